Context: an optimization exercise on an open-source flow, tuned for small area. The choices shown serve that exercise and are no tape-out recipe.
Only simulation tests tie the RTL to the original design; equivalence was not proved.
The runs stand in the order in which they began. Some may have run side by side, so a run need not build on the results above it, and the first need not be the original design.
Some runs may be left out. An edit can pass the tests and still lose a function that they never use.

--- flow/run.sh ---
#!/bin/bash
# synth_recipe.tcl (not shown) runs the flow's synth.tcl, then flattens the netlist and writes it again
# the make line also repeats each setting of config.mk as NAME=value (left out here)
make -C /OpenROAD-flow-scripts/flow DESIGN_CONFIG=/design/flow/config.mk WORK_HOME=/design/flow/orfs CLKGATE_MAP_FILE= SYNTH_SCRIPT=/design/flow/synth_recipe.tcl finish
--- flow/config.mk ---
export PLATFORM = sky130hd
export DESIGN_NAME = tx_dds
export DESIGN_NICKNAME = tx_dds
export VERILOG_FILES = /design/flow/design.v
export SDC_FILE = /design/flow/constraint.sdc
export NUM_CORES = 4
export LEC_CHECK = 0
export CAP_MARGIN = 20
export CORE_MARGIN = 2
export CORE_UTILIZATION = 40
export SLEW_MARGIN = 20
--- flow/constraint.sdc ---
create_clock -name core_clock -period 7.0 [get_ports {clk}]
set_input_delay 1.4000 -clock core_clock [delete_from_list [all_inputs] [get_ports {clk}]]
set_output_delay 1.4000 -clock core_clock [all_outputs]
set_load 0.01 [all_outputs]
--- flow/design.v ---
`timescale 1ps/1ps
module ad_mul #(
  parameter   A_DATA_WIDTH = 17,
  parameter   B_DATA_WIDTH = 17,
  parameter   DELAY_DATA_WIDTH = 16
) (
  input                                     clk,
  input   [               A_DATA_WIDTH-1:0] data_a,
  input   [               B_DATA_WIDTH-1:0] data_b,
  output  [A_DATA_WIDTH + B_DATA_WIDTH-1:0] data_p,
  input       [(DELAY_DATA_WIDTH-1):0]  ddata_in,
  output  reg [(DELAY_DATA_WIDTH-1):0]  ddata_out
);
  reg     [(DELAY_DATA_WIDTH-1):0]    p1_ddata;
  reg     [(DELAY_DATA_WIDTH-1):0]    p2_ddata;
  always @(posedge clk) begin
    p1_ddata <= ddata_in;
    p2_ddata <= p1_ddata;
    ddata_out <= p2_ddata;
  end
  reg     [               A_DATA_WIDTH-1:0] a_reg;
  reg     [               B_DATA_WIDTH-1:0] b_reg;
  reg     [A_DATA_WIDTH + B_DATA_WIDTH-1:0] m_reg;
  reg     [A_DATA_WIDTH + B_DATA_WIDTH-1:0] p_reg;
  always @(posedge clk) begin
    a_reg <= data_a;
    b_reg <= data_b;
    m_reg <= $signed(a_reg) * $signed(b_reg);
    p_reg <= m_reg;
  end
  assign data_p = p_reg;
endmodule
`timescale 1ns/100ps
module ad_dds_cordic_pipe#(
  parameter P_DW = 16,
  parameter D_DW = 16,
  parameter DELAY_DW = 1,
  parameter SHIFT = 0
) (
                      input                          clk,
                      input                          dir,
                      input             [  D_DW-1:0] dataa_x,
                      input             [  D_DW-1:0] dataa_y,
                      input             [  P_DW-1:0] dataa_z,
                      input             [  P_DW-1:0] datab_z,
                      output reg        [  D_DW-1:0] result_x,
                      output reg        [  D_DW-1:0] result_y,
                      output reg        [  P_DW-1:0] result_z,
                      input             [DELAY_DW:1] data_delay_in,
                      output            [DELAY_DW:1] data_delay_out
);
  reg   [DELAY_DW:1] data_delay;
  wire  [  D_DW-1:0]  sgn_shift_x;
  wire  [  D_DW-1:0]  sgn_shift_y;
  wire                dir_inv = ~dir;
  assign sgn_shift_x = {{SHIFT{dataa_x[D_DW-1]}}, dataa_x[D_DW-1:SHIFT]};
  assign sgn_shift_y = {{SHIFT{dataa_y[D_DW-1]}}, dataa_y[D_DW-1:SHIFT]};
  always @(posedge clk) begin
    result_x <= dataa_x + ({D_DW{dir_inv}} ^ sgn_shift_y) + dir_inv;
    result_y <= dataa_y + ({D_DW{dir}}     ^ sgn_shift_x) + dir;
    result_z <= dataa_z + ({P_DW{dir_inv}} ^     datab_z) + dir_inv;
  end
  generate
    if (DELAY_DW > 1) begin
      always @(posedge clk) begin
        data_delay <= data_delay_in;
      end
    end else begin
      always @(*) begin
        data_delay = {DELAY_DW{1'b0}};
      end
    end
  endgenerate
  assign data_delay_out = data_delay;
endmodule
`timescale 1ns/100ps
module ad_dds_sine_cordic #(
  parameter   PHASE_DW = 16,
  parameter   CORDIC_DW = 16,
  parameter   DELAY_DW  = 1
) (
  input                        clk,
  input      [ PHASE_DW-1:0]   angle,
  output reg [CORDIC_DW-1:0]   sine,
  output reg [CORDIC_DW-1:0]   cosine,
  input      [ DELAY_DW-1:0]   ddata_in,
  output reg [ DELAY_DW-1:0]   ddata_out
);
  localparam LUT_FSCALE = 1 << (PHASE_DW);
  localparam X_FSCALE = 1 << (CORDIC_DW);
  localparam APROX_DW_GAIN_ERR = (CORDIC_DW < 21) ? 4 :
                                 (CORDIC_DW <= 24) ? 7 : 0;
  localparam [CORDIC_DW-1:0] X_VALUE = ((64'd100000*(X_FSCALE/2)) + 64'd82338)/64'd164676 - APROX_DW_GAIN_ERR;
  reg  [CORDIC_DW-1:0] x0;
  reg  [CORDIC_DW-1:0] y0;
  reg  [ PHASE_DW-1:0] z0;
  wire [CORDIC_DW-1:0] x_s       [0:CORDIC_DW-1];
  wire [CORDIC_DW-1:0] y_s       [0:CORDIC_DW-1];
  wire [ PHASE_DW-1:0] z_s       [0:CORDIC_DW-1];
  wire [ DELAY_DW-1:0] data_in_d [0:CORDIC_DW-1];
  wire [ PHASE_DW-1:0] atan_table[0:CORDIC_DW-2];
  wire [          1:0] quadrant;
  generate
    if (PHASE_DW == 24) begin
      assign atan_table[ 0] = 24'd2097152;  
      assign atan_table[ 1] = 24'd1238021;  
      assign atan_table[ 2] = 24'd654136;   
      assign atan_table[ 3] = 24'd332050;   
      assign atan_table[ 4] = 24'd166669;   
      assign atan_table[ 5] = 24'd83416;    
      assign atan_table[ 6] = 24'd41718;    
      assign atan_table[ 7] = 24'd20860;    
      assign atan_table[ 8] = 24'd10430;    
      assign atan_table[ 9] = 24'd5215;     
      assign atan_table[10] = 24'd2608;     
      assign atan_table[11] = 24'd1304;     
      assign atan_table[12] = 24'd652;      
      assign atan_table[13] = 24'd326;      
      assign atan_table[14] = 24'd163;      
      assign atan_table[15] = 24'd81;       
      assign atan_table[16] = 24'd41;       
      assign atan_table[17] = 24'd20;       
      assign atan_table[18] = 24'd10;       
      assign atan_table[19] = 24'd5;        
      assign atan_table[20] = 24'd3;        
      assign atan_table[21] = 24'd1;        
      assign atan_table[22] = 24'd1;        
    end else if (PHASE_DW == 23) begin
      assign atan_table[ 0] = 23'd1048576;  
      assign atan_table[ 1] = 23'd619011;   
      assign atan_table[ 2] = 23'd327068;   
      assign atan_table[ 3] = 23'd166025;   
      assign atan_table[ 4] = 23'd83335;    
      assign atan_table[ 5] = 23'd41708;    
      assign atan_table[ 6] = 23'd20859;    
      assign atan_table[ 7] = 23'd10430;    
      assign atan_table[ 8] = 23'd5215;     
      assign atan_table[ 9] = 23'd2608;     
      assign atan_table[10] = 23'd1304;     
      assign atan_table[11] = 23'd652;      
      assign atan_table[12] = 23'd326;      
      assign atan_table[13] = 23'd163;      
      assign atan_table[14] = 23'd81;       
      assign atan_table[15] = 23'd41;       
      assign atan_table[16] = 23'd20;       
      assign atan_table[17] = 23'd10;       
      assign atan_table[18] = 23'd5;        
      assign atan_table[19] = 23'd3;        
      assign atan_table[20] = 23'd1;        
      assign atan_table[21] = 23'd1;        
    end else if (PHASE_DW == 22) begin
      assign atan_table[ 0] = 22'd524288;  
      assign atan_table[ 1] = 22'd309505;
      assign atan_table[ 2] = 22'd163534;
      assign atan_table[ 3] = 22'd83012;
      assign atan_table[ 4] = 22'd41667;
      assign atan_table[ 5] = 22'd20854;
      assign atan_table[ 6] = 22'd10430;
      assign atan_table[ 7] = 22'd5215;
      assign atan_table[ 8] = 22'd2608;
      assign atan_table[ 9] = 22'd1304;
      assign atan_table[10] = 22'd652;
      assign atan_table[11] = 22'd326;
      assign atan_table[12] = 22'd163;
      assign atan_table[13] = 22'd81;
      assign atan_table[14] = 22'd41;
      assign atan_table[15] = 22'd20;
      assign atan_table[16] = 22'd10;
      assign atan_table[17] = 22'd5;
      assign atan_table[18] = 22'd3;
      assign atan_table[19] = 22'd1;
      assign atan_table[20] = 22'd1;
    end else if (PHASE_DW == 21) begin
      assign atan_table[ 0] = 21'd262144;
      assign atan_table[ 1] = 21'd154753;
      assign atan_table[ 2] = 21'd81767;
      assign atan_table[ 3] = 21'd41506;
      assign atan_table[ 4] = 21'd20834;
      assign atan_table[ 5] = 21'd10427;
      assign atan_table[ 6] = 21'd5215;
      assign atan_table[ 7] = 21'd2608;
      assign atan_table[ 8] = 21'd1304;
      assign atan_table[ 9] = 21'd652;
      assign atan_table[10] = 21'd326;
      assign atan_table[11] = 21'd163;
      assign atan_table[12] = 21'd81;
      assign atan_table[13] = 21'd41;
      assign atan_table[14] = 21'd20;
      assign atan_table[15] = 21'd10;
      assign atan_table[16] = 21'd5;
      assign atan_table[17] = 21'd3;
      assign atan_table[18] = 21'd1;
      assign atan_table[19] = 21'd1;
    end else if (PHASE_DW == 20) begin
      assign atan_table[ 0] = 20'd131072;
      assign atan_table[ 1] = 20'd77376;
      assign atan_table[ 2] = 20'd40884;
      assign atan_table[ 3] = 20'd20753;
      assign atan_table[ 4] = 20'd10417;
      assign atan_table[ 5] = 20'd5213;
      assign atan_table[ 6] = 20'd2607;
      assign atan_table[ 7] = 20'd1304;
      assign atan_table[ 8] = 20'd652;
      assign atan_table[ 9] = 20'd326;
      assign atan_table[10] = 20'd163;
      assign atan_table[11] = 20'd81;
      assign atan_table[12] = 20'd41;
      assign atan_table[13] = 20'd20;
      assign atan_table[14] = 20'd10;
      assign atan_table[15] = 20'd5;
      assign atan_table[16] = 20'd3;
      assign atan_table[17] = 20'd1;
      assign atan_table[18] = 20'd1;
    end else if (PHASE_DW == 19) begin
      assign atan_table[ 0] = 19'd65536;
      assign atan_table[ 1] = 19'd38688;
      assign atan_table[ 2] = 19'd20442;
      assign atan_table[ 3] = 19'd10377;
      assign atan_table[ 4] = 19'd5208;
      assign atan_table[ 5] = 19'd2607;
      assign atan_table[ 6] = 19'd1304;
      assign atan_table[ 7] = 19'd652;
      assign atan_table[ 8] = 19'd326;
      assign atan_table[ 9] = 19'd163;
      assign atan_table[10] = 19'd81;
      assign atan_table[11] = 19'd41;
      assign atan_table[12] = 19'd20;
      assign atan_table[13] = 19'd10;
      assign atan_table[14] = 19'd5;
      assign atan_table[15] = 19'd3;
      assign atan_table[16] = 19'd1;
      assign atan_table[17] = 19'd1;
    end else if (PHASE_DW == 18) begin
      assign atan_table[ 0] = 18'd32768;
      assign atan_table[ 1] = 18'd19344;
      assign atan_table[ 2] = 18'd10221;
      assign atan_table[ 3] = 18'd5188;
      assign atan_table[ 4] = 18'd2604;
      assign atan_table[ 5] = 18'd1303;
      assign atan_table[ 6] = 18'd652;
      assign atan_table[ 7] = 18'd326;
      assign atan_table[ 8] = 18'd163;
      assign atan_table[ 9] = 18'd81;
      assign atan_table[10] = 18'd41;
      assign atan_table[11] = 18'd20;
      assign atan_table[12] = 18'd10;
      assign atan_table[13] = 18'd5;
      assign atan_table[14] = 18'd3;
      assign atan_table[15] = 18'd1;
      assign atan_table[16] = 18'd1;
    end else if (PHASE_DW == 17) begin
      assign atan_table[ 0] = 17'd16384;
      assign atan_table[ 1] = 17'd9672;
      assign atan_table[ 2] = 17'd5110;
      assign atan_table[ 3] = 17'd2594;
      assign atan_table[ 4] = 17'd1302;
      assign atan_table[ 5] = 17'd652;
      assign atan_table[ 6] = 17'd326;
      assign atan_table[ 7] = 17'd163;
      assign atan_table[ 8] = 17'd81;
      assign atan_table[ 9] = 17'd41;
      assign atan_table[10] = 17'd20;
      assign atan_table[11] = 17'd10;
      assign atan_table[12] = 17'd5;
      assign atan_table[13] = 17'd3;
      assign atan_table[14] = 17'd1;
      assign atan_table[15] = 17'd1;
    end else if (PHASE_DW == 16) begin
      assign atan_table[ 0] = 16'd8192;
      assign atan_table[ 1] = 16'd4836;
      assign atan_table[ 2] = 16'd2555;
      assign atan_table[ 3] = 16'd1297;
      assign atan_table[ 4] = 16'd651;
      assign atan_table[ 5] = 16'd326;
      assign atan_table[ 6] = 16'd163;
      assign atan_table[ 7] = 16'd81;
      assign atan_table[ 8] = 16'd41;
      assign atan_table[ 9] = 16'd20;
      assign atan_table[10] = 16'd10;
      assign atan_table[11] = 16'd5;
      assign atan_table[12] = 16'd3;
      assign atan_table[13] = 16'd1;
      assign atan_table[14] = 16'd1;
    end else if (PHASE_DW == 15) begin
      assign atan_table[ 0] = 15'd4096;
      assign atan_table[ 1] = 15'd2418;
      assign atan_table[ 2] = 15'd1278;
      assign atan_table[ 3] = 15'd649;
      assign atan_table[ 4] = 15'd326;
      assign atan_table[ 5] = 15'd163;
      assign atan_table[ 6] = 15'd81;
      assign atan_table[ 7] = 15'd41;
      assign atan_table[ 8] = 15'd20;
      assign atan_table[ 9] = 15'd10;
      assign atan_table[10] = 15'd5;
      assign atan_table[11] = 15'd3;
      assign atan_table[12] = 15'd1;
      assign atan_table[13] = 15'd1;
    end else if (PHASE_DW == 14) begin
      assign atan_table[ 0] = 14'd2048;
      assign atan_table[ 1] = 14'd1209;
      assign atan_table[ 2] = 14'd639;
      assign atan_table[ 3] = 14'd324;
      assign atan_table[ 4] = 14'd163;
      assign atan_table[ 5] = 14'd81;
      assign atan_table[ 6] = 14'd41;
      assign atan_table[ 7] = 14'd20;
      assign atan_table[ 8] = 14'd10;
      assign atan_table[ 9] = 14'd5;
      assign atan_table[10] = 14'd3;
      assign atan_table[11] = 14'd1;
      assign atan_table[12] = 14'd1;
    end else if (PHASE_DW == 13) begin
      assign atan_table[ 0] = 13'd1024;
      assign atan_table[ 1] = 13'd605;
      assign atan_table[ 2] = 13'd319;
      assign atan_table[ 3] = 13'd162;
      assign atan_table[ 4] = 13'd81;
      assign atan_table[ 5] = 13'd41;
      assign atan_table[ 6] = 13'd20;
      assign atan_table[ 7] = 13'd10;
      assign atan_table[ 8] = 13'd5;
      assign atan_table[ 9] = 13'd3;
      assign atan_table[10] = 13'd1;
      assign atan_table[11] = 13'd1;
    end else if (PHASE_DW == 12) begin
      assign atan_table[ 0] = 12'd512;
      assign atan_table[ 1] = 12'd302;
      assign atan_table[ 2] = 12'd160;
      assign atan_table[ 3] = 12'd81;
      assign atan_table[ 4] = 12'd41;
      assign atan_table[ 5] = 12'd20;
      assign atan_table[ 6] = 12'd10;
      assign atan_table[ 7] = 12'd5;
      assign atan_table[ 8] = 12'd3;
      assign atan_table[ 9] = 12'd1;
      assign atan_table[10] = 12'd1;
    end else if (PHASE_DW == 11) begin
      assign atan_table[ 0] = 11'd256;
      assign atan_table[ 1] = 11'd151;
      assign atan_table[ 2] = 11'd80;
      assign atan_table[ 3] = 11'd41;
      assign atan_table[ 4] = 11'd20;
      assign atan_table[ 5] = 11'd10;
      assign atan_table[ 6] = 11'd5;
      assign atan_table[ 7] = 11'd3;
      assign atan_table[ 8] = 11'd1;
      assign atan_table[ 9] = 11'd1;
    end else if (PHASE_DW == 10) begin
      assign atan_table[ 0] = 10'd128;
      assign atan_table[ 1] = 10'd76;
      assign atan_table[ 2] = 10'd40;
      assign atan_table[ 3] = 10'd20;
      assign atan_table[ 4] = 10'd10;
      assign atan_table[ 5] = 10'd5;
      assign atan_table[ 6] = 10'd3;
      assign atan_table[ 7] = 10'd1;
      assign atan_table[ 8] = 10'd1;
    end else if (PHASE_DW == 9) begin
      assign atan_table[ 0] = 9'd64;
      assign atan_table[ 1] = 9'd38;
      assign atan_table[ 2] = 9'd20;
      assign atan_table[ 3] = 9'd10;
      assign atan_table[ 4] = 9'd5;
      assign atan_table[ 5] = 9'd3;
      assign atan_table[ 6] = 9'd1;
      assign atan_table[ 7] = 9'd1;
    end else if (PHASE_DW == 8) begin
      assign atan_table[ 0] = 8'd32;
      assign atan_table[ 1] = 8'd19;
      assign atan_table[ 2] = 8'd10;
      assign atan_table[ 3] = 8'd5;
      assign atan_table[ 4] = 8'd3;
      assign atan_table[ 5] = 8'd1;
      assign atan_table[ 6] = 8'd1;
    end
  endgenerate
  assign   quadrant = angle[PHASE_DW-1:PHASE_DW-2];
  always @(posedge clk) begin
    case (quadrant)
      2'b00,
      2'b11: begin
         x0 <= X_VALUE;
         y0 <= 0;
         z0 <= angle;
      end
      2'b01: begin
         x0 <= 0;
         y0 <= X_VALUE;
         z0 <= {2'b00, angle[PHASE_DW-3:0]};
      end
      2'b10: begin
         x0 <= 0;
         y0 <= -X_VALUE;
         z0 <= {2'b11, angle[PHASE_DW-3:0]};
      end
    endcase
  end
  assign x_s[0] = x0;
  assign y_s[0] = y0;
  assign z_s[0] = z0;
  assign data_in_d[0] = ddata_in;
  genvar i;
  generate
  for (i=0; i < PHASE_DW-1; i=i+1) begin: rotation
      ad_dds_cordic_pipe #(
        .P_DW (PHASE_DW),
        .D_DW (CORDIC_DW),
        .DELAY_DW (DELAY_DW),
        .SHIFT(i)
      ) pipe (
        .clk (clk),
        .dataa_x (x_s[i]),
        .dataa_y (y_s[i]),
        .dataa_z (z_s[i]),
        .datab_z (atan_table[i]),
        .dir (z_s[i][PHASE_DW-1]),
        .result_x (x_s[i+1]),
        .result_y (y_s[i+1]),
        .result_z (z_s[i+1]),
        .data_delay_in (data_in_d[i]),
        .data_delay_out (data_in_d[i+1]));
    end
  endgenerate
  always @(posedge clk) begin
    ddata_out <= data_in_d[PHASE_DW-1];
    sine <= y_s[PHASE_DW-1];
    cosine <= x_s[PHASE_DW-1];
  end
endmodule
`timescale 1ns/100ps
module ad_dds_1 #(
  parameter   DDS_TYPE = 1,
  parameter   DDS_D_DW = 16,
  parameter   DDS_P_DW = 16
) (
  input                       clk,
  input       [DDS_P_DW-1:0]  angle,
  input       [        15:0]  scale,
  output  reg [DDS_D_DW-1:0]  dds_data
);
  localparam DDS_CORDIC_TYPE = 1;
  localparam DDS_POLINOMIAL_TYPE = 2;
  wire    [ DDS_D_DW-1:0] sine_s;
  wire    [DDS_D_DW+17:0] s1_data_s;
  generate
    if (DDS_TYPE == DDS_CORDIC_TYPE) begin
      ad_dds_sine_cordic #(
        .CORDIC_DW(DDS_D_DW),
        .PHASE_DW(DDS_P_DW),
        .DELAY_DW(1)
      ) i_dds_sine (
        .clk (clk),
        .angle (angle),
        .sine (sine_s),
        .cosine (),
        .ddata_in (1'b0),
        .ddata_out ());
    end
  endgenerate
  ad_mul #(
    .A_DATA_WIDTH(DDS_D_DW + 1),
    .B_DATA_WIDTH(17),
    .DELAY_DATA_WIDTH(1)
  ) i_dds_scale (
    .clk (clk),
    .data_a ({sine_s[DDS_D_DW-1], sine_s}),
    .data_b ({scale[15], scale}),
    .data_p (s1_data_s),
    .ddata_in (1'b0),
    .ddata_out ());
  always @(posedge clk) begin
    dds_data <= s1_data_s[DDS_D_DW+13:14];
  end
endmodule
`timescale 1ns/100ps
module ad_dds_2 #(
  parameter   DDS_DW = 16,
  parameter   PHASE_DW = 16,
  parameter   DDS_TYPE = 1,
  parameter   CORDIC_DW = 16,
  parameter   CORDIC_PHASE_DW = 16
) (
  input                   clk,
  input                   dds_format,
  input   [PHASE_DW-1:0]  dds_phase_0,
  input   [        15:0]  dds_scale_0,
  input   [PHASE_DW-1:0]  dds_phase_1,
  input   [        15:0]  dds_scale_1,
  output  [  DDS_DW-1:0]  dds_data
);
  localparam CORDIC = 1;
  localparam POLYNOMIAL = 2;
  localparam DDS_D_DW = (DDS_TYPE == CORDIC) ? CORDIC_DW : 16;
  localparam DDS_P_DW = (DDS_TYPE == CORDIC) ? CORDIC_PHASE_DW : 16;
  localparam C_T_WIDTH = (DDS_D_DW > DDS_DW) ? (DDS_D_DW - DDS_DW) : (DDS_DW - DDS_D_DW);
  reg     [  DDS_DW-1:0]  dds_data_width;
  reg     [DDS_D_DW-1:0]  dds_data_rownd;
  reg     [DDS_D_DW-1:0]  dds_data_int;
  reg     [        15:0]  dds_scale_0_d;
  reg     [        15:0]  dds_scale_1_d;
  reg     [  DDS_DW-1:0]  dds_data_out;
  wire    [DDS_D_DW-1:0]  dds_data_0_s;
  wire    [DDS_D_DW-1:0]  dds_data_1_s;
  wire    [DDS_P_DW-1:0]  dds_phase_0_s;
  wire    [DDS_P_DW-1:0]  dds_phase_1_s;
  generate
    assign dds_data = dds_data_out;
    always @(posedge clk) begin
      dds_data_out[DDS_DW-1] <= dds_data_width[DDS_DW-1] ^ dds_format;
      dds_data_out[DDS_DW-2: 0] <= dds_data_width[DDS_DW-2: 0];
    end
    always @(posedge clk) begin
      if (DDS_DW < DDS_D_DW) begin  
        dds_data_rownd <= dds_data_int + {(C_T_WIDTH){dds_data_int[DDS_D_DW-1]}};
        dds_data_width <= dds_data_rownd[DDS_D_DW-1:DDS_D_DW-DDS_DW];
      end else begin  
        dds_data_width <= dds_data_int << C_T_WIDTH;
      end
    end
    always @(posedge clk) begin
      dds_data_int <= dds_data_0_s + dds_data_1_s;
    end
    always @(posedge clk) begin
      dds_scale_0_d <= dds_scale_0;
      dds_scale_1_d <= dds_scale_1;
    end
    if (DDS_P_DW > PHASE_DW) begin
      assign dds_phase_0_s = {dds_phase_0,{DDS_P_DW-PHASE_DW{1'b0}}};
      assign dds_phase_1_s = {dds_phase_1,{DDS_P_DW-PHASE_DW{1'b0}}};
    end else begin
      assign dds_phase_0_s = dds_phase_0[(PHASE_DW-1):PHASE_DW-DDS_P_DW];
      assign dds_phase_1_s = dds_phase_1[(PHASE_DW-1):PHASE_DW-DDS_P_DW];
    end
    ad_dds_1 #(
      .DDS_TYPE(DDS_TYPE),
      .DDS_D_DW(DDS_D_DW),
      .DDS_P_DW(DDS_P_DW)
    ) i_dds_1_0 (
      .clk (clk),
      .angle (dds_phase_0_s),
      .scale (dds_scale_0_d),
      .dds_data (dds_data_0_s));
    ad_dds_1 #(
      .DDS_TYPE(DDS_TYPE),
      .DDS_D_DW(DDS_D_DW),
      .DDS_P_DW(DDS_P_DW)
    ) i_dds_1_1 (
      .clk (clk),
      .angle (dds_phase_1_s),
      .scale (dds_scale_1_d),
      .dds_data (dds_data_1_s));
  endgenerate
endmodule
`timescale 1ns/100ps
module ad_dds #(
  parameter DISABLE = 0,
  parameter DDS_DW = 16,
  parameter PHASE_DW = 16,
  parameter DDS_TYPE = 1,
  parameter CORDIC_DW = 16,
  parameter CORDIC_PHASE_DW = 16,
  parameter CLK_RATIO = 1
) (
  input                               clk,
  input                               dac_dds_format,
  input                               dac_data_sync,
  input                               dac_valid,
  input       [                15:0]  tone_1_scale,
  input       [                15:0]  tone_2_scale,
  input       [        PHASE_DW-1:0]  tone_1_init_offset,
  input       [        PHASE_DW-1:0]  tone_2_init_offset,
  input       [        PHASE_DW-1:0]  tone_1_freq_word,
  input       [        PHASE_DW-1:0]  tone_2_freq_word,
  output  reg [DDS_DW*CLK_RATIO-1:0]  dac_dds_data
);
  wire [DDS_DW*CLK_RATIO-1:0] dac_dds_data_s;
  reg                         dac_data_sync_m;
  always @(posedge clk) begin
    dac_dds_data <= dac_dds_data_s;
  end
  genvar i;
  generate
    if (DISABLE == 1) begin
      assign dac_dds_data_s = {(DDS_DW*CLK_RATIO-1){1'b0}};
    end else begin
      reg  [PHASE_DW-1:0]  dac_dds_phase_0[1:CLK_RATIO];
      reg  [PHASE_DW-1:0]  dac_dds_phase_1[1:CLK_RATIO];
      reg  [PHASE_DW-1:0]  dac_dds_phase_0_m[1:CLK_RATIO];
      reg  [PHASE_DW-1:0]  dac_dds_phase_1_m[1:CLK_RATIO];
      reg  [PHASE_DW-1:0]  dac_dds_incr_0;
      reg  [PHASE_DW-1:0]  dac_dds_incr_1;
      reg  [CLK_RATIO :1]  sync_min_pulse_m;
      always @(posedge clk) begin
        dac_data_sync_m <= dac_data_sync;
        sync_min_pulse_m[1] <= dac_data_sync_m & !dac_data_sync |
                               sync_min_pulse_m[1] & !sync_min_pulse_m[CLK_RATIO];
      end
      for (i=1; i < CLK_RATIO; i=i+1) begin: sync_delay
        always @(posedge clk) begin
          sync_min_pulse_m[i+1] <= sync_min_pulse_m[i];
        end
      end
      always @(posedge clk) begin
        dac_dds_incr_0 <= tone_1_freq_word * CLK_RATIO;
        dac_dds_incr_1 <= tone_2_freq_word * CLK_RATIO;
      end
      for (i=1; i <= CLK_RATIO; i=i+1) begin: dds_phase
        always @(posedge clk) begin
          if (dac_data_sync == 1'b1) begin
            dac_dds_phase_0[i] <= 'd0;
            dac_dds_phase_1[i] <= 'd0;
          end else if (sync_min_pulse_m[1] == 1'b1) begin
            if (i == 1) begin
              dac_dds_phase_0[1] <= tone_1_init_offset;
              dac_dds_phase_1[1] <= tone_2_init_offset;
            end else if (CLK_RATIO > 1)begin
              dac_dds_phase_0[i] <= dac_dds_phase_0[i-1] + tone_1_freq_word;
              dac_dds_phase_1[i] <= dac_dds_phase_1[i-1] + tone_2_freq_word;
            end
          end else if (dac_valid == 1'b1) begin
            dac_dds_phase_0[i] <= dac_dds_phase_0[i] + dac_dds_incr_0;
            dac_dds_phase_1[i] <= dac_dds_phase_1[i] + dac_dds_incr_1;
          end
          if (dac_data_sync == 1'b1 || sync_min_pulse_m[1]) begin
            dac_dds_phase_0_m[i] <= 'd0;
            dac_dds_phase_1_m[i] <= 'd0;
          end else begin
            dac_dds_phase_0_m[i] <= dac_dds_phase_0[i];
            dac_dds_phase_1_m[i] <= dac_dds_phase_1[i];
          end
        end
        ad_dds_2 #(
          .DDS_DW (DDS_DW),
          .PHASE_DW (PHASE_DW),
          .DDS_TYPE (DDS_TYPE),
          .CORDIC_DW (CORDIC_DW),
          .CORDIC_PHASE_DW (CORDIC_PHASE_DW)
        ) i_dds_2 (
          .clk (clk),
          .dds_format (dac_dds_format),
          .dds_phase_0 (dac_dds_phase_0_m[i]),
          .dds_scale_0 (tone_1_scale),
          .dds_phase_1 (dac_dds_phase_1_m[i]),
          .dds_scale_1 (tone_2_scale),
          .dds_data (dac_dds_data_s[(DDS_DW*i)-1:DDS_DW*(i-1)]));
      end
    end
  endgenerate
endmodule
`timescale 1ns/100ps
module tx_dds (
  input           clk,
  input           dac_dds_format,
  input           dac_data_sync,
  input           dac_valid,
  input   [15:0]  tone_1_scale,
  input   [15:0]  tone_2_scale,
  input   [15:0]  tone_1_init_offset,
  input   [15:0]  tone_2_init_offset,
  input   [15:0]  tone_1_freq_word,
  input   [15:0]  tone_2_freq_word,
  output  [11:0]  dac_dds_data
);
  ad_dds #(
    .DISABLE (0),
    .DDS_DW (12),
    .PHASE_DW (16),
    .DDS_TYPE (1),
    .CORDIC_DW (14),
    .CORDIC_PHASE_DW (13),
    .CLK_RATIO (1)
  ) i_dds (
    .clk (clk),
    .dac_dds_format (dac_dds_format),
    .dac_data_sync (dac_data_sync),
    .dac_valid (dac_valid),
    .tone_1_scale (tone_1_scale),
    .tone_2_scale (tone_2_scale),
    .tone_1_init_offset (tone_1_init_offset),
    .tone_2_init_offset (tone_2_init_offset),
    .tone_1_freq_word (tone_1_freq_word),
    .tone_2_freq_word (tone_2_freq_word),
    .dac_dds_data (dac_dds_data));
endmodule
==> run_results.csv, run 1 <==
group,metric,value,unit
critical_path,worstPathMaxFanout,16,
clock_network,postCtsHoldBufs,0,
cells_and_area,nNetsFinal,9886,
sta,hold_viol_final,0,
global_routing,grt_pass1_vias,54600,
critical_path,endpoint_kind,"register",
synth,async_flop_share,0,%
clock_network,clockRootBuffer,"clkbuf_16",
cells_and_area,layout-drive-gt1-share,3.92,%
sta,skew,0.0313,ns
routing,first_iter_violations,1733,
sta,maxSlewViolCount,0,
global_routing,grt_pass1_wl,250000,um
routing,drc,0,
global_routing,track_usage,14.4,%
worst_hold_path,hold_path_class,"reg2reg",
synth,ys_warn_count,25,
synth,netlist_area,79600,um^2
synth,seq_area_frac_synth,32.0,%
clock_network,htreeDepth,4,
floorplan,die_w,450,um
critical_path,required,7.71,ns
clock_network,clockBufferDepth,3,
sta,finalCriticalPeriod,6.38,ns
clock_network,clk_pin_slew,0.06,ns
clock_network,clkSinkCount,1272,
sta,rsz0062_at_grt,"false",
floorplan,io-pin-count,112,
clock_network,post_cts_resized,0,
critical_path,timing_worst_setup_path_type,"reg2reg",
placement,gp_congestion,0.850,
floorplan,die_height,450,um
routing,vias,53100,
clock_network,numCtsBuffers,145,
routing,routed_wl,145000,um
global_routing,overflow,0,
sta,worst_pin_slew,0.939,ns
cells_and_area,area_delta_synth_final,11.8,%
sta,max_slew_margin,37.2,%
synth,netlist_instances,8177,
synth,synth_edf_count,0,
floorplan,dieArea,203000,um^2
sta,finalSetupTns,0,ns
global_routing,grt_max_degree,70,
cells_and_area,finish.utilization,45.1,%
clock_network,cts_tree,"built",
placement,hpwl,115000,um
routing,vias_per_cell,4.78,
placement,io_buffers,111,
clock_network,post-cts-setup-buffers,0,
synth,ys_types,71,
critical_path,setup.worst_path.start_class,"register",
job,drv_cap,0,
floorplan,fp-row-count,163,
routing,ant_nets,0,
floorplan,start_util,40.3,%
sta,finalCritPeriodShare,91.1,%
synth,ys_ff_latch,1272,
synth,synth_area_per_cell,9.73,um^2
global_routing,antenna_found_initial,1,
routing,wl_per_cell,13.0,um
floorplan,design.core.area,197000,um^2
routing,drt_first_pass_iters,6,
sta,finalSetupViolations,0,
run_status,status,"no timing/DRC/antenna violations",
sta,fmax,157,MHz
synth,synth-main-ff-cell,"dfxtp_1",
clock_network,clk_latency,0.78,ns
synth,synthesis.nets,9727,
critical_path,arrival,7.09,ns
cells_and_area,insertedDiodeCount,0,
## worst max-delay path, stage by stage, from the launching register on
cell,delay (ns)
dfxtp_1,0.76
and2_1,0.26
fa_1,0.39
inv_1,0.08
fa_1,0.41
inv_1,0.09
fa_1,0.45
fa_1,0.51
fa_1,0.49
inv_1,0.05
fa_1,0.48
inv_1,0.05
ha_1,0.28
a211o_1,0.28
nor3_1,0.15
o221a_1,0.26
o211ai_1,0.13
and3_1,0.28
o221ai_1,0.37
o2111a_1,0.30
o21ba_1,0.14
xnor2_1,0.11
## cell usage in the layout (no fill, tap or decap), types with 177 or more instances in the layout
cell / synthesis / layout
xnor2_1: 659 / 659
nor2_1: 459 / 459
inv_1: 870 / 870
a21oi_1: 418 / 418
xor2_1: 411 / 411
dfxtp_1: 1272 / 1270
fa_1: 472 / 472
and2_1: 292 / 292
nand2_1: 416 / 416
o21ai_1: 177 / 177
ha_1: 978 / 978
## area by class of cell
| class | instances | area, um^2 |
|---|---|---|
| clock buffer | 201 | 4210 |
| clock inverter | 63 | 1060 |
| fill | 18600 | 108000 |
| inverter | 874 | 3280 |
| multi-input combinational | 5901 | 50300 |
| sequential | 1272 | 25500 |
| tap | 2640 | 3300 |
| timing repair buffer | 142 | 1340 |
## through the flow
step	setup slack [ns]	instance area [um^2]	std cells	hold WS (ns)
final	0.621	89000	11100	0.303
after global routing	0.174	89000	11100	0.307
after CTS	0.567	89000	11100	0.299
after detailed placement	0.564	83700	10800	0.312
after global placement	0.656	83700	10800	0.310
after floorplan	1.19	79600	8177	0.310
## cells in the mapped netlist (34+ instances only)
master	n	share of area (%)
nor2b_1	83	0.65
xor2_1	411	4.5
o21ai_0	173	1.1
nand2b_1	70	0.55
nor3_1	175	1.1
a31oi_1	37	0.29
ha_1	978	15
o21bai_1	41	0.39
or3_1	99	0.78
nor2_1	459	2.2
o21a_1	130	1.2
xnor2_1	659	7.3
a211oi_1	72	0.68
and2_1	292	2.3
and3_1	65	0.51
nand2_1	416	2.0
dfxtp_1	1272	32
fa_1	472	12
a21o_1	156	1.5
inv_1	870	4.1
clkbuf_1	97	0.46
nand3_1	81	0.51
mux2i_1	34	0.43
o41ai_1	52	0.57
a21boi_1	42	0.40
a21oi_1	418	2.6
o21ai_1	177	1.1
o31a_1	38	0.42
## worst paths after layout
check,slack [ns],start,endpoint,cells past startpoint
worst min register to register,0.30,register,register,0
worst max register to register,0.62,register,register,21
worst min-delay path,0.30,register,register,0
worst max-delay path,0.62,register,register,21
## logic make-up after synthesis
| group | Yosys count | share of synthesized area (%) |
|---|---|---|
| xor gates and xnor gates | 1070 | 11.8 |
| muxes | 58 | 0.767 |
| and+or+nand+nor | 1797 | 11.0 |
| DFF | 1272 | 32.0 |
| AOI/OAI and AO/OA | 1526 | 12.4 |
| adders and majority gates | 1450 | 27.3 |
| buffers and inverters | 1004 | 4.75 |
## metal layers
metal,global-route usage (%),wire length (um),share of wire [%]
met5,0,11,0.0076
met4,4.22,3600,2.5
met3,2.39,4330,3.0
met2,27.0,73500,51
met1,16.5,63300,44
Power of run 1 is left out: the tool's default activity adds up to more than one toggle a clock period on the data nets, which glitch-free logic cannot reach.
==> run 2: changes to the inputs <==
==> flow/design.v (replaced) <==
`timescale 1ns/100ps
module dds_scale_mul (
  input  [13:0] a,
  input  [15:0] b,
  output [13:0] p
);
  wire signed [29:0] full = $signed(a) * $signed(b);
  assign p = full[27:14];
endmodule
`timescale 1ns/100ps
module dds_angle_0 (
  input  [12:0] si,
  output [13:0] so
);
  wire sx = si[12] ^ si[11];
  wire sy = si[12];
  wire signed [10:0] z1 = {~si[10], si[9:0]};
  wire d1 = z1[10];
  wire signed [10:0] z1_n = d1 ? z1 + 11'sd605 : z1 - 11'sd605;
  wire signed [10:0] z2 = z1_n[10:0];
  wire d2 = z2[10];
  wire signed [10:0] z2_n = d2 ? z2 + 11'sd319 : z2 - 11'sd319;
  wire signed [9:0] z3 = z2_n[9:0];
  wire d3 = z3[9];
  wire signed [9:0] z3_n = d3 ? z3 + 10'sd162 : z3 - 10'sd162;
  wire signed [8:0] z4 = z3_n[8:0];
  wire d4 = z4[8];
  wire signed [8:0] z4_n = d4 ? z4 + 9'sd81 : z4 - 9'sd81;
  wire signed [7:0] z5 = z4_n[7:0];
  assign so = {sx, sy, d1, d2, d3, d4, z5};
endmodule
module dds_angle_1 (
  input  [13:0] si,
  output [13:0] so
);
  wire sx = si[13];
  wire sy = si[12];
  wire [3:0] dp = si[11:8];
  wire signed [7:0] z5 = si[7:0];
  wire d5 = z5[7];
  wire signed [7:0] z5_n = d5 ? z5 + 8'sd41 : z5 - 8'sd41;
  wire signed [6:0] z6 = z5_n[6:0];
  wire d6 = z6[6];
  wire signed [6:0] z6_n = d6 ? z6 + 7'sd20 : z6 - 7'sd20;
  wire signed [5:0] z7 = z6_n[5:0];
  wire d7 = z7[5];
  wire signed [5:0] z7_n = d7 ? z7 + 6'sd10 : z7 - 6'sd10;
  wire signed [4:0] z8 = z7_n[4:0];
  wire d8 = z8[4];
  wire signed [4:0] z8_n = d8 ? z8 + 5'sd5 : z8 - 5'sd5;
  wire signed [3:0] z9 = z8_n[3:0];
  assign so = {sx, sy, dp, d5, d6, d7, d8, z9};
endmodule
module dds_angle_2 (
  input  [13:0] si,
  output [12:0] so
);
  wire sx = si[13];
  wire sy = si[12];
  wire [7:0] dp = si[11:4];
  wire signed [3:0] z9 = si[3:0];
  wire d9 = z9[3];
  wire signed [3:0] z9_n = d9 ? z9 + 4'sd3 : z9 - 4'sd3;
  wire signed [2:0] z10 = z9_n[2:0];
  wire d10 = z10[2];
  wire signed [2:0] z10_n = d10 ? z10 + 3'sd1 : z10 - 3'sd1;
  wire signed [1:0] z11 = z10_n[1:0];
  wire d11 = z11[1];
  assign so = {sx, sy, dp, d9, d10, d11};
endmodule
`timescale 1ns/100ps
module dds_xy_table (
  input  [5:0] sel,
  output reg [27:0] xy
);
  always @(*) begin
    case (sel)
      6'd0: xy = {14'd15488, 14'd8129};
      6'd1: xy = {14'd122, 14'd8179};
      6'd2: xy = {14'd1131, 14'd8101};
      6'd3: xy = {14'd2131, 14'd7899};
      6'd4: xy = {14'd3035, 14'd7596};
      6'd5: xy = {14'd3957, 14'd7160};
      6'd6: xy = {14'd4811, 14'd6617};
      6'd7: xy = {14'd5597, 14'd5967};
      6'd8: xy = {14'd5967, 14'd5597};
      6'd9: xy = {14'd6617, 14'd4811};
      6'd10: xy = {14'd7160, 14'd3957};
      6'd11: xy = {14'd7596, 14'd3035};
      6'd12: xy = {14'd7899, 14'd2131};
      6'd13: xy = {14'd8101, 14'd1131};
      6'd14: xy = {14'd8179, 14'd122};
      6'd15: xy = {14'd8129, 14'd15488};
      6'd16: xy = {14'd8133, 14'd896};
      6'd17: xy = {14'd8181, 14'd16262};
      6'd18: xy = {14'd8103, 14'd15253};
      6'd19: xy = {14'd7899, 14'd14253};
      6'd20: xy = {14'd7598, 14'd13349};
      6'd21: xy = {14'd7160, 14'd12427};
      6'd22: xy = {14'd6617, 14'd11573};
      6'd23: xy = {14'd5965, 14'd10787};
      6'd24: xy = {14'd5598, 14'd10417};
      6'd25: xy = {14'd4810, 14'd9767};
      6'd26: xy = {14'd3956, 14'd9224};
      6'd27: xy = {14'd3032, 14'd8788};
      6'd28: xy = {14'd2131, 14'd8485};
      6'd29: xy = {14'd1131, 14'd8283};
      6'd30: xy = {14'd121, 14'd8205};
      6'd31: xy = {14'd15485, 14'd8255};
      6'd32: xy = {14'd8255, 14'd15485};
      6'd33: xy = {14'd8205, 14'd121};
      6'd34: xy = {14'd8283, 14'd1131};
      6'd35: xy = {14'd8485, 14'd2131};
      6'd36: xy = {14'd8788, 14'd3032};
      6'd37: xy = {14'd9224, 14'd3956};
      6'd38: xy = {14'd9767, 14'd4810};
      6'd39: xy = {14'd10417, 14'd5598};
      6'd40: xy = {14'd10787, 14'd5965};
      6'd41: xy = {14'd11573, 14'd6617};
      6'd42: xy = {14'd12427, 14'd7160};
      6'd43: xy = {14'd13349, 14'd7598};
      6'd44: xy = {14'd14253, 14'd7899};
      6'd45: xy = {14'd15253, 14'd8103};
      6'd46: xy = {14'd16262, 14'd8181};
      6'd47: xy = {14'd896, 14'd8133};
      6'd48: xy = {14'd900, 14'd8251};
      6'd49: xy = {14'd16264, 14'd8203};
      6'd50: xy = {14'd15255, 14'd8281};
      6'd51: xy = {14'd14253, 14'd8485};
      6'd52: xy = {14'd13351, 14'd8786};
      6'd53: xy = {14'd12427, 14'd9224};
      6'd54: xy = {14'd11573, 14'd9767};
      6'd55: xy = {14'd10785, 14'd10419};
      6'd56: xy = {14'd10419, 14'd10785};
      6'd57: xy = {14'd9767, 14'd11573};
      6'd58: xy = {14'd9224, 14'd12427};
      6'd59: xy = {14'd8786, 14'd13351};
      6'd60: xy = {14'd8485, 14'd14253};
      6'd61: xy = {14'd8281, 14'd15255};
      6'd62: xy = {14'd8203, 14'd16264};
      6'd63: xy = {14'd8251, 14'd900};
      default: xy = 28'd0;
    endcase
  end
endmodule
module dds_addsub (
  input  [13:0] a,
  input  [13:0] b,
  input         sub,
  output [13:0] s
);
  wire [13:0] bb = b ^ {14{sub}};
  wire [14:0] c;
  assign c[0] = sub;
  genvar k;
  generate
    for (k = 0; k < 14; k = k + 1) begin : g_bit
      assign s[k] = a[k] ^ bb[k] ^ c[k];
      assign c[k+1] = (a[k] & bb[k]) | (c[k] & (a[k] ^ bb[k]));
    end
  endgenerate
endmodule
module dds_sine (
  input              clk,
  input       [12:0] dv,
  output reg  [13:0] sine
);
  wire [27:0] t;
  dds_xy_table i_table (.sel (dv[12:7]), .xy (t));
  wire [13:0] x5 = t[27:14];
  wire [13:0] y5 = t[13:0];
  wire [13:0] x6;
  dds_addsub i_x5 (.a (x5), .b ({{5{y5[13]}}, y5[13:5]}), .sub (~dv[6]), .s (x6));
  wire [13:0] y6;
  dds_addsub i_y5 (.a (y5), .b ({{5{x5[13]}}, x5[13:5]}), .sub (dv[6]), .s (y6));
  reg [13:0] m0_x, m0_y;
  reg [5:0] m0_d;
  always @(posedge clk) begin
    m0_x <= x6;
    m0_y <= y6;
    m0_d <= dv[5:0];
  end
  wire [13:0] x7;
  dds_addsub i_x6 (.a (m0_x), .b ({{6{m0_y[13]}}, m0_y[13:6]}), .sub (~m0_d[5]), .s (x7));
  wire [13:0] y7;
  dds_addsub i_y6 (.a (m0_y), .b ({{6{m0_x[13]}}, m0_x[13:6]}), .sub (m0_d[5]), .s (y7));
  reg [13:0] m1_x, m1_y;
  reg [4:0] m1_d;
  always @(posedge clk) begin
    m1_x <= x7;
    m1_y <= y7;
    m1_d <= m0_d[4:0];
  end
  wire [13:0] x8;
  dds_addsub i_x7 (.a (m1_x), .b ({{7{m1_y[13]}}, m1_y[13:7]}), .sub (~m1_d[4]), .s (x8));
  wire [13:0] y8;
  dds_addsub i_y7 (.a (m1_y), .b ({{7{m1_x[13]}}, m1_x[13:7]}), .sub (m1_d[4]), .s (y8));
  reg [13:0] m2_x, m2_y;
  reg [3:0] m2_d;
  always @(posedge clk) begin
    m2_x <= x8;
    m2_y <= y8;
    m2_d <= m1_d[3:0];
  end
  wire [13:0] x9;
  dds_addsub i_x8 (.a (m2_x), .b ({{8{m2_y[13]}}, m2_y[13:8]}), .sub (~m2_d[3]), .s (x9));
  wire [13:0] y9;
  dds_addsub i_y8 (.a (m2_y), .b ({{8{m2_x[13]}}, m2_x[13:8]}), .sub (m2_d[3]), .s (y9));
  reg [13:0] m3_x, m3_y;
  reg [2:0] m3_d;
  always @(posedge clk) begin
    m3_x <= x9;
    m3_y <= y9;
    m3_d <= m2_d[2:0];
  end
  wire [13:0] x10;
  dds_addsub i_x9 (.a (m3_x), .b ({{9{m3_y[13]}}, m3_y[13:9]}), .sub (~m3_d[2]), .s (x10));
  wire [13:0] y10;
  dds_addsub i_y9 (.a (m3_y), .b ({{9{m3_x[13]}}, m3_x[13:9]}), .sub (m3_d[2]), .s (y10));
  reg [13:0] m4_x, m4_y;
  reg [1:0] m4_d;
  always @(posedge clk) begin
    m4_x <= x10;
    m4_y <= y10;
    m4_d <= m3_d[1:0];
  end
  wire [13:0] x11;
  dds_addsub i_x10 (.a (m4_x), .b ({{10{m4_y[13]}}, m4_y[13:10]}), .sub (~m4_d[1]), .s (x11));
  wire [13:0] y11;
  dds_addsub i_y10 (.a (m4_y), .b ({{10{m4_x[13]}}, m4_x[13:10]}), .sub (m4_d[1]), .s (y11));
  reg [13:0] m5_x, m5_y;
  reg [0:0] m5_d;
  always @(posedge clk) begin
    m5_x <= x11;
    m5_y <= y11;
    m5_d <= m4_d[0:0];
  end
  wire [13:0] y12;
  dds_addsub i_y11 (.a (m5_y), .b ({{11{m5_x[13]}}, m5_x[13:11]}), .sub (m5_d[0]), .s (y12));
  always @(posedge clk) sine <= y12;
endmodule
`timescale 1ns/100ps
module dds_tone (
  input         clk,
  input         zero,
  input  [12:0] phase,
  input  [15:0] scale,
  output [13:0] data
);
  reg [12:0] phase_m;
  always @(posedge clk) phase_m <= zero ? 13'd0 : phase;
  wire [13:0] a0_s;
  dds_angle_0 i_angle_0 (.si (phase_m), .so (a0_s));
  reg [13:0] a0;
  always @(posedge clk) a0 <= a0_s;
  wire [13:0] a1_s;
  dds_angle_1 i_angle_1 (.si (a0), .so (a1_s));
  reg [13:0] a1;
  always @(posedge clk) a1 <= a1_s;
  wire [12:0] a2_s;
  dds_angle_2 i_angle_2 (.si (a1), .so (a2_s));
  reg [13*5-1:0] dl;
  always @(posedge clk) dl <= {dl[13*4-1:0], a2_s};
  wire [13:0] sine;
  dds_sine i_sine (.clk (clk), .dv (dl[13*5-1:13*4]), .sine (sine));
  reg [15:0] scale_d;
  always @(posedge clk) scale_d <= scale;
  dds_scale_mul i_mul (.a (sine), .b (scale_d), .p (data));
endmodule
`timescale 1ns/100ps
`timescale 1ns/100ps
`timescale 1ns/100ps
module tx_dds (
  input           clk,
  input           dac_dds_format,
  input           dac_data_sync,
  input           dac_valid,
  input   [15:0]  tone_1_scale,
  input   [15:0]  tone_2_scale,
  input   [15:0]  tone_1_init_offset,
  input   [15:0]  tone_2_init_offset,
  input   [15:0]  tone_1_freq_word,
  input   [15:0]  tone_2_freq_word,
  output  [11:0]  dac_dds_data
);
  reg         sync_m;
  reg         sync_pulse;
  reg  [15:0] incr_0;
  reg  [15:0] incr_1;
  reg  [15:0] phase_0;
  reg  [15:0] phase_1;
  always @(posedge clk) begin
    sync_m <= dac_data_sync;
    sync_pulse <= sync_m & ~dac_data_sync;
    incr_0 <= tone_1_freq_word;
    incr_1 <= tone_2_freq_word;
    if (dac_data_sync) begin
      phase_0 <= 16'd0;
      phase_1 <= 16'd0;
    end else if (sync_pulse) begin
      phase_0 <= tone_1_init_offset;
      phase_1 <= tone_2_init_offset;
    end else if (dac_valid) begin
      phase_0 <= phase_0 + incr_0;
      phase_1 <= phase_1 + incr_1;
    end
  end
  wire zero = dac_data_sync | sync_pulse;
  wire [13:0] data_0;
  wire [13:0] data_1;
  dds_tone i_tone_0 (.clk (clk), .zero (zero), .phase (phase_0[15:3]),
                     .scale (tone_1_scale), .data (data_0));
  dds_tone i_tone_1 (.clk (clk), .zero (zero), .phase (phase_1[15:3]),
                     .scale (tone_2_scale), .data (data_1));
  reg  [13:0] data_0_d;
  reg  [13:0] data_1_d;
  always @(posedge clk) begin
    data_0_d <= data_0;
    data_1_d <= data_1;
  end
  wire [13:0] sum = data_0_d + data_1_d;
  wire [13:0] rnd = sum + {12'd0, sum[13], sum[13]};
  reg  [12*6-1:0] dly;
  reg  [11:0] fmt;
  reg  [11:0] out;
  always @(posedge clk) begin
    dly <= {dly[12*5-1:0], rnd[13:2]};
    fmt <= {dly[12*6-1] ^ dac_dds_format, dly[12*6-2:12*5]};
    out <= fmt;
  end
  assign dac_dds_data = out;
endmodule
==> run 2 against run 1 <==
Design area down 33%. Hold slack better by 0.018 ns. Non-clock buffer count up 30. Clock skew up 0.0072 ns. Synthesized cell count down 35%. Via count down 37%. Flip-flop and latch count down 410.
==> run_results.csv, run 2 <==
group,metric,value,unit
synth,synth_xor_xnor_area_share,6.58,%
clock_network,clk_pin_slew,0.06,ns
synth,synth_area_per_cell,10.0,um^2
synth,synth_edf_count,0,
clock_network,clockRootBuffer,"clkbuf_16",
routing,routed_wl,96200,um
synth,synthMuxAreaShare,1.09,%
routing,ant_nets,0,
placement,hpwl,75600,um
critical_path,crit_buf_inv,1,
routing,drt_first_pass_iters,6,
cells_and_area,final_common_cell,"inv_1",
global_routing,grt_pass1_vias,34600,
synth,synth_top_family_by_area,"adder cells",
critical_path,slowest_stage,"or3b_2",
cells_and_area,area_delta_synth_final,11.8,%
cells_and_area,nNetsFinal,6515,
global_routing,track_usage,14.6,%
critical_path,max_stage_delay,0.48,ns
job,drv_cap,0,
floorplan,io-pin-count,112,
routing,drc,0,
sta,rsz0062_at_grt,"false",
clock_network,clkSinkCount,862,
cells_and_area,insertedDiodeCount,0,
critical_path,r2r-start,"i_tone_0.phase_m[10]$_SDFF_PP0_",
clock_network,clk_latency,0.68,ns
critical_path,endpoint_kind,"register",
cells_and_area,largest_register_ffs,72,
synth,ys_types,84,
critical_path,setup.worst_path.start_class,"register",
synth,synthesis.nets,6433,
clock_network,numCtsBuffers,91,
sta,finalCritPeriodShare,93.0,%
critical_path,cp_common_cell,"ha_1",
floorplan,dieArea,136000,um^2
clock_network,cts_tree,"built",
synth,netlist_area,53400,um^2
clock_network,clockBufferDepth,3,
global_routing,antenna_found_initial,0,
worst_hold_path,hold_path_class,"reg2reg",
synth,netlist_instances,5328,
synth,synth_commonest_cells,"inv_1 (1142), dfxtp_1 (862), fa_1 (717)",
synth,yosysTopAreaCell,"dfxtp_1",
synth,synthSimpleGateAreaFrac,8.81,%
routing,wl_per_cell,13.3,um
sta,fin_hold_ws,0.320,ns
floorplan,die_height,369,um
global_routing,overflow,0,
critical_path,worstPathMaxFanout,8,
synth,yosys.area_share.adder,33.6,%
synth,ys_ff_latch,862,
floorplan,fp-row-count,134,
sta,finalSetupTns,0,ns
clock_network,postCtsHoldBufs,0,
cells_and_area,finish.utilization,44.9,%
clock_network,post-cts-setup-buffers,0,
synth,synth-main-ff-cell,"dfxtp_1",
placement,io_buffers,111,
synth,seq_area_frac_synth,32.3,%
critical_path,required,7.58,ns
run_status,status,"no timing/DRC/antenna violations",
sta,fmax,154,MHz
synth,ys_warn_count,4,
cells_and_area,fillers,12500,
synth,async_flop_share,0,%
routing,first_iter_violations,1723,
synth,synth_compound_area_share,8.21,%
synth,synthTopCellsByArea,"dfxtp_1 (32%), fa_1 (27%), inv_1 (8.0%), ha_1 (6.7%), xnor2_1 (4.1%)",
placement,gp_congestion,0.863,
placement,place_ws,0.167,ns
critical_path,path_delay_family,"compound AO/OA/AOI/OAI gates",
critical_path,arrival,7.10,ns
clock_network,post_cts_resized,0,
synth,synth.most_common_cell,"inv_1",
floorplan,design.core.area,133000,um^2
critical_path,timing_worst_setup_path_type,"reg2reg",
sta,finalCriticalPeriod,6.51,ns
sta,hold_viol_final,0,
sta,maxSlewViolCount,0,
floorplan,start_util,40.2,%
global_routing,grt_pass1_wl,165000,um
sta,worst_pin_slew,1.08,ns
global_routing,grt_max_degree,77,
critical_path,crit_path_start,"i_tone_0.phase_m[10]$_SDFF_PP0_",
routing,vias,33200,
sta,finalWorstSetupSlack,0.488,ns
cells_and_area,layout_common_cells,"inv_1 (1141), dfxtp_1 (847), fa_1 (717), nand2_1 (406), ha_1 (287)",
cells_and_area,layout-drive-gt1-share,4.78,%
clock_network,htreeDepth,3,
worst_hold_path,min-delay-start,"i_tone_0.dl[20]$_DFF_P_",
sta,max_slew_margin,27.8,%
sta,finalSetupViolations,0,
routing,vias_per_cell,4.58,
cells_and_area,regMostFlops,"dly",
sta,skew,0.0386,ns
synth,synth_top_area_share,32.3,%
floorplan,die_w,369,um
==> run 2: changes by cell type after synthesis, moves of 116 or more <==
cell / delta
nor2_1: -276
o21ai_1: -170
ha_1: -690
o21a_1: -116
nor3_1: -128
a21oi_1: -203
inv_1: +272
fa_1: +245
dfxtp_1: -410
xnor2_1: -410
xor2_1: -259
==> run 2: path summary, 6_finish.rpt <==
check	endpoint	slack (ns)	cells after the start
worst max register to register	i_tone_0.a0[6]$_DFF_P_	0.49	25
worst min register to register	i_tone_0.dl[33]$_DFF_P_	0.32	0
worst max-delay path	i_tone_0.a0[6]$_DFF_P_	0.49	25
worst min-delay path	i_tone_0.dl[33]$_DFF_P_	0.32	0
==> run 2: kinds of logic after synthesis <==
group	Yosys count
buf+inv	1329
fa+ha+maj	1006
simple gates	996
flops	862
compound gates	684
xor+xnor	401
mux	50
==> run 2: metal layers <==
layer / wire length [um] / GRT usage [%] / vias to the layer above
met4: 2220 / 4.07 / 0
met2: 49600 / 26.8 / 635
met1: 40300 / 17.3 / 15900
met5: 0 / 0 / -
li1: - / - / 16500
met3: 4110 / 2.45 / 168
==> run 2: area by class of cell <==
type	instances	area, um^2	area share, %
multi-input cells	3137	31200	52.2
flip-flops and latches	862	17300	28.9
inverters	1146	4300	7.20
clock buffers	132	2630	4.41
well taps	1768	2210	3.71
repair buffers	172	1570	2.63
clock inverters	31	524	0.878
==> run 2: worst reg2reg max path: stages (launching register included) <==
cell,delay [ns]
dfxtp_1,0.45
inv_1,0.17
ha_1,0.36
o21ai_0,0.15
or3_1,0.39
nand2_1,0.14
o22ai_4,0.12
ha_1,0.41
nor2b_1,0.18
o21a_1,0.19
o21ai_1,0.20
a211oi_1,0.12
or3_1,0.38
a21oi_1,0.27
nor2_1,0.10
ha_1,0.33
or3b_2,0.48
a41oi_1,0.31
o31ai_1,0.10
a2bb2oi_1,0.28
xnor2_2,0.24
ha_2,0.37
a21o_1,0.16
a21o_1,0.17
a31o_2,0.23
xnor2_1,0.12
==> run 2: stage by stage <==
| step | cell area, um^2 | cells |
|---|---|---|
| 2_1_floorplan | 53400 | 5328 |
| 3_3_place_gp | 56500 | 7085 |
| 3_5_place_dp | 56500 | 7085 |
| 4_1_cts | 59700 | 7248 |
| 5_1_grt | 59700 | 7248 |
| 6_report | 59700 | 7248 |
Power of run 2 is left out for the same reason.
==> run 3: changes to the inputs <==
--- a/flow/design.v
+++ b/flow/design.v
@@ -1,11 +1,840 @@
 `timescale 1ns/100ps
-module dds_scale_mul (
-  input  [13:0] a,
-  input  [15:0] b,
-  output [13:0] p
+module dds_mul2 (
+  input  [13:0] a0,
+  input  [15:0] b0,
+  input  [13:0] a1,
+  input  [15:0] b1,
+  output [13:0] qa,
+  output [13:0] qb
 );
-  wire signed [29:0] full = $signed(a) * $signed(b);
-  assign p = full[27:14];
+  wire one0_0_1 = b0[0] ^ 1'b0;
+  wire two0_0_2 = (b0[1] & ~b0[0] & ~1'b0) | (~b0[1] & b0[0] & 1'b0);
+  wire w0_0_3 = ((one0_0_1 & a0[0])) ^ b0[1];
+  wire w0_0_4 = ((one0_0_1 & a0[1]) | (two0_0_2 & a0[0])) ^ b0[1];
+  wire w0_0_5 = ((one0_0_1 & a0[2]) | (two0_0_2 & a0[1])) ^ b0[1];
+  wire w0_0_6 = ((one0_0_1 & a0[3]) | (two0_0_2 & a0[2])) ^ b0[1];
+  wire w0_0_7 = ((one0_0_1 & a0[4]) | (two0_0_2 & a0[3])) ^ b0[1];
+  wire w0_0_8 = ((one0_0_1 & a0[5]) | (two0_0_2 & a0[4])) ^ b0[1];
+  wire w0_0_9 = ((one0_0_1 & a0[6]) | (two0_0_2 & a0[5])) ^ b0[1];
+  wire w0_0_10 = ((one0_0_1 & a0[7]) | (two0_0_2 & a0[6])) ^ b0[1];
+  wire w0_0_11 = ((one0_0_1 & a0[8]) | (two0_0_2 & a0[7])) ^ b0[1];
+  wire w0_0_12 = ((one0_0_1 & a0[9]) | (two0_0_2 & a0[8])) ^ b0[1];
+  wire w0_0_13 = ((one0_0_1 & a0[10]) | (two0_0_2 & a0[9])) ^ b0[1];
+  wire w0_0_14 = ((one0_0_1 & a0[11]) | (two0_0_2 & a0[10])) ^ b0[1];
+  wire w0_0_15 = ((one0_0_1 & a0[12]) | (two0_0_2 & a0[11])) ^ b0[1];
+  wire w0_0_16 = ((one0_0_1 & a0[13]) | (two0_0_2 & a0[12])) ^ b0[1];
+  wire w0_0_17 = ((one0_0_1 & a0[13]) | (two0_0_2 & a0[13])) ^ b0[1];
+  wire w0_0_18 = ~w0_0_17;
+  wire one0_1_19 = b0[2] ^ b0[1];
+  wire two0_1_20 = (b0[3] & ~b0[2] & ~b0[1]) | (~b0[3] & b0[2] & b0[1]);
+  wire w0_1_21 = ((one0_1_19 & a0[0])) ^ b0[3];
+  wire w0_1_22 = ((one0_1_19 & a0[1]) | (two0_1_20 & a0[0])) ^ b0[3];
+  wire w0_1_23 = ((one0_1_19 & a0[2]) | (two0_1_20 & a0[1])) ^ b0[3];
+  wire w0_1_24 = ((one0_1_19 & a0[3]) | (two0_1_20 & a0[2])) ^ b0[3];
+  wire w0_1_25 = ((one0_1_19 & a0[4]) | (two0_1_20 & a0[3])) ^ b0[3];
+  wire w0_1_26 = ((one0_1_19 & a0[5]) | (two0_1_20 & a0[4])) ^ b0[3];
+  wire w0_1_27 = ((one0_1_19 & a0[6]) | (two0_1_20 & a0[5])) ^ b0[3];
+  wire w0_1_28 = ((one0_1_19 & a0[7]) | (two0_1_20 & a0[6])) ^ b0[3];
+  wire w0_1_29 = ((one0_1_19 & a0[8]) | (two0_1_20 & a0[7])) ^ b0[3];
+  wire w0_1_30 = ((one0_1_19 & a0[9]) | (two0_1_20 & a0[8])) ^ b0[3];
+  wire w0_1_31 = ((one0_1_19 & a0[10]) | (two0_1_20 & a0[9])) ^ b0[3];
+  wire w0_1_32 = ((one0_1_19 & a0[11]) | (two0_1_20 & a0[10])) ^ b0[3];
+  wire w0_1_33 = ((one0_1_19 & a0[12]) | (two0_1_20 & a0[11])) ^ b0[3];
+  wire w0_1_34 = ((one0_1_19 & a0[13]) | (two0_1_20 & a0[12])) ^ b0[3];
+  wire w0_1_35 = ((one0_1_19 & a0[13]) | (two0_1_20 & a0[13])) ^ b0[3];
+  wire w0_1_36 = ~w0_1_35;
+  wire one0_2_37 = b0[4] ^ b0[3];
+  wire two0_2_38 = (b0[5] & ~b0[4] & ~b0[3]) | (~b0[5] & b0[4] & b0[3]);
+  wire w0_2_39 = ((one0_2_37 & a0[0])) ^ b0[5];
+  wire w0_2_40 = ((one0_2_37 & a0[1]) | (two0_2_38 & a0[0])) ^ b0[5];
+  wire w0_2_41 = ((one0_2_37 & a0[2]) | (two0_2_38 & a0[1])) ^ b0[5];
+  wire w0_2_42 = ((one0_2_37 & a0[3]) | (two0_2_38 & a0[2])) ^ b0[5];
+  wire w0_2_43 = ((one0_2_37 & a0[4]) | (two0_2_38 & a0[3])) ^ b0[5];
+  wire w0_2_44 = ((one0_2_37 & a0[5]) | (two0_2_38 & a0[4])) ^ b0[5];
+  wire w0_2_45 = ((one0_2_37 & a0[6]) | (two0_2_38 & a0[5])) ^ b0[5];
+  wire w0_2_46 = ((one0_2_37 & a0[7]) | (two0_2_38 & a0[6])) ^ b0[5];
+  wire w0_2_47 = ((one0_2_37 & a0[8]) | (two0_2_38 & a0[7])) ^ b0[5];
+  wire w0_2_48 = ((one0_2_37 & a0[9]) | (two0_2_38 & a0[8])) ^ b0[5];
+  wire w0_2_49 = ((one0_2_37 & a0[10]) | (two0_2_38 & a0[9])) ^ b0[5];
+  wire w0_2_50 = ((one0_2_37 & a0[11]) | (two0_2_38 & a0[10])) ^ b0[5];
+  wire w0_2_51 = ((one0_2_37 & a0[12]) | (two0_2_38 & a0[11])) ^ b0[5];
+  wire w0_2_52 = ((one0_2_37 & a0[13]) | (two0_2_38 & a0[12])) ^ b0[5];
+  wire w0_2_53 = ((one0_2_37 & a0[13]) | (two0_2_38 & a0[13])) ^ b0[5];
+  wire w0_2_54 = ~w0_2_53;
+  wire one0_3_55 = b0[6] ^ b0[5];
+  wire two0_3_56 = (b0[7] & ~b0[6] & ~b0[5]) | (~b0[7] & b0[6] & b0[5]);
+  wire w0_3_57 = ((one0_3_55 & a0[0])) ^ b0[7];
+  wire w0_3_58 = ((one0_3_55 & a0[1]) | (two0_3_56 & a0[0])) ^ b0[7];
+  wire w0_3_59 = ((one0_3_55 & a0[2]) | (two0_3_56 & a0[1])) ^ b0[7];
+  wire w0_3_60 = ((one0_3_55 & a0[3]) | (two0_3_56 & a0[2])) ^ b0[7];
+  wire w0_3_61 = ((one0_3_55 & a0[4]) | (two0_3_56 & a0[3])) ^ b0[7];
+  wire w0_3_62 = ((one0_3_55 & a0[5]) | (two0_3_56 & a0[4])) ^ b0[7];
+  wire w0_3_63 = ((one0_3_55 & a0[6]) | (two0_3_56 & a0[5])) ^ b0[7];
+  wire w0_3_64 = ((one0_3_55 & a0[7]) | (two0_3_56 & a0[6])) ^ b0[7];
+  wire w0_3_65 = ((one0_3_55 & a0[8]) | (two0_3_56 & a0[7])) ^ b0[7];
+  wire w0_3_66 = ((one0_3_55 & a0[9]) | (two0_3_56 & a0[8])) ^ b0[7];
+  wire w0_3_67 = ((one0_3_55 & a0[10]) | (two0_3_56 & a0[9])) ^ b0[7];
+  wire w0_3_68 = ((one0_3_55 & a0[11]) | (two0_3_56 & a0[10])) ^ b0[7];
+  wire w0_3_69 = ((one0_3_55 & a0[12]) | (two0_3_56 & a0[11])) ^ b0[7];
+  wire w0_3_70 = ((one0_3_55 & a0[13]) | (two0_3_56 & a0[12])) ^ b0[7];
+  wire w0_3_71 = ((one0_3_55 & a0[13]) | (two0_3_56 & a0[13])) ^ b0[7];
+  wire w0_3_72 = ~w0_3_71;
+  wire one0_4_73 = b0[8] ^ b0[7];
+  wire two0_4_74 = (b0[9] & ~b0[8] & ~b0[7]) | (~b0[9] & b0[8] & b0[7]);
+  wire w0_4_75 = ((one0_4_73 & a0[0])) ^ b0[9];
+  wire w0_4_76 = ((one0_4_73 & a0[1]) | (two0_4_74 & a0[0])) ^ b0[9];
+  wire w0_4_77 = ((one0_4_73 & a0[2]) | (two0_4_74 & a0[1])) ^ b0[9];
+  wire w0_4_78 = ((one0_4_73 & a0[3]) | (two0_4_74 & a0[2])) ^ b0[9];
+  wire w0_4_79 = ((one0_4_73 & a0[4]) | (two0_4_74 & a0[3])) ^ b0[9];
+  wire w0_4_80 = ((one0_4_73 & a0[5]) | (two0_4_74 & a0[4])) ^ b0[9];
+  wire w0_4_81 = ((one0_4_73 & a0[6]) | (two0_4_74 & a0[5])) ^ b0[9];
+  wire w0_4_82 = ((one0_4_73 & a0[7]) | (two0_4_74 & a0[6])) ^ b0[9];
+  wire w0_4_83 = ((one0_4_73 & a0[8]) | (two0_4_74 & a0[7])) ^ b0[9];
+  wire w0_4_84 = ((one0_4_73 & a0[9]) | (two0_4_74 & a0[8])) ^ b0[9];
+  wire w0_4_85 = ((one0_4_73 & a0[10]) | (two0_4_74 & a0[9])) ^ b0[9];
+  wire w0_4_86 = ((one0_4_73 & a0[11]) | (two0_4_74 & a0[10])) ^ b0[9];
+  wire w0_4_87 = ((one0_4_73 & a0[12]) | (two0_4_74 & a0[11])) ^ b0[9];
+  wire w0_4_88 = ((one0_4_73 & a0[13]) | (two0_4_74 & a0[12])) ^ b0[9];
+  wire w0_4_89 = ((one0_4_73 & a0[13]) | (two0_4_74 & a0[13])) ^ b0[9];
+  wire w0_4_90 = ~w0_4_89;
+  wire one0_5_91 = b0[10] ^ b0[9];
+  wire two0_5_92 = (b0[11] & ~b0[10] & ~b0[9]) | (~b0[11] & b0[10] & b0[9]);
+  wire w0_5_93 = ((one0_5_91 & a0[0])) ^ b0[11];
+  wire w0_5_94 = ((one0_5_91 & a0[1]) | (two0_5_92 & a0[0])) ^ b0[11];
+  wire w0_5_95 = ((one0_5_91 & a0[2]) | (two0_5_92 & a0[1])) ^ b0[11];
+  wire w0_5_96 = ((one0_5_91 & a0[3]) | (two0_5_92 & a0[2])) ^ b0[11];
+  wire w0_5_97 = ((one0_5_91 & a0[4]) | (two0_5_92 & a0[3])) ^ b0[11];
+  wire w0_5_98 = ((one0_5_91 & a0[5]) | (two0_5_92 & a0[4])) ^ b0[11];
+  wire w0_5_99 = ((one0_5_91 & a0[6]) | (two0_5_92 & a0[5])) ^ b0[11];
+  wire w0_5_100 = ((one0_5_91 & a0[7]) | (two0_5_92 & a0[6])) ^ b0[11];
+  wire w0_5_101 = ((one0_5_91 & a0[8]) | (two0_5_92 & a0[7])) ^ b0[11];
+  wire w0_5_102 = ((one0_5_91 & a0[9]) | (two0_5_92 & a0[8])) ^ b0[11];
+  wire w0_5_103 = ((one0_5_91 & a0[10]) | (two0_5_92 & a0[9])) ^ b0[11];
+  wire w0_5_104 = ((one0_5_91 & a0[11]) | (two0_5_92 & a0[10])) ^ b0[11];
+  wire w0_5_105 = ((one0_5_91 & a0[12]) | (two0_5_92 & a0[11])) ^ b0[11];
+  wire w0_5_106 = ((one0_5_91 & a0[13]) | (two0_5_92 & a0[12])) ^ b0[11];
+  wire w0_5_107 = ((one0_5_91 & a0[13]) | (two0_5_92 & a0[13])) ^ b0[11];
+  wire w0_5_108 = ~w0_5_107;
+  wire one0_6_109 = b0[12] ^ b0[11];
+  wire two0_6_110 = (b0[13] & ~b0[12] & ~b0[11]) | (~b0[13] & b0[12] & b0[11]);
+  wire w0_6_111 = ((one0_6_109 & a0[0])) ^ b0[13];
+  wire w0_6_112 = ((one0_6_109 & a0[1]) | (two0_6_110 & a0[0])) ^ b0[13];
+  wire w0_6_113 = ((one0_6_109 & a0[2]) | (two0_6_110 & a0[1])) ^ b0[13];
+  wire w0_6_114 = ((one0_6_109 & a0[3]) | (two0_6_110 & a0[2])) ^ b0[13];
+  wire w0_6_115 = ((one0_6_109 & a0[4]) | (two0_6_110 & a0[3])) ^ b0[13];
+  wire w0_6_116 = ((one0_6_109 & a0[5]) | (two0_6_110 & a0[4])) ^ b0[13];
+  wire w0_6_117 = ((one0_6_109 & a0[6]) | (two0_6_110 & a0[5])) ^ b0[13];
+  wire w0_6_118 = ((one0_6_109 & a0[7]) | (two0_6_110 & a0[6])) ^ b0[13];
+  wire w0_6_119 = ((one0_6_109 & a0[8]) | (two0_6_110 & a0[7])) ^ b0[13];
+  wire w0_6_120 = ((one0_6_109 & a0[9]) | (two0_6_110 & a0[8])) ^ b0[13];
+  wire w0_6_121 = ((one0_6_109 & a0[10]) | (two0_6_110 & a0[9])) ^ b0[13];
+  wire w0_6_122 = ((one0_6_109 & a0[11]) | (two0_6_110 & a0[10])) ^ b0[13];
+  wire w0_6_123 = ((one0_6_109 & a0[12]) | (two0_6_110 & a0[11])) ^ b0[13];
+  wire w0_6_124 = ((one0_6_109 & a0[13]) | (two0_6_110 & a0[12])) ^ b0[13];
+  wire w0_6_125 = ((one0_6_109 & a0[13]) | (two0_6_110 & a0[13])) ^ b0[13];
+  wire w0_6_126 = ~w0_6_125;
+  wire one0_7_127 = b0[14] ^ b0[13];
+  wire two0_7_128 = (b0[15] & ~b0[14] & ~b0[13]) | (~b0[15] & b0[14] & b0[13]);
+  wire w0_7_129 = ((one0_7_127 & a0[0])) ^ b0[15];
+  wire w0_7_130 = ((one0_7_127 & a0[1]) | (two0_7_128 & a0[0])) ^ b0[15];
+  wire w0_7_131 = ((one0_7_127 & a0[2]) | (two0_7_128 & a0[1])) ^ b0[15];
+  wire w0_7_132 = ((one0_7_127 & a0[3]) | (two0_7_128 & a0[2])) ^ b0[15];
+  wire w0_7_133 = ((one0_7_127 & a0[4]) | (two0_7_128 & a0[3])) ^ b0[15];
+  wire w0_7_134 = ((one0_7_127 & a0[5]) | (two0_7_128 & a0[4])) ^ b0[15];
+  wire w0_7_135 = ((one0_7_127 & a0[6]) | (two0_7_128 & a0[5])) ^ b0[15];
+  wire w0_7_136 = ((one0_7_127 & a0[7]) | (two0_7_128 & a0[6])) ^ b0[15];
+  wire w0_7_137 = ((one0_7_127 & a0[8]) | (two0_7_128 & a0[7])) ^ b0[15];
+  wire w0_7_138 = ((one0_7_127 & a0[9]) | (two0_7_128 & a0[8])) ^ b0[15];
+  wire w0_7_139 = ((one0_7_127 & a0[10]) | (two0_7_128 & a0[9])) ^ b0[15];
+  wire w0_7_140 = ((one0_7_127 & a0[11]) | (two0_7_128 & a0[10])) ^ b0[15];
+  wire w0_7_141 = ((one0_7_127 & a0[12]) | (two0_7_128 & a0[11])) ^ b0[15];
+  wire w0_7_142 = ((one0_7_127 & a0[13]) | (two0_7_128 & a0[12])) ^ b0[15];
+  wire w0_7_143 = ((one0_7_127 & a0[13]) | (two0_7_128 & a0[13])) ^ b0[15];
+  wire w0_7_144 = ~w0_7_143;
+  wire s145 = b0[11] ^ w0_0_13;
+  wire k146 = b0[11] & w0_0_13;
+  wire s147 = w0_0_14 ^ w0_1_30;
+  wire k148 = w0_0_14 & w0_1_30;
+  wire s149 = b0[13] ^ w0_0_15 ^ w0_1_31;
+  wire k150 = (b0[13] & w0_0_15) | (b0[13] & w0_1_31) | (w0_0_15 & w0_1_31);
+  wire s151 = w0_2_47 ^ w0_3_63;
+  wire k152 = w0_2_47 & w0_3_63;
+  wire s153 = w0_0_16 ^ w0_1_32 ^ w0_2_48;
+  wire k154 = (w0_0_16 & w0_1_32) | (w0_0_16 & w0_2_48) | (w0_1_32 & w0_2_48);
+  wire s155 = w0_3_64 ^ w0_4_80;
+  wire k156 = w0_3_64 & w0_4_80;
+  wire s157 = b0[7] ^ w0_0_9;
+  wire k158 = b0[7] & w0_0_9;
+  wire s159 = w0_0_10 ^ w0_1_26;
+  wire k160 = w0_0_10 & w0_1_26;
+  wire s161 = b0[9] ^ w0_0_11 ^ w0_1_27;
+  wire k162 = (b0[9] & w0_0_11) | (b0[9] & w0_1_27) | (w0_0_11 & w0_1_27);
+  wire s163 = w0_2_43 ^ w0_3_59;
+  wire k164 = w0_2_43 & w0_3_59;
+  wire s165 = w0_0_12 ^ w0_1_28 ^ w0_2_44;
+  wire k166 = (w0_0_12 & w0_1_28) | (w0_0_12 & w0_2_44) | (w0_1_28 & w0_2_44);
+  wire s167 = w0_3_60 ^ w0_4_76;
+  wire k168 = w0_3_60 & w0_4_76;
+  wire s169 = w0_1_29 ^ w0_2_45 ^ w0_3_61;
+  wire k170 = (w0_1_29 & w0_2_45) | (w0_1_29 & w0_3_61) | (w0_2_45 & w0_3_61);
+  wire s171 = w0_4_77 ^ w0_5_93 ^ s145;
+  wire k172 = (w0_4_77 & w0_5_93) | (w0_4_77 & s145) | (w0_5_93 & s145);
+  wire s173 = w0_2_46 ^ w0_3_62 ^ w0_4_78;
+  wire k174 = (w0_2_46 & w0_3_62) | (w0_2_46 & w0_4_78) | (w0_3_62 & w0_4_78);
+  wire s175 = w0_5_94 ^ k146 ^ s147;
+  wire k176 = (w0_5_94 & k146) | (w0_5_94 & s147) | (k146 & s147);
+  wire s177 = w0_4_79 ^ w0_5_95 ^ w0_6_111;
+  wire k178 = (w0_4_79 & w0_5_95) | (w0_4_79 & w0_6_111) | (w0_5_95 & w0_6_111);
+  wire s179 = k148 ^ s151 ^ s149;
+  wire k180 = (k148 & s151) | (k148 & s149) | (s151 & s149);
+  wire s181 = w0_5_96 ^ w0_6_112 ^ k152;
+  wire k182 = (w0_5_96 & w0_6_112) | (w0_5_96 & k152) | (w0_6_112 & k152);
+  wire s183 = s155 ^ k150 ^ s153;
+  wire k184 = (s155 & k150) | (s155 & s153) | (k150 & s153);
+  wire s185 = b0[5] ^ w0_0_7;
+  wire k186 = b0[5] & w0_0_7;
+  wire s187 = w0_0_8 ^ w0_1_24;
+  wire k188 = w0_0_8 & w0_1_24;
+  wire s189 = w0_1_25 ^ w0_2_41 ^ w0_3_57;
+  wire k190 = (w0_1_25 & w0_2_41) | (w0_1_25 & w0_3_57) | (w0_2_41 & w0_3_57);
+  wire s191 = w0_2_42 ^ w0_3_58 ^ k158;
+  wire k192 = (w0_2_42 & w0_3_58) | (w0_2_42 & k158) | (w0_3_58 & k158);
+  wire s193 = w0_4_75 ^ k160 ^ s163;
+  wire k194 = (w0_4_75 & k160) | (w0_4_75 & s163) | (k160 & s163);
+  wire s195 = k164 ^ s167 ^ k162;
+  wire k196 = (k164 & s167) | (k164 & k162) | (s167 & k162);
+  wire s197 = k168 ^ k166 ^ s169;
+  wire k198 = (k168 & k166) | (k168 & s169) | (k166 & s169);
+  wire s199 = k170 ^ s173 ^ k172;
+  wire k200 = (k170 & s173) | (k170 & k172) | (s173 & k172);
+  wire s201 = k174 ^ s177 ^ k176;
+  wire k202 = (k174 & s177) | (k174 & k176) | (s177 & k176);
+  wire s203 = k178 ^ s181 ^ k180;
+  wire k204 = (k178 & s181) | (k178 & k180) | (s181 & k180);
+  wire s205 = b0[3] ^ w0_0_5;
+  wire k206 = b0[3] & w0_0_5;
+  wire s207 = w0_0_6 ^ w0_1_22;
+  wire k208 = w0_0_6 & w0_1_22;
+  wire s209 = w0_1_23 ^ w0_2_39 ^ s185;
+  wire k210 = (w0_1_23 & w0_2_39) | (w0_1_23 & s185) | (w0_2_39 & s185);
+  wire s211 = w0_2_40 ^ k186 ^ s187;
+  wire k212 = (w0_2_40 & k186) | (w0_2_40 & s187) | (k186 & s187);
+  wire s213 = k188 ^ s157 ^ s189;
+  wire k214 = (k188 & s157) | (k188 & s189) | (s157 & s189);
+  wire s215 = s159 ^ k190 ^ s191;
+  wire k216 = (s159 & k190) | (s159 & s191) | (k190 & s191);
+  wire s217 = s161 ^ k192 ^ s193;
+  wire k218 = (s161 & k192) | (s161 & s193) | (k192 & s193);
+  wire s219 = s165 ^ k194 ^ s195;
+  wire k220 = (s165 & k194) | (s165 & s195) | (k194 & s195);
+  wire s221 = s171 ^ k196 ^ s197;
+  wire k222 = (s171 & k196) | (s171 & s197) | (k196 & s197);
+  wire s223 = s175 ^ k198 ^ s199;
+  wire k224 = (s175 & k198) | (s175 & s199) | (k198 & s199);
+  wire s225 = s179 ^ k200 ^ s201;
+  wire k226 = (s179 & k200) | (s179 & s201) | (k200 & s201);
+  wire s227 = s183 ^ k202 ^ s203;
+  wire k228 = (s183 & k202) | (s183 & s203) | (k202 & s203);
+  wire g229 = b0[1] & w0_0_3;
+  wire p230 = b0[1] | w0_0_3;
+  wire g231 = s205 & w0_1_21;
+  wire p232 = s205 | w0_1_21;
+  wire g233 = k206 & s207;
+  wire p234 = k206 | s207;
+  wire g235 = k208 & s209;
+  wire p236 = k208 | s209;
+  wire g237 = k210 & s211;
+  wire p238 = k210 | s211;
+  wire g239 = k212 & s213;
+  wire p240 = k212 | s213;
+  wire g241 = k214 & s215;
+  wire p242 = k214 | s215;
+  wire g243 = k216 & s217;
+  wire p244 = k216 | s217;
+  wire g245 = k218 & s219;
+  wire p246 = k218 | s219;
+  wire g247 = k220 & s221;
+  wire p248 = k220 | s221;
+  wire g249 = k222 & s223;
+  wire p250 = k222 | s223;
+  wire g251 = k224 & s225;
+  wire p252 = k224 | s225;
+  wire g253 = k226 & s227;
+  wire p254 = k226 | s227;
+  wire g255 = 1'b0 | (w0_0_4 & g229);
+  wire p256 = w0_0_4 & p230;
+  wire g257 = g233 | (p234 & g231);
+  wire p258 = p234 & p232;
+  wire g259 = g237 | (p238 & g235);
+  wire p260 = p238 & p236;
+  wire g261 = g241 | (p242 & g239);
+  wire p262 = p242 & p240;
+  wire g263 = g245 | (p246 & g243);
+  wire p264 = p246 & p244;
+  wire g265 = g249 | (p250 & g247);
+  wire p266 = p250 & p248;
+  wire g267 = g253 | (p254 & g251);
+  wire p268 = p254 & p252;
+  wire g269 = g257 | (p258 & g255);
+  wire p270 = p258 & p256;
+  wire g271 = g261 | (p262 & g259);
+  wire p272 = p262 & p260;
+  wire g273 = g265 | (p266 & g263);
+  wire p274 = p266 & p264;
+  wire g275 = g271 | (p272 & g269);
+  wire p276 = p272 & p270;
+  wire g277 = g267 | (p268 & g273);
+  wire p278 = p268 & p274;
+  wire g279 = g277 | (p278 & g275);
+  wire p280 = p278 & p276;
+  wire one1_0_281 = b1[0] ^ 1'b0;
+  wire two1_0_282 = (b1[1] & ~b1[0] & ~1'b0) | (~b1[1] & b1[0] & 1'b0);
+  wire w1_0_283 = ((one1_0_281 & a1[0])) ^ b1[1];
+  wire w1_0_284 = ((one1_0_281 & a1[1]) | (two1_0_282 & a1[0])) ^ b1[1];
+  wire w1_0_285 = ((one1_0_281 & a1[2]) | (two1_0_282 & a1[1])) ^ b1[1];
+  wire w1_0_286 = ((one1_0_281 & a1[3]) | (two1_0_282 & a1[2])) ^ b1[1];
+  wire w1_0_287 = ((one1_0_281 & a1[4]) | (two1_0_282 & a1[3])) ^ b1[1];
+  wire w1_0_288 = ((one1_0_281 & a1[5]) | (two1_0_282 & a1[4])) ^ b1[1];
+  wire w1_0_289 = ((one1_0_281 & a1[6]) | (two1_0_282 & a1[5])) ^ b1[1];
+  wire w1_0_290 = ((one1_0_281 & a1[7]) | (two1_0_282 & a1[6])) ^ b1[1];
+  wire w1_0_291 = ((one1_0_281 & a1[8]) | (two1_0_282 & a1[7])) ^ b1[1];
+  wire w1_0_292 = ((one1_0_281 & a1[9]) | (two1_0_282 & a1[8])) ^ b1[1];
+  wire w1_0_293 = ((one1_0_281 & a1[10]) | (two1_0_282 & a1[9])) ^ b1[1];
+  wire w1_0_294 = ((one1_0_281 & a1[11]) | (two1_0_282 & a1[10])) ^ b1[1];
+  wire w1_0_295 = ((one1_0_281 & a1[12]) | (two1_0_282 & a1[11])) ^ b1[1];
+  wire w1_0_296 = ((one1_0_281 & a1[13]) | (two1_0_282 & a1[12])) ^ b1[1];
+  wire w1_0_297 = ((one1_0_281 & a1[13]) | (two1_0_282 & a1[13])) ^ b1[1];
+  wire w1_0_298 = ~w1_0_297;
+  wire one1_1_299 = b1[2] ^ b1[1];
+  wire two1_1_300 = (b1[3] & ~b1[2] & ~b1[1]) | (~b1[3] & b1[2] & b1[1]);
+  wire w1_1_301 = ((one1_1_299 & a1[0])) ^ b1[3];
+  wire w1_1_302 = ((one1_1_299 & a1[1]) | (two1_1_300 & a1[0])) ^ b1[3];
+  wire w1_1_303 = ((one1_1_299 & a1[2]) | (two1_1_300 & a1[1])) ^ b1[3];
+  wire w1_1_304 = ((one1_1_299 & a1[3]) | (two1_1_300 & a1[2])) ^ b1[3];
+  wire w1_1_305 = ((one1_1_299 & a1[4]) | (two1_1_300 & a1[3])) ^ b1[3];
+  wire w1_1_306 = ((one1_1_299 & a1[5]) | (two1_1_300 & a1[4])) ^ b1[3];
+  wire w1_1_307 = ((one1_1_299 & a1[6]) | (two1_1_300 & a1[5])) ^ b1[3];
+  wire w1_1_308 = ((one1_1_299 & a1[7]) | (two1_1_300 & a1[6])) ^ b1[3];
+  wire w1_1_309 = ((one1_1_299 & a1[8]) | (two1_1_300 & a1[7])) ^ b1[3];
+  wire w1_1_310 = ((one1_1_299 & a1[9]) | (two1_1_300 & a1[8])) ^ b1[3];
+  wire w1_1_311 = ((one1_1_299 & a1[10]) | (two1_1_300 & a1[9])) ^ b1[3];
+  wire w1_1_312 = ((one1_1_299 & a1[11]) | (two1_1_300 & a1[10])) ^ b1[3];
+  wire w1_1_313 = ((one1_1_299 & a1[12]) | (two1_1_300 & a1[11])) ^ b1[3];
+  wire w1_1_314 = ((one1_1_299 & a1[13]) | (two1_1_300 & a1[12])) ^ b1[3];
+  wire w1_1_315 = ((one1_1_299 & a1[13]) | (two1_1_300 & a1[13])) ^ b1[3];
+  wire w1_1_316 = ~w1_1_315;
+  wire one1_2_317 = b1[4] ^ b1[3];
+  wire two1_2_318 = (b1[5] & ~b1[4] & ~b1[3]) | (~b1[5] & b1[4] & b1[3]);
+  wire w1_2_319 = ((one1_2_317 & a1[0])) ^ b1[5];
+  wire w1_2_320 = ((one1_2_317 & a1[1]) | (two1_2_318 & a1[0])) ^ b1[5];
+  wire w1_2_321 = ((one1_2_317 & a1[2]) | (two1_2_318 & a1[1])) ^ b1[5];
+  wire w1_2_322 = ((one1_2_317 & a1[3]) | (two1_2_318 & a1[2])) ^ b1[5];
+  wire w1_2_323 = ((one1_2_317 & a1[4]) | (two1_2_318 & a1[3])) ^ b1[5];
+  wire w1_2_324 = ((one1_2_317 & a1[5]) | (two1_2_318 & a1[4])) ^ b1[5];
+  wire w1_2_325 = ((one1_2_317 & a1[6]) | (two1_2_318 & a1[5])) ^ b1[5];
+  wire w1_2_326 = ((one1_2_317 & a1[7]) | (two1_2_318 & a1[6])) ^ b1[5];
+  wire w1_2_327 = ((one1_2_317 & a1[8]) | (two1_2_318 & a1[7])) ^ b1[5];
+  wire w1_2_328 = ((one1_2_317 & a1[9]) | (two1_2_318 & a1[8])) ^ b1[5];
+  wire w1_2_329 = ((one1_2_317 & a1[10]) | (two1_2_318 & a1[9])) ^ b1[5];
+  wire w1_2_330 = ((one1_2_317 & a1[11]) | (two1_2_318 & a1[10])) ^ b1[5];
+  wire w1_2_331 = ((one1_2_317 & a1[12]) | (two1_2_318 & a1[11])) ^ b1[5];
+  wire w1_2_332 = ((one1_2_317 & a1[13]) | (two1_2_318 & a1[12])) ^ b1[5];
+  wire w1_2_333 = ((one1_2_317 & a1[13]) | (two1_2_318 & a1[13])) ^ b1[5];
+  wire w1_2_334 = ~w1_2_333;
+  wire one1_3_335 = b1[6] ^ b1[5];
+  wire two1_3_336 = (b1[7] & ~b1[6] & ~b1[5]) | (~b1[7] & b1[6] & b1[5]);
+  wire w1_3_337 = ((one1_3_335 & a1[0])) ^ b1[7];
+  wire w1_3_338 = ((one1_3_335 & a1[1]) | (two1_3_336 & a1[0])) ^ b1[7];
+  wire w1_3_339 = ((one1_3_335 & a1[2]) | (two1_3_336 & a1[1])) ^ b1[7];
+  wire w1_3_340 = ((one1_3_335 & a1[3]) | (two1_3_336 & a1[2])) ^ b1[7];
+  wire w1_3_341 = ((one1_3_335 & a1[4]) | (two1_3_336 & a1[3])) ^ b1[7];
+  wire w1_3_342 = ((one1_3_335 & a1[5]) | (two1_3_336 & a1[4])) ^ b1[7];
+  wire w1_3_343 = ((one1_3_335 & a1[6]) | (two1_3_336 & a1[5])) ^ b1[7];
+  wire w1_3_344 = ((one1_3_335 & a1[7]) | (two1_3_336 & a1[6])) ^ b1[7];
+  wire w1_3_345 = ((one1_3_335 & a1[8]) | (two1_3_336 & a1[7])) ^ b1[7];
+  wire w1_3_346 = ((one1_3_335 & a1[9]) | (two1_3_336 & a1[8])) ^ b1[7];
+  wire w1_3_347 = ((one1_3_335 & a1[10]) | (two1_3_336 & a1[9])) ^ b1[7];
+  wire w1_3_348 = ((one1_3_335 & a1[11]) | (two1_3_336 & a1[10])) ^ b1[7];
+  wire w1_3_349 = ((one1_3_335 & a1[12]) | (two1_3_336 & a1[11])) ^ b1[7];
+  wire w1_3_350 = ((one1_3_335 & a1[13]) | (two1_3_336 & a1[12])) ^ b1[7];
+  wire w1_3_351 = ((one1_3_335 & a1[13]) | (two1_3_336 & a1[13])) ^ b1[7];
+  wire w1_3_352 = ~w1_3_351;
+  wire one1_4_353 = b1[8] ^ b1[7];
+  wire two1_4_354 = (b1[9] & ~b1[8] & ~b1[7]) | (~b1[9] & b1[8] & b1[7]);
+  wire w1_4_355 = ((one1_4_353 & a1[0])) ^ b1[9];
+  wire w1_4_356 = ((one1_4_353 & a1[1]) | (two1_4_354 & a1[0])) ^ b1[9];
+  wire w1_4_357 = ((one1_4_353 & a1[2]) | (two1_4_354 & a1[1])) ^ b1[9];
+  wire w1_4_358 = ((one1_4_353 & a1[3]) | (two1_4_354 & a1[2])) ^ b1[9];
+  wire w1_4_359 = ((one1_4_353 & a1[4]) | (two1_4_354 & a1[3])) ^ b1[9];
+  wire w1_4_360 = ((one1_4_353 & a1[5]) | (two1_4_354 & a1[4])) ^ b1[9];
+  wire w1_4_361 = ((one1_4_353 & a1[6]) | (two1_4_354 & a1[5])) ^ b1[9];
+  wire w1_4_362 = ((one1_4_353 & a1[7]) | (two1_4_354 & a1[6])) ^ b1[9];
+  wire w1_4_363 = ((one1_4_353 & a1[8]) | (two1_4_354 & a1[7])) ^ b1[9];
+  wire w1_4_364 = ((one1_4_353 & a1[9]) | (two1_4_354 & a1[8])) ^ b1[9];
+  wire w1_4_365 = ((one1_4_353 & a1[10]) | (two1_4_354 & a1[9])) ^ b1[9];
+  wire w1_4_366 = ((one1_4_353 & a1[11]) | (two1_4_354 & a1[10])) ^ b1[9];
+  wire w1_4_367 = ((one1_4_353 & a1[12]) | (two1_4_354 & a1[11])) ^ b1[9];
+  wire w1_4_368 = ((one1_4_353 & a1[13]) | (two1_4_354 & a1[12])) ^ b1[9];
+  wire w1_4_369 = ((one1_4_353 & a1[13]) | (two1_4_354 & a1[13])) ^ b1[9];
+  wire w1_4_370 = ~w1_4_369;
+  wire one1_5_371 = b1[10] ^ b1[9];
+  wire two1_5_372 = (b1[11] & ~b1[10] & ~b1[9]) | (~b1[11] & b1[10] & b1[9]);
+  wire w1_5_373 = ((one1_5_371 & a1[0])) ^ b1[11];
+  wire w1_5_374 = ((one1_5_371 & a1[1]) | (two1_5_372 & a1[0])) ^ b1[11];
+  wire w1_5_375 = ((one1_5_371 & a1[2]) | (two1_5_372 & a1[1])) ^ b1[11];
+  wire w1_5_376 = ((one1_5_371 & a1[3]) | (two1_5_372 & a1[2])) ^ b1[11];
+  wire w1_5_377 = ((one1_5_371 & a1[4]) | (two1_5_372 & a1[3])) ^ b1[11];
+  wire w1_5_378 = ((one1_5_371 & a1[5]) | (two1_5_372 & a1[4])) ^ b1[11];
+  wire w1_5_379 = ((one1_5_371 & a1[6]) | (two1_5_372 & a1[5])) ^ b1[11];
+  wire w1_5_380 = ((one1_5_371 & a1[7]) | (two1_5_372 & a1[6])) ^ b1[11];
+  wire w1_5_381 = ((one1_5_371 & a1[8]) | (two1_5_372 & a1[7])) ^ b1[11];
+  wire w1_5_382 = ((one1_5_371 & a1[9]) | (two1_5_372 & a1[8])) ^ b1[11];
+  wire w1_5_383 = ((one1_5_371 & a1[10]) | (two1_5_372 & a1[9])) ^ b1[11];
+  wire w1_5_384 = ((one1_5_371 & a1[11]) | (two1_5_372 & a1[10])) ^ b1[11];
+  wire w1_5_385 = ((one1_5_371 & a1[12]) | (two1_5_372 & a1[11])) ^ b1[11];
+  wire w1_5_386 = ((one1_5_371 & a1[13]) | (two1_5_372 & a1[12])) ^ b1[11];
+  wire w1_5_387 = ((one1_5_371 & a1[13]) | (two1_5_372 & a1[13])) ^ b1[11];
+  wire w1_5_388 = ~w1_5_387;
+  wire one1_6_389 = b1[12] ^ b1[11];
+  wire two1_6_390 = (b1[13] & ~b1[12] & ~b1[11]) | (~b1[13] & b1[12] & b1[11]);
+  wire w1_6_391 = ((one1_6_389 & a1[0])) ^ b1[13];
+  wire w1_6_392 = ((one1_6_389 & a1[1]) | (two1_6_390 & a1[0])) ^ b1[13];
+  wire w1_6_393 = ((one1_6_389 & a1[2]) | (two1_6_390 & a1[1])) ^ b1[13];
+  wire w1_6_394 = ((one1_6_389 & a1[3]) | (two1_6_390 & a1[2])) ^ b1[13];
+  wire w1_6_395 = ((one1_6_389 & a1[4]) | (two1_6_390 & a1[3])) ^ b1[13];
+  wire w1_6_396 = ((one1_6_389 & a1[5]) | (two1_6_390 & a1[4])) ^ b1[13];
+  wire w1_6_397 = ((one1_6_389 & a1[6]) | (two1_6_390 & a1[5])) ^ b1[13];
+  wire w1_6_398 = ((one1_6_389 & a1[7]) | (two1_6_390 & a1[6])) ^ b1[13];
+  wire w1_6_399 = ((one1_6_389 & a1[8]) | (two1_6_390 & a1[7])) ^ b1[13];
+  wire w1_6_400 = ((one1_6_389 & a1[9]) | (two1_6_390 & a1[8])) ^ b1[13];
+  wire w1_6_401 = ((one1_6_389 & a1[10]) | (two1_6_390 & a1[9])) ^ b1[13];
+  wire w1_6_402 = ((one1_6_389 & a1[11]) | (two1_6_390 & a1[10])) ^ b1[13];
+  wire w1_6_403 = ((one1_6_389 & a1[12]) | (two1_6_390 & a1[11])) ^ b1[13];
+  wire w1_6_404 = ((one1_6_389 & a1[13]) | (two1_6_390 & a1[12])) ^ b1[13];
+  wire w1_6_405 = ((one1_6_389 & a1[13]) | (two1_6_390 & a1[13])) ^ b1[13];
+  wire w1_6_406 = ~w1_6_405;
+  wire one1_7_407 = b1[14] ^ b1[13];
+  wire two1_7_408 = (b1[15] & ~b1[14] & ~b1[13]) | (~b1[15] & b1[14] & b1[13]);
+  wire w1_7_409 = ((one1_7_407 & a1[0])) ^ b1[15];
+  wire w1_7_410 = ((one1_7_407 & a1[1]) | (two1_7_408 & a1[0])) ^ b1[15];
+  wire w1_7_411 = ((one1_7_407 & a1[2]) | (two1_7_408 & a1[1])) ^ b1[15];
+  wire w1_7_412 = ((one1_7_407 & a1[3]) | (two1_7_408 & a1[2])) ^ b1[15];
+  wire w1_7_413 = ((one1_7_407 & a1[4]) | (two1_7_408 & a1[3])) ^ b1[15];
+  wire w1_7_414 = ((one1_7_407 & a1[5]) | (two1_7_408 & a1[4])) ^ b1[15];
+  wire w1_7_415 = ((one1_7_407 & a1[6]) | (two1_7_408 & a1[5])) ^ b1[15];
+  wire w1_7_416 = ((one1_7_407 & a1[7]) | (two1_7_408 & a1[6])) ^ b1[15];
+  wire w1_7_417 = ((one1_7_407 & a1[8]) | (two1_7_408 & a1[7])) ^ b1[15];
+  wire w1_7_418 = ((one1_7_407 & a1[9]) | (two1_7_408 & a1[8])) ^ b1[15];
+  wire w1_7_419 = ((one1_7_407 & a1[10]) | (two1_7_408 & a1[9])) ^ b1[15];
+  wire w1_7_420 = ((one1_7_407 & a1[11]) | (two1_7_408 & a1[10])) ^ b1[15];
+  wire w1_7_421 = ((one1_7_407 & a1[12]) | (two1_7_408 & a1[11])) ^ b1[15];
+  wire w1_7_422 = ((one1_7_407 & a1[13]) | (two1_7_408 & a1[12])) ^ b1[15];
+  wire w1_7_423 = ((one1_7_407 & a1[13]) | (two1_7_408 & a1[13])) ^ b1[15];
+  wire w1_7_424 = ~w1_7_423;
+  wire s425 = b1[11] ^ w1_0_293;
+  wire k426 = b1[11] & w1_0_293;
+  wire s427 = w1_0_294 ^ w1_1_310;
+  wire k428 = w1_0_294 & w1_1_310;
+  wire s429 = b1[13] ^ w1_0_295 ^ w1_1_311;
+  wire k430 = (b1[13] & w1_0_295) | (b1[13] & w1_1_311) | (w1_0_295 & w1_1_311);
+  wire s431 = w1_2_327 ^ w1_3_343;
+  wire k432 = w1_2_327 & w1_3_343;
+  wire s433 = w1_0_296 ^ w1_1_312 ^ w1_2_328;
+  wire k434 = (w1_0_296 & w1_1_312) | (w1_0_296 & w1_2_328) | (w1_1_312 & w1_2_328);
+  wire s435 = w1_3_344 ^ w1_4_360;
+  wire k436 = w1_3_344 & w1_4_360;
+  wire s437 = b1[7] ^ w1_0_289;
+  wire k438 = b1[7] & w1_0_289;
+  wire s439 = w1_0_290 ^ w1_1_306;
+  wire k440 = w1_0_290 & w1_1_306;
+  wire s441 = b1[9] ^ w1_0_291 ^ w1_1_307;
+  wire k442 = (b1[9] & w1_0_291) | (b1[9] & w1_1_307) | (w1_0_291 & w1_1_307);
+  wire s443 = w1_2_323 ^ w1_3_339;
+  wire k444 = w1_2_323 & w1_3_339;
+  wire s445 = w1_0_292 ^ w1_1_308 ^ w1_2_324;
+  wire k446 = (w1_0_292 & w1_1_308) | (w1_0_292 & w1_2_324) | (w1_1_308 & w1_2_324);
+  wire s447 = w1_3_340 ^ w1_4_356;
+  wire k448 = w1_3_340 & w1_4_356;
+  wire s449 = w1_1_309 ^ w1_2_325 ^ w1_3_341;
+  wire k450 = (w1_1_309 & w1_2_325) | (w1_1_309 & w1_3_341) | (w1_2_325 & w1_3_341);
+  wire s451 = w1_4_357 ^ w1_5_373 ^ s425;
+  wire k452 = (w1_4_357 & w1_5_373) | (w1_4_357 & s425) | (w1_5_373 & s425);
+  wire s453 = w1_2_326 ^ w1_3_342 ^ w1_4_358;
+  wire k454 = (w1_2_326 & w1_3_342) | (w1_2_326 & w1_4_358) | (w1_3_342 & w1_4_358);
+  wire s455 = w1_5_374 ^ k426 ^ s427;
+  wire k456 = (w1_5_374 & k426) | (w1_5_374 & s427) | (k426 & s427);
+  wire s457 = w1_4_359 ^ w1_5_375 ^ w1_6_391;
+  wire k458 = (w1_4_359 & w1_5_375) | (w1_4_359 & w1_6_391) | (w1_5_375 & w1_6_391);
+  wire s459 = k428 ^ s431 ^ s429;
+  wire k460 = (k428 & s431) | (k428 & s429) | (s431 & s429);
+  wire s461 = w1_5_376 ^ w1_6_392 ^ k432;
+  wire k462 = (w1_5_376 & w1_6_392) | (w1_5_376 & k432) | (w1_6_392 & k432);
+  wire s463 = s435 ^ k430 ^ s433;
+  wire k464 = (s435 & k430) | (s435 & s433) | (k430 & s433);
+  wire s465 = b1[5] ^ w1_0_287;
+  wire k466 = b1[5] & w1_0_287;
+  wire s467 = w1_0_288 ^ w1_1_304;
+  wire k468 = w1_0_288 & w1_1_304;
+  wire s469 = w1_1_305 ^ w1_2_321 ^ w1_3_337;
+  wire k470 = (w1_1_305 & w1_2_321) | (w1_1_305 & w1_3_337) | (w1_2_321 & w1_3_337);
+  wire s471 = w1_2_322 ^ w1_3_338 ^ k438;
+  wire k472 = (w1_2_322 & w1_3_338) | (w1_2_322 & k438) | (w1_3_338 & k438);
+  wire s473 = w1_4_355 ^ k440 ^ s443;
+  wire k474 = (w1_4_355 & k440) | (w1_4_355 & s443) | (k440 & s443);
+  wire s475 = k444 ^ s447 ^ k442;
+  wire k476 = (k444 & s447) | (k444 & k442) | (s447 & k442);
+  wire s477 = k448 ^ k446 ^ s449;
+  wire k478 = (k448 & k446) | (k448 & s449) | (k446 & s449);
+  wire s479 = k450 ^ s453 ^ k452;
+  wire k480 = (k450 & s453) | (k450 & k452) | (s453 & k452);
+  wire s481 = k454 ^ s457 ^ k456;
+  wire k482 = (k454 & s457) | (k454 & k456) | (s457 & k456);
+  wire s483 = k458 ^ s461 ^ k460;
+  wire k484 = (k458 & s461) | (k458 & k460) | (s461 & k460);
+  wire s485 = b1[3] ^ w1_0_285;
+  wire k486 = b1[3] & w1_0_285;
+  wire s487 = w1_0_286 ^ w1_1_302;
+  wire k488 = w1_0_286 & w1_1_302;
+  wire s489 = w1_1_303 ^ w1_2_319 ^ s465;
+  wire k490 = (w1_1_303 & w1_2_319) | (w1_1_303 & s465) | (w1_2_319 & s465);
+  wire s491 = w1_2_320 ^ k466 ^ s467;
+  wire k492 = (w1_2_320 & k466) | (w1_2_320 & s467) | (k466 & s467);
+  wire s493 = k468 ^ s437 ^ s469;
+  wire k494 = (k468 & s437) | (k468 & s469) | (s437 & s469);
+  wire s495 = s439 ^ k470 ^ s471;
+  wire k496 = (s439 & k470) | (s439 & s471) | (k470 & s471);
+  wire s497 = s441 ^ k472 ^ s473;
+  wire k498 = (s441 & k472) | (s441 & s473) | (k472 & s473);
+  wire s499 = s445 ^ k474 ^ s475;
+  wire k500 = (s445 & k474) | (s445 & s475) | (k474 & s475);
+  wire s501 = s451 ^ k476 ^ s477;
+  wire k502 = (s451 & k476) | (s451 & s477) | (k476 & s477);
+  wire s503 = s455 ^ k478 ^ s479;
+  wire k504 = (s455 & k478) | (s455 & s479) | (k478 & s479);
+  wire s505 = s459 ^ k480 ^ s481;
+  wire k506 = (s459 & k480) | (s459 & s481) | (k480 & s481);
+  wire s507 = s463 ^ k482 ^ s483;
+  wire k508 = (s463 & k482) | (s463 & s483) | (k482 & s483);
+  wire g509 = b1[1] & w1_0_283;
+  wire p510 = b1[1] | w1_0_283;
+  wire g511 = s485 & w1_1_301;
+  wire p512 = s485 | w1_1_301;
+  wire g513 = k486 & s487;
+  wire p514 = k486 | s487;
+  wire g515 = k488 & s489;
+  wire p516 = k488 | s489;
+  wire g517 = k490 & s491;
+  wire p518 = k490 | s491;
+  wire g519 = k492 & s493;
+  wire p520 = k492 | s493;
+  wire g521 = k494 & s495;
+  wire p522 = k494 | s495;
+  wire g523 = k496 & s497;
+  wire p524 = k496 | s497;
+  wire g525 = k498 & s499;
+  wire p526 = k498 | s499;
+  wire g527 = k500 & s501;
+  wire p528 = k500 | s501;
+  wire g529 = k502 & s503;
+  wire p530 = k502 | s503;
+  wire g531 = k504 & s505;
+  wire p532 = k504 | s505;
+  wire g533 = k506 & s507;
+  wire p534 = k506 | s507;
+  wire g535 = 1'b0 | (w1_0_284 & g509);
+  wire p536 = w1_0_284 & p510;
+  wire g537 = g513 | (p514 & g511);
+  wire p538 = p514 & p512;
+  wire g539 = g517 | (p518 & g515);
+  wire p540 = p518 & p516;
+  wire g541 = g521 | (p522 & g519);
+  wire p542 = p522 & p520;
+  wire g543 = g525 | (p526 & g523);
+  wire p544 = p526 & p524;
+  wire g545 = g529 | (p530 & g527);
+  wire p546 = p530 & p528;
+  wire g547 = g533 | (p534 & g531);
+  wire p548 = p534 & p532;
+  wire g549 = g537 | (p538 & g535);
+  wire p550 = p538 & p536;
+  wire g551 = g541 | (p542 & g539);
+  wire p552 = p542 & p540;
+  wire g553 = g545 | (p546 & g543);
+  wire p554 = p546 & p544;
+  wire g555 = g551 | (p552 & g549);
+  wire p556 = p552 & p550;
+  wire g557 = g547 | (p548 & g553);
+  wire p558 = p548 & p554;
+  wire g559 = g557 | (p558 & g555);
+  wire p560 = p558 & p556;
+  wire s561 = b0[15] ^ b1[15] ^ w0_0_18;
+  wire k562 = (b0[15] & b1[15]) | (b0[15] & w0_0_18) | (b1[15] & w0_0_18);
+  wire s563 = w0_1_33 ^ w0_2_49 ^ w0_3_65;
+  wire k564 = (w0_1_33 & w0_2_49) | (w0_1_33 & w0_3_65) | (w0_2_49 & w0_3_65);
+  wire s565 = w0_4_81 ^ w0_5_97 ^ w0_6_113;
+  wire k566 = (w0_4_81 & w0_5_97) | (w0_4_81 & w0_6_113) | (w0_5_97 & w0_6_113);
+  wire s567 = w0_7_129 ^ w1_0_298 ^ w1_1_313;
+  wire k568 = (w0_7_129 & w1_0_298) | (w0_7_129 & w1_1_313) | (w1_0_298 & w1_1_313);
+  wire s569 = w1_2_329 ^ w1_3_345 ^ w1_4_361;
+  wire k570 = (w1_2_329 & w1_3_345) | (w1_2_329 & w1_4_361) | (w1_3_345 & w1_4_361);
+  wire s571 = w1_5_377 ^ w1_6_393 ^ w1_7_409;
+  wire k572 = (w1_5_377 & w1_6_393) | (w1_5_377 & w1_7_409) | (w1_6_393 & w1_7_409);
+  wire s573 = k156 ^ k436;
+  wire k574 = k156 & k436;
+  wire s575 = 1'b1 ^ w0_1_34 ^ w0_2_50;
+  wire k576 = (1'b1 & w0_1_34) | (1'b1 & w0_2_50) | (w0_1_34 & w0_2_50);
+  wire s577 = w0_3_66 ^ w0_4_82;
+  wire k578 = w0_3_66 & w0_4_82;
+  wire s579 = s565 ^ s567 ^ s569;
+  wire k580 = (s565 & s567) | (s565 & s569) | (s567 & s569);
+  wire s581 = s571 ^ s561 ^ s563;
+  wire k582 = (s571 & s561) | (s571 & s563) | (s561 & s563);
+  wire s583 = k154 ^ k434 ^ s573;
+  wire k584 = (k154 & k434) | (k154 & s573) | (k434 & s573);
+  wire s585 = w0_5_98 ^ w0_6_114 ^ w0_7_130;
+  wire k586 = (w0_5_98 & w0_6_114) | (w0_5_98 & w0_7_130) | (w0_6_114 & w0_7_130);
+  wire s587 = w1_1_314 ^ w1_2_330 ^ w1_3_346;
+  wire k588 = (w1_1_314 & w1_2_330) | (w1_1_314 & w1_3_346) | (w1_2_330 & w1_3_346);
+  wire s589 = w1_4_362 ^ w1_5_378 ^ w1_6_394;
+  wire k590 = (w1_4_362 & w1_5_378) | (w1_4_362 & w1_6_394) | (w1_5_378 & w1_6_394);
+  wire s591 = w1_7_410 ^ s577 ^ k566;
+  wire k592 = (w1_7_410 & s577) | (w1_7_410 & k566) | (s577 & k566);
+  wire s593 = k568 ^ k570;
+  wire k594 = k568 & k570;
+  wire s595 = 1'b1 ^ w0_1_36 ^ w0_2_51;
+  wire k596 = (1'b1 & w0_1_36) | (1'b1 & w0_2_51) | (w0_1_36 & w0_2_51);
+  wire s597 = w0_3_67 ^ w0_4_83 ^ w0_5_99;
+  wire k598 = (w0_3_67 & w0_4_83) | (w0_3_67 & w0_5_99) | (w0_4_83 & w0_5_99);
+  wire s599 = w0_6_115 ^ w0_7_131 ^ w1_1_316;
+  wire k600 = (w0_6_115 & w0_7_131) | (w0_6_115 & w1_1_316) | (w0_7_131 & w1_1_316);
+  wire s601 = w1_2_331 ^ w1_3_347 ^ w1_4_363;
+  wire k602 = (w1_2_331 & w1_3_347) | (w1_2_331 & w1_4_363) | (w1_3_347 & w1_4_363);
+  wire s603 = w1_5_379 ^ w1_6_395;
+  wire k604 = w1_5_379 & w1_6_395;
+  wire s605 = w0_2_52 ^ w0_3_68 ^ w0_4_84;
+  wire k606 = (w0_2_52 & w0_3_68) | (w0_2_52 & w0_4_84) | (w0_3_68 & w0_4_84);
+  wire s607 = w0_5_100 ^ w0_6_116 ^ w0_7_132;
+  wire k608 = (w0_5_100 & w0_6_116) | (w0_5_100 & w0_7_132) | (w0_6_116 & w0_7_132);
+  wire s609 = 1'b1 ^ w0_2_54 ^ w0_3_69;
+  wire k610 = (1'b1 & w0_2_54) | (1'b1 & w0_3_69) | (w0_2_54 & w0_3_69);
+  wire s611 = k182 ^ k462 ^ s579;
+  wire k612 = (k182 & k462) | (k182 & s579) | (k462 & s579);
+  wire s613 = s581 ^ k184 ^ k464;
+  wire k614 = (s581 & k184) | (s581 & k464) | (k184 & k464);
+  wire s615 = s585 ^ s587 ^ s589;
+  wire k616 = (s585 & s587) | (s585 & s589) | (s587 & s589);
+  wire s617 = k572 ^ s575 ^ k562;
+  wire k618 = (k572 & s575) | (k572 & k562) | (s575 & k562);
+  wire s619 = k564 ^ k574 ^ s593;
+  wire k620 = (k564 & k574) | (k564 & s593) | (k574 & s593);
+  wire s621 = w1_7_411 ^ s603 ^ k578;
+  wire k622 = (w1_7_411 & s603) | (w1_7_411 & k578) | (s603 & k578);
+  wire s623 = k586 ^ k588 ^ k590;
+  wire k624 = (k586 & k588) | (k586 & k590) | (k588 & k590);
+  wire s625 = s595 ^ s597 ^ s599;
+  wire k626 = (s595 & s597) | (s595 & s599) | (s597 & s599);
+  wire s627 = s601 ^ k576;
+  wire k628 = s601 & k576;
+  wire s629 = w1_2_332 ^ w1_3_348 ^ w1_4_364;
+  wire k630 = (w1_2_332 & w1_3_348) | (w1_2_332 & w1_4_364) | (w1_3_348 & w1_4_364);
+  wire s631 = w1_5_380 ^ w1_6_396 ^ w1_7_412;
+  wire k632 = (w1_5_380 & w1_6_396) | (w1_5_380 & w1_7_412) | (w1_6_396 & w1_7_412);
+  wire s633 = k604 ^ k596 ^ k598;
+  wire k634 = (k604 & k596) | (k604 & k598) | (k596 & k598);
+  wire s635 = k600 ^ k602 ^ s605;
+  wire k636 = (k600 & k602) | (k600 & s605) | (k602 & s605);
+  wire s637 = w0_4_85 ^ w0_5_101 ^ w0_6_117;
+  wire k638 = (w0_4_85 & w0_5_101) | (w0_4_85 & w0_6_117) | (w0_5_101 & w0_6_117);
+  wire s639 = w0_7_133 ^ w1_2_334 ^ w1_3_349;
+  wire k640 = (w0_7_133 & w1_2_334) | (w0_7_133 & w1_3_349) | (w1_2_334 & w1_3_349);
+  wire s641 = w1_4_365 ^ w1_5_381 ^ w1_6_397;
+  wire k642 = (w1_4_365 & w1_5_381) | (w1_4_365 & w1_6_397) | (w1_5_381 & w1_6_397);
+  wire s643 = w1_7_413 ^ k606 ^ k608;
+  wire k644 = (w1_7_413 & k606) | (w1_7_413 & k608) | (k606 & k608);
+  wire s645 = w0_3_70 ^ w0_4_86 ^ w0_5_102;
+  wire k646 = (w0_3_70 & w0_4_86) | (w0_3_70 & w0_5_102) | (w0_4_86 & w0_5_102);
+  wire s647 = w0_6_118 ^ w0_7_134 ^ w1_3_350;
+  wire k648 = (w0_6_118 & w0_7_134) | (w0_6_118 & w1_3_350) | (w0_7_134 & w1_3_350);
+  wire s649 = w1_4_366 ^ w1_5_382 ^ w1_6_398;
+  wire k650 = (w1_4_366 & w1_5_382) | (w1_4_366 & w1_6_398) | (w1_5_382 & w1_6_398);
+  wire s651 = 1'b1 ^ w0_3_72 ^ w0_4_87;
+  wire k652 = (1'b1 & w0_3_72) | (1'b1 & w0_4_87) | (w0_3_72 & w0_4_87);
+  wire s653 = w0_5_103 ^ w0_6_119 ^ w0_7_135;
+  wire k654 = (w0_5_103 & w0_6_119) | (w0_5_103 & w0_7_135) | (w0_6_119 & w0_7_135);
+  wire s655 = w1_3_352 ^ w1_4_367;
+  wire k656 = w1_3_352 & w1_4_367;
+  wire s657 = w0_4_88 ^ w0_5_104 ^ w0_6_120;
+  wire k658 = (w0_4_88 & w0_5_104) | (w0_4_88 & w0_6_120) | (w0_5_104 & w0_6_120);
+  wire s659 = 1'b1 ^ w0_4_90;
+  wire k660 = 1'b1 & w0_4_90;
+  wire s661 = s583 ^ s611 ^ s613;
+  wire k662 = (s583 & s611) | (s583 & s613) | (s611 & s613);
+  wire s663 = k204 ^ k484;
+  wire k664 = k204 & k484;
+  wire s665 = s615 ^ s617 ^ k580;
+  wire k666 = (s615 & s617) | (s615 & k580) | (s617 & k580);
+  wire s667 = k582 ^ s591 ^ k584;
+  wire k668 = (k582 & s591) | (k582 & k584) | (s591 & k584);
+  wire s669 = s619 ^ k612;
+  wire k670 = s619 & k612;
+  wire s671 = s621 ^ s627 ^ k594;
+  wire k672 = (s621 & s627) | (s621 & k594) | (s627 & k594);
+  wire s673 = k616 ^ k618 ^ s623;
+  wire k674 = (k616 & k618) | (k616 & s623) | (k618 & s623);
+  wire s675 = s625 ^ k592 ^ k620;
+  wire k676 = (s625 & k592) | (s625 & k620) | (k592 & k620);
+  wire s677 = s629 ^ s631 ^ s607;
+  wire k678 = (s629 & s631) | (s629 & s607) | (s631 & s607);
+  wire s679 = k622 ^ k628 ^ k624;
+  wire k680 = (k622 & k628) | (k622 & k624) | (k628 & k624);
+  wire s681 = k626 ^ s633 ^ s635;
+  wire k682 = (k626 & s633) | (k626 & s635) | (s633 & s635);
+  wire s683 = k630 ^ k632 ^ s637;
+  wire k684 = (k630 & k632) | (k630 & s637) | (k632 & s637);
+  wire s685 = s639 ^ s641 ^ s609;
+  wire k686 = (s639 & s641) | (s639 & s609) | (s641 & s609);
+  wire s687 = k634 ^ k636 ^ s643;
+  wire k688 = (k634 & k636) | (k634 & s643) | (k636 & s643);
+  wire s689 = w1_7_414 ^ k638 ^ k640;
+  wire k690 = (w1_7_414 & k638) | (w1_7_414 & k640) | (k638 & k640);
+  wire s691 = k642 ^ s645 ^ s647;
+  wire k692 = (k642 & s645) | (k642 & s647) | (s645 & s647);
+  wire s693 = s649 ^ k610 ^ k644;
+  wire k694 = (s649 & k610) | (s649 & k644) | (k610 & k644);
+  wire s695 = w1_5_383 ^ w1_6_399 ^ w1_7_415;
+  wire k696 = (w1_5_383 & w1_6_399) | (w1_5_383 & w1_7_415) | (w1_6_399 & w1_7_415);
+  wire s697 = s655 ^ k646 ^ k648;
+  wire k698 = (s655 & k646) | (s655 & k648) | (k646 & k648);
+  wire s699 = k650 ^ s651 ^ s653;
+  wire k700 = (k650 & s651) | (k650 & s653) | (s651 & s653);
+  wire s701 = w0_7_136 ^ w1_4_368 ^ w1_5_384;
+  wire k702 = (w0_7_136 & w1_4_368) | (w0_7_136 & w1_5_384) | (w1_4_368 & w1_5_384);
+  wire s703 = w1_6_400 ^ w1_7_416 ^ k656;
+  wire k704 = (w1_6_400 & w1_7_416) | (w1_6_400 & k656) | (w1_7_416 & k656);
+  wire s705 = k652 ^ k654 ^ s657;
+  wire k706 = (k652 & k654) | (k652 & s657) | (k654 & s657);
+  wire s707 = w0_5_105 ^ w0_6_121 ^ w0_7_137;
+  wire k708 = (w0_5_105 & w0_6_121) | (w0_5_105 & w0_7_137) | (w0_6_121 & w0_7_137);
+  wire s709 = w1_4_370 ^ w1_5_385 ^ w1_6_401;
+  wire k710 = (w1_4_370 & w1_5_385) | (w1_4_370 & w1_6_401) | (w1_5_385 & w1_6_401);
+  wire s711 = w1_7_417 ^ s659 ^ k658;
+  wire k712 = (w1_7_417 & s659) | (w1_7_417 & k658) | (s659 & k658);
+  wire s713 = w0_5_106 ^ w0_6_122 ^ w0_7_138;
+  wire k714 = (w0_5_106 & w0_6_122) | (w0_5_106 & w0_7_138) | (w0_6_122 & w0_7_138);
+  wire s715 = w1_5_386 ^ w1_6_402 ^ w1_7_418;
+  wire k716 = (w1_5_386 & w1_6_402) | (w1_5_386 & w1_7_418) | (w1_6_402 & w1_7_418);
+  wire s717 = 1'b1 ^ w0_5_108 ^ w0_6_123;
+  wire k718 = (1'b1 & w0_5_108) | (1'b1 & w0_6_123) | (w0_5_108 & w0_6_123);
+  wire s719 = w0_7_139 ^ w1_5_388;
+  wire k720 = w0_7_139 & w1_5_388;
+  wire s721 = s663 ^ s661 ^ k228;
+  wire k722 = (s663 & s661) | (s663 & k228) | (s661 & k228);
+  wire s723 = s665 ^ k614 ^ s667;
+  wire k724 = (s665 & k614) | (s665 & s667) | (k614 & s667);
+  wire s725 = k664 ^ s669;
+  wire k726 = k664 & s669;
+  wire s727 = s671 ^ k666 ^ s673;
+  wire k728 = (s671 & k666) | (s671 & s673) | (k666 & s673);
+  wire s729 = k668 ^ k670 ^ s675;
+  wire k730 = (k668 & k670) | (k668 & s675) | (k670 & s675);
+  wire s731 = s677 ^ k672 ^ k674;
+  wire k732 = (s677 & k672) | (s677 & k674) | (k672 & k674);
+  wire s733 = s679 ^ s681 ^ k676;
+  wire k734 = (s679 & s681) | (s679 & k676) | (s681 & k676);
+  wire s735 = k678 ^ s683 ^ s685;
+  wire k736 = (k678 & s683) | (k678 & s685) | (s683 & s685);
+  wire s737 = k680 ^ k682 ^ s687;
+  wire k738 = (k680 & k682) | (k680 & s687) | (k682 & s687);
+  wire s739 = k684 ^ k686 ^ s689;
+  wire k740 = (k684 & k686) | (k684 & s689) | (k686 & s689);
+  wire s741 = s691 ^ k688 ^ s693;
+  wire k742 = (s691 & k688) | (s691 & s693) | (k688 & s693);
+  wire s743 = s695 ^ k690 ^ k692;
+  wire k744 = (s695 & k690) | (s695 & k692) | (k690 & k692);
+  wire s745 = s697 ^ s699 ^ k694;
+  wire k746 = (s697 & s699) | (s697 & k694) | (s699 & k694);
+  wire s747 = k696 ^ s701 ^ s703;
+  wire k748 = (k696 & s701) | (k696 & s703) | (s701 & s703);
+  wire s749 = k698 ^ k700 ^ s705;
+  wire k750 = (k698 & k700) | (k698 & s705) | (k700 & s705);
+  wire s751 = k702 ^ s707 ^ s709;
+  wire k752 = (k702 & s707) | (k702 & s709) | (s707 & s709);
+  wire s753 = k704 ^ k706 ^ s711;
+  wire k754 = (k704 & k706) | (k704 & s711) | (k706 & s711);
+  wire s755 = k660 ^ k708 ^ k710;
+  wire k756 = (k660 & k708) | (k660 & k710) | (k708 & k710);
+  wire s757 = s713 ^ s715 ^ k712;
+  wire k758 = (s713 & s715) | (s713 & k712) | (s715 & k712);
+  wire s759 = w1_6_403 ^ w1_7_419 ^ s719;
+  wire k760 = (w1_6_403 & w1_7_419) | (w1_6_403 & s719) | (w1_7_419 & s719);
+  wire s761 = k714 ^ k716 ^ s717;
+  wire k762 = (k714 & k716) | (k714 & s717) | (k716 & s717);
+  wire s763 = w0_6_124 ^ w0_7_140 ^ w1_6_404;
+  wire k764 = (w0_6_124 & w0_7_140) | (w0_6_124 & w1_6_404) | (w0_7_140 & w1_6_404);
+  wire s765 = w1_7_420 ^ k720 ^ k718;
+  wire k766 = (w1_7_420 & k720) | (w1_7_420 & k718) | (k720 & k718);
+  wire s767 = 1'b1 ^ w0_6_126 ^ w0_7_141;
+  wire k768 = (1'b1 & w0_6_126) | (1'b1 & w0_7_141) | (w0_6_126 & w0_7_141);
+  wire s769 = w1_6_406 ^ w1_7_421;
+  wire k770 = w1_6_406 & w1_7_421;
+  wire s771 = k508 ^ s721;
+  wire k772 = k508 & s721;
+  wire s773 = k662 ^ s725 ^ s723;
+  wire k774 = (k662 & s725) | (k662 & s723) | (s725 & s723);
+  wire s775 = s727 ^ k726 ^ k724;
+  wire k776 = (s727 & k726) | (s727 & k724) | (k726 & k724);
+  wire s777 = k728 ^ s731 ^ k730;
+  wire k778 = (k728 & s731) | (k728 & k730) | (s731 & k730);
+  wire s779 = s735 ^ k732 ^ s737;
+  wire k780 = (s735 & k732) | (s735 & s737) | (k732 & s737);
+  wire s781 = k736 ^ s739 ^ k738;
+  wire k782 = (k736 & s739) | (k736 & k738) | (s739 & k738);
+  wire s783 = k740 ^ s743 ^ k742;
+  wire k784 = (k740 & s743) | (k740 & k742) | (s743 & k742);
+  wire s785 = s747 ^ k744 ^ s749;
+  wire k786 = (s747 & k744) | (s747 & s749) | (k744 & s749);
+  wire s787 = s751 ^ k748 ^ k750;
+  wire k788 = (s751 & k748) | (s751 & k750) | (k748 & k750);
+  wire s789 = k752 ^ s755 ^ k754;
+  wire k790 = (k752 & s755) | (k752 & k754) | (s755 & k754);
+  wire s791 = s759 ^ k756 ^ s761;
+  wire k792 = (s759 & k756) | (s759 & s761) | (k756 & s761);
+  wire s793 = s763 ^ k760 ^ k762;
+  wire k794 = (s763 & k760) | (s763 & k762) | (k760 & k762);
+  wire s795 = s769 ^ k764 ^ s767;
+  wire k796 = (s769 & k764) | (s769 & s767) | (k764 & s767);
+  wire s797 = w0_7_142 ^ w1_7_422 ^ k770;
+  wire k798 = (w0_7_142 & w1_7_422) | (w0_7_142 & k770) | (w1_7_422 & k770);
+  wire s799 = s771 ^ g279;
+  wire k800 = s771 & g279;
+  wire s801 = k722 ^ s773 ^ k772;
+  wire k802 = (k722 & s773) | (k722 & k772) | (s773 & k772);
+  wire s803 = s729 ^ k774 ^ s775;
+  wire k804 = (s729 & k774) | (s729 & s775) | (k774 & s775);
+  wire s805 = s733 ^ k776 ^ s777;
+  wire k806 = (s733 & k776) | (s733 & s777) | (k776 & s777);
+  wire s807 = k734 ^ s779 ^ k778;
+  wire k808 = (k734 & s779) | (k734 & k778) | (s779 & k778);
+  wire s809 = s741 ^ k780 ^ s781;
+  wire k810 = (s741 & k780) | (s741 & s781) | (k780 & s781);
+  wire s811 = s745 ^ k782 ^ s783;
+  wire k812 = (s745 & k782) | (s745 & s783) | (k782 & s783);
+  wire s813 = s785 ^ k746 ^ k784;
+  wire k814 = (s785 & k746) | (s785 & k784) | (k746 & k784);
+  wire s815 = s753 ^ k786 ^ s787;
+  wire k816 = (s753 & k786) | (s753 & s787) | (k786 & s787);
+  wire s817 = s757 ^ k788 ^ s789;
+  wire k818 = (s757 & k788) | (s757 & s789) | (k788 & s789);
+  wire s819 = s791 ^ k758 ^ k790;
+  wire k820 = (s791 & k758) | (s791 & k790) | (k758 & k790);
+  wire s821 = s765 ^ k792 ^ s793;
+  wire k822 = (s765 & k792) | (s765 & s793) | (k792 & s793);
+  wire s823 = s795 ^ k766 ^ k794;
+  wire k824 = (s795 & k766) | (s795 & k794) | (k766 & k794);
+  wire s825 = k768 ^ s797 ^ k796;
+  wire k826 = (k768 & s797) | (k768 & k796) | (s797 & k796);
+  assign qa = {k824, k822, k820, k818, k816, k814, k812, k810, k808, k806, k804, k802, k800, s799};
+  assign qb = {s825, s823, s821, s819, s817, s815, s813, s811, s809, s807, s805, s803, s801, g559};
 endmodule
 `timescale 1ns/100ps
 module dds_angle_0 (
@@ -16,57 +845,97 @@
   wire sy = si[12];
   wire signed [10:0] z1 = {~si[10], si[9:0]};
   wire d1 = z1[10];
-  wire signed [10:0] z1_n = d1 ? z1 + 11'sd605 : z1 - 11'sd605;
+  wire [10:0] z1_n;
+  dds_rca #(.W(11)) i_z1 (.a (z1), .b (11'd605 ^ {11{~d1}}), .ci (~d1), .s (z1_n));
   wire signed [10:0] z2 = z1_n[10:0];
+  assign so = {sx, sy, d1, z2};
+endmodule
+module dds_angle_1 (
+  input  [13:0] si,
+  output [13:0] so
+);
+  wire sx = si[13];
+  wire sy = si[12];
+  wire [0:0] dp = si[11:11];
+  wire signed [10:0] z2 = si[10:0];
   wire d2 = z2[10];
-  wire signed [10:0] z2_n = d2 ? z2 + 11'sd319 : z2 - 11'sd319;
+  wire [10:0] z2_n;
+  dds_rca #(.W(11)) i_z2 (.a (z2), .b (11'd319 ^ {11{~d2}}), .ci (~d2), .s (z2_n));
   wire signed [9:0] z3 = z2_n[9:0];
   wire d3 = z3[9];
-  wire signed [9:0] z3_n = d3 ? z3 + 10'sd162 : z3 - 10'sd162;
+  wire [9:0] z3_n;
+  dds_rca #(.W(10)) i_z3 (.a (z3), .b (10'd162 ^ {10{~d3}}), .ci (~d3), .s (z3_n));
   wire signed [8:0] z4 = z3_n[8:0];
-  wire d4 = z4[8];
-  wire signed [8:0] z4_n = d4 ? z4 + 9'sd81 : z4 - 9'sd81;
-  wire signed [7:0] z5 = z4_n[7:0];
-  assign so = {sx, sy, d1, d2, d3, d4, z5};
+  assign so = {sx, sy, dp, d2, d3, z4};
 endmodule
-module dds_angle_1 (
+module dds_angle_2 (
   input  [13:0] si,
   output [13:0] so
 );
   wire sx = si[13];
   wire sy = si[12];
-  wire [3:0] dp = si[11:8];
-  wire signed [7:0] z5 = si[7:0];
+  wire [2:0] dp = si[11:9];
+  wire signed [8:0] z4 = si[8:0];
+  wire d4 = z4[8];
+  wire [8:0] z4_n;
+  dds_rca #(.W(9)) i_z4 (.a (z4), .b (9'd81 ^ {9{~d4}}), .ci (~d4), .s (z4_n));
+  wire signed [7:0] z5 = z4_n[7:0];
   wire d5 = z5[7];
-  wire signed [7:0] z5_n = d5 ? z5 + 8'sd41 : z5 - 8'sd41;
+  wire [7:0] z5_n;
+  dds_rca #(.W(8)) i_z5 (.a (z5), .b (8'd41 ^ {8{~d5}}), .ci (~d5), .s (z5_n));
   wire signed [6:0] z6 = z5_n[6:0];
+  assign so = {sx, sy, dp, d4, d5, z6};
+endmodule
+module dds_angle_3 (
+  input  [13:0] si,
+  output [13:0] so
+);
+  wire sx = si[13];
+  wire sy = si[12];
+  wire [4:0] dp = si[11:7];
+  wire signed [6:0] z6 = si[6:0];
   wire d6 = z6[6];
-  wire signed [6:0] z6_n = d6 ? z6 + 7'sd20 : z6 - 7'sd20;
+  wire [6:0] z6_n;
+  dds_rca #(.W(7)) i_z6 (.a (z6), .b (7'd20 ^ {7{~d6}}), .ci (~d6), .s (z6_n));
   wire signed [5:0] z7 = z6_n[5:0];
   wire d7 = z7[5];
-  wire signed [5:0] z7_n = d7 ? z7 + 6'sd10 : z7 - 6'sd10;
+  wire [5:0] z7_n;
+  dds_rca #(.W(6)) i_z7 (.a (z7), .b (6'd10 ^ {6{~d7}}), .ci (~d7), .s (z7_n));
   wire signed [4:0] z8 = z7_n[4:0];
+  assign so = {sx, sy, dp, d6, d7, z8};
+endmodule
+module dds_angle_4 (
+  input  [13:0] si,
+  output [13:0] so
+);
+  wire sx = si[13];
+  wire sy = si[12];
+  wire [6:0] dp = si[11:5];
+  wire signed [4:0] z8 = si[4:0];
   wire d8 = z8[4];
-  wire signed [4:0] z8_n = d8 ? z8 + 5'sd5 : z8 - 5'sd5;
+  wire [4:0] z8_n;
+  dds_rca #(.W(5)) i_z8 (.a (z8), .b (5'd5 ^ {5{~d8}}), .ci (~d8), .s (z8_n));
   wire signed [3:0] z9 = z8_n[3:0];
-  assign so = {sx, sy, dp, d5, d6, d7, d8, z9};
+  wire d9 = z9[3];
+  wire [3:0] z9_n;
+  dds_rca #(.W(4)) i_z9 (.a (z9), .b (4'd3 ^ {4{~d9}}), .ci (~d9), .s (z9_n));
+  wire signed [2:0] z10 = z9_n[2:0];
+  assign so = {sx, sy, dp, d8, d9, z10};
 endmodule
-module dds_angle_2 (
+module dds_angle_5 (
   input  [13:0] si,
   output [12:0] so
 );
   wire sx = si[13];
   wire sy = si[12];
-  wire [7:0] dp = si[11:4];
-  wire signed [3:0] z9 = si[3:0];
-  wire d9 = z9[3];
-  wire signed [3:0] z9_n = d9 ? z9 + 4'sd3 : z9 - 4'sd3;
-  wire signed [2:0] z10 = z9_n[2:0];
+  wire [8:0] dp = si[11:3];
+  wire signed [2:0] z10 = si[2:0];
   wire d10 = z10[2];
-  wire signed [2:0] z10_n = d10 ? z10 + 3'sd1 : z10 - 3'sd1;
+  wire [2:0] z10_n;
+  dds_rca #(.W(3)) i_z10 (.a (z10), .b (3'd1 ^ {3{~d10}}), .ci (~d10), .s (z10_n));
   wire signed [1:0] z11 = z10_n[1:0];
   wire d11 = z11[1];
-  assign so = {sx, sy, dp, d9, d10, d11};
+  assign so = {sx, sy, dp, d10, d11};
 endmodule
 `timescale 1ns/100ps
 module dds_xy_table (
@@ -173,68 +1042,80 @@
   dds_addsub i_x5 (.a (x5), .b ({{5{y5[13]}}, y5[13:5]}), .sub (~dv[6]), .s (x6));
   wire [13:0] y6;
   dds_addsub i_y5 (.a (y5), .b ({{5{x5[13]}}, x5[13:5]}), .sub (dv[6]), .s (y6));
-  reg [13:0] m0_x, m0_y;
+  reg [13:0] m0_xn, m0_yn;
   reg [5:0] m0_d;
   always @(posedge clk) begin
-    m0_x <= x6;
-    m0_y <= y6;
+    m0_xn <= ~x6;
+    m0_yn <= ~y6;
     m0_d <= dv[5:0];
   end
+  wire [13:0] m0_x = ~m0_xn;
+  wire [13:0] m0_y = ~m0_yn;
   wire [13:0] x7;
   dds_addsub i_x6 (.a (m0_x), .b ({{6{m0_y[13]}}, m0_y[13:6]}), .sub (~m0_d[5]), .s (x7));
   wire [13:0] y7;
   dds_addsub i_y6 (.a (m0_y), .b ({{6{m0_x[13]}}, m0_x[13:6]}), .sub (m0_d[5]), .s (y7));
-  reg [13:0] m1_x, m1_y;
+  reg [13:0] m1_xn, m1_yn;
   reg [4:0] m1_d;
   always @(posedge clk) begin
-    m1_x <= x7;
-    m1_y <= y7;
+    m1_xn <= ~x7;
+    m1_yn <= ~y7;
     m1_d <= m0_d[4:0];
   end
+  wire [13:0] m1_x = ~m1_xn;
+  wire [13:0] m1_y = ~m1_yn;
   wire [13:0] x8;
   dds_addsub i_x7 (.a (m1_x), .b ({{7{m1_y[13]}}, m1_y[13:7]}), .sub (~m1_d[4]), .s (x8));
   wire [13:0] y8;
   dds_addsub i_y7 (.a (m1_y), .b ({{7{m1_x[13]}}, m1_x[13:7]}), .sub (m1_d[4]), .s (y8));
-  reg [13:0] m2_x, m2_y;
+  reg [13:0] m2_xn, m2_yn;
   reg [3:0] m2_d;
   always @(posedge clk) begin
-    m2_x <= x8;
-    m2_y <= y8;
+    m2_xn <= ~x8;
+    m2_yn <= ~y8;
     m2_d <= m1_d[3:0];
   end
+  wire [13:0] m2_x = ~m2_xn;
+  wire [13:0] m2_y = ~m2_yn;
   wire [13:0] x9;
   dds_addsub i_x8 (.a (m2_x), .b ({{8{m2_y[13]}}, m2_y[13:8]}), .sub (~m2_d[3]), .s (x9));
   wire [13:0] y9;
   dds_addsub i_y8 (.a (m2_y), .b ({{8{m2_x[13]}}, m2_x[13:8]}), .sub (m2_d[3]), .s (y9));
-  reg [13:0] m3_x, m3_y;
+  reg [13:0] m3_xn, m3_yn;
   reg [2:0] m3_d;
   always @(posedge clk) begin
-    m3_x <= x9;
-    m3_y <= y9;
+    m3_xn <= ~x9;
+    m3_yn <= ~y9;
     m3_d <= m2_d[2:0];
   end
+  wire [13:0] m3_x = ~m3_xn;
+  wire [13:0] m3_y = ~m3_yn;
   wire [13:0] x10;
   dds_addsub i_x9 (.a (m3_x), .b ({{9{m3_y[13]}}, m3_y[13:9]}), .sub (~m3_d[2]), .s (x10));
   wire [13:0] y10;
   dds_addsub i_y9 (.a (m3_y), .b ({{9{m3_x[13]}}, m3_x[13:9]}), .sub (m3_d[2]), .s (y10));
-  reg [13:0] m4_x, m4_y;
+  reg [13:0] m4_xn, m4_yn;
   reg [1:0] m4_d;
   always @(posedge clk) begin
-    m4_x <= x10;
-    m4_y <= y10;
+    m4_xn <= ~x10;
+    m4_yn <= ~y10;
     m4_d <= m3_d[1:0];
   end
+  wire [13:0] m4_x = ~m4_xn;
+  wire [13:0] m4_y = ~m4_yn;
   wire [13:0] x11;
   dds_addsub i_x10 (.a (m4_x), .b ({{10{m4_y[13]}}, m4_y[13:10]}), .sub (~m4_d[1]), .s (x11));
   wire [13:0] y11;
   dds_addsub i_y10 (.a (m4_y), .b ({{10{m4_x[13]}}, m4_x[13:10]}), .sub (m4_d[1]), .s (y11));
-  reg [13:0] m5_x, m5_y;
+  reg [13:0] m5_xn, m5_yn;
   reg [0:0] m5_d;
   always @(posedge clk) begin
-    m5_x <= x11;
-    m5_y <= y11;
+    m5_xn <= ~x11;
+    m5_yn <= ~y11;
     m5_d <= m4_d[0:0];
   end
+  wire [13:0] m5_x = ~m5_xn;
+  wire [13:0] m5_y = ~m5_yn;
   wire [13:0] y12;
   dds_addsub i_y11 (.a (m5_y), .b ({{11{m5_x[13]}}, m5_x[13:11]}), .sub (m5_d[0]), .s (y12));
   always @(posedge clk) sine <= y12;
@@ -245,7 +1126,8 @@
   input         zero,
   input  [12:0] phase,
   input  [15:0] scale,
-  output [13:0] data
+  output [13:0] sine,
+  output reg [15:0] scale_d
 );
   reg [12:0] phase_m;
   always @(posedge clk) phase_m <= zero ? 13'd0 : phase;
@@ -257,17 +1139,44 @@
   dds_angle_1 i_angle_1 (.si (a0), .so (a1_s));
   reg [13:0] a1;
   always @(posedge clk) a1 <= a1_s;
-  wire [12:0] a2_s;
+  wire [13:0] a2_s;
   dds_angle_2 i_angle_2 (.si (a1), .so (a2_s));
-  reg [13*5-1:0] dl;
-  always @(posedge clk) dl <= {dl[13*4-1:0], a2_s};
-  wire [13:0] sine;
-  dds_sine i_sine (.clk (clk), .dv (dl[13*5-1:13*4]), .sine (sine));
-  reg [15:0] scale_d;
+  reg [13:0] a2;
+  always @(posedge clk) a2 <= a2_s;
+  wire [13:0] a3_s;
+  dds_angle_3 i_angle_3 (.si (a2), .so (a3_s));
+  reg [13:0] a3;
+  always @(posedge clk) a3 <= a3_s;
+  wire [13:0] a4_s;
+  dds_angle_4 i_angle_4 (.si (a3), .so (a4_s));
+  reg [13:0] a4;
+  always @(posedge clk) a4 <= a4_s;
+  wire [12:0] a5_s;
+  dds_angle_5 i_angle_5 (.si (a4), .so (a5_s));
+  reg [13*2-1:0] dl;
+  always @(posedge clk) dl <= {dl[13*1-1:0], a5_s};
+  dds_sine i_sine (.clk (clk), .dv (dl[13*2-1:13*1]), .sine (sine));
   always @(posedge clk) scale_d <= scale;
-  dds_scale_mul i_mul (.a (sine), .b (scale_d), .p (data));
 endmodule
 `timescale 1ns/100ps
+module dds_rca #(
+  parameter W = 14
+) (
+  input  [W-1:0] a,
+  input  [W-1:0] b,
+  input          ci,
+  output [W-1:0] s
+);
+  wire [W:0] c;
+  assign c[0] = ci;
+  genvar k;
+  generate
+    for (k = 0; k < W; k = k + 1) begin : g_bit
+      assign s[k] = a[k] ^ b[k] ^ c[k];
+      assign c[k+1] = (a[k] & b[k]) | (a[k] & c[k]) | (b[k] & c[k]);
+    end
+  endgenerate
+endmodule
 `timescale 1ns/100ps
 `timescale 1ns/100ps
 module tx_dds (
@@ -306,26 +1215,36 @@
     end
   end
   wire zero = dac_data_sync | sync_pulse;
-  wire [13:0] data_0;
-  wire [13:0] data_1;
+  wire [13:0] sine_0;
+  wire [13:0] sine_1;
+  wire [15:0] scale_0;
+  wire [15:0] scale_1;
   dds_tone i_tone_0 (.clk (clk), .zero (zero), .phase (phase_0[15:3]),
-                     .scale (tone_1_scale), .data (data_0));
+                     .scale (tone_1_scale), .sine (sine_0), .scale_d (scale_0));
   dds_tone i_tone_1 (.clk (clk), .zero (zero), .phase (phase_1[15:3]),
-                     .scale (tone_2_scale), .data (data_1));
-  reg  [13:0] data_0_d;
-  reg  [13:0] data_1_d;
+                     .scale (tone_2_scale), .sine (sine_1), .scale_d (scale_1));
+  wire [13:0] qa_s;
+  wire [13:0] qb_s;
+  dds_mul2 i_mul (.a0 (sine_0), .b0 (scale_0), .a1 (sine_1), .b1 (scale_1),
+                  .qa (qa_s), .qb (qb_s));
+  reg  [13:0] qa;
+  reg  [13:0] qb;
+  reg  [13:0] sum;
   always @(posedge clk) begin
-    data_0_d <= data_0;
-    data_1_d <= data_1;
+    qa <= qa_s;
+    qb <= qb_s;
   end
-  wire [13:0] sum = data_0_d + data_1_d;
-  wire [13:0] rnd = sum + {12'd0, sum[13], sum[13]};
-  reg  [12*6-1:0] dly;
+  wire [13:0] sum_s;
+  dds_rca #(.W(14)) i_sum (.a (qa), .b (qb), .ci (1'b0), .s (sum_s));
+  always @(posedge clk) sum <= sum_s;
+  wire [11:0] rnd;
+  dds_rca #(.W(12)) i_rnd (.a (sum[13:2]), .b (12'd0), .ci (sum[13] & (sum[1] | sum[0])), .s (rnd));
+  reg  [12*5-1:0] dly;
   reg  [11:0] fmt;
   reg  [11:0] out;
   always @(posedge clk) begin
-    dly <= {dly[12*5-1:0], rnd[13:2]};
-    fmt <= {dly[12*6-1] ^ dac_dds_format, dly[12*6-2:12*5]};
+    dly <= {dly[12*4-1:0], rnd};
+    fmt <= {dly[12*5-1] ^ dac_dds_format, dly[12*5-2:12*4]};
     out <= fmt;
   end
   assign dac_dds_data = out;
--- a/flow/config.mk
+++ b/flow/config.mk
@@ -5,6 +5,7 @@
 export SDC_FILE = /design/flow/constraint.sdc
 export NUM_CORES = 4
 export LEC_CHECK = 0
+export ABC_AREA = 1
 export CAP_MARGIN = 20
 export CORE_MARGIN = 2
 export CORE_UTILIZATION = 40
==> run 3 against run 2 <==
Area after synthesis fell by 15%. Highest routed layer unchanged. Critical path type unchanged. Sequential share of layout area is 5.2 points higher. Routed wire length shrank 11%. Hold slack lost 0.00065 ns. Synthesized cell count decreased by 18%. Via count is 16% lower. Clock skew up 0.0058 ns. Register-to-register slack got worse by 0.04 ns. Worst setup slack worse by 0.042 ns. Critical path depth is 3 higher. Die area decreased by 15%. Design area is 15% lower. Critical endpoint is now i_tone_0.a1[8]$_DFF_P_.
==> run_results.csv, run 3 <==
group,metric,value,unit
run_status,status,"no timing/DRC/antenna violations",
synth,async_flop_share,0,%
critical_path,timing_worst_setup_path_type,"reg2reg",
global_routing,grt_pass1_wl,144000,um
critical_path,endpoint_kind,"register",
cells_and_area,fillers,10500,
global_routing,overflow,0,
cells_and_area,layout_common_cells,"dfxtp_1 (870), inv_1 (765), fa_1 (565), nand2_1 (420), xor2_1 (338)",
global_routing,grt_pass1_vias,29200,
synth,netlist_area,45100,um^2
floorplan,start_util,40.2,%
clock_network,htreeDepth,3,
cells_and_area,regMostFlops,"dly",
floorplan,dieArea,116000,um^2
synth,ys_ff_latch,870,
cells_and_area,nNetsFinal,5268,
cells_and_area,largest_register_ffs,60,
cells_and_area,final_common_cell,"dfxtp_1",
global_routing,antenna_found_initial,0,
sta,skew,0.0443,ns
synth,ys_warn_count,4,
placement,hpwl,65600,um
clock_network,post-cts-setup-buffers,0,
synth,synthesis.nets,5182,
worst_hold_path,hold_path_class,"reg2reg",
synth,synth_top_area_share,38.6,%
cells_and_area,area_delta_synth_final,13.0,%
floorplan,io-pin-count,112,
routing,drt_first_pass_iters,5,
critical_path,max_stage_delay,0.46,ns
clock_network,post_cts_resized,0,
sta,fmax,153,MHz
synth,seq_area_frac_synth,38.6,%
sta,finalSetupTns,0,ns
routing,first_iter_violations,1485,
critical_path,setup.worst_path.start_class,"register",
critical_path,worstPathMaxFanout,5,
clock_network,clockRootBuffer,"clkbuf_16",
synth,ys_types,51,
global_routing,grt_max_degree,48,
cells_and_area,design_area,51000,um^2
floorplan,fp-row-count,123,
synth,synth_area_per_cell,10.3,um^2
synth,synthTopCellsByArea,"dfxtp_1 (39%), fa_1 (25%), xor2_1 (6.6%), inv_1 (6.4%), ha_1 (4.1%)",
cells_and_area,insertedDiodeCount,0,
placement,io_buffers,111,
routing,routed_wl,85900,um
routing,vias_per_cell,4.62,
placement,dpl_cell_area,47800,um^2
sta,hold_viol_final,0,
floorplan,die_w,340,um
critical_path,slowest_stage,"fa_1",
job,drv_cap,0,
synth,yosysTopAreaCell,"dfxtp_1",
sta,max_slew_margin,31.0,%
critical_path,reg2reg_slack,0.45,ns
critical_path,r2r-start,"i_tone_0.a0[10]$_DFF_P_",
critical_path,arrival,7.10,ns
sta,finalCriticalPeriod,6.55,ns
routing,drc,0,
synth,netlist_instances,4370,
synth,synth_commonest_cells,"dfxtp_1 (870), inv_1 (765), fa_1 (565)",
clock_network,cts_tree,"built",
clock_network,numCtsBuffers,89,
critical_path,reg2reg_depth,28,
global_routing,track_usage,15.2,%
worst_hold_path,min-delay-start,"i_tone_0.a3[8]$_DFF_P_",
sta,maxSlewViolCount,0,
floorplan,design.core.area,112000,um^2
routing,ant_nets,0,
sta,finalCritPeriodShare,93.6,%
cells_and_area,finish.utilization,45.4,%
synth,synth-main-ff-cell,"dfxtp_1",
cells_and_area,layout-drive-gt1-share,5.67,%
critical_path,reg2reg_to,"i_tone_0.a1[8]$_DFF_P_",
placement,place_ws,0.442,ns
clock_network,clockBufferDepth,3,
sta,finalWorstSetupSlack,0.446,ns
worst_hold_path,hold_end,"i_tone_0.a4[8]$_DFF_P_",
routing,vias,27900,
sta,rsz0062_at_grt,"false",
clock_network,clk_pin_slew,0.06,ns
synth,synth_edf_count,0,
critical_path,cp_common_cell,"fa_1",
clock_network,clk_latency,0.66,ns
sta,finalSetupViolations,0,
worst_hold_path,hold_depth,0,
clock_network,postCtsHoldBufs,0,
synth,synth.most_common_cell,"dfxtp_1",
floorplan,die_height,340,um
placement,gp_congestion,0.883,
sta,worst_pin_slew,1.03,ns
critical_path,required,7.54,ns
routing,wl_per_cell,14.2,um
clock_network,clkSinkCount,870,
-- run 3: final cells by class --
class	count	area, um^2	area share [%]
Clock buffer	116	2540	4.98
Clock inverter	50	638	1.25
Inverter	780	2930	5.74
Multi-Input combinational cell	2553	24100	47.3
Sequential cell	870	17400	34.2
Tap cell	1500	1880	3.68
Timing Repair Buffer	162	1490	2.93
-- run 3: worst max path at each step --
stage / end / from / cells after the start / slack (ns)
after floorplan: i_tone_0.a1[8]$_DFF_P_ / i_tone_0.a0[10]$_DFF_P_ / 26 / 0.09
after global placement: i_tone_0.a1[8]$_DFF_P_ / i_tone_0.a0[10]$_DFF_P_ / 28 / 0.46
after detailed placement: i_tone_0.a1[8]$_DFF_P_ / i_tone_0.a0[10]$_DFF_P_ / 28 / 0.44
after CTS: i_tone_0.a1[8]$_DFF_P_ / i_tone_0.a0[10]$_DFF_P_ / 28 / 0.42
after global routing: i_tone_0.a1[8]$_DFF_P_ / i_tone_0.a0[10]$_DFF_P_ / 28 / 0.04
final: i_tone_0.a1[8]$_DFF_P_ / i_tone_0.a0[10]$_DFF_P_ / 28 / 0.45
-- run 3: cells by family after synthesis --
logic type      Yosys count  synth area share [%]
compound gates          634                  8.46
simple gates            735                  6.55
fa+ha+maj               712                  29.1
buf+inv                 947                  8.09
flops                   870                  38.6
xor+xnor                471                  9.14
mux                       1                0.0250
-- run 3: critical path: cells and delay by family, from the launching register on --
| family | cells | cell delay [ns] |
|---|---|---|
| adders and majority gates | 15 | 4.78 |
| buffers and inverters | 10 | 0.71 |
| xor gates and xnor gates | 3 | 0.50 |
| DFF | 1 | 0.44 |
-- run 3: layer usage --
metal  global-route usage (%)  share of wire (%)
met1                     18.4                 42
met3                     2.25                4.5
met4                     6.01                3.4
met2                     27.0                 50
met5                        0                  0
-- run 3: stage by stage --
stage          hold slack, ns  cells
2_1_floorplan           0.310   4370
3_3_place_gp            0.310   5865
3_5_place_dp            0.312   5865
4_1_cts                 0.321   6031
5_1_grt                 0.322   6031
6_report                0.320   6031
Power of run 3 is left out for the same reason.
==> run 4: changes to the inputs <==
--- a/flow/config.mk
+++ b/flow/config.mk
@@ -9,4 +9,5 @@
 export CAP_MARGIN = 20
 export CORE_MARGIN = 2
 export CORE_UTILIZATION = 40
+export CTS_BUF_LIST = sky130_fd_sc_hd__clkbuf_4
 export SLEW_MARGIN = 20
==> run 4 against run 3 <==
First-iteration DRC count down 4.3%. Maximum frequency hardly changed. Clock skew up 0.038 ns. Area after synthesis unchanged. Non-clock buffer count unchanged. Highest routed layer unchanged. Critical path type unchanged. Flip-flop and latch count is the same. Hold slack lost 0.056 ns.
==> run_results.csv, run 4 <==
group,metric,value,unit
clock_network,cts_tree,"built",
cells_and_area,area.sequential,17400,um^2
sta,finalSetupViolations,0,
routing,wl_per_cell,13.9,um
cells_and_area,largest_register_ffs,60,
clock_network,clk_pin_slew,0.07,ns
run_status,status,"no timing/DRC/antenna violations",
sta,maxSlewViolCount,0,
floorplan,start_util,40.2,%
sta,skew,0.0822,ns
floorplan,die_height,340,um
synth,ys_warn_count,4,
floorplan,dieArea,116000,um^2
placement,dpl_cell_area,47800,um^2
critical_path,timing_worst_setup_path_type,"reg2reg",
synth,synth-main-ff-cell,"dfxtp_1",
routing,vias_per_cell,4.58,
critical_path,required,7.97,ns
routing,first_iter_violations,1421,
clock_network,numCtsBuffers,217,
cells_and_area,multi_input_area,24100,um^2
worst_hold_path,hold_path_class,"reg2reg",
sta,fmax,153,MHz
global_routing,track_usage,15.5,%
routing,drc,0,
sta,max_slew_margin,30.7,%
synth,synthTopCellsByArea,"dfxtp_1 (39%), fa_1 (25%), xor2_1 (6.6%), inv_1 (6.4%), ha_1 (4.1%)",
synth,yosysTopAreaCell,"dfxtp_1",
cells_and_area,regMostFlops,"dly",
routing,ant_nets,0,
global_routing,grt_max_degree,48,
critical_path,arrival,7.53,ns
critical_path,max_stage_delay,0.46,ns
cells_and_area,layout_common_cells,"dfxtp_1 (870), inv_1 (765), fa_1 (565), nand2_1 (420), xor2_1 (338)",
cells_and_area,area_delta_synth_final,12.4,%
cells_and_area,design_area,50700,um^2
clock_network,postCtsHoldBufs,0,
cells_and_area,fillers,10700,
sta,worst_pin_slew,1.03,ns
cells_and_area,nNetsFinal,5396,
clock_network,clockBufferDepth,3,
global_routing,grt_pass1_vias,30100,
synth,ys_ff_latch,870,
routing,drt_first_pass_iters,6,
synth,synthesis.nets,5182,
routing,routed_wl,87100,um
synth,synth_commonest_cells,"dfxtp_1 (870), inv_1 (765), fa_1 (565)",
critical_path,path_delay_family,"adder cells",
cells_and_area,layout-drive-gt1-share,8.97,%
critical_path,setup.worst_path.start_class,"register",
synth,netlist_area,45100,um^2
clock_network,clkSinkCount,870,
sta,finalCritPeriodShare,93.6,%
placement,hpwl,65600,um
critical_path,cp_common_cell,"fa_1",
floorplan,die_w,340,um
critical_path,endpoint_kind,"register",
job,drv_cap,0,
placement,gp_congestion,0.883,
synth,synth_edf_count,0,
sta,hold_viol_final,0,
floorplan,io-pin-count,112,
placement,io_buffers,111,
synth,seq_area_frac_synth,38.6,%
clock_network,clk_latency,1.10,ns
sta,rsz0062_at_grt,"false",
clock_network,post-cts-setup-buffers,0,
global_routing,overflow,0,
synth,synth_area_per_cell,10.3,um^2
global_routing,grt_pass1_wl,146000,um
synth,netlist_instances,4370,
synth,synth.most_common_cell,"dfxtp_1",
sta,finalSetupTns,0,ns
critical_path,slowest_stage,"fa_1",
floorplan,fp-row-count,123,
clock_network,htreeDepth,4,
floorplan,design.core.area,112000,um^2
critical_path,crit_buf_inv,10,
cells_and_area,final_common_cell,"dfxtp_1",
clock_network,post_cts_resized,0,
clock_network,clockRootBuffer,"clkbuf_4",
routing,vias,28700,
synth,synth_top_area_share,38.6,%
synth,ys_types,51,
synth,async_flop_share,0,%
sta,finalCriticalPeriod,6.55,ns
global_routing,antenna_found_initial,2,
critical_path,worstPathMaxFanout,5,
## run 4: layout make-up
type,instances,area share (%)
Antenna cell,5,0.0247
Clock buffer,295,4.36
Clock inverter,100,1.40
Inverter,780,5.77
Multi-Input combinational cell,2553,47.5
Sequential cell,870,34.3
Tap cell,1500,3.70
Timing Repair Buffer,162,2.94
## run 4: worst reg2reg max path: cells and delay by family (launching register included)
family	cells	cell delay [ns]
buf+inv	10	0.72
fa+ha+maj	15	4.78
xor+xnor	3	0.49
flops	1	0.43
## run 4: logic make-up after synthesis
logic type | count (synthesis) | share of synthesized area (%)
buffers and inverters | 947 | 8.09
adders and majority gates | 712 | 29.1
muxes | 1 | 0.0250
and+or+nand+nor | 735 | 6.55
DFF | 870 | 38.6
xor gates and xnor gates | 471 | 9.14
AOI/OAI and AO/OA | 634 | 8.46
## run 4: per-stage QoR
| stage | util [%] | setup slack (ns) | hold WS (ns) | std cells |
|---|---|---|---|---|
| final | 45.2 | 0.449 | 0.264 | 6265 |
| after global routing | 45.2 | 0.0445 | 0.282 | 6265 |
| after CTS | 45.2 | 0.423 | 0.267 | 6260 |
| after detailed placement | 42.6 | 0.442 | 0.312 | 5865 |
| after global placement | 42.6 | 0.457 | 0.310 | 5865 |
| after floorplan | - | 0.0855 | 0.310 | 4370 |
## run 4: worst paths after layout
check | slack, ns | cells past startpoint | from | to
min reg2reg | 0.26 | 0 | i_tone_0.i_sine.m0_d[2]$_DFF_P_ | i_tone_0.i_sine.m1_d[2]$_DFF_P_
max reg2reg | 0.45 | 28 | i_tone_0.a0[10]$_DFF_P_ | i_tone_0.a1[8]$_DFF_P_
max | 0.45 | 28 | i_tone_0.a0[10]$_DFF_P_ | i_tone_0.a1[8]$_DFF_P_
min | 0.26 | 0 | i_tone_0.i_sine.m0_d[2]$_DFF_P_ | i_tone_0.i_sine.m1_d[2]$_DFF_P_
## run 4: layer usage
| metal | track usage, % | wire length, um | up-vias | share of wire (%) |
|---|---|---|---|---|
| li1 | - | - | 14100 | - |
| met2 | 26.9 | 43500 | 736 | 50 |
| met4 | 7.49 | 2850 | 0 | 3.3 |
| met3 | 3.37 | 4640 | 185 | 5.3 |
| met5 | 0 | 0 | - | 0 |
| met1 | 18.0 | 36100 | 13600 | 41 |
Power of run 4 is left out for the same reason.
==> run 5: changes to the inputs <==
--- a/flow/config.mk
+++ b/flow/config.mk
@@ -9,5 +9,6 @@
 export CAP_MARGIN = 20
 export CORE_MARGIN = 2
 export CORE_UTILIZATION = 40
-export CTS_BUF_LIST = sky130_fd_sc_hd__clkbuf_4
+export CTS_BUF_LIST = sky130_fd_sc_hd__clkbuf_8
+export CTS_CLUSTER_SIZE = 30
 export SLEW_MARGIN = 20
==> run 5 against run 4 <==
Die area is the same. Maximum frequency is essentially flat. Cell count shrank 2.4%. Register-to-register slack is essentially flat. Global-route usage shrank 0.11 points. Worst setup slack gained 0.0028 ns. Area after synthesis is the same. Non-clock buffer count is the same. Routed wire length shrank 0.72%. Sequential share of layout area shrank 0.069 points. Highest routed layer unchanged.
==> run_results.csv, run 5 <==
group,metric,value,unit
run_status,status,"no timing/DRC/antenna violations",
cells_and_area,final_common_cell,"dfxtp_1",
clock_network,clockRootBuffer,"clkbuf_8",
sta,skew,0.0344,ns
global_routing,grt_pass1_vias,29600,
clock_network,cts_tree,"built",
routing,drt_first_pass_iters,5,
synth,ys_ff_latch,870,
clock_network,clkSinkCount,870,
worst_hold_path,min-delay-start,"i_tone_0.a4[12]$_DFF_P_",
placement,dpl_cell_area,47800,um^2
critical_path,reg2reg_slack,0.45,ns
sta,finalSetupViolations,0,
critical_path,reg2reg_to,"i_tone_0.a1[8]$_DFF_P_",
cells_and_area,finish.utilization,45.3,%
critical_path,cp_common_cell,"fa_1",
global_routing,grt_max_degree,48,
worst_hold_path,hold_depth,0,
routing,vias,28200,
floorplan,start_util,40.2,%
synth,netlist_area,45100,um^2
clock_network,postCtsHoldBufs,0,
critical_path,worstPathMaxFanout,5,
placement,hpwl,65600,um
global_routing,grt_pass1_wl,145000,um
worst_hold_path,hold_path_class,"reg2reg",
synth,synth-main-ff-cell,"dfxtp_1",
clock_network,clockBufferDepth,3,
cells_and_area,nNetsFinal,5322,
clock_network,post_cts_resized,0,
routing,routed_wl,86500,um
synth,yosysTopAreaCell,"dfxtp_1",
clock_network,clk_latency,0.81,ns
cells_and_area,area.sequential,17400,um^2
floorplan,dieArea,116000,um^2
critical_path,setup.worst_path.start_class,"register",
critical_path,max_stage_delay,0.46,ns
clock_network,post-cts-setup-buffers,0,
synth,synthTopCellsByArea,"dfxtp_1 (39%), fa_1 (25%), xor2_1 (6.6%), inv_1 (6.4%), ha_1 (4.1%)",
cells_and_area,design_area,50800,um^2
global_routing,overflow,0,
synth,seq_area_frac_synth,38.6,%
cells_and_area,layout_common_cells,"dfxtp_1 (870), inv_1 (804), fa_1 (565), nand2_1 (420), xor2_1 (338)",
floorplan,fp-row-count,123,
synth,ys_types,51,
floorplan,io-pin-count,112,
synth,synthesis.nets,5182,
sta,hold_viol_final,0,
synth,synth_edf_count,0,
placement,io_buffers,111,
critical_path,reg2reg_depth,28,
placement,gp_congestion,0.883,
synth,synth_area_per_cell,10.3,um^2
critical_path,timing_worst_setup_path_type,"reg2reg",
sta,rsz0062_at_grt,"false",
cells_and_area,area_delta_synth_final,12.7,%
routing,ant_nets,0,
sta,max_slew_margin,32.6,%
job,drv_cap,0,
synth,async_flop_share,0,%
sta,finalSetupTns,0,ns
cells_and_area,multi_input_area,24100,um^2
sta,fmax,153,MHz
sta,finalCritPeriodShare,93.6,%
critical_path,endpoint_kind,"register",
cells_and_area,largest_register_ffs,60,
clock_network,clk_pin_slew,0.06,ns
synth,synth_top_area_share,38.6,%
critical_path,arrival,7.26,ns
synth,synth_commonest_cells,"dfxtp_1 (870), inv_1 (765), fa_1 (565)",
global_routing,track_usage,15.4,%
clock_network,htreeDepth,4,
sta,maxSlewViolCount,0,
cells_and_area,layout-drive-gt1-share,6.67,%
synth,synth.most_common_cell,"dfxtp_1",
floorplan,design.core.area,112000,um^2
routing,first_iter_violations,1501,
cells_and_area,fillers,10600,
sta,finalCriticalPeriod,6.55,ns
routing,wl_per_cell,14.1,um
critical_path,r2r-start,"i_tone_0.a0[10]$_DFF_P_",
global_routing,antenna_found_initial,1,
floorplan,die_w,340,um
sta,worst_pin_slew,1.00,ns
synth,netlist_instances,4370,
cells_and_area,regMostFlops,"dly",
routing,drc,0,
floorplan,die_height,340,um
synth,ys_warn_count,4,
worst_hold_path,hold_end,"i_tone_0.dl[11]$_DFF_P_",
critical_path,required,7.71,ns
routing,vias_per_cell,4.62,
clock_network,numCtsBuffers,143,
critical_path,slowest_stage,"fa_1",
==> run 5: routing by layer <==
layer,global-route usage (%),routed length (um),up-vias
met5,0,0,-
met4,7.00,3100,0
met3,3.07,4630,203
met2,26.8,42600,733
met1,18.3,36200,13500
li1,-,-,13800
==> run 5: stage by stage <==
stage	setup WS (ns)	cells	hold slack, ns
floorplan	0.0855	4370	0.310
CTS	0.425	6115	0.286
detailed placement	0.442	5865	0.312
finish	0.451	6116	0.296
global route	0.0418	6116	0.289
global placement	0.457	5865	0.310
==> run 5: logic make-up after synthesis <==
kind of cell,after synthesis,share of synthesized area [%]
buf+inv,947,8.09
flops,870,38.6
simple gates,735,6.55
fa+ha+maj,712,29.1
compound gates,634,8.46
xor+xnor,471,9.14
mux,1,0.0250
==> run 5: worst max-delay path: cells and delay by family, from the launching register on <==
kind	cells	cell delay, ns
buffers and inverters	10	0.71
adders and majority gates	15	4.78
DFF	1	0.44
xor gates and xnor gates	3	0.49
==> run 5: worst max path at each step <==
stage	startpoint	end	slack, ns	depth (start not counted)
after global routing	i_tone_0.a0[10]$_DFF_P_	i_tone_0.a1[8]$_DFF_P_	0.04	28
after global placement	i_tone_0.a0[10]$_DFF_P_	i_tone_0.a1[8]$_DFF_P_	0.46	28
after detailed placement	i_tone_0.a0[10]$_DFF_P_	i_tone_0.a1[8]$_DFF_P_	0.44	28
after CTS	i_tone_0.a0[10]$_DFF_P_	i_tone_0.a1[8]$_DFF_P_	0.42	28
after floorplan	i_tone_0.a0[10]$_DFF_P_	i_tone_0.a1[8]$_DFF_P_	0.09	26
final	i_tone_0.a0[10]$_DFF_P_	i_tone_0.a1[8]$_DFF_P_	0.45	28
==> run 5: cell type report <==
type,instances,share of cell area [%]
Timing Repair Buffer,162,2.94
Clock inverter,73,1.18
Clock buffer,177,4.79
Inverter,780,5.76
Antenna cell,1,0.00492
Sequential cell,870,34.3
Multi-Input combinational cell,2553,47.4
Tap cell,1500,3.69
Power of run 5 is left out for the same reason.
==> run 6: changes to the inputs <==
--- a/flow/design.v
+++ b/flow/design.v
@@ -1127,7 +1127,7 @@
   input  [12:0] phase,
   input  [15:0] scale,
   output [13:0] sine,
-  output reg [15:0] scale_d
+  output [15:0] scale_d
 );
   reg [12:0] phase_m;
   always @(posedge clk) phase_m <= zero ? 13'd0 : phase;
@@ -1153,10 +1153,10 @@
   always @(posedge clk) a4 <= a4_s;
   wire [12:0] a5_s;
   dds_angle_5 i_angle_5 (.si (a4), .so (a5_s));
-  reg [13*2-1:0] dl;
-  always @(posedge clk) dl <= {dl[13*1-1:0], a5_s};
-  dds_sine i_sine (.clk (clk), .dv (dl[13*2-1:13*1]), .sine (sine));
-  always @(posedge clk) scale_d <= scale;
+  reg [13*1-1:0] dl;
+  always @(posedge clk) dl <= a5_s;
+  dds_sine i_sine (.clk (clk), .dv (dl[13*1-1:13*0]), .sine (sine));
+  assign scale_d = scale;   
 endmodule
 `timescale 1ns/100ps
 module dds_rca #(
@@ -1239,12 +1239,12 @@
   always @(posedge clk) sum <= sum_s;
   wire [11:0] rnd;
   dds_rca #(.W(12)) i_rnd (.a (sum[13:2]), .b (12'd0), .ci (sum[13] & (sum[1] | sum[0])), .s (rnd));
-  reg  [12*5-1:0] dly;
+  reg  [12*6-1:0] dly;
   reg  [11:0] fmt;
   reg  [11:0] out;
   always @(posedge clk) begin
-    dly <= {dly[12*4-1:0], rnd};
-    fmt <= {dly[12*5-1] ^ dac_dds_format, dly[12*5-2:12*4]};
+    dly <= {dly[12*5-1:0], rnd};
+    fmt <= {dly[12*6-1] ^ dac_dds_format, dly[12*6-2:12*5]};
     out <= fmt;
   end
   assign dac_dds_data = out;
--- a/flow/config.mk
+++ b/flow/config.mk
@@ -9,6 +9,5 @@
 export CAP_MARGIN = 20
 export CORE_MARGIN = 2
 export CORE_UTILIZATION = 40
-export CTS_BUF_LIST = sky130_fd_sc_hd__clkbuf_8
-export CTS_CLUSTER_SIZE = 30
+export CTS_BUF_LIST = sky130_fd_sc_hd__clkbuf_4
 export SLEW_MARGIN = 20
==> run 6 against run 5 <==
Still clean on timing, DRC and antenna. Via count increased by 1.2%. Utilization increased by 0.12 points. First-iteration DRC count decreased by 3.1%. Maximum frequency about the same. Critical path depth decreased by 2. Sequential share of layout area decreased by 1.0 points. Routed wire length increased by 0.65%. Global-route usage increased by 0.68 points. Register-to-register slack about the same. Synthesized cell count decreased by 1.1%. Worst setup slack improved by 0.0053 ns. Critical path type unchanged. Highest routed layer is now met5.
==> run_results.csv, run 6 <==
group,metric,value,unit
sta,worst_pin_slew,0.921,ns
critical_path,worstPathMaxFanout,5,
clock_network,cts_tree,"built",
synth,synthMuxAreaShare,0,%
critical_path,reg2reg_slack,0.46,ns
placement,place_ws,0.352,ns
global_routing,grt_pass1_wl,147000,um
synth,synthTopCellsByArea,"dfxtp_1 (37%), fa_1 (26%), xor2_1 (6.7%), inv_1 (6.4%), ha_1 (4.2%)",
global_routing,antenna_found_initial,3,
worst_hold_path,min-delay-start,"i_tone_0.a2[13]$_DFF_P_",
floorplan,design.core.area,109000,um^2
cells_and_area,stdcell_count,6179,
synth,netlist_area,44200,um^2
floorplan,fp-row-count,121,
synth,synth-main-ff-cell,"dfxtp_1",
critical_path,r2r-start,"i_tone_0.a0[10]$_DFF_P_",
critical_path,reg2reg_to,"i_tone_0.a1[8]$_DFF_P_",
routing,vias_per_cell,4.63,
cells_and_area,fillers,10500,
clock_network,clockRootBuffer,"clkbuf_4",
placement,hpwl,66700,um
synth,synthSimpleGateAreaFrac,6.77,%
synth,synth_top_family_by_area,"adder cells",
clock_network,htreeDepth,4,
floorplan,io-pin-count,112,
routing,vias,28600,
synth,synth_commonest_cells,"dfxtp_1 (824), inv_1 (751), fa_1 (565)",
sta,maxSlewViolCount,0,
synth,ys_types,46,
sta,hold_viol_final,0,
critical_path,arrival,7.48,ns
cells_and_area,regMostFlops,"dly",
worst_hold_path,hold_path_class,"reg2reg",
clock_network,post_cts_resized,0,
routing,ant_nets,0,
critical_path,endpoint_kind,"register",
clock_network,postCtsHoldBufs,0,
clock_network,clk_pin_slew,0.06,ns
sta,max_slew_margin,38.2,%
critical_path,cp-endpoint,"i_tone_0.a1[8]$_DFF_P_",
synth,ys_ff_latch,824,
clock_network,clockBufferDepth,3,
global_routing,track_usage,16.0,%
sta,finalSetupTns,0,ns
critical_path,required,7.93,ns
routing,drc,0,
clock_network,clk_latency,1.04,ns
cells_and_area,layout_common_cells,"dfxtp_1 (824), inv_1 (751), fa_1 (565), nand2_1 (422), xor2_1 (336)",
global_routing,grt_max_degree,52,
synth,synth_area_per_cell,10.2,um^2
floorplan,die_height,336,um
placement,dp.cells,5817,
synth,async_flop_share,0,%
critical_path,setup.worst_path.start_class,"register",
clock_network,post-cts-setup-buffers,0,
sta,finalSetupViolations,0,
sta,rsz0062_at_grt,"false",
synth,synthesis.nets,5136,
global_routing,overflow,0,
synth,synth.most_common_cell,"dfxtp_1",
cells_and_area,layout-drive-gt1-share,9.56,%
routing,first_iter_violations,1455,
placement,io_buffers,111,
floorplan,dieArea,113000,um^2
synth,ys_warn_count,4,
synth,netlist_instances,4324,
run_status,status,"no timing/DRC/antenna violations",
clock_network,numCtsBuffers,204,
synth,yosys.area_share.adder,29.8,%
synth,yosysTopAreaCell,"dfxtp_1",
routing,drt_first_pass_iters,6,
job,drv_cap,0,
routing,routed_wl,87000,um
routing,wl_per_cell,14.1,um
floorplan,start_util,40.5,%
placement,gp_congestion,0.883,
cells_and_area,final_common_cell,"dfxtp_1",
synth,seq_area_frac_synth,37.3,%
cells_and_area,area_delta_synth_final,12.3,%
cells_and_area,nNetsFinal,5359,
sta,finalCritPeriodShare,93.5,%
sta,finalCriticalPeriod,6.54,ns
critical_path,crit_path_start,"i_tone_0.a0[10]$_DFF_P_",
synth,synth_top_area_share,37.3,%
synth,synth_xor_xnor_area_share,9.26,%
critical_path,reg2reg_depth,26,
synth,synth_edf_count,0,
cells_and_area,largest_register_ffs,72,
floorplan,die_w,336,um
global_routing,grt_pass1_vias,30000,
critical_path,timing_worst_setup_path_type,"reg2reg",
synth,synth_compound_area_share,8.72,%
sta,fmax,153,MHz
sta,skew,0.0964,ns
sta,finalWorstSetupSlack,0.457,ns
clock_network,clkSinkCount,824,
[run 6: changes by cell type after synthesis, moves of 6 or more]
| cell | change |
|---|---|
| a21oi_1 | +11 |
| a31oi_1 | +9 |
| dfxtp_1 | -46 |
| inv_1 | -14 |
| nand2_2 | +6 |
| nand3_1 | +7 |
| o21ai_0 | +12 |
| o21ai_1 | -20 |
| or2_1 | -6 |
| or2_2 | +10 |
[run 6: cell families (layout without fill, tap and decap cells)]
family | after synthesis | in the layout
AOI/OAI and AO/OA | 641 | 641
xor gates and xnor gates | 467 | 467
adders and majority gates | 712 | 712
buffers and inverters | 936 | 1311
DFF | 824 | 824
other | 0 | 4
and+or+nand+nor | 744 | 744
[run 6: per-stage QoR]
step	utilization, %	instance area, um^2	hold WS (ns)
floorplan	-	44200	0.310
global placement	43.1	47000	0.310
detailed placement	43.1	47000	0.312
CTS	45.4	49600	0.289
global route	45.4	49600	0.293
finish	45.4	49600	0.292
[run 6: per-layer routing]
| metal | global-route usage [%] | routed length (um) | share of wire (%) |
|---|---|---|---|
| met1 | 18.8 | 35600 | 41 |
| met2 | 28.6 | 43900 | 50 |
| met3 | 3.34 | 5170 | 5.9 |
| met4 | 6.31 | 2310 | 2.7 |
| met5 | 0 | 13 | 0.015 |
[run 6: area by class of cell]
| type | count | area (um^2) | area share (%) |
|---|---|---|---|
| inverter | 766 | 2880 | 5.80 |
| clock buffer | 287 | 2150 | 4.34 |
| multi-input combinational | 2564 | 24100 | 48.6 |
| sequential | 824 | 16500 | 33.3 |
| tap | 1476 | 1850 | 3.72 |
| antenna | 4 | 10.0 | 0.0202 |
| clock inverter | 71 | 425 | 0.858 |
| timing repair buffer | 187 | 1680 | 3.39 |
[run 6: critical path, cell delays in order, from the launching register on]
cell and delay (ns):
dfxtp_1 0.43, fa_1 0.20, inv_1 0.05, fa_1 0.44, fa_1 0.46, fa_1 0.46
fa_1 0.42, inv_1 0.09, fa_1 0.20, fa_1 0.18, inv_1 0.06, fa_1 0.45
xor2_1 0.32, fa_1 0.23, inv_1 0.05, fa_1 0.39, fa_1 0.41, fa_1 0.37
inv_1 0.07, fa_1 0.16, inv_1 0.05, fa_1 0.35, inv_1 0.08, fa_1 0.18
xnor2_1 0.13, xor2_1 0.15, inv_1 0.04
[run 6: worst min-delay path by stage]
stage	to	slack (ns)	cells after the start
after global placement	fmt[10]$_DFF_P_	0.31	0
after CTS	i_tone_0.a3[13]$_DFF_P_	0.29	0
after floorplan	dly[12]$_DFF_P_	0.31	0
after detailed placement	i_tone_0.a3[12]$_DFF_P_	0.31	0
after global routing	i_tone_0.a3[13]$_DFF_P_	0.29	0
final	i_tone_0.a3[13]$_DFF_P_	0.29	0
Power of run 6 is left out for the same reason.
==> run 7: changes to the inputs <==
--- a/flow/config.mk
+++ b/flow/config.mk
@@ -9,5 +9,7 @@
 export CAP_MARGIN = 20
 export CORE_MARGIN = 2
 export CORE_UTILIZATION = 40
-export CTS_BUF_LIST = sky130_fd_sc_hd__clkbuf_4
+export CTS_BUF_LIST = sky130_fd_sc_hd__clkbuf_16
+export CTS_CLUSTER_DIAMETER = 60
+export CTS_CLUSTER_SIZE = 36
 export SLEW_MARGIN = 20
==> run 7 against run 6 <==
Flip-flop and latch count did not move. Die area unchanged. Clock skew is 0.038 ns lower.
==> run_results.csv, run 7 <==
group,metric,value,unit
critical_path,reg2reg_to,"i_tone_1.a1[8]$_DFF_P_",
sta,max_slew_margin,38.3,%
routing,vias_per_cell,4.67,
clock_network,htreeDepth,3,
global_routing,grt_pass1_wl,144000,um
global_routing,overflow,0,
job,drv_cap,0,
clock_network,clockRootBuffer,"clkbuf_16",
synth,synth.most_common_cell,"dfxtp_1",
critical_path,timing_worst_setup_path_type,"reg2reg",
worst_hold_path,min-delay-start,"i_tone_0.a3[13]$_DFF_P_",
critical_path,reg2reg_slack,0.49,ns
run_status,status,"no timing/DRC/antenna violations",
synth,synth_commonest_cells,"dfxtp_1 (824), inv_1 (751), fa_1 (565)",
cells_and_area,insertedDiodeCount,0,
critical_path,max_stage_delay,0.46,ns
critical_path,reg2reg_depth,26,
critical_path,required,7.54,ns
sta,maxSlewViolCount,0,
placement,io_buffers,111,
sta,skew,0.0586,ns
clock_network,post_cts_resized,0,
cells_and_area,layout-drive-gt1-share,5.60,%
critical_path,setup.worst_path.start_class,"register",
cells_and_area,largest_register_ffs,72,
synth,synth_top_area_share,37.3,%
global_routing,grt_pass1_vias,28800,
sta,fmax,154,MHz
clock_network,clkSinkCount,824,
synth,async_flop_share,0,%
routing,first_iter_violations,1507,
synth,synth-main-ff-cell,"dfxtp_1",
critical_path,arrival,7.04,ns
floorplan,fp-row-count,121,
critical_path,endpoint_kind,"register",
worst_hold_path,hold_end,"i_tone_0.a4[13]$_DFF_P_",
routing,wl_per_cell,14.4,um
cells_and_area,fillers,10400,
critical_path,cp_common_cell,"fa_1",
critical_path,r2r-start,"i_tone_1.a0[10]$_DFF_P_",
synth,ys_types,46,
cells_and_area,final_common_cell,"dfxtp_1",
worst_hold_path,hold_path_class,"reg2reg",
floorplan,die_height,336,um
sta,finalCriticalPeriod,6.51,ns
clock_network,cts_tree,"built",
clock_network,clk_pin_slew,0.10,ns
synth,yosysTopAreaCell,"dfxtp_1",
synth,netlist_area,44200,um^2
synth,ys_ff_latch,824,
routing,drt_first_pass_iters,5,
floorplan,dieArea,113000,um^2
global_routing,track_usage,15.7,%
synth,seq_area_frac_synth,37.3,%
floorplan,design.core.area,109000,um^2
sta,worst_pin_slew,0.919,ns
synth,synth_edf_count,0,
sta,finalSetupViolations,0,
cells_and_area,stdcell_count,5939,
synth,synthesis.nets,5136,
placement,hpwl,66700,um
routing,ant_nets,0,
worst_hold_path,hold_depth,0,
sta,finalCritPeriodShare,93.0,%
cells_and_area,regMostFlops,"dly",
placement,dp.cells,5817,
placement,gp_congestion,0.883,
floorplan,die_w,336,um
critical_path,worstPathMaxFanout,5,
synth,synthTopCellsByArea,"dfxtp_1 (37%), fa_1 (26%), xor2_1 (6.7%), inv_1 (6.4%), ha_1 (4.2%)",
synth,netlist_instances,4324,
floorplan,start_util,40.5,%
floorplan,io-pin-count,112,
synth,ys_warn_count,4,
clock_network,clockBufferDepth,3,
routing,drc,0,
clock_network,clk_latency,0.66,ns
sta,rsz0062_at_grt,"false",
routing,vias,27700,
synth,synth_area_per_cell,10.2,um^2
clock_network,post-cts-setup-buffers,0,
critical_path,slowest_stage,"fa_1",
global_routing,antenna_found_initial,1,
global_routing,grt_max_degree,52,
cells_and_area,layout_common_cells,"dfxtp_1 (824), inv_1 (751), fa_1 (565), nand2_1 (422), xor2_1 (336)",
clock_network,numCtsBuffers,66,
clock_network,postCtsHoldBufs,0,
routing,routed_wl,85700,um
sta,hold_viol_final,0,
cells_and_area,area_delta_synth_final,12.3,%
cells_and_area,nNetsFinal,5221,
sta,finalSetupTns,0,ns
## run 7: worst max path at each step
stage                     depth (start not counted)                    start  slack [ns]                endpoint
after detailed placement                         13          tone_1_scale[9]        0.35           qb[1]$_DFF_P_
after CTS                                        26  i_tone_1.a0[10]$_DFF_P_        0.44  i_tone_1.a1[8]$_DFF_P_
final                                            26  i_tone_1.a0[10]$_DFF_P_        0.49  i_tone_1.a1[8]$_DFF_P_
after global routing                             26  i_tone_1.a0[10]$_DFF_P_       0.004  i_tone_1.a1[8]$_DFF_P_
after floorplan                                  26  i_tone_0.a0[10]$_DFF_P_        0.09  i_tone_0.a1[8]$_DFF_P_
after global placement                           13          tone_1_scale[9]        0.40           qb[1]$_DFF_P_
## run 7: critical path, delay by kind of cell, from the launching register on
kind,cells,cell delay (ns)
XOR/XNOR,3,0.57
flip-flops,1,0.45
buffers and inverters,8,0.50
adder cells (fa/ha/maj),15,4.88
## run 7: cell type report
type / instances / area [um^2] / area share (%)
well taps: 1476 / 1850 / 3.72
flip-flops and latches: 824 / 16500 / 33.2
multi-input cells: 2564 / 24100 / 48.6
inverters: 766 / 2880 / 5.80
clock buffers: 68 / 1700 / 3.43
repair buffers: 187 / 1680 / 3.39
clock inverters: 54 / 900 / 1.81
## run 7: through the flow
| step | cell area (um^2) | setup WS, ns | utilization, % | hold slack, ns |
|---|---|---|---|---|
| final | 49600 | 0.493 | 45.5 | 0.312 |
| after global routing | 49600 | 0.00375 | 45.5 | 0.306 |
| after CTS | 49600 | 0.442 | 45.4 | 0.309 |
| after detailed placement | 47000 | 0.352 | 43.1 | 0.312 |
| after global placement | 47000 | 0.402 | 43.1 | 0.310 |
| after floorplan | 44200 | 0.0855 | - | 0.310 |
## run 7: kinds of logic (layout without fill, tap and decap cells)
kind of cell / after synthesis / count (layout) / share of synthesized area, %
XOR/XNOR: 467 / 467 / 9.26
adder cells (fa/ha/maj): 712 / 712 / 29.8
flip-flops: 824 / 824 / 37.3
buffers and inverters: 936 / 1075 / 8.12
AO/OA/AOI/OAI: 641 / 641 / 8.72
AND/OR/NAND/NOR: 744 / 744 / 6.77
## run 7: per-layer routing
metal	up-vias	part of all wire (%)	global-route usage, %
met5	-	0.015	0
met3	155	5.1	2.49
met2	706	51	28.4
met1	13300	41	19.1
met4	2	2.8	4.94
li1	13600	-	-
Power of run 7 is left out for the same reason.
==> run 8: changes to the inputs <==
--- a/flow/config.mk
+++ b/flow/config.mk
@@ -9,7 +9,7 @@
 export CAP_MARGIN = 20
 export CORE_MARGIN = 2
 export CORE_UTILIZATION = 40
-export CTS_BUF_LIST = sky130_fd_sc_hd__clkbuf_16
-export CTS_CLUSTER_DIAMETER = 60
-export CTS_CLUSTER_SIZE = 36
+export CTS_BUF_LIST = sky130_fd_sc_hd__clkbuf_8
+export CTS_CLUSTER_DIAMETER = 50
+export CTS_CLUSTER_SIZE = 20
 export SLEW_MARGIN = 20
==> run 8 against run 7 <==
Sequential share of layout area rose by 0.48 points. Critical path type unchanged. Design area decreased by 1.4%. Clock skew shrank 0.0045 ns. Global-route usage decreased by 0.054 points. Largest cell class unchanged. Count of clock-buffer cells in the layout grew 17. Via count hardly changed. Utilization fell by 0.65 points. Still clean. Register-to-register slack hardly changed. First-iteration DRC count is 0.73% higher.
==> run_results.csv, run 8 <==
group,metric,value,unit
global_routing,grt_pass1_vias,28800,
global_routing,overflow,0,
synth,ys_ff_latch,824,
synth,seq_area_frac_synth,37.3,%
global_routing,grt_busiest_layer,"met2",
cells_and_area,largest_register_ffs,72,
routing,vias_per_cell,4.65,
critical_path,cp_common_cell,"fa_1",
clock_network,cts_tree,"built",
critical_path,required,7.63,ns
global_routing,gr-usage-met1,19.1,%
placement,io_buffers,111,
synth,synth_commonest_cells,"dfxtp_1 (824), inv_1 (751), fa_1 (565)",
cells_and_area,area.sequential,16500,um^2
synth,netlist_area,44200,um^2
cells_and_area,fillers,10500,
run_status,status,"no timing/DRC/antenna violations",
cells_and_area,area_delta_synth_final,10.7,%
sta,finalSetupTns,0,ns
critical_path,path_delay_family,"adder cells",
synth,yosysTopAreaCell,"dfxtp_1",
global_routing,grt_max_degree,52,
synth,synth.most_common_cell,"dfxtp_1",
critical_path,reg2reg_slack,0.51,ns
critical_path,slowest_stage,"fa_1",
floorplan,fp-row-count,121,
routing,first_iter_violations,1518,
synth,synth_edf_count,0,
sta,hold_viol_final,0,
clock_network,clkSinkCount,824,
global_routing,track_usage,15.7,%
routing,ant_nets,0,
placement,gp_congestion,0.883,
global_routing,grt_pass1_wl,144000,um
synth,synthTopCellsByArea,"dfxtp_1 (37%), fa_1 (26%), xor2_1 (6.7%), inv_1 (6.4%), ha_1 (4.2%)",
sta,finalSetupViolations,0,
cells_and_area,nNetsFinal,5235,
routing,vias,27800,
synth,synth-main-ff-cell,"dfxtp_1",
cells_and_area,layout_common_cells,"dfxtp_1 (824), inv_1 (756), fa_1 (565), nand2_1 (422), xor2_1 (335)",
global_routing,met3_usage,2.34,%
clock_network,clk_latency,0.73,ns
job,drv_cap,0,
cells_and_area,multi_input_area,24100,um^2
cells_and_area,final_common_cell,"dfxtp_1",
clock_network,numCtsBuffers,80,
critical_path,endpoint_kind,"register",
clock_network,htreeDepth,3,
synth,ys_warn_count,4,
sta,finalCritPeriodShare,92.8,%
global_routing,use_met2,28.2,%
critical_path,timing_worst_setup_path_type,"reg2reg",
placement,hpwl,66700,um
sta,worst_pin_slew,0.923,ns
routing,drc,0,
routing,drt_first_pass_iters,6,
sta,skew,0.0541,ns
cells_and_area,regMostFlops,"dly",
floorplan,io-pin-count,112,
synth,async_flop_share,0,%
sta,maxSlewViolCount,0,
floorplan,die_w,336,um
synth,synth_area_per_cell,10.2,um^2
clock_network,clockBufferDepth,3,
sta,max_slew_margin,38.0,%
cells_and_area,layout-drive-gt1-share,6.10,%
synth,synth_top_area_share,37.3,%
floorplan,die_height,336,um
critical_path,max_stage_delay,0.47,ns
floorplan,dieArea,113000,um^2
sta,fmax,154,MHz
critical_path,setup.worst_path.start_class,"register",
synth,ys_types,46,
clock_network,clockRootBuffer,"clkbuf_8",
floorplan,start_util,40.5,%
synth,netlist_instances,4324,
critical_path,arrival,7.13,ns
synth,synthesis.nets,5136,
floorplan,design.core.area,109000,um^2
routing,wl_per_cell,14.3,um
sta,rsz0062_at_grt,"false",
worst_hold_path,hold_path_class,"reg2reg",
routing,routed_wl,85500,um
critical_path,crit_buf_inv,9,
critical_path,worstPathMaxFanout,5,
sta,finalCriticalPeriod,6.49,ns
clock_network,clk_pin_slew,0.11,ns
global_routing,antenna_found_initial,2,
## run 8: changes by cell type in the layout (fill, tap and decap cells not counted), sizes merged
cell / delta
diode: +1
clkinvlp: +7
clkinv: -9
clkbuf: +17
bufinv: +4
inv: +7
## run 8: final timing paths
path	start	end	depth (start not counted)
max	i_tone_1.a0[10]$_DFF_P_	i_tone_1.a1[8]$_DFF_P_	27
min	i_tone_0.a3[12]$_DFF_P_	i_tone_0.a4[12]$_DFF_P_	0
max reg2reg	i_tone_1.a0[10]$_DFF_P_	i_tone_1.a1[8]$_DFF_P_	27
min reg2reg	i_tone_0.a3[12]$_DFF_P_	i_tone_0.a4[12]$_DFF_P_	0
## run 8: logic make-up after synthesis
family | after synthesis | share of synthesized area, %
compound gates | 641 | 8.72
xor+xnor | 467 | 9.26
simple gates | 744 | 6.77
fa+ha+maj | 712 | 29.8
buf+inv | 936 | 8.12
flops | 824 | 37.3
## run 8: stage by stage
stage / area [um^2] / hold slack, ns / std cells / setup slack, ns / util [%]
after floorplan: 44200 / 0.310 / 4324 / 0.0855 / -
after global placement: 47000 / 0.310 / 5817 / 0.402 / 43.1
after detailed placement: 47000 / 0.312 / 5817 / 0.352 / 43.1
after CTS: 48900 / 0.322 / 5965 / 0.424 / 44.8
after global routing: 48900 / 0.322 / 5966 / 0.0382 / 44.8
final: 48900 / 0.325 / 5966 / 0.505 / 44.8
## run 8: area by class of cell
| cell class | count | share of cell area (%) |
|---|---|---|
| Antenna cell | 1 | 0.00512 |
| Clock buffer | 85 | 2.39 |
| Clock inverter | 63 | 1.46 |
| Inverter | 766 | 5.88 |
| Multi-Input combinational cell | 2564 | 49.3 |
| Sequential cell | 824 | 33.7 |
| Tap cell | 1476 | 3.78 |
| Timing Repair Buffer | 187 | 3.44 |
## run 8: routing by layer
layer	vias to the layer above	share of wire, %
met5	-	0.011
met4	2	2.9
met3	168	5.1
met2	702	50
met1	13300	42
li1	13600	-
## run 8: repair_timing
item                       in CTS  in global routing
setup endpoints to repair       0                  1
hold buffers                    0                  0
resized for setup               0                  1
buffers inserted                0                  0
Power of run 8 is left out for the same reason.
==> run 9: changes to the inputs <==
==> flow/flow/run.sh (new file) <==
#!/bin/bash
# Layout with the standard flow (standard.sh), unchanged synthesis, with
# two placement/CTS options set through ORFS's own variables:
#  - port buffers use the smallest buffer (buf_1) instead of clkdlybuf4s50_1;
#  - clock tree with clkbuf_8 and larger sink clusters, without dummy loads.
set -euo pipefail
cd "$(dirname "$0")/.."
bash standard.sh synth > synth.log 2>&1
export BUFFER_PORTS_ARGS="-buffer_cell sky130_fd_sc_hd__buf_1"
export CTS_ARGS="-sink_clustering_enable -repair_clock_nets -dont_use_dummy_load -buf_list sky130_fd_sc_hd__clkbuf_8 -sink_clustering_size 20 -sink_clustering_max_diameter 50"
bash standard.sh > layout.log 2>&1
==> flow/standard.sh (new file) <==
#!/bin/bash
# synth_recipe.tcl (not shown) runs the flow's synth.tcl, then flattens the netlist and writes it again
# the make line also repeats each setting of config.mk as NAME=value (left out here)
make -C /OpenROAD-flow-scripts/flow DESIGN_CONFIG=/design/flow/config.mk WORK_HOME=/design/flow/orfs CLKGATE_MAP_FILE= SYNTH_SCRIPT=/design/flow/synth_recipe.tcl "${@:-finish}"
--- a/flow/config.mk
+++ b/flow/config.mk
@@ -9,7 +9,4 @@
 export CAP_MARGIN = 20
 export CORE_MARGIN = 2
 export CORE_UTILIZATION = 40
-export CTS_BUF_LIST = sky130_fd_sc_hd__clkbuf_8
-export CTS_CLUSTER_DIAMETER = 50
-export CTS_CLUSTER_SIZE = 20
 export SLEW_MARGIN = 20
removed: flow/run.sh
==> run 9 against run 8 <==
Synthesized cell count did not move. Routed wire length shrank 2.6%. Register-to-register slack worse by 0.03 ns. Clock skew increased by 0.058 ns. First-iteration DRC count fell by 0.86%. Critical path type unchanged. Critical endpoint is now i_tone_0.a1[8]$_DFF_P_. Highest routed layer unchanged.
==> run_results.csv, run 9 <==
group,metric,value,unit
run_status,status,"no timing/DRC/antenna violations",
sta,finalSetupViolations,0,
clock_network,clockBufferDepth,3,
critical_path,setup.worst_path.start_class,"register",
routing,routed_wl,83300,um
floorplan,die_height,336,um
cells_and_area,design_area,47400,um^2
synth,synthesis.nets,5136,
sta,hold_viol_final,0,
cells_and_area,layout_common_cells,"dfxtp_1 (824), inv_1 (751), fa_1 (565), nand2_1 (422), xor2_1 (336)",
synth,yosysTopAreaCell,"dfxtp_1",
synth,async_flop_share,0,%
synth,ys_ff_latch,824,
clock_network,cts_tree,"built",
clock_network,post-cts-setup-buffers,0,
floorplan,fp-row-count,121,
global_routing,antenna_found_initial,3,
clock_network,clk_latency,0.71,ns
clock_network,post_cts_resized,0,
critical_path,cp_common_cell,"fa_1",
sta,finalCriticalPeriod,6.53,ns
cells_and_area,fillers,10500,
cells_and_area,largest_register_ffs,72,
critical_path,reg2reg_slack,0.47,ns
sta,max_slew_margin,38.3,%
critical_path,endpoint_kind,"register",
worst_hold_path,min-delay-start,"dly[6]$_DFF_P_",
sta,finalSetupTns,0,ns
job,drv_cap,0,
clock_network,htreeDepth,3,
floorplan,io-pin-count,112,
synth,synth_area_per_cell,10.2,um^2
sta,finalCritPeriodShare,93.3,%
clock_network,clockRootBuffer,"clkbuf_8",
floorplan,dieArea,113000,um^2
synth,ys_warn_count,4,
cells_and_area,layout-drive-gt1-share,4.69,%
cells_and_area,area_delta_synth_final,7.31,%
placement,hpwl,65300,um
synth,synth.most_common_cell,"dfxtp_1",
routing,first_iter_violations,1505,
critical_path,slowest_stage,"fa_1",
floorplan,design.core.area,109000,um^2
synth,netlist_instances,4324,
sta,maxSlewViolCount,0,
placement,dpl_cell_area,46300,um^2
floorplan,die_w,336,um
placement,io_buffers,111,
clock_network,numCtsBuffers,79,
critical_path,path_delay_family,"adder cells",
routing,wl_per_cell,14.1,um
routing,ant_nets,0,
global_routing,grt_max_degree,52,
routing,drt_first_pass_iters,6,
global_routing,track_usage,15.2,%
cells_and_area,nNetsFinal,5232,
critical_path,timing_worst_setup_path_type,"reg2reg",
cells_and_area,stdcell_count,5897,
synth,synth_top_area_share,37.3,%
worst_hold_path,hold_path_class,"reg2reg",
sta,fmax,153,MHz
floorplan,start_util,40.5,%
global_routing,grt_pass1_wl,140000,um
cells_and_area,final_common_cell,"dfxtp_1",
clock_network,clkSinkCount,824,
synth,synth_edf_count,0,
critical_path,required,7.57,ns
synth,ys_types,46,
critical_path,max_stage_delay,0.46,ns
synth,seq_area_frac_synth,37.3,%
critical_path,r2r-start,"i_tone_0.a0[10]$_DFF_P_",
synth,synth_commonest_cells,"dfxtp_1 (824), inv_1 (751), fa_1 (565)",
sta,skew,0.112,ns
critical_path,worstPathMaxFanout,5,
routing,vias,27400,
clock_network,postCtsHoldBufs,0,
synth,netlist_area,44200,um^2
synth,synth-main-ff-cell,"dfxtp_1",
routing,vias_per_cell,4.64,
placement,gp_congestion,0.879,
synth,synthTopCellsByArea,"dfxtp_1 (37%), fa_1 (26%), xor2_1 (6.7%), inv_1 (6.4%), ha_1 (4.2%)",
clock_network,clk_pin_slew,0.10,ns
global_routing,overflow,0,
global_routing,grt_pass1_vias,28200,
sta,worst_pin_slew,0.919,ns
critical_path,crit_path_start,"i_tone_0.a0[10]$_DFF_P_",
sta,rsz0062_at_grt,"false",
critical_path,crit_buf_inv,10,
routing,drc,0,
cells_and_area,regMostFlops,"dly",
placement,dp.cells,5815,
critical_path,arrival,7.10,ns
==> run 9: worst paths after layout <==
check                      endpoint  cells after the start
max          i_tone_0.a1[8]$_DFF_P_                     28
min                 dly[18]$_DFF_P_                      0
max reg2reg  i_tone_0.a1[8]$_DFF_P_                     28
min reg2reg         dly[18]$_DFF_P_                      0
==> run 9: kinds of logic (layout without fill, tap and decap cells) <==
| group | Yosys count | count (layout) | synth area share (%) |
|---|---|---|---|
| buffers and inverters | 936 | 1030 | 8.12 |
| DFF | 824 | 824 | 37.3 |
| and+or+nand+nor | 744 | 744 | 6.77 |
| adders and majority gates | 712 | 712 | 29.8 |
| AOI/OAI and AO/OA | 641 | 641 | 8.72 |
| xor gates and xnor gates | 467 | 467 | 9.26 |
| other | 0 | 3 | 0 |
==> run 9: final cells by class <==
cell class | count | area [um^2] | share of cell area [%]
Multi-Input combinational cell | 2564 | 24100 | 50.9
Sequential cell | 824 | 16500 | 34.8
Inverter | 766 | 2880 | 6.07
Tap cell | 1476 | 1850 | 3.90
Clock buffer | 79 | 1090 | 2.29
Timing Repair Buffer | 185 | 972 | 2.05
Antenna cell | 3 | 7.51 | 0.0158
==> run 9: routing by layer <==
| metal | share of wire (%) | vias to the layer above | track usage [%] |
|---|---|---|---|
| met5 | 0.016 | - | 0 |
| met1 | 42 | 13100 | 18.6 |
| met3 | 4.8 | 134 | 2.30 |
| met2 | 50 | 654 | 27.3 |
| met4 | 2.6 | 2 | 4.69 |
| li1 | - | 13500 | - |
==> run 9: stage by stage <==
stage	utilization [%]	setup slack (ns)	hold slack, ns
final	43.4	0.472	0.283
after global placement	42.4	0.445	0.310
after global routing	43.4	0.0224	0.284
after CTS	43.4	0.393	0.283
after detailed placement	42.4	0.383	0.312
after floorplan	-	0.0855	0.310
Power of run 9 is left out for the same reason.
==> run 10: changes to the inputs <==
==> flow/design.v (replaced) <==
`timescale 1ns/100ps
module dds_mul2 (
  input  [13:0] a0,
  input  [15:0] b0,
  input  [13:0] a1,
  input  [15:0] b1,
  output [13:0] qa,
  output [13:0] qb
);
  wire one0_0_1 = b0[0] ^ 1'b0;
  wire two0_0_2 = (b0[1] & ~b0[0] & ~1'b0) | (~b0[1] & b0[0] & 1'b0);
  wire w0_0_3 = ((one0_0_1 & a0[0])) ^ b0[1];
  wire w0_0_4 = ((one0_0_1 & a0[1]) | (two0_0_2 & a0[0])) ^ b0[1];
  wire w0_0_5 = ((one0_0_1 & a0[2]) | (two0_0_2 & a0[1])) ^ b0[1];
  wire w0_0_6 = ((one0_0_1 & a0[3]) | (two0_0_2 & a0[2])) ^ b0[1];
  wire w0_0_7 = ((one0_0_1 & a0[4]) | (two0_0_2 & a0[3])) ^ b0[1];
  wire w0_0_8 = ((one0_0_1 & a0[5]) | (two0_0_2 & a0[4])) ^ b0[1];
  wire w0_0_9 = ((one0_0_1 & a0[6]) | (two0_0_2 & a0[5])) ^ b0[1];
  wire w0_0_10 = ((one0_0_1 & a0[7]) | (two0_0_2 & a0[6])) ^ b0[1];
  wire w0_0_11 = ((one0_0_1 & a0[8]) | (two0_0_2 & a0[7])) ^ b0[1];
  wire w0_0_12 = ((one0_0_1 & a0[9]) | (two0_0_2 & a0[8])) ^ b0[1];
  wire w0_0_13 = ((one0_0_1 & a0[10]) | (two0_0_2 & a0[9])) ^ b0[1];
  wire w0_0_14 = ((one0_0_1 & a0[11]) | (two0_0_2 & a0[10])) ^ b0[1];
  wire w0_0_15 = ((one0_0_1 & a0[12]) | (two0_0_2 & a0[11])) ^ b0[1];
  wire w0_0_16 = ((one0_0_1 & a0[13]) | (two0_0_2 & a0[12])) ^ b0[1];
  wire w0_0_17 = ((one0_0_1 & a0[13]) | (two0_0_2 & a0[13])) ^ b0[1];
  wire w0_0_18 = ~w0_0_17;
  wire one0_1_19 = b0[2] ^ b0[1];
  wire two0_1_20 = (b0[3] & ~b0[2] & ~b0[1]) | (~b0[3] & b0[2] & b0[1]);
  wire w0_1_21 = ((one0_1_19 & a0[0])) ^ b0[3];
  wire w0_1_22 = ((one0_1_19 & a0[1]) | (two0_1_20 & a0[0])) ^ b0[3];
  wire w0_1_23 = ((one0_1_19 & a0[2]) | (two0_1_20 & a0[1])) ^ b0[3];
  wire w0_1_24 = ((one0_1_19 & a0[3]) | (two0_1_20 & a0[2])) ^ b0[3];
  wire w0_1_25 = ((one0_1_19 & a0[4]) | (two0_1_20 & a0[3])) ^ b0[3];
  wire w0_1_26 = ((one0_1_19 & a0[5]) | (two0_1_20 & a0[4])) ^ b0[3];
  wire w0_1_27 = ((one0_1_19 & a0[6]) | (two0_1_20 & a0[5])) ^ b0[3];
  wire w0_1_28 = ((one0_1_19 & a0[7]) | (two0_1_20 & a0[6])) ^ b0[3];
  wire w0_1_29 = ((one0_1_19 & a0[8]) | (two0_1_20 & a0[7])) ^ b0[3];
  wire w0_1_30 = ((one0_1_19 & a0[9]) | (two0_1_20 & a0[8])) ^ b0[3];
  wire w0_1_31 = ((one0_1_19 & a0[10]) | (two0_1_20 & a0[9])) ^ b0[3];
  wire w0_1_32 = ((one0_1_19 & a0[11]) | (two0_1_20 & a0[10])) ^ b0[3];
  wire w0_1_33 = ((one0_1_19 & a0[12]) | (two0_1_20 & a0[11])) ^ b0[3];
  wire w0_1_34 = ((one0_1_19 & a0[13]) | (two0_1_20 & a0[12])) ^ b0[3];
  wire w0_1_35 = ((one0_1_19 & a0[13]) | (two0_1_20 & a0[13])) ^ b0[3];
  wire w0_1_36 = ~w0_1_35;
  wire one0_2_37 = b0[4] ^ b0[3];
  wire two0_2_38 = (b0[5] & ~b0[4] & ~b0[3]) | (~b0[5] & b0[4] & b0[3]);
  wire w0_2_39 = ((one0_2_37 & a0[0])) ^ b0[5];
  wire w0_2_40 = ((one0_2_37 & a0[1]) | (two0_2_38 & a0[0])) ^ b0[5];
  wire w0_2_41 = ((one0_2_37 & a0[2]) | (two0_2_38 & a0[1])) ^ b0[5];
  wire w0_2_42 = ((one0_2_37 & a0[3]) | (two0_2_38 & a0[2])) ^ b0[5];
  wire w0_2_43 = ((one0_2_37 & a0[4]) | (two0_2_38 & a0[3])) ^ b0[5];
  wire w0_2_44 = ((one0_2_37 & a0[5]) | (two0_2_38 & a0[4])) ^ b0[5];
  wire w0_2_45 = ((one0_2_37 & a0[6]) | (two0_2_38 & a0[5])) ^ b0[5];
  wire w0_2_46 = ((one0_2_37 & a0[7]) | (two0_2_38 & a0[6])) ^ b0[5];
  wire w0_2_47 = ((one0_2_37 & a0[8]) | (two0_2_38 & a0[7])) ^ b0[5];
  wire w0_2_48 = ((one0_2_37 & a0[9]) | (two0_2_38 & a0[8])) ^ b0[5];
  wire w0_2_49 = ((one0_2_37 & a0[10]) | (two0_2_38 & a0[9])) ^ b0[5];
  wire w0_2_50 = ((one0_2_37 & a0[11]) | (two0_2_38 & a0[10])) ^ b0[5];
  wire w0_2_51 = ((one0_2_37 & a0[12]) | (two0_2_38 & a0[11])) ^ b0[5];
  wire w0_2_52 = ((one0_2_37 & a0[13]) | (two0_2_38 & a0[12])) ^ b0[5];
  wire w0_2_53 = ((one0_2_37 & a0[13]) | (two0_2_38 & a0[13])) ^ b0[5];
  wire w0_2_54 = ~w0_2_53;
  wire one0_3_55 = b0[6] ^ b0[5];
  wire two0_3_56 = (b0[7] & ~b0[6] & ~b0[5]) | (~b0[7] & b0[6] & b0[5]);
  wire w0_3_57 = ((one0_3_55 & a0[0])) ^ b0[7];
  wire w0_3_58 = ((one0_3_55 & a0[1]) | (two0_3_56 & a0[0])) ^ b0[7];
  wire w0_3_59 = ((one0_3_55 & a0[2]) | (two0_3_56 & a0[1])) ^ b0[7];
  wire w0_3_60 = ((one0_3_55 & a0[3]) | (two0_3_56 & a0[2])) ^ b0[7];
  wire w0_3_61 = ((one0_3_55 & a0[4]) | (two0_3_56 & a0[3])) ^ b0[7];
  wire w0_3_62 = ((one0_3_55 & a0[5]) | (two0_3_56 & a0[4])) ^ b0[7];
  wire w0_3_63 = ((one0_3_55 & a0[6]) | (two0_3_56 & a0[5])) ^ b0[7];
  wire w0_3_64 = ((one0_3_55 & a0[7]) | (two0_3_56 & a0[6])) ^ b0[7];
  wire w0_3_65 = ((one0_3_55 & a0[8]) | (two0_3_56 & a0[7])) ^ b0[7];
  wire w0_3_66 = ((one0_3_55 & a0[9]) | (two0_3_56 & a0[8])) ^ b0[7];
  wire w0_3_67 = ((one0_3_55 & a0[10]) | (two0_3_56 & a0[9])) ^ b0[7];
  wire w0_3_68 = ((one0_3_55 & a0[11]) | (two0_3_56 & a0[10])) ^ b0[7];
  wire w0_3_69 = ((one0_3_55 & a0[12]) | (two0_3_56 & a0[11])) ^ b0[7];
  wire w0_3_70 = ((one0_3_55 & a0[13]) | (two0_3_56 & a0[12])) ^ b0[7];
  wire w0_3_71 = ((one0_3_55 & a0[13]) | (two0_3_56 & a0[13])) ^ b0[7];
  wire w0_3_72 = ~w0_3_71;
  wire one0_4_73 = b0[8] ^ b0[7];
  wire two0_4_74 = (b0[9] & ~b0[8] & ~b0[7]) | (~b0[9] & b0[8] & b0[7]);
  wire w0_4_75 = ((one0_4_73 & a0[0])) ^ b0[9];
  wire w0_4_76 = ((one0_4_73 & a0[1]) | (two0_4_74 & a0[0])) ^ b0[9];
  wire w0_4_77 = ((one0_4_73 & a0[2]) | (two0_4_74 & a0[1])) ^ b0[9];
  wire w0_4_78 = ((one0_4_73 & a0[3]) | (two0_4_74 & a0[2])) ^ b0[9];
  wire w0_4_79 = ((one0_4_73 & a0[4]) | (two0_4_74 & a0[3])) ^ b0[9];
  wire w0_4_80 = ((one0_4_73 & a0[5]) | (two0_4_74 & a0[4])) ^ b0[9];
  wire w0_4_81 = ((one0_4_73 & a0[6]) | (two0_4_74 & a0[5])) ^ b0[9];
  wire w0_4_82 = ((one0_4_73 & a0[7]) | (two0_4_74 & a0[6])) ^ b0[9];
  wire w0_4_83 = ((one0_4_73 & a0[8]) | (two0_4_74 & a0[7])) ^ b0[9];
  wire w0_4_84 = ((one0_4_73 & a0[9]) | (two0_4_74 & a0[8])) ^ b0[9];
  wire w0_4_85 = ((one0_4_73 & a0[10]) | (two0_4_74 & a0[9])) ^ b0[9];
  wire w0_4_86 = ((one0_4_73 & a0[11]) | (two0_4_74 & a0[10])) ^ b0[9];
  wire w0_4_87 = ((one0_4_73 & a0[12]) | (two0_4_74 & a0[11])) ^ b0[9];
  wire w0_4_88 = ((one0_4_73 & a0[13]) | (two0_4_74 & a0[12])) ^ b0[9];
  wire w0_4_89 = ((one0_4_73 & a0[13]) | (two0_4_74 & a0[13])) ^ b0[9];
  wire w0_4_90 = ~w0_4_89;
  wire one0_5_91 = b0[10] ^ b0[9];
  wire two0_5_92 = (b0[11] & ~b0[10] & ~b0[9]) | (~b0[11] & b0[10] & b0[9]);
  wire w0_5_93 = ((one0_5_91 & a0[0])) ^ b0[11];
  wire w0_5_94 = ((one0_5_91 & a0[1]) | (two0_5_92 & a0[0])) ^ b0[11];
  wire w0_5_95 = ((one0_5_91 & a0[2]) | (two0_5_92 & a0[1])) ^ b0[11];
  wire w0_5_96 = ((one0_5_91 & a0[3]) | (two0_5_92 & a0[2])) ^ b0[11];
  wire w0_5_97 = ((one0_5_91 & a0[4]) | (two0_5_92 & a0[3])) ^ b0[11];
  wire w0_5_98 = ((one0_5_91 & a0[5]) | (two0_5_92 & a0[4])) ^ b0[11];
  wire w0_5_99 = ((one0_5_91 & a0[6]) | (two0_5_92 & a0[5])) ^ b0[11];
  wire w0_5_100 = ((one0_5_91 & a0[7]) | (two0_5_92 & a0[6])) ^ b0[11];
  wire w0_5_101 = ((one0_5_91 & a0[8]) | (two0_5_92 & a0[7])) ^ b0[11];
  wire w0_5_102 = ((one0_5_91 & a0[9]) | (two0_5_92 & a0[8])) ^ b0[11];
  wire w0_5_103 = ((one0_5_91 & a0[10]) | (two0_5_92 & a0[9])) ^ b0[11];
  wire w0_5_104 = ((one0_5_91 & a0[11]) | (two0_5_92 & a0[10])) ^ b0[11];
  wire w0_5_105 = ((one0_5_91 & a0[12]) | (two0_5_92 & a0[11])) ^ b0[11];
  wire w0_5_106 = ((one0_5_91 & a0[13]) | (two0_5_92 & a0[12])) ^ b0[11];
  wire w0_5_107 = ((one0_5_91 & a0[13]) | (two0_5_92 & a0[13])) ^ b0[11];
  wire w0_5_108 = ~w0_5_107;
  wire one0_6_109 = b0[12] ^ b0[11];
  wire two0_6_110 = (b0[13] & ~b0[12] & ~b0[11]) | (~b0[13] & b0[12] & b0[11]);
  wire w0_6_111 = ((one0_6_109 & a0[0])) ^ b0[13];
  wire w0_6_112 = ((one0_6_109 & a0[1]) | (two0_6_110 & a0[0])) ^ b0[13];
  wire w0_6_113 = ((one0_6_109 & a0[2]) | (two0_6_110 & a0[1])) ^ b0[13];
  wire w0_6_114 = ((one0_6_109 & a0[3]) | (two0_6_110 & a0[2])) ^ b0[13];
  wire w0_6_115 = ((one0_6_109 & a0[4]) | (two0_6_110 & a0[3])) ^ b0[13];
  wire w0_6_116 = ((one0_6_109 & a0[5]) | (two0_6_110 & a0[4])) ^ b0[13];
  wire w0_6_117 = ((one0_6_109 & a0[6]) | (two0_6_110 & a0[5])) ^ b0[13];
  wire w0_6_118 = ((one0_6_109 & a0[7]) | (two0_6_110 & a0[6])) ^ b0[13];
  wire w0_6_119 = ((one0_6_109 & a0[8]) | (two0_6_110 & a0[7])) ^ b0[13];
  wire w0_6_120 = ((one0_6_109 & a0[9]) | (two0_6_110 & a0[8])) ^ b0[13];
  wire w0_6_121 = ((one0_6_109 & a0[10]) | (two0_6_110 & a0[9])) ^ b0[13];
  wire w0_6_122 = ((one0_6_109 & a0[11]) | (two0_6_110 & a0[10])) ^ b0[13];
  wire w0_6_123 = ((one0_6_109 & a0[12]) | (two0_6_110 & a0[11])) ^ b0[13];
  wire w0_6_124 = ((one0_6_109 & a0[13]) | (two0_6_110 & a0[12])) ^ b0[13];
  wire w0_6_125 = ((one0_6_109 & a0[13]) | (two0_6_110 & a0[13])) ^ b0[13];
  wire w0_6_126 = ~w0_6_125;
  wire one0_7_127 = b0[14] ^ b0[13];
  wire two0_7_128 = (b0[15] & ~b0[14] & ~b0[13]) | (~b0[15] & b0[14] & b0[13]);
  wire w0_7_129 = ((one0_7_127 & a0[0])) ^ b0[15];
  wire w0_7_130 = ((one0_7_127 & a0[1]) | (two0_7_128 & a0[0])) ^ b0[15];
  wire w0_7_131 = ((one0_7_127 & a0[2]) | (two0_7_128 & a0[1])) ^ b0[15];
  wire w0_7_132 = ((one0_7_127 & a0[3]) | (two0_7_128 & a0[2])) ^ b0[15];
  wire w0_7_133 = ((one0_7_127 & a0[4]) | (two0_7_128 & a0[3])) ^ b0[15];
  wire w0_7_134 = ((one0_7_127 & a0[5]) | (two0_7_128 & a0[4])) ^ b0[15];
  wire w0_7_135 = ((one0_7_127 & a0[6]) | (two0_7_128 & a0[5])) ^ b0[15];
  wire w0_7_136 = ((one0_7_127 & a0[7]) | (two0_7_128 & a0[6])) ^ b0[15];
  wire w0_7_137 = ((one0_7_127 & a0[8]) | (two0_7_128 & a0[7])) ^ b0[15];
  wire w0_7_138 = ((one0_7_127 & a0[9]) | (two0_7_128 & a0[8])) ^ b0[15];
  wire w0_7_139 = ((one0_7_127 & a0[10]) | (two0_7_128 & a0[9])) ^ b0[15];
  wire w0_7_140 = ((one0_7_127 & a0[11]) | (two0_7_128 & a0[10])) ^ b0[15];
  wire w0_7_141 = ((one0_7_127 & a0[12]) | (two0_7_128 & a0[11])) ^ b0[15];
  wire w0_7_142 = ((one0_7_127 & a0[13]) | (two0_7_128 & a0[12])) ^ b0[15];
  wire w0_7_143 = ((one0_7_127 & a0[13]) | (two0_7_128 & a0[13])) ^ b0[15];
  wire w0_7_144 = ~w0_7_143;
  wire s145 = b0[11] ^ w0_0_13;
  wire k146 = b0[11] & w0_0_13;
  wire s147 = w0_0_14 ^ w0_1_30;
  wire k148 = w0_0_14 & w0_1_30;
  wire x149 = b0[13] ^ w0_0_15;
  wire s150 = x149 ^ w0_1_31;
  wire k151 = (b0[13] & w0_0_15) | (x149 & w0_1_31);
  wire s152 = w0_2_47 ^ w0_3_63;
  wire k153 = w0_2_47 & w0_3_63;
  wire x154 = w0_0_16 ^ w0_1_32;
  wire s155 = x154 ^ w0_2_48;
  wire k156 = (w0_0_16 & w0_1_32) | (x154 & w0_2_48);
  wire s157 = w0_3_64 ^ w0_4_80;
  wire k158 = w0_3_64 & w0_4_80;
  wire s159 = b0[7] ^ w0_0_9;
  wire k160 = b0[7] & w0_0_9;
  wire s161 = w0_0_10 ^ w0_1_26;
  wire k162 = w0_0_10 & w0_1_26;
  wire x163 = b0[9] ^ w0_0_11;
  wire s164 = x163 ^ w0_1_27;
  wire k165 = (b0[9] & w0_0_11) | (x163 & w0_1_27);
  wire s166 = w0_2_43 ^ w0_3_59;
  wire k167 = w0_2_43 & w0_3_59;
  wire x168 = w0_0_12 ^ w0_1_28;
  wire s169 = x168 ^ w0_2_44;
  wire k170 = (w0_0_12 & w0_1_28) | (x168 & w0_2_44);
  wire s171 = w0_3_60 ^ w0_4_76;
  wire k172 = w0_3_60 & w0_4_76;
  wire x173 = w0_1_29 ^ w0_2_45;
  wire s174 = x173 ^ w0_3_61;
  wire k175 = (w0_1_29 & w0_2_45) | (x173 & w0_3_61);
  wire x176 = w0_4_77 ^ w0_5_93;
  wire s177 = x176 ^ s145;
  wire k178 = (w0_4_77 & w0_5_93) | (x176 & s145);
  wire x179 = w0_2_46 ^ w0_3_62;
  wire s180 = x179 ^ w0_4_78;
  wire k181 = (w0_2_46 & w0_3_62) | (x179 & w0_4_78);
  wire x182 = w0_5_94 ^ k146;
  wire s183 = x182 ^ s147;
  wire k184 = (w0_5_94 & k146) | (x182 & s147);
  wire x185 = w0_4_79 ^ w0_5_95;
  wire s186 = x185 ^ w0_6_111;
  wire k187 = (w0_4_79 & w0_5_95) | (x185 & w0_6_111);
  wire x188 = k148 ^ s152;
  wire s189 = x188 ^ s150;
  wire k190 = (k148 & s152) | (x188 & s150);
  wire x191 = w0_5_96 ^ w0_6_112;
  wire s192 = x191 ^ k153;
  wire k193 = (w0_5_96 & w0_6_112) | (x191 & k153);
  wire x194 = s157 ^ k151;
  wire s195 = x194 ^ s155;
  wire k196 = (s157 & k151) | (x194 & s155);
  wire s197 = b0[5] ^ w0_0_7;
  wire k198 = b0[5] & w0_0_7;
  wire s199 = w0_0_8 ^ w0_1_24;
  wire k200 = w0_0_8 & w0_1_24;
  wire x201 = w0_1_25 ^ w0_2_41;
  wire s202 = x201 ^ w0_3_57;
  wire k203 = (w0_1_25 & w0_2_41) | (x201 & w0_3_57);
  wire x204 = w0_2_42 ^ w0_3_58;
  wire s205 = x204 ^ k160;
  wire k206 = (w0_2_42 & w0_3_58) | (x204 & k160);
  wire x207 = w0_4_75 ^ k162;
  wire s208 = x207 ^ s166;
  wire k209 = (w0_4_75 & k162) | (x207 & s166);
  wire x210 = k167 ^ s171;
  wire s211 = x210 ^ k165;
  wire k212 = (k167 & s171) | (x210 & k165);
  wire x213 = k172 ^ k170;
  wire s214 = x213 ^ s174;
  wire k215 = (k172 & k170) | (x213 & s174);
  wire x216 = k175 ^ s180;
  wire s217 = x216 ^ k178;
  wire k218 = (k175 & s180) | (x216 & k178);
  wire x219 = k181 ^ s186;
  wire s220 = x219 ^ k184;
  wire k221 = (k181 & s186) | (x219 & k184);
  wire x222 = k187 ^ s192;
  wire s223 = x222 ^ k190;
  wire k224 = (k187 & s192) | (x222 & k190);
  wire s225 = b0[3] ^ w0_0_5;
  wire k226 = b0[3] & w0_0_5;
  wire s227 = w0_0_6 ^ w0_1_22;
  wire k228 = w0_0_6 & w0_1_22;
  wire x229 = w0_1_23 ^ w0_2_39;
  wire s230 = x229 ^ s197;
  wire k231 = (w0_1_23 & w0_2_39) | (x229 & s197);
  wire x232 = w0_2_40 ^ k198;
  wire s233 = x232 ^ s199;
  wire k234 = (w0_2_40 & k198) | (x232 & s199);
  wire x235 = k200 ^ s159;
  wire s236 = x235 ^ s202;
  wire k237 = (k200 & s159) | (x235 & s202);
  wire x238 = s161 ^ k203;
  wire s239 = x238 ^ s205;
  wire k240 = (s161 & k203) | (x238 & s205);
  wire x241 = s164 ^ k206;
  wire s242 = x241 ^ s208;
  wire k243 = (s164 & k206) | (x241 & s208);
  wire x244 = s169 ^ k209;
  wire s245 = x244 ^ s211;
  wire k246 = (s169 & k209) | (x244 & s211);
  wire x247 = s177 ^ k212;
  wire s248 = x247 ^ s214;
  wire k249 = (s177 & k212) | (x247 & s214);
  wire x250 = s183 ^ k215;
  wire s251 = x250 ^ s217;
  wire k252 = (s183 & k215) | (x250 & s217);
  wire x253 = s189 ^ k218;
  wire s254 = x253 ^ s220;
  wire k255 = (s189 & k218) | (x253 & s220);
  wire x256 = s195 ^ k221;
  wire s257 = x256 ^ s223;
  wire k258 = (s195 & k221) | (x256 & s223);
  wire g259 = b0[1] & w0_0_3;
  wire p260 = b0[1] | w0_0_3;
  wire g261 = s225 & w0_1_21;
  wire p262 = s225 | w0_1_21;
  wire g263 = k226 & s227;
  wire p264 = k226 | s227;
  wire g265 = k228 & s230;
  wire p266 = k228 | s230;
  wire g267 = k231 & s233;
  wire p268 = k231 | s233;
  wire g269 = k234 & s236;
  wire p270 = k234 | s236;
  wire g271 = k237 & s239;
  wire p272 = k237 | s239;
  wire g273 = k240 & s242;
  wire p274 = k240 | s242;
  wire g275 = k243 & s245;
  wire p276 = k243 | s245;
  wire g277 = k246 & s248;
  wire p278 = k246 | s248;
  wire g279 = k249 & s251;
  wire p280 = k249 | s251;
  wire g281 = k252 & s254;
  wire p282 = k252 | s254;
  wire g283 = k255 & s257;
  wire p284 = k255 | s257;
  wire g285 = 1'b0 | (w0_0_4 & g259);
  wire p286 = w0_0_4 & p260;
  wire g287 = g263 | (p264 & g261);
  wire p288 = p264 & p262;
  wire g289 = g267 | (p268 & g265);
  wire p290 = p268 & p266;
  wire g291 = g271 | (p272 & g269);
  wire p292 = p272 & p270;
  wire g293 = g275 | (p276 & g273);
  wire p294 = p276 & p274;
  wire g295 = g279 | (p280 & g277);
  wire p296 = p280 & p278;
  wire g297 = g283 | (p284 & g281);
  wire p298 = p284 & p282;
  wire g299 = g287 | (p288 & g285);
  wire p300 = p288 & p286;
  wire g301 = g291 | (p292 & g289);
  wire p302 = p292 & p290;
  wire g303 = g295 | (p296 & g293);
  wire p304 = p296 & p294;
  wire g305 = g301 | (p302 & g299);
  wire p306 = p302 & p300;
  wire g307 = g297 | (p298 & g303);
  wire p308 = p298 & p304;
  wire g309 = g307 | (p308 & g305);
  wire p310 = p308 & p306;
  wire one1_0_311 = b1[0] ^ 1'b0;
  wire two1_0_312 = (b1[1] & ~b1[0] & ~1'b0) | (~b1[1] & b1[0] & 1'b0);
  wire w1_0_313 = ((one1_0_311 & a1[0])) ^ b1[1];
  wire w1_0_314 = ((one1_0_311 & a1[1]) | (two1_0_312 & a1[0])) ^ b1[1];
  wire w1_0_315 = ((one1_0_311 & a1[2]) | (two1_0_312 & a1[1])) ^ b1[1];
  wire w1_0_316 = ((one1_0_311 & a1[3]) | (two1_0_312 & a1[2])) ^ b1[1];
  wire w1_0_317 = ((one1_0_311 & a1[4]) | (two1_0_312 & a1[3])) ^ b1[1];
  wire w1_0_318 = ((one1_0_311 & a1[5]) | (two1_0_312 & a1[4])) ^ b1[1];
  wire w1_0_319 = ((one1_0_311 & a1[6]) | (two1_0_312 & a1[5])) ^ b1[1];
  wire w1_0_320 = ((one1_0_311 & a1[7]) | (two1_0_312 & a1[6])) ^ b1[1];
  wire w1_0_321 = ((one1_0_311 & a1[8]) | (two1_0_312 & a1[7])) ^ b1[1];
  wire w1_0_322 = ((one1_0_311 & a1[9]) | (two1_0_312 & a1[8])) ^ b1[1];
  wire w1_0_323 = ((one1_0_311 & a1[10]) | (two1_0_312 & a1[9])) ^ b1[1];
  wire w1_0_324 = ((one1_0_311 & a1[11]) | (two1_0_312 & a1[10])) ^ b1[1];
  wire w1_0_325 = ((one1_0_311 & a1[12]) | (two1_0_312 & a1[11])) ^ b1[1];
  wire w1_0_326 = ((one1_0_311 & a1[13]) | (two1_0_312 & a1[12])) ^ b1[1];
  wire w1_0_327 = ((one1_0_311 & a1[13]) | (two1_0_312 & a1[13])) ^ b1[1];
  wire w1_0_328 = ~w1_0_327;
  wire one1_1_329 = b1[2] ^ b1[1];
  wire two1_1_330 = (b1[3] & ~b1[2] & ~b1[1]) | (~b1[3] & b1[2] & b1[1]);
  wire w1_1_331 = ((one1_1_329 & a1[0])) ^ b1[3];
  wire w1_1_332 = ((one1_1_329 & a1[1]) | (two1_1_330 & a1[0])) ^ b1[3];
  wire w1_1_333 = ((one1_1_329 & a1[2]) | (two1_1_330 & a1[1])) ^ b1[3];
  wire w1_1_334 = ((one1_1_329 & a1[3]) | (two1_1_330 & a1[2])) ^ b1[3];
  wire w1_1_335 = ((one1_1_329 & a1[4]) | (two1_1_330 & a1[3])) ^ b1[3];
  wire w1_1_336 = ((one1_1_329 & a1[5]) | (two1_1_330 & a1[4])) ^ b1[3];
  wire w1_1_337 = ((one1_1_329 & a1[6]) | (two1_1_330 & a1[5])) ^ b1[3];
  wire w1_1_338 = ((one1_1_329 & a1[7]) | (two1_1_330 & a1[6])) ^ b1[3];
  wire w1_1_339 = ((one1_1_329 & a1[8]) | (two1_1_330 & a1[7])) ^ b1[3];
  wire w1_1_340 = ((one1_1_329 & a1[9]) | (two1_1_330 & a1[8])) ^ b1[3];
  wire w1_1_341 = ((one1_1_329 & a1[10]) | (two1_1_330 & a1[9])) ^ b1[3];
  wire w1_1_342 = ((one1_1_329 & a1[11]) | (two1_1_330 & a1[10])) ^ b1[3];
  wire w1_1_343 = ((one1_1_329 & a1[12]) | (two1_1_330 & a1[11])) ^ b1[3];
  wire w1_1_344 = ((one1_1_329 & a1[13]) | (two1_1_330 & a1[12])) ^ b1[3];
  wire w1_1_345 = ((one1_1_329 & a1[13]) | (two1_1_330 & a1[13])) ^ b1[3];
  wire w1_1_346 = ~w1_1_345;
  wire one1_2_347 = b1[4] ^ b1[3];
  wire two1_2_348 = (b1[5] & ~b1[4] & ~b1[3]) | (~b1[5] & b1[4] & b1[3]);
  wire w1_2_349 = ((one1_2_347 & a1[0])) ^ b1[5];
  wire w1_2_350 = ((one1_2_347 & a1[1]) | (two1_2_348 & a1[0])) ^ b1[5];
  wire w1_2_351 = ((one1_2_347 & a1[2]) | (two1_2_348 & a1[1])) ^ b1[5];
  wire w1_2_352 = ((one1_2_347 & a1[3]) | (two1_2_348 & a1[2])) ^ b1[5];
  wire w1_2_353 = ((one1_2_347 & a1[4]) | (two1_2_348 & a1[3])) ^ b1[5];
  wire w1_2_354 = ((one1_2_347 & a1[5]) | (two1_2_348 & a1[4])) ^ b1[5];
  wire w1_2_355 = ((one1_2_347 & a1[6]) | (two1_2_348 & a1[5])) ^ b1[5];
  wire w1_2_356 = ((one1_2_347 & a1[7]) | (two1_2_348 & a1[6])) ^ b1[5];
  wire w1_2_357 = ((one1_2_347 & a1[8]) | (two1_2_348 & a1[7])) ^ b1[5];
  wire w1_2_358 = ((one1_2_347 & a1[9]) | (two1_2_348 & a1[8])) ^ b1[5];
  wire w1_2_359 = ((one1_2_347 & a1[10]) | (two1_2_348 & a1[9])) ^ b1[5];
  wire w1_2_360 = ((one1_2_347 & a1[11]) | (two1_2_348 & a1[10])) ^ b1[5];
  wire w1_2_361 = ((one1_2_347 & a1[12]) | (two1_2_348 & a1[11])) ^ b1[5];
  wire w1_2_362 = ((one1_2_347 & a1[13]) | (two1_2_348 & a1[12])) ^ b1[5];
  wire w1_2_363 = ((one1_2_347 & a1[13]) | (two1_2_348 & a1[13])) ^ b1[5];
  wire w1_2_364 = ~w1_2_363;
  wire one1_3_365 = b1[6] ^ b1[5];
  wire two1_3_366 = (b1[7] & ~b1[6] & ~b1[5]) | (~b1[7] & b1[6] & b1[5]);
  wire w1_3_367 = ((one1_3_365 & a1[0])) ^ b1[7];
  wire w1_3_368 = ((one1_3_365 & a1[1]) | (two1_3_366 & a1[0])) ^ b1[7];
  wire w1_3_369 = ((one1_3_365 & a1[2]) | (two1_3_366 & a1[1])) ^ b1[7];
  wire w1_3_370 = ((one1_3_365 & a1[3]) | (two1_3_366 & a1[2])) ^ b1[7];
  wire w1_3_371 = ((one1_3_365 & a1[4]) | (two1_3_366 & a1[3])) ^ b1[7];
  wire w1_3_372 = ((one1_3_365 & a1[5]) | (two1_3_366 & a1[4])) ^ b1[7];
  wire w1_3_373 = ((one1_3_365 & a1[6]) | (two1_3_366 & a1[5])) ^ b1[7];
  wire w1_3_374 = ((one1_3_365 & a1[7]) | (two1_3_366 & a1[6])) ^ b1[7];
  wire w1_3_375 = ((one1_3_365 & a1[8]) | (two1_3_366 & a1[7])) ^ b1[7];
  wire w1_3_376 = ((one1_3_365 & a1[9]) | (two1_3_366 & a1[8])) ^ b1[7];
  wire w1_3_377 = ((one1_3_365 & a1[10]) | (two1_3_366 & a1[9])) ^ b1[7];
  wire w1_3_378 = ((one1_3_365 & a1[11]) | (two1_3_366 & a1[10])) ^ b1[7];
  wire w1_3_379 = ((one1_3_365 & a1[12]) | (two1_3_366 & a1[11])) ^ b1[7];
  wire w1_3_380 = ((one1_3_365 & a1[13]) | (two1_3_366 & a1[12])) ^ b1[7];
  wire w1_3_381 = ((one1_3_365 & a1[13]) | (two1_3_366 & a1[13])) ^ b1[7];
  wire w1_3_382 = ~w1_3_381;
  wire one1_4_383 = b1[8] ^ b1[7];
  wire two1_4_384 = (b1[9] & ~b1[8] & ~b1[7]) | (~b1[9] & b1[8] & b1[7]);
  wire w1_4_385 = ((one1_4_383 & a1[0])) ^ b1[9];
  wire w1_4_386 = ((one1_4_383 & a1[1]) | (two1_4_384 & a1[0])) ^ b1[9];
  wire w1_4_387 = ((one1_4_383 & a1[2]) | (two1_4_384 & a1[1])) ^ b1[9];
  wire w1_4_388 = ((one1_4_383 & a1[3]) | (two1_4_384 & a1[2])) ^ b1[9];
  wire w1_4_389 = ((one1_4_383 & a1[4]) | (two1_4_384 & a1[3])) ^ b1[9];
  wire w1_4_390 = ((one1_4_383 & a1[5]) | (two1_4_384 & a1[4])) ^ b1[9];
  wire w1_4_391 = ((one1_4_383 & a1[6]) | (two1_4_384 & a1[5])) ^ b1[9];
  wire w1_4_392 = ((one1_4_383 & a1[7]) | (two1_4_384 & a1[6])) ^ b1[9];
  wire w1_4_393 = ((one1_4_383 & a1[8]) | (two1_4_384 & a1[7])) ^ b1[9];
  wire w1_4_394 = ((one1_4_383 & a1[9]) | (two1_4_384 & a1[8])) ^ b1[9];
  wire w1_4_395 = ((one1_4_383 & a1[10]) | (two1_4_384 & a1[9])) ^ b1[9];
  wire w1_4_396 = ((one1_4_383 & a1[11]) | (two1_4_384 & a1[10])) ^ b1[9];
  wire w1_4_397 = ((one1_4_383 & a1[12]) | (two1_4_384 & a1[11])) ^ b1[9];
  wire w1_4_398 = ((one1_4_383 & a1[13]) | (two1_4_384 & a1[12])) ^ b1[9];
  wire w1_4_399 = ((one1_4_383 & a1[13]) | (two1_4_384 & a1[13])) ^ b1[9];
  wire w1_4_400 = ~w1_4_399;
  wire one1_5_401 = b1[10] ^ b1[9];
  wire two1_5_402 = (b1[11] & ~b1[10] & ~b1[9]) | (~b1[11] & b1[10] & b1[9]);
  wire w1_5_403 = ((one1_5_401 & a1[0])) ^ b1[11];
  wire w1_5_404 = ((one1_5_401 & a1[1]) | (two1_5_402 & a1[0])) ^ b1[11];
  wire w1_5_405 = ((one1_5_401 & a1[2]) | (two1_5_402 & a1[1])) ^ b1[11];
  wire w1_5_406 = ((one1_5_401 & a1[3]) | (two1_5_402 & a1[2])) ^ b1[11];
  wire w1_5_407 = ((one1_5_401 & a1[4]) | (two1_5_402 & a1[3])) ^ b1[11];
  wire w1_5_408 = ((one1_5_401 & a1[5]) | (two1_5_402 & a1[4])) ^ b1[11];
  wire w1_5_409 = ((one1_5_401 & a1[6]) | (two1_5_402 & a1[5])) ^ b1[11];
  wire w1_5_410 = ((one1_5_401 & a1[7]) | (two1_5_402 & a1[6])) ^ b1[11];
  wire w1_5_411 = ((one1_5_401 & a1[8]) | (two1_5_402 & a1[7])) ^ b1[11];
  wire w1_5_412 = ((one1_5_401 & a1[9]) | (two1_5_402 & a1[8])) ^ b1[11];
  wire w1_5_413 = ((one1_5_401 & a1[10]) | (two1_5_402 & a1[9])) ^ b1[11];
  wire w1_5_414 = ((one1_5_401 & a1[11]) | (two1_5_402 & a1[10])) ^ b1[11];
  wire w1_5_415 = ((one1_5_401 & a1[12]) | (two1_5_402 & a1[11])) ^ b1[11];
  wire w1_5_416 = ((one1_5_401 & a1[13]) | (two1_5_402 & a1[12])) ^ b1[11];
  wire w1_5_417 = ((one1_5_401 & a1[13]) | (two1_5_402 & a1[13])) ^ b1[11];
  wire w1_5_418 = ~w1_5_417;
  wire one1_6_419 = b1[12] ^ b1[11];
  wire two1_6_420 = (b1[13] & ~b1[12] & ~b1[11]) | (~b1[13] & b1[12] & b1[11]);
  wire w1_6_421 = ((one1_6_419 & a1[0])) ^ b1[13];
  wire w1_6_422 = ((one1_6_419 & a1[1]) | (two1_6_420 & a1[0])) ^ b1[13];
  wire w1_6_423 = ((one1_6_419 & a1[2]) | (two1_6_420 & a1[1])) ^ b1[13];
  wire w1_6_424 = ((one1_6_419 & a1[3]) | (two1_6_420 & a1[2])) ^ b1[13];
  wire w1_6_425 = ((one1_6_419 & a1[4]) | (two1_6_420 & a1[3])) ^ b1[13];
  wire w1_6_426 = ((one1_6_419 & a1[5]) | (two1_6_420 & a1[4])) ^ b1[13];
  wire w1_6_427 = ((one1_6_419 & a1[6]) | (two1_6_420 & a1[5])) ^ b1[13];
  wire w1_6_428 = ((one1_6_419 & a1[7]) | (two1_6_420 & a1[6])) ^ b1[13];
  wire w1_6_429 = ((one1_6_419 & a1[8]) | (two1_6_420 & a1[7])) ^ b1[13];
  wire w1_6_430 = ((one1_6_419 & a1[9]) | (two1_6_420 & a1[8])) ^ b1[13];
  wire w1_6_431 = ((one1_6_419 & a1[10]) | (two1_6_420 & a1[9])) ^ b1[13];
  wire w1_6_432 = ((one1_6_419 & a1[11]) | (two1_6_420 & a1[10])) ^ b1[13];
  wire w1_6_433 = ((one1_6_419 & a1[12]) | (two1_6_420 & a1[11])) ^ b1[13];
  wire w1_6_434 = ((one1_6_419 & a1[13]) | (two1_6_420 & a1[12])) ^ b1[13];
  wire w1_6_435 = ((one1_6_419 & a1[13]) | (two1_6_420 & a1[13])) ^ b1[13];
  wire w1_6_436 = ~w1_6_435;
  wire one1_7_437 = b1[14] ^ b1[13];
  wire two1_7_438 = (b1[15] & ~b1[14] & ~b1[13]) | (~b1[15] & b1[14] & b1[13]);
  wire w1_7_439 = ((one1_7_437 & a1[0])) ^ b1[15];
  wire w1_7_440 = ((one1_7_437 & a1[1]) | (two1_7_438 & a1[0])) ^ b1[15];
  wire w1_7_441 = ((one1_7_437 & a1[2]) | (two1_7_438 & a1[1])) ^ b1[15];
  wire w1_7_442 = ((one1_7_437 & a1[3]) | (two1_7_438 & a1[2])) ^ b1[15];
  wire w1_7_443 = ((one1_7_437 & a1[4]) | (two1_7_438 & a1[3])) ^ b1[15];
  wire w1_7_444 = ((one1_7_437 & a1[5]) | (two1_7_438 & a1[4])) ^ b1[15];
  wire w1_7_445 = ((one1_7_437 & a1[6]) | (two1_7_438 & a1[5])) ^ b1[15];
  wire w1_7_446 = ((one1_7_437 & a1[7]) | (two1_7_438 & a1[6])) ^ b1[15];
  wire w1_7_447 = ((one1_7_437 & a1[8]) | (two1_7_438 & a1[7])) ^ b1[15];
  wire w1_7_448 = ((one1_7_437 & a1[9]) | (two1_7_438 & a1[8])) ^ b1[15];
  wire w1_7_449 = ((one1_7_437 & a1[10]) | (two1_7_438 & a1[9])) ^ b1[15];
  wire w1_7_450 = ((one1_7_437 & a1[11]) | (two1_7_438 & a1[10])) ^ b1[15];
  wire w1_7_451 = ((one1_7_437 & a1[12]) | (two1_7_438 & a1[11])) ^ b1[15];
  wire w1_7_452 = ((one1_7_437 & a1[13]) | (two1_7_438 & a1[12])) ^ b1[15];
  wire w1_7_453 = ((one1_7_437 & a1[13]) | (two1_7_438 & a1[13])) ^ b1[15];
  wire w1_7_454 = ~w1_7_453;
  wire s455 = b1[11] ^ w1_0_323;
  wire k456 = b1[11] & w1_0_323;
  wire s457 = w1_0_324 ^ w1_1_340;
  wire k458 = w1_0_324 & w1_1_340;
  wire x459 = b1[13] ^ w1_0_325;
  wire s460 = x459 ^ w1_1_341;
  wire k461 = (b1[13] & w1_0_325) | (x459 & w1_1_341);
  wire s462 = w1_2_357 ^ w1_3_373;
  wire k463 = w1_2_357 & w1_3_373;
  wire x464 = w1_0_326 ^ w1_1_342;
  wire s465 = x464 ^ w1_2_358;
  wire k466 = (w1_0_326 & w1_1_342) | (x464 & w1_2_358);
  wire s467 = w1_3_374 ^ w1_4_390;
  wire k468 = w1_3_374 & w1_4_390;
  wire s469 = b1[7] ^ w1_0_319;
  wire k470 = b1[7] & w1_0_319;
  wire s471 = w1_0_320 ^ w1_1_336;
  wire k472 = w1_0_320 & w1_1_336;
  wire x473 = b1[9] ^ w1_0_321;
  wire s474 = x473 ^ w1_1_337;
  wire k475 = (b1[9] & w1_0_321) | (x473 & w1_1_337);
  wire s476 = w1_2_353 ^ w1_3_369;
  wire k477 = w1_2_353 & w1_3_369;
  wire x478 = w1_0_322 ^ w1_1_338;
  wire s479 = x478 ^ w1_2_354;
  wire k480 = (w1_0_322 & w1_1_338) | (x478 & w1_2_354);
  wire s481 = w1_3_370 ^ w1_4_386;
  wire k482 = w1_3_370 & w1_4_386;
  wire x483 = w1_1_339 ^ w1_2_355;
  wire s484 = x483 ^ w1_3_371;
  wire k485 = (w1_1_339 & w1_2_355) | (x483 & w1_3_371);
  wire x486 = w1_4_387 ^ w1_5_403;
  wire s487 = x486 ^ s455;
  wire k488 = (w1_4_387 & w1_5_403) | (x486 & s455);
  wire x489 = w1_2_356 ^ w1_3_372;
  wire s490 = x489 ^ w1_4_388;
  wire k491 = (w1_2_356 & w1_3_372) | (x489 & w1_4_388);
  wire x492 = w1_5_404 ^ k456;
  wire s493 = x492 ^ s457;
  wire k494 = (w1_5_404 & k456) | (x492 & s457);
  wire x495 = w1_4_389 ^ w1_5_405;
  wire s496 = x495 ^ w1_6_421;
  wire k497 = (w1_4_389 & w1_5_405) | (x495 & w1_6_421);
  wire x498 = k458 ^ s462;
  wire s499 = x498 ^ s460;
  wire k500 = (k458 & s462) | (x498 & s460);
  wire x501 = w1_5_406 ^ w1_6_422;
  wire s502 = x501 ^ k463;
  wire k503 = (w1_5_406 & w1_6_422) | (x501 & k463);
  wire x504 = s467 ^ k461;
  wire s505 = x504 ^ s465;
  wire k506 = (s467 & k461) | (x504 & s465);
  wire s507 = b1[5] ^ w1_0_317;
  wire k508 = b1[5] & w1_0_317;
  wire s509 = w1_0_318 ^ w1_1_334;
  wire k510 = w1_0_318 & w1_1_334;
  wire x511 = w1_1_335 ^ w1_2_351;
  wire s512 = x511 ^ w1_3_367;
  wire k513 = (w1_1_335 & w1_2_351) | (x511 & w1_3_367);
  wire x514 = w1_2_352 ^ w1_3_368;
  wire s515 = x514 ^ k470;
  wire k516 = (w1_2_352 & w1_3_368) | (x514 & k470);
  wire x517 = w1_4_385 ^ k472;
  wire s518 = x517 ^ s476;
  wire k519 = (w1_4_385 & k472) | (x517 & s476);
  wire x520 = k477 ^ s481;
  wire s521 = x520 ^ k475;
  wire k522 = (k477 & s481) | (x520 & k475);
  wire x523 = k482 ^ k480;
  wire s524 = x523 ^ s484;
  wire k525 = (k482 & k480) | (x523 & s484);
  wire x526 = k485 ^ s490;
  wire s527 = x526 ^ k488;
  wire k528 = (k485 & s490) | (x526 & k488);
  wire x529 = k491 ^ s496;
  wire s530 = x529 ^ k494;
  wire k531 = (k491 & s496) | (x529 & k494);
  wire x532 = k497 ^ s502;
  wire s533 = x532 ^ k500;
  wire k534 = (k497 & s502) | (x532 & k500);
  wire s535 = b1[3] ^ w1_0_315;
  wire k536 = b1[3] & w1_0_315;
  wire s537 = w1_0_316 ^ w1_1_332;
  wire k538 = w1_0_316 & w1_1_332;
  wire x539 = w1_1_333 ^ w1_2_349;
  wire s540 = x539 ^ s507;
  wire k541 = (w1_1_333 & w1_2_349) | (x539 & s507);
  wire x542 = w1_2_350 ^ k508;
  wire s543 = x542 ^ s509;
  wire k544 = (w1_2_350 & k508) | (x542 & s509);
  wire x545 = k510 ^ s469;
  wire s546 = x545 ^ s512;
  wire k547 = (k510 & s469) | (x545 & s512);
  wire x548 = s471 ^ k513;
  wire s549 = x548 ^ s515;
  wire k550 = (s471 & k513) | (x548 & s515);
  wire x551 = s474 ^ k516;
  wire s552 = x551 ^ s518;
  wire k553 = (s474 & k516) | (x551 & s518);
  wire x554 = s479 ^ k519;
  wire s555 = x554 ^ s521;
  wire k556 = (s479 & k519) | (x554 & s521);
  wire x557 = s487 ^ k522;
  wire s558 = x557 ^ s524;
  wire k559 = (s487 & k522) | (x557 & s524);
  wire x560 = s493 ^ k525;
  wire s561 = x560 ^ s527;
  wire k562 = (s493 & k525) | (x560 & s527);
  wire x563 = s499 ^ k528;
  wire s564 = x563 ^ s530;
  wire k565 = (s499 & k528) | (x563 & s530);
  wire x566 = s505 ^ k531;
  wire s567 = x566 ^ s533;
  wire k568 = (s505 & k531) | (x566 & s533);
  wire g569 = b1[1] & w1_0_313;
  wire p570 = b1[1] | w1_0_313;
  wire g571 = s535 & w1_1_331;
  wire p572 = s535 | w1_1_331;
  wire g573 = k536 & s537;
  wire p574 = k536 | s537;
  wire g575 = k538 & s540;
  wire p576 = k538 | s540;
  wire g577 = k541 & s543;
  wire p578 = k541 | s543;
  wire g579 = k544 & s546;
  wire p580 = k544 | s546;
  wire g581 = k547 & s549;
  wire p582 = k547 | s549;
  wire g583 = k550 & s552;
  wire p584 = k550 | s552;
  wire g585 = k553 & s555;
  wire p586 = k553 | s555;
  wire g587 = k556 & s558;
  wire p588 = k556 | s558;
  wire g589 = k559 & s561;
  wire p590 = k559 | s561;
  wire g591 = k562 & s564;
  wire p592 = k562 | s564;
  wire g593 = k565 & s567;
  wire p594 = k565 | s567;
  wire g595 = 1'b0 | (w1_0_314 & g569);
  wire p596 = w1_0_314 & p570;
  wire g597 = g573 | (p574 & g571);
  wire p598 = p574 & p572;
  wire g599 = g577 | (p578 & g575);
  wire p600 = p578 & p576;
  wire g601 = g581 | (p582 & g579);
  wire p602 = p582 & p580;
  wire g603 = g585 | (p586 & g583);
  wire p604 = p586 & p584;
  wire g605 = g589 | (p590 & g587);
  wire p606 = p590 & p588;
  wire g607 = g593 | (p594 & g591);
  wire p608 = p594 & p592;
  wire g609 = g597 | (p598 & g595);
  wire p610 = p598 & p596;
  wire g611 = g601 | (p602 & g599);
  wire p612 = p602 & p600;
  wire g613 = g605 | (p606 & g603);
  wire p614 = p606 & p604;
  wire g615 = g611 | (p612 & g609);
  wire p616 = p612 & p610;
  wire g617 = g607 | (p608 & g613);
  wire p618 = p608 & p614;
  wire g619 = g617 | (p618 & g615);
  wire p620 = p618 & p616;
  wire x621 = b0[15] ^ b1[15];
  wire s622 = x621 ^ w0_0_18;
  wire k623 = (b0[15] & b1[15]) | (x621 & w0_0_18);
  wire x624 = w0_1_33 ^ w0_2_49;
  wire s625 = x624 ^ w0_3_65;
  wire k626 = (w0_1_33 & w0_2_49) | (x624 & w0_3_65);
  wire x627 = w0_4_81 ^ w0_5_97;
  wire s628 = x627 ^ w0_6_113;
  wire k629 = (w0_4_81 & w0_5_97) | (x627 & w0_6_113);
  wire x630 = w0_7_129 ^ w1_0_328;
  wire s631 = x630 ^ w1_1_343;
  wire k632 = (w0_7_129 & w1_0_328) | (x630 & w1_1_343);
  wire x633 = w1_2_359 ^ w1_3_375;
  wire s634 = x633 ^ w1_4_391;
  wire k635 = (w1_2_359 & w1_3_375) | (x633 & w1_4_391);
  wire x636 = w1_5_407 ^ w1_6_423;
  wire s637 = x636 ^ w1_7_439;
  wire k638 = (w1_5_407 & w1_6_423) | (x636 & w1_7_439);
  wire s639 = k158 ^ k468;
  wire k640 = k158 & k468;
  wire x641 = 1'b1 ^ w0_1_34;
  wire s642 = x641 ^ w0_2_50;
  wire k643 = (1'b1 & w0_1_34) | (x641 & w0_2_50);
  wire s644 = w0_3_66 ^ w0_4_82;
  wire k645 = w0_3_66 & w0_4_82;
  wire x646 = s628 ^ s631;
  wire s647 = x646 ^ s634;
  wire k648 = (s628 & s631) | (x646 & s634);
  wire x649 = s637 ^ s622;
  wire s650 = x649 ^ s625;
  wire k651 = (s637 & s622) | (x649 & s625);
  wire x652 = k156 ^ k466;
  wire s653 = x652 ^ s639;
  wire k654 = (k156 & k466) | (x652 & s639);
  wire x655 = w0_5_98 ^ w0_6_114;
  wire s656 = x655 ^ w0_7_130;
  wire k657 = (w0_5_98 & w0_6_114) | (x655 & w0_7_130);
  wire x658 = w1_1_344 ^ w1_2_360;
  wire s659 = x658 ^ w1_3_376;
  wire k660 = (w1_1_344 & w1_2_360) | (x658 & w1_3_376);
  wire x661 = w1_4_392 ^ w1_5_408;
  wire s662 = x661 ^ w1_6_424;
  wire k663 = (w1_4_392 & w1_5_408) | (x661 & w1_6_424);
  wire x664 = w1_7_440 ^ s644;
  wire s665 = x664 ^ k629;
  wire k666 = (w1_7_440 & s644) | (x664 & k629);
  wire s667 = k632 ^ k635;
  wire k668 = k632 & k635;
  wire x669 = 1'b1 ^ w0_1_36;
  wire s670 = x669 ^ w0_2_51;
  wire k671 = (1'b1 & w0_1_36) | (x669 & w0_2_51);
  wire x672 = w0_3_67 ^ w0_4_83;
  wire s673 = x672 ^ w0_5_99;
  wire k674 = (w0_3_67 & w0_4_83) | (x672 & w0_5_99);
  wire x675 = w0_6_115 ^ w0_7_131;
  wire s676 = x675 ^ w1_1_346;
  wire k677 = (w0_6_115 & w0_7_131) | (x675 & w1_1_346);
  wire x678 = w1_2_361 ^ w1_3_377;
  wire s679 = x678 ^ w1_4_393;
  wire k680 = (w1_2_361 & w1_3_377) | (x678 & w1_4_393);
  wire s681 = w1_5_409 ^ w1_6_425;
  wire k682 = w1_5_409 & w1_6_425;
  wire x683 = w0_2_52 ^ w0_3_68;
  wire s684 = x683 ^ w0_4_84;
  wire k685 = (w0_2_52 & w0_3_68) | (x683 & w0_4_84);
  wire x686 = w0_5_100 ^ w0_6_116;
  wire s687 = x686 ^ w0_7_132;
  wire k688 = (w0_5_100 & w0_6_116) | (x686 & w0_7_132);
  wire x689 = 1'b1 ^ w0_2_54;
  wire s690 = x689 ^ w0_3_69;
  wire k691 = (1'b1 & w0_2_54) | (x689 & w0_3_69);
  wire x692 = k193 ^ k503;
  wire s693 = x692 ^ s647;
  wire k694 = (k193 & k503) | (x692 & s647);
  wire x695 = s650 ^ k196;
  wire s696 = x695 ^ k506;
  wire k697 = (s650 & k196) | (x695 & k506);
  wire x698 = s656 ^ s659;
  wire s699 = x698 ^ s662;
  wire k700 = (s656 & s659) | (x698 & s662);
  wire x701 = k638 ^ s642;
  wire s702 = x701 ^ k623;
  wire k703 = (k638 & s642) | (x701 & k623);
  wire x704 = k626 ^ k640;
  wire s705 = x704 ^ s667;
  wire k706 = (k626 & k640) | (x704 & s667);
  wire x707 = w1_7_441 ^ s681;
  wire s708 = x707 ^ k645;
  wire k709 = (w1_7_441 & s681) | (x707 & k645);
  wire x710 = k657 ^ k660;
  wire s711 = x710 ^ k663;
  wire k712 = (k657 & k660) | (x710 & k663);
  wire x713 = s670 ^ s673;
  wire s714 = x713 ^ s676;
  wire k715 = (s670 & s673) | (x713 & s676);
  wire s716 = s679 ^ k643;
  wire k717 = s679 & k643;
  wire x718 = w1_2_362 ^ w1_3_378;
  wire s719 = x718 ^ w1_4_394;
  wire k720 = (w1_2_362 & w1_3_378) | (x718 & w1_4_394);
  wire x721 = w1_5_410 ^ w1_6_426;
  wire s722 = x721 ^ w1_7_442;
  wire k723 = (w1_5_410 & w1_6_426) | (x721 & w1_7_442);
  wire x724 = k682 ^ k671;
  wire s725 = x724 ^ k674;
  wire k726 = (k682 & k671) | (x724 & k674);
  wire x727 = k677 ^ k680;
  wire s728 = x727 ^ s684;
  wire k729 = (k677 & k680) | (x727 & s684);
  wire x730 = w0_4_85 ^ w0_5_101;
  wire s731 = x730 ^ w0_6_117;
  wire k732 = (w0_4_85 & w0_5_101) | (x730 & w0_6_117);
  wire x733 = w0_7_133 ^ w1_2_364;
  wire s734 = x733 ^ w1_3_379;
  wire k735 = (w0_7_133 & w1_2_364) | (x733 & w1_3_379);
  wire x736 = w1_4_395 ^ w1_5_411;
  wire s737 = x736 ^ w1_6_427;
  wire k738 = (w1_4_395 & w1_5_411) | (x736 & w1_6_427);
  wire x739 = w1_7_443 ^ k685;
  wire s740 = x739 ^ k688;
  wire k741 = (w1_7_443 & k685) | (x739 & k688);
  wire x742 = w0_3_70 ^ w0_4_86;
  wire s743 = x742 ^ w0_5_102;
  wire k744 = (w0_3_70 & w0_4_86) | (x742 & w0_5_102);
  wire x745 = w0_6_118 ^ w0_7_134;
  wire s746 = x745 ^ w1_3_380;
  wire k747 = (w0_6_118 & w0_7_134) | (x745 & w1_3_380);
  wire x748 = w1_4_396 ^ w1_5_412;
  wire s749 = x748 ^ w1_6_428;
  wire k750 = (w1_4_396 & w1_5_412) | (x748 & w1_6_428);
  wire x751 = 1'b1 ^ w0_3_72;
  wire s752 = x751 ^ w0_4_87;
  wire k753 = (1'b1 & w0_3_72) | (x751 & w0_4_87);
  wire x754 = w0_5_103 ^ w0_6_119;
  wire s755 = x754 ^ w0_7_135;
  wire k756 = (w0_5_103 & w0_6_119) | (x754 & w0_7_135);
  wire s757 = w1_3_382 ^ w1_4_397;
  wire k758 = w1_3_382 & w1_4_397;
  wire x759 = w0_4_88 ^ w0_5_104;
  wire s760 = x759 ^ w0_6_120;
  wire k761 = (w0_4_88 & w0_5_104) | (x759 & w0_6_120);
  wire s762 = 1'b1 ^ w0_4_90;
  wire k763 = 1'b1 & w0_4_90;
  wire x764 = s653 ^ s693;
  wire s765 = x764 ^ s696;
  wire k766 = (s653 & s693) | (x764 & s696);
  wire s767 = k224 ^ k534;
  wire k768 = k224 & k534;
  wire x769 = s699 ^ s702;
  wire s770 = x769 ^ k648;
  wire k771 = (s699 & s702) | (x769 & k648);
  wire x772 = k651 ^ s665;
  wire s773 = x772 ^ k654;
  wire k774 = (k651 & s665) | (x772 & k654);
  wire s775 = s705 ^ k694;
  wire k776 = s705 & k694;
  wire x777 = s708 ^ s716;
  wire s778 = x777 ^ k668;
  wire k779 = (s708 & s716) | (x777 & k668);
  wire x780 = k700 ^ k703;
  wire s781 = x780 ^ s711;
  wire k782 = (k700 & k703) | (x780 & s711);
  wire x783 = s714 ^ k666;
  wire s784 = x783 ^ k706;
  wire k785 = (s714 & k666) | (x783 & k706);
  wire x786 = s719 ^ s722;
  wire s787 = x786 ^ s687;
  wire k788 = (s719 & s722) | (x786 & s687);
  wire x789 = k709 ^ k717;
  wire s790 = x789 ^ k712;
  wire k791 = (k709 & k717) | (x789 & k712);
  wire x792 = k715 ^ s725;
  wire s793 = x792 ^ s728;
  wire k794 = (k715 & s725) | (x792 & s728);
  wire x795 = k720 ^ k723;
  wire s796 = x795 ^ s731;
  wire k797 = (k720 & k723) | (x795 & s731);
  wire x798 = s734 ^ s737;
  wire s799 = x798 ^ s690;
  wire k800 = (s734 & s737) | (x798 & s690);
  wire x801 = k726 ^ k729;
  wire s802 = x801 ^ s740;
  wire k803 = (k726 & k729) | (x801 & s740);
  wire x804 = w1_7_444 ^ k732;
  wire s805 = x804 ^ k735;
  wire k806 = (w1_7_444 & k732) | (x804 & k735);
  wire x807 = k738 ^ s743;
  wire s808 = x807 ^ s746;
  wire k809 = (k738 & s743) | (x807 & s746);
  wire x810 = s749 ^ k691;
  wire s811 = x810 ^ k741;
  wire k812 = (s749 & k691) | (x810 & k741);
  wire x813 = w1_5_413 ^ w1_6_429;
  wire s814 = x813 ^ w1_7_445;
  wire k815 = (w1_5_413 & w1_6_429) | (x813 & w1_7_445);
  wire x816 = s757 ^ k744;
  wire s817 = x816 ^ k747;
  wire k818 = (s757 & k744) | (x816 & k747);
  wire x819 = k750 ^ s752;
  wire s820 = x819 ^ s755;
  wire k821 = (k750 & s752) | (x819 & s755);
  wire x822 = w0_7_136 ^ w1_4_398;
  wire s823 = x822 ^ w1_5_414;
  wire k824 = (w0_7_136 & w1_4_398) | (x822 & w1_5_414);
  wire x825 = w1_6_430 ^ w1_7_446;
  wire s826 = x825 ^ k758;
  wire k827 = (w1_6_430 & w1_7_446) | (x825 & k758);
  wire x828 = k753 ^ k756;
  wire s829 = x828 ^ s760;
  wire k830 = (k753 & k756) | (x828 & s760);
  wire x831 = w0_5_105 ^ w0_6_121;
  wire s832 = x831 ^ w0_7_137;
  wire k833 = (w0_5_105 & w0_6_121) | (x831 & w0_7_137);
  wire x834 = w1_4_400 ^ w1_5_415;
  wire s835 = x834 ^ w1_6_431;
  wire k836 = (w1_4_400 & w1_5_415) | (x834 & w1_6_431);
  wire x837 = w1_7_447 ^ s762;
  wire s838 = x837 ^ k761;
  wire k839 = (w1_7_447 & s762) | (x837 & k761);
  wire x840 = w0_5_106 ^ w0_6_122;
  wire s841 = x840 ^ w0_7_138;
  wire k842 = (w0_5_106 & w0_6_122) | (x840 & w0_7_138);
  wire x843 = w1_5_416 ^ w1_6_432;
  wire s844 = x843 ^ w1_7_448;
  wire k845 = (w1_5_416 & w1_6_432) | (x843 & w1_7_448);
  wire x846 = 1'b1 ^ w0_5_108;
  wire s847 = x846 ^ w0_6_123;
  wire k848 = (1'b1 & w0_5_108) | (x846 & w0_6_123);
  wire s849 = w0_7_139 ^ w1_5_418;
  wire k850 = w0_7_139 & w1_5_418;
  wire x851 = s767 ^ s765;
  wire s852 = x851 ^ k258;
  wire k853 = (s767 & s765) | (x851 & k258);
  wire x854 = s770 ^ k697;
  wire s855 = x854 ^ s773;
  wire k856 = (s770 & k697) | (x854 & s773);
  wire s857 = k768 ^ s775;
  wire k858 = k768 & s775;
  wire x859 = s778 ^ k771;
  wire s860 = x859 ^ s781;
  wire k861 = (s778 & k771) | (x859 & s781);
  wire x862 = k774 ^ k776;
  wire s863 = x862 ^ s784;
  wire k864 = (k774 & k776) | (x862 & s784);
  wire x865 = s787 ^ k779;
  wire s866 = x865 ^ k782;
  wire k867 = (s787 & k779) | (x865 & k782);
  wire x868 = s790 ^ s793;
  wire s869 = x868 ^ k785;
  wire k870 = (s790 & s793) | (x868 & k785);
  wire x871 = k788 ^ s796;
  wire s872 = x871 ^ s799;
  wire k873 = (k788 & s796) | (x871 & s799);
  wire x874 = k791 ^ k794;
  wire s875 = x874 ^ s802;
  wire k876 = (k791 & k794) | (x874 & s802);
  wire x877 = k797 ^ k800;
  wire s878 = x877 ^ s805;
  wire k879 = (k797 & k800) | (x877 & s805);
  wire x880 = s808 ^ k803;
  wire s881 = x880 ^ s811;
  wire k882 = (s808 & k803) | (x880 & s811);
  wire x883 = s814 ^ k806;
  wire s884 = x883 ^ k809;
  wire k885 = (s814 & k806) | (x883 & k809);
  wire x886 = s817 ^ s820;
  wire s887 = x886 ^ k812;
  wire k888 = (s817 & s820) | (x886 & k812);
  wire x889 = k815 ^ s823;
  wire s890 = x889 ^ s826;
  wire k891 = (k815 & s823) | (x889 & s826);
  wire x892 = k818 ^ k821;
  wire s893 = x892 ^ s829;
  wire k894 = (k818 & k821) | (x892 & s829);
  wire x895 = k824 ^ s832;
  wire s896 = x895 ^ s835;
  wire k897 = (k824 & s832) | (x895 & s835);
  wire x898 = k827 ^ k830;
  wire s899 = x898 ^ s838;
  wire k900 = (k827 & k830) | (x898 & s838);
  wire x901 = k763 ^ k833;
  wire s902 = x901 ^ k836;
  wire k903 = (k763 & k833) | (x901 & k836);
  wire x904 = s841 ^ s844;
  wire s905 = x904 ^ k839;
  wire k906 = (s841 & s844) | (x904 & k839);
  wire x907 = w1_6_433 ^ w1_7_449;
  wire s908 = x907 ^ s849;
  wire k909 = (w1_6_433 & w1_7_449) | (x907 & s849);
  wire x910 = k842 ^ k845;
  wire s911 = x910 ^ s847;
  wire k912 = (k842 & k845) | (x910 & s847);
  wire x913 = w0_6_124 ^ w0_7_140;
  wire s914 = x913 ^ w1_6_434;
  wire k915 = (w0_6_124 & w0_7_140) | (x913 & w1_6_434);
  wire x916 = w1_7_450 ^ k850;
  wire s917 = x916 ^ k848;
  wire k918 = (w1_7_450 & k850) | (x916 & k848);
  wire x919 = 1'b1 ^ w0_6_126;
  wire s920 = x919 ^ w0_7_141;
  wire k921 = (1'b1 & w0_6_126) | (x919 & w0_7_141);
  wire s922 = w1_6_436 ^ w1_7_451;
  wire k923 = w1_6_436 & w1_7_451;
  wire s924 = k568 ^ s852;
  wire k925 = k568 & s852;
  wire x926 = k766 ^ s857;
  wire s927 = x926 ^ s855;
  wire k928 = (k766 & s857) | (x926 & s855);
  wire x929 = s860 ^ k858;
  wire s930 = x929 ^ k856;
  wire k931 = (s860 & k858) | (x929 & k856);
  wire x932 = k861 ^ s866;
  wire s933 = x932 ^ k864;
  wire k934 = (k861 & s866) | (x932 & k864);
  wire x935 = s872 ^ k867;
  wire s936 = x935 ^ s875;
  wire k937 = (s872 & k867) | (x935 & s875);
  wire x938 = k873 ^ s878;
  wire s939 = x938 ^ k876;
  wire k940 = (k873 & s878) | (x938 & k876);
  wire x941 = k879 ^ s884;
  wire s942 = x941 ^ k882;
  wire k943 = (k879 & s884) | (x941 & k882);
  wire x944 = s890 ^ k885;
  wire s945 = x944 ^ s893;
  wire k946 = (s890 & k885) | (x944 & s893);
  wire x947 = s896 ^ k891;
  wire s948 = x947 ^ k894;
  wire k949 = (s896 & k891) | (x947 & k894);
  wire x950 = k897 ^ s902;
  wire s951 = x950 ^ k900;
  wire k952 = (k897 & s902) | (x950 & k900);
  wire x953 = s908 ^ k903;
  wire s954 = x953 ^ s911;
  wire k955 = (s908 & k903) | (x953 & s911);
  wire x956 = s914 ^ k909;
  wire s957 = x956 ^ k912;
  wire k958 = (s914 & k909) | (x956 & k912);
  wire x959 = s922 ^ k915;
  wire s960 = x959 ^ s920;
  wire k961 = (s922 & k915) | (x959 & s920);
  wire x962 = w0_7_142 ^ w1_7_452;
  wire s963 = x962 ^ k923;
  wire k964 = (w0_7_142 & w1_7_452) | (x962 & k923);
  wire s965 = s924 ^ g309;
  wire k966 = s924 & g309;
  wire x967 = k853 ^ s927;
  wire s968 = x967 ^ k925;
  wire k969 = (k853 & s927) | (x967 & k925);
  wire x970 = s863 ^ k928;
  wire s971 = x970 ^ s930;
  wire k972 = (s863 & k928) | (x970 & s930);
  wire x973 = s869 ^ k931;
  wire s974 = x973 ^ s933;
  wire k975 = (s869 & k931) | (x973 & s933);
  wire x976 = k870 ^ s936;
  wire s977 = x976 ^ k934;
  wire k978 = (k870 & s936) | (x976 & k934);
  wire x979 = s881 ^ k937;
  wire s980 = x979 ^ s939;
  wire k981 = (s881 & k937) | (x979 & s939);
  wire x982 = s887 ^ k940;
  wire s983 = x982 ^ s942;
  wire k984 = (s887 & k940) | (x982 & s942);
  wire x985 = s945 ^ k888;
  wire s986 = x985 ^ k943;
  wire k987 = (s945 & k888) | (x985 & k943);
  wire x988 = s899 ^ k946;
  wire s989 = x988 ^ s948;
  wire k990 = (s899 & k946) | (x988 & s948);
  wire x991 = s905 ^ k949;
  wire s992 = x991 ^ s951;
  wire k993 = (s905 & k949) | (x991 & s951);
  wire x994 = s954 ^ k906;
  wire s995 = x994 ^ k952;
  wire k996 = (s954 & k906) | (x994 & k952);
  wire x997 = s917 ^ k955;
  wire s998 = x997 ^ s957;
  wire k999 = (s917 & k955) | (x997 & s957);
  wire x1000 = s960 ^ k918;
  wire s1001 = x1000 ^ k958;
  wire k1002 = (s960 & k918) | (x1000 & k958);
  wire x1003 = k921 ^ s963;
  wire s1004 = x1003 ^ k961;
  wire k1005 = (k921 & s963) | (x1003 & k961);
  assign qa = {k1002, k999, k996, k993, k990, k987, k984, k981, k978, k975, k972, k969, k966, s965};
  assign qb = {s1004, s1001, s998, s995, s992, s989, s986, s983, s980, s977, s974, s971, s968, g619};
endmodule
`timescale 1ns/100ps
module dds_angle_0 (
  input  [12:0] si,
  output [13:0] so
);
  wire sx = si[12] ^ si[11];
  wire sy = si[12];
  wire signed [10:0] z1 = {~si[10], si[9:0]};
  wire d1 = z1[10];
  wire [10:0] z1_n;
  dds_rca #(.W(11)) i_z1 (.a (z1), .b (11'd605 ^ {11{~d1}}), .ci (~d1), .s (z1_n));
  wire signed [10:0] z2 = z1_n[10:0];
  assign so = {sx, sy, d1, z2};
endmodule
module dds_angle_1 (
  input  [13:0] si,
  output [13:0] so
);
  wire sx = si[13];
  wire sy = si[12];
  wire [0:0] dp = si[11:11];
  wire signed [10:0] z2 = si[10:0];
  wire d2 = z2[10];
  wire [10:0] z2_n;
  dds_rca #(.W(11)) i_z2 (.a (z2), .b (11'd319 ^ {11{~d2}}), .ci (~d2), .s (z2_n));
  wire signed [9:0] z3 = z2_n[9:0];
  wire d3 = z3[9];
  wire [9:0] z3_n;
  dds_rca #(.W(10)) i_z3 (.a (z3), .b (10'd162 ^ {10{~d3}}), .ci (~d3), .s (z3_n));
  wire signed [8:0] z4 = z3_n[8:0];
  assign so = {sx, sy, dp, d2, d3, z4};
endmodule
module dds_angle_2 (
  input  [13:0] si,
  output [13:0] so
);
  wire sx = si[13];
  wire sy = si[12];
  wire [2:0] dp = si[11:9];
  wire signed [8:0] z4 = si[8:0];
  wire d4 = z4[8];
  wire [8:0] z4_n;
  dds_rca #(.W(9)) i_z4 (.a (z4), .b (9'd81 ^ {9{~d4}}), .ci (~d4), .s (z4_n));
  wire signed [7:0] z5 = z4_n[7:0];
  wire d5 = z5[7];
  wire [7:0] z5_n;
  dds_rca #(.W(8)) i_z5 (.a (z5), .b (8'd41 ^ {8{~d5}}), .ci (~d5), .s (z5_n));
  wire signed [6:0] z6 = z5_n[6:0];
  assign so = {sx, sy, dp, d4, d5, z6};
endmodule
module dds_angle_3 (
  input  [13:0] si,
  output [13:0] so
);
  wire sx = si[13];
  wire sy = si[12];
  wire [4:0] dp = si[11:7];
  wire signed [6:0] z6 = si[6:0];
  wire d6 = z6[6];
  wire [6:0] z6_n;
  dds_rca #(.W(7)) i_z6 (.a (z6), .b (7'd20 ^ {7{~d6}}), .ci (~d6), .s (z6_n));
  wire signed [5:0] z7 = z6_n[5:0];
  wire d7 = z7[5];
  wire [5:0] z7_n;
  dds_rca #(.W(6)) i_z7 (.a (z7), .b (6'd10 ^ {6{~d7}}), .ci (~d7), .s (z7_n));
  wire signed [4:0] z8 = z7_n[4:0];
  assign so = {sx, sy, dp, d6, d7, z8};
endmodule
module dds_angle_4 (
  input  [13:0] si,
  output [13:0] so
);
  wire sx = si[13];
  wire sy = si[12];
  wire [6:0] dp = si[11:5];
  wire signed [4:0] z8 = si[4:0];
  wire d8 = z8[4];
  wire [4:0] z8_n;
  dds_rca #(.W(5)) i_z8 (.a (z8), .b (5'd5 ^ {5{~d8}}), .ci (~d8), .s (z8_n));
  wire signed [3:0] z9 = z8_n[3:0];
  wire d9 = z9[3];
  wire [3:0] z9_n;
  dds_rca #(.W(4)) i_z9 (.a (z9), .b (4'd3 ^ {4{~d9}}), .ci (~d9), .s (z9_n));
  wire signed [2:0] z10 = z9_n[2:0];
  assign so = {sx, sy, dp, d8, d9, z10};
endmodule
module dds_angle_5 (
  input  [13:0] si,
  output [12:0] so
);
  wire sx = si[13];
  wire sy = si[12];
  wire [8:0] dp = si[11:3];
  wire signed [2:0] z10 = si[2:0];
  wire d10 = z10[2];
  wire [2:0] z10_n;
  dds_rca #(.W(3)) i_z10 (.a (z10), .b (3'd1 ^ {3{~d10}}), .ci (~d10), .s (z10_n));
  wire signed [1:0] z11 = z10_n[1:0];
  wire d11 = z11[1];
  assign so = {sx, sy, dp, d10, d11};
endmodule
`timescale 1ns/100ps
module dds_xy_table (
  input  [5:0] sel,
  output reg [27:0] xy
);
  always @(*) begin
    case (sel)
      6'd0: xy = {14'd15488, 14'd8129};
      6'd1: xy = {14'd122, 14'd8179};
      6'd2: xy = {14'd1131, 14'd8101};
      6'd3: xy = {14'd2131, 14'd7899};
      6'd4: xy = {14'd3035, 14'd7596};
      6'd5: xy = {14'd3957, 14'd7160};
      6'd6: xy = {14'd4811, 14'd6617};
      6'd7: xy = {14'd5597, 14'd5967};
      6'd8: xy = {14'd5967, 14'd5597};
      6'd9: xy = {14'd6617, 14'd4811};
      6'd10: xy = {14'd7160, 14'd3957};
      6'd11: xy = {14'd7596, 14'd3035};
      6'd12: xy = {14'd7899, 14'd2131};
      6'd13: xy = {14'd8101, 14'd1131};
      6'd14: xy = {14'd8179, 14'd122};
      6'd15: xy = {14'd8129, 14'd15488};
      6'd16: xy = {14'd8133, 14'd896};
      6'd17: xy = {14'd8181, 14'd16262};
      6'd18: xy = {14'd8103, 14'd15253};
      6'd19: xy = {14'd7899, 14'd14253};
      6'd20: xy = {14'd7598, 14'd13349};
      6'd21: xy = {14'd7160, 14'd12427};
      6'd22: xy = {14'd6617, 14'd11573};
      6'd23: xy = {14'd5965, 14'd10787};
      6'd24: xy = {14'd5598, 14'd10417};
      6'd25: xy = {14'd4810, 14'd9767};
      6'd26: xy = {14'd3956, 14'd9224};
      6'd27: xy = {14'd3032, 14'd8788};
      6'd28: xy = {14'd2131, 14'd8485};
      6'd29: xy = {14'd1131, 14'd8283};
      6'd30: xy = {14'd121, 14'd8205};
      6'd31: xy = {14'd15485, 14'd8255};
      6'd32: xy = {14'd8255, 14'd15485};
      6'd33: xy = {14'd8205, 14'd121};
      6'd34: xy = {14'd8283, 14'd1131};
      6'd35: xy = {14'd8485, 14'd2131};
      6'd36: xy = {14'd8788, 14'd3032};
      6'd37: xy = {14'd9224, 14'd3956};
      6'd38: xy = {14'd9767, 14'd4810};
      6'd39: xy = {14'd10417, 14'd5598};
      6'd40: xy = {14'd10787, 14'd5965};
      6'd41: xy = {14'd11573, 14'd6617};
      6'd42: xy = {14'd12427, 14'd7160};
      6'd43: xy = {14'd13349, 14'd7598};
      6'd44: xy = {14'd14253, 14'd7899};
      6'd45: xy = {14'd15253, 14'd8103};
      6'd46: xy = {14'd16262, 14'd8181};
      6'd47: xy = {14'd896, 14'd8133};
      6'd48: xy = {14'd900, 14'd8251};
      6'd49: xy = {14'd16264, 14'd8203};
      6'd50: xy = {14'd15255, 14'd8281};
      6'd51: xy = {14'd14253, 14'd8485};
      6'd52: xy = {14'd13351, 14'd8786};
      6'd53: xy = {14'd12427, 14'd9224};
      6'd54: xy = {14'd11573, 14'd9767};
      6'd55: xy = {14'd10785, 14'd10419};
      6'd56: xy = {14'd10419, 14'd10785};
      6'd57: xy = {14'd9767, 14'd11573};
      6'd58: xy = {14'd9224, 14'd12427};
      6'd59: xy = {14'd8786, 14'd13351};
      6'd60: xy = {14'd8485, 14'd14253};
      6'd61: xy = {14'd8281, 14'd15255};
      6'd62: xy = {14'd8203, 14'd16264};
      6'd63: xy = {14'd8251, 14'd900};
      default: xy = 28'd0;
    endcase
  end
endmodule
module dds_addsub (
  input  [13:0] a,
  input  [13:0] b,
  input         sub,
  output [13:0] s
);
  wire [13:0] bb = b ^ {14{sub}};
  wire [14:0] c;
  assign c[0] = sub;
  genvar k;
  generate
    for (k = 0; k < 14; k = k + 1) begin : g_bit
      assign s[k] = a[k] ^ bb[k] ^ c[k];
      assign c[k+1] = (a[k] & bb[k]) | (c[k] & (a[k] ^ bb[k]));
    end
  endgenerate
endmodule
module dds_sine (
  input              clk,
  input       [12:0] dv,
  output reg  [13:0] sine
);
  wire [27:0] t;
  dds_xy_table i_table (.sel (dv[12:7]), .xy (t));
  wire [13:0] x5 = t[27:14];
  wire [13:0] y5 = t[13:0];
  wire [13:0] x6;
  dds_addsub i_x5 (.a (x5), .b ({{5{y5[13]}}, y5[13:5]}), .sub (~dv[6]), .s (x6));
  wire [13:0] y6;
  dds_addsub i_y5 (.a (y5), .b ({{5{x5[13]}}, x5[13:5]}), .sub (dv[6]), .s (y6));
  reg [13:0] m0_xn, m0_yn;
  reg [5:0] m0_d;
  always @(posedge clk) begin
    m0_xn <= ~x6;
    m0_yn <= ~y6;
    m0_d <= dv[5:0];
  end
  wire [13:0] m0_x = ~m0_xn;
  wire [13:0] m0_y = ~m0_yn;
  wire [13:0] x7;
  dds_addsub i_x6 (.a (m0_x), .b ({{6{m0_y[13]}}, m0_y[13:6]}), .sub (~m0_d[5]), .s (x7));
  wire [13:0] y7;
  dds_addsub i_y6 (.a (m0_y), .b ({{6{m0_x[13]}}, m0_x[13:6]}), .sub (m0_d[5]), .s (y7));
  reg [13:0] m1_xn, m1_yn;
  reg [4:0] m1_d;
  always @(posedge clk) begin
    m1_xn <= ~x7;
    m1_yn <= ~y7;
    m1_d <= m0_d[4:0];
  end
  wire [13:0] m1_x = ~m1_xn;
  wire [13:0] m1_y = ~m1_yn;
  wire [13:0] x8;
  dds_addsub i_x7 (.a (m1_x), .b ({{7{m1_y[13]}}, m1_y[13:7]}), .sub (~m1_d[4]), .s (x8));
  wire [13:0] y8;
  dds_addsub i_y7 (.a (m1_y), .b ({{7{m1_x[13]}}, m1_x[13:7]}), .sub (m1_d[4]), .s (y8));
  reg [13:0] m2_xn, m2_yn;
  reg [3:0] m2_d;
  always @(posedge clk) begin
    m2_xn <= ~x8;
    m2_yn <= ~y8;
    m2_d <= m1_d[3:0];
  end
  wire [13:0] m2_x = ~m2_xn;
  wire [13:0] m2_y = ~m2_yn;
  wire [13:0] x9;
  dds_addsub i_x8 (.a (m2_x), .b ({{8{m2_y[13]}}, m2_y[13:8]}), .sub (~m2_d[3]), .s (x9));
  wire [13:0] y9;
  dds_addsub i_y8 (.a (m2_y), .b ({{8{m2_x[13]}}, m2_x[13:8]}), .sub (m2_d[3]), .s (y9));
  reg [13:0] m3_xn, m3_yn;
  reg [2:0] m3_d;
  always @(posedge clk) begin
    m3_xn <= ~x9;
    m3_yn <= ~y9;
    m3_d <= m2_d[2:0];
  end
  wire [13:0] m3_x = ~m3_xn;
  wire [13:0] m3_y = ~m3_yn;
  wire [13:0] x10;
  dds_addsub i_x9 (.a (m3_x), .b ({{9{m3_y[13]}}, m3_y[13:9]}), .sub (~m3_d[2]), .s (x10));
  wire [13:0] y10;
  dds_addsub i_y9 (.a (m3_y), .b ({{9{m3_x[13]}}, m3_x[13:9]}), .sub (m3_d[2]), .s (y10));
  reg [13:0] m4_xn, m4_yn;
  reg [1:0] m4_d;
  always @(posedge clk) begin
    m4_xn <= ~x10;
    m4_yn <= ~y10;
    m4_d <= m3_d[1:0];
  end
  wire [13:0] m4_x = ~m4_xn;
  wire [13:0] m4_y = ~m4_yn;
  wire [13:0] x11;
  dds_addsub i_x10 (.a (m4_x), .b ({{10{m4_y[13]}}, m4_y[13:10]}), .sub (~m4_d[1]), .s (x11));
  wire [13:0] y11;
  dds_addsub i_y10 (.a (m4_y), .b ({{10{m4_x[13]}}, m4_x[13:10]}), .sub (m4_d[1]), .s (y11));
  reg [13:0] m5_xn, m5_yn;
  reg [0:0] m5_d;
  always @(posedge clk) begin
    m5_xn <= ~x11;
    m5_yn <= ~y11;
    m5_d <= m4_d[0:0];
  end
  wire [13:0] m5_x = ~m5_xn;
  wire [13:0] m5_y = ~m5_yn;
  wire [13:0] y12;
  dds_addsub i_y11 (.a (m5_y), .b ({{11{m5_x[13]}}, m5_x[13:11]}), .sub (m5_d[0]), .s (y12));
  always @(posedge clk) sine <= y12;
endmodule
`timescale 1ns/100ps
module dds_tone (
  input         clk,
  input         zero,
  input  [12:0] phase,
  input  [15:0] scale,
  output [13:0] sine,
  output [15:0] scale_d
);
  reg [12:0] phase_m;
  always @(posedge clk) phase_m <= zero ? 13'd0 : phase;
  wire [13:0] a0_s;
  dds_angle_0 i_angle_0 (.si (phase_m), .so (a0_s));
  reg [13:0] a0;
  always @(posedge clk) a0 <= a0_s;
  wire [13:0] a1_s;
  dds_angle_1 i_angle_1 (.si (a0), .so (a1_s));
  reg [13:0] a1;
  always @(posedge clk) a1 <= a1_s;
  wire [13:0] a2_s;
  dds_angle_2 i_angle_2 (.si (a1), .so (a2_s));
  reg [13:0] a2;
  always @(posedge clk) a2 <= a2_s;
  wire [13:0] a3_s;
  dds_angle_3 i_angle_3 (.si (a2), .so (a3_s));
  reg [13:0] a3;
  always @(posedge clk) a3 <= a3_s;
  wire [13:0] a4_s;
  dds_angle_4 i_angle_4 (.si (a3), .so (a4_s));
  reg [13:0] a4;
  always @(posedge clk) a4 <= a4_s;
  wire [12:0] a5_s;
  dds_angle_5 i_angle_5 (.si (a4), .so (a5_s));
  reg [13*1-1:0] dl;
  always @(posedge clk) dl <= a5_s;
  dds_sine i_sine (.clk (clk), .dv (dl[13*1-1:13*0]), .sine (sine));
  assign scale_d = scale;   
endmodule
`timescale 1ns/100ps
module dds_fa (
  input  a,
  input  b,
  input  c,
  output s,
  output co
);
  assign s = a ^ b ^ c;
  assign co = (a & b) | (a & c) | (b & c);
endmodule
module dds_ha (
  input  a,
  input  b,
  output s,
  output co
);
  assign s = a ^ b;
  assign co = a & b;
endmodule
module dds_rca #(
  parameter W = 14
) (
  input  [W-1:0] a,
  input  [W-1:0] b,
  input          ci,
  output [W-1:0] s
);
  wire [W:0] c;
  assign c[0] = ci;
  genvar k;
  generate
    for (k = 0; k < W; k = k + 1) begin : g_bit
      assign s[k] = a[k] ^ b[k] ^ c[k];
      assign c[k+1] = (a[k] & b[k]) | (a[k] & c[k]) | (b[k] & c[k]);
    end
  endgenerate
endmodule
`timescale 1ns/100ps
`timescale 1ns/100ps
module tx_dds (
  input           clk,
  input           dac_dds_format,
  input           dac_data_sync,
  input           dac_valid,
  input   [15:0]  tone_1_scale,
  input   [15:0]  tone_2_scale,
  input   [15:0]  tone_1_init_offset,
  input   [15:0]  tone_2_init_offset,
  input   [15:0]  tone_1_freq_word,
  input   [15:0]  tone_2_freq_word,
  output  [11:0]  dac_dds_data
);
  reg         sync_m;
  reg         sync_pulse;
  reg  [15:0] incr_0;
  reg  [15:0] incr_1;
  reg  [15:0] phase_0;
  reg  [15:0] phase_1;
  always @(posedge clk) begin
    sync_m <= dac_data_sync;
    sync_pulse <= sync_m & ~dac_data_sync;
    incr_0 <= tone_1_freq_word;
    incr_1 <= tone_2_freq_word;
    if (dac_data_sync) begin
      phase_0 <= 16'd0;
      phase_1 <= 16'd0;
    end else if (sync_pulse) begin
      phase_0 <= tone_1_init_offset;
      phase_1 <= tone_2_init_offset;
    end else if (dac_valid) begin
      phase_0 <= phase_0 + incr_0;
      phase_1 <= phase_1 + incr_1;
    end
  end
  wire zero = dac_data_sync | sync_pulse;
  wire [13:0] sine_0;
  wire [13:0] sine_1;
  wire [15:0] scale_0;
  wire [15:0] scale_1;
  dds_tone i_tone_0 (.clk (clk), .zero (zero), .phase (phase_0[15:3]),
                     .scale (tone_1_scale), .sine (sine_0), .scale_d (scale_0));
  dds_tone i_tone_1 (.clk (clk), .zero (zero), .phase (phase_1[15:3]),
                     .scale (tone_2_scale), .sine (sine_1), .scale_d (scale_1));
  wire [13:0] qa_s;
  wire [13:0] qb_s;
  dds_mul2 i_mul (.a0 (sine_0), .b0 (scale_0), .a1 (sine_1), .b1 (scale_1),
                  .qa (qa_s), .qb (qb_s));
  reg  [13:0] qa;
  reg  [13:0] qb;
  reg  [13:0] sum;
  always @(posedge clk) begin
    qa <= qa_s;
    qb <= qb_s;
  end
  wire [13:0] sum_s;
  dds_rca #(.W(14)) i_sum (.a (qa), .b (qb), .ci (1'b0), .s (sum_s));
  always @(posedge clk) sum <= sum_s;
  wire [11:0] rnd;
  dds_rca #(.W(12)) i_rnd (.a (sum[13:2]), .b (12'd0), .ci (sum[13] & (sum[1] | sum[0])), .s (rnd));
  reg  [12*6-1:0] dly;
  reg  [11:0] fmt;
  reg  [11:0] out;
  always @(posedge clk) begin
    dly <= {dly[12*5-1:0], rnd};
    fmt <= {dly[12*6-1] ^ dac_dds_format, dly[12*6-2:12*5]};
    out <= fmt;
  end
  assign dac_dds_data = out;
endmodule
==> flow/run.sh (new file) <==
#!/bin/bash
# synth_recipe.tcl (not shown) runs the flow's synth.tcl, then flattens the netlist and writes it again
# the make line also repeats each setting of config.mk as NAME=value (left out here)
make -C /OpenROAD-flow-scripts/flow DESIGN_CONFIG=/design/flow/config.mk WORK_HOME=/design/flow/orfs CLKGATE_MAP_FILE= SYNTH_SCRIPT=/design/flow/synth_recipe.tcl finish
--- a/flow/config.mk
+++ b/flow/config.mk
@@ -9,4 +9,7 @@
 export CAP_MARGIN = 20
 export CORE_MARGIN = 2
 export CORE_UTILIZATION = 40
+export CTS_BUF_LIST = sky130_fd_sc_hd__clkbuf_8
+export CTS_CLUSTER_DIAMETER = 50
+export CTS_CLUSTER_SIZE = 20
 export SLEW_MARGIN = 20
removed: flow/flow/run.sh
removed: flow/standard.sh
==> run 10 against run 9 <==
Still clean on timing, DRC and antenna. Hold slack improved by 0.032 ns. Flip-flop and latch count unchanged. Global-route usage increased by 0.40 points. Worst setup slack improved by 0.0030 ns.
==> run_results.csv, run 10 <==
group,metric,value,unit
run_status,status,"no timing/DRC/antenna violations",
synth,synth_commonest_cells,"dfxtp_1 (824), inv_1 (722), fa_1 (565)",
cells_and_area,layout-drive-gt1-share,6.07,%
cells_and_area,area_delta_synth_final,10.5,%
sta,maxSlewViolCount,0,
sta,finalSetupViolations,0,
synth,ys_types,52,
synth,ys_ff_latch,824,
critical_path,path_delay_family,"adder cells",
global_routing,grt_max_degree,48,
cells_and_area,largest_register_ffs,72,
critical_path,setup.worst_path.start_class,"register",
synth,async_flop_share,0,%
global_routing,grt_pass1_wl,142000,um
synth,ys_warn_count,4,
synth,synth_area_per_cell,10.4,um^2
sta,finalCriticalPeriod,6.53,ns
critical_path,crit_buf_inv,8,
sta,worst_pin_slew,1.03,ns
clock_network,cts_tree,"built",
worst_hold_path,hold_path_class,"reg2reg",
synth,yosysTopAreaCell,"dfxtp_1",
routing,drt_first_pass_iters,6,
critical_path,slowest_stage,"fa_1",
placement,hpwl,66600,um
synth,synth_edf_count,0,
synth,synthesis.nets,5052,
synth,synth-main-ff-cell,"dfxtp_1",
critical_path,endpoint_kind,"register",
critical_path,r2r-start,"i_tone_0.a0[10]$_DFF_P_",
placement,gp_congestion,0.865,
synth,synth_top_area_share,37.5,%
synth,netlist_area,44000,um^2
sta,fmax,153,MHz
routing,vias_per_cell,4.70,
floorplan,design.core.area,109000,um^2
sta,skew,0.0519,ns
global_routing,overflow,0,
floorplan,fp-row-count,121,
routing,drc,0,
critical_path,worstPathMaxFanout,5,
synth,netlist_instances,4240,
clock_network,htreeDepth,3,
cells_and_area,nNetsFinal,5144,
sta,finalCritPeriodShare,93.2,%
routing,ant_nets,0,
global_routing,grt_pass1_vias,28400,
placement,io_buffers,111,
clock_network,clk_pin_slew,0.10,ns
critical_path,required,7.60,ns
sta,finalSetupTns,0,ns
synth,seq_area_frac_synth,37.5,%
global_routing,antenna_found_initial,1,
cells_and_area,final_common_cell,"dfxtp_1",
worst_hold_path,min-delay-start,"i_tone_1.i_sine.m0_d[3]$_DFF_P_",
clock_network,numCtsBuffers,81,
critical_path,cp_common_cell,"fa_1",
clock_network,clk_latency,0.73,ns
sta,rsz0062_at_grt,"false",
synth,synthTopCellsByArea,"dfxtp_1 (38%), fa_1 (26%), xor2_1 (7.1%), inv_1 (6.2%), ha_1 (4.2%)",
clock_network,clockBufferDepth,3,
clock_network,clkSinkCount,824,
routing,routed_wl,85800,um
routing,wl_per_cell,14.8,um
critical_path,arrival,7.12,ns
floorplan,io-pin-count,112,
floorplan,dieArea,113000,um^2
clock_network,post-cts-setup-buffers,0,
routing,vias,27300,
floorplan,die_height,336,um
clock_network,post_cts_resized,0,
job,drv_cap,0,
critical_path,crit_path_start,"i_tone_0.a0[10]$_DFF_P_",
sta,hold_viol_final,0,
floorplan,start_util,40.4,%
cells_and_area,layout_common_cells,"dfxtp_1 (824), inv_1 (725), fa_1 (565), nand2_1 (378), xor2_1 (356)",
clock_network,clockRootBuffer,"clkbuf_8",
synth,synth.most_common_cell,"dfxtp_1",
floorplan,die_w,336,um
global_routing,track_usage,15.6,%
critical_path,timing_worst_setup_path_type,"reg2reg",
cells_and_area,regMostFlops,"dly",
critical_path,max_stage_delay,0.46,ns
routing,first_iter_violations,1660,
critical_path,reg2reg_slack,0.47,ns
sta,max_slew_margin,31.3,%
clock_network,postCtsHoldBufs,0,
==> run 10: logic make-up after synthesis <==
family | Yosys count | share of synthesized area (%)
AO/OA/AOI/OAI | 629 | 8.63
XOR/XNOR | 487 | 9.70
adder cells (fa/ha/maj) | 712 | 29.9
buffers and inverters | 909 | 7.99
flip-flops | 824 | 37.5
multiplexers | 1 | 0.0256
AND/OR/NAND/NOR | 678 | 6.25
==> run 10: layout make-up <==
cell class	instances	area [um^2]
multi-input combinational	2507	24000
inverter	735	2760
tap	1414	1770
timing repair buffer	183	1650
clock inverter	68	810
clock buffer	82	1130
fill	10400	60400
antenna	1	2.50
sequential	824	16500
==> run 10: per-layer routing <==
metal  vias up  wire length, um  global-route usage (%)
met3       199             3740                    2.09
met2       687            43700                    28.2
li1      13400                -                       -
met1     13100            34900                    18.5
met5         -                0                       0
met4         0             3430                    6.34
==> run 10: worst reg2reg max path, delay by kind of cell (launching register included) <==
| kind | cells | cell delay (ns) |
|---|---|---|
| DFF | 1 | 0.45 |
| xor gates and xnor gates | 3 | 0.65 |
| buffers and inverters | 8 | 0.50 |
| adders and majority gates | 15 | 4.85 |
==> run 10: metrics by stage <==
step	instance area [um^2]	cells	utilization [%]	hold WS, ns	setup slack [ns]
finish	48600	5814	44.6	0.316	0.475
floorplan	44000	4240	-	0.310	0.0855
global route	48600	5814	44.6	0.315	0.0344
CTS	48600	5813	44.6	0.301	0.393
global placement	46700	5663	42.8	0.310	0.422
detailed placement	46700	5663	42.8	0.312	0.432
==> run 10: worst paths after layout <==
kind	end	cells after the start
max	i_tone_0.a1[8]$_DFF_P_	26
min	i_tone_1.i_sine.m1_d[3]$_DFF_P_	0
max reg2reg	i_tone_0.a1[8]$_DFF_P_	26
min reg2reg	i_tone_1.i_sine.m1_d[3]$_DFF_P_	0
Power of run 10 is left out for the same reason.
==> run 11: changes to the inputs <==
--- a/flow/design.v
+++ b/flow/design.v
@@ -1376,6 +1376,36 @@
   endgenerate
 endmodule
 `timescale 1ns/100ps
+module dds_phase_add (
+  input  [15:0] a,
+  input  [15:0] b,
+  output [15:0] s
+);
+  wire [12:0] c;
+  assign c[0] = 1'b0;
+  genvar k;
+  generate
+    for (k = 0; k < 12; k = k + 1) begin : g_lo
+      assign s[k] = a[k] ^ b[k] ^ c[k];
+      assign c[k+1] = (a[k] & b[k]) | (c[k] & (a[k] ^ b[k]));
+    end
+  endgenerate
+  wire [4:0] c0;
+  wire [4:0] c1;
+  wire [3:0] s0;
+  wire [3:0] s1;
+  assign c0[0] = 1'b0;
+  assign c1[0] = 1'b1;
+  generate
+    for (k = 0; k < 4; k = k + 1) begin : g_hi
+      assign s0[k] = a[12+k] ^ b[12+k] ^ c0[k];
+      assign c0[k+1] = (a[12+k] & b[12+k]) | (c0[k] & (a[12+k] ^ b[12+k]));
+      assign s1[k] = a[12+k] ^ b[12+k] ^ c1[k];
+      assign c1[k+1] = (a[12+k] & b[12+k]) | (c1[k] & (a[12+k] ^ b[12+k]));
+    end
+  endgenerate
+  assign s[15:12] = c[12] ? s1 : s0;
+endmodule
 `timescale 1ns/100ps
 module tx_dds (
   input           clk,
@@ -1396,6 +1426,10 @@
   reg  [15:0] incr_1;
   reg  [15:0] phase_0;
   reg  [15:0] phase_1;
+  wire [15:0] phase_0_s;
+  wire [15:0] phase_1_s;
+  dds_phase_add i_add_0 (.a (phase_0), .b (incr_0), .s (phase_0_s));
+  dds_phase_add i_add_1 (.a (phase_1), .b (incr_1), .s (phase_1_s));
   always @(posedge clk) begin
     sync_m <= dac_data_sync;
     sync_pulse <= sync_m & ~dac_data_sync;
@@ -1408,8 +1442,8 @@
       phase_0 <= tone_1_init_offset;
       phase_1 <= tone_2_init_offset;
     end else if (dac_valid) begin
-      phase_0 <= phase_0 + incr_0;
-      phase_1 <= phase_1 + incr_1;
+      phase_0 <= phase_0_s;
+      phase_1 <= phase_1_s;
     end
   end
   wire zero = dac_data_sync | sync_pulse;
==> flow/flow/run.sh (new file) <==
#!/bin/bash
# Layout with the standard flow (standard.sh), unchanged synthesis, with
# two placement/CTS options set through ORFS's own variables:
#  - port buffers use the smallest buffer (buf_1) instead of clkdlybuf4s50_1;
#  - clock tree with clkbuf_8 and larger sink clusters, without dummy loads.
set -euo pipefail
cd "$(dirname "$0")/.."
bash standard.sh synth > synth.log 2>&1
export BUFFER_PORTS_ARGS="-buffer_cell sky130_fd_sc_hd__buf_1"
export CTS_ARGS="-sink_clustering_enable -repair_clock_nets -dont_use_dummy_load -buf_list sky130_fd_sc_hd__clkbuf_8 -sink_clustering_size 20 -sink_clustering_max_diameter 50"
bash standard.sh > layout.log 2>&1
==> flow/standard.sh (new file) <==
#!/bin/bash
# synth_recipe.tcl (not shown) runs the flow's synth.tcl, then flattens the netlist and writes it again
# the make line also repeats each setting of config.mk as NAME=value (left out here)
make -C /OpenROAD-flow-scripts/flow DESIGN_CONFIG=/design/flow/config.mk WORK_HOME=/design/flow/orfs CLKGATE_MAP_FILE= SYNTH_SCRIPT=/design/flow/synth_recipe.tcl "${@:-finish}"
--- a/flow/config.mk
+++ b/flow/config.mk
@@ -9,7 +9,4 @@
 export CAP_MARGIN = 20
 export CORE_MARGIN = 2
 export CORE_UTILIZATION = 40
-export CTS_BUF_LIST = sky130_fd_sc_hd__clkbuf_8
-export CTS_CLUSTER_DIAMETER = 50
-export CTS_CLUSTER_SIZE = 20
 export SLEW_MARGIN = 20
removed: flow/run.sh
==> run 11 against run 10 <==
Maximum frequency fell by 3.1%. Utilization fell by 1.5 points. Count of clock-buffer cells in the layout did not move. Critical path type unchanged.
==> run_results.csv, run 11 <==
group,metric,value,unit
sta,fmax,149,MHz
clock_network,clk_latency,0.68,ns
global_routing,grt_pass1_vias,27300,
synth,async_flop_share,0,%
routing,drt_first_pass_iters,6,
worst_hold_path,min-delay-start,"i_tone_1.a3[13]$_DFF_P_",
cells_and_area,stdcell_count,5665,
worst_hold_path,hold_path_class,"reg2reg",
critical_path,r2r-start,"incr_0[0]$_DFF_P_",
global_routing,antenna_found_initial,1,
critical_path,worstPathMaxFanout,2,
run_status,status,"no timing/DRC/antenna violations",
critical_path,path_delay_family,"adder cells",
floorplan,die_height,334,um
critical_path,reg2reg_slack,0.27,ns
global_routing,grt_busiest_layer,"met2",
sta,maxSlewViolCount,0,
floorplan,start_util,40.2,%
cells_and_area,area_delta_synth_final,7.32,%
synth,netlist_instances,4152,
sta,finalCriticalPeriod,6.73,ns
global_routing,track_usage,14.9,%
routing,first_iter_violations,1358,
placement,gp_congestion,0.894,
synth,synthTopCellsByArea,"dfxtp_1 (38%), fa_1 (27%), xor2_1 (7.1%), inv_1 (6.3%), ha_1 (3.5%)",
floorplan,die_w,334,um
sta,hold_viol_final,0,
critical_path,slowest_stage,"fa_1",
clock_network,clkSinkCount,824,
cells_and_area,finish.utilization,43.1,%
floorplan,fp-row-count,121,
clock_network,clk_pin_slew,0.11,ns
synth,synth_commonest_cells,"dfxtp_1 (824), inv_1 (726), fa_1 (589)",
synth,synth_edf_count,0,
clock_network,cts_tree,"built",
routing,ant_nets,0,
worst_hold_path,hold_depth,0,
synth,ys_types,49,
synth,ys_ff_latch,824,
sta,finalSetupTns,0,ns
floorplan,io-pin-count,112,
clock_network,clockBufferDepth,3,
global_routing,use_met2,27.5,%
clock_network,numCtsBuffers,82,
synth,synth.most_common_cell,"dfxtp_1",
sta,max_slew_margin,37.1,%
clock_network,clockRootBuffer,"clkbuf_8",
critical_path,cp_cell_sequence,"ha_1, inv_1, fa_1, inv_1, fa_1, fa_2, fa_1, fa_2, fa_2, fa_1, fa_2, fa_2, fa_2, fa_1, nor2_1, a21oi_1, fa_1, fa_2, xnor2_2, xor2_1, nand2_1, a31oi_1",
routing,drc,0,
placement,dp.cells,5582,
global_routing,met3_usage,2.24,%
synth,seq_area_frac_synth,37.9,%
critical_path,arrival,7.32,ns
global_routing,overflow,0,
sta,skew,0.107,ns
cells_and_area,regMostFlops,"dly",
routing,wl_per_cell,14.4,um
global_routing,grt_pass1_wl,135000,um
critical_path,timing_worst_setup_path_type,"reg2reg",
sta,finalCritPeriodShare,96.2,%
synth,yosysTopAreaCell,"dfxtp_1",
synth,synth-main-ff-cell,"dfxtp_1",
critical_path,required,7.59,ns
floorplan,design.core.area,108000,um^2
cells_and_area,final_common_cell,"dfxtp_1",
cells_and_area,layout-drive-gt1-share,5.08,%
critical_path,cp_common_cell,"fa_2",
synth,netlist_area,43600,um^2
job,drv_cap,0,
synth,synth_area_per_cell,10.5,um^2
synth,ys_warn_count,4,
routing,vias_per_cell,4.63,
sta,finalSetupViolations,0,
placement,hpwl,62800,um
global_routing,gr-usage-met1,17.6,%
cells_and_area,layout_common_cells,"dfxtp_1 (824), inv_1 (726), fa_1 (575), nand2_1 (389), xor2_1 (349)",
sta,worst_pin_slew,0.937,ns
routing,vias,26200,
synth,synth_top_area_share,37.9,%
critical_path,crit_buf_inv,2,
routing,routed_wl,81400,um
clock_network,htreeDepth,3,
critical_path,endpoint_kind,"register",
placement,io_buffers,111,
critical_path,max_stage_delay,0.47,ns
synth,synthesis.nets,4964,
worst_hold_path,hold_end,"i_tone_1.a4[13]$_DFF_P_",
cells_and_area,nNetsFinal,5064,
floorplan,dieArea,112000,um^2
critical_path,setup.worst_path.start_class,"register",
critical_path,reg2reg_depth,22,
cells_and_area,largest_register_ffs,72,
critical_path,reg2reg_to,"phase_0[15]$_SDFFE_PP0P_",
global_routing,grt_max_degree,47,
==> run 11: timing repair <==
action                                  in CTS  in global routing
buffers inserted                             0                  0
hold buffers                                 0                  0
pin swaps                                    1                  1
endpoints found under the setup margin       2                  7
gates resized for setup                      6                 11
==> run 11: worst max path at each step <==
stage	start	endpoint	slack (ns)	cells past startpoint
3_3_place_gp	incr_0[0]$_DFF_P_	phase_0[15]$_SDFFE_PP0P_	-0.14	22
2_1_floorplan	i_tone_1.a0[10]$_DFF_P_	i_tone_1.a1[8]$_DFF_P_	0.09	26
5_1_grt	incr_0[0]$_DFF_P_	phase_0[15]$_SDFFE_PP0P_	-0.02	22
3_5_place_dp	phase_1[0]$_SDFFE_PP0P_	phase_1[15]$_SDFFE_PP0P_	-0.17	22
6_report	incr_0[0]$_DFF_P_	phase_0[15]$_SDFFE_PP0P_	0.27	22
4_1_cts	phase_1[0]$_SDFFE_PP0P_	phase_1[15]$_SDFFE_PP0P_	0.01	22
==> run 11: metrics by stage <==
step | area [um^2] | hold WS (ns) | setup slack (ns)
final | 46800 | 0.244 | 0.268
after global routing | 46800 | 0.238 | -0.0178
after CTS | 46700 | 0.246 | 0.0131
after detailed placement | 45600 | 0.312 | -0.173
after global placement | 45600 | 0.310 | -0.135
after floorplan | 43600 | 0.310 | 0.0855
==> run 11: cell type report <==
cell class / count / area (um^2)
antenna: 1 / 2.50
clock buffer: 82 / 1130
fill: 10400 / 61600
inverter: 737 / 2770
multi-input combinational: 2417 / 23600
sequential: 824 / 16500
tap: 1414 / 1770
timing repair buffer: 190 / 1010
==> run 11: routing by layer <==
metal  vias up  share of wire, %
li1      12900                 -
met1     12700                41
met2       581                52
met3       135               4.3
met4         0               2.8
met5         -                 0
==> run 11: cell families after synthesis <==
family                     after synthesis  share of synthesized area, %
adders and majority gates              712                          30.6
xor gates and xnor gates               474                          9.53
DFF                                    824                          37.9
and+or+nand+nor                        680                          6.24
AOI/OAI and AO/OA                      549                          7.54
muxes                                    2                        0.0517
buffers and inverters                  911                          8.18
Power of run 11 is left out for the same reason.
==> run 12: changes to the inputs <==
--- a/flow/flow/run.sh
+++ b/flow/flow/run.sh
@@ -7,5 +7,5 @@
 cd "$(dirname "$0")/.."
 bash standard.sh synth > synth.log 2>&1
 export BUFFER_PORTS_ARGS="-buffer_cell sky130_fd_sc_hd__buf_1"
-export CTS_ARGS="-sink_clustering_enable -repair_clock_nets -dont_use_dummy_load -buf_list sky130_fd_sc_hd__clkbuf_8 -sink_clustering_size 20 -sink_clustering_max_diameter 50"
+export CTS_ARGS="-sink_clustering_enable -repair_clock_nets -dont_use_dummy_load -buf_list sky130_fd_sc_hd__clkbuf_16 -sink_clustering_size 36 -sink_clustering_max_diameter 60"
 bash standard.sh > layout.log 2>&1
==> run 12 against run 11 <==
Still clean on timing, DRC and antenna. Non-clock buffer count is the same. Synthesized cell count did not move. Clock skew up 0.0097 ns. Hold slack better by 0.022 ns. Area after synthesis is the same. Worst setup slack improved by 0.036 ns. Register-to-register slack improved by 0.04 ns. Global-route usage fell by 0.12 points. Critical path depth stayed put. Maximum frequency increased by 0.53%. Design area grew 0.53%. Highest routed layer unchanged.
==> run_results.csv, run 12 <==
group,metric,value,unit
clock_network,htreeDepth,2,
routing,ant_nets,0,
critical_path,setup.worst_path.start_class,"register",
global_routing,antenna_found_initial,0,
critical_path,endpoint_kind,"register",
routing,vias,26000,
synth,synth-main-ff-cell,"dfxtp_1",
floorplan,die_w,334,um
job,drv_cap,0,
synth,synthesis.nets,4964,
clock_network,cts_tree,"built",
synth,ys_warn_count,4,
sta,finalCriticalPeriod,6.70,ns
global_routing,track_usage,14.8,%
sta,maxSlewViolCount,0,
synth,synthTopCellsByArea,"dfxtp_1 (38%), fa_1 (27%), xor2_1 (7.1%), inv_1 (6.3%), ha_1 (3.5%)",
clock_network,clkSinkCount,824,
synth,ys_ff_latch,824,
clock_network,postCtsHoldBufs,0,
routing,vias_per_cell,4.62,
clock_network,numCtsBuffers,55,
routing,met3WireLength,3400,um
routing,drt_first_pass_iters,6,
floorplan,io-pin-count,112,
floorplan,design.core.area,108000,um^2
sta,finalWorstSetupSlack,0.304,ns
synth,yosysTopAreaCell,"dfxtp_1",
cells_and_area,layout_common_cells,"dfxtp_1 (824), inv_1 (726), fa_1 (574), nand2_1 (389), xor2_1 (349)",
synth,synth_top_area_share,37.9,%
routing,highest_layer,"met4",
run_status,status,"no timing/DRC/antenna violations",
cells_and_area,stdcell_count,5637,
synth,async_flop_share,0,%
synth,synth_commonest_cells,"dfxtp_1 (824), inv_1 (726), fa_1 (589)",
floorplan,start_util,40.2,%
global_routing,grt_pass1_vias,27000,
floorplan,fp-row-count,121,
floorplan,dieArea,112000,um^2
routing,drc,0,
synth,netlist_instances,4152,
cells_and_area,area_delta_synth_final,7.89,%
critical_path,arrival,7.27,ns
routing,first_iter_violations,1360,
clock_network,clk_latency,0.66,ns
global_routing,overflow,0,
sta,finalCritPeriodShare,95.7,%
routing,routed_wl,80900,um
synth,synth_edf_count,0,
sta,finalSetupViolations,0,
placement,gp_congestion,0.894,
cells_and_area,nNetsFinal,5037,
synth,seq_area_frac_synth,37.9,%
routing,wl_met1,33300,um
cells_and_area,regMostFlops,"dly",
sta,skew,0.116,ns
clock_network,post-cts-setup-buffers,0,
critical_path,timing_worst_setup_path_type,"reg2reg",
sta,fmax,149,MHz
critical_path,required,7.57,ns
placement,io_buffers,111,
sta,max_slew_margin,36.4,%
placement,place_ws,-0.173,ns
synth,synth_area_per_cell,10.5,um^2
critical_path,worstPathMaxFanout,2,
synth,ys_types,49,
cells_and_area,layout-drive-gt1-share,4.50,%
clock_network,clockRootBuffer,"clkbuf_16",
cells_and_area,final_common_cell,"dfxtp_1",
synth,synth.most_common_cell,"dfxtp_1",
floorplan,die_height,334,um
clock_network,clockBufferDepth,3,
cells_and_area,insertedDiodeCount,0,
routing,dr_wl_met2,42100,um
global_routing,grt_max_degree,47,
cells_and_area,largest_register_ffs,72,
cells_and_area,fillers,10400,
global_routing,grt_pass1_wl,135000,um
placement,dp.cells,5582,
synth,netlist_area,43600,um^2
clock_network,clk_pin_slew,0.12,ns
sta,hold_viol_final,0,
placement,hpwl,62800,um
sta,rsz0062_at_grt,"false",
sta,worst_pin_slew,0.948,ns
routing,wl_per_cell,14.3,um
worst_hold_path,hold_path_class,"reg2reg",
==> run 12: changes by cell type in the layout (fill, tap and decap cells not counted) <==
| cell | before | now |
|---|---|---|
| clkbuf_16 | 0 | 55 |
| clkbuf_8 | 82 | 0 |
| diode_2 | 1 | 0 |
| fa_2 | 14 | 15 |
| fa_1 | 575 | 574 |
==> run 12: layout make-up <==
class	count	area, um^2	share of cell area (%)
Multi-Input combinational cell	2417	23600	50.2
Tap cell	1414	1770	3.76
Clock buffer	55	1380	2.93
Timing Repair Buffer	190	1010	2.15
Inverter	737	2770	5.89
Sequential cell	824	16500	35.1
==> run 12: what timing repair did <==
action | in CTS | in global routing
resized for setup | 7 | 11
pin swaps | 1 | 2
setup endpoints to repair | 2 | 6
==> run 12: critical path, cell delays in order, from the launching register on <==
cell and delay (ns):
dfxtp_1 0.31, ha_1 0.18, inv_1 0.07, fa_1 0.17
inv_1 0.06, fa_1 0.45, fa_1 0.47, fa_2 0.41
fa_1 0.46, fa_2 0.41, fa_2 0.41, fa_2 0.40
fa_2 0.41, fa_2 0.41, fa_1 0.44, nor2_1 0.10
a21oi_1 0.06, fa_1 0.46, fa_2 0.42, xnor2_2 0.15
xor2_1 0.16, nand2_1 0.06, a31oi_1 0.12
==> run 12: worst paths after layout <==
check | from | cells after the start | end | slack, ns
max reg2reg | incr_0[0]$_DFF_P_ | 22 | phase_0[15]$_SDFFE_PP0P_ | 0.30
min | dly[5]$_DFF_P_ | 0 | dly[17]$_DFF_P_ | 0.27
max | incr_0[0]$_DFF_P_ | 22 | phase_0[15]$_SDFFE_PP0P_ | 0.30
min reg2reg | dly[5]$_DFF_P_ | 0 | dly[17]$_DFF_P_ | 0.27
==> run 12: per-stage QoR <==
stage | util (%) | TNS, ns | area, um^2 | hold slack, ns
2_1_floorplan | - | 0 | 43600 | 0.310
3_3_place_gp | 42.0 | -0.245 | 45600 | 0.310
3_5_place_dp | 42.0 | -0.265 | 45600 | 0.312
4_1_cts | 43.3 | 0 | 47000 | 0.263
5_1_grt | 43.4 | 0 | 47000 | 0.259
6_report | 43.4 | 0 | 47000 | 0.266
==> run 12: routing by layer <==
layer / vias to the layer above / GRT usage, %
met1: 12500 / 17.6
li1: 12800 / -
met2: 555 / 27.6
met4: 0 / 4.33
met5: - / 0
met3: 112 / 1.87
==> run 12: cells by family after synthesis <==
family	after synthesis	synth area share [%]
fa+ha+maj	712	30.6
flops	824	37.9
xor+xnor	474	9.53
mux	2	0.0517
compound gates	549	7.54
buf+inv	911	8.18
simple gates	680	6.24
Power of run 12 is left out for the same reason.
==> run 13: changes to the inputs <==
--- a/flow/design.v
+++ b/flow/design.v
@@ -1119,77 +1119,64 @@
 `timescale 1ns/100ps
 module dds_xy_table (
   input  [5:0] sel,
-  output reg [27:0] xy
+  output [27:0] xy
 );
-  always @(*) begin
-    case (sel)
-      6'd0: xy = {14'd15488, 14'd8129};
-      6'd1: xy = {14'd122, 14'd8179};
-      6'd2: xy = {14'd1131, 14'd8101};
-      6'd3: xy = {14'd2131, 14'd7899};
-      6'd4: xy = {14'd3035, 14'd7596};
-      6'd5: xy = {14'd3957, 14'd7160};
-      6'd6: xy = {14'd4811, 14'd6617};
-      6'd7: xy = {14'd5597, 14'd5967};
-      6'd8: xy = {14'd5967, 14'd5597};
-      6'd9: xy = {14'd6617, 14'd4811};
-      6'd10: xy = {14'd7160, 14'd3957};
-      6'd11: xy = {14'd7596, 14'd3035};
-      6'd12: xy = {14'd7899, 14'd2131};
-      6'd13: xy = {14'd8101, 14'd1131};
-      6'd14: xy = {14'd8179, 14'd122};
-      6'd15: xy = {14'd8129, 14'd15488};
-      6'd16: xy = {14'd8133, 14'd896};
-      6'd17: xy = {14'd8181, 14'd16262};
-      6'd18: xy = {14'd8103, 14'd15253};
-      6'd19: xy = {14'd7899, 14'd14253};
-      6'd20: xy = {14'd7598, 14'd13349};
-      6'd21: xy = {14'd7160, 14'd12427};
-      6'd22: xy = {14'd6617, 14'd11573};
-      6'd23: xy = {14'd5965, 14'd10787};
-      6'd24: xy = {14'd5598, 14'd10417};
-      6'd25: xy = {14'd4810, 14'd9767};
-      6'd26: xy = {14'd3956, 14'd9224};
-      6'd27: xy = {14'd3032, 14'd8788};
-      6'd28: xy = {14'd2131, 14'd8485};
-      6'd29: xy = {14'd1131, 14'd8283};
-      6'd30: xy = {14'd121, 14'd8205};
-      6'd31: xy = {14'd15485, 14'd8255};
-      6'd32: xy = {14'd8255, 14'd15485};
-      6'd33: xy = {14'd8205, 14'd121};
-      6'd34: xy = {14'd8283, 14'd1131};
-      6'd35: xy = {14'd8485, 14'd2131};
-      6'd36: xy = {14'd8788, 14'd3032};
-      6'd37: xy = {14'd9224, 14'd3956};
-      6'd38: xy = {14'd9767, 14'd4810};
-      6'd39: xy = {14'd10417, 14'd5598};
-      6'd40: xy = {14'd10787, 14'd5965};
-      6'd41: xy = {14'd11573, 14'd6617};
-      6'd42: xy = {14'd12427, 14'd7160};
-      6'd43: xy = {14'd13349, 14'd7598};
-      6'd44: xy = {14'd14253, 14'd7899};
-      6'd45: xy = {14'd15253, 14'd8103};
-      6'd46: xy = {14'd16262, 14'd8181};
-      6'd47: xy = {14'd896, 14'd8133};
-      6'd48: xy = {14'd900, 14'd8251};
-      6'd49: xy = {14'd16264, 14'd8203};
-      6'd50: xy = {14'd15255, 14'd8281};
-      6'd51: xy = {14'd14253, 14'd8485};
-      6'd52: xy = {14'd13351, 14'd8786};
-      6'd53: xy = {14'd12427, 14'd9224};
-      6'd54: xy = {14'd11573, 14'd9767};
-      6'd55: xy = {14'd10785, 14'd10419};
-      6'd56: xy = {14'd10419, 14'd10785};
-      6'd57: xy = {14'd9767, 14'd11573};
-      6'd58: xy = {14'd9224, 14'd12427};
-      6'd59: xy = {14'd8786, 14'd13351};
-      6'd60: xy = {14'd8485, 14'd14253};
-      6'd61: xy = {14'd8281, 14'd15255};
-      6'd62: xy = {14'd8203, 14'd16264};
-      6'd63: xy = {14'd8251, 14'd900};
-      default: xy = 28'd0;
-    endcase
-  end
+  wire [63:0] m0 = 64'h3fcff30ff3fc3fcf;
+  assign xy[0] = m0[sel];
+  wire [63:0] m1 = 64'h2cd338cca2a27a8a;
+  assign xy[1] = m1[sel];
+  wire [63:0] m2 = 64'hba48e9a1da5e0594;
+  assign xy[2] = m2[sel];
+  wire [63:0] m3 = 64'h54271fd7e4286bf8;
+  assign xy[3] = m3[sel];
+  wire [63:0] m4 = 64'h229556bba9445d6a;
+  assign xy[4] = m4[sel];
+  wire [63:0] m5 = 64'h1bc96c2793d86436;
+  assign xy[5] = m5[sel];
+  wire [63:0] m6 = 64'h0014d7ff28007feb;
+  assign xy[6] = m6[sel];
+  wire [63:0] m7 = 64'hf480fed0012f8b7f;
+  assign xy[7] = m7[sel];
+  wire [63:0] m8 = 64'hf208efb0104f0df7;
+  assign xy[8] = m8[sel];
+  wire [63:0] m9 = 64'hf150f5700a8f0eaf;
+  assign xy[9] = m9[sel];
+  wire [63:0] m10 = 64'h5a60f9a5065aa59f;
+  assign xy[10] = m10[sel];
+  wire [63:0] m11 = 64'h6380fe3901c69c7f;
+  assign xy[11] = m11[sel];
+  wire [63:0] m12 = 64'h7c00ffc1003e83ff;
+  assign xy[12] = m12[sel];
+  wire [63:0] m13 = 64'h7fff0001fffe8000;
+  assign xy[13] = m13[sel];
+  wire [63:0] m14 = 64'hf3fc3fcff0cff3fc;
+  assign xy[14] = m14[sel];
+  wire [63:0] m15 = 64'hcb344545331c515e;
+  assign xy[15] = m15[sel];
+  wire [63:0] m16 = 64'h125d7a5b859729a0;
+  assign xy[16] = m16[sel];
+  wire [63:0] m17 = 64'he42a1427ebf81fd6;
+  assign xy[17] = m17[sel];
+  wire [63:0] m18 = 64'ha9442295dd6a56ba;
+  assign xy[18] = m18[sel];
+  wire [63:0] m19 = 64'h93d81bc9e4366c26;
+  assign xy[19] = m19[sel];
+  wire [63:0] m20 = 64'h28000014ffebd7fe;
+  assign xy[20] = m20[sel];
+  wire [63:0] m21 = 64'h012ff4800b7ffed1;
+  assign xy[21] = m21[sel];
+  wire [63:0] m22 = 64'h104ff2080df7efb0;
+  assign xy[22] = m22[sel];
+  wire [63:0] m23 = 64'h0a8ff1500eaff570;
+  assign xy[23] = m23[sel];
+  wire [63:0] m24 = 64'h065a5a60a59ff9a5;
+  assign xy[24] = m24[sel];
+  wire [63:0] m25 = 64'h01c663809c7ffe39;
+  assign xy[25] = m25[sel];
+  wire [63:0] m26 = 64'h003e7c0083ffffc1;
+  assign xy[26] = m26[sel];
+  wire [63:0] m27 = 64'hfffe7fff80000001;
+  assign xy[27] = m27[sel];
 endmodule
 module dds_addsub (
   input  [13:0] a,
==> flow/flow/run.sh (replaced) <==
#!/bin/bash
# Layout with the standard flow (standard.sh), unchanged synthesis, with
# two placement/CTS options set through ORFS's own variables:
#  - port buffers use the smallest buffer (buf_1) instead of clkdlybuf4s50_1;
#  - clock tree with clkbuf_16 and larger sink clusters, without dummy loads.
set -euo pipefail
cd "$(dirname "$0")/.."
bash standard.sh synth > synth.log 2>&1
export BUFFER_PORTS_ARGS="-buffer_cell sky130_fd_sc_hd__buf_1"
export CTS_ARGS="-sink_clustering_enable -repair_clock_nets -dont_use_dummy_load -buf_list sky130_fd_sc_hd__clkbuf_16 -sink_clustering_size 30 -sink_clustering_max_diameter 60"
bash standard.sh > layout.log 2>&1
==> run 13 against run 12 <==
Still clean. Area after synthesis decreased by 2.4%. Routed wire length decreased by 2.4%. Worst setup slack got worse by 0.010 ns. Utilization increased by 0.19 points. Critical endpoint unchanged. Largest cell class unchanged.
==> run_results.csv, run 13 <==
group,metric,value,unit
run_status,status,"no timing/DRC/antenna violations",
cells_and_area,area.sequential,15600,um^2
synth,synth_compound_area_share,7.42,%
sta,worst_pin_slew,0.924,ns
routing,vias,25700,
synth,synth_top_family_by_area,"adder cells",
clock_network,htreeDepth,2,
clock_network,cts_tree,"built",
synth,synth_top_area_share,36.7,%
synth,synth_commonest_cells,"dfxtp_1 (780), inv_1 (717), fa_1 (589)",
clock_network,clockRootBuffer,"clkbuf_16",
placement,gp_congestion,0.888,
routing,drt_first_pass_iters,17,
cells_and_area,design_area,45900,um^2
synth,yosys.area_share.adder,31.0,%
critical_path,reg2reg_depth,22,
synth,async_flop_share,0,%
sta,hold_viol_final,0,
cells_and_area,finish.utilization,43.6,%
cells_and_area,nNetsFinal,4961,
worst_hold_path,hold_depth,0,
sta,finalSetupViolations,0,
placement,dpl_cell_area,44600,um^2
cells_and_area,stdcell_count,5551,
floorplan,io-pin-count,112,
global_routing,grt_pass1_vias,26700,
cells_and_area,multi_input_area,23500,um^2
floorplan,die_w,330,um
critical_path,endpoint_kind,"register",
critical_path,cp_common_cell,"fa_2",
cells_and_area,regMostFlops,"dly",
synth,synth_xor_xnor_area_share,9.85,%
synth,synthSimpleGateAreaFrac,6.75,%
floorplan,dieArea,109000,um^2
cells_and_area,final_common_cell,"dfxtp_1",
floorplan,fp-row-count,119,
routing,first_iter_violations,1320,
sta,maxSlewViolCount,0,
synth,seq_area_frac_synth,36.7,%
routing,wl_per_cell,14.2,um
synth,netlist_area,42500,um^2
floorplan,start_util,40.4,%
routing,drc,0,
routing,ant_nets,0,
worst_hold_path,hold_path_class,"reg2reg",
synth,synth.most_common_cell,"dfxtp_1",
critical_path,worstPathMaxFanout,2,
clock_network,postCtsHoldBufs,0,
synth,netlist_instances,4083,
critical_path,arrival,7.22,ns
routing,vias_per_cell,4.62,
sta,fmax,149,MHz
synth,synth_area_per_cell,10.4,um^2
global_routing,overflow,0,
synth,ys_ff_latch,780,
sta,finalCritPeriodShare,95.8,%
sta,max_slew_margin,38.0,%
global_routing,grt_max_degree,45,
clock_network,numCtsBuffers,51,
floorplan,die_height,330,um
critical_path,timing_worst_setup_path_type,"reg2reg",
cells_and_area,largest_register_ffs,72,
global_routing,grt_pass1_wl,132000,um
synth,ys_warn_count,3,
synth,ys_types,57,
synth,synth_edf_count,0,
clock_network,clk_latency,0.64,ns
critical_path,reg2reg_to,"phase_0[15]$_SDFFE_PP0P_",
critical_path,r2r-start,"phase_0[0]$_SDFFE_PP0P_",
critical_path,max_stage_delay,0.46,ns
placement,hpwl,62100,um
cells_and_area,area_delta_synth_final,7.92,%
global_routing,antenna_found_initial,1,
cells_and_area,layout_common_cells,"dfxtp_1 (780), inv_1 (717), fa_1 (574), nand2_1 (407), xor2_1 (367)",
critical_path,required,7.52,ns
synth,synthesis.nets,4883,
sta,finalCriticalPeriod,6.71,ns
placement,dp.cells,5499,
global_routing,track_usage,14.8,%
sta,rsz0062_at_grt,"false",
routing,routed_wl,79000,um
critical_path,cp_cell_sequence,"ha_1, inv_1, fa_1, inv_1, fa_1, fa_2, fa_2, fa_2, fa_2, fa_2, fa_1, fa_2, fa_1, fa_2, nor2_1, a21oi_1, fa_1, fa_1, xnor2_1, xor2_1, nand2_1, a31oi_1",
sta,skew,0.108,ns
worst_hold_path,hold_end,"dly[23]$_DFF_P_",
job,drv_cap,0,
critical_path,reg2reg_slack,0.29,ns
critical_path,slowest_stage,"fa_1",
critical_path,setup.worst_path.start_class,"register",
synth,synth-main-ff-cell,"dfxtp_1",
clock_network,clockBufferDepth,3,
clock_network,clkSinkCount,780,
synth,yosysTopAreaCell,"dfxtp_1",
clock_network,clk_pin_slew,0.10,ns
floorplan,design.core.area,105000,um^2
cells_and_area,layout-drive-gt1-share,5.15,%
placement,io_buffers,111,
synth,synthMuxAreaShare,0,%
synth,synthTopCellsByArea,"dfxtp_1 (37%), fa_1 (28%), xor2_1 (7.6%), inv_1 (6.3%), nand2_1 (3.6%)",
cells_and_area,fillers,10200,
worst_hold_path,min-delay-start,"dly[11]$_DFF_P_",
run 13: changes by cell type after synthesis, moves of 8 or more:
| cell | change |
|---|---|
| a21oi_1 | -17 |
| a31oi_1 | -8 |
| o21ai_0 | -8 |
| xor2_1 | +17 |
| buf_1 | +14 |
| ha_1 | -12 |
| dfxtp_1 | -44 |
| xnor2_1 | -20 |
| nor2_1 | -32 |
| nand3_1 | +30 |
| nand2_1 | +18 |
| inv_1 | -9 |
run 13: worst max path at each step:
| stage | from | end | slack (ns) |
|---|---|---|---|
| after floorplan | i_tone_0.a0[10]$_DFF_P_ | i_tone_0.a1[8]$_DFF_P_ | 0.09 |
| after global routing | phase_0[0]$_SDFFE_PP0P_ | phase_0[15]$_SDFFE_PP0P_ | 0.02 |
| after CTS | phase_0[0]$_SDFFE_PP0P_ | phase_0[15]$_SDFFE_PP0P_ | 0.002 |
| final | phase_0[0]$_SDFFE_PP0P_ | phase_0[15]$_SDFFE_PP0P_ | 0.29 |
| after detailed placement | phase_0[0]$_SDFFE_PP0P_ | phase_0[15]$_SDFFE_PP0P_ | -0.14 |
| after global placement | incr_0[0]$_DFF_P_ | phase_0[15]$_SDFFE_PP0P_ | -0.10 |
run 13: repair_timing:
item / 4_1_cts / 5_1_grt
setup endpoints to repair: 2 / 5
pin swaps: 1 / 2
cloned: 0 / 0
buffers inserted: 0 / 0
gates resized for setup: 5 / 11
run 13: final cells by class:
type | count | share of cell area [%]
antenna | 1 | 0.00545
clock buffer | 51 | 2.78
inverter | 736 | 6.04
multi-input combinational | 2398 | 51.1
sequential | 780 | 34.0
tap | 1391 | 3.79
timing repair buffer | 194 | 2.26
run 13: through the flow:
| step | hold WS [ns] | TNS (ns) | setup WS, ns |
|---|---|---|---|
| floorplan | 0.310 | 0 | 0.0863 |
| global placement | 0.310 | -0.180 | -0.102 |
| detailed placement | 0.312 | -0.243 | -0.137 |
| CTS | 0.293 | 0 | 0.00210 |
| global route | 0.297 | 0 | 0.0208 |
| finish | 0.291 | 0 | 0.294 |
run 13: worst max-delay path, delay by kind of cell, from the launching register on:
family	cells	cell delay, ns
adders and majority gates	14	5.47
xor gates and xnor gates	2	0.32
DFF	1	0.32
AOI/OAI and AO/OA	2	0.20
and+or+nand+nor	2	0.16
buffers and inverters	2	0.13
run 13: cell families after synthesis:
group,after synthesis
simple gates,701
compound gates,522
buf+inv,905
flops,780
xor+xnor,475
fa+ha+maj,700
run 13: per-layer routing:
layer  up-vias  part of all wire [%]  track usage [%]
met5         -                 0.016                0
met3       109                   4.2             1.78
met2       547                    52             27.8
met1     12400                    41             17.9
met4         2                   2.3             3.99
li1      12600                     -                -
Power of run 13 is left out for the same reason.
==> run 14: changes to the inputs <==
==> flow/flow/run.sh (replaced) <==
#!/bin/bash
# Layout with the standard flow (standard.sh), unchanged synthesis, with
# two placement/CTS options set through ORFS's own variables:
#  - port buffers use the smallest buffer (buf_1) instead of clkdlybuf4s50_1;
#  - clock tree with clkbuf_8 and larger sink clusters, without dummy loads.
set -euo pipefail
cd "$(dirname "$0")/.."
bash standard.sh synth > synth.log 2>&1
export BUFFER_PORTS_ARGS="-buffer_cell sky130_fd_sc_hd__buf_1"
export CTS_ARGS="-sink_clustering_enable -repair_clock_nets -dont_use_dummy_load -buf_list sky130_fd_sc_hd__clkbuf_8 -sink_clustering_size 20 -sink_clustering_max_diameter 50"
bash standard.sh > layout.log 2>&1
==> run 14 against run 13 <==
Area after synthesis unchanged. Via count about the same. Maximum frequency up 0.58%. Critical path depth unchanged. Critical path type unchanged. Non-clock buffer count unchanged. Highest routed layer unchanged. Hold slack worse by 0.017 ns.
==> run_results.csv, run 14 <==
group,metric,value,unit
global_routing,grt_pass1_wl,132000,um
clock_network,numCtsBuffers,77,
synth,synthTopCellsByArea,"dfxtp_1 (37%), fa_1 (28%), xor2_1 (7.6%), inv_1 (6.3%), nand2_1 (3.6%)",
sta,max_slew_margin,38.0,%
clock_network,htreeDepth,3,
synth,netlist_instances,4083,
synth,synthMuxAreaShare,0,%
cells_and_area,layout-drive-gt1-share,5.76,%
floorplan,dieArea,109000,um^2
critical_path,required,7.55,ns
synth,synthesis.nets,4883,
synth,synth_top_family_by_area,"adder cells",
cells_and_area,largest_register_ffs,72,
cells_and_area,final_common_cell,"dfxtp_1",
synth,synth_edf_count,0,
synth,seq_area_frac_synth,36.7,%
global_routing,track_usage,14.9,%
placement,dp.cells,5499,
synth,synth-main-ff-cell,"dfxtp_1",
critical_path,timing_worst_setup_path_type,"reg2reg",
cells_and_area,layout_common_cells,"dfxtp_1 (780), inv_1 (717), fa_1 (573), nand2_1 (407), xor2_1 (367)",
sta,worst_pin_slew,0.924,ns
sta,fmax,150,MHz
clock_network,clk_pin_slew,0.10,ns
critical_path,setup.worst_path.start_class,"register",
cells_and_area,stdcell_count,5581,
worst_hold_path,hold_depth,0,
clock_network,clk_latency,0.70,ns
clock_network,clockBufferDepth,3,
job,drv_cap,0,
routing,drc,0,
global_routing,grt_pass1_vias,26800,
synth,netlist_area,42500,um^2
sta,rsz0062_at_grt,"false",
synth,synth_top_area_share,36.7,%
synth,ys_warn_count,3,
routing,routed_wl,79100,um
routing,ant_nets,0,
critical_path,cp_common_cell,"fa_2",
critical_path,max_stage_delay,0.47,ns
cells_and_area,nNetsFinal,4987,
global_routing,antenna_found_initial,2,
sta,hold_viol_final,0,
floorplan,fp-row-count,119,
synth,ys_types,57,
clock_network,clkSinkCount,780,
placement,place_ws,-0.137,ns
placement,hpwl,62100,um
sta,maxSlewViolCount,0,
placement,gp_congestion,0.888,
run_status,status,"no timing/DRC/antenna violations",
sta,skew,0.109,ns
clock_network,clockRootBuffer,"clkbuf_8",
synth,yosys.area_share.adder,31.0,%
floorplan,start_util,40.4,%
synth,async_flop_share,0,%
global_routing,grt_max_degree,45,
worst_hold_path,hold_path_class,"reg2reg",
synth,synth_area_per_cell,10.4,um^2
critical_path,worstPathMaxFanout,2,
routing,vias,25700,
synth,synth_compound_area_share,7.42,%
floorplan,die_height,330,um
sta,finalCriticalPeriod,6.67,ns
sta,finalWorstSetupSlack,0.332,ns
sta,finalCritPeriodShare,95.3,%
cells_and_area,area_delta_synth_final,7.44,%
synth,ys_ff_latch,780,
cells_and_area,design_area,45700,um^2
synth,synth_commonest_cells,"dfxtp_1 (780), inv_1 (717), fa_1 (589)",
synth,yosysTopAreaCell,"dfxtp_1",
placement,io_buffers,111,
sta,finalSetupViolations,0,
synth,synth_xor_xnor_area_share,9.85,%
cells_and_area,fillers,10200,
critical_path,endpoint_kind,"register",
synth,synth.most_common_cell,"dfxtp_1",
routing,drt_first_pass_iters,16,
clock_network,cts_tree,"built",
routing,vias_per_cell,4.60,
critical_path,arrival,7.22,ns
critical_path,reg2reg_depth,22,
cells_and_area,finish.utilization,43.4,%
critical_path,slowest_stage,"fa_1",
global_routing,overflow,0,
floorplan,die_w,330,um
floorplan,design.core.area,105000,um^2
cells_and_area,regMostFlops,"dly",
routing,wl_per_cell,14.2,um
routing,first_iter_violations,1375,
placement,dpl_cell_area,44600,um^2
floorplan,io-pin-count,112,
clock_network,post-cts-setup-buffers,0,
critical_path,cp_cell_sequence,"ha_1, inv_1, fa_1, inv_1, fa_1, fa_2, fa_2, fa_2, fa_2, fa_2, fa_2, fa_2, fa_1, fa_2, nor2_1, a21oi_1, fa_2, fa_1, xnor2_1, xor2_1, nand2_1, a31oi_1",
synth,synthSimpleGateAreaFrac,6.75,%
-- run 14: cell counts after synthesis --
No cell type changed its count.
-- run 14: kinds of logic after synthesis --
kind of cell,count (synthesis)
buffers and inverters,905
flip-flops,780
adder cells (fa/ha/maj),700
AO/OA/AOI/OAI,522
AND/OR/NAND/NOR,701
XOR/XNOR,475
-- run 14: cell type report --
type / instances / area, um^2 / share of cell area [%]
repair buffers: 194 / 1040 / 2.27
well taps: 1391 / 1740 / 3.81
flip-flops and latches: 780 / 15600 / 34.2
diodes: 5 / 12.5 / 0.0274
clock buffers: 77 / 1060 / 2.32
inverters: 736 / 2780 / 6.07
multi-input cells: 2398 / 23500 / 51.3
-- run 14: worst max-delay path: cells and delay by family (launching register included) --
family / cells / cell delay (ns)
xor gates and xnor gates: 2 / 0.34
adders and majority gates: 14 / 5.34
and+or+nand+nor: 2 / 0.17
buffers and inverters: 2 / 0.13
AOI/OAI and AO/OA: 2 / 0.21
DFF: 1 / 0.33
-- run 14: timing repair --
action,4_1_cts,5_1_grt
hold buffers,0,0
gates resized for setup,6,11
endpoints found under the setup margin,3,5
pin swaps,2,2
-- run 14: layer usage --
layer  share of wire (%)  wire length, um  GRT usage (%)  vias up
met1                  41            32700           17.9    12400
li1                    -                -              -    12700
met4                 2.4             1880           4.38        2
met2                  52            41200           27.6      539
met5               0.016               13              0        -
met3                 4.2             3340           2.25      121
-- run 14: final timing paths --
path,start,slack [ns],end
hold / removal,i_tone_0.i_sine.m0_d[4]$_DFF_P_,0.27,i_tone_0.i_sine.m1_d[4]$_DFF_P_
hold reg to reg,i_tone_0.i_sine.m0_d[4]$_DFF_P_,0.27,i_tone_0.i_sine.m1_d[4]$_DFF_P_
setup / recovery,phase_0[0]$_SDFFE_PP0P_,0.33,phase_0[15]$_SDFFE_PP0P_
setup reg to reg,phase_0[0]$_SDFFE_PP0P_,0.33,phase_0[15]$_SDFFE_PP0P_
-- run 14: per-stage QoR --
| step | TNS (ns) | hold WS [ns] |
|---|---|---|
| 2_1_floorplan | 0 | 0.310 |
| 3_3_place_gp | -0.180 | 0.310 |
| 3_5_place_dp | -0.243 | 0.312 |
| 4_1_cts | 0 | 0.266 |
| 5_1_grt | 0 | 0.285 |
| 6_report | 0 | 0.274 |
Power of run 14 is left out for the same reason.
==> run 15: changes to the inputs <==
==> flow/flow/run.sh (replaced) <==
#!/bin/bash
# Layout with the standard flow (standard.sh), unchanged synthesis, with
# two placement/CTS options set through ORFS's own variables:
#  - port buffers use the smallest buffer (buf_1) instead of clkdlybuf4s50_1;
#  - clock tree with clkbuf_16 and larger sink clusters, without dummy loads.
set -euo pipefail
cd "$(dirname "$0")/.."
bash standard.sh synth > synth.log 2>&1
export BUFFER_PORTS_ARGS="-buffer_cell sky130_fd_sc_hd__buf_1"
export CTS_ARGS="-sink_clustering_enable -repair_clock_nets -dont_use_dummy_load -buf_list sky130_fd_sc_hd__clkbuf_16 -sink_clustering_size 30 -sink_clustering_max_diameter 60"
bash standard.sh > layout.log 2>&1
--- a/flow/config.mk
+++ b/flow/config.mk
@@ -8,5 +8,5 @@
 export ABC_AREA = 1
 export CAP_MARGIN = 20
 export CORE_MARGIN = 2
-export CORE_UTILIZATION = 40
+export CORE_UTILIZATION = 60
 export SLEW_MARGIN = 20
==> run 15 against run 14 <==
Clock skew down 0.053 ns. Routed wire length about the same. Hold slack improved by 0.029 ns. Die area is 33% lower. Design area fell by 0.87%. Critical endpoint is now phase_1[15]$_SDFFE_PP0P_. Non-clock buffer count shrank 8. Worst setup slack worse by 0.051 ns. Utilization increased by 21 points. Synthesized cell count stayed put.
==> run_results.csv, run 15 <==
group,metric,value,unit
routing,vias_per_cell,5.09,
worst_hold_path,hold_end,"i_tone_1.dl[3]$_DFF_P_",
clock_network,clockBufferDepth,3,
cells_and_area,finish.utilization,64.6,%
placement,gp_congestion,0.914,
synth,synthTopCellsByArea,"dfxtp_1 (37%), fa_1 (28%), xor2_1 (7.6%), inv_1 (6.3%), nand2_1 (3.6%)",
synth,async_flop_share,0,%
routing,drt_first_pass_iters,6,
floorplan,fp-row-count,97,
cells_and_area,layout-drive-gt1-share,4.96,%
critical_path,required,7.56,ns
critical_path,reg2reg_depth,22,
clock_network,clk_latency,0.61,ns
cells_and_area,final_common_cell,"dfxtp_1",
routing,wl_per_cell,15.5,um
placement,hpwl,61600,um
synth,synth-main-ff-cell,"dfxtp_1",
placement,io_buffers,111,
sta,hold_viol_final,0,
synth,synth_area_per_cell,10.4,um^2
clock_network,clockRootBuffer,"clkbuf_16",
synth,ys_warn_count,3,
worst_hold_path,min-delay-start,"i_tone_1.a4[4]$_DFF_P_",
floorplan,dieArea,73000,um^2
sta,fmax,149,MHz
critical_path,reg2reg_slack,0.28,ns
run_status,status,"no timing/DRC/antenna violations",
worst_hold_path,hold_depth,0,
global_routing,grt_max_degree,45,
global_routing,track_usage,22.5,%
worst_hold_path,hold_path_class,"reg2reg",
synth,netlist_area,42500,um^2
global_routing,overflow,0,
critical_path,setup.worst_path.start_class,"register",
clock_network,numCtsBuffers,51,
cells_and_area,insertedDiodeCount,0,
synth,synth_edf_count,0,
critical_path,r2r-start,"incr_1[0]$_DFF_P_",
sta,finalCritPeriodShare,96.0,%
critical_path,reg2reg_to,"phase_1[15]$_SDFFE_PP0P_",
placement,place_ws,-0.165,ns
synth,ys_types,57,
cells_and_area,regMostFlops,"dly",
synth,synthesis.nets,4883,
routing,vias,25900,
sta,maxSlewViolCount,0,
job,drv_cap,0,
critical_path,timing_worst_setup_path_type,"reg2reg",
floorplan,die_w,270,um
clock_network,post-cts-setup-buffers,0,
synth,ys_ff_latch,780,
clock_network,clkSinkCount,780,
sta,worst_pin_slew,0.935,ns
cells_and_area,area_delta_synth_final,6.52,%
critical_path,endpoint_kind,"register",
sta,skew,0.0559,ns
synth,yosysTopAreaCell,"dfxtp_1",
sta,rsz0062_at_grt,"false",
clock_network,htreeDepth,2,
floorplan,die_height,270,um
global_routing,grt_pass1_vias,26800,
routing,routed_wl,79100,um
cells_and_area,layout_common_cells,"dfxtp_1 (780), inv_1 (717), fa_1 (575), nand2_1 (407), xor2_1 (367)",
sta,max_slew_margin,37.2,%
global_routing,antenna_found_initial,0,
floorplan,io-pin-count,112,
critical_path,worstPathMaxFanout,2,
synth,synth_commonest_cells,"dfxtp_1 (780), inv_1 (717), fa_1 (589)",
floorplan,start_util,60.6,%
routing,drc,0,
synth,synth.most_common_cell,"dfxtp_1",
floorplan,design.core.area,70100,um^2
synth,synth_top_area_share,36.7,%
critical_path,arrival,7.28,ns
clock_network,clk_pin_slew,0.10,ns
sta,finalCriticalPeriod,6.72,ns
routing,first_iter_violations,1596,
cells_and_area,design_area,45300,um^2
clock_network,cts_tree,"built",
routing,ant_nets,0,
global_routing,grt_pass1_wl,134000,um
cells_and_area,nNetsFinal,4953,
sta,finalSetupViolations,0,
sta,finalWorstSetupSlack,0.281,ns
synth,seq_area_frac_synth,36.7,%
synth,netlist_instances,4083,
placement,dpl_cell_area,44000,um^2
cells_and_area,largest_register_ffs,72,
## run 15: cell counts after synthesis
Identical to the previous run, type by type.
## run 15: critical path, cell delays in order (launching register included)
cell and delay (ns):
dfxtp_1 0.32, ha_1 0.18, inv_1 0.08, fa_1 0.17
inv_1 0.05, fa_1 0.45, fa_2 0.41, fa_2 0.40
fa_2 0.40, fa_2 0.41, fa_2 0.41, fa_2 0.40
fa_1 0.46, fa_1 0.46, fa_1 0.44, nor2_1 0.10
a21oi_1 0.07, fa_1 0.45, fa_1 0.44, xnor2_1 0.18
xor2_1 0.16, nand2_1 0.06, a31oi_1 0.13
## run 15: logic make-up (layout without fill, tap and decap cells)
family / count (synthesis) / after routing / synth area share, %
compound gates: 522 / 522 / 7.42
xor+xnor: 475 / 475 / 9.85
fa+ha+maj: 700 / 700 / 31.0
buf+inv: 905 / 973 / 8.29
flops: 780 / 780 / 36.7
simple gates: 701 / 701 / 6.75
## run 15: cell type report
class / count / area, um^2
clock buffer: 51 / 1280
fill: 5786 / 24800
inverter: 736 / 2780
multi-input combinational: 2398 / 23500
sequential: 780 / 15600
tap: 940 / 1180
timing repair buffer: 186 / 980
## run 15: worst max path at each step
stage | startpoint | endpoint
2_1_floorplan | i_tone_0.a0[10]$_DFF_P_ | i_tone_0.a1[8]$_DFF_P_
3_3_place_gp | incr_0[0]$_DFF_P_ | phase_0[15]$_SDFFE_PP0P_
3_5_place_dp | phase_0[0]$_SDFFE_PP0P_ | phase_0[15]$_SDFFE_PP0P_
4_1_cts | phase_0[0]$_SDFFE_PP0P_ | phase_0[15]$_SDFFE_PP0P_
5_1_grt | phase_0[0]$_SDFFE_PP0P_ | phase_0[15]$_SDFFE_PP0P_
6_report | incr_1[0]$_DFF_P_ | phase_1[15]$_SDFFE_PP0P_
## run 15: through the flow
step | cells | setup TNS [ns] | hold slack, ns
after floorplan | 4083 | 0 | 0.310
after global placement | 5040 | -0.0807 | 0.310
after detailed placement | 5040 | -0.273 | 0.312
after CTS | 5091 | 0 | 0.303
after global routing | 5091 | 0 | 0.302
final | 5091 | 0 | 0.304
## run 15: repair_timing
action,4_1_cts,5_1_grt
hold endpoints to repair,0,0
setup endpoints to repair,2,4
hold buffers,0,0
pin swaps,1,2
gates resized for setup,5,11
## run 15: metal layers
layer	up-vias	GRT usage (%)	share of wire, %	routed length [um]
met5	-	0	0	0
met4	0	6.50	2.7	2140
met3	136	2.64	5.0	3940
met2	682	39.3	50	39300
met1	12500	29.7	43	33700
li1	12600	-	-	-
Power of run 15 is left out for the same reason.
==> run 16: changes to the inputs <==
==> flow/flow/run.sh (replaced) <==
#!/bin/bash
# Layout with the standard flow (standard.sh), unchanged synthesis, with
# two placement/CTS options set through ORFS's own variables:
#  - port buffers use the smallest buffer (buf_1) instead of clkdlybuf4s50_1;
#  - clock tree with clkbuf_8 and larger sink clusters, without dummy loads.
set -euo pipefail
cd "$(dirname "$0")/.."
bash standard.sh synth > synth.log 2>&1
export BUFFER_PORTS_ARGS="-buffer_cell sky130_fd_sc_hd__buf_1"
export CTS_ARGS="-sink_clustering_enable -repair_clock_nets -dont_use_dummy_load -buf_list sky130_fd_sc_hd__clkbuf_8 -sink_clustering_size 20 -sink_clustering_max_diameter 50"
bash standard.sh > layout.log 2>&1
--- a/flow/config.mk
+++ b/flow/config.mk
@@ -6,7 +6,7 @@
 export NUM_CORES = 4
 export LEC_CHECK = 0
 export ABC_AREA = 1
-export CAP_MARGIN = 20
+export CAP_MARGIN = 5
 export CORE_MARGIN = 2
 export CORE_UTILIZATION = 60
-export SLEW_MARGIN = 20
+export SLEW_MARGIN = 5
==> run 16 against run 15 <==
Die area stayed put. Still clean. Via count hardly changed. Count of clock-buffer cells in the layout grew 26. Critical path depth unchanged. Sequential share of layout area is 0.18 points higher. Cell count is 0.53% higher. Register-to-register slack hardly changed.
==> run_results.csv, run 16 <==
group,metric,value,unit
job,drv_cap,0,
sta,worst_pin_slew,1.11,ns
global_routing,track_usage,22.6,%
critical_path,reg2reg_to,"phase_1[15]$_SDFFE_PP0P_",
synth,synth.most_common_cell,"dfxtp_1",
synth,synthesis.nets,4883,
clock_network,clk_pin_slew,0.10,ns
sta,max_slew_margin,25.7,%
sta,maxSlewViolCount,0,
critical_path,required,7.63,ns
cells_and_area,design_area,45100,um^2
clock_network,cts_tree,"built",
synth,netlist_area,42500,um^2
cells_and_area,multi_input_area,23500,um^2
placement,io_buffers,111,
cells_and_area,final_common_cell,"dfxtp_1",
floorplan,io-pin-count,112,
synth,synth-main-ff-cell,"dfxtp_1",
cells_and_area,nNetsFinal,4979,
global_routing,grt_pass1_vias,26900,
routing,routed_wl,78900,um
worst_hold_path,min-delay-start,"i_tone_0.i_sine.m4_d[0]$_DFF_P_",
worst_hold_path,hold_path_class,"reg2reg",
cells_and_area,layout_common_cells,"dfxtp_1 (780), inv_1 (717), fa_1 (574), nand2_1 (407), xor2_1 (367)",
global_routing,grt_max_degree,45,
global_routing,antenna_found_initial,1,
sta,finalCriticalPeriod,6.73,ns
sta,finalSetupTns,0,ns
clock_network,clk_latency,0.71,ns
global_routing,grt_pass1_wl,134000,um
synth,yosysTopAreaCell,"dfxtp_1",
clock_network,htreeDepth,3,
critical_path,r2r-start,"incr_1[0]$_DFF_P_",
routing,ant_nets,0,
clock_network,clockRootBuffer,"clkbuf_8",
routing,vias,25900,
cells_and_area,area.sequential,15600,um^2
clock_network,post-cts-setup-buffers,0,
critical_path,endpoint_kind,"register",
cells_and_area,largest_register_ffs,72,
sta,fmax,149,MHz
synth,synth_commonest_cells,"dfxtp_1 (780), inv_1 (717), fa_1 (589)",
worst_hold_path,hold_end,"i_tone_0.i_sine.m5_d$_DFF_P_",
placement,hpwl,61600,um
critical_path,timing_worst_setup_path_type,"reg2reg",
floorplan,fp-row-count,97,
floorplan,dieArea,73000,um^2
global_routing,overflow,0,
critical_path,setup.worst_path.start_class,"register",
sta,finalSetupViolations,0,
placement,dpl_cell_area,44000,um^2
synth,netlist_instances,4083,
placement,place_ws,-0.165,ns
floorplan,die_w,270,um
routing,drc,0,
synth,synthTopCellsByArea,"dfxtp_1 (37%), fa_1 (28%), xor2_1 (7.6%), inv_1 (6.3%), nand2_1 (3.6%)",
run_status,status,"no timing/DRC/antenna violations",
critical_path,reg2reg_slack,0.27,ns
sta,finalCritPeriodShare,96.2,%
synth,async_flop_share,0,%
placement,dp.cells,5040,
routing,wl_per_cell,15.4,um
sta,finalWorstSetupSlack,0.269,ns
clock_network,numCtsBuffers,77,
routing,vias_per_cell,5.06,
synth,synth_top_area_share,36.7,%
critical_path,reg2reg_depth,22,
routing,first_iter_violations,1488,
synth,ys_warn_count,3,
clock_network,clkSinkCount,780,
sta,skew,0.119,ns
synth,ys_ff_latch,780,
cells_and_area,area_delta_synth_final,5.96,%
floorplan,start_util,60.6,%
clock_network,clockBufferDepth,3,
cells_and_area,layout-drive-gt1-share,5.58,%
worst_hold_path,hold_depth,0,
synth,synth_edf_count,0,
cells_and_area,fillers,5840,
routing,drt_first_pass_iters,6,
floorplan,design.core.area,70100,um^2
placement,gp_congestion,0.914,
sta,hold_viol_final,0,
critical_path,worstPathMaxFanout,2,
critical_path,arrival,7.36,ns
synth,synth_area_per_cell,10.4,um^2
cells_and_area,regMostFlops,"dly",
cells_and_area,stdcell_count,5118,
floorplan,die_height,270,um
synth,ys_types,57,
synth,seq_area_frac_synth,36.7,%
[run 16: changes by cell type in the layout (fill, tap and decap cells not counted)]
cell / previous run / this run
xnor2_2: 1 / 3
clkbuf_16: 51 / 0
fa_2: 14 / 15
fa_1: 575 / 574
xnor2_4: 2 / 0
diode_2: 0 / 1
clkbuf_8: 0 / 77
[run 16: per-stage QoR]
step | hold WS (ns) | utilization, %
5_1_grt | 0.263 | 64.3
2_1_floorplan | 0.310 | -
3_3_place_gp | 0.310 | 62.7
4_1_cts | 0.272 | 64.2
6_report | 0.273 | 64.3
3_5_place_dp | 0.312 | 62.7
[run 16: worst max path at each step]
stage,from,to,slack (ns),depth (start not counted)
2_1_floorplan,i_tone_0.a0[10]$_DFF_P_,i_tone_0.a1[8]$_DFF_P_,0.09,26
3_3_place_gp,incr_0[0]$_DFF_P_,phase_0[15]$_SDFFE_PP0P_,-0.05,22
3_5_place_dp,phase_0[0]$_SDFFE_PP0P_,phase_0[15]$_SDFFE_PP0P_,-0.16,22
4_1_cts,incr_1[0]$_DFF_P_,phase_1[15]$_SDFFE_PP0P_,0.02,22
5_1_grt,phase_0[0]$_SDFFE_PP0P_,phase_0[15]$_SDFFE_PP0P_,-0.01,22
6_report,incr_1[0]$_DFF_P_,phase_1[15]$_SDFFE_PP0P_,0.27,22
[run 16: area by class of cell]
| class | instances | share of cell area (%) |
|---|---|---|
| multi-input combinational | 2398 | 52.1 |
| sequential | 780 | 34.6 |
| inverter | 736 | 6.16 |
| tap | 940 | 2.61 |
| clock buffer | 77 | 2.35 |
| timing repair buffer | 186 | 2.17 |
| antenna | 1 | 0.00555 |
[run 16: worst max-delay path: stages (launching register included)]
cell     delay [ns]
dfxtp_1        0.32
ha_1           0.18
inv_1          0.08
fa_1           0.17
inv_1          0.05
fa_1           0.45
fa_2           0.41
fa_2           0.40
fa_2           0.40
fa_2           0.41
fa_2           0.41
fa_2           0.40
fa_1           0.46
fa_1           0.46
fa_1           0.44
nor2_1         0.11
a21oi_1        0.07
fa_1           0.45
fa_1           0.45
xnor2_1        0.18
xor2_1         0.16
nand2_1        0.06
a31oi_1        0.12
[run 16: timing repair]
action / CTS / global route
hold buffers: 0 / 0
resized for setup: 6 / 11
pin swaps: 1 / 2
gates cloned: 0 / 0
setup endpoints to repair: 2 / 4
[run 16: layer usage]
layer / up-vias / global-route usage [%] / part of all wire, %
li1: 12600 / - / -
met1: 12400 / 29.6 / 43
met2: 671 / 39.0 / 49
met3: 159 / 3.12 / 4.8
met4: 0 / 7.20 / 3.0
met5: - / 0 / 0
[run 16: logic make-up after synthesis]
| group | share of synthesized area [%] |
|---|---|
| XOR/XNOR | 9.85 |
| AO/OA/AOI/OAI | 7.42 |
| AND/OR/NAND/NOR | 6.75 |
| buffers and inverters | 8.29 |
| flip-flops | 36.7 |
| adder cells (fa/ha/maj) | 31.0 |
Power of run 16 is left out for the same reason.
==> run 17: changes to the inputs <==
--- a/flow/flow/run.sh
+++ b/flow/flow/run.sh
@@ -7,5 +7,5 @@
 cd "$(dirname "$0")/.."
 bash standard.sh synth > synth.log 2>&1
 export BUFFER_PORTS_ARGS="-buffer_cell sky130_fd_sc_hd__buf_1"
-export CTS_ARGS="-sink_clustering_enable -repair_clock_nets -dont_use_dummy_load -buf_list sky130_fd_sc_hd__clkbuf_8 -sink_clustering_size 20 -sink_clustering_max_diameter 50"
+export CTS_ARGS="-sink_clustering_enable -repair_clock_nets -dont_use_dummy_load -buf_list sky130_fd_sc_hd__clkbuf_8 -sink_clustering_size 22 -sink_clustering_max_diameter 50"
 bash standard.sh > layout.log 2>&1
==> run 17 against run 16 <==
Sequential share of layout area hardly changed. Design area hardly changed. Flip-flop and latch count stayed put. Synthesized cell count stayed put. Non-clock buffer count stayed put. Clock skew is 0.0050 ns higher. Area after synthesis stayed put. Largest cell class unchanged. Still clean. Critical path depth stayed put. Die area stayed put.
==> run_results.csv, run 17 <==
group,metric,value,unit
run_status,status,"no timing/DRC/antenna violations",
clock_network,post-cts-setup-buffers,0,
critical_path,r2r-start,"incr_1[0]$_DFF_P_",
clock_network,numCtsBuffers,77,
critical_path,cp_common_cell,"fa_1",
critical_path,required,7.63,ns
critical_path,reg2reg_to,"phase_1[15]$_SDFFE_PP0P_",
routing,ant_nets,0,
sta,max_slew_margin,25.7,%
clock_network,cts_tree,"built",
synth,seq_area_frac_synth,36.7,%
routing,drc,0,
placement,gp_congestion,0.914,
synth,synthTopCellsByArea,"dfxtp_1 (37%), fa_1 (28%), xor2_1 (7.6%), inv_1 (6.3%), nand2_1 (3.6%)",
placement,place_ws,-0.165,ns
cells_and_area,nNetsFinal,4979,
clock_network,clk_latency,0.74,ns
placement,dpl_cell_area,44000,um^2
sta,maxSlewViolCount,0,
critical_path,cp_cell_sequence,"ha_1, inv_1, fa_1, inv_1, fa_1, fa_2, fa_2, fa_2, fa_2, fa_2, fa_2, fa_1, fa_1, fa_1, nor2_1, a21oi_1, fa_1, fa_1, xnor2_1, xor2_1, nand2_1, a31oi_1",
critical_path,crit_buf_inv,2,
placement,io_buffers,111,
synth,async_flop_share,0,%
critical_path,reg2reg_slack,0.30,ns
floorplan,io-pin-count,112,
sta,hold_viol_final,0,
routing,wl_per_cell,15.4,um
critical_path,reg2reg_depth,22,
placement,hpwl,61600,um
global_routing,track_usage,22.6,%
routing,vias,25900,
synth,synth_top_area_share,36.7,%
synth,ys_warn_count,3,
worst_hold_path,min-delay-start,"i_tone_0.i_sine.m4_d[0]$_DFF_P_",
global_routing,grt_pass1_vias,26900,
cells_and_area,layout-drive-gt1-share,5.58,%
critical_path,arrival,7.33,ns
critical_path,setup.worst_path.start_class,"register",
synth,netlist_instances,4083,
synth,synth.most_common_cell,"dfxtp_1",
floorplan,die_w,270,um
sta,finalSetupViolations,0,
sta,fin_hold_ws,0.274,ns
floorplan,dieArea,73000,um^2
cells_and_area,finish.utilization,64.3,%
synth,ys_ff_latch,780,
routing,drt_first_pass_iters,5,
cells_and_area,area_delta_synth_final,5.97,%
critical_path,path_delay_family,"adder cells",
cells_and_area,layout_common_cells,"dfxtp_1 (780), inv_1 (717), fa_1 (574), nand2_1 (407), xor2_1 (367)",
cells_and_area,largest_register_ffs,72,
critical_path,max_stage_delay,0.46,ns
cells_and_area,regMostFlops,"dly",
clock_network,htreeDepth,3,
synth,synth_edf_count,0,
clock_network,clk_pin_slew,0.10,ns
global_routing,overflow,0,
floorplan,start_util,60.6,%
global_routing,antenna_found_initial,1,
sta,fmax,149,MHz
clock_network,clkSinkCount,780,
synth,synthesis.nets,4883,
sta,skew,0.124,ns
cells_and_area,design_area,45100,um^2
synth,netlist_area,42500,um^2
clock_network,clockRootBuffer,"clkbuf_8",
sta,finalCritPeriodShare,95.7,%
critical_path,slowest_stage,"fa_1",
sta,finalWorstSetupSlack,0.298,ns
routing,first_iter_violations,1716,
worst_hold_path,hold_depth,0,
global_routing,grt_pass1_wl,134000,um
synth,yosysTopAreaCell,"dfxtp_1",
cells_and_area,final_common_cell,"dfxtp_1",
sta,worst_pin_slew,1.11,ns
floorplan,design.core.area,70100,um^2
worst_hold_path,hold_path_class,"reg2reg",
synth,ys_types,57,
job,drv_cap,0,
critical_path,worstPathMaxFanout,2,
routing,vias_per_cell,5.07,
synth,synth-main-ff-cell,"dfxtp_1",
global_routing,grt_max_degree,45,
routing,routed_wl,78900,um
critical_path,endpoint_kind,"register",
synth,synth_area_per_cell,10.4,um^2
floorplan,fp-row-count,97,
sta,finalCriticalPeriod,6.70,ns
critical_path,timing_worst_setup_path_type,"reg2reg",
worst_hold_path,hold_end,"i_tone_0.i_sine.m5_d$_DFF_P_",
clock_network,clockBufferDepth,3,
synth,synth_commonest_cells,"dfxtp_1 (780), inv_1 (717), fa_1 (589)",
floorplan,die_height,270,um
## run 17: cell types whose count changed in the layout (fill, tap and decap cells not counted), sizes merged
| cell | change |
|---|---|
| diode | +1 |
## run 17: cell families (layout without fill, tap and decap cells)
family	after synthesis	count (layout)	synth area share [%]
DFF	780	780	36.7
adders and majority gates	700	700	31.0
and+or+nand+nor	701	701	6.75
other	0	2	0
xor gates and xnor gates	475	475	9.85
AOI/OAI and AO/OA	522	522	7.42
buffers and inverters	905	999	8.29
## run 17: layout make-up
| class | instances | area, um^2 |
|---|---|---|
| repair buffers | 186 | 980 |
| fillers | 5834 | 25100 |
| clock buffers | 77 | 1060 |
| diodes | 2 | 5.00 |
| inverters | 736 | 2780 |
| well taps | 940 | 1180 |
| flip-flops and latches | 780 | 15600 |
| multi-input cells | 2398 | 23500 |
## run 17: what timing repair did
item | 4_1_cts | 5_1_grt
gates resized for setup | 6 | 11
setup endpoints to repair | 2 | 4
pin swaps | 1 | 2
hold buffers | 0 | 0
## run 17: worst max-delay path by stage
stage | from | end | slack [ns] | cells past startpoint
after floorplan | i_tone_0.a0[10]$_DFF_P_ | i_tone_0.a1[8]$_DFF_P_ | 0.09 | 26
after global placement | incr_0[0]$_DFF_P_ | phase_0[15]$_SDFFE_PP0P_ | -0.05 | 22
after detailed placement | phase_0[0]$_SDFFE_PP0P_ | phase_0[15]$_SDFFE_PP0P_ | -0.16 | 22
after CTS | phase_0[0]$_SDFFE_PP0P_ | phase_0[15]$_SDFFE_PP0P_ | 0.03 | 22
after global routing | phase_0[0]$_SDFFE_PP0P_ | phase_0[15]$_SDFFE_PP0P_ | -0.01 | 22
final | incr_1[0]$_DFF_P_ | phase_1[15]$_SDFFE_PP0P_ | 0.30 | 22
## run 17: stage by stage
| stage | TNS (ns) | instances |
|---|---|---|
| 2_1_floorplan | 0 | 4083 |
| 3_3_place_gp | -0.0807 | 5040 |
| 3_5_place_dp | -0.273 | 5040 |
| 4_1_cts | 0 | 5117 |
| 5_1_grt | -0.0131 | 5119 |
| 6_report | 0 | 5119 |
## run 17: per-layer routing
layer | vias up | global-route usage [%] | part of all wire, %
met5 | - | 0 | 0
met1 | 12500 | 29.6 | 43
met2 | 688 | 39.0 | 49
met4 | 0 | 7.12 | 2.9
met3 | 162 | 3.15 | 5.1
li1 | 12600 | - | -
## run 17: worst register-to-register path, delay by kind of cell, from the launching register on
family / cells / cell delay (ns)
buffers and inverters: 2 / 0.13
xor gates and xnor gates: 2 / 0.34
AOI/OAI and AO/OA: 2 / 0.19
DFF: 1 / 0.31
adders and majority gates: 14 / 5.48
and+or+nand+nor: 2 / 0.16
Power of run 17 is left out for the same reason.
==> run 18: changes to the inputs <==
--- a/flow/flow/run.sh
+++ b/flow/flow/run.sh
@@ -7,5 +7,5 @@
 cd "$(dirname "$0")/.."
 bash standard.sh synth > synth.log 2>&1
 export BUFFER_PORTS_ARGS="-buffer_cell sky130_fd_sc_hd__buf_1"
-export CTS_ARGS="-sink_clustering_enable -repair_clock_nets -dont_use_dummy_load -buf_list sky130_fd_sc_hd__clkbuf_8 -sink_clustering_size 22 -sink_clustering_max_diameter 50"
+export CTS_ARGS="-sink_clustering_enable -repair_clock_nets -dont_use_dummy_load -buf_list sky130_fd_sc_hd__clkbuf_8 -sink_clustering_size 20 -sink_clustering_max_diameter 50"
 bash standard.sh > layout.log 2>&1
--- a/flow/config.mk
+++ b/flow/config.mk
@@ -8,5 +8,5 @@
 export ABC_AREA = 1
 export CAP_MARGIN = 5
 export CORE_MARGIN = 2
-export CORE_UTILIZATION = 60
+export CORE_UTILIZATION = 70
 export SLEW_MARGIN = 5
==> run 18 against run 17 <==
Still clean. Die area fell by 14%. Area after synthesis did not move. Routed wire length rose by 0.36%. Flip-flop and latch count did not move. Critical path depth did not move. Count of clock-buffer cells in the layout fell by 9. Design area fell by 0.59%. Synthesized cell count did not move. Maximum frequency rose by 0.21%.
==> run_results.csv, run 18 <==
group,metric,value,unit
run_status,status,"no timing/DRC/antenna violations",
job,drv_cap,0,
cells_and_area,design_area,44800,um^2
synth,synth.most_common_cell,"dfxtp_1",
critical_path,max_stage_delay,0.46,ns
cells_and_area,finish.utilization,74.4,%
worst_hold_path,hold_end,"fmt[1]$_DFF_P_",
cells_and_area,largest_register_ffs,72,
sta,finalWorstSetupSlack,0.312,ns
synth,netlist_area,42500,um^2
sta,skew,0.130,ns
floorplan,fp-row-count,90,
sta,hold_viol_final,0,
critical_path,setup.worst_path.start_class,"register",
synth,synth_top_area_share,36.7,%
placement,gp_congestion,0.929,
worst_hold_path,min-delay-start,"dly[61]$_DFF_P_",
floorplan,die_height,251,um
cells_and_area,area_delta_synth_final,5.35,%
routing,drc,0,
sta,rsz0062_at_grt,"false",
clock_network,numCtsBuffers,68,
critical_path,endpoint_kind,"register",
floorplan,start_util,70.6,%
clock_network,htreeDepth,3,
synth,ys_ff_latch,780,
critical_path,arrival,7.30,ns
sta,finalCritPeriodShare,95.5,%
critical_path,cp_cell_sequence,"ha_1, inv_1, fa_1, inv_1, fa_1, fa_2, fa_2, fa_1, fa_2, fa_2, fa_2, fa_2, fa_2, fa_1, nor2_1, a21oi_1, fa_1, fa_1, xnor2_1, xor2_1, nand2_1, a31oi_1",
global_routing,antenna_found_initial,2,
clock_network,clkSinkCount,780,
sta,finalCriticalPeriod,6.69,ns
sta,fmax,150,MHz
clock_network,clockBufferDepth,3,
routing,ant_nets,0,
routing,routed_wl,79200,um
clock_network,clockRootBuffer,"clkbuf_8",
sta,max_slew_margin,23.9,%
placement,dpl_cell_area,43800,um^2
cells_and_area,layout_common_cells,"dfxtp_1 (780), inv_1 (717), fa_1 (573), nand2_1 (407), xor2_1 (368)",
critical_path,reg2reg_to,"phase_1[15]$_SDFFE_PP0P_",
clock_network,cts_tree,"built",
floorplan,design.core.area,60200,um^2
sta,worst_pin_slew,1.14,ns
routing,drt_first_pass_iters,8,
floorplan,dieArea,62800,um^2
global_routing,grt_max_degree,45,
sta,finalSetupViolations,0,
global_routing,overflow,0,
cells_and_area,regMostFlops,"dly",
critical_path,reg2reg_slack,0.31,ns
critical_path,worstPathMaxFanout,2,
placement,place_ws,-0.141,ns
synth,synth_commonest_cells,"dfxtp_1 (780), inv_1 (717), fa_1 (589)",
routing,vias_per_cell,5.30,
synth,synthTopCellsByArea,"dfxtp_1 (37%), fa_1 (28%), xor2_1 (7.6%), inv_1 (6.3%), nand2_1 (3.6%)",
clock_network,postCtsHoldBufs,0,
clock_network,post-cts-setup-buffers,0,
global_routing,grt_pass1_vias,27700,
global_routing,grt_pass1_wl,134000,um
cells_and_area,nNetsFinal,4979,
placement,hpwl,61300,um
critical_path,required,7.61,ns
cells_and_area,layout-drive-gt1-share,5.55,%
sta,fin_hold_ws,0.282,ns
clock_network,clk_pin_slew,0.11,ns
synth,ys_warn_count,3,
synth,seq_area_frac_synth,36.7,%
clock_network,clk_latency,0.70,ns
critical_path,r2r-start,"incr_1[0]$_DFF_P_",
sta,maxSlewViolCount,0,
critical_path,slowest_stage,"fa_1",
critical_path,timing_worst_setup_path_type,"reg2reg",
critical_path,cp_common_cell,"fa_2",
worst_hold_path,hold_depth,0,
synth,yosysTopAreaCell,"dfxtp_1",
synth,async_flop_share,0,%
placement,io_buffers,111,
critical_path,reg2reg_depth,22,
cells_and_area,final_common_cell,"dfxtp_1",
floorplan,io-pin-count,112,
worst_hold_path,hold_path_class,"reg2reg",
synth,netlist_instances,4083,
routing,first_iter_violations,1697,
synth,ys_types,57,
routing,vias,26300,
synth,synthesis.nets,4883,
routing,wl_per_cell,16.0,um
synth,synth_area_per_cell,10.4,um^2
synth,synth-main-ff-cell,"dfxtp_1",
floorplan,die_w,251,um
synth,synth_edf_count,0,
global_routing,track_usage,26.6,%
run 18: worst max path at each step:
stage	slack (ns)	depth (start not counted)	to	startpoint
2_1_floorplan	0.09	26	i_tone_0.a1[8]$_DFF_P_	i_tone_0.a0[10]$_DFF_P_
3_3_place_gp	-0.03	22	phase_0[15]$_SDFFE_PP0P_	incr_0[0]$_DFF_P_
3_5_place_dp	-0.14	22	phase_0[15]$_SDFFE_PP0P_	incr_0[0]$_DFF_P_
4_1_cts	0.01	22	phase_1[15]$_SDFFE_PP0P_	incr_1[0]$_DFF_P_
5_1_grt	0.01	26	i_tone_0.a1[8]$_DFF_P_	i_tone_0.a0[10]$_DFF_P_
6_report	0.31	22	phase_1[15]$_SDFFE_PP0P_	incr_1[0]$_DFF_P_
run 18: logic make-up after synthesis:
family / Yosys count / synth area share [%]
and+or+nand+nor: 701 / 6.75
xor gates and xnor gates: 475 / 9.85
adders and majority gates: 700 / 31.0
AOI/OAI and AO/OA: 522 / 7.42
DFF: 780 / 36.7
buffers and inverters: 905 / 8.29
run 18: worst max-delay path: cells and delay by family (launching register included):
kind	cells	cell delay, ns
compound gates	2	0.22
xor+xnor	2	0.33
fa+ha+maj	14	5.46
buf+inv	2	0.12
flops	1	0.32
simple gates	2	0.18
run 18: per-layer routing:
metal	part of all wire, %	track usage [%]	vias to the layer above
li1	-	-	12600
met1	40	33.5	12600
met2	50	46.2	866
met3	6.5	4.60	206
met4	3.7	9.91	0
met5	0	0	-
run 18: stage by stage:
step / cells / TNS (ns)
3_5_place_dp: 4891 / -0.249
4_1_cts: 4959 / 0
3_3_place_gp: 4891 / -0.0439
6_report: 4962 / 0
2_1_floorplan: 4083 / 0
5_1_grt: 4962 / 0
run 18: cell type report:
type                       count  area [um^2]
fill                        4317        15400
antenna                        3         7.51
tap                          782          978
multi-input combinational   2398        23500
inverter                     736         2780
clock buffer                  68          936
sequential                   780        15600
timing repair buffer         195         1050
run 18: repair_timing:
| item | 4_1_cts | 5_1_grt |
|---|---|---|
| gates cloned | 0 | 0 |
| pin swaps | 2 | 4 |
| resized for setup | 6 | 10 |
| endpoints found under the setup margin | 2 | 4 |
Power of run 18 is left out for the same reason.
==> run 19: changes to the inputs <==
==> flow/design.v (replaced) <==
`timescale 1ns/100ps
module dds_mul2 (
  input  [13:0] a0,
  input  [15:0] b0,
  input  [13:0] a1,
  input  [15:0] b1,
  output [13:0] qa,
  output [13:0] qb
);
  wire one0_0_1 = b0[0] ^ 1'b0;
  wire two0_0_2 = (b0[1] & ~b0[0] & ~1'b0) | (~b0[1] & b0[0] & 1'b0);
  wire w0_0_3 = ((one0_0_1 & a0[0])) ^ ~b0[1];
  wire w0_0_4 = ((one0_0_1 & a0[1]) | (two0_0_2 & a0[0])) ^ ~b0[1];
  wire w0_0_5 = ((one0_0_1 & a0[2]) | (two0_0_2 & a0[1])) ^ ~b0[1];
  wire w0_0_6 = ((one0_0_1 & a0[3]) | (two0_0_2 & a0[2])) ^ ~b0[1];
  wire w0_0_7 = ((one0_0_1 & a0[4]) | (two0_0_2 & a0[3])) ^ ~b0[1];
  wire w0_0_8 = ((one0_0_1 & a0[5]) | (two0_0_2 & a0[4])) ^ ~b0[1];
  wire w0_0_9 = ((one0_0_1 & a0[6]) | (two0_0_2 & a0[5])) ^ ~b0[1];
  wire w0_0_10 = ((one0_0_1 & a0[7]) | (two0_0_2 & a0[6])) ^ ~b0[1];
  wire w0_0_11 = ((one0_0_1 & a0[8]) | (two0_0_2 & a0[7])) ^ ~b0[1];
  wire w0_0_12 = ((one0_0_1 & a0[9]) | (two0_0_2 & a0[8])) ^ ~b0[1];
  wire w0_0_13 = ((one0_0_1 & a0[10]) | (two0_0_2 & a0[9])) ^ ~b0[1];
  wire w0_0_14 = ((one0_0_1 & a0[11]) | (two0_0_2 & a0[10])) ^ ~b0[1];
  wire w0_0_15 = ((one0_0_1 & a0[12]) | (two0_0_2 & a0[11])) ^ ~b0[1];
  wire w0_0_16 = ((one0_0_1 & a0[13]) | (two0_0_2 & a0[12])) ^ ~b0[1];
  wire w0_0_17 = ((one0_0_1 & a0[13]) | (two0_0_2 & a0[13])) ^ b0[1];
  wire one0_1_18 = b0[2] ^ b0[1];
  wire two0_1_19 = (b0[3] & ~b0[2] & ~b0[1]) | (~b0[3] & b0[2] & b0[1]);
  wire w0_1_20 = ((one0_1_18 & a0[0])) ^ ~b0[3];
  wire w0_1_21 = ((one0_1_18 & a0[1]) | (two0_1_19 & a0[0])) ^ ~b0[3];
  wire w0_1_22 = ((one0_1_18 & a0[2]) | (two0_1_19 & a0[1])) ^ ~b0[3];
  wire w0_1_23 = ((one0_1_18 & a0[3]) | (two0_1_19 & a0[2])) ^ ~b0[3];
  wire w0_1_24 = ((one0_1_18 & a0[4]) | (two0_1_19 & a0[3])) ^ ~b0[3];
  wire w0_1_25 = ((one0_1_18 & a0[5]) | (two0_1_19 & a0[4])) ^ ~b0[3];
  wire w0_1_26 = ((one0_1_18 & a0[6]) | (two0_1_19 & a0[5])) ^ ~b0[3];
  wire w0_1_27 = ((one0_1_18 & a0[7]) | (two0_1_19 & a0[6])) ^ ~b0[3];
  wire w0_1_28 = ((one0_1_18 & a0[8]) | (two0_1_19 & a0[7])) ^ ~b0[3];
  wire w0_1_29 = ((one0_1_18 & a0[9]) | (two0_1_19 & a0[8])) ^ ~b0[3];
  wire w0_1_30 = ((one0_1_18 & a0[10]) | (two0_1_19 & a0[9])) ^ ~b0[3];
  wire w0_1_31 = ((one0_1_18 & a0[11]) | (two0_1_19 & a0[10])) ^ ~b0[3];
  wire w0_1_32 = ((one0_1_18 & a0[12]) | (two0_1_19 & a0[11])) ^ ~b0[3];
  wire w0_1_33 = ((one0_1_18 & a0[13]) | (two0_1_19 & a0[12])) ^ ~b0[3];
  wire w0_1_34 = ((one0_1_18 & a0[13]) | (two0_1_19 & a0[13])) ^ b0[3];
  wire one0_2_35 = b0[4] ^ b0[3];
  wire two0_2_36 = (b0[5] & ~b0[4] & ~b0[3]) | (~b0[5] & b0[4] & b0[3]);
  wire w0_2_37 = ((one0_2_35 & a0[0])) ^ ~b0[5];
  wire w0_2_38 = ((one0_2_35 & a0[1]) | (two0_2_36 & a0[0])) ^ ~b0[5];
  wire w0_2_39 = ((one0_2_35 & a0[2]) | (two0_2_36 & a0[1])) ^ ~b0[5];
  wire w0_2_40 = ((one0_2_35 & a0[3]) | (two0_2_36 & a0[2])) ^ ~b0[5];
  wire w0_2_41 = ((one0_2_35 & a0[4]) | (two0_2_36 & a0[3])) ^ ~b0[5];
  wire w0_2_42 = ((one0_2_35 & a0[5]) | (two0_2_36 & a0[4])) ^ ~b0[5];
  wire w0_2_43 = ((one0_2_35 & a0[6]) | (two0_2_36 & a0[5])) ^ ~b0[5];
  wire w0_2_44 = ((one0_2_35 & a0[7]) | (two0_2_36 & a0[6])) ^ ~b0[5];
  wire w0_2_45 = ((one0_2_35 & a0[8]) | (two0_2_36 & a0[7])) ^ ~b0[5];
  wire w0_2_46 = ((one0_2_35 & a0[9]) | (two0_2_36 & a0[8])) ^ ~b0[5];
  wire w0_2_47 = ((one0_2_35 & a0[10]) | (two0_2_36 & a0[9])) ^ ~b0[5];
  wire w0_2_48 = ((one0_2_35 & a0[11]) | (two0_2_36 & a0[10])) ^ ~b0[5];
  wire w0_2_49 = ((one0_2_35 & a0[12]) | (two0_2_36 & a0[11])) ^ ~b0[5];
  wire w0_2_50 = ((one0_2_35 & a0[13]) | (two0_2_36 & a0[12])) ^ ~b0[5];
  wire w0_2_51 = ((one0_2_35 & a0[13]) | (two0_2_36 & a0[13])) ^ b0[5];
  wire one0_3_52 = b0[6] ^ b0[5];
  wire two0_3_53 = (b0[7] & ~b0[6] & ~b0[5]) | (~b0[7] & b0[6] & b0[5]);
  wire w0_3_54 = ((one0_3_52 & a0[0])) ^ ~b0[7];
  wire w0_3_55 = ((one0_3_52 & a0[1]) | (two0_3_53 & a0[0])) ^ ~b0[7];
  wire w0_3_56 = ((one0_3_52 & a0[2]) | (two0_3_53 & a0[1])) ^ ~b0[7];
  wire w0_3_57 = ((one0_3_52 & a0[3]) | (two0_3_53 & a0[2])) ^ ~b0[7];
  wire w0_3_58 = ((one0_3_52 & a0[4]) | (two0_3_53 & a0[3])) ^ ~b0[7];
  wire w0_3_59 = ((one0_3_52 & a0[5]) | (two0_3_53 & a0[4])) ^ ~b0[7];
  wire w0_3_60 = ((one0_3_52 & a0[6]) | (two0_3_53 & a0[5])) ^ ~b0[7];
  wire w0_3_61 = ((one0_3_52 & a0[7]) | (two0_3_53 & a0[6])) ^ ~b0[7];
  wire w0_3_62 = ((one0_3_52 & a0[8]) | (two0_3_53 & a0[7])) ^ ~b0[7];
  wire w0_3_63 = ((one0_3_52 & a0[9]) | (two0_3_53 & a0[8])) ^ ~b0[7];
  wire w0_3_64 = ((one0_3_52 & a0[10]) | (two0_3_53 & a0[9])) ^ ~b0[7];
  wire w0_3_65 = ((one0_3_52 & a0[11]) | (two0_3_53 & a0[10])) ^ ~b0[7];
  wire w0_3_66 = ((one0_3_52 & a0[12]) | (two0_3_53 & a0[11])) ^ ~b0[7];
  wire w0_3_67 = ((one0_3_52 & a0[13]) | (two0_3_53 & a0[12])) ^ ~b0[7];
  wire w0_3_68 = ((one0_3_52 & a0[13]) | (two0_3_53 & a0[13])) ^ b0[7];
  wire one0_4_69 = b0[8] ^ b0[7];
  wire two0_4_70 = (b0[9] & ~b0[8] & ~b0[7]) | (~b0[9] & b0[8] & b0[7]);
  wire w0_4_71 = ((one0_4_69 & a0[0])) ^ ~b0[9];
  wire w0_4_72 = ((one0_4_69 & a0[1]) | (two0_4_70 & a0[0])) ^ ~b0[9];
  wire w0_4_73 = ((one0_4_69 & a0[2]) | (two0_4_70 & a0[1])) ^ ~b0[9];
  wire w0_4_74 = ((one0_4_69 & a0[3]) | (two0_4_70 & a0[2])) ^ ~b0[9];
  wire w0_4_75 = ((one0_4_69 & a0[4]) | (two0_4_70 & a0[3])) ^ ~b0[9];
  wire w0_4_76 = ((one0_4_69 & a0[5]) | (two0_4_70 & a0[4])) ^ ~b0[9];
  wire w0_4_77 = ((one0_4_69 & a0[6]) | (two0_4_70 & a0[5])) ^ ~b0[9];
  wire w0_4_78 = ((one0_4_69 & a0[7]) | (two0_4_70 & a0[6])) ^ ~b0[9];
  wire w0_4_79 = ((one0_4_69 & a0[8]) | (two0_4_70 & a0[7])) ^ ~b0[9];
  wire w0_4_80 = ((one0_4_69 & a0[9]) | (two0_4_70 & a0[8])) ^ ~b0[9];
  wire w0_4_81 = ((one0_4_69 & a0[10]) | (two0_4_70 & a0[9])) ^ ~b0[9];
  wire w0_4_82 = ((one0_4_69 & a0[11]) | (two0_4_70 & a0[10])) ^ ~b0[9];
  wire w0_4_83 = ((one0_4_69 & a0[12]) | (two0_4_70 & a0[11])) ^ ~b0[9];
  wire w0_4_84 = ((one0_4_69 & a0[13]) | (two0_4_70 & a0[12])) ^ ~b0[9];
  wire w0_4_85 = ((one0_4_69 & a0[13]) | (two0_4_70 & a0[13])) ^ b0[9];
  wire one0_5_86 = b0[10] ^ b0[9];
  wire two0_5_87 = (b0[11] & ~b0[10] & ~b0[9]) | (~b0[11] & b0[10] & b0[9]);
  wire w0_5_88 = ((one0_5_86 & a0[0])) ^ ~b0[11];
  wire w0_5_89 = ((one0_5_86 & a0[1]) | (two0_5_87 & a0[0])) ^ ~b0[11];
  wire w0_5_90 = ((one0_5_86 & a0[2]) | (two0_5_87 & a0[1])) ^ ~b0[11];
  wire w0_5_91 = ((one0_5_86 & a0[3]) | (two0_5_87 & a0[2])) ^ ~b0[11];
  wire w0_5_92 = ((one0_5_86 & a0[4]) | (two0_5_87 & a0[3])) ^ ~b0[11];
  wire w0_5_93 = ((one0_5_86 & a0[5]) | (two0_5_87 & a0[4])) ^ ~b0[11];
  wire w0_5_94 = ((one0_5_86 & a0[6]) | (two0_5_87 & a0[5])) ^ ~b0[11];
  wire w0_5_95 = ((one0_5_86 & a0[7]) | (two0_5_87 & a0[6])) ^ ~b0[11];
  wire w0_5_96 = ((one0_5_86 & a0[8]) | (two0_5_87 & a0[7])) ^ ~b0[11];
  wire w0_5_97 = ((one0_5_86 & a0[9]) | (two0_5_87 & a0[8])) ^ ~b0[11];
  wire w0_5_98 = ((one0_5_86 & a0[10]) | (two0_5_87 & a0[9])) ^ ~b0[11];
  wire w0_5_99 = ((one0_5_86 & a0[11]) | (two0_5_87 & a0[10])) ^ ~b0[11];
  wire w0_5_100 = ((one0_5_86 & a0[12]) | (two0_5_87 & a0[11])) ^ ~b0[11];
  wire w0_5_101 = ((one0_5_86 & a0[13]) | (two0_5_87 & a0[12])) ^ ~b0[11];
  wire w0_5_102 = ((one0_5_86 & a0[13]) | (two0_5_87 & a0[13])) ^ b0[11];
  wire one0_6_103 = b0[12] ^ b0[11];
  wire two0_6_104 = (b0[13] & ~b0[12] & ~b0[11]) | (~b0[13] & b0[12] & b0[11]);
  wire w0_6_105 = ((one0_6_103 & a0[0])) ^ ~b0[13];
  wire w0_6_106 = ((one0_6_103 & a0[1]) | (two0_6_104 & a0[0])) ^ ~b0[13];
  wire w0_6_107 = ((one0_6_103 & a0[2]) | (two0_6_104 & a0[1])) ^ ~b0[13];
  wire w0_6_108 = ((one0_6_103 & a0[3]) | (two0_6_104 & a0[2])) ^ ~b0[13];
  wire w0_6_109 = ((one0_6_103 & a0[4]) | (two0_6_104 & a0[3])) ^ ~b0[13];
  wire w0_6_110 = ((one0_6_103 & a0[5]) | (two0_6_104 & a0[4])) ^ ~b0[13];
  wire w0_6_111 = ((one0_6_103 & a0[6]) | (two0_6_104 & a0[5])) ^ ~b0[13];
  wire w0_6_112 = ((one0_6_103 & a0[7]) | (two0_6_104 & a0[6])) ^ ~b0[13];
  wire w0_6_113 = ((one0_6_103 & a0[8]) | (two0_6_104 & a0[7])) ^ ~b0[13];
  wire w0_6_114 = ((one0_6_103 & a0[9]) | (two0_6_104 & a0[8])) ^ ~b0[13];
  wire w0_6_115 = ((one0_6_103 & a0[10]) | (two0_6_104 & a0[9])) ^ ~b0[13];
  wire w0_6_116 = ((one0_6_103 & a0[11]) | (two0_6_104 & a0[10])) ^ ~b0[13];
  wire w0_6_117 = ((one0_6_103 & a0[12]) | (two0_6_104 & a0[11])) ^ ~b0[13];
  wire w0_6_118 = ((one0_6_103 & a0[13]) | (two0_6_104 & a0[12])) ^ ~b0[13];
  wire w0_6_119 = ((one0_6_103 & a0[13]) | (two0_6_104 & a0[13])) ^ b0[13];
  wire one0_7_120 = b0[14] ^ b0[13];
  wire two0_7_121 = (b0[15] & ~b0[14] & ~b0[13]) | (~b0[15] & b0[14] & b0[13]);
  wire w0_7_122 = ((one0_7_120 & a0[0])) ^ ~b0[15];
  wire w0_7_123 = ((one0_7_120 & a0[1]) | (two0_7_121 & a0[0])) ^ ~b0[15];
  wire w0_7_124 = ((one0_7_120 & a0[2]) | (two0_7_121 & a0[1])) ^ ~b0[15];
  wire w0_7_125 = ((one0_7_120 & a0[3]) | (two0_7_121 & a0[2])) ^ ~b0[15];
  wire w0_7_126 = ((one0_7_120 & a0[4]) | (two0_7_121 & a0[3])) ^ ~b0[15];
  wire w0_7_127 = ((one0_7_120 & a0[5]) | (two0_7_121 & a0[4])) ^ ~b0[15];
  wire w0_7_128 = ((one0_7_120 & a0[6]) | (two0_7_121 & a0[5])) ^ ~b0[15];
  wire w0_7_129 = ((one0_7_120 & a0[7]) | (two0_7_121 & a0[6])) ^ ~b0[15];
  wire w0_7_130 = ((one0_7_120 & a0[8]) | (two0_7_121 & a0[7])) ^ ~b0[15];
  wire w0_7_131 = ((one0_7_120 & a0[9]) | (two0_7_121 & a0[8])) ^ ~b0[15];
  wire w0_7_132 = ((one0_7_120 & a0[10]) | (two0_7_121 & a0[9])) ^ ~b0[15];
  wire w0_7_133 = ((one0_7_120 & a0[11]) | (two0_7_121 & a0[10])) ^ ~b0[15];
  wire w0_7_134 = ((one0_7_120 & a0[12]) | (two0_7_121 & a0[11])) ^ ~b0[15];
  wire w0_7_135 = ((one0_7_120 & a0[13]) | (two0_7_121 & a0[12])) ^ ~b0[15];
  wire w0_7_136 = ((one0_7_120 & a0[13]) | (two0_7_121 & a0[13])) ^ b0[15];
  wire s137 = ~(~b0[11] ^ w0_0_13);
  wire k138 = ~b0[11] | w0_0_13;
  wire s139 = ~(w0_0_14 ^ w0_1_29);
  wire k140 = w0_0_14 | w0_1_29;
  wire x141 = ~b0[13] ^ w0_0_15;
  wire s142 = x141 ^ w0_1_30;
  wire k143 = (~b0[13] & w0_0_15) | (x141 & w0_1_30);
  wire s144 = ~(w0_2_45 ^ w0_3_60);
  wire k145 = w0_2_45 | w0_3_60;
  wire x146 = w0_0_16 ^ w0_1_31;
  wire s147 = x146 ^ w0_2_46;
  wire k148 = (w0_0_16 & w0_1_31) | (x146 & w0_2_46);
  wire s149 = ~(w0_3_61 ^ w0_4_76);
  wire k150 = w0_3_61 | w0_4_76;
  wire s151 = ~(~b0[7] ^ w0_0_9);
  wire k152 = ~b0[7] | w0_0_9;
  wire s153 = ~(w0_0_10 ^ w0_1_25);
  wire k154 = w0_0_10 | w0_1_25;
  wire x155 = ~b0[9] ^ w0_0_11;
  wire s156 = x155 ^ w0_1_26;
  wire k157 = (~b0[9] & w0_0_11) | (x155 & w0_1_26);
  wire s158 = ~(w0_2_41 ^ w0_3_56);
  wire k159 = w0_2_41 | w0_3_56;
  wire x160 = w0_0_12 ^ w0_1_27;
  wire s161 = x160 ^ w0_2_42;
  wire k162 = (w0_0_12 & w0_1_27) | (x160 & w0_2_42);
  wire s163 = ~(w0_3_57 ^ w0_4_72);
  wire k164 = w0_3_57 | w0_4_72;
  wire x165 = w0_1_28 ^ w0_2_43;
  wire s166 = x165 ^ w0_3_58;
  wire k167 = (w0_1_28 & w0_2_43) | (x165 & w0_3_58);
  wire x168 = w0_4_73 ^ w0_5_88;
  wire s169 = x168 ^ s137;
  wire k170 = (w0_4_73 & w0_5_88) | (x168 & s137);
  wire x171 = w0_2_44 ^ w0_3_59;
  wire s172 = x171 ^ w0_4_74;
  wire k173 = (w0_2_44 & w0_3_59) | (x171 & w0_4_74);
  wire x174 = w0_5_89 ^ k138;
  wire s175 = x174 ^ s139;
  wire k176 = (w0_5_89 & k138) | (x174 & s139);
  wire x177 = w0_4_75 ^ w0_5_90;
  wire s178 = x177 ^ w0_6_105;
  wire k179 = (w0_4_75 & w0_5_90) | (x177 & w0_6_105);
  wire x180 = k140 ^ s144;
  wire s181 = x180 ^ s142;
  wire k182 = (k140 & s144) | (x180 & s142);
  wire x183 = w0_5_91 ^ w0_6_106;
  wire s184 = x183 ^ k145;
  wire k185 = (w0_5_91 & w0_6_106) | (x183 & k145);
  wire x186 = s149 ^ k143;
  wire s187 = x186 ^ s147;
  wire k188 = (s149 & k143) | (x186 & s147);
  wire s189 = ~(~b0[5] ^ w0_0_7);
  wire k190 = ~b0[5] | w0_0_7;
  wire s191 = ~(w0_0_8 ^ w0_1_23);
  wire k192 = w0_0_8 | w0_1_23;
  wire x193 = w0_1_24 ^ w0_2_39;
  wire s194 = x193 ^ w0_3_54;
  wire k195 = (w0_1_24 & w0_2_39) | (x193 & w0_3_54);
  wire x196 = w0_2_40 ^ w0_3_55;
  wire s197 = x196 ^ k152;
  wire k198 = (w0_2_40 & w0_3_55) | (x196 & k152);
  wire x199 = w0_4_71 ^ k154;
  wire s200 = x199 ^ s158;
  wire k201 = (w0_4_71 & k154) | (x199 & s158);
  wire x202 = k159 ^ s163;
  wire s203 = x202 ^ k157;
  wire k204 = (k159 & s163) | (x202 & k157);
  wire x205 = k164 ^ k162;
  wire s206 = x205 ^ s166;
  wire k207 = (k164 & k162) | (x205 & s166);
  wire x208 = k167 ^ s172;
  wire s209 = x208 ^ k170;
  wire k210 = (k167 & s172) | (x208 & k170);
  wire x211 = k173 ^ s178;
  wire s212 = x211 ^ k176;
  wire k213 = (k173 & s178) | (x211 & k176);
  wire x214 = k179 ^ s184;
  wire s215 = x214 ^ k182;
  wire k216 = (k179 & s184) | (x214 & k182);
  wire s217 = ~(~b0[3] ^ w0_0_5);
  wire k218 = ~b0[3] | w0_0_5;
  wire s219 = ~(w0_0_6 ^ w0_1_21);
  wire k220 = w0_0_6 | w0_1_21;
  wire x221 = w0_1_22 ^ w0_2_37;
  wire s222 = x221 ^ s189;
  wire k223 = (w0_1_22 & w0_2_37) | (x221 & s189);
  wire x224 = w0_2_38 ^ k190;
  wire s225 = x224 ^ s191;
  wire k226 = (w0_2_38 & k190) | (x224 & s191);
  wire x227 = k192 ^ s151;
  wire s228 = x227 ^ s194;
  wire k229 = (k192 & s151) | (x227 & s194);
  wire x230 = s153 ^ k195;
  wire s231 = x230 ^ s197;
  wire k232 = (s153 & k195) | (x230 & s197);
  wire x233 = s156 ^ k198;
  wire s234 = x233 ^ s200;
  wire k235 = (s156 & k198) | (x233 & s200);
  wire x236 = s161 ^ k201;
  wire s237 = x236 ^ s203;
  wire k238 = (s161 & k201) | (x236 & s203);
  wire x239 = s169 ^ k204;
  wire s240 = x239 ^ s206;
  wire k241 = (s169 & k204) | (x239 & s206);
  wire x242 = s175 ^ k207;
  wire s243 = x242 ^ s209;
  wire k244 = (s175 & k207) | (x242 & s209);
  wire x245 = s181 ^ k210;
  wire s246 = x245 ^ s212;
  wire k247 = (s181 & k210) | (x245 & s212);
  wire x248 = s187 ^ k213;
  wire s249 = x248 ^ s215;
  wire k250 = (s187 & k213) | (x248 & s215);
  wire g251 = ~(~b0[1] | w0_0_3);
  wire p252 = ~(~b0[1] & w0_0_3);
  wire p253 = ~w0_0_4;
  wire g254 = ~(s217 | w0_1_20);
  wire p255 = ~(s217 & w0_1_20);
  wire g256 = ~(k218 | s219);
  wire p257 = ~(k218 & s219);
  wire g258 = ~(k220 | s222);
  wire p259 = ~(k220 & s222);
  wire g260 = ~(k223 | s225);
  wire p261 = ~(k223 & s225);
  wire g262 = ~(k226 | s228);
  wire p263 = ~(k226 & s228);
  wire g264 = ~(k229 | s231);
  wire p265 = ~(k229 & s231);
  wire g266 = ~(k232 | s234);
  wire p267 = ~(k232 & s234);
  wire g268 = ~(k235 | s237);
  wire p269 = ~(k235 & s237);
  wire g270 = ~(k238 | s240);
  wire p271 = ~(k238 & s240);
  wire g272 = ~(k241 | s243);
  wire p273 = ~(k241 & s243);
  wire g274 = ~(k244 | s246);
  wire p275 = ~(k244 & s246);
  wire g276 = ~(k247 | s249);
  wire p277 = ~(k247 & s249);
  wire g278 = 1'b0 | (p253 & g251);
  wire p279 = p253 & p252;
  wire g280 = g256 | (p257 & g254);
  wire p281 = p257 & p255;
  wire g282 = g260 | (p261 & g258);
  wire p283 = p261 & p259;
  wire g284 = g264 | (p265 & g262);
  wire p285 = p265 & p263;
  wire g286 = g268 | (p269 & g266);
  wire p287 = p269 & p267;
  wire g288 = g272 | (p273 & g270);
  wire p289 = p273 & p271;
  wire g290 = g276 | (p277 & g274);
  wire p291 = p277 & p275;
  wire g292 = g280 | (p281 & g278);
  wire p293 = p281 & p279;
  wire g294 = g284 | (p285 & g282);
  wire p295 = p285 & p283;
  wire g296 = g288 | (p289 & g286);
  wire p297 = p289 & p287;
  wire g298 = g294 | (p295 & g292);
  wire p299 = p295 & p293;
  wire g300 = g290 | (p291 & g296);
  wire p301 = p291 & p297;
  wire g302 = g300 | (p301 & g298);
  wire p303 = p301 & p299;
  wire c304 = ~g302;
  wire one1_0_305 = b1[0] ^ 1'b0;
  wire two1_0_306 = (b1[1] & ~b1[0] & ~1'b0) | (~b1[1] & b1[0] & 1'b0);
  wire w1_0_307 = ((one1_0_305 & a1[0])) ^ ~b1[1];
  wire w1_0_308 = ((one1_0_305 & a1[1]) | (two1_0_306 & a1[0])) ^ ~b1[1];
  wire w1_0_309 = ((one1_0_305 & a1[2]) | (two1_0_306 & a1[1])) ^ ~b1[1];
  wire w1_0_310 = ((one1_0_305 & a1[3]) | (two1_0_306 & a1[2])) ^ ~b1[1];
  wire w1_0_311 = ((one1_0_305 & a1[4]) | (two1_0_306 & a1[3])) ^ ~b1[1];
  wire w1_0_312 = ((one1_0_305 & a1[5]) | (two1_0_306 & a1[4])) ^ ~b1[1];
  wire w1_0_313 = ((one1_0_305 & a1[6]) | (two1_0_306 & a1[5])) ^ ~b1[1];
  wire w1_0_314 = ((one1_0_305 & a1[7]) | (two1_0_306 & a1[6])) ^ ~b1[1];
  wire w1_0_315 = ((one1_0_305 & a1[8]) | (two1_0_306 & a1[7])) ^ ~b1[1];
  wire w1_0_316 = ((one1_0_305 & a1[9]) | (two1_0_306 & a1[8])) ^ ~b1[1];
  wire w1_0_317 = ((one1_0_305 & a1[10]) | (two1_0_306 & a1[9])) ^ ~b1[1];
  wire w1_0_318 = ((one1_0_305 & a1[11]) | (two1_0_306 & a1[10])) ^ ~b1[1];
  wire w1_0_319 = ((one1_0_305 & a1[12]) | (two1_0_306 & a1[11])) ^ ~b1[1];
  wire w1_0_320 = ((one1_0_305 & a1[13]) | (two1_0_306 & a1[12])) ^ ~b1[1];
  wire w1_0_321 = ((one1_0_305 & a1[13]) | (two1_0_306 & a1[13])) ^ b1[1];
  wire one1_1_322 = b1[2] ^ b1[1];
  wire two1_1_323 = (b1[3] & ~b1[2] & ~b1[1]) | (~b1[3] & b1[2] & b1[1]);
  wire w1_1_324 = ((one1_1_322 & a1[0])) ^ ~b1[3];
  wire w1_1_325 = ((one1_1_322 & a1[1]) | (two1_1_323 & a1[0])) ^ ~b1[3];
  wire w1_1_326 = ((one1_1_322 & a1[2]) | (two1_1_323 & a1[1])) ^ ~b1[3];
  wire w1_1_327 = ((one1_1_322 & a1[3]) | (two1_1_323 & a1[2])) ^ ~b1[3];
  wire w1_1_328 = ((one1_1_322 & a1[4]) | (two1_1_323 & a1[3])) ^ ~b1[3];
  wire w1_1_329 = ((one1_1_322 & a1[5]) | (two1_1_323 & a1[4])) ^ ~b1[3];
  wire w1_1_330 = ((one1_1_322 & a1[6]) | (two1_1_323 & a1[5])) ^ ~b1[3];
  wire w1_1_331 = ((one1_1_322 & a1[7]) | (two1_1_323 & a1[6])) ^ ~b1[3];
  wire w1_1_332 = ((one1_1_322 & a1[8]) | (two1_1_323 & a1[7])) ^ ~b1[3];
  wire w1_1_333 = ((one1_1_322 & a1[9]) | (two1_1_323 & a1[8])) ^ ~b1[3];
  wire w1_1_334 = ((one1_1_322 & a1[10]) | (two1_1_323 & a1[9])) ^ ~b1[3];
  wire w1_1_335 = ((one1_1_322 & a1[11]) | (two1_1_323 & a1[10])) ^ ~b1[3];
  wire w1_1_336 = ((one1_1_322 & a1[12]) | (two1_1_323 & a1[11])) ^ ~b1[3];
  wire w1_1_337 = ((one1_1_322 & a1[13]) | (two1_1_323 & a1[12])) ^ ~b1[3];
  wire w1_1_338 = ((one1_1_322 & a1[13]) | (two1_1_323 & a1[13])) ^ b1[3];
  wire one1_2_339 = b1[4] ^ b1[3];
  wire two1_2_340 = (b1[5] & ~b1[4] & ~b1[3]) | (~b1[5] & b1[4] & b1[3]);
  wire w1_2_341 = ((one1_2_339 & a1[0])) ^ ~b1[5];
  wire w1_2_342 = ((one1_2_339 & a1[1]) | (two1_2_340 & a1[0])) ^ ~b1[5];
  wire w1_2_343 = ((one1_2_339 & a1[2]) | (two1_2_340 & a1[1])) ^ ~b1[5];
  wire w1_2_344 = ((one1_2_339 & a1[3]) | (two1_2_340 & a1[2])) ^ ~b1[5];
  wire w1_2_345 = ((one1_2_339 & a1[4]) | (two1_2_340 & a1[3])) ^ ~b1[5];
  wire w1_2_346 = ((one1_2_339 & a1[5]) | (two1_2_340 & a1[4])) ^ ~b1[5];
  wire w1_2_347 = ((one1_2_339 & a1[6]) | (two1_2_340 & a1[5])) ^ ~b1[5];
  wire w1_2_348 = ((one1_2_339 & a1[7]) | (two1_2_340 & a1[6])) ^ ~b1[5];
  wire w1_2_349 = ((one1_2_339 & a1[8]) | (two1_2_340 & a1[7])) ^ ~b1[5];
  wire w1_2_350 = ((one1_2_339 & a1[9]) | (two1_2_340 & a1[8])) ^ ~b1[5];
  wire w1_2_351 = ((one1_2_339 & a1[10]) | (two1_2_340 & a1[9])) ^ ~b1[5];
  wire w1_2_352 = ((one1_2_339 & a1[11]) | (two1_2_340 & a1[10])) ^ ~b1[5];
  wire w1_2_353 = ((one1_2_339 & a1[12]) | (two1_2_340 & a1[11])) ^ ~b1[5];
  wire w1_2_354 = ((one1_2_339 & a1[13]) | (two1_2_340 & a1[12])) ^ ~b1[5];
  wire w1_2_355 = ((one1_2_339 & a1[13]) | (two1_2_340 & a1[13])) ^ b1[5];
  wire one1_3_356 = b1[6] ^ b1[5];
  wire two1_3_357 = (b1[7] & ~b1[6] & ~b1[5]) | (~b1[7] & b1[6] & b1[5]);
  wire w1_3_358 = ((one1_3_356 & a1[0])) ^ ~b1[7];
  wire w1_3_359 = ((one1_3_356 & a1[1]) | (two1_3_357 & a1[0])) ^ ~b1[7];
  wire w1_3_360 = ((one1_3_356 & a1[2]) | (two1_3_357 & a1[1])) ^ ~b1[7];
  wire w1_3_361 = ((one1_3_356 & a1[3]) | (two1_3_357 & a1[2])) ^ ~b1[7];
  wire w1_3_362 = ((one1_3_356 & a1[4]) | (two1_3_357 & a1[3])) ^ ~b1[7];
  wire w1_3_363 = ((one1_3_356 & a1[5]) | (two1_3_357 & a1[4])) ^ ~b1[7];
  wire w1_3_364 = ((one1_3_356 & a1[6]) | (two1_3_357 & a1[5])) ^ ~b1[7];
  wire w1_3_365 = ((one1_3_356 & a1[7]) | (two1_3_357 & a1[6])) ^ ~b1[7];
  wire w1_3_366 = ((one1_3_356 & a1[8]) | (two1_3_357 & a1[7])) ^ ~b1[7];
  wire w1_3_367 = ((one1_3_356 & a1[9]) | (two1_3_357 & a1[8])) ^ ~b1[7];
  wire w1_3_368 = ((one1_3_356 & a1[10]) | (two1_3_357 & a1[9])) ^ ~b1[7];
  wire w1_3_369 = ((one1_3_356 & a1[11]) | (two1_3_357 & a1[10])) ^ ~b1[7];
  wire w1_3_370 = ((one1_3_356 & a1[12]) | (two1_3_357 & a1[11])) ^ ~b1[7];
  wire w1_3_371 = ((one1_3_356 & a1[13]) | (two1_3_357 & a1[12])) ^ ~b1[7];
  wire w1_3_372 = ((one1_3_356 & a1[13]) | (two1_3_357 & a1[13])) ^ b1[7];
  wire one1_4_373 = b1[8] ^ b1[7];
  wire two1_4_374 = (b1[9] & ~b1[8] & ~b1[7]) | (~b1[9] & b1[8] & b1[7]);
  wire w1_4_375 = ((one1_4_373 & a1[0])) ^ ~b1[9];
  wire w1_4_376 = ((one1_4_373 & a1[1]) | (two1_4_374 & a1[0])) ^ ~b1[9];
  wire w1_4_377 = ((one1_4_373 & a1[2]) | (two1_4_374 & a1[1])) ^ ~b1[9];
  wire w1_4_378 = ((one1_4_373 & a1[3]) | (two1_4_374 & a1[2])) ^ ~b1[9];
  wire w1_4_379 = ((one1_4_373 & a1[4]) | (two1_4_374 & a1[3])) ^ ~b1[9];
  wire w1_4_380 = ((one1_4_373 & a1[5]) | (two1_4_374 & a1[4])) ^ ~b1[9];
  wire w1_4_381 = ((one1_4_373 & a1[6]) | (two1_4_374 & a1[5])) ^ ~b1[9];
  wire w1_4_382 = ((one1_4_373 & a1[7]) | (two1_4_374 & a1[6])) ^ ~b1[9];
  wire w1_4_383 = ((one1_4_373 & a1[8]) | (two1_4_374 & a1[7])) ^ ~b1[9];
  wire w1_4_384 = ((one1_4_373 & a1[9]) | (two1_4_374 & a1[8])) ^ ~b1[9];
  wire w1_4_385 = ((one1_4_373 & a1[10]) | (two1_4_374 & a1[9])) ^ ~b1[9];
  wire w1_4_386 = ((one1_4_373 & a1[11]) | (two1_4_374 & a1[10])) ^ ~b1[9];
  wire w1_4_387 = ((one1_4_373 & a1[12]) | (two1_4_374 & a1[11])) ^ ~b1[9];
  wire w1_4_388 = ((one1_4_373 & a1[13]) | (two1_4_374 & a1[12])) ^ ~b1[9];
  wire w1_4_389 = ((one1_4_373 & a1[13]) | (two1_4_374 & a1[13])) ^ b1[9];
  wire one1_5_390 = b1[10] ^ b1[9];
  wire two1_5_391 = (b1[11] & ~b1[10] & ~b1[9]) | (~b1[11] & b1[10] & b1[9]);
  wire w1_5_392 = ((one1_5_390 & a1[0])) ^ ~b1[11];
  wire w1_5_393 = ((one1_5_390 & a1[1]) | (two1_5_391 & a1[0])) ^ ~b1[11];
  wire w1_5_394 = ((one1_5_390 & a1[2]) | (two1_5_391 & a1[1])) ^ ~b1[11];
  wire w1_5_395 = ((one1_5_390 & a1[3]) | (two1_5_391 & a1[2])) ^ ~b1[11];
  wire w1_5_396 = ((one1_5_390 & a1[4]) | (two1_5_391 & a1[3])) ^ ~b1[11];
  wire w1_5_397 = ((one1_5_390 & a1[5]) | (two1_5_391 & a1[4])) ^ ~b1[11];
  wire w1_5_398 = ((one1_5_390 & a1[6]) | (two1_5_391 & a1[5])) ^ ~b1[11];
  wire w1_5_399 = ((one1_5_390 & a1[7]) | (two1_5_391 & a1[6])) ^ ~b1[11];
  wire w1_5_400 = ((one1_5_390 & a1[8]) | (two1_5_391 & a1[7])) ^ ~b1[11];
  wire w1_5_401 = ((one1_5_390 & a1[9]) | (two1_5_391 & a1[8])) ^ ~b1[11];
  wire w1_5_402 = ((one1_5_390 & a1[10]) | (two1_5_391 & a1[9])) ^ ~b1[11];
  wire w1_5_403 = ((one1_5_390 & a1[11]) | (two1_5_391 & a1[10])) ^ ~b1[11];
  wire w1_5_404 = ((one1_5_390 & a1[12]) | (two1_5_391 & a1[11])) ^ ~b1[11];
  wire w1_5_405 = ((one1_5_390 & a1[13]) | (two1_5_391 & a1[12])) ^ ~b1[11];
  wire w1_5_406 = ((one1_5_390 & a1[13]) | (two1_5_391 & a1[13])) ^ b1[11];
  wire one1_6_407 = b1[12] ^ b1[11];
  wire two1_6_408 = (b1[13] & ~b1[12] & ~b1[11]) | (~b1[13] & b1[12] & b1[11]);
  wire w1_6_409 = ((one1_6_407 & a1[0])) ^ ~b1[13];
  wire w1_6_410 = ((one1_6_407 & a1[1]) | (two1_6_408 & a1[0])) ^ ~b1[13];
  wire w1_6_411 = ((one1_6_407 & a1[2]) | (two1_6_408 & a1[1])) ^ ~b1[13];
  wire w1_6_412 = ((one1_6_407 & a1[3]) | (two1_6_408 & a1[2])) ^ ~b1[13];
  wire w1_6_413 = ((one1_6_407 & a1[4]) | (two1_6_408 & a1[3])) ^ ~b1[13];
  wire w1_6_414 = ((one1_6_407 & a1[5]) | (two1_6_408 & a1[4])) ^ ~b1[13];
  wire w1_6_415 = ((one1_6_407 & a1[6]) | (two1_6_408 & a1[5])) ^ ~b1[13];
  wire w1_6_416 = ((one1_6_407 & a1[7]) | (two1_6_408 & a1[6])) ^ ~b1[13];
  wire w1_6_417 = ((one1_6_407 & a1[8]) | (two1_6_408 & a1[7])) ^ ~b1[13];
  wire w1_6_418 = ((one1_6_407 & a1[9]) | (two1_6_408 & a1[8])) ^ ~b1[13];
  wire w1_6_419 = ((one1_6_407 & a1[10]) | (two1_6_408 & a1[9])) ^ ~b1[13];
  wire w1_6_420 = ((one1_6_407 & a1[11]) | (two1_6_408 & a1[10])) ^ ~b1[13];
  wire w1_6_421 = ((one1_6_407 & a1[12]) | (two1_6_408 & a1[11])) ^ ~b1[13];
  wire w1_6_422 = ((one1_6_407 & a1[13]) | (two1_6_408 & a1[12])) ^ ~b1[13];
  wire w1_6_423 = ((one1_6_407 & a1[13]) | (two1_6_408 & a1[13])) ^ b1[13];
  wire one1_7_424 = b1[14] ^ b1[13];
  wire two1_7_425 = (b1[15] & ~b1[14] & ~b1[13]) | (~b1[15] & b1[14] & b1[13]);
  wire w1_7_426 = ((one1_7_424 & a1[0])) ^ ~b1[15];
  wire w1_7_427 = ((one1_7_424 & a1[1]) | (two1_7_425 & a1[0])) ^ ~b1[15];
  wire w1_7_428 = ((one1_7_424 & a1[2]) | (two1_7_425 & a1[1])) ^ ~b1[15];
  wire w1_7_429 = ((one1_7_424 & a1[3]) | (two1_7_425 & a1[2])) ^ ~b1[15];
  wire w1_7_430 = ((one1_7_424 & a1[4]) | (two1_7_425 & a1[3])) ^ ~b1[15];
  wire w1_7_431 = ((one1_7_424 & a1[5]) | (two1_7_425 & a1[4])) ^ ~b1[15];
  wire w1_7_432 = ((one1_7_424 & a1[6]) | (two1_7_425 & a1[5])) ^ ~b1[15];
  wire w1_7_433 = ((one1_7_424 & a1[7]) | (two1_7_425 & a1[6])) ^ ~b1[15];
  wire w1_7_434 = ((one1_7_424 & a1[8]) | (two1_7_425 & a1[7])) ^ ~b1[15];
  wire w1_7_435 = ((one1_7_424 & a1[9]) | (two1_7_425 & a1[8])) ^ ~b1[15];
  wire w1_7_436 = ((one1_7_424 & a1[10]) | (two1_7_425 & a1[9])) ^ ~b1[15];
  wire w1_7_437 = ((one1_7_424 & a1[11]) | (two1_7_425 & a1[10])) ^ ~b1[15];
  wire w1_7_438 = ((one1_7_424 & a1[12]) | (two1_7_425 & a1[11])) ^ ~b1[15];
  wire w1_7_439 = ((one1_7_424 & a1[13]) | (two1_7_425 & a1[12])) ^ ~b1[15];
  wire w1_7_440 = ((one1_7_424 & a1[13]) | (two1_7_425 & a1[13])) ^ b1[15];
  wire s441 = ~(~b1[11] ^ w1_0_317);
  wire k442 = ~b1[11] | w1_0_317;
  wire s443 = ~(w1_0_318 ^ w1_1_333);
  wire k444 = w1_0_318 | w1_1_333;
  wire x445 = ~b1[13] ^ w1_0_319;
  wire s446 = x445 ^ w1_1_334;
  wire k447 = (~b1[13] & w1_0_319) | (x445 & w1_1_334);
  wire s448 = ~(w1_2_349 ^ w1_3_364);
  wire k449 = w1_2_349 | w1_3_364;
  wire x450 = w1_0_320 ^ w1_1_335;
  wire s451 = x450 ^ w1_2_350;
  wire k452 = (w1_0_320 & w1_1_335) | (x450 & w1_2_350);
  wire s453 = ~(w1_3_365 ^ w1_4_380);
  wire k454 = w1_3_365 | w1_4_380;
  wire s455 = ~(~b1[7] ^ w1_0_313);
  wire k456 = ~b1[7] | w1_0_313;
  wire s457 = ~(w1_0_314 ^ w1_1_329);
  wire k458 = w1_0_314 | w1_1_329;
  wire x459 = ~b1[9] ^ w1_0_315;
  wire s460 = x459 ^ w1_1_330;
  wire k461 = (~b1[9] & w1_0_315) | (x459 & w1_1_330);
  wire s462 = ~(w1_2_345 ^ w1_3_360);
  wire k463 = w1_2_345 | w1_3_360;
  wire x464 = w1_0_316 ^ w1_1_331;
  wire s465 = x464 ^ w1_2_346;
  wire k466 = (w1_0_316 & w1_1_331) | (x464 & w1_2_346);
  wire s467 = ~(w1_3_361 ^ w1_4_376);
  wire k468 = w1_3_361 | w1_4_376;
  wire x469 = w1_1_332 ^ w1_2_347;
  wire s470 = x469 ^ w1_3_362;
  wire k471 = (w1_1_332 & w1_2_347) | (x469 & w1_3_362);
  wire x472 = w1_4_377 ^ w1_5_392;
  wire s473 = x472 ^ s441;
  wire k474 = (w1_4_377 & w1_5_392) | (x472 & s441);
  wire x475 = w1_2_348 ^ w1_3_363;
  wire s476 = x475 ^ w1_4_378;
  wire k477 = (w1_2_348 & w1_3_363) | (x475 & w1_4_378);
  wire x478 = w1_5_393 ^ k442;
  wire s479 = x478 ^ s443;
  wire k480 = (w1_5_393 & k442) | (x478 & s443);
  wire x481 = w1_4_379 ^ w1_5_394;
  wire s482 = x481 ^ w1_6_409;
  wire k483 = (w1_4_379 & w1_5_394) | (x481 & w1_6_409);
  wire x484 = k444 ^ s448;
  wire s485 = x484 ^ s446;
  wire k486 = (k444 & s448) | (x484 & s446);
  wire x487 = w1_5_395 ^ w1_6_410;
  wire s488 = x487 ^ k449;
  wire k489 = (w1_5_395 & w1_6_410) | (x487 & k449);
  wire x490 = s453 ^ k447;
  wire s491 = x490 ^ s451;
  wire k492 = (s453 & k447) | (x490 & s451);
  wire s493 = ~(~b1[5] ^ w1_0_311);
  wire k494 = ~b1[5] | w1_0_311;
  wire s495 = ~(w1_0_312 ^ w1_1_327);
  wire k496 = w1_0_312 | w1_1_327;
  wire x497 = w1_1_328 ^ w1_2_343;
  wire s498 = x497 ^ w1_3_358;
  wire k499 = (w1_1_328 & w1_2_343) | (x497 & w1_3_358);
  wire x500 = w1_2_344 ^ w1_3_359;
  wire s501 = x500 ^ k456;
  wire k502 = (w1_2_344 & w1_3_359) | (x500 & k456);
  wire x503 = w1_4_375 ^ k458;
  wire s504 = x503 ^ s462;
  wire k505 = (w1_4_375 & k458) | (x503 & s462);
  wire x506 = k463 ^ s467;
  wire s507 = x506 ^ k461;
  wire k508 = (k463 & s467) | (x506 & k461);
  wire x509 = k468 ^ k466;
  wire s510 = x509 ^ s470;
  wire k511 = (k468 & k466) | (x509 & s470);
  wire x512 = k471 ^ s476;
  wire s513 = x512 ^ k474;
  wire k514 = (k471 & s476) | (x512 & k474);
  wire x515 = k477 ^ s482;
  wire s516 = x515 ^ k480;
  wire k517 = (k477 & s482) | (x515 & k480);
  wire x518 = k483 ^ s488;
  wire s519 = x518 ^ k486;
  wire k520 = (k483 & s488) | (x518 & k486);
  wire s521 = ~(~b1[3] ^ w1_0_309);
  wire k522 = ~b1[3] | w1_0_309;
  wire s523 = ~(w1_0_310 ^ w1_1_325);
  wire k524 = w1_0_310 | w1_1_325;
  wire x525 = w1_1_326 ^ w1_2_341;
  wire s526 = x525 ^ s493;
  wire k527 = (w1_1_326 & w1_2_341) | (x525 & s493);
  wire x528 = w1_2_342 ^ k494;
  wire s529 = x528 ^ s495;
  wire k530 = (w1_2_342 & k494) | (x528 & s495);
  wire x531 = k496 ^ s455;
  wire s532 = x531 ^ s498;
  wire k533 = (k496 & s455) | (x531 & s498);
  wire x534 = s457 ^ k499;
  wire s535 = x534 ^ s501;
  wire k536 = (s457 & k499) | (x534 & s501);
  wire x537 = s460 ^ k502;
  wire s538 = x537 ^ s504;
  wire k539 = (s460 & k502) | (x537 & s504);
  wire x540 = s465 ^ k505;
  wire s541 = x540 ^ s507;
  wire k542 = (s465 & k505) | (x540 & s507);
  wire x543 = s473 ^ k508;
  wire s544 = x543 ^ s510;
  wire k545 = (s473 & k508) | (x543 & s510);
  wire x546 = s479 ^ k511;
  wire s547 = x546 ^ s513;
  wire k548 = (s479 & k511) | (x546 & s513);
  wire x549 = s485 ^ k514;
  wire s550 = x549 ^ s516;
  wire k551 = (s485 & k514) | (x549 & s516);
  wire x552 = s491 ^ k517;
  wire s553 = x552 ^ s519;
  wire k554 = (s491 & k517) | (x552 & s519);
  wire g555 = ~(~b1[1] | w1_0_307);
  wire p556 = ~(~b1[1] & w1_0_307);
  wire p557 = ~w1_0_308;
  wire g558 = ~(s521 | w1_1_324);
  wire p559 = ~(s521 & w1_1_324);
  wire g560 = ~(k522 | s523);
  wire p561 = ~(k522 & s523);
  wire g562 = ~(k524 | s526);
  wire p563 = ~(k524 & s526);
  wire g564 = ~(k527 | s529);
  wire p565 = ~(k527 & s529);
  wire g566 = ~(k530 | s532);
  wire p567 = ~(k530 & s532);
  wire g568 = ~(k533 | s535);
  wire p569 = ~(k533 & s535);
  wire g570 = ~(k536 | s538);
  wire p571 = ~(k536 & s538);
  wire g572 = ~(k539 | s541);
  wire p573 = ~(k539 & s541);
  wire g574 = ~(k542 | s544);
  wire p575 = ~(k542 & s544);
  wire g576 = ~(k545 | s547);
  wire p577 = ~(k545 & s547);
  wire g578 = ~(k548 | s550);
  wire p579 = ~(k548 & s550);
  wire g580 = ~(k551 | s553);
  wire p581 = ~(k551 & s553);
  wire g582 = 1'b0 | (p557 & g555);
  wire p583 = p557 & p556;
  wire g584 = g560 | (p561 & g558);
  wire p585 = p561 & p559;
  wire g586 = g564 | (p565 & g562);
  wire p587 = p565 & p563;
  wire g588 = g568 | (p569 & g566);
  wire p589 = p569 & p567;
  wire g590 = g572 | (p573 & g570);
  wire p591 = p573 & p571;
  wire g592 = g576 | (p577 & g574);
  wire p593 = p577 & p575;
  wire g594 = g580 | (p581 & g578);
  wire p595 = p581 & p579;
  wire g596 = g584 | (p585 & g582);
  wire p597 = p585 & p583;
  wire g598 = g588 | (p589 & g586);
  wire p599 = p589 & p587;
  wire g600 = g592 | (p593 & g590);
  wire p601 = p593 & p591;
  wire g602 = g598 | (p599 & g596);
  wire p603 = p599 & p597;
  wire g604 = g594 | (p595 & g600);
  wire p605 = p595 & p601;
  wire g606 = g604 | (p605 & g602);
  wire p607 = p605 & p603;
  wire c608 = ~g606;
  wire x609 = ~b0[15] ^ ~b1[15];
  wire s610 = x609 ^ w0_0_17;
  wire k611 = (~b0[15] & ~b1[15]) | (x609 & w0_0_17);
  wire x612 = w0_1_32 ^ w0_2_47;
  wire s613 = x612 ^ w0_3_62;
  wire k614 = (w0_1_32 & w0_2_47) | (x612 & w0_3_62);
  wire x615 = w0_4_77 ^ w0_5_92;
  wire s616 = x615 ^ w0_6_107;
  wire k617 = (w0_4_77 & w0_5_92) | (x615 & w0_6_107);
  wire x618 = w0_7_122 ^ w1_0_321;
  wire s619 = x618 ^ w1_1_336;
  wire k620 = (w0_7_122 & w1_0_321) | (x618 & w1_1_336);
  wire x621 = w1_2_351 ^ w1_3_366;
  wire s622 = x621 ^ w1_4_381;
  wire k623 = (w1_2_351 & w1_3_366) | (x621 & w1_4_381);
  wire x624 = w1_5_396 ^ w1_6_411;
  wire s625 = x624 ^ w1_7_426;
  wire k626 = (w1_5_396 & w1_6_411) | (x624 & w1_7_426);
  wire s627 = ~(k150 ^ k454);
  wire k628 = k150 | k454;
  wire x629 = 1'b0 ^ w0_1_33;
  wire s630 = x629 ^ w0_2_48;
  wire k631 = (1'b0 & w0_1_33) | (x629 & w0_2_48);
  wire s632 = ~(w0_3_63 ^ w0_4_78);
  wire k633 = w0_3_63 | w0_4_78;
  wire x634 = s616 ^ s619;
  wire s635 = x634 ^ s622;
  wire k636 = (s616 & s619) | (x634 & s622);
  wire x637 = s625 ^ s610;
  wire s638 = x637 ^ s613;
  wire k639 = (s625 & s610) | (x637 & s613);
  wire x640 = k148 ^ k452;
  wire s641 = x640 ^ s627;
  wire k642 = (k148 & k452) | (x640 & s627);
  wire x643 = w0_5_93 ^ w0_6_108;
  wire s644 = x643 ^ w0_7_123;
  wire k645 = (w0_5_93 & w0_6_108) | (x643 & w0_7_123);
  wire x646 = w1_1_337 ^ w1_2_352;
  wire s647 = x646 ^ w1_3_367;
  wire k648 = (w1_1_337 & w1_2_352) | (x646 & w1_3_367);
  wire x649 = w1_4_382 ^ w1_5_397;
  wire s650 = x649 ^ w1_6_412;
  wire k651 = (w1_4_382 & w1_5_397) | (x649 & w1_6_412);
  wire x652 = w1_7_427 ^ s632;
  wire s653 = x652 ^ k617;
  wire k654 = (w1_7_427 & s632) | (x652 & k617);
  wire s655 = ~(k620 ^ k623);
  wire k656 = k620 | k623;
  wire x657 = 1'b0 ^ w0_1_34;
  wire s658 = x657 ^ w0_2_49;
  wire k659 = (1'b0 & w0_1_34) | (x657 & w0_2_49);
  wire x660 = w0_3_64 ^ w0_4_79;
  wire s661 = x660 ^ w0_5_94;
  wire k662 = (w0_3_64 & w0_4_79) | (x660 & w0_5_94);
  wire x663 = w0_6_109 ^ w0_7_124;
  wire s664 = x663 ^ w1_1_338;
  wire k665 = (w0_6_109 & w0_7_124) | (x663 & w1_1_338);
  wire x666 = w1_2_353 ^ w1_3_368;
  wire s667 = x666 ^ w1_4_383;
  wire k668 = (w1_2_353 & w1_3_368) | (x666 & w1_4_383);
  wire s669 = ~(w1_5_398 ^ w1_6_413);
  wire k670 = w1_5_398 | w1_6_413;
  wire x671 = w0_2_50 ^ w0_3_65;
  wire s672 = x671 ^ w0_4_80;
  wire k673 = (w0_2_50 & w0_3_65) | (x671 & w0_4_80);
  wire x674 = w0_5_95 ^ w0_6_110;
  wire s675 = x674 ^ w0_7_125;
  wire k676 = (w0_5_95 & w0_6_110) | (x674 & w0_7_125);
  wire x677 = 1'b0 ^ w0_2_51;
  wire s678 = x677 ^ w0_3_66;
  wire k679 = (1'b0 & w0_2_51) | (x677 & w0_3_66);
  wire x680 = k185 ^ k489;
  wire s681 = x680 ^ s635;
  wire k682 = (k185 & k489) | (x680 & s635);
  wire x683 = s638 ^ k188;
  wire s684 = x683 ^ k492;
  wire k685 = (s638 & k188) | (x683 & k492);
  wire x686 = s644 ^ s647;
  wire s687 = x686 ^ s650;
  wire k688 = (s644 & s647) | (x686 & s650);
  wire x689 = k626 ^ s630;
  wire s690 = x689 ^ k611;
  wire k691 = (k626 & s630) | (x689 & k611);
  wire x692 = k614 ^ k628;
  wire s693 = x692 ^ s655;
  wire k694 = (k614 & k628) | (x692 & s655);
  wire x695 = w1_7_428 ^ s669;
  wire s696 = x695 ^ k633;
  wire k697 = (w1_7_428 & s669) | (x695 & k633);
  wire x698 = k645 ^ k648;
  wire s699 = x698 ^ k651;
  wire k700 = (k645 & k648) | (x698 & k651);
  wire x701 = s658 ^ s661;
  wire s702 = x701 ^ s664;
  wire k703 = (s658 & s661) | (x701 & s664);
  wire s704 = ~(s667 ^ k631);
  wire k705 = s667 | k631;
  wire x706 = w1_2_354 ^ w1_3_369;
  wire s707 = x706 ^ w1_4_384;
  wire k708 = (w1_2_354 & w1_3_369) | (x706 & w1_4_384);
  wire x709 = w1_5_399 ^ w1_6_414;
  wire s710 = x709 ^ w1_7_429;
  wire k711 = (w1_5_399 & w1_6_414) | (x709 & w1_7_429);
  wire x712 = k670 ^ k659;
  wire s713 = x712 ^ k662;
  wire k714 = (k670 & k659) | (x712 & k662);
  wire x715 = k665 ^ k668;
  wire s716 = x715 ^ s672;
  wire k717 = (k665 & k668) | (x715 & s672);
  wire x718 = w0_4_81 ^ w0_5_96;
  wire s719 = x718 ^ w0_6_111;
  wire k720 = (w0_4_81 & w0_5_96) | (x718 & w0_6_111);
  wire x721 = w0_7_126 ^ w1_2_355;
  wire s722 = x721 ^ w1_3_370;
  wire k723 = (w0_7_126 & w1_2_355) | (x721 & w1_3_370);
  wire x724 = w1_4_385 ^ w1_5_400;
  wire s725 = x724 ^ w1_6_415;
  wire k726 = (w1_4_385 & w1_5_400) | (x724 & w1_6_415);
  wire x727 = w1_7_430 ^ k673;
  wire s728 = x727 ^ k676;
  wire k729 = (w1_7_430 & k673) | (x727 & k676);
  wire x730 = w0_3_67 ^ w0_4_82;
  wire s731 = x730 ^ w0_5_97;
  wire k732 = (w0_3_67 & w0_4_82) | (x730 & w0_5_97);
  wire x733 = w0_6_112 ^ w0_7_127;
  wire s734 = x733 ^ w1_3_371;
  wire k735 = (w0_6_112 & w0_7_127) | (x733 & w1_3_371);
  wire x736 = w1_4_386 ^ w1_5_401;
  wire s737 = x736 ^ w1_6_416;
  wire k738 = (w1_4_386 & w1_5_401) | (x736 & w1_6_416);
  wire x739 = 1'b0 ^ w0_3_68;
  wire s740 = x739 ^ w0_4_83;
  wire k741 = (1'b0 & w0_3_68) | (x739 & w0_4_83);
  wire x742 = w0_5_98 ^ w0_6_113;
  wire s743 = x742 ^ w0_7_128;
  wire k744 = (w0_5_98 & w0_6_113) | (x742 & w0_7_128);
  wire s745 = ~(w1_3_372 ^ w1_4_387);
  wire k746 = w1_3_372 | w1_4_387;
  wire x747 = w0_4_84 ^ w0_5_99;
  wire s748 = x747 ^ w0_6_114;
  wire k749 = (w0_4_84 & w0_5_99) | (x747 & w0_6_114);
  wire s750 = ~(1'b0 ^ w0_4_85);
  wire k751 = 1'b0 | w0_4_85;
  wire x752 = s641 ^ s681;
  wire s753 = x752 ^ s684;
  wire k754 = (s641 & s681) | (x752 & s684);
  wire s755 = ~(k216 ^ k520);
  wire k756 = k216 | k520;
  wire x757 = s687 ^ s690;
  wire s758 = x757 ^ k636;
  wire k759 = (s687 & s690) | (x757 & k636);
  wire x760 = k639 ^ s653;
  wire s761 = x760 ^ k642;
  wire k762 = (k639 & s653) | (x760 & k642);
  wire s763 = ~(s693 ^ k682);
  wire k764 = s693 | k682;
  wire x765 = s696 ^ s704;
  wire s766 = x765 ^ k656;
  wire k767 = (s696 & s704) | (x765 & k656);
  wire x768 = k688 ^ k691;
  wire s769 = x768 ^ s699;
  wire k770 = (k688 & k691) | (x768 & s699);
  wire x771 = s702 ^ k654;
  wire s772 = x771 ^ k694;
  wire k773 = (s702 & k654) | (x771 & k694);
  wire x774 = s707 ^ s710;
  wire s775 = x774 ^ s675;
  wire k776 = (s707 & s710) | (x774 & s675);
  wire x777 = k697 ^ k705;
  wire s778 = x777 ^ k700;
  wire k779 = (k697 & k705) | (x777 & k700);
  wire x780 = k703 ^ s713;
  wire s781 = x780 ^ s716;
  wire k782 = (k703 & s713) | (x780 & s716);
  wire x783 = k708 ^ k711;
  wire s784 = x783 ^ s719;
  wire k785 = (k708 & k711) | (x783 & s719);
  wire x786 = s722 ^ s725;
  wire s787 = x786 ^ s678;
  wire k788 = (s722 & s725) | (x786 & s678);
  wire x789 = k714 ^ k717;
  wire s790 = x789 ^ s728;
  wire k791 = (k714 & k717) | (x789 & s728);
  wire x792 = w1_7_431 ^ k720;
  wire s793 = x792 ^ k723;
  wire k794 = (w1_7_431 & k720) | (x792 & k723);
  wire x795 = k726 ^ s731;
  wire s796 = x795 ^ s734;
  wire k797 = (k726 & s731) | (x795 & s734);
  wire x798 = s737 ^ k679;
  wire s799 = x798 ^ k729;
  wire k800 = (s737 & k679) | (x798 & k729);
  wire x801 = w1_5_402 ^ w1_6_417;
  wire s802 = x801 ^ w1_7_432;
  wire k803 = (w1_5_402 & w1_6_417) | (x801 & w1_7_432);
  wire x804 = s745 ^ k732;
  wire s805 = x804 ^ k735;
  wire k806 = (s745 & k732) | (x804 & k735);
  wire x807 = k738 ^ s740;
  wire s808 = x807 ^ s743;
  wire k809 = (k738 & s740) | (x807 & s743);
  wire x810 = w0_7_129 ^ w1_4_388;
  wire s811 = x810 ^ w1_5_403;
  wire k812 = (w0_7_129 & w1_4_388) | (x810 & w1_5_403);
  wire x813 = w1_6_418 ^ w1_7_433;
  wire s814 = x813 ^ k746;
  wire k815 = (w1_6_418 & w1_7_433) | (x813 & k746);
  wire x816 = k741 ^ k744;
  wire s817 = x816 ^ s748;
  wire k818 = (k741 & k744) | (x816 & s748);
  wire x819 = w0_5_100 ^ w0_6_115;
  wire s820 = x819 ^ w0_7_130;
  wire k821 = (w0_5_100 & w0_6_115) | (x819 & w0_7_130);
  wire x822 = w1_4_389 ^ w1_5_404;
  wire s823 = x822 ^ w1_6_419;
  wire k824 = (w1_4_389 & w1_5_404) | (x822 & w1_6_419);
  wire x825 = w1_7_434 ^ s750;
  wire s826 = x825 ^ k749;
  wire k827 = (w1_7_434 & s750) | (x825 & k749);
  wire x828 = w0_5_101 ^ w0_6_116;
  wire s829 = x828 ^ w0_7_131;
  wire k830 = (w0_5_101 & w0_6_116) | (x828 & w0_7_131);
  wire x831 = w1_5_405 ^ w1_6_420;
  wire s832 = x831 ^ w1_7_435;
  wire k833 = (w1_5_405 & w1_6_420) | (x831 & w1_7_435);
  wire x834 = 1'b0 ^ w0_5_102;
  wire s835 = x834 ^ w0_6_117;
  wire k836 = (1'b0 & w0_5_102) | (x834 & w0_6_117);
  wire s837 = ~(w0_7_132 ^ w1_5_406);
  wire k838 = w0_7_132 | w1_5_406;
  wire x839 = s755 ^ s753;
  wire s840 = x839 ^ k250;
  wire k841 = (s755 & s753) | (x839 & k250);
  wire x842 = s758 ^ k685;
  wire s843 = x842 ^ s761;
  wire k844 = (s758 & k685) | (x842 & s761);
  wire s845 = ~(k756 ^ s763);
  wire k846 = k756 | s763;
  wire x847 = s766 ^ k759;
  wire s848 = x847 ^ s769;
  wire k849 = (s766 & k759) | (x847 & s769);
  wire x850 = k762 ^ k764;
  wire s851 = x850 ^ s772;
  wire k852 = (k762 & k764) | (x850 & s772);
  wire x853 = s775 ^ k767;
  wire s854 = x853 ^ k770;
  wire k855 = (s775 & k767) | (x853 & k770);
  wire x856 = s778 ^ s781;
  wire s857 = x856 ^ k773;
  wire k858 = (s778 & s781) | (x856 & k773);
  wire x859 = k776 ^ s784;
  wire s860 = x859 ^ s787;
  wire k861 = (k776 & s784) | (x859 & s787);
  wire x862 = k779 ^ k782;
  wire s863 = x862 ^ s790;
  wire k864 = (k779 & k782) | (x862 & s790);
  wire x865 = k785 ^ k788;
  wire s866 = x865 ^ s793;
  wire k867 = (k785 & k788) | (x865 & s793);
  wire x868 = s796 ^ k791;
  wire s869 = x868 ^ s799;
  wire k870 = (s796 & k791) | (x868 & s799);
  wire x871 = s802 ^ k794;
  wire s872 = x871 ^ k797;
  wire k873 = (s802 & k794) | (x871 & k797);
  wire x874 = s805 ^ s808;
  wire s875 = x874 ^ k800;
  wire k876 = (s805 & s808) | (x874 & k800);
  wire x877 = k803 ^ s811;
  wire s878 = x877 ^ s814;
  wire k879 = (k803 & s811) | (x877 & s814);
  wire x880 = k806 ^ k809;
  wire s881 = x880 ^ s817;
  wire k882 = (k806 & k809) | (x880 & s817);
  wire x883 = k812 ^ s820;
  wire s884 = x883 ^ s823;
  wire k885 = (k812 & s820) | (x883 & s823);
  wire x886 = k815 ^ k818;
  wire s887 = x886 ^ s826;
  wire k888 = (k815 & k818) | (x886 & s826);
  wire x889 = k751 ^ k821;
  wire s890 = x889 ^ k824;
  wire k891 = (k751 & k821) | (x889 & k824);
  wire x892 = s829 ^ s832;
  wire s893 = x892 ^ k827;
  wire k894 = (s829 & s832) | (x892 & k827);
  wire x895 = w1_6_421 ^ w1_7_436;
  wire s896 = x895 ^ s837;
  wire k897 = (w1_6_421 & w1_7_436) | (x895 & s837);
  wire x898 = k830 ^ k833;
  wire s899 = x898 ^ s835;
  wire k900 = (k830 & k833) | (x898 & s835);
  wire x901 = w0_6_118 ^ w0_7_133;
  wire s902 = x901 ^ w1_6_422;
  wire k903 = (w0_6_118 & w0_7_133) | (x901 & w1_6_422);
  wire x904 = w1_7_437 ^ k838;
  wire s905 = x904 ^ k836;
  wire k906 = (w1_7_437 & k838) | (x904 & k836);
  wire x907 = 1'b0 ^ w0_6_119;
  wire s908 = x907 ^ w0_7_134;
  wire k909 = (1'b0 & w0_6_119) | (x907 & w0_7_134);
  wire s910 = ~(w1_6_423 ^ w1_7_438);
  wire k911 = w1_6_423 | w1_7_438;
  wire s912 = ~(k554 ^ s840);
  wire k913 = k554 | s840;
  wire x914 = k754 ^ s845;
  wire s915 = x914 ^ s843;
  wire k916 = (k754 & s845) | (x914 & s843);
  wire x917 = s848 ^ k846;
  wire s918 = x917 ^ k844;
  wire k919 = (s848 & k846) | (x917 & k844);
  wire x920 = k849 ^ s854;
  wire s921 = x920 ^ k852;
  wire k922 = (k849 & s854) | (x920 & k852);
  wire x923 = s860 ^ k855;
  wire s924 = x923 ^ s863;
  wire k925 = (s860 & k855) | (x923 & s863);
  wire x926 = k861 ^ s866;
  wire s927 = x926 ^ k864;
  wire k928 = (k861 & s866) | (x926 & k864);
  wire x929 = k867 ^ s872;
  wire s930 = x929 ^ k870;
  wire k931 = (k867 & s872) | (x929 & k870);
  wire x932 = s878 ^ k873;
  wire s933 = x932 ^ s881;
  wire k934 = (s878 & k873) | (x932 & s881);
  wire x935 = s884 ^ k879;
  wire s936 = x935 ^ k882;
  wire k937 = (s884 & k879) | (x935 & k882);
  wire x938 = k885 ^ s890;
  wire s939 = x938 ^ k888;
  wire k940 = (k885 & s890) | (x938 & k888);
  wire x941 = s896 ^ k891;
  wire s942 = x941 ^ s899;
  wire k943 = (s896 & k891) | (x941 & s899);
  wire x944 = s902 ^ k897;
  wire s945 = x944 ^ k900;
  wire k946 = (s902 & k897) | (x944 & k900);
  wire x947 = s910 ^ k903;
  wire s948 = x947 ^ s908;
  wire k949 = (s910 & k903) | (x947 & s908);
  wire x950 = w0_7_135 ^ w1_7_439;
  wire s951 = x950 ^ k911;
  wire k952 = (w0_7_135 & w1_7_439) | (x950 & k911);
  wire s953 = ~(s912 ^ c304);
  wire k954 = s912 | c304;
  wire x955 = k841 ^ s915;
  wire s956 = x955 ^ k913;
  wire k957 = (k841 & s915) | (x955 & k913);
  wire x958 = s851 ^ k916;
  wire s959 = x958 ^ s918;
  wire k960 = (s851 & k916) | (x958 & s918);
  wire x961 = s857 ^ k919;
  wire s962 = x961 ^ s921;
  wire k963 = (s857 & k919) | (x961 & s921);
  wire x964 = k858 ^ s924;
  wire s965 = x964 ^ k922;
  wire k966 = (k858 & s924) | (x964 & k922);
  wire x967 = s869 ^ k925;
  wire s968 = x967 ^ s927;
  wire k969 = (s869 & k925) | (x967 & s927);
  wire x970 = s875 ^ k928;
  wire s971 = x970 ^ s930;
  wire k972 = (s875 & k928) | (x970 & s930);
  wire x973 = s933 ^ k876;
  wire s974 = x973 ^ k931;
  wire k975 = (s933 & k876) | (x973 & k931);
  wire x976 = s887 ^ k934;
  wire s977 = x976 ^ s936;
  wire k978 = (s887 & k934) | (x976 & s936);
  wire x979 = s893 ^ k937;
  wire s980 = x979 ^ s939;
  wire k981 = (s893 & k937) | (x979 & s939);
  wire x982 = s942 ^ k894;
  wire s983 = x982 ^ k940;
  wire k984 = (s942 & k894) | (x982 & k940);
  wire x985 = s905 ^ k943;
  wire s986 = x985 ^ s945;
  wire k987 = (s905 & k943) | (x985 & s945);
  wire x988 = s948 ^ k906;
  wire s989 = x988 ^ k946;
  wire k990 = (s948 & k906) | (x988 & k946);
  wire x991 = k909 ^ s951;
  wire s992 = x991 ^ k949;
  wire k993 = (k909 & s951) | (x991 & k949);
  assign qa = {~k990, ~k987, ~k984, ~k981, ~k978, ~k975, ~k972, ~k969, ~k966, ~k963, ~k960, ~k957, ~k954, ~s953};
  assign qb = {~s992, ~s989, ~s986, ~s983, ~s980, ~s977, ~s974, ~s971, ~s968, ~s965, ~s962, ~s959, ~s956, ~c608};
endmodule
`timescale 1ns/100ps
module dds_angle_0 (
  input  [12:0] si,
  output [13:0] so
);
  wire sx = si[12] ^ si[11];
  wire sy = si[12];
  wire signed [10:0] z1 = {~si[10], si[9:0]};
  wire d1 = z1[10];
  wire [10:0] z1_n;
  dds_rca #(.W(11)) i_z1 (.a (z1), .b (11'd605 ^ {11{~d1}}), .ci (~d1), .s (z1_n));
  wire signed [10:0] z2 = z1_n[10:0];
  assign so = {sx, sy, d1, z2};
endmodule
module dds_angle_1 (
  input  [13:0] si,
  output [13:0] so
);
  wire sx = si[13];
  wire sy = si[12];
  wire [0:0] dp = si[11:11];
  wire signed [10:0] z2 = si[10:0];
  wire d2 = z2[10];
  wire [10:0] z2_n;
  dds_rca #(.W(11)) i_z2 (.a (z2), .b (11'd319 ^ {11{~d2}}), .ci (~d2), .s (z2_n));
  wire signed [9:0] z3 = z2_n[9:0];
  wire d3 = z3[9];
  wire [9:0] z3_n;
  dds_rca #(.W(10)) i_z3 (.a (z3), .b (10'd162 ^ {10{~d3}}), .ci (~d3), .s (z3_n));
  wire signed [8:0] z4 = z3_n[8:0];
  assign so = {sx, sy, dp, d2, d3, z4};
endmodule
module dds_angle_2 (
  input  [13:0] si,
  output [13:0] so
);
  wire sx = si[13];
  wire sy = si[12];
  wire [2:0] dp = si[11:9];
  wire signed [8:0] z4 = si[8:0];
  wire d4 = z4[8];
  wire [8:0] z4_n;
  dds_rca #(.W(9)) i_z4 (.a (z4), .b (9'd81 ^ {9{~d4}}), .ci (~d4), .s (z4_n));
  wire signed [7:0] z5 = z4_n[7:0];
  wire d5 = z5[7];
  wire [7:0] z5_n;
  dds_rca #(.W(8)) i_z5 (.a (z5), .b (8'd41 ^ {8{~d5}}), .ci (~d5), .s (z5_n));
  wire signed [6:0] z6 = z5_n[6:0];
  assign so = {sx, sy, dp, d4, d5, z6};
endmodule
module dds_angle_3 (
  input  [13:0] si,
  output [13:0] so
);
  wire sx = si[13];
  wire sy = si[12];
  wire [4:0] dp = si[11:7];
  wire signed [6:0] z6 = si[6:0];
  wire d6 = z6[6];
  wire [6:0] z6_n;
  dds_rca #(.W(7)) i_z6 (.a (z6), .b (7'd20 ^ {7{~d6}}), .ci (~d6), .s (z6_n));
  wire signed [5:0] z7 = z6_n[5:0];
  wire d7 = z7[5];
  wire [5:0] z7_n;
  dds_rca #(.W(6)) i_z7 (.a (z7), .b (6'd10 ^ {6{~d7}}), .ci (~d7), .s (z7_n));
  wire signed [4:0] z8 = z7_n[4:0];
  assign so = {sx, sy, dp, d6, d7, z8};
endmodule
module dds_angle_4 (
  input  [13:0] si,
  output [13:0] so
);
  wire sx = si[13];
  wire sy = si[12];
  wire [6:0] dp = si[11:5];
  wire signed [4:0] z8 = si[4:0];
  wire d8 = z8[4];
  wire [4:0] z8_n;
  dds_rca #(.W(5)) i_z8 (.a (z8), .b (5'd5 ^ {5{~d8}}), .ci (~d8), .s (z8_n));
  wire signed [3:0] z9 = z8_n[3:0];
  wire d9 = z9[3];
  wire [3:0] z9_n;
  dds_rca #(.W(4)) i_z9 (.a (z9), .b (4'd3 ^ {4{~d9}}), .ci (~d9), .s (z9_n));
  wire signed [2:0] z10 = z9_n[2:0];
  assign so = {sx, sy, dp, d8, d9, z10};
endmodule
module dds_angle_5 (
  input  [13:0] si,
  output [12:0] so
);
  wire sx = si[13];
  wire sy = si[12];
  wire [8:0] dp = si[11:3];
  wire signed [2:0] z10 = si[2:0];
  wire d10 = z10[2];
  wire [2:0] z10_n;
  dds_rca #(.W(3)) i_z10 (.a (z10), .b (3'd1 ^ {3{~d10}}), .ci (~d10), .s (z10_n));
  wire signed [1:0] z11 = z10_n[1:0];
  wire d11 = z11[1];
  assign so = {sx, sy, dp, d10, d11};
endmodule
`timescale 1ns/100ps
module dds_xy_table (
  input  [5:0] sel,
  output [27:0] xy
);
  wire [63:0] m0 = 64'h3fcff30ff3fc3fcf;
  assign xy[0] = m0[sel];
  wire [63:0] m1 = 64'h2cd338cca2a27a8a;
  assign xy[1] = m1[sel];
  wire [63:0] m2 = 64'hba48e9a1da5e0594;
  assign xy[2] = m2[sel];
  wire [63:0] m3 = 64'h54271fd7e4286bf8;
  assign xy[3] = m3[sel];
  wire [63:0] m4 = 64'h229556bba9445d6a;
  assign xy[4] = m4[sel];
  wire [63:0] m5 = 64'h1bc96c2793d86436;
  assign xy[5] = m5[sel];
  wire [63:0] m6 = 64'h0014d7ff28007feb;
  assign xy[6] = m6[sel];
  wire [63:0] m7 = 64'hf480fed0012f8b7f;
  assign xy[7] = m7[sel];
  wire [63:0] m8 = 64'hf208efb0104f0df7;
  assign xy[8] = m8[sel];
  wire [63:0] m9 = 64'hf150f5700a8f0eaf;
  assign xy[9] = m9[sel];
  wire [63:0] m10 = 64'h5a60f9a5065aa59f;
  assign xy[10] = m10[sel];
  wire [63:0] m11 = 64'h6380fe3901c69c7f;
  assign xy[11] = m11[sel];
  wire [63:0] m12 = 64'h7c00ffc1003e83ff;
  assign xy[12] = m12[sel];
  wire [63:0] m13 = 64'h7fff0001fffe8000;
  assign xy[13] = m13[sel];
  wire [63:0] m14 = 64'hf3fc3fcff0cff3fc;
  assign xy[14] = m14[sel];
  wire [63:0] m15 = 64'hcb344545331c515e;
  assign xy[15] = m15[sel];
  wire [63:0] m16 = 64'h125d7a5b859729a0;
  assign xy[16] = m16[sel];
  wire [63:0] m17 = 64'he42a1427ebf81fd6;
  assign xy[17] = m17[sel];
  wire [63:0] m18 = 64'ha9442295dd6a56ba;
  assign xy[18] = m18[sel];
  wire [63:0] m19 = 64'h93d81bc9e4366c26;
  assign xy[19] = m19[sel];
  wire [63:0] m20 = 64'h28000014ffebd7fe;
  assign xy[20] = m20[sel];
  wire [63:0] m21 = 64'h012ff4800b7ffed1;
  assign xy[21] = m21[sel];
  wire [63:0] m22 = 64'h104ff2080df7efb0;
  assign xy[22] = m22[sel];
  wire [63:0] m23 = 64'h0a8ff1500eaff570;
  assign xy[23] = m23[sel];
  wire [63:0] m24 = 64'h065a5a60a59ff9a5;
  assign xy[24] = m24[sel];
  wire [63:0] m25 = 64'h01c663809c7ffe39;
  assign xy[25] = m25[sel];
  wire [63:0] m26 = 64'h003e7c0083ffffc1;
  assign xy[26] = m26[sel];
  wire [63:0] m27 = 64'hfffe7fff80000001;
  assign xy[27] = m27[sel];
endmodule
module dds_addsub (
  input  [13:0] a,
  input  [13:0] b,
  input         sub,
  output [13:0] s
);
  wire [13:0] bb = b ^ {14{sub}};
  wire [14:0] c;
  assign c[0] = sub;
  genvar k;
  generate
    for (k = 0; k < 14; k = k + 1) begin : g_bit
      assign s[k] = a[k] ^ bb[k] ^ c[k];
      assign c[k+1] = (a[k] & bb[k]) | (c[k] & (a[k] ^ bb[k]));
    end
  endgenerate
endmodule
module dds_sine (
  input              clk,
  input       [12:0] dv,
  output reg  [13:0] sine
);
  wire [27:0] t;
  dds_xy_table i_table (.sel (dv[12:7]), .xy (t));
  wire [13:0] x5 = t[27:14];
  wire [13:0] y5 = t[13:0];
  wire [13:0] x6;
  dds_addsub i_x5 (.a (x5), .b ({{5{y5[13]}}, y5[13:5]}), .sub (~dv[6]), .s (x6));
  wire [13:0] y6;
  dds_addsub i_y5 (.a (y5), .b ({{5{x5[13]}}, x5[13:5]}), .sub (dv[6]), .s (y6));
  reg [13:0] m0_xn, m0_yn;
  reg [5:0] m0_d;
  always @(posedge clk) begin
    m0_xn <= ~x6;
    m0_yn <= ~y6;
    m0_d <= dv[5:0];
  end
  wire [13:0] m0_x = ~m0_xn;
  wire [13:0] m0_y = ~m0_yn;
  wire [13:0] x7;
  dds_addsub i_x6 (.a (m0_x), .b ({{6{m0_y[13]}}, m0_y[13:6]}), .sub (~m0_d[5]), .s (x7));
  wire [13:0] y7;
  dds_addsub i_y6 (.a (m0_y), .b ({{6{m0_x[13]}}, m0_x[13:6]}), .sub (m0_d[5]), .s (y7));
  reg [13:0] m1_xn, m1_yn;
  reg [4:0] m1_d;
  always @(posedge clk) begin
    m1_xn <= ~x7;
    m1_yn <= ~y7;
    m1_d <= m0_d[4:0];
  end
  wire [13:0] m1_x = ~m1_xn;
  wire [13:0] m1_y = ~m1_yn;
  wire [13:0] x8;
  dds_addsub i_x7 (.a (m1_x), .b ({{7{m1_y[13]}}, m1_y[13:7]}), .sub (~m1_d[4]), .s (x8));
  wire [13:0] y8;
  dds_addsub i_y7 (.a (m1_y), .b ({{7{m1_x[13]}}, m1_x[13:7]}), .sub (m1_d[4]), .s (y8));
  reg [13:0] m2_xn, m2_yn;
  reg [3:0] m2_d;
  always @(posedge clk) begin
    m2_xn <= ~x8;
    m2_yn <= ~y8;
    m2_d <= m1_d[3:0];
  end
  wire [13:0] m2_x = ~m2_xn;
  wire [13:0] m2_y = ~m2_yn;
  wire [13:0] x9;
  dds_addsub i_x8 (.a (m2_x), .b ({{8{m2_y[13]}}, m2_y[13:8]}), .sub (~m2_d[3]), .s (x9));
  wire [13:0] y9;
  dds_addsub i_y8 (.a (m2_y), .b ({{8{m2_x[13]}}, m2_x[13:8]}), .sub (m2_d[3]), .s (y9));
  reg [13:0] m3_xn, m3_yn;
  reg [2:0] m3_d;
  always @(posedge clk) begin
    m3_xn <= ~x9;
    m3_yn <= ~y9;
    m3_d <= m2_d[2:0];
  end
  wire [13:0] m3_x = ~m3_xn;
  wire [13:0] m3_y = ~m3_yn;
  wire [13:0] x10;
  dds_addsub i_x9 (.a (m3_x), .b ({{9{m3_y[13]}}, m3_y[13:9]}), .sub (~m3_d[2]), .s (x10));
  wire [13:0] y10;
  dds_addsub i_y9 (.a (m3_y), .b ({{9{m3_x[13]}}, m3_x[13:9]}), .sub (m3_d[2]), .s (y10));
  reg [13:0] m4_xn, m4_yn;
  reg [1:0] m4_d;
  always @(posedge clk) begin
    m4_xn <= ~x10;
    m4_yn <= ~y10;
    m4_d <= m3_d[1:0];
  end
  wire [13:0] m4_x = ~m4_xn;
  wire [13:0] m4_y = ~m4_yn;
  wire [13:0] x11;
  dds_addsub i_x10 (.a (m4_x), .b ({{10{m4_y[13]}}, m4_y[13:10]}), .sub (~m4_d[1]), .s (x11));
  wire [13:0] y11;
  dds_addsub i_y10 (.a (m4_y), .b ({{10{m4_x[13]}}, m4_x[13:10]}), .sub (m4_d[1]), .s (y11));
  reg [13:0] m5_xn, m5_yn;
  reg [0:0] m5_d;
  always @(posedge clk) begin
    m5_xn <= ~x11;
    m5_yn <= ~y11;
    m5_d <= m4_d[0:0];
  end
  wire [13:0] m5_x = ~m5_xn;
  wire [13:0] m5_y = ~m5_yn;
  wire [13:0] y12;
  dds_addsub i_y11 (.a (m5_y), .b ({{11{m5_x[13]}}, m5_x[13:11]}), .sub (m5_d[0]), .s (y12));
  always @(posedge clk) sine <= y12;
endmodule
`timescale 1ns/100ps
module dds_tone (
  input         clk,
  input         zero,
  input  [12:0] phase,
  input  [15:0] scale,
  output [13:0] sine,
  output [15:0] scale_d
);
  reg [12:0] phase_m;
  always @(posedge clk) phase_m <= zero ? 13'd0 : phase;
  wire [13:0] a0_s;
  dds_angle_0 i_angle_0 (.si (phase_m), .so (a0_s));
  reg [13:0] a0;
  always @(posedge clk) a0 <= a0_s;
  wire [13:0] a1_s;
  dds_angle_1 i_angle_1 (.si (a0), .so (a1_s));
  reg [13:0] a1;
  always @(posedge clk) a1 <= a1_s;
  wire [13:0] a2_s;
  dds_angle_2 i_angle_2 (.si (a1), .so (a2_s));
  reg [13:0] a2;
  always @(posedge clk) a2 <= a2_s;
  wire [13:0] a3_s;
  dds_angle_3 i_angle_3 (.si (a2), .so (a3_s));
  reg [13:0] a3;
  always @(posedge clk) a3 <= a3_s;
  wire [13:0] a4_s;
  dds_angle_4 i_angle_4 (.si (a3), .so (a4_s));
  reg [13:0] a4;
  always @(posedge clk) a4 <= a4_s;
  wire [12:0] a5_s;
  dds_angle_5 i_angle_5 (.si (a4), .so (a5_s));
  reg [13*1-1:0] dl;
  always @(posedge clk) dl <= a5_s;
  dds_sine i_sine (.clk (clk), .dv (dl[13*1-1:13*0]), .sine (sine));
  assign scale_d = scale;   
endmodule
`timescale 1ns/100ps
module dds_fa (
  input  a,
  input  b,
  input  c,
  output s,
  output co
);
  assign s = a ^ b ^ c;
  assign co = (a & b) | (a & c) | (b & c);
endmodule
module dds_ha (
  input  a,
  input  b,
  output s,
  output co
);
  assign s = a ^ b;
  assign co = a & b;
endmodule
module dds_rca #(
  parameter W = 14
) (
  input  [W-1:0] a,
  input  [W-1:0] b,
  input          ci,
  output [W-1:0] s
);
  wire [W:0] c;
  assign c[0] = ci;
  genvar k;
  generate
    for (k = 0; k < W; k = k + 1) begin : g_bit
      assign s[k] = a[k] ^ b[k] ^ c[k];
      assign c[k+1] = (a[k] & b[k]) | (a[k] & c[k]) | (b[k] & c[k]);
    end
  endgenerate
endmodule
`timescale 1ns/100ps
module dds_phase_add (
  input  [15:0] a,
  input  [15:0] b,
  output [15:0] s
);
  wire [12:0] c;
  assign c[0] = 1'b0;
  genvar k;
  generate
    for (k = 0; k < 12; k = k + 1) begin : g_lo
      assign s[k] = a[k] ^ b[k] ^ c[k];
      assign c[k+1] = (a[k] & b[k]) | (c[k] & (a[k] ^ b[k]));
    end
  endgenerate
  wire [4:0] c0;
  wire [4:0] c1;
  wire [3:0] s0;
  wire [3:0] s1;
  assign c0[0] = 1'b0;
  assign c1[0] = 1'b1;
  generate
    for (k = 0; k < 4; k = k + 1) begin : g_hi
      assign s0[k] = a[12+k] ^ b[12+k] ^ c0[k];
      assign c0[k+1] = (a[12+k] & b[12+k]) | (c0[k] & (a[12+k] ^ b[12+k]));
      assign s1[k] = a[12+k] ^ b[12+k] ^ c1[k];
      assign c1[k+1] = (a[12+k] & b[12+k]) | (c1[k] & (a[12+k] ^ b[12+k]));
    end
  endgenerate
  assign s[15:12] = c[12] ? s1 : s0;
endmodule
`timescale 1ns/100ps
module tx_dds (
  input           clk,
  input           dac_dds_format,
  input           dac_data_sync,
  input           dac_valid,
  input   [15:0]  tone_1_scale,
  input   [15:0]  tone_2_scale,
  input   [15:0]  tone_1_init_offset,
  input   [15:0]  tone_2_init_offset,
  input   [15:0]  tone_1_freq_word,
  input   [15:0]  tone_2_freq_word,
  output  [11:0]  dac_dds_data
);
  reg         sync_m;
  reg         sync_pulse;
  reg  [15:0] incr_0;
  reg  [15:0] incr_1;
  reg  [15:0] phase_0;
  reg  [15:0] phase_1;
  wire [15:0] phase_0_s;
  wire [15:0] phase_1_s;
  dds_phase_add i_add_0 (.a (phase_0), .b (incr_0), .s (phase_0_s));
  dds_phase_add i_add_1 (.a (phase_1), .b (incr_1), .s (phase_1_s));
  always @(posedge clk) begin
    sync_m <= dac_data_sync;
    sync_pulse <= sync_m & ~dac_data_sync;
    incr_0 <= tone_1_freq_word;
    incr_1 <= tone_2_freq_word;
    if (dac_data_sync) begin
      phase_0 <= 16'd0;
      phase_1 <= 16'd0;
    end else if (sync_pulse) begin
      phase_0 <= tone_1_init_offset;
      phase_1 <= tone_2_init_offset;
    end else if (dac_valid) begin
      phase_0 <= phase_0_s;
      phase_1 <= phase_1_s;
    end
  end
  wire zero = dac_data_sync | sync_pulse;
  wire [13:0] sine_0;
  wire [13:0] sine_1;
  wire [15:0] scale_0;
  wire [15:0] scale_1;
  dds_tone i_tone_0 (.clk (clk), .zero (zero), .phase (phase_0[15:3]),
                     .scale (tone_1_scale), .sine (sine_0), .scale_d (scale_0));
  dds_tone i_tone_1 (.clk (clk), .zero (zero), .phase (phase_1[15:3]),
                     .scale (tone_2_scale), .sine (sine_1), .scale_d (scale_1));
  wire [13:0] qa_s;
  wire [13:0] qb_s;
  dds_mul2 i_mul (.a0 (sine_0), .b0 (scale_0), .a1 (sine_1), .b1 (scale_1),
                  .qa (qa_s), .qb (qb_s));
  reg  [13:0] qa;
  reg  [13:0] qb;
  always @(posedge clk) begin
    qa <= qa_s;
    qb <= qb_s;
  end
  reg  [13:0] sum;
  wire [13:0] sum_s;
  dds_rca #(.W(14)) i_sum (.a (qa), .b (qb), .ci (1'b0), .s (sum_s));
  always @(posedge clk) sum <= sum_s;
  wire [11:0] rnd;
  dds_rca #(.W(12)) i_rnd (.a (sum[13:2]), .b (12'd0), .ci (sum[13] & (sum[1] | sum[0])), .s (rnd));
  reg  [12*6-1:0] dly;
  reg  [11:0] fmt;
  reg  [11:0] out;
  always @(posedge clk) begin
    dly <= {dly[12*5-1:0], rnd};
    fmt <= {dly[12*6-1] ^ dac_dds_format, dly[12*6-2:12*5]};
    out <= fmt;
  end
  assign dac_dds_data = out;
endmodule
==> run 19 against run 18 <==
Still clean on timing, DRC and antenna. Global-route usage up 1.5 points. Hold slack got worse by 0.027 ns. Sequential share of layout area is 0.19 points higher. Die area is 0.62% lower. Area after synthesis fell by 0.63%. Count of clock-buffer cells in the layout stayed put. Worst setup slack better by 0.050 ns. Cell count decreased by 0.91%.
==> run_results.csv, run 19 <==
group,metric,value,unit
run_status,status,"no timing/DRC/antenna violations",
worst_hold_path,hold_path_class,"reg2reg",
cells_and_area,regMostFlops,"dly",
clock_network,postCtsHoldBufs,0,
sta,fmax,151,MHz
synth,seq_area_frac_synth,36.9,%
floorplan,die_w,250,um
sta,hold_viol_final,0,
critical_path,timing_worst_setup_path_type,"reg2reg",
synth,netlist_instances,4045,
routing,vias,26800,
cells_and_area,layout_common_cells,"dfxtp_1 (780), inv_1 (705), fa_1 (573), nand2_1 (383), xor2_1 (368)",
synth,synth.most_common_cell,"dfxtp_1",
sta,skew,0.0858,ns
synth,synth_top_area_share,36.9,%
critical_path,worstPathMaxFanout,2,
critical_path,required,7.58,ns
routing,ant_nets,0,
floorplan,fp-row-count,90,
job,drv_cap,0,
routing,vias_per_cell,5.45,
sta,finalCriticalPeriod,6.64,ns
synth,netlist_area,42300,um^2
sta,worst_pin_slew,1.11,ns
synth,ys_ff_latch,780,
synth,synth-main-ff-cell,"dfxtp_1",
critical_path,arrival,7.22,ns
cells_and_area,area.sequential,15600,um^2
routing,drt_first_pass_iters,6,
floorplan,dieArea,62400,um^2
routing,drc,0,
clock_network,clockRootBuffer,"clkbuf_8",
floorplan,design.core.area,60000,um^2
synth,synthTopCellsByArea,"dfxtp_1 (37%), fa_1 (28%), xor2_1 (7.6%), inv_1 (6.3%), nand2_1 (3.4%)",
cells_and_area,layout-drive-gt1-share,4.89,%
floorplan,io-pin-count,112,
critical_path,setup.worst_path.start_class,"register",
clock_network,cts_tree,"built",
cells_and_area,nNetsFinal,4935,
placement,io_buffers,111,
critical_path,endpoint_kind,"register",
sta,max_slew_margin,25.9,%
routing,wl_per_cell,17.1,um
sta,maxSlewViolCount,0,
clock_network,clockBufferDepth,3,
routing,first_iter_violations,1826,
global_routing,grt_max_degree,47,
synth,synth_commonest_cells,"dfxtp_1 (780), inv_1 (705), fa_1 (589)",
cells_and_area,multi_input_area,23300,um^2
clock_network,numCtsBuffers,68,
clock_network,clk_pin_slew,0.11,ns
routing,routed_wl,84200,um
cells_and_area,fillers,4153,
placement,gp_congestion,0.943,
global_routing,overflow,0,
floorplan,die_height,250,um
clock_network,clk_latency,0.68,ns
synth,async_flop_share,0,%
clock_network,post-cts-setup-buffers,0,
global_routing,track_usage,28.1,%
synth,synthesis.nets,4845,
global_routing,antenna_found_initial,5,
sta,finalSetupViolations,0,
synth,ys_warn_count,3,
sta,fin_hold_ws,0.256,ns
synth,synth_edf_count,0,
clock_network,htreeDepth,3,
placement,hpwl,66100,um
cells_and_area,final_common_cell,"dfxtp_1",
clock_network,clkSinkCount,780,
floorplan,start_util,70.4,%
global_routing,grt_pass1_wl,140000,um
sta,finalCritPeriodShare,94.8,%
synth,ys_types,51,
synth,yosysTopAreaCell,"dfxtp_1",
synth,synth_area_per_cell,10.5,um^2
global_routing,grt_pass1_vias,29000,
cells_and_area,area_delta_synth_final,5.45,%
cells_and_area,largest_register_ffs,72,
[run 19: cell types whose count changed in the layout (fill, tap and decap cells not counted), sizes merged, moves of 6 or more]
cell / previous run / this run
o22ai: 220 / 214
o21ai: 146 / 122
inv: 729 / 711
buf: 195 / 188
nor3: 6 / 12
nand2: 415 / 384
a21oi: 74 / 86
o31ai: 5 / 14
nand3: 87 / 72
nor2: 169 / 202
[run 19: logic make-up after synthesis]
logic type	count (synthesis)	share of synthesized area, %
buf+inv	883	7.99
flops	780	36.9
compound gates	518	7.46
fa+ha+maj	700	31.2
xor+xnor	478	9.96
simple gates	686	6.47
[run 19: timing repair]
| action | CTS | global route |
|---|---|---|
| gates resized for setup | 6 | 11 |
| endpoints found under the setup margin | 2 | 6 |
| pin swaps | 1 | 2 |
[run 19: path summary, 6_finish.rpt]
kind                                               from                        to  slack [ns]  depth (start not counted)
worst min-delay path                     dly[4]$_DFF_P_           dly[16]$_DFF_P_        0.26                          0
worst max register to register  phase_1[0]$_SDFFE_PP0P_  phase_1[15]$_SDFFE_PP0P_        0.36                         22
worst max-delay path            phase_1[0]$_SDFFE_PP0P_  phase_1[15]$_SDFFE_PP0P_        0.36                         22
worst min register to register           dly[4]$_DFF_P_           dly[16]$_DFF_P_        0.26                          0
[run 19: stage by stage]
stage	TNS [ns]	util [%]	cell area [um^2]	setup WS [ns]	std cells
finish	0	74.3	44600	0.361	4917
global route	-0.00465	74.3	44600	-0.00465	4917
CTS	0	74.2	44500	0.00985	4915
detailed placement	-0.224	72.6	43600	-0.151	4847
global placement	-0.0502	72.6	43600	-0.0357	4847
floorplan	0	-	42300	0.0863	4045
[run 19: cell type report]
type | count | share of cell area (%)
diodes | 2 | 0.0112
inverters | 715 | 6.03
well taps | 782 | 2.20
repair buffers | 188 | 2.26
clock buffers | 68 | 2.10
flip-flops and latches | 780 | 35.0
multi-input cells | 2382 | 52.4
[run 19: layer usage]
metal / vias up / wire, um / global-route usage [%]
met4: 6 / 4030 / 12.6
met2: 822 / 43200 / 50.3
met1: 13200 / 32400 / 33.4
met3: 273 / 4460 / 4.50
li1: 12500 / - / -
met5: - / 36 / 0
[run 19: worst max-delay path, cell delays in order (launching register included)]
cell and delay, ns:
dfxtp_1 0.32, ha_1 0.17, inv_1 0.07, fa_1 0.18
inv_1 0.07, fa_1 0.45, fa_2 0.42, fa_2 0.40
fa_2 0.41, fa_2 0.41, fa_2 0.41, fa_2 0.41
fa_1 0.46, fa_2 0.41, fa_1 0.45, nor2_1 0.10
a21oi_1 0.07, fa_2 0.40, fa_1 0.44, xnor2_1 0.17
xor2_1 0.16, nand2_1 0.07, a31oi_1 0.13
Power of run 19 is left out for the same reason.
==> run 20: changes to the inputs <==
--- a/flow/config.mk
+++ b/flow/config.mk
@@ -9,4 +9,5 @@
 export CAP_MARGIN = 5
 export CORE_MARGIN = 2
 export CORE_UTILIZATION = 70
+export GPL_TIMING_DRIVEN = 0
 export SLEW_MARGIN = 5
==> run 20 against run 19 <==
First-iteration DRC count is 12% higher. Clock skew is 0.012 ns higher. Utilization is 0.39 points higher. Die area stayed put.
==> run_results.csv, run 20 <==
group,metric,value,unit
floorplan,fp-row-count,90,
synth,netlist_instances,4045,
sta,skew,0.0983,ns
routing,ant_nets,0,
clock_network,numCtsBuffers,66,
critical_path,arrival,7.32,ns
placement,gp_congestion,0.995,
sta,fmax,149,MHz
clock_network,clkSinkCount,780,
synth,async_flop_share,0,%
cells_and_area,final_common_cell,"dfxtp_1",
synth,synth_top_area_share,36.9,%
floorplan,die_height,250,um
placement,hpwl,69400,um
routing,vias,27000,
cells_and_area,regMostFlops,"dly",
sta,finalSetupViolations,0,
critical_path,timing_worst_setup_path_type,"reg2reg",
clock_network,htreeDepth,3,
critical_path,worstPathMaxFanout,3,
global_routing,grt_max_degree,21,
critical_path,setup.worst_path.start_class,"register",
cells_and_area,nNetsFinal,5034,
clock_network,postCtsHoldBufs,0,
sta,finalCritPeriodShare,95.9,%
clock_network,cts_tree,"built",
floorplan,die_w,250,um
critical_path,required,7.60,ns
run_status,status,"no timing/DRC/antenna violations",
routing,drc,0,
global_routing,track_usage,29.2,%
clock_network,clk_latency,0.67,ns
cells_and_area,layout_common_cells,"dfxtp_1 (778), inv_1 (704), fa_1 (575), nand2_1 (383), xor2_1 (367)",
routing,first_iter_violations,2053,
synth,ys_warn_count,3,
floorplan,dieArea,62400,um^2
placement,dpl_cell_area,43700,um^2
sta,max_slew_margin,26.8,%
cells_and_area,area_delta_synth_final,6.00,%
synth,ys_ff_latch,780,
critical_path,endpoint_kind,"register",
global_routing,antenna_found_initial,6,
job,drv_cap,0,
synth,synth-main-ff-cell,"dfxtp_1",
cells_and_area,design_area,44800,um^2
routing,vias_per_cell,5.37,
synth,synth_area_per_cell,10.5,um^2
cells_and_area,fillers,4149,
worst_hold_path,hold_path_class,"reg2reg",
floorplan,design.core.area,60000,um^2
synth,netlist_area,42300,um^2
floorplan,io-pin-count,112,
cells_and_area,largest_register_ffs,72,
global_routing,grt_pass1_vias,28500,
synth,ys_types,51,
floorplan,start_util,70.4,%
sta,finalCriticalPeriod,6.72,ns
sta,worst_pin_slew,1.09,ns
synth,synth_commonest_cells,"dfxtp_1 (780), inv_1 (705), fa_1 (589)",
routing,drt_first_pass_iters,6,
routing,wl_per_cell,17.5,um
routing,routed_wl,87500,um
synth,synthTopCellsByArea,"dfxtp_1 (37%), fa_1 (28%), xor2_1 (7.6%), inv_1 (6.3%), nand2_1 (3.4%)",
critical_path,reg2reg_slack,0.28,ns
clock_network,clockBufferDepth,3,
synth,seq_area_frac_synth,36.9,%
synth,yosysTopAreaCell,"dfxtp_1",
synth,synth_edf_count,0,
synth,synth.most_common_cell,"dfxtp_1",
sta,hold_viol_final,0,
sta,maxSlewViolCount,0,
clock_network,clk_pin_slew,0.10,ns
clock_network,clockRootBuffer,"clkbuf_8",
global_routing,grt_pass1_wl,143000,um
global_routing,overflow,0,
synth,synthesis.nets,4845,
placement,io_buffers,109,
cells_and_area,layout-drive-gt1-share,4.25,%
run 20: metal layers:
metal / wire (um) / vias to the layer above / GRT usage, %
met2: 44500 / 909 / 51.4
met1: 34000 / 13100 / 35.6
met3: 5010 / 244 / 4.35
li1: - / 12700 / -
met4: 3970 / 6 / 13.4
met5: 35 / - / 0
run 20: timing repair:
action | 4_1_cts | 5_1_grt
endpoints found under the setup margin | 8 | 18
buffers inserted | 0 | 10
pin swaps | 1 | 4
gates resized for setup | 11 | 17
run 20: logic make-up after synthesis:
family / Yosys count / synth area share, %
AO/OA/AOI/OAI: 518 / 7.46
XOR/XNOR: 478 / 9.96
adder cells (fa/ha/maj): 700 / 31.2
buffers and inverters: 883 / 7.99
flip-flops: 780 / 36.9
AND/OR/NAND/NOR: 686 / 6.47
run 20: worst max-delay path: stages (launching register included):
cell and delay (ns):
dfxtp_1 0.33, ha_1 0.20, inv_1 0.08, fa_1 0.17, inv_1 0.05, fa_1 0.46
fa_2 0.41, fa_2 0.41, fa_2 0.41, fa_2 0.42, fa_2 0.40, fa_1 0.46
fa_2 0.41, fa_2 0.40, fa_2 0.42, nor2_1 0.11, a21oi_1 0.06, fa_1 0.46
fa_1 0.44, xnor2_1 0.17, xor2_1 0.16, nand2_1 0.06, a31oi_1 0.15
run 20: per-stage QoR:
step	hold slack [ns]	worst slack [ns]	util [%]	cells	setup TNS, ns
2_1_floorplan	0.310	0.0863	-	4045	0
3_3_place_gp	0.309	-0.278	72.7	4936	-1.14
3_5_place_dp	0.312	-0.416	72.8	4938	-1.72
4_1_cts	0.266	0.000848	74.4	5004	0
5_1_grt	0.259	-0.0579	74.6	5015	-0.0579
6_report	0.270	0.284	74.7	5016	0
run 20: final cells by class:
cell class | instances | area, um^2 | area share [%]
clock buffers | 66 | 908 | 2.03
diodes | 2 | 5.00 | 0.0112
flip-flops and latches | 780 | 15600 | 34.9
well taps | 782 | 978 | 2.18
multi-input cells | 2382 | 23400 | 52.2
repair buffers | 121 | 510 | 1.14
plain buffers | 168 | 697 | 1.56
inverters | 715 | 2690 | 6.00
run 20: final timing paths:
kind / startpoint / endpoint / cells after the start
worst max-delay path: incr_0[0]$_DFF_P_ / phase_0[15]$_SDFFE_PP0P_ / 22
worst min-delay path: i_tone_1.i_sine.m4_d[0]$_DFF_P_ / i_tone_1.i_sine.m5_d$_DFF_P_ / 0
worst max register to register: incr_0[0]$_DFF_P_ / phase_0[15]$_SDFFE_PP0P_ / 22
worst min register to register: i_tone_1.i_sine.m4_d[0]$_DFF_P_ / i_tone_1.i_sine.m5_d$_DFF_P_ / 0
Power of run 20 is left out for the same reason.
==> run 21: changes to the inputs <==
--- a/flow/config.mk
+++ b/flow/config.mk
@@ -8,6 +8,5 @@
 export ABC_AREA = 1
 export CAP_MARGIN = 5
 export CORE_MARGIN = 2
-export CORE_UTILIZATION = 70
-export GPL_TIMING_DRIVEN = 0
+export CORE_UTILIZATION = 80
 export SLEW_MARGIN = 5
==> run 21 against run 20 <==
Still clean. Via count grew 4.4%. Count of clock-buffer cells in the layout shrank 11. Design area shrank 1.2%. Die area shrank 12%. Hold slack lost 0.0072 ns. Sequential share of layout area grew 0.43 points. Routed wire length grew 11%. Register-to-register slack lost 0.06 ns. Non-clock buffer count shrank 106. Critical endpoint unchanged. Highest routed layer unchanged.
==> run_results.csv, run 21 <==
group,metric,value,unit
floorplan,start_util,80.6,%
routing,first_iter_violations,2998,
clock_network,clockBufferDepth,3,
routing,wl_per_cell,20.3,um
cells_and_area,layout_common_cells,"dfxtp_1 (778), inv_1 (705), fa_1 (574), nand2_1 (383), xor2_1 (367)",
sta,fmax,148,MHz
worst_hold_path,hold_depth,0,
routing,vias,28200,
sta,worst_pin_slew,1.10,ns
floorplan,fp-row-count,84,
synth,synth-main-ff-cell,"dfxtp_1",
synth,ys_warn_count,3,
cells_and_area,final_common_cell,"dfxtp_1",
synth,seq_area_frac_synth,36.9,%
critical_path,r2r-start,"incr_0[0]$_DFF_P_",
synth,ys_types,51,
clock_network,cts_tree,"built",
critical_path,worstPathMaxFanout,2,
floorplan,die_w,234,um
sta,finalCriticalPeriod,6.78,ns
synth,netlist_instances,4045,
cells_and_area,fillers,2688,
routing,drc,0,
job,drv_cap,0,
synth,synth_top_area_share,36.9,%
sta,finalCritPeriodShare,96.8,%
worst_hold_path,hold_end,"dly[32]$_DFF_P_",
global_routing,track_usage,36.8,%
synth,synth_area_per_cell,10.5,um^2
critical_path,timing_worst_setup_path_type,"reg2reg",
clock_network,htreeDepth,2,
clock_network,postCtsHoldBufs,0,
synth,ys_ff_latch,780,
floorplan,dieArea,54700,um^2
cells_and_area,regMostFlops,"dly",
routing,drt_first_pass_iters,8,
placement,io_buffers,111,
routing,vias_per_cell,5.86,
synth,async_flop_share,0,%
sta,skew,0.0853,ns
worst_hold_path,min-delay-start,"dly[20]$_DFF_P_",
sta,finalSetupViolations,0,
floorplan,design.core.area,52400,um^2
clock_network,numCtsBuffers,55,
critical_path,reg2reg_slack,0.22,ns
global_routing,grt_pass1_vias,30300,
cells_and_area,multi_input_area,23400,um^2
critical_path,cp_cell_sequence,"ha_1, inv_1, fa_1, inv_1, fa_2, fa_2, fa_1, fa_2, fa_2, fa_2, fa_2, fa_1, fa_1, fa_2, nor2_2, a21oi_1, fa_1, fa_1, xnor2_1, xor2_1, nand2_1, a31oi_1",
critical_path,arrival,7.39,ns
routing,routed_wl,97500,um
synth,yosysTopAreaCell,"dfxtp_1",
critical_path,slowest_stage,"fa_1",
cells_and_area,nNetsFinal,4917,
clock_network,clk_latency,0.69,ns
synth,synth_edf_count,0,
cells_and_area,largest_register_ffs,72,
critical_path,reg2reg_depth,22,
run_status,status,"no timing/DRC/antenna violations",
global_routing,overflow,0,
cells_and_area,layout-drive-gt1-share,4.52,%
clock_network,clk_pin_slew,0.11,ns
floorplan,io-pin-count,112,
routing,ant_nets,0,
cells_and_area,area_delta_synth_final,4.69,%
synth,netlist_area,42300,um^2
worst_hold_path,hold_path_class,"reg2reg",
global_routing,grt_pass1_wl,155000,um
clock_network,post-cts-setup-buffers,0,
synth,synthTopCellsByArea,"dfxtp_1 (37%), fa_1 (28%), xor2_1 (7.6%), inv_1 (6.3%), nand2_1 (3.4%)",
cells_and_area,area.sequential,15600,um^2
clock_network,clockRootBuffer,"clkbuf_8",
global_routing,antenna_found_initial,11,
critical_path,endpoint_kind,"register",
sta,maxSlewViolCount,0,
clock_network,clkSinkCount,780,
critical_path,reg2reg_to,"phase_0[15]$_SDFFE_PP0P_",
floorplan,die_height,234,um
cells_and_area,finish.utilization,84.4,%
critical_path,required,7.61,ns
placement,gp_congestion,0.967,
critical_path,setup.worst_path.start_class,"register",
synth,synthesis.nets,4845,
sta,hold_viol_final,0,
synth,synth_commonest_cells,"dfxtp_1 (780), inv_1 (705), fa_1 (589)",
critical_path,max_stage_delay,0.48,ns
sta,max_slew_margin,26.5,%
critical_path,cp_common_cell,"fa_2",
synth,synth.most_common_cell,"dfxtp_1",
placement,hpwl,73200,um
global_routing,grt_max_degree,47,
[run 21: logic make-up after synthesis]
family | share of synthesized area, %
buf+inv | 7.99
compound gates | 7.46
xor+xnor | 9.96
fa+ha+maj | 31.2
simple gates | 6.47
flops | 36.9
[run 21: final cells by class]
class | instances | area share (%)
multi-input cells | 2382 | 52.8
flip-flops and latches | 780 | 35.3
inverters | 715 | 6.07
repair buffers | 183 | 2.19
well taps | 688 | 1.95
clock buffers | 55 | 1.71
diodes | 5 | 0.0283
[run 21: routing by layer]
metal,part of all wire [%],track usage (%)
met5,0.099,0
met4,5.8,18.9
met3,8.4,8.55
met2,52,65.4
met1,34,41.2
[run 21: how the worst max path moves through the flow]
stage,slack (ns),endpoint,startpoint
2_1_floorplan,0.09,i_tone_1.a1[8]$_DFF_P_,i_tone_1.a0[10]$_DFF_P_
3_5_place_dp,-0.18,phase_1[15]$_SDFFE_PP0P_,incr_1[0]$_DFF_P_
4_1_cts,0.04,phase_0[15]$_SDFFE_PP0P_,incr_0[0]$_DFF_P_
6_report,0.22,phase_0[15]$_SDFFE_PP0P_,incr_0[0]$_DFF_P_
3_3_place_gp,-0.02,phase_0[15]$_SDFFE_PP0P_,incr_0[0]$_DFF_P_
5_1_grt,-0.005,phase_0[15]$_SDFFE_PP0P_,incr_0[0]$_DFF_P_
[run 21: critical path: cells and delay by family, from the launching register on]
kind	cells	cell delay (ns)
adders and majority gates	14	5.51
xor gates and xnor gates	2	0.37
AOI/OAI and AO/OA	2	0.19
DFF	1	0.33
and+or+nand+nor	2	0.19
buffers and inverters	2	0.13
[run 21: stage by stage]
stage               cell area [um^2]  hold slack, ns  cells  TNS [ns]  worst slack (ns)
detailed placement             43400           0.312   4748    -0.353            -0.177
global route                   44200           0.249   4805  -0.00516          -0.00516
floorplan                      42300           0.310   4045         0            0.0863
global placement               43400           0.310   4748   -0.0195           -0.0195
finish                         44300           0.263   4808         0             0.222
CTS                            44200           0.251   4803         0            0.0441
[run 21: timing repair]
item,in CTS,in global routing
pin swaps,2,3
endpoints found under the setup margin,3,6
resized for setup,8,12
cloned,0,0
Power of run 21 is left out for the same reason.

## static timing again, ports no longer ideal
In the flow no input, the clock included, has a driving cell. The finished layouts below were timed again as built, in two steps.
Step 1 assumes that a clkbuf_16 drives the clock port and a buf_2 every other input.
Step 2 also shifts input and output timing later by t, the mid clock arrival at the registers, as if the neighbouring blocks saw the same clock.
Slacks: ideal ports / drivers / drivers and shift; pairs: ideal ports / drivers.
run | shift t [ns] | slack for setup (ns) | worst slew at a driven data input, ns
run 1 | 0.852 | 0.621 / 0.621 / 0.621 | 0.05
run 2 | 0.739 | 0.488 / 0.488 / 0.488 | 0.05
run 3 | 0.710 | 0.446 / 0.446 / 0.446 | 0.09
run 4 | 1.126 | 0.449 / 0.449 / 0.449 | 0.09
run 5 | 0.857 | 0.451 / 0.451 / 0.451 | 0.09
run 6 | 1.056 | 0.457 / 0.457 / 0.271 | 0.18
run 7 | 0.696 | 0.493 / 0.493 / 0.347 | 0.16
run 8 | 0.768 | 0.505 / 0.505 / 0.366 | 0.16
run 9 | 0.726 | 0.472 / 0.472 / 0.472 | 0.16
run 10 | 0.768 | 0.475 / 0.475 / 0.475 | 0.07
run 11 | 0.706 | 0.268 / 0.268 / 0.268 | 0.08
run 12 | 0.668 | 0.304 / 0.304 / 0.304 | 0.08
run 13 | 0.653 | 0.294 / 0.294 / 0.294 | 0.07
run 14 | 0.714 | 0.332 / 0.332 / 0.332 | 0.07
run 15 | 0.660 | 0.281 / 0.281 / 0.281 | 0.05
run 16 | 0.710 | 0.269 / 0.269 / 0.269 | 0.05
run 17 | 0.721 | 0.298 / 0.298 / 0.298 | 0.05
run 18 | 0.695 | 0.312 / 0.312 / 0.312 | 0.04
run 19 | 0.698 | 0.361 / 0.361 / 0.361 | 0.11
run 20 | 0.694 | 0.284 / 0.284 / 0.129 | 0.11
run 21 | 0.710 | 0.222 / 0.222 / 0.176 | 0.12
After both steps every run listed still meets setup and hold. The setup slack of run 6, which loses most, moves by 0.000 ns with the drivers and by -0.186 ns with both steps.
